Background: an optimization exercise with open tools, aiming at small area and a short achievable clock period. Do not read the settings as production practice. RTL that was checked went through simulation tests only; none was proved equivalent to the original. Runs are listed by start time; runs that overlapped did not see each other's results, and the first one shown may already differ from the original design. The series may have gaps, and a smaller design here may also do less where the tests do not look. The RTL of runs 2, 11, 12, 16 and 17 was laid out without a check of its function. No driver is modelled on the clock port, so clocking that relies on it looks cheaper here than on a real chip. No activity file was given, so power comes from the tool's default toggle rates.

**design/flow/run.sh**
```bash
#!/bin/bash
# synth_recipe.tcl (not shown) runs the flow's synth.tcl, then flattens the netlist and writes it again
# the make line also repeats each setting of config.mk as NAME=value (left out here)
make -C /OpenROAD-flow-scripts/flow DESIGN_CONFIG=/design/flow/config.mk WORK_HOME=/design/flow/orfs CLKGATE_MAP_FILE= SYNTH_SCRIPT=/design/flow/synth_recipe.tcl finish
```
**design/flow/config.mk**
```make
export PLATFORM = sky130hd
export DESIGN_NAME = frequency_measurement
export DESIGN_NICKNAME = frequency_measurement
export VERILOG_FILES = /design/flow/design.v
export SDC_FILE = /design/flow/constraint.sdc
export NUM_CORES = 4
export LEC_CHECK = 0
export CAP_MARGIN = 20
export CORE_MARGIN = 2
export CORE_UTILIZATION = 50
export CTS_CLUSTER_DIAMETER = 40
export CTS_CLUSTER_SIZE = 10
export SLEW_MARGIN = 20
```
**design/flow/constraint.sdc**
```tcl
create_clock -name core_clock -period 75.0 [get_ports {clk}]
set_input_delay 15.0000 -clock core_clock [delete_from_list [all_inputs] [get_ports {clk}]]
set_output_delay 15.0000 -clock core_clock [all_outputs]
set_load 0.01 [all_outputs]
```
**design/flow/design.v**
```verilog
module full_adder #(
    parameter WIDTH = 1   
)(
    input logic [WIDTH-1:0] a,   
    input logic [WIDTH-1:0] b,   
    input logic [WIDTH-1:0] cin,  
    output logic [WIDTH-1:0] sum,  
    output logic [WIDTH-1:0] cout  
);
    assign sum = a ^ b ^ cin;                 
    assign cout = (a & b) | (cin & (a ^ b));  
endmodule
module adder #(
    parameter WIDTH = 4   
)(
    input logic [WIDTH-1:0] a, b,                 
    output logic [WIDTH-1:0] result,              
    output logic carry, overflow
);
    logic [WIDTH-1:0] carry_out;                  
    logic cin;
    assign cin = 1'b0;  
    genvar i;
    generate
        for (i = 0; i < WIDTH; i = i + 1) begin : adder_block
            if (i == 0) begin
                full_adder #(
                    .WIDTH(1)   
                ) fa (
                    .a(a[i]),
                    .b(b[i]),
                    .cin(cin),
                    .sum(result[i]),
                    .cout(carry_out[i])
                );
            end else begin
                full_adder #(
                    .WIDTH(1)   
                ) fa (
                    .a(a[i]),
                    .b(b[i]),
                    .cin(carry_out[i-1]),
                    .sum(result[i]),
                    .cout(carry_out[i])
                );
            end
        end
    endgenerate
    assign carry = carry_out[WIDTH-1];            
    assign overflow = (a[WIDTH-1] == b[WIDTH-1]) && (result[WIDTH-1] != a[WIDTH-1]);
endmodule
module subtractor #(
    parameter WIDTH = 4   
)(
    input logic [WIDTH-1:0] a, b,                 
    output logic [WIDTH-1:0] result,              
    output logic borrow, overflow
);
    logic [WIDTH-1:0] b_complement;
    logic [WIDTH-1:0] b_not;
    logic [WIDTH-1:0] one;                         
    logic carry_out;
    assign one = {WIDTH{1'b0}} + 1;                
    assign b_not = ~b;                             
    adder #(
        .WIDTH(WIDTH)   
    ) add_1_to_complement (
        .a(b_not),
        .b(one),           
        .result(b_complement),
        .carry(),             
        .overflow()           
    );
    adder #(
        .WIDTH(WIDTH)   
    ) subtract_add (
        .a(a),
        .b(b_complement),
        .result(result),
        .carry(carry_out),
        .overflow(overflow)
    );
    assign borrow = ~carry_out;   
endmodule
module partial_multiplier #(
    parameter WIDTH = 4   
)(
    input logic [WIDTH-1:0] a,           
    input logic b,                       
    input logic [WIDTH-1:0] shift,       
    output logic [2*WIDTH-1:0] result    
);
    always_comb begin
        if (b) begin
            result = {{WIDTH{1'b0}}, a} << shift;   
        end else begin
            result = {2*WIDTH{1'b0}};             
        end
    end
endmodule
module multiplier #(
    parameter WIDTH = 4   
)(
    input logic [WIDTH-1:0] a,                 
    input logic [WIDTH-1:0] b,
    output logic [2*WIDTH-1:0] result          
);
    logic [2*WIDTH-1:0] partial_sum[WIDTH-1:0];   
    logic [2*WIDTH-1:0] product;                  
    generate
        genvar i;
        for (i = 0; i < WIDTH; i = i + 1) begin : gen_partial_multipliers
            partial_multiplier #(
                .WIDTH(WIDTH)
            ) pm (
                .a(a),
                .b(b[i]),
                .shift(i),
                .result(partial_sum[i])
            );
        end
    endgenerate
    always_comb begin
        product = {2*WIDTH{1'b0}};  
        for (int i = 0; i < WIDTH; i = i + 1) begin
            product = product + partial_sum[i];
        end
        result = product[2*WIDTH-1:0];   
    end
endmodule
module alu #(
    parameter WIDTH = 4   
)(
    input logic [WIDTH-1:0] a, b,                      
    input logic [3:0] opcode,                          
    output logic [WIDTH-1:0] result,                   
    output logic N, Z, C, V
);
    logic [WIDTH-1:0] sum, diff, prod, quotient, remainder;
    logic [WIDTH-1:0] and_res, or_res, xor_res, shl_res, shr_res;
    logic carry_out, overflow_sum, overflow_diff;
    adder #(
        .WIDTH(WIDTH)
    ) add_unit (
        .a(a),
        .b(b),
        .result(sum),
        .carry(carry_out),
        .overflow(overflow_sum)
    );
    subtractor #(
        .WIDTH(WIDTH)
    ) sub_unit (
        .a(a),
        .b(b),
        .result(diff),
        .borrow(),  
        .overflow(overflow_diff)
    );
    multiplier #(
        .WIDTH(WIDTH)
    ) mul_unit (
        .a(a),
        .b(b),
        .result(prod)
    );
    assign and_res = a & b;
    assign or_res = a | b;
    assign xor_res = a ^ b;
    assign shl_res = a << b[WIDTH-1:0];   
    assign shr_res = a >> b[WIDTH-1:0];
    assign quotient = b != 0 ? a / b : {WIDTH{1'b0}};  
    assign remainder = b != 0 ? a % b : {WIDTH{1'b0}};  
    always_comb begin
        case (opcode)
            4'b0000: result = sum;           
            4'b0001: result = diff;          
            4'b0010: result = prod;          
            4'b0011: result = quotient;      
            4'b0100: result = remainder;     
            4'b0101: result = and_res;       
            4'b0110: result = or_res;        
            4'b0111: result = xor_res;       
            4'b1000: result = shl_res;       
            4'b1001: result = shr_res;       
            default: result = {WIDTH{1'b0}};  
        endcase
    end
    assign N = result[WIDTH-1];                
    assign Z = (result == {WIDTH{1'b0}});     
    assign C = (opcode == 4'b0000) ? carry_out :  
               (opcode == 4'b1000) ? a[WIDTH-1] :  
               (opcode == 4'b1001) ? a[0] : 1'b0;  
    assign V = (opcode == 4'b0000) ? overflow_sum :  
               (opcode == 4'b0001) ? overflow_diff : 1'b0;  
endmodule
module register #(
    parameter WIDTH = 4     
)(
    input logic clk,        
    input logic reset,      
    input logic [WIDTH-1:0] d,  
    output logic [WIDTH-1:0] q   
);
    always_ff @(posedge clk or posedge reset) begin
        if (reset)
            q <= {WIDTH{1'b0}};   
        else
            q <= d;               
    end
endmodule
module frequency_measurement #(
    parameter WIDTH = 32   
)(
    input logic clk,                 
    input logic reset,               
    input logic [WIDTH-1:0] a, b,    
    input logic [3:0] opcode,        
    output logic [WIDTH-1:0] result, 
    output logic N, Z, C, V          
);
    logic [WIDTH-1:0] reg_a, reg_b;
    logic [WIDTH-1:0] alu_result;
    logic alu_N, alu_Z, alu_C, alu_V;
    register #(.WIDTH(WIDTH)) reg_a_inst (
        .clk(clk),
        .reset(reset),
        .d(a),
        .q(reg_a)
    );
    register #(.WIDTH(WIDTH)) reg_b_inst (
        .clk(clk),
        .reset(reset),
        .d(b),
        .q(reg_b)
    );
    alu #(
        .WIDTH(WIDTH)
    ) alu_instance (
        .a(reg_a),
        .b(reg_b),
        .opcode(opcode),
        .result(alu_result),
        .N(alu_N),
        .Z(alu_Z),
        .C(alu_C),
        .V(alu_V)
    );
    register #(.WIDTH(WIDTH)) reg_out_inst (
        .clk(clk),
        .reset(reset),
        .d(alu_result),
        .q(result)
    );
    register #(.WIDTH(1)) reg_N_inst (
        .clk(clk),
        .reset(reset),
        .d(alu_N),
        .q(N)
    );
    register #(.WIDTH(1)) reg_Z_inst (
        .clk(clk),
        .reset(reset),
        .d(alu_Z),
        .q(Z)
    );
    register #(.WIDTH(1)) reg_C_inst (
        .clk(clk),
        .reset(reset),
        .d(alu_C),
        .q(C)
    );
    register #(.WIDTH(1)) reg_V_inst (
        .clk(clk),
        .reset(reset),
        .d(alu_V),
        .q(V)
    );
endmodule
```
==> flow_metrics.tcl, run 1 <==
set metrics [dict create \
    nFillCells 10800 \
    numPlacedInstances 9234 \
    nets 9039 \
    clockRootBuffer "clkbuf_16" \
    synth_top_family_by_area "adder cells" \
    synth-edff-count 0 \
    wire_per_inst_um 31.4 \
    clkPwrFrac 0.023 \
    cts_tree "done" \
    fin_skew_ns 0.0400 \
    clk_pin_slew_ns 0.11 \
    gp_congestion 1.15 \
    maxCapViolations 0 \
    critPathMaxFanout 23 \
    core_mm2 0.113 \
    grt_pass1_vias 61600 \
    critPathKind "reg2reg" \
    synth_top_area_cell "fa_1" \
    cp.required_ns 75.37 \
    via_per_inst 6.95 \
    synth_compound_area_frac 0.251 \
    slew-limit-headroom 0.223 \
    fp-row-count 123 \
    antenna_found_initial 31 \
    final_cells 9271 \
    drt_iter0_markers 9285 \
    fin_area_mm2 0.0629 \
    die_h_um 342 \
    drc 0 \
    area.growth.synth_to_final_pct 10.4 \
    min_path_type "reg2reg" \
    grt_max_degree 65 \
    status "timing/DRC/antenna clean" \
    path_buf_inv 32 \
    hold_violations 0 \
    postPlaceCellArea_mm2 0.0618 \
    synth_area_leaders "fa_1, ha_1, nand2_1" \
    crit_arrival_ns 72.97 \
    firstDrtPassIters 9 \
    worst_pin_slew_ns 1.15 \
    synthAdderAreaFrac 0.330 \
    p_int_uw 947 \
    multi_input_area_mm2 0.0517 \
    pin_count 106 \
    die_area_mm2 0.117 \
    drive_above_1_share 0.100 \
    synth_mux_area_frac 0.0384 \
    routed_wl_um 291000 \
    powerDensity_mw_per_mm2 38.4 \
    grt-ovfl-total 0 \
    postSynthAreaPerCell_um2 7.52 \
    cts-hold-fix-buffers 0 \
    cp_top_family "compound AO/OA/AOI/OAI gates" \
    register_area_mm2 0.00250 \
    ys.flop_type "dfrtp_1" \
    synth_top_area_frac 0.167 \
    gr-usage-all-layers 0.487 \
    dpl.hpwl_um 229000 \
    grt_pass1_wl_um 419000 \
    synthXorXnorAreaFrac 0.0698 \
    p_leak_uw 0.0292 \
    cp-start-kind "flip-flop" \
    start_util 0.505 \
    period_needed_ns 72.60 \
    cts_sinks 99 \
    htree_levels 3 \
    ant_nets 0 \
    ys.warnings.count 7 \
    crit_top_cell "ha_1" \
    setup.worst_path.end_class "flip-flop" \
    num_vias 64400 \
    combPwrFrac 0.948 \
    worst_ir_drop_vdd_mv 0.155 \
    async_flop_share 1.00 \
    cts_max_path_buffers 2 \
    synthCells 7576 \
    syn_nets 8865 \
    fmax_mhz 13.8 \
    power.switching_uw 1470 \
    seqPwrFrac 0.029 \
    synth_cell_type_count 106 \
    io_buffers 105 \
    yosysSeqAreaShare 0.0435 \
    final_core_util 0.558 \
    cp_slowest_cell "nor3_1" \
    timing.final.crit_share 0.968 \
    swShare 0.608 \
    numCtsBuffers 9 \
    slew_violations 0 \
    ys_seq_elements 99 \
    die_w_um 342 \
    synth-simple-area-share 0.204 \
    setup-violations-final 0 \
    synth_area_mm2 0.0570 \
    insertion_delay_ns 0.48 \
    cpPeakStageDelay_ns 0.73 \
]
-- final cells by class --
class                           count  area share
Sequential cell                    99      0.0397
Multi-Input combinational cell   6534       0.822
Antenna cell                       17    0.000676
Clock inverter                      6    0.000895
Timing Repair Buffer              507      0.0674
Inverter                          599      0.0359
Clock buffer                        9     0.00358
Tap cell                         1500      0.0298
-- placed cells by master (no fill, tap or decap), types with 74 or more instances in the layout --
cell,n
o21a_1,127
a21o_1,189
nor2_1,723
fa_1,476
o21ai_0,373
nor3_1,173
xor2_1,184
ha_1,742
a211oi_1,74
nand2_1,951
buf_4,385
dfrtp_1,87
nand3_1,144
xnor2_1,269
clkdlybuf4s50_1,105
a21oi_1,516
a31oi_1,78
mux2i_1,85
or3_1,76
inv_1,575
-- worst paths after layout --
kind | startpoint | depth (start not counted) | slack, ns | endpoint
setup / recovery | reg_b_inst.q[21]$_DFF_PP0_ | 285 | 2.40 | reg_Z_inst.q$_DFF_PP0_
hold reg to reg | reg_a_inst.q[31]$_DFF_PP0_ | 3 | 1.01 | reg_V_inst.q$_DFF_PP0_
hold / removal | reg_a_inst.q[31]$_DFF_PP0_ | 3 | 1.01 | reg_V_inst.q$_DFF_PP0_
min in group asynchronous | reset | 2 | 14.97 | reg_a_inst.q[10]$_DFF_PP0_
max in group asynchronous | reset | 3 | 58.47 | reg_b_inst.q[1]$_DFF_PP0_
setup reg to reg | reg_b_inst.q[21]$_DFF_PP0_ | 285 | 2.40 | reg_Z_inst.q$_DFF_PP0_
-- power by group through the flow --
stage | sequential (uW) | combinational, uW | clock (uW)
6_report | 69.1 | 2290 | 56.7
3_5_place_dp | 69.4 | 2150 | 0
4_1_cts | 68.5 | 2180 | 57.3
2_1_floorplan | 68.7 | 1430 | 0
5_1_grt | 69.2 | 2430 | 58.8
3_3_place_gp | 69.3 | 2130 | 0
-- what timing repair did --
item                                    4_1_cts  5_1_grt
setup buffers                                 0        5
gates resized for setup                      25      145
pin swaps                                     0        5
endpoints found under the setup margin       33       33
-- cells by family after synthesis --
group | count (synthesis)
XOR/XNOR | 454
AO/OA/AOI/OAI | 2133
multiplexers | 171
adder cells (fa/ha/maj) | 1219
buffers and inverters | 943
AND/OR/NAND/NOR | 2557
flip-flops | 99
-- synth_stat cells, drive strengths merged (47+ instances only) --
cell type and n:
a211o 47, a211oi 79, a21o 189, a21oi 530, a31oi 82, and3 57
buf 93, clkbuf 251, dfrtp 99, fa 476, ha 743, inv 589
mux2 51, mux2i 87, nand2 956, nand2b 59, nand3 145, nand4 55
nor2 739, nor3 187, nor4 53, o211ai 70, o21a 131, o21ai 403
o21bai 56, o31ai 49, or2 52, or3 77, xnor2 270, xor2 184
-- registers in the layout, indices dropped and copies added (netlist names) --
register	flops
reg_b_inst.q	32
reg_C_inst.q	1
reg_V_inst.q	1
reg_out_inst.q	31
reg_a_inst.q	32
reg_N_inst.q	1
reg_Z_inst.q	1
-- layer usage --
| metal | vias to the layer above | track usage | routed length (um) |
|---|---|---|---|
| met1 | 30600 | 0.622 | 108000 |
| met2 | 5008 | 0.692 | 116000 |
| li1 | 27400 | - | - |
| met3 | 1312 | 0.160 | 41800 |
| met5 | - | 0 | 194 |
| met4 | 28 | 0.335 | 24700 |
-- tightest hold or removal path, cell delays in order (launching register included) --
cell and delay [ns]:
dfrtp_1 0.34, buf_4 0.27, xnor2_1 0.16, o32ai_1 0.14
-- per-stage QoR --
stage | hold slack, ns | setup TNS (ns) | worst slack, ns | total power (uW)
after CTS | 0.977 | 0 | 0.0634 | 2300
after global placement | 0.963 | -11.96 | -2.40 | 2200
after floorplan | 0.743 | 0 | 2.51 | 1500
after detailed placement | 0.942 | -27.13 | -2.24 | 2220
after global routing | 1.02 | -0.0553 | -0.0553 | 2560
final | 1.01 | 0 | 2.40 | 2420
==> run 2, diff against run 1 <==
==> design/flow/design.v (replaced) <==
module frequency_measurement #(
    parameter WIDTH = 32
)(
    input  logic clk,
    input  logic reset,
    input  logic [WIDTH-1:0] a, b,
    input  logic [3:0] opcode,
    output logic [WIDTH-1:0] result,
    output logic N, Z, C, V
);
    wire [0:0] a_t31 = a[31];
    wire [1:0] a_d31 = {1'b0, a_t31} - {1'b0, b[0:0]};
    wire qa31 = (~|b[31:1]) & ~a_d31[1];
    wire [0:0] a_r31 = qa31 ? a_d31[0:0] : a_t31;
    wire [1:0] a_t30 = {a_r31, a[30]};
    wire [2:0] a_d30 = {1'b0, a_t30} - {1'b0, b[1:0]};
    wire qa30 = (~|b[31:2]) & ~a_d30[2];
    wire [1:0] a_r30 = qa30 ? a_d30[1:0] : a_t30;
    wire [2:0] a_t29 = {a_r30, a[29]};
    wire [3:0] a_d29 = {1'b0, a_t29} - {1'b0, b[2:0]};
    wire qa29 = (~|b[31:3]) & ~a_d29[3];
    wire [2:0] a_r29 = qa29 ? a_d29[2:0] : a_t29;
    wire [3:0] a_t28 = {a_r29, a[28]};
    wire [4:0] a_d28 = {1'b0, a_t28} - {1'b0, b[3:0]};
    wire qa28 = (~|b[31:4]) & ~a_d28[4];
    wire [3:0] a_r28 = qa28 ? a_d28[3:0] : a_t28;
    wire [4:0] a_t27 = {a_r28, a[27]};
    wire [5:0] a_d27 = {1'b0, a_t27} - {1'b0, b[4:0]};
    wire qa27 = (~|b[31:5]) & ~a_d27[5];
    wire [4:0] a_r27 = qa27 ? a_d27[4:0] : a_t27;
    wire [5:0] a_t26 = {a_r27, a[26]};
    wire [6:0] a_d26 = {1'b0, a_t26} - {1'b0, b[5:0]};
    wire qa26 = (~|b[31:6]) & ~a_d26[6];
    wire [5:0] a_r26 = qa26 ? a_d26[5:0] : a_t26;
    wire [6:0] a_t25 = {a_r26, a[25]};
    wire [7:0] a_d25 = {1'b0, a_t25} - {1'b0, b[6:0]};
    wire qa25 = (~|b[31:7]) & ~a_d25[7];
    wire [6:0] a_r25 = qa25 ? a_d25[6:0] : a_t25;
    wire [7:0] a_t24 = {a_r25, a[24]};
    wire [8:0] a_d24 = {1'b0, a_t24} - {1'b0, b[7:0]};
    wire qa24 = (~|b[31:8]) & ~a_d24[8];
    wire [7:0] a_r24 = qa24 ? a_d24[7:0] : a_t24;
    wire [8:0] a_t23 = {a_r24, a[23]};
    wire [9:0] a_d23 = {1'b0, a_t23} - {1'b0, b[8:0]};
    wire qa23 = (~|b[31:9]) & ~a_d23[9];
    wire [8:0] a_r23 = qa23 ? a_d23[8:0] : a_t23;
    wire [9:0] a_t22 = {a_r23, a[22]};
    wire [10:0] a_d22 = {1'b0, a_t22} - {1'b0, b[9:0]};
    wire qa22 = (~|b[31:10]) & ~a_d22[10];
    wire [9:0] a_r22 = qa22 ? a_d22[9:0] : a_t22;
    logic [31:0] ra, rb;
    logic [9:0] rq, rc;
    always_ff @(posedge clk or posedge reset)
        if (reset) begin ra <= '0; rb <= '0; end
        else begin ra <= a; rb <= b; end
    always_ff @(posedge clk) begin
        rq <= {qa31, qa30, qa29, qa28, qa27, qa26, qa25, qa24, qa23, qa22};
        rc <= a_r22;
    end
    wire [10:0] b_t21 = {rc, ra[21]};
    wire [11:0] b_d21 = {1'b0, b_t21} - {1'b0, rb[10:0]};
    wire qb21 = (~|rb[31:11]) & ~b_d21[11];
    wire [10:0] b_r21 = qb21 ? b_d21[10:0] : b_t21;
    wire [11:0] b_t20 = {b_r21, ra[20]};
    wire [12:0] b_d20 = {1'b0, b_t20} - {1'b0, rb[11:0]};
    wire qb20 = (~|rb[31:12]) & ~b_d20[12];
    wire [11:0] b_r20 = qb20 ? b_d20[11:0] : b_t20;
    wire [12:0] b_t19 = {b_r20, ra[19]};
    wire [13:0] b_d19 = {1'b0, b_t19} - {1'b0, rb[12:0]};
    wire qb19 = (~|rb[31:13]) & ~b_d19[13];
    wire [12:0] b_r19 = qb19 ? b_d19[12:0] : b_t19;
    wire [13:0] b_t18 = {b_r19, ra[18]};
    wire [14:0] b_d18 = {1'b0, b_t18} - {1'b0, rb[13:0]};
    wire qb18 = (~|rb[31:14]) & ~b_d18[14];
    wire [13:0] b_r18 = qb18 ? b_d18[13:0] : b_t18;
    wire [14:0] b_t17 = {b_r18, ra[17]};
    wire [15:0] b_d17 = {1'b0, b_t17} - {1'b0, rb[14:0]};
    wire qb17 = (~|rb[31:15]) & ~b_d17[15];
    wire [14:0] b_r17 = qb17 ? b_d17[14:0] : b_t17;
    wire [15:0] b_t16 = {b_r17, ra[16]};
    wire [16:0] b_d16 = {1'b0, b_t16} - {1'b0, rb[15:0]};
    wire qb16 = (~|rb[31:16]) & ~b_d16[16];
    wire [15:0] b_r16 = qb16 ? b_d16[15:0] : b_t16;
    wire [16:0] b_t15 = {b_r16, ra[15]};
    wire [17:0] b_d15 = {1'b0, b_t15} - {1'b0, rb[16:0]};
    wire qb15 = (~|rb[31:17]) & ~b_d15[17];
    wire [16:0] b_r15 = qb15 ? b_d15[16:0] : b_t15;
    wire [17:0] b_t14 = {b_r15, ra[14]};
    wire [18:0] b_d14 = {1'b0, b_t14} - {1'b0, rb[17:0]};
    wire qb14 = (~|rb[31:18]) & ~b_d14[18];
    wire [17:0] b_r14 = qb14 ? b_d14[17:0] : b_t14;
    wire [18:0] b_t13 = {b_r14, ra[13]};
    wire [19:0] b_d13 = {1'b0, b_t13} - {1'b0, rb[18:0]};
    wire qb13 = (~|rb[31:19]) & ~b_d13[19];
    wire [18:0] b_r13 = qb13 ? b_d13[18:0] : b_t13;
    wire [19:0] b_t12 = {b_r13, ra[12]};
    wire [20:0] b_d12 = {1'b0, b_t12} - {1'b0, rb[19:0]};
    wire qb12 = (~|rb[31:20]) & ~b_d12[20];
    wire [19:0] b_r12 = qb12 ? b_d12[19:0] : b_t12;
    wire [20:0] b_t11 = {b_r12, ra[11]};
    wire [21:0] b_d11 = {1'b0, b_t11} - {1'b0, rb[20:0]};
    wire qb11 = (~|rb[31:21]) & ~b_d11[21];
    wire [20:0] b_r11 = qb11 ? b_d11[20:0] : b_t11;
    wire [21:0] b_t10 = {b_r11, ra[10]};
    wire [22:0] b_d10 = {1'b0, b_t10} - {1'b0, rb[21:0]};
    wire qb10 = (~|rb[31:22]) & ~b_d10[22];
    wire [21:0] b_r10 = qb10 ? b_d10[21:0] : b_t10;
    wire [22:0] b_t9 = {b_r10, ra[9]};
    wire [23:0] b_d9 = {1'b0, b_t9} - {1'b0, rb[22:0]};
    wire qb9 = (~|rb[31:23]) & ~b_d9[23];
    wire [22:0] b_r9 = qb9 ? b_d9[22:0] : b_t9;
    wire [23:0] b_t8 = {b_r9, ra[8]};
    wire [24:0] b_d8 = {1'b0, b_t8} - {1'b0, rb[23:0]};
    wire qb8 = (~|rb[31:24]) & ~b_d8[24];
    wire [23:0] b_r8 = qb8 ? b_d8[23:0] : b_t8;
    wire [24:0] b_t7 = {b_r8, ra[7]};
    wire [25:0] b_d7 = {1'b0, b_t7} - {1'b0, rb[24:0]};
    wire qb7 = (~|rb[31:25]) & ~b_d7[25];
    wire [24:0] b_r7 = qb7 ? b_d7[24:0] : b_t7;
    wire bnz = |rb;
    wire sub = (opcode == 4'd1);
    wire [32:0] addr = {1'b0, ra} + {1'b0, rb ^ {32{sub}}} + {32'd0, sub};
    wire [31:0] prod;
    wire bo0_one = rb[0] ^ 1'b0;
    wire bo0_two = (rb[1] & ~rb[0] & ~1'b0) | (~rb[1] & rb[0] & 1'b0);
    wire bo0_neg = rb[1];
    wire [31:0] pp0;
    assign pp0[0] = ((bo0_one & ra[0]) | (bo0_two & 1'b0)) ^ bo0_neg;
    assign pp0[1] = ((bo0_one & ra[1]) | (bo0_two & ra[0])) ^ bo0_neg;
    assign pp0[2] = ((bo0_one & ra[2]) | (bo0_two & ra[1])) ^ bo0_neg;
    assign pp0[3] = ((bo0_one & ra[3]) | (bo0_two & ra[2])) ^ bo0_neg;
    assign pp0[4] = ((bo0_one & ra[4]) | (bo0_two & ra[3])) ^ bo0_neg;
    assign pp0[5] = ((bo0_one & ra[5]) | (bo0_two & ra[4])) ^ bo0_neg;
    assign pp0[6] = ((bo0_one & ra[6]) | (bo0_two & ra[5])) ^ bo0_neg;
    assign pp0[7] = ((bo0_one & ra[7]) | (bo0_two & ra[6])) ^ bo0_neg;
    assign pp0[8] = ((bo0_one & ra[8]) | (bo0_two & ra[7])) ^ bo0_neg;
    assign pp0[9] = ((bo0_one & ra[9]) | (bo0_two & ra[8])) ^ bo0_neg;
    assign pp0[10] = ((bo0_one & ra[10]) | (bo0_two & ra[9])) ^ bo0_neg;
    assign pp0[11] = ((bo0_one & ra[11]) | (bo0_two & ra[10])) ^ bo0_neg;
    assign pp0[12] = ((bo0_one & ra[12]) | (bo0_two & ra[11])) ^ bo0_neg;
    assign pp0[13] = ((bo0_one & ra[13]) | (bo0_two & ra[12])) ^ bo0_neg;
    assign pp0[14] = ((bo0_one & ra[14]) | (bo0_two & ra[13])) ^ bo0_neg;
    assign pp0[15] = ((bo0_one & ra[15]) | (bo0_two & ra[14])) ^ bo0_neg;
    assign pp0[16] = ((bo0_one & ra[16]) | (bo0_two & ra[15])) ^ bo0_neg;
    assign pp0[17] = ((bo0_one & ra[17]) | (bo0_two & ra[16])) ^ bo0_neg;
    assign pp0[18] = ((bo0_one & ra[18]) | (bo0_two & ra[17])) ^ bo0_neg;
    assign pp0[19] = ((bo0_one & ra[19]) | (bo0_two & ra[18])) ^ bo0_neg;
    assign pp0[20] = ((bo0_one & ra[20]) | (bo0_two & ra[19])) ^ bo0_neg;
    assign pp0[21] = ((bo0_one & ra[21]) | (bo0_two & ra[20])) ^ bo0_neg;
    assign pp0[22] = ((bo0_one & ra[22]) | (bo0_two & ra[21])) ^ bo0_neg;
    assign pp0[23] = ((bo0_one & ra[23]) | (bo0_two & ra[22])) ^ bo0_neg;
    assign pp0[24] = ((bo0_one & ra[24]) | (bo0_two & ra[23])) ^ bo0_neg;
    assign pp0[25] = ((bo0_one & ra[25]) | (bo0_two & ra[24])) ^ bo0_neg;
    assign pp0[26] = ((bo0_one & ra[26]) | (bo0_two & ra[25])) ^ bo0_neg;
    assign pp0[27] = ((bo0_one & ra[27]) | (bo0_two & ra[26])) ^ bo0_neg;
    assign pp0[28] = ((bo0_one & ra[28]) | (bo0_two & ra[27])) ^ bo0_neg;
    assign pp0[29] = ((bo0_one & ra[29]) | (bo0_two & ra[28])) ^ bo0_neg;
    assign pp0[30] = ((bo0_one & ra[30]) | (bo0_two & ra[29])) ^ bo0_neg;
    assign pp0[31] = ((bo0_one & ra[31]) | (bo0_two & ra[30])) ^ bo0_neg;
    wire bo1_one = rb[2] ^ rb[1];
    wire bo1_two = (rb[3] & ~rb[2] & ~rb[1]) | (~rb[3] & rb[2] & rb[1]);
    wire bo1_neg = rb[3];
    wire [29:0] pp1;
    assign pp1[0] = ((bo1_one & ra[0]) | (bo1_two & 1'b0)) ^ bo1_neg;
    assign pp1[1] = ((bo1_one & ra[1]) | (bo1_two & ra[0])) ^ bo1_neg;
    assign pp1[2] = ((bo1_one & ra[2]) | (bo1_two & ra[1])) ^ bo1_neg;
    assign pp1[3] = ((bo1_one & ra[3]) | (bo1_two & ra[2])) ^ bo1_neg;
    assign pp1[4] = ((bo1_one & ra[4]) | (bo1_two & ra[3])) ^ bo1_neg;
    assign pp1[5] = ((bo1_one & ra[5]) | (bo1_two & ra[4])) ^ bo1_neg;
    assign pp1[6] = ((bo1_one & ra[6]) | (bo1_two & ra[5])) ^ bo1_neg;
    assign pp1[7] = ((bo1_one & ra[7]) | (bo1_two & ra[6])) ^ bo1_neg;
    assign pp1[8] = ((bo1_one & ra[8]) | (bo1_two & ra[7])) ^ bo1_neg;
    assign pp1[9] = ((bo1_one & ra[9]) | (bo1_two & ra[8])) ^ bo1_neg;
    assign pp1[10] = ((bo1_one & ra[10]) | (bo1_two & ra[9])) ^ bo1_neg;
    assign pp1[11] = ((bo1_one & ra[11]) | (bo1_two & ra[10])) ^ bo1_neg;
    assign pp1[12] = ((bo1_one & ra[12]) | (bo1_two & ra[11])) ^ bo1_neg;
    assign pp1[13] = ((bo1_one & ra[13]) | (bo1_two & ra[12])) ^ bo1_neg;
    assign pp1[14] = ((bo1_one & ra[14]) | (bo1_two & ra[13])) ^ bo1_neg;
    assign pp1[15] = ((bo1_one & ra[15]) | (bo1_two & ra[14])) ^ bo1_neg;
    assign pp1[16] = ((bo1_one & ra[16]) | (bo1_two & ra[15])) ^ bo1_neg;
    assign pp1[17] = ((bo1_one & ra[17]) | (bo1_two & ra[16])) ^ bo1_neg;
    assign pp1[18] = ((bo1_one & ra[18]) | (bo1_two & ra[17])) ^ bo1_neg;
    assign pp1[19] = ((bo1_one & ra[19]) | (bo1_two & ra[18])) ^ bo1_neg;
    assign pp1[20] = ((bo1_one & ra[20]) | (bo1_two & ra[19])) ^ bo1_neg;
    assign pp1[21] = ((bo1_one & ra[21]) | (bo1_two & ra[20])) ^ bo1_neg;
    assign pp1[22] = ((bo1_one & ra[22]) | (bo1_two & ra[21])) ^ bo1_neg;
    assign pp1[23] = ((bo1_one & ra[23]) | (bo1_two & ra[22])) ^ bo1_neg;
    assign pp1[24] = ((bo1_one & ra[24]) | (bo1_two & ra[23])) ^ bo1_neg;
    assign pp1[25] = ((bo1_one & ra[25]) | (bo1_two & ra[24])) ^ bo1_neg;
    assign pp1[26] = ((bo1_one & ra[26]) | (bo1_two & ra[25])) ^ bo1_neg;
    assign pp1[27] = ((bo1_one & ra[27]) | (bo1_two & ra[26])) ^ bo1_neg;
    assign pp1[28] = ((bo1_one & ra[28]) | (bo1_two & ra[27])) ^ bo1_neg;
    assign pp1[29] = ((bo1_one & ra[29]) | (bo1_two & ra[28])) ^ bo1_neg;
    wire bo2_one = rb[4] ^ rb[3];
    wire bo2_two = (rb[5] & ~rb[4] & ~rb[3]) | (~rb[5] & rb[4] & rb[3]);
    wire bo2_neg = rb[5];
    wire [27:0] pp2;
    assign pp2[0] = ((bo2_one & ra[0]) | (bo2_two & 1'b0)) ^ bo2_neg;
    assign pp2[1] = ((bo2_one & ra[1]) | (bo2_two & ra[0])) ^ bo2_neg;
    assign pp2[2] = ((bo2_one & ra[2]) | (bo2_two & ra[1])) ^ bo2_neg;
    assign pp2[3] = ((bo2_one & ra[3]) | (bo2_two & ra[2])) ^ bo2_neg;
    assign pp2[4] = ((bo2_one & ra[4]) | (bo2_two & ra[3])) ^ bo2_neg;
    assign pp2[5] = ((bo2_one & ra[5]) | (bo2_two & ra[4])) ^ bo2_neg;
    assign pp2[6] = ((bo2_one & ra[6]) | (bo2_two & ra[5])) ^ bo2_neg;
    assign pp2[7] = ((bo2_one & ra[7]) | (bo2_two & ra[6])) ^ bo2_neg;
    assign pp2[8] = ((bo2_one & ra[8]) | (bo2_two & ra[7])) ^ bo2_neg;
    assign pp2[9] = ((bo2_one & ra[9]) | (bo2_two & ra[8])) ^ bo2_neg;
    assign pp2[10] = ((bo2_one & ra[10]) | (bo2_two & ra[9])) ^ bo2_neg;
    assign pp2[11] = ((bo2_one & ra[11]) | (bo2_two & ra[10])) ^ bo2_neg;
    assign pp2[12] = ((bo2_one & ra[12]) | (bo2_two & ra[11])) ^ bo2_neg;
    assign pp2[13] = ((bo2_one & ra[13]) | (bo2_two & ra[12])) ^ bo2_neg;
    assign pp2[14] = ((bo2_one & ra[14]) | (bo2_two & ra[13])) ^ bo2_neg;
    assign pp2[15] = ((bo2_one & ra[15]) | (bo2_two & ra[14])) ^ bo2_neg;
    assign pp2[16] = ((bo2_one & ra[16]) | (bo2_two & ra[15])) ^ bo2_neg;
    assign pp2[17] = ((bo2_one & ra[17]) | (bo2_two & ra[16])) ^ bo2_neg;
    assign pp2[18] = ((bo2_one & ra[18]) | (bo2_two & ra[17])) ^ bo2_neg;
    assign pp2[19] = ((bo2_one & ra[19]) | (bo2_two & ra[18])) ^ bo2_neg;
    assign pp2[20] = ((bo2_one & ra[20]) | (bo2_two & ra[19])) ^ bo2_neg;
    assign pp2[21] = ((bo2_one & ra[21]) | (bo2_two & ra[20])) ^ bo2_neg;
    assign pp2[22] = ((bo2_one & ra[22]) | (bo2_two & ra[21])) ^ bo2_neg;
    assign pp2[23] = ((bo2_one & ra[23]) | (bo2_two & ra[22])) ^ bo2_neg;
    assign pp2[24] = ((bo2_one & ra[24]) | (bo2_two & ra[23])) ^ bo2_neg;
    assign pp2[25] = ((bo2_one & ra[25]) | (bo2_two & ra[24])) ^ bo2_neg;
    assign pp2[26] = ((bo2_one & ra[26]) | (bo2_two & ra[25])) ^ bo2_neg;
    assign pp2[27] = ((bo2_one & ra[27]) | (bo2_two & ra[26])) ^ bo2_neg;
    wire bo3_one = rb[6] ^ rb[5];
    wire bo3_two = (rb[7] & ~rb[6] & ~rb[5]) | (~rb[7] & rb[6] & rb[5]);
    wire bo3_neg = rb[7];
    wire [25:0] pp3;
    assign pp3[0] = ((bo3_one & ra[0]) | (bo3_two & 1'b0)) ^ bo3_neg;
    assign pp3[1] = ((bo3_one & ra[1]) | (bo3_two & ra[0])) ^ bo3_neg;
    assign pp3[2] = ((bo3_one & ra[2]) | (bo3_two & ra[1])) ^ bo3_neg;
    assign pp3[3] = ((bo3_one & ra[3]) | (bo3_two & ra[2])) ^ bo3_neg;
    assign pp3[4] = ((bo3_one & ra[4]) | (bo3_two & ra[3])) ^ bo3_neg;
    assign pp3[5] = ((bo3_one & ra[5]) | (bo3_two & ra[4])) ^ bo3_neg;
    assign pp3[6] = ((bo3_one & ra[6]) | (bo3_two & ra[5])) ^ bo3_neg;
    assign pp3[7] = ((bo3_one & ra[7]) | (bo3_two & ra[6])) ^ bo3_neg;
    assign pp3[8] = ((bo3_one & ra[8]) | (bo3_two & ra[7])) ^ bo3_neg;
    assign pp3[9] = ((bo3_one & ra[9]) | (bo3_two & ra[8])) ^ bo3_neg;
    assign pp3[10] = ((bo3_one & ra[10]) | (bo3_two & ra[9])) ^ bo3_neg;
    assign pp3[11] = ((bo3_one & ra[11]) | (bo3_two & ra[10])) ^ bo3_neg;
    assign pp3[12] = ((bo3_one & ra[12]) | (bo3_two & ra[11])) ^ bo3_neg;
    assign pp3[13] = ((bo3_one & ra[13]) | (bo3_two & ra[12])) ^ bo3_neg;
    assign pp3[14] = ((bo3_one & ra[14]) | (bo3_two & ra[13])) ^ bo3_neg;
    assign pp3[15] = ((bo3_one & ra[15]) | (bo3_two & ra[14])) ^ bo3_neg;
    assign pp3[16] = ((bo3_one & ra[16]) | (bo3_two & ra[15])) ^ bo3_neg;
    assign pp3[17] = ((bo3_one & ra[17]) | (bo3_two & ra[16])) ^ bo3_neg;
    assign pp3[18] = ((bo3_one & ra[18]) | (bo3_two & ra[17])) ^ bo3_neg;
    assign pp3[19] = ((bo3_one & ra[19]) | (bo3_two & ra[18])) ^ bo3_neg;
    assign pp3[20] = ((bo3_one & ra[20]) | (bo3_two & ra[19])) ^ bo3_neg;
    assign pp3[21] = ((bo3_one & ra[21]) | (bo3_two & ra[20])) ^ bo3_neg;
    assign pp3[22] = ((bo3_one & ra[22]) | (bo3_two & ra[21])) ^ bo3_neg;
    assign pp3[23] = ((bo3_one & ra[23]) | (bo3_two & ra[22])) ^ bo3_neg;
    assign pp3[24] = ((bo3_one & ra[24]) | (bo3_two & ra[23])) ^ bo3_neg;
    assign pp3[25] = ((bo3_one & ra[25]) | (bo3_two & ra[24])) ^ bo3_neg;
    wire bo4_one = rb[8] ^ rb[7];
    wire bo4_two = (rb[9] & ~rb[8] & ~rb[7]) | (~rb[9] & rb[8] & rb[7]);
    wire bo4_neg = rb[9];
    wire [23:0] pp4;
    assign pp4[0] = ((bo4_one & ra[0]) | (bo4_two & 1'b0)) ^ bo4_neg;
    assign pp4[1] = ((bo4_one & ra[1]) | (bo4_two & ra[0])) ^ bo4_neg;
    assign pp4[2] = ((bo4_one & ra[2]) | (bo4_two & ra[1])) ^ bo4_neg;
    assign pp4[3] = ((bo4_one & ra[3]) | (bo4_two & ra[2])) ^ bo4_neg;
    assign pp4[4] = ((bo4_one & ra[4]) | (bo4_two & ra[3])) ^ bo4_neg;
    assign pp4[5] = ((bo4_one & ra[5]) | (bo4_two & ra[4])) ^ bo4_neg;
    assign pp4[6] = ((bo4_one & ra[6]) | (bo4_two & ra[5])) ^ bo4_neg;
    assign pp4[7] = ((bo4_one & ra[7]) | (bo4_two & ra[6])) ^ bo4_neg;
    assign pp4[8] = ((bo4_one & ra[8]) | (bo4_two & ra[7])) ^ bo4_neg;
    assign pp4[9] = ((bo4_one & ra[9]) | (bo4_two & ra[8])) ^ bo4_neg;
    assign pp4[10] = ((bo4_one & ra[10]) | (bo4_two & ra[9])) ^ bo4_neg;
    assign pp4[11] = ((bo4_one & ra[11]) | (bo4_two & ra[10])) ^ bo4_neg;
    assign pp4[12] = ((bo4_one & ra[12]) | (bo4_two & ra[11])) ^ bo4_neg;
    assign pp4[13] = ((bo4_one & ra[13]) | (bo4_two & ra[12])) ^ bo4_neg;
    assign pp4[14] = ((bo4_one & ra[14]) | (bo4_two & ra[13])) ^ bo4_neg;
    assign pp4[15] = ((bo4_one & ra[15]) | (bo4_two & ra[14])) ^ bo4_neg;
    assign pp4[16] = ((bo4_one & ra[16]) | (bo4_two & ra[15])) ^ bo4_neg;
    assign pp4[17] = ((bo4_one & ra[17]) | (bo4_two & ra[16])) ^ bo4_neg;
    assign pp4[18] = ((bo4_one & ra[18]) | (bo4_two & ra[17])) ^ bo4_neg;
    assign pp4[19] = ((bo4_one & ra[19]) | (bo4_two & ra[18])) ^ bo4_neg;
    assign pp4[20] = ((bo4_one & ra[20]) | (bo4_two & ra[19])) ^ bo4_neg;
    assign pp4[21] = ((bo4_one & ra[21]) | (bo4_two & ra[20])) ^ bo4_neg;
    assign pp4[22] = ((bo4_one & ra[22]) | (bo4_two & ra[21])) ^ bo4_neg;
    assign pp4[23] = ((bo4_one & ra[23]) | (bo4_two & ra[22])) ^ bo4_neg;
    wire bo5_one = rb[10] ^ rb[9];
    wire bo5_two = (rb[11] & ~rb[10] & ~rb[9]) | (~rb[11] & rb[10] & rb[9]);
    wire bo5_neg = rb[11];
    wire [21:0] pp5;
    assign pp5[0] = ((bo5_one & ra[0]) | (bo5_two & 1'b0)) ^ bo5_neg;
    assign pp5[1] = ((bo5_one & ra[1]) | (bo5_two & ra[0])) ^ bo5_neg;
    assign pp5[2] = ((bo5_one & ra[2]) | (bo5_two & ra[1])) ^ bo5_neg;
    assign pp5[3] = ((bo5_one & ra[3]) | (bo5_two & ra[2])) ^ bo5_neg;
    assign pp5[4] = ((bo5_one & ra[4]) | (bo5_two & ra[3])) ^ bo5_neg;
    assign pp5[5] = ((bo5_one & ra[5]) | (bo5_two & ra[4])) ^ bo5_neg;
    assign pp5[6] = ((bo5_one & ra[6]) | (bo5_two & ra[5])) ^ bo5_neg;
    assign pp5[7] = ((bo5_one & ra[7]) | (bo5_two & ra[6])) ^ bo5_neg;
    assign pp5[8] = ((bo5_one & ra[8]) | (bo5_two & ra[7])) ^ bo5_neg;
    assign pp5[9] = ((bo5_one & ra[9]) | (bo5_two & ra[8])) ^ bo5_neg;
    assign pp5[10] = ((bo5_one & ra[10]) | (bo5_two & ra[9])) ^ bo5_neg;
    assign pp5[11] = ((bo5_one & ra[11]) | (bo5_two & ra[10])) ^ bo5_neg;
    assign pp5[12] = ((bo5_one & ra[12]) | (bo5_two & ra[11])) ^ bo5_neg;
    assign pp5[13] = ((bo5_one & ra[13]) | (bo5_two & ra[12])) ^ bo5_neg;
    assign pp5[14] = ((bo5_one & ra[14]) | (bo5_two & ra[13])) ^ bo5_neg;
    assign pp5[15] = ((bo5_one & ra[15]) | (bo5_two & ra[14])) ^ bo5_neg;
    assign pp5[16] = ((bo5_one & ra[16]) | (bo5_two & ra[15])) ^ bo5_neg;
    assign pp5[17] = ((bo5_one & ra[17]) | (bo5_two & ra[16])) ^ bo5_neg;
    assign pp5[18] = ((bo5_one & ra[18]) | (bo5_two & ra[17])) ^ bo5_neg;
    assign pp5[19] = ((bo5_one & ra[19]) | (bo5_two & ra[18])) ^ bo5_neg;
    assign pp5[20] = ((bo5_one & ra[20]) | (bo5_two & ra[19])) ^ bo5_neg;
    assign pp5[21] = ((bo5_one & ra[21]) | (bo5_two & ra[20])) ^ bo5_neg;
    wire bo6_one = rb[12] ^ rb[11];
    wire bo6_two = (rb[13] & ~rb[12] & ~rb[11]) | (~rb[13] & rb[12] & rb[11]);
    wire bo6_neg = rb[13];
    wire [19:0] pp6;
    assign pp6[0] = ((bo6_one & ra[0]) | (bo6_two & 1'b0)) ^ bo6_neg;
    assign pp6[1] = ((bo6_one & ra[1]) | (bo6_two & ra[0])) ^ bo6_neg;
    assign pp6[2] = ((bo6_one & ra[2]) | (bo6_two & ra[1])) ^ bo6_neg;
    assign pp6[3] = ((bo6_one & ra[3]) | (bo6_two & ra[2])) ^ bo6_neg;
    assign pp6[4] = ((bo6_one & ra[4]) | (bo6_two & ra[3])) ^ bo6_neg;
    assign pp6[5] = ((bo6_one & ra[5]) | (bo6_two & ra[4])) ^ bo6_neg;
    assign pp6[6] = ((bo6_one & ra[6]) | (bo6_two & ra[5])) ^ bo6_neg;
    assign pp6[7] = ((bo6_one & ra[7]) | (bo6_two & ra[6])) ^ bo6_neg;
    assign pp6[8] = ((bo6_one & ra[8]) | (bo6_two & ra[7])) ^ bo6_neg;
    assign pp6[9] = ((bo6_one & ra[9]) | (bo6_two & ra[8])) ^ bo6_neg;
    assign pp6[10] = ((bo6_one & ra[10]) | (bo6_two & ra[9])) ^ bo6_neg;
    assign pp6[11] = ((bo6_one & ra[11]) | (bo6_two & ra[10])) ^ bo6_neg;
    assign pp6[12] = ((bo6_one & ra[12]) | (bo6_two & ra[11])) ^ bo6_neg;
    assign pp6[13] = ((bo6_one & ra[13]) | (bo6_two & ra[12])) ^ bo6_neg;
    assign pp6[14] = ((bo6_one & ra[14]) | (bo6_two & ra[13])) ^ bo6_neg;
    assign pp6[15] = ((bo6_one & ra[15]) | (bo6_two & ra[14])) ^ bo6_neg;
    assign pp6[16] = ((bo6_one & ra[16]) | (bo6_two & ra[15])) ^ bo6_neg;
    assign pp6[17] = ((bo6_one & ra[17]) | (bo6_two & ra[16])) ^ bo6_neg;
    assign pp6[18] = ((bo6_one & ra[18]) | (bo6_two & ra[17])) ^ bo6_neg;
    assign pp6[19] = ((bo6_one & ra[19]) | (bo6_two & ra[18])) ^ bo6_neg;
    wire bo7_one = rb[14] ^ rb[13];
    wire bo7_two = (rb[15] & ~rb[14] & ~rb[13]) | (~rb[15] & rb[14] & rb[13]);
    wire bo7_neg = rb[15];
    wire [17:0] pp7;
    assign pp7[0] = ((bo7_one & ra[0]) | (bo7_two & 1'b0)) ^ bo7_neg;
    assign pp7[1] = ((bo7_one & ra[1]) | (bo7_two & ra[0])) ^ bo7_neg;
    assign pp7[2] = ((bo7_one & ra[2]) | (bo7_two & ra[1])) ^ bo7_neg;
    assign pp7[3] = ((bo7_one & ra[3]) | (bo7_two & ra[2])) ^ bo7_neg;
    assign pp7[4] = ((bo7_one & ra[4]) | (bo7_two & ra[3])) ^ bo7_neg;
    assign pp7[5] = ((bo7_one & ra[5]) | (bo7_two & ra[4])) ^ bo7_neg;
    assign pp7[6] = ((bo7_one & ra[6]) | (bo7_two & ra[5])) ^ bo7_neg;
    assign pp7[7] = ((bo7_one & ra[7]) | (bo7_two & ra[6])) ^ bo7_neg;
    assign pp7[8] = ((bo7_one & ra[8]) | (bo7_two & ra[7])) ^ bo7_neg;
    assign pp7[9] = ((bo7_one & ra[9]) | (bo7_two & ra[8])) ^ bo7_neg;
    assign pp7[10] = ((bo7_one & ra[10]) | (bo7_two & ra[9])) ^ bo7_neg;
    assign pp7[11] = ((bo7_one & ra[11]) | (bo7_two & ra[10])) ^ bo7_neg;
    assign pp7[12] = ((bo7_one & ra[12]) | (bo7_two & ra[11])) ^ bo7_neg;
    assign pp7[13] = ((bo7_one & ra[13]) | (bo7_two & ra[12])) ^ bo7_neg;
    assign pp7[14] = ((bo7_one & ra[14]) | (bo7_two & ra[13])) ^ bo7_neg;
    assign pp7[15] = ((bo7_one & ra[15]) | (bo7_two & ra[14])) ^ bo7_neg;
    assign pp7[16] = ((bo7_one & ra[16]) | (bo7_two & ra[15])) ^ bo7_neg;
    assign pp7[17] = ((bo7_one & ra[17]) | (bo7_two & ra[16])) ^ bo7_neg;
    wire bo8_one = rb[16] ^ rb[15];
    wire bo8_two = (rb[17] & ~rb[16] & ~rb[15]) | (~rb[17] & rb[16] & rb[15]);
    wire bo8_neg = rb[17];
    wire [15:0] pp8;
    assign pp8[0] = ((bo8_one & ra[0]) | (bo8_two & 1'b0)) ^ bo8_neg;
    assign pp8[1] = ((bo8_one & ra[1]) | (bo8_two & ra[0])) ^ bo8_neg;
    assign pp8[2] = ((bo8_one & ra[2]) | (bo8_two & ra[1])) ^ bo8_neg;
    assign pp8[3] = ((bo8_one & ra[3]) | (bo8_two & ra[2])) ^ bo8_neg;
    assign pp8[4] = ((bo8_one & ra[4]) | (bo8_two & ra[3])) ^ bo8_neg;
    assign pp8[5] = ((bo8_one & ra[5]) | (bo8_two & ra[4])) ^ bo8_neg;
    assign pp8[6] = ((bo8_one & ra[6]) | (bo8_two & ra[5])) ^ bo8_neg;
    assign pp8[7] = ((bo8_one & ra[7]) | (bo8_two & ra[6])) ^ bo8_neg;
    assign pp8[8] = ((bo8_one & ra[8]) | (bo8_two & ra[7])) ^ bo8_neg;
    assign pp8[9] = ((bo8_one & ra[9]) | (bo8_two & ra[8])) ^ bo8_neg;
    assign pp8[10] = ((bo8_one & ra[10]) | (bo8_two & ra[9])) ^ bo8_neg;
    assign pp8[11] = ((bo8_one & ra[11]) | (bo8_two & ra[10])) ^ bo8_neg;
    assign pp8[12] = ((bo8_one & ra[12]) | (bo8_two & ra[11])) ^ bo8_neg;
    assign pp8[13] = ((bo8_one & ra[13]) | (bo8_two & ra[12])) ^ bo8_neg;
    assign pp8[14] = ((bo8_one & ra[14]) | (bo8_two & ra[13])) ^ bo8_neg;
    assign pp8[15] = ((bo8_one & ra[15]) | (bo8_two & ra[14])) ^ bo8_neg;
    wire bo9_one = rb[18] ^ rb[17];
    wire bo9_two = (rb[19] & ~rb[18] & ~rb[17]) | (~rb[19] & rb[18] & rb[17]);
    wire bo9_neg = rb[19];
    wire [13:0] pp9;
    assign pp9[0] = ((bo9_one & ra[0]) | (bo9_two & 1'b0)) ^ bo9_neg;
    assign pp9[1] = ((bo9_one & ra[1]) | (bo9_two & ra[0])) ^ bo9_neg;
    assign pp9[2] = ((bo9_one & ra[2]) | (bo9_two & ra[1])) ^ bo9_neg;
    assign pp9[3] = ((bo9_one & ra[3]) | (bo9_two & ra[2])) ^ bo9_neg;
    assign pp9[4] = ((bo9_one & ra[4]) | (bo9_two & ra[3])) ^ bo9_neg;
    assign pp9[5] = ((bo9_one & ra[5]) | (bo9_two & ra[4])) ^ bo9_neg;
    assign pp9[6] = ((bo9_one & ra[6]) | (bo9_two & ra[5])) ^ bo9_neg;
    assign pp9[7] = ((bo9_one & ra[7]) | (bo9_two & ra[6])) ^ bo9_neg;
    assign pp9[8] = ((bo9_one & ra[8]) | (bo9_two & ra[7])) ^ bo9_neg;
    assign pp9[9] = ((bo9_one & ra[9]) | (bo9_two & ra[8])) ^ bo9_neg;
    assign pp9[10] = ((bo9_one & ra[10]) | (bo9_two & ra[9])) ^ bo9_neg;
    assign pp9[11] = ((bo9_one & ra[11]) | (bo9_two & ra[10])) ^ bo9_neg;
    assign pp9[12] = ((bo9_one & ra[12]) | (bo9_two & ra[11])) ^ bo9_neg;
    assign pp9[13] = ((bo9_one & ra[13]) | (bo9_two & ra[12])) ^ bo9_neg;
    wire bo10_one = rb[20] ^ rb[19];
    wire bo10_two = (rb[21] & ~rb[20] & ~rb[19]) | (~rb[21] & rb[20] & rb[19]);
    wire bo10_neg = rb[21];
    wire [11:0] pp10;
    assign pp10[0] = ((bo10_one & ra[0]) | (bo10_two & 1'b0)) ^ bo10_neg;
    assign pp10[1] = ((bo10_one & ra[1]) | (bo10_two & ra[0])) ^ bo10_neg;
    assign pp10[2] = ((bo10_one & ra[2]) | (bo10_two & ra[1])) ^ bo10_neg;
    assign pp10[3] = ((bo10_one & ra[3]) | (bo10_two & ra[2])) ^ bo10_neg;
    assign pp10[4] = ((bo10_one & ra[4]) | (bo10_two & ra[3])) ^ bo10_neg;
    assign pp10[5] = ((bo10_one & ra[5]) | (bo10_two & ra[4])) ^ bo10_neg;
    assign pp10[6] = ((bo10_one & ra[6]) | (bo10_two & ra[5])) ^ bo10_neg;
    assign pp10[7] = ((bo10_one & ra[7]) | (bo10_two & ra[6])) ^ bo10_neg;
    assign pp10[8] = ((bo10_one & ra[8]) | (bo10_two & ra[7])) ^ bo10_neg;
    assign pp10[9] = ((bo10_one & ra[9]) | (bo10_two & ra[8])) ^ bo10_neg;
    assign pp10[10] = ((bo10_one & ra[10]) | (bo10_two & ra[9])) ^ bo10_neg;
    assign pp10[11] = ((bo10_one & ra[11]) | (bo10_two & ra[10])) ^ bo10_neg;
    wire bo11_one = rb[22] ^ rb[21];
    wire bo11_two = (rb[23] & ~rb[22] & ~rb[21]) | (~rb[23] & rb[22] & rb[21]);
    wire bo11_neg = rb[23];
    wire [9:0] pp11;
    assign pp11[0] = ((bo11_one & ra[0]) | (bo11_two & 1'b0)) ^ bo11_neg;
    assign pp11[1] = ((bo11_one & ra[1]) | (bo11_two & ra[0])) ^ bo11_neg;
    assign pp11[2] = ((bo11_one & ra[2]) | (bo11_two & ra[1])) ^ bo11_neg;
    assign pp11[3] = ((bo11_one & ra[3]) | (bo11_two & ra[2])) ^ bo11_neg;
    assign pp11[4] = ((bo11_one & ra[4]) | (bo11_two & ra[3])) ^ bo11_neg;
    assign pp11[5] = ((bo11_one & ra[5]) | (bo11_two & ra[4])) ^ bo11_neg;
    assign pp11[6] = ((bo11_one & ra[6]) | (bo11_two & ra[5])) ^ bo11_neg;
    assign pp11[7] = ((bo11_one & ra[7]) | (bo11_two & ra[6])) ^ bo11_neg;
    assign pp11[8] = ((bo11_one & ra[8]) | (bo11_two & ra[7])) ^ bo11_neg;
    assign pp11[9] = ((bo11_one & ra[9]) | (bo11_two & ra[8])) ^ bo11_neg;
    wire bo12_one = rb[24] ^ rb[23];
    wire bo12_two = (rb[25] & ~rb[24] & ~rb[23]) | (~rb[25] & rb[24] & rb[23]);
    wire bo12_neg = rb[25];
    wire [7:0] pp12;
    assign pp12[0] = ((bo12_one & ra[0]) | (bo12_two & 1'b0)) ^ bo12_neg;
    assign pp12[1] = ((bo12_one & ra[1]) | (bo12_two & ra[0])) ^ bo12_neg;
    assign pp12[2] = ((bo12_one & ra[2]) | (bo12_two & ra[1])) ^ bo12_neg;
    assign pp12[3] = ((bo12_one & ra[3]) | (bo12_two & ra[2])) ^ bo12_neg;
    assign pp12[4] = ((bo12_one & ra[4]) | (bo12_two & ra[3])) ^ bo12_neg;
    assign pp12[5] = ((bo12_one & ra[5]) | (bo12_two & ra[4])) ^ bo12_neg;
    assign pp12[6] = ((bo12_one & ra[6]) | (bo12_two & ra[5])) ^ bo12_neg;
    assign pp12[7] = ((bo12_one & ra[7]) | (bo12_two & ra[6])) ^ bo12_neg;
    wire bo13_one = rb[26] ^ rb[25];
    wire bo13_two = (rb[27] & ~rb[26] & ~rb[25]) | (~rb[27] & rb[26] & rb[25]);
    wire bo13_neg = rb[27];
    wire [5:0] pp13;
    assign pp13[0] = ((bo13_one & ra[0]) | (bo13_two & 1'b0)) ^ bo13_neg;
    assign pp13[1] = ((bo13_one & ra[1]) | (bo13_two & ra[0])) ^ bo13_neg;
    assign pp13[2] = ((bo13_one & ra[2]) | (bo13_two & ra[1])) ^ bo13_neg;
    assign pp13[3] = ((bo13_one & ra[3]) | (bo13_two & ra[2])) ^ bo13_neg;
    assign pp13[4] = ((bo13_one & ra[4]) | (bo13_two & ra[3])) ^ bo13_neg;
    assign pp13[5] = ((bo13_one & ra[5]) | (bo13_two & ra[4])) ^ bo13_neg;
    wire bo14_one = rb[28] ^ rb[27];
    wire bo14_two = (rb[29] & ~rb[28] & ~rb[27]) | (~rb[29] & rb[28] & rb[27]);
    wire bo14_neg = rb[29];
    wire [3:0] pp14;
    assign pp14[0] = ((bo14_one & ra[0]) | (bo14_two & 1'b0)) ^ bo14_neg;
    assign pp14[1] = ((bo14_one & ra[1]) | (bo14_two & ra[0])) ^ bo14_neg;
    assign pp14[2] = ((bo14_one & ra[2]) | (bo14_two & ra[1])) ^ bo14_neg;
    assign pp14[3] = ((bo14_one & ra[3]) | (bo14_two & ra[2])) ^ bo14_neg;
    wire bo15_one = rb[30] ^ rb[29];
    wire bo15_two = (rb[31] & ~rb[30] & ~rb[29]) | (~rb[31] & rb[30] & rb[29]);
    wire bo15_neg = rb[31];
    wire [1:0] pp15;
    assign pp15[0] = ((bo15_one & ra[0]) | (bo15_two & 1'b0)) ^ bo15_neg;
    assign pp15[1] = ((bo15_one & ra[1]) | (bo15_two & ra[0])) ^ bo15_neg;
    wire cs0_s = bo1_neg ^ pp0[2] ^ pp1[0];
    wire cs0_c = (bo1_neg & pp0[2]) | (bo1_neg & pp1[0]) | (pp0[2] & pp1[0]);
    wire cs1_s = pp0[3] ^ pp1[1] ^ cs0_c;
    wire cs1_c = (pp0[3] & pp1[1]) | (pp0[3] & cs0_c) | (pp1[1] & cs0_c);
    wire cs2_s = bo2_neg ^ pp0[4] ^ pp1[2];
    wire cs2_c = (bo2_neg & pp0[4]) | (bo2_neg & pp1[2]) | (pp0[4] & pp1[2]);
    wire cs3_s = pp2[0] ^ cs2_s ^ cs1_c;
    wire cs3_c = (pp2[0] & cs2_s) | (pp2[0] & cs1_c) | (cs2_s & cs1_c);
    wire cs4_s = pp0[5] ^ pp1[3] ^ pp2[1];
    wire cs4_c = (pp0[5] & pp1[3]) | (pp0[5] & pp2[1]) | (pp1[3] & pp2[1]);
    wire cs5_s = cs2_c ^ cs4_s ^ cs3_c;
    wire cs5_c = (cs2_c & cs4_s) | (cs2_c & cs3_c) | (cs4_s & cs3_c);
    wire cs6_s = bo3_neg ^ pp0[6] ^ pp1[4];
    wire cs6_c = (bo3_neg & pp0[6]) | (bo3_neg & pp1[4]) | (pp0[6] & pp1[4]);
    wire cs7_s = pp2[2] ^ pp3[0] ^ cs4_c;
    wire cs7_c = (pp2[2] & pp3[0]) | (pp2[2] & cs4_c) | (pp3[0] & cs4_c);
    wire cs8_s = cs6_s ^ cs7_s ^ cs5_c;
    wire cs8_c = (cs6_s & cs7_s) | (cs6_s & cs5_c) | (cs7_s & cs5_c);
    wire cs9_s = pp0[7] ^ pp1[5] ^ pp2[3];
    wire cs9_c = (pp0[7] & pp1[5]) | (pp0[7] & pp2[3]) | (pp1[5] & pp2[3]);
    wire cs10_s = pp3[1] ^ cs6_c ^ cs9_s;
    wire cs10_c = (pp3[1] & cs6_c) | (pp3[1] & cs9_s) | (cs6_c & cs9_s);
    wire cs11_s = cs7_c ^ cs10_s ^ cs8_c;
    wire cs11_c = (cs7_c & cs10_s) | (cs7_c & cs8_c) | (cs10_s & cs8_c);
    wire cs12_s = bo4_neg ^ pp0[8] ^ pp1[6];
    wire cs12_c = (bo4_neg & pp0[8]) | (bo4_neg & pp1[6]) | (pp0[8] & pp1[6]);
    wire cs13_s = pp2[4] ^ pp3[2] ^ pp4[0];
    wire cs13_c = (pp2[4] & pp3[2]) | (pp2[4] & pp4[0]) | (pp3[2] & pp4[0]);
    wire cs14_s = cs9_c ^ cs12_s ^ cs13_s;
    wire cs14_c = (cs9_c & cs12_s) | (cs9_c & cs13_s) | (cs12_s & cs13_s);
    wire cs15_s = cs10_c ^ cs14_s ^ cs11_c;
    wire cs15_c = (cs10_c & cs14_s) | (cs10_c & cs11_c) | (cs14_s & cs11_c);
    wire cs16_s = pp0[9] ^ pp1[7] ^ pp2[5];
    wire cs16_c = (pp0[9] & pp1[7]) | (pp0[9] & pp2[5]) | (pp1[7] & pp2[5]);
    wire cs17_s = pp3[3] ^ pp4[1] ^ cs12_c;
    wire cs17_c = (pp3[3] & pp4[1]) | (pp3[3] & cs12_c) | (pp4[1] & cs12_c);
    wire cs18_s = cs13_c ^ cs16_s ^ cs14_c;
    wire cs18_c = (cs13_c & cs16_s) | (cs13_c & cs14_c) | (cs16_s & cs14_c);
    wire cs19_s = cs17_s ^ cs18_s ^ cs15_c;
    wire cs19_c = (cs17_s & cs18_s) | (cs17_s & cs15_c) | (cs18_s & cs15_c);
    wire cs20_s = bo5_neg ^ pp0[10] ^ pp1[8];
    wire cs20_c = (bo5_neg & pp0[10]) | (bo5_neg & pp1[8]) | (pp0[10] & pp1[8]);
    wire cs21_s = pp2[6] ^ pp3[4] ^ pp4[2];
    wire cs21_c = (pp2[6] & pp3[4]) | (pp2[6] & pp4[2]) | (pp3[4] & pp4[2]);
    wire cs22_s = pp5[0] ^ cs16_c ^ cs20_s;
    wire cs22_c = (pp5[0] & cs16_c) | (pp5[0] & cs20_s) | (cs16_c & cs20_s);
    wire cs23_s = cs21_s ^ cs17_c ^ cs22_s;
    wire cs23_c = (cs21_s & cs17_c) | (cs21_s & cs22_s) | (cs17_c & cs22_s);
    wire cs24_s = cs18_c ^ cs23_s ^ cs19_c;
    wire cs24_c = (cs18_c & cs23_s) | (cs18_c & cs19_c) | (cs23_s & cs19_c);
    wire cs25_s = pp0[11] ^ pp1[9] ^ pp2[7];
    wire cs25_c = (pp0[11] & pp1[9]) | (pp0[11] & pp2[7]) | (pp1[9] & pp2[7]);
    wire cs26_s = pp3[5] ^ pp4[3] ^ pp5[1];
    wire cs26_c = (pp3[5] & pp4[3]) | (pp3[5] & pp5[1]) | (pp4[3] & pp5[1]);
    wire cs27_s = cs20_c ^ cs21_c ^ cs25_s;
    wire cs27_c = (cs20_c & cs21_c) | (cs20_c & cs25_s) | (cs21_c & cs25_s);
    wire cs28_s = cs26_s ^ cs22_c ^ cs27_s;
    wire cs28_c = (cs26_s & cs22_c) | (cs26_s & cs27_s) | (cs22_c & cs27_s);
    wire cs29_s = cs23_c ^ cs28_s ^ cs24_c;
    wire cs29_c = (cs23_c & cs28_s) | (cs23_c & cs24_c) | (cs28_s & cs24_c);
    wire cs30_s = bo6_neg ^ pp0[12] ^ pp1[10];
    wire cs30_c = (bo6_neg & pp0[12]) | (bo6_neg & pp1[10]) | (pp0[12] & pp1[10]);
    wire cs31_s = pp2[8] ^ pp3[6] ^ pp4[4];
    wire cs31_c = (pp2[8] & pp3[6]) | (pp2[8] & pp4[4]) | (pp3[6] & pp4[4]);
    wire cs32_s = pp5[2] ^ pp6[0] ^ cs25_c;
    wire cs32_c = (pp5[2] & pp6[0]) | (pp5[2] & cs25_c) | (pp6[0] & cs25_c);
    wire cs33_s = cs26_c ^ cs30_s ^ cs31_s;
    wire cs33_c = (cs26_c & cs30_s) | (cs26_c & cs31_s) | (cs30_s & cs31_s);
    wire cs34_s = cs27_c ^ cs32_s ^ cs33_s;
    wire cs34_c = (cs27_c & cs32_s) | (cs27_c & cs33_s) | (cs32_s & cs33_s);
    wire cs35_s = cs28_c ^ cs34_s ^ cs29_c;
    wire cs35_c = (cs28_c & cs34_s) | (cs28_c & cs29_c) | (cs34_s & cs29_c);
    wire cs36_s = pp0[13] ^ pp1[11] ^ pp2[9];
    wire cs36_c = (pp0[13] & pp1[11]) | (pp0[13] & pp2[9]) | (pp1[11] & pp2[9]);
    wire cs37_s = pp3[7] ^ pp4[5] ^ pp5[3];
    wire cs37_c = (pp3[7] & pp4[5]) | (pp3[7] & pp5[3]) | (pp4[5] & pp5[3]);
    wire cs38_s = pp6[1] ^ cs30_c ^ cs31_c;
    wire cs38_c = (pp6[1] & cs30_c) | (pp6[1] & cs31_c) | (cs30_c & cs31_c);
    wire cs39_s = cs36_s ^ cs37_s ^ cs32_c;
    wire cs39_c = (cs36_s & cs37_s) | (cs36_s & cs32_c) | (cs37_s & cs32_c);
    wire cs40_s = cs33_c ^ cs38_s ^ cs34_c;
    wire cs40_c = (cs33_c & cs38_s) | (cs33_c & cs34_c) | (cs38_s & cs34_c);
    wire cs41_s = cs39_s ^ cs40_s ^ cs35_c;
    wire cs41_c = (cs39_s & cs40_s) | (cs39_s & cs35_c) | (cs40_s & cs35_c);
    wire cs42_s = bo7_neg ^ pp0[14] ^ pp1[12];
    wire cs42_c = (bo7_neg & pp0[14]) | (bo7_neg & pp1[12]) | (pp0[14] & pp1[12]);
    wire cs43_s = pp2[10] ^ pp3[8] ^ pp4[6];
    wire cs43_c = (pp2[10] & pp3[8]) | (pp2[10] & pp4[6]) | (pp3[8] & pp4[6]);
    wire cs44_s = pp5[4] ^ pp6[2] ^ pp7[0];
    wire cs44_c = (pp5[4] & pp6[2]) | (pp5[4] & pp7[0]) | (pp6[2] & pp7[0]);
    wire cs45_s = cs36_c ^ cs37_c ^ cs42_s;
    wire cs45_c = (cs36_c & cs37_c) | (cs36_c & cs42_s) | (cs37_c & cs42_s);
    wire cs46_s = cs43_s ^ cs44_s ^ cs38_c;
    wire cs46_c = (cs43_s & cs44_s) | (cs43_s & cs38_c) | (cs44_s & cs38_c);
    wire cs47_s = cs45_s ^ cs39_c ^ cs46_s;
    wire cs47_c = (cs45_s & cs39_c) | (cs45_s & cs46_s) | (cs39_c & cs46_s);
    wire cs48_s = cs40_c ^ cs47_s ^ cs41_c;
    wire cs48_c = (cs40_c & cs47_s) | (cs40_c & cs41_c) | (cs47_s & cs41_c);
    wire cs49_s = pp0[15] ^ pp1[13] ^ pp2[11];
    wire cs49_c = (pp0[15] & pp1[13]) | (pp0[15] & pp2[11]) | (pp1[13] & pp2[11]);
    wire cs50_s = pp3[9] ^ pp4[7] ^ pp5[5];
    wire cs50_c = (pp3[9] & pp4[7]) | (pp3[9] & pp5[5]) | (pp4[7] & pp5[5]);
    wire cs51_s = pp6[3] ^ pp7[1] ^ cs42_c;
    wire cs51_c = (pp6[3] & pp7[1]) | (pp6[3] & cs42_c) | (pp7[1] & cs42_c);
    wire cs52_s = cs43_c ^ cs44_c ^ cs49_s;
    wire cs52_c = (cs43_c & cs44_c) | (cs43_c & cs49_s) | (cs44_c & cs49_s);
    wire cs53_s = cs50_s ^ cs45_c ^ cs51_s;
    wire cs53_c = (cs50_s & cs45_c) | (cs50_s & cs51_s) | (cs45_c & cs51_s);
    wire cs54_s = cs52_s ^ cs46_c ^ cs53_s;
    wire cs54_c = (cs52_s & cs46_c) | (cs52_s & cs53_s) | (cs46_c & cs53_s);
    wire cs55_s = cs47_c ^ cs54_s ^ cs48_c;
    wire cs55_c = (cs47_c & cs54_s) | (cs47_c & cs48_c) | (cs54_s & cs48_c);
    wire cs56_s = bo8_neg ^ pp0[16] ^ pp1[14];
    wire cs56_c = (bo8_neg & pp0[16]) | (bo8_neg & pp1[14]) | (pp0[16] & pp1[14]);
    wire cs57_s = pp2[12] ^ pp3[10] ^ pp4[8];
    wire cs57_c = (pp2[12] & pp3[10]) | (pp2[12] & pp4[8]) | (pp3[10] & pp4[8]);
    wire cs58_s = pp5[6] ^ pp6[4] ^ pp7[2];
    wire cs58_c = (pp5[6] & pp6[4]) | (pp5[6] & pp7[2]) | (pp6[4] & pp7[2]);
    wire cs59_s = pp8[0] ^ cs49_c ^ cs50_c;
    wire cs59_c = (pp8[0] & cs49_c) | (pp8[0] & cs50_c) | (cs49_c & cs50_c);
    wire cs60_s = cs56_s ^ cs57_s ^ cs58_s;
    wire cs60_c = (cs56_s & cs57_s) | (cs56_s & cs58_s) | (cs57_s & cs58_s);
    wire cs61_s = cs51_c ^ cs52_c ^ cs59_s;
    wire cs61_c = (cs51_c & cs52_c) | (cs51_c & cs59_s) | (cs52_c & cs59_s);
    wire cs62_s = cs60_s ^ cs53_c ^ cs61_s;
    wire cs62_c = (cs60_s & cs53_c) | (cs60_s & cs61_s) | (cs53_c & cs61_s);
    wire cs63_s = cs54_c ^ cs62_s ^ cs55_c;
    wire cs63_c = (cs54_c & cs62_s) | (cs54_c & cs55_c) | (cs62_s & cs55_c);
    wire cs64_s = pp0[17] ^ pp1[15] ^ pp2[13];
    wire cs64_c = (pp0[17] & pp1[15]) | (pp0[17] & pp2[13]) | (pp1[15] & pp2[13]);
    wire cs65_s = pp3[11] ^ pp4[9] ^ pp5[7];
    wire cs65_c = (pp3[11] & pp4[9]) | (pp3[11] & pp5[7]) | (pp4[9] & pp5[7]);
    wire cs66_s = pp6[5] ^ pp7[3] ^ pp8[1];
    wire cs66_c = (pp6[5] & pp7[3]) | (pp6[5] & pp8[1]) | (pp7[3] & pp8[1]);
    wire cs67_s = cs56_c ^ cs57_c ^ cs58_c;
    wire cs67_c = (cs56_c & cs57_c) | (cs56_c & cs58_c) | (cs57_c & cs58_c);
    wire cs68_s = cs64_s ^ cs65_s ^ cs66_s;
    wire cs68_c = (cs64_s & cs65_s) | (cs64_s & cs66_s) | (cs65_s & cs66_s);
    wire cs69_s = cs59_c ^ cs60_c ^ cs67_s;
    wire cs69_c = (cs59_c & cs60_c) | (cs59_c & cs67_s) | (cs60_c & cs67_s);
    wire cs70_s = cs68_s ^ cs61_c ^ cs69_s;
    wire cs70_c = (cs68_s & cs61_c) | (cs68_s & cs69_s) | (cs61_c & cs69_s);
    wire cs71_s = cs62_c ^ cs70_s ^ cs63_c;
    wire cs71_c = (cs62_c & cs70_s) | (cs62_c & cs63_c) | (cs70_s & cs63_c);
    wire cs72_s = bo9_neg ^ pp0[18] ^ pp1[16];
    wire cs72_c = (bo9_neg & pp0[18]) | (bo9_neg & pp1[16]) | (pp0[18] & pp1[16]);
    wire cs73_s = pp2[14] ^ pp3[12] ^ pp4[10];
    wire cs73_c = (pp2[14] & pp3[12]) | (pp2[14] & pp4[10]) | (pp3[12] & pp4[10]);
    wire cs74_s = pp5[8] ^ pp6[6] ^ pp7[4];
    wire cs74_c = (pp5[8] & pp6[6]) | (pp5[8] & pp7[4]) | (pp6[6] & pp7[4]);
    wire cs75_s = pp8[2] ^ pp9[0] ^ cs64_c;
    wire cs75_c = (pp8[2] & pp9[0]) | (pp8[2] & cs64_c) | (pp9[0] & cs64_c);
    wire cs76_s = cs65_c ^ cs66_c ^ cs72_s;
    wire cs76_c = (cs65_c & cs66_c) | (cs65_c & cs72_s) | (cs66_c & cs72_s);
    wire cs77_s = cs73_s ^ cs74_s ^ cs67_c;
    wire cs77_c = (cs73_s & cs74_s) | (cs73_s & cs67_c) | (cs74_s & cs67_c);
    wire cs78_s = cs68_c ^ cs75_s ^ cs76_s;
    wire cs78_c = (cs68_c & cs75_s) | (cs68_c & cs76_s) | (cs75_s & cs76_s);
    wire cs79_s = cs69_c ^ cs77_s ^ cs78_s;
    wire cs79_c = (cs69_c & cs77_s) | (cs69_c & cs78_s) | (cs77_s & cs78_s);
    wire cs80_s = cs70_c ^ cs79_s ^ cs71_c;
    wire cs80_c = (cs70_c & cs79_s) | (cs70_c & cs71_c) | (cs79_s & cs71_c);
    wire cs81_s = pp0[19] ^ pp1[17] ^ pp2[15];
    wire cs81_c = (pp0[19] & pp1[17]) | (pp0[19] & pp2[15]) | (pp1[17] & pp2[15]);
    wire cs82_s = pp3[13] ^ pp4[11] ^ pp5[9];
    wire cs82_c = (pp3[13] & pp4[11]) | (pp3[13] & pp5[9]) | (pp4[11] & pp5[9]);
    wire cs83_s = pp6[7] ^ pp7[5] ^ pp8[3];
    wire cs83_c = (pp6[7] & pp7[5]) | (pp6[7] & pp8[3]) | (pp7[5] & pp8[3]);
    wire cs84_s = pp9[1] ^ cs72_c ^ cs73_c;
    wire cs84_c = (pp9[1] & cs72_c) | (pp9[1] & cs73_c) | (cs72_c & cs73_c);
    wire cs85_s = cs74_c ^ cs81_s ^ cs82_s;
    wire cs85_c = (cs74_c & cs81_s) | (cs74_c & cs82_s) | (cs81_s & cs82_s);
    wire cs86_s = cs83_s ^ cs75_c ^ cs76_c;
    wire cs86_c = (cs83_s & cs75_c) | (cs83_s & cs76_c) | (cs75_c & cs76_c);
    wire cs87_s = cs84_s ^ cs85_s ^ cs77_c;
    wire cs87_c = (cs84_s & cs85_s) | (cs84_s & cs77_c) | (cs85_s & cs77_c);
    wire cs88_s = cs78_c ^ cs86_s ^ cs79_c;
    wire cs88_c = (cs78_c & cs86_s) | (cs78_c & cs79_c) | (cs86_s & cs79_c);
    wire cs89_s = cs87_s ^ cs88_s ^ cs80_c;
    wire cs89_c = (cs87_s & cs88_s) | (cs87_s & cs80_c) | (cs88_s & cs80_c);
    wire cs90_s = bo10_neg ^ pp0[20] ^ pp1[18];
    wire cs90_c = (bo10_neg & pp0[20]) | (bo10_neg & pp1[18]) | (pp0[20] & pp1[18]);
    wire cs91_s = pp2[16] ^ pp3[14] ^ pp4[12];
    wire cs91_c = (pp2[16] & pp3[14]) | (pp2[16] & pp4[12]) | (pp3[14] & pp4[12]);
    wire cs92_s = pp5[10] ^ pp6[8] ^ pp7[6];
    wire cs92_c = (pp5[10] & pp6[8]) | (pp5[10] & pp7[6]) | (pp6[8] & pp7[6]);
    wire cs93_s = pp8[4] ^ pp9[2] ^ pp10[0];
    wire cs93_c = (pp8[4] & pp9[2]) | (pp8[4] & pp10[0]) | (pp9[2] & pp10[0]);
    wire cs94_s = cs81_c ^ cs82_c ^ cs83_c;
    wire cs94_c = (cs81_c & cs82_c) | (cs81_c & cs83_c) | (cs82_c & cs83_c);
    wire cs95_s = cs90_s ^ cs91_s ^ cs92_s;
    wire cs95_c = (cs90_s & cs91_s) | (cs90_s & cs92_s) | (cs91_s & cs92_s);
    wire cs96_s = cs93_s ^ cs84_c ^ cs85_c;
    wire cs96_c = (cs93_s & cs84_c) | (cs93_s & cs85_c) | (cs84_c & cs85_c);
    wire cs97_s = cs94_s ^ cs95_s ^ cs86_c;
    wire cs97_c = (cs94_s & cs95_s) | (cs94_s & cs86_c) | (cs95_s & cs86_c);
    wire cs98_s = cs96_s ^ cs87_c ^ cs97_s;
    wire cs98_c = (cs96_s & cs87_c) | (cs96_s & cs97_s) | (cs87_c & cs97_s);
    wire cs99_s = cs88_c ^ cs98_s ^ cs89_c;
    wire cs99_c = (cs88_c & cs98_s) | (cs88_c & cs89_c) | (cs98_s & cs89_c);
    wire cs100_s = pp0[21] ^ pp1[19] ^ pp2[17];
    wire cs100_c = (pp0[21] & pp1[19]) | (pp0[21] & pp2[17]) | (pp1[19] & pp2[17]);
    wire cs101_s = pp3[15] ^ pp4[13] ^ pp5[11];
    wire cs101_c = (pp3[15] & pp4[13]) | (pp3[15] & pp5[11]) | (pp4[13] & pp5[11]);
    wire cs102_s = pp6[9] ^ pp7[7] ^ pp8[5];
    wire cs102_c = (pp6[9] & pp7[7]) | (pp6[9] & pp8[5]) | (pp7[7] & pp8[5]);
    wire cs103_s = pp9[3] ^ pp10[1] ^ cs90_c;
    wire cs103_c = (pp9[3] & pp10[1]) | (pp9[3] & cs90_c) | (pp10[1] & cs90_c);
    wire cs104_s = cs91_c ^ cs92_c ^ cs93_c;
    wire cs104_c = (cs91_c & cs92_c) | (cs91_c & cs93_c) | (cs92_c & cs93_c);
    wire cs105_s = cs100_s ^ cs101_s ^ cs102_s;
    wire cs105_c = (cs100_s & cs101_s) | (cs100_s & cs102_s) | (cs101_s & cs102_s);
    wire cs106_s = cs94_c ^ cs95_c ^ cs103_s;
    wire cs106_c = (cs94_c & cs95_c) | (cs94_c & cs103_s) | (cs95_c & cs103_s);
    wire cs107_s = cs104_s ^ cs105_s ^ cs96_c;
    wire cs107_c = (cs104_s & cs105_s) | (cs104_s & cs96_c) | (cs105_s & cs96_c);
    wire cs108_s = cs106_s ^ cs97_c ^ cs107_s;
    wire cs108_c = (cs106_s & cs97_c) | (cs106_s & cs107_s) | (cs97_c & cs107_s);
    wire cs109_s = cs98_c ^ cs108_s ^ cs99_c;
    wire cs109_c = (cs98_c & cs108_s) | (cs98_c & cs99_c) | (cs108_s & cs99_c);
    wire cs110_s = bo11_neg ^ pp0[22] ^ pp1[20];
    wire cs110_c = (bo11_neg & pp0[22]) | (bo11_neg & pp1[20]) | (pp0[22] & pp1[20]);
    wire cs111_s = pp2[18] ^ pp3[16] ^ pp4[14];
    wire cs111_c = (pp2[18] & pp3[16]) | (pp2[18] & pp4[14]) | (pp3[16] & pp4[14]);
    wire cs112_s = pp5[12] ^ pp6[10] ^ pp7[8];
    wire cs112_c = (pp5[12] & pp6[10]) | (pp5[12] & pp7[8]) | (pp6[10] & pp7[8]);
    wire cs113_s = pp8[6] ^ pp9[4] ^ pp10[2];
    wire cs113_c = (pp8[6] & pp9[4]) | (pp8[6] & pp10[2]) | (pp9[4] & pp10[2]);
    wire cs114_s = pp11[0] ^ cs100_c ^ cs101_c;
    wire cs114_c = (pp11[0] & cs100_c) | (pp11[0] & cs101_c) | (cs100_c & cs101_c);
    wire cs115_s = cs102_c ^ cs110_s ^ cs111_s;
    wire cs115_c = (cs102_c & cs110_s) | (cs102_c & cs111_s) | (cs110_s & cs111_s);
    wire cs116_s = cs112_s ^ cs113_s ^ cs103_c;
    wire cs116_c = (cs112_s & cs113_s) | (cs112_s & cs103_c) | (cs113_s & cs103_c);
    wire cs117_s = cs104_c ^ cs105_c ^ cs114_s;
    wire cs117_c = (cs104_c & cs105_c) | (cs104_c & cs114_s) | (cs105_c & cs114_s);
    wire cs118_s = cs115_s ^ cs106_c ^ cs116_s;
    wire cs118_c = (cs115_s & cs106_c) | (cs115_s & cs116_s) | (cs106_c & cs116_s);
    wire cs119_s = cs117_s ^ cs107_c ^ cs118_s;
    wire cs119_c = (cs117_s & cs107_c) | (cs117_s & cs118_s) | (cs107_c & cs118_s);
    wire cs120_s = cs108_c ^ cs119_s ^ cs109_c;
    wire cs120_c = (cs108_c & cs119_s) | (cs108_c & cs109_c) | (cs119_s & cs109_c);
    wire cs121_s = pp0[23] ^ pp1[21] ^ pp2[19];
    wire cs121_c = (pp0[23] & pp1[21]) | (pp0[23] & pp2[19]) | (pp1[21] & pp2[19]);
    wire cs122_s = pp3[17] ^ pp4[15] ^ pp5[13];
    wire cs122_c = (pp3[17] & pp4[15]) | (pp3[17] & pp5[13]) | (pp4[15] & pp5[13]);
    wire cs123_s = pp6[11] ^ pp7[9] ^ pp8[7];
    wire cs123_c = (pp6[11] & pp7[9]) | (pp6[11] & pp8[7]) | (pp7[9] & pp8[7]);
    wire cs124_s = pp9[5] ^ pp10[3] ^ pp11[1];
    wire cs124_c = (pp9[5] & pp10[3]) | (pp9[5] & pp11[1]) | (pp10[3] & pp11[1]);
    wire cs125_s = cs110_c ^ cs111_c ^ cs112_c;
    wire cs125_c = (cs110_c & cs111_c) | (cs110_c & cs112_c) | (cs111_c & cs112_c);
    wire cs126_s = cs113_c ^ cs121_s ^ cs122_s;
    wire cs126_c = (cs113_c & cs121_s) | (cs113_c & cs122_s) | (cs121_s & cs122_s);
    wire cs127_s = cs123_s ^ cs124_s ^ cs114_c;
    wire cs127_c = (cs123_s & cs124_s) | (cs123_s & cs114_c) | (cs124_s & cs114_c);
    wire cs128_s = cs115_c ^ cs125_s ^ cs126_s;
    wire cs128_c = (cs115_c & cs125_s) | (cs115_c & cs126_s) | (cs125_s & cs126_s);
    wire cs129_s = cs116_c ^ cs117_c ^ cs127_s;
    wire cs129_c = (cs116_c & cs117_c) | (cs116_c & cs127_s) | (cs117_c & cs127_s);
    wire cs130_s = cs128_s ^ cs118_c ^ cs129_s;
    wire cs130_c = (cs128_s & cs118_c) | (cs128_s & cs129_s) | (cs118_c & cs129_s);
    wire cs131_s = cs119_c ^ cs130_s ^ cs120_c;
    wire cs131_c = (cs119_c & cs130_s) | (cs119_c & cs120_c) | (cs130_s & cs120_c);
    wire cs132_s = bo12_neg ^ pp0[24] ^ pp1[22];
    wire cs132_c = (bo12_neg & pp0[24]) | (bo12_neg & pp1[22]) | (pp0[24] & pp1[22]);
    wire cs133_s = pp2[20] ^ pp3[18] ^ pp4[16];
    wire cs133_c = (pp2[20] & pp3[18]) | (pp2[20] & pp4[16]) | (pp3[18] & pp4[16]);
    wire cs134_s = pp5[14] ^ pp6[12] ^ pp7[10];
    wire cs134_c = (pp5[14] & pp6[12]) | (pp5[14] & pp7[10]) | (pp6[12] & pp7[10]);
    wire cs135_s = pp8[8] ^ pp9[6] ^ pp10[4];
    wire cs135_c = (pp8[8] & pp9[6]) | (pp8[8] & pp10[4]) | (pp9[6] & pp10[4]);
    wire cs136_s = pp11[2] ^ pp12[0] ^ cs121_c;
    wire cs136_c = (pp11[2] & pp12[0]) | (pp11[2] & cs121_c) | (pp12[0] & cs121_c);
    wire cs137_s = cs122_c ^ cs123_c ^ cs124_c;
    wire cs137_c = (cs122_c & cs123_c) | (cs122_c & cs124_c) | (cs123_c & cs124_c);
    wire cs138_s = cs132_s ^ cs133_s ^ cs134_s;
    wire cs138_c = (cs132_s & cs133_s) | (cs132_s & cs134_s) | (cs133_s & cs134_s);
    wire cs139_s = cs135_s ^ cs125_c ^ cs126_c;
    wire cs139_c = (cs135_s & cs125_c) | (cs135_s & cs126_c) | (cs125_c & cs126_c);
    wire cs140_s = cs136_s ^ cs137_s ^ cs138_s;
    wire cs140_c = (cs136_s & cs137_s) | (cs136_s & cs138_s) | (cs137_s & cs138_s);
    wire cs141_s = cs127_c ^ cs128_c ^ cs139_s;
    wire cs141_c = (cs127_c & cs128_c) | (cs127_c & cs139_s) | (cs128_c & cs139_s);
    wire cs142_s = cs140_s ^ cs129_c ^ cs141_s;
    wire cs142_c = (cs140_s & cs129_c) | (cs140_s & cs141_s) | (cs129_c & cs141_s);
    wire cs143_s = cs130_c ^ cs142_s ^ cs131_c;
    wire cs143_c = (cs130_c & cs142_s) | (cs130_c & cs131_c) | (cs142_s & cs131_c);
    wire cs144_s = pp0[25] ^ pp1[23] ^ pp2[21];
    wire cs144_c = (pp0[25] & pp1[23]) | (pp0[25] & pp2[21]) | (pp1[23] & pp2[21]);
    wire cs145_s = pp3[19] ^ pp4[17] ^ pp5[15];
    wire cs145_c = (pp3[19] & pp4[17]) | (pp3[19] & pp5[15]) | (pp4[17] & pp5[15]);
    wire cs146_s = pp6[13] ^ pp7[11] ^ pp8[9];
    wire cs146_c = (pp6[13] & pp7[11]) | (pp6[13] & pp8[9]) | (pp7[11] & pp8[9]);
    wire cs147_s = pp9[7] ^ pp10[5] ^ pp11[3];
    wire cs147_c = (pp9[7] & pp10[5]) | (pp9[7] & pp11[3]) | (pp10[5] & pp11[3]);
    wire cs148_s = pp12[1] ^ cs132_c ^ cs133_c;
    wire cs148_c = (pp12[1] & cs132_c) | (pp12[1] & cs133_c) | (cs132_c & cs133_c);
    wire cs149_s = cs134_c ^ cs135_c ^ cs144_s;
    wire cs149_c = (cs134_c & cs135_c) | (cs134_c & cs144_s) | (cs135_c & cs144_s);
    wire cs150_s = cs145_s ^ cs146_s ^ cs147_s;
    wire cs150_c = (cs145_s & cs146_s) | (cs145_s & cs147_s) | (cs146_s & cs147_s);
    wire cs151_s = cs136_c ^ cs137_c ^ cs138_c;
    wire cs151_c = (cs136_c & cs137_c) | (cs136_c & cs138_c) | (cs137_c & cs138_c);
    wire cs152_s = cs148_s ^ cs149_s ^ cs150_s;
    wire cs152_c = (cs148_s & cs149_s) | (cs148_s & cs150_s) | (cs149_s & cs150_s);
    wire cs153_s = cs139_c ^ cs140_c ^ cs151_s;
    wire cs153_c = (cs139_c & cs140_c) | (cs139_c & cs151_s) | (cs140_c & cs151_s);
    wire cs154_s = cs152_s ^ cs141_c ^ cs153_s;
    wire cs154_c = (cs152_s & cs141_c) | (cs152_s & cs153_s) | (cs141_c & cs153_s);
    wire cs155_s = cs142_c ^ cs154_s ^ cs143_c;
    wire cs155_c = (cs142_c & cs154_s) | (cs142_c & cs143_c) | (cs154_s & cs143_c);
    wire cs156_s = bo13_neg ^ pp0[26] ^ pp1[24];
    wire cs156_c = (bo13_neg & pp0[26]) | (bo13_neg & pp1[24]) | (pp0[26] & pp1[24]);
    wire cs157_s = pp2[22] ^ pp3[20] ^ pp4[18];
    wire cs157_c = (pp2[22] & pp3[20]) | (pp2[22] & pp4[18]) | (pp3[20] & pp4[18]);
    wire cs158_s = pp5[16] ^ pp6[14] ^ pp7[12];
    wire cs158_c = (pp5[16] & pp6[14]) | (pp5[16] & pp7[12]) | (pp6[14] & pp7[12]);
    wire cs159_s = pp8[10] ^ pp9[8] ^ pp10[6];
    wire cs159_c = (pp8[10] & pp9[8]) | (pp8[10] & pp10[6]) | (pp9[8] & pp10[6]);
    wire cs160_s = pp11[4] ^ pp12[2] ^ pp13[0];
    wire cs160_c = (pp11[4] & pp12[2]) | (pp11[4] & pp13[0]) | (pp12[2] & pp13[0]);
    wire cs161_s = cs144_c ^ cs145_c ^ cs146_c;
    wire cs161_c = (cs144_c & cs145_c) | (cs144_c & cs146_c) | (cs145_c & cs146_c);
    wire cs162_s = cs147_c ^ cs156_s ^ cs157_s;
    wire cs162_c = (cs147_c & cs156_s) | (cs147_c & cs157_s) | (cs156_s & cs157_s);
    wire cs163_s = cs158_s ^ cs159_s ^ cs160_s;
    wire cs163_c = (cs158_s & cs159_s) | (cs158_s & cs160_s) | (cs159_s & cs160_s);
    wire cs164_s = cs148_c ^ cs149_c ^ cs150_c;
    wire cs164_c = (cs148_c & cs149_c) | (cs148_c & cs150_c) | (cs149_c & cs150_c);
    wire cs165_s = cs161_s ^ cs162_s ^ cs163_s;
    wire cs165_c = (cs161_s & cs162_s) | (cs161_s & cs163_s) | (cs162_s & cs163_s);
    wire cs166_s = cs151_c ^ cs152_c ^ cs164_s;
    wire cs166_c = (cs151_c & cs152_c) | (cs151_c & cs164_s) | (cs152_c & cs164_s);
    wire cs167_s = cs165_s ^ cs153_c ^ cs166_s;
    wire cs167_c = (cs165_s & cs153_c) | (cs165_s & cs166_s) | (cs153_c & cs166_s);
    wire cs168_s = cs154_c ^ cs167_s ^ cs155_c;
    wire cs168_c = (cs154_c & cs167_s) | (cs154_c & cs155_c) | (cs167_s & cs155_c);
    wire cs169_s = pp0[27] ^ pp1[25] ^ pp2[23];
    wire cs169_c = (pp0[27] & pp1[25]) | (pp0[27] & pp2[23]) | (pp1[25] & pp2[23]);
    wire cs170_s = pp3[21] ^ pp4[19] ^ pp5[17];
    wire cs170_c = (pp3[21] & pp4[19]) | (pp3[21] & pp5[17]) | (pp4[19] & pp5[17]);
    wire cs171_s = pp6[15] ^ pp7[13] ^ pp8[11];
    wire cs171_c = (pp6[15] & pp7[13]) | (pp6[15] & pp8[11]) | (pp7[13] & pp8[11]);
    wire cs172_s = pp9[9] ^ pp10[7] ^ pp11[5];
    wire cs172_c = (pp9[9] & pp10[7]) | (pp9[9] & pp11[5]) | (pp10[7] & pp11[5]);
    wire cs173_s = pp12[3] ^ pp13[1] ^ cs156_c;
    wire cs173_c = (pp12[3] & pp13[1]) | (pp12[3] & cs156_c) | (pp13[1] & cs156_c);
    wire cs174_s = cs157_c ^ cs158_c ^ cs159_c;
    wire cs174_c = (cs157_c & cs158_c) | (cs157_c & cs159_c) | (cs158_c & cs159_c);
    wire cs175_s = cs160_c ^ cs169_s ^ cs170_s;
    wire cs175_c = (cs160_c & cs169_s) | (cs160_c & cs170_s) | (cs169_s & cs170_s);
    wire cs176_s = cs171_s ^ cs172_s ^ cs161_c;
    wire cs176_c = (cs171_s & cs172_s) | (cs171_s & cs161_c) | (cs172_s & cs161_c);
    wire cs177_s = cs162_c ^ cs163_c ^ cs173_s;
    wire cs177_c = (cs162_c & cs163_c) | (cs162_c & cs173_s) | (cs163_c & cs173_s);
    wire cs178_s = cs174_s ^ cs175_s ^ cs164_c;
    wire cs178_c = (cs174_s & cs175_s) | (cs174_s & cs164_c) | (cs175_s & cs164_c);
    wire cs179_s = cs165_c ^ cs176_s ^ cs177_s;
    wire cs179_c = (cs165_c & cs176_s) | (cs165_c & cs177_s) | (cs176_s & cs177_s);
    wire cs180_s = cs166_c ^ cs178_s ^ cs179_s;
    wire cs180_c = (cs166_c & cs178_s) | (cs166_c & cs179_s) | (cs178_s & cs179_s);
    wire cs181_s = cs167_c ^ cs180_s ^ cs168_c;
    wire cs181_c = (cs167_c & cs180_s) | (cs167_c & cs168_c) | (cs180_s & cs168_c);
    wire cs182_s = bo14_neg ^ pp0[28] ^ pp1[26];
    wire cs182_c = (bo14_neg & pp0[28]) | (bo14_neg & pp1[26]) | (pp0[28] & pp1[26]);
    wire cs183_s = pp2[24] ^ pp3[22] ^ pp4[20];
    wire cs183_c = (pp2[24] & pp3[22]) | (pp2[24] & pp4[20]) | (pp3[22] & pp4[20]);
    wire cs184_s = pp5[18] ^ pp6[16] ^ pp7[14];
    wire cs184_c = (pp5[18] & pp6[16]) | (pp5[18] & pp7[14]) | (pp6[16] & pp7[14]);
    wire cs185_s = pp8[12] ^ pp9[10] ^ pp10[8];
    wire cs185_c = (pp8[12] & pp9[10]) | (pp8[12] & pp10[8]) | (pp9[10] & pp10[8]);
    wire cs186_s = pp11[6] ^ pp12[4] ^ pp13[2];
    wire cs186_c = (pp11[6] & pp12[4]) | (pp11[6] & pp13[2]) | (pp12[4] & pp13[2]);
    wire cs187_s = pp14[0] ^ cs169_c ^ cs170_c;
    wire cs187_c = (pp14[0] & cs169_c) | (pp14[0] & cs170_c) | (cs169_c & cs170_c);
    wire cs188_s = cs171_c ^ cs172_c ^ cs182_s;
    wire cs188_c = (cs171_c & cs172_c) | (cs171_c & cs182_s) | (cs172_c & cs182_s);
    wire cs189_s = cs183_s ^ cs184_s ^ cs185_s;
    wire cs189_c = (cs183_s & cs184_s) | (cs183_s & cs185_s) | (cs184_s & cs185_s);
    wire cs190_s = cs186_s ^ cs173_c ^ cs174_c;
    wire cs190_c = (cs186_s & cs173_c) | (cs186_s & cs174_c) | (cs173_c & cs174_c);
    wire cs191_s = cs175_c ^ cs187_s ^ cs188_s;
    wire cs191_c = (cs175_c & cs187_s) | (cs175_c & cs188_s) | (cs187_s & cs188_s);
    wire cs192_s = cs189_s ^ cs176_c ^ cs177_c;
    wire cs192_c = (cs189_s & cs176_c) | (cs189_s & cs177_c) | (cs176_c & cs177_c);
    wire cs193_s = cs190_s ^ cs191_s ^ cs178_c;
    wire cs193_c = (cs190_s & cs191_s) | (cs190_s & cs178_c) | (cs191_s & cs178_c);
    wire cs194_s = cs179_c ^ cs192_s ^ cs180_c;
    wire cs194_c = (cs179_c & cs192_s) | (cs179_c & cs180_c) | (cs192_s & cs180_c);
    wire cs195_s = cs193_s ^ cs194_s ^ cs181_c;
    wire cs195_c = (cs193_s & cs194_s) | (cs193_s & cs181_c) | (cs194_s & cs181_c);
    wire cs196_s = pp0[29] ^ pp1[27] ^ pp2[25];
    wire cs196_c = (pp0[29] & pp1[27]) | (pp0[29] & pp2[25]) | (pp1[27] & pp2[25]);
    wire cs197_s = pp3[23] ^ pp4[21] ^ pp5[19];
    wire cs197_c = (pp3[23] & pp4[21]) | (pp3[23] & pp5[19]) | (pp4[21] & pp5[19]);
    wire cs198_s = pp6[17] ^ pp7[15] ^ pp8[13];
    wire cs198_c = (pp6[17] & pp7[15]) | (pp6[17] & pp8[13]) | (pp7[15] & pp8[13]);
    wire cs199_s = pp9[11] ^ pp10[9] ^ pp11[7];
    wire cs199_c = (pp9[11] & pp10[9]) | (pp9[11] & pp11[7]) | (pp10[9] & pp11[7]);
    wire cs200_s = pp12[5] ^ pp13[3] ^ pp14[1];
    wire cs200_c = (pp12[5] & pp13[3]) | (pp12[5] & pp14[1]) | (pp13[3] & pp14[1]);
    wire cs201_s = cs182_c ^ cs183_c ^ cs184_c;
    wire cs201_c = (cs182_c & cs183_c) | (cs182_c & cs184_c) | (cs183_c & cs184_c);
    wire cs202_s = cs185_c ^ cs186_c ^ cs196_s;
    wire cs202_c = (cs185_c & cs186_c) | (cs185_c & cs196_s) | (cs186_c & cs196_s);
    wire cs203_s = cs197_s ^ cs198_s ^ cs199_s;
    wire cs203_c = (cs197_s & cs198_s) | (cs197_s & cs199_s) | (cs198_s & cs199_s);
    wire cs204_s = cs200_s ^ cs187_c ^ cs188_c;
    wire cs204_c = (cs200_s & cs187_c) | (cs200_s & cs188_c) | (cs187_c & cs188_c);
    wire cs205_s = cs189_c ^ cs201_s ^ cs202_s;
    wire cs205_c = (cs189_c & cs201_s) | (cs189_c & cs202_s) | (cs201_s & cs202_s);
    wire cs206_s = cs203_s ^ cs190_c ^ cs191_c;
    wire cs206_c = (cs203_s & cs190_c) | (cs203_s & cs191_c) | (cs190_c & cs191_c);
    wire cs207_s = cs204_s ^ cs205_s ^ cs192_c;
    wire cs207_c = (cs204_s & cs205_s) | (cs204_s & cs192_c) | (cs205_s & cs192_c);
    wire cs208_s = cs206_s ^ cs193_c ^ cs207_s;
    wire cs208_c = (cs206_s & cs193_c) | (cs206_s & cs207_s) | (cs193_c & cs207_s);
    wire cs209_s = cs194_c ^ cs208_s ^ cs195_c;
    wire cs209_c = (cs194_c & cs208_s) | (cs194_c & cs195_c) | (cs208_s & cs195_c);
    wire cs210_s = bo15_neg ^ pp0[30] ^ pp1[28];
    wire cs210_c = (bo15_neg & pp0[30]) | (bo15_neg & pp1[28]) | (pp0[30] & pp1[28]);
    wire cs211_s = pp2[26] ^ pp3[24] ^ pp4[22];
    wire cs211_c = (pp2[26] & pp3[24]) | (pp2[26] & pp4[22]) | (pp3[24] & pp4[22]);
    wire cs212_s = pp5[20] ^ pp6[18] ^ pp7[16];
    wire cs212_c = (pp5[20] & pp6[18]) | (pp5[20] & pp7[16]) | (pp6[18] & pp7[16]);
    wire cs213_s = pp8[14] ^ pp9[12] ^ pp10[10];
    wire cs213_c = (pp8[14] & pp9[12]) | (pp8[14] & pp10[10]) | (pp9[12] & pp10[10]);
    wire cs214_s = pp11[8] ^ pp12[6] ^ pp13[4];
    wire cs214_c = (pp11[8] & pp12[6]) | (pp11[8] & pp13[4]) | (pp12[6] & pp13[4]);
    wire cs215_s = pp14[2] ^ pp15[0] ^ cs196_c;
    wire cs215_c = (pp14[2] & pp15[0]) | (pp14[2] & cs196_c) | (pp15[0] & cs196_c);
    wire cs216_s = cs197_c ^ cs198_c ^ cs199_c;
    wire cs216_c = (cs197_c & cs198_c) | (cs197_c & cs199_c) | (cs198_c & cs199_c);
    wire cs217_s = cs200_c ^ cs210_s ^ cs211_s;
    wire cs217_c = (cs200_c & cs210_s) | (cs200_c & cs211_s) | (cs210_s & cs211_s);
    wire cs218_s = cs212_s ^ cs213_s ^ cs214_s;
    wire cs218_c = (cs212_s & cs213_s) | (cs212_s & cs214_s) | (cs213_s & cs214_s);
    wire cs219_s = cs201_c ^ cs202_c ^ cs203_c;
    wire cs219_c = (cs201_c & cs202_c) | (cs201_c & cs203_c) | (cs202_c & cs203_c);
    wire cs220_s = cs215_s ^ cs216_s ^ cs217_s;
    wire cs220_c = (cs215_s & cs216_s) | (cs215_s & cs217_s) | (cs216_s & cs217_s);
    wire cs221_s = cs218_s ^ cs204_c ^ cs205_c;
    wire cs221_c = (cs218_s & cs204_c) | (cs218_s & cs205_c) | (cs204_c & cs205_c);
    wire cs222_s = cs219_s ^ cs220_s ^ cs206_c;
    wire cs222_c = (cs219_s & cs220_s) | (cs219_s & cs206_c) | (cs220_s & cs206_c);
    wire cs223_s = cs221_s ^ cs207_c ^ cs222_s;
    wire cs223_c = (cs221_s & cs207_c) | (cs221_s & cs222_s) | (cs207_c & cs222_s);
    wire cs224_s = cs208_c ^ cs223_s ^ cs209_c;
    wire cs224_c = (cs208_c & cs223_s) | (cs208_c & cs209_c) | (cs223_s & cs209_c);
    wire cs225_s = pp0[31] ^ pp1[29] ^ pp2[27];
    wire cs226_s = pp3[25] ^ pp4[23] ^ pp5[21];
    wire cs227_s = pp6[19] ^ pp7[17] ^ pp8[15];
    wire cs228_s = pp9[13] ^ pp10[11] ^ pp11[9];
    wire cs229_s = pp12[7] ^ pp13[5] ^ pp14[3];
    wire cs230_s = pp15[1] ^ cs210_c ^ cs211_c;
    wire cs231_s = cs212_c ^ cs213_c ^ cs214_c;
    wire cs232_s = cs225_s ^ cs226_s ^ cs227_s;
    wire cs233_s = cs228_s ^ cs229_s ^ cs215_c;
    wire cs234_s = cs216_c ^ cs217_c ^ cs218_c;
    wire cs235_s = cs230_s ^ cs231_s ^ cs232_s;
    wire cs236_s = cs219_c ^ cs220_c ^ cs233_s;
    wire cs237_s = cs234_s ^ cs235_s ^ cs221_c;
    wire cs238_s = cs236_s ^ cs222_c ^ cs237_s;
    wire cs239_s = cs223_c ^ cs238_s ^ cs224_c;
    wire [31:0] mr0 = {cs239_s, cs224_s, cs209_s, cs195_s, cs181_s, cs168_s, cs155_s, cs143_s, cs131_s, cs120_s, cs109_s, cs99_s, cs89_s, cs80_s, cs71_s, cs63_s, cs55_s, cs48_s, cs41_s, cs35_s, cs29_s, cs24_s, cs19_s, cs15_s, cs11_s, cs8_s, cs5_s, cs3_s, cs1_s, cs0_s, pp0[1], pp0[0]};
    wire [31:0] mr1 = {1'b0, 1'b0, 1'b0, 1'b0, 1'b0, 1'b0, 1'b0, 1'b0, 1'b0, 1'b0, 1'b0, 1'b0, 1'b0, 1'b0, 1'b0, 1'b0, 1'b0, 1'b0, 1'b0, 1'b0, 1'b0, 1'b0, 1'b0, 1'b0, 1'b0, 1'b0, 1'b0, 1'b0, 1'b0, 1'b0, 1'b0, bo0_neg};
    assign prod = mr0 + mr1;
    wire big = |rb[31:5];
    wire right = opcode[0];
    wire [31:0] sh_in, sh_rev, sh_out, sh_res;
    genvar gi;
    for (gi = 0; gi < 32; gi = gi + 1) begin : rev
        assign sh_rev[gi] = ra[31-gi];
        assign sh_res[gi] = right ? sh_out[31-gi] : sh_out[gi];
    end
    assign sh_in = right ? sh_rev : ra;
    assign sh_out = big ? 32'd0 : (sh_in << rb[4:0]);
    wire m31 = rb[31] ^ (|rb[30:0]);
    logic [31:0] oth;
    logic c_n, v_n;
    logic [1:0] sel;
    always_comb begin
        c_n = 1'b0;
        v_n = 1'b0;
        sel = 2'd0;
        oth = 32'd0;
        case (opcode)
            4'd0: begin oth = addr[31:0]; c_n = addr[32]; v_n = (ra[31] == rb[31]) && (addr[31] != ra[31]); end
            4'd1: begin oth = addr[31:0]; v_n = (ra[31] == m31) && (addr[31] != ra[31]); end
            4'd2: oth = prod;
            4'd3: sel = bnz ? 2'd1 : 2'd0;
            4'd4: sel = bnz ? 2'd2 : 2'd0;
            4'd5: oth = ra & rb;
            4'd6: oth = ra | rb;
            4'd7: oth = ra ^ rb;
            4'd8: begin oth = sh_res; c_n = ra[31]; end
            4'd9: begin oth = sh_res; c_n = ra[0]; end
            default: ;
        endcase
    end
    logic [31:0] roth;
    logic [1:0] rsel;
    logic rzo;
    always_ff @(posedge clk or posedge reset)
        if (reset) begin roth <= '0; rsel <= 2'd0; rzo <= 1'b0; C <= 1'b0; V <= 1'b0; end
        else begin roth <= oth; rsel <= sel; rzo <= (oth == 32'd0); C <= c_n; V <= v_n; end
    logic [31:0] cb;
    logic [24:0] cq;
    logic [24:0] cr;
    logic [6:0] ca;
    always_ff @(posedge clk) begin
        cb <= rb;
        cq <= {rq, qb21, qb20, qb19, qb18, qb17, qb16, qb15, qb14, qb13, qb12, qb11, qb10, qb9, qb8, qb7};
        cr <= b_r7;
        ca <= ra[6:0];
    end
    wire [25:0] c_t6 = {cr, ca[6]};
    wire [26:0] c_d6 = {1'b0, c_t6} - {1'b0, cb[25:0]};
    wire qc6 = (~|cb[31:26]) & ~c_d6[26];
    wire [25:0] c_r6 = qc6 ? c_d6[25:0] : c_t6;
    wire [26:0] c_t5 = {c_r6, ca[5]};
    wire [27:0] c_d5 = {1'b0, c_t5} - {1'b0, cb[26:0]};
    wire qc5 = (~|cb[31:27]) & ~c_d5[27];
    wire [26:0] c_r5 = qc5 ? c_d5[26:0] : c_t5;
    wire [27:0] c_t4 = {c_r5, ca[4]};
    wire [28:0] c_d4 = {1'b0, c_t4} - {1'b0, cb[27:0]};
    wire qc4 = (~|cb[31:28]) & ~c_d4[28];
    wire [27:0] c_r4 = qc4 ? c_d4[27:0] : c_t4;
    wire [28:0] c_t3 = {c_r4, ca[3]};
    wire [29:0] c_d3 = {1'b0, c_t3} - {1'b0, cb[28:0]};
    wire qc3 = (~|cb[31:29]) & ~c_d3[29];
    wire [28:0] c_r3 = qc3 ? c_d3[28:0] : c_t3;
    wire [29:0] c_t2 = {c_r3, ca[2]};
    wire [30:0] c_d2 = {1'b0, c_t2} - {1'b0, cb[29:0]};
    wire qc2 = (~|cb[31:30]) & ~c_d2[30];
    wire [29:0] c_r2 = qc2 ? c_d2[29:0] : c_t2;
    wire [30:0] c_t1 = {c_r2, ca[1]};
    wire [31:0] c_d1 = {1'b0, c_t1} - {1'b0, cb[30:0]};
    wire qc1 = (~|cb[31:31]) & ~c_d1[31];
    wire [30:0] c_r1 = qc1 ? c_d1[30:0] : c_t1;
    wire [31:0] c_t0 = {c_r1, ca[0]};
    wire [32:0] c_d0 = {1'b0, c_t0} - {1'b0, cb[31:0]};
    wire qc0 = (1'b1) & ~c_d0[32];
    wire [31:0] c_r0 = qc0 ? c_d0[31:0] : c_t0;
    wire [31:0] quo = {cq, qc6, qc5, qc4, qc3, qc2, qc1, qc0};
    wire [31:0] rem = c_r0;
    always_comb begin
        case (rsel)
            2'd1: begin result = quo; Z = (quo == 32'd0); end
            2'd2: begin result = rem; Z = (rem == 32'd0); end
            default: begin result = roth; Z = rzo; end
        endcase
        N = result[31];
    end
endmodule
--- a/design/flow/config.mk
+++ b/design/flow/config.mk
@@ -5,6 +5,7 @@
 export SDC_FILE = /design/flow/constraint.sdc
 export NUM_CORES = 4
 export LEC_CHECK = 0
+export ABC_AREA = 1
 export CAP_MARGIN = 20
 export CORE_MARGIN = 2
 export CORE_UTILIZATION = 50
==> flow_metrics.tcl, run 2 <==
set metrics [dict create \
    status "timing/DRC/antenna clean" \
    setup_ws_ns 37.10 \
    worst_pin_slew_ns 1.17 \
    postSynthAreaPerCell_um2 6.46 \
    grt_pass1_vias 57600 \
    r2r_cells 187 \
    synthCells 8462 \
    fin_area_mm2 0.0592 \
    ys.flop_type "dfxtp_1" \
    layout_common_cells "nand2_1, inv_1, a21oi_1, ha_1, xor2_1" \
    fin_skew_ns 0.0647 \
    core_mm2 0.109 \
    ys_seq_elements 210 \
    drc 0 \
    drive_above_1_share 0.0484 \
    synth-edff-count 0 \
    cp_slowest_cell "dfrtp_1" \
    slew_violations 0 \
    clk_pin_slew_ns 0.05 \
    tns_ns 0 \
    r2r_end "cr[18]$_DFF_P_" \
    setup.worst_path.end_class "flip-flop" \
    rrSetupSlack_ns 37.10 \
    grt_pass1_wl_um 374000 \
    setup-violations-final 0 \
    maxCapViolations 0 \
    routed_wl_um 260000 \
    crit_top_cell "nand2_1" \
    synth_area_leaders "ha_1, nand2_1, fa_1" \
    die_h_um 335 \
    critPathMaxFanout 33 \
    layout_commonest_cell "nand2_1" \
    timing.final.crit_share 0.505 \
    cp.required_ns 75.50 \
    critPathKind "reg2reg" \
    die_w_um 335 \
    gr-usage-all-layers 0.451 \
    cts_sinks 210 \
    worst_ir_drop_vdd_mv 0.120 \
    nFillCells 11000 \
    powerDensity_mw_per_mm2 35.1 \
    postCtsResizedCells 0 \
    cp-start-kind "flip-flop" \
    pre_cts_ws_ns 37.43 \
    antenna_found_initial 21 \
    rsz0062_at_grt "false" \
    cpPeakStageDelay_ns 0.81 \
    hold_violations 0 \
    synth_top_area_frac 0.150 \
    ant_nets 0 \
    numCtsBuffers 53 \
    firstDrtPassIters 10 \
    synth_cell_type_count 74 \
    htree_levels 2 \
    final_cells 9969 \
    gp_congestion 1.08 \
    grt_max_degree 61 \
    clockRootBuffer "clkbuf_16" \
    cts_setup_buffers 0 \
    drt_iter0_markers 7124 \
    io_buffers 105 \
    slew-limit-headroom 0.214 \
    crit_path_start "rb[8]$_DFF_PP0_" \
    grt-ovfl-total 0 \
    async_flop_share 0.481 \
    numPlacedInstances 9851 \
    via_per_inst 6.18 \
    yosysSeqAreaShare 0.0862 \
    synth_area_mm2 0.0546 \
    yosysMostFrequentCell "nand2_1" \
    wire_per_inst_um 26.1 \
    crit_end "cr[18]$_DFF_P_" \
    nets 9474 \
    die_area_mm2 0.112 \
    fp-row-count 121 \
    postPlaceCellArea_mm2 0.0574 \
    ys.warnings.count 1 \
    p_leak_uw 0.0304 \
    cts_max_path_buffers 3 \
    crit_arrival_ns 38.40 \
    area.growth.synth_to_final_pct 8.42 \
    cts_tree "done" \
    fmax_mhz 26.4 \
    synth_top_area_cell "ha_1" \
    insertion_delay_ns 0.66 \
    syn_nets 9442 \
    synthTopCellsByCount "nand2_1, inv_1, a21oi_1, ha_1, xor2_1" \
    start_util 0.503 \
    period_needed_ns 37.90 \
    pin_count 106 \
    dpl.hpwl_um 204000 \
    min_path_type "reg2reg" \
    num_vias 61600 \
    cts-hold-fix-buffers 0 \
    r2r-start "rb[8]$_DFF_PP0_" \
]
==> run 2: changes by cell type in the layout (fill, tap and decap cells not counted), moves of 96 or more <==
cell | before | now
a21oi_1 | 516 | 680
nor2_1 | 723 | 444
inv_1 | 575 | 1065
o22ai_1 | 35 | 245
buf_4 | 385 | 136
nand2_1 | 951 | 2079
xor2_1 | 184 | 529
o21a_1 | 127 | 31
a21o_1 | 189 | 33
dfxtp_1 | 0 | 109
fa_1 | 476 | 256
nand3_1 | 144 | 479
==> run 2: cell families after synthesis <==
| group | share of synthesized area |
|---|---|
| adders and majority gates | 0.244 |
| and+or+nand+nor | 0.263 |
| buffers and inverters | 0.0979 |
| DFF | 0.0862 |
| AOI/OAI and AO/OA | 0.189 |
| muxes | 0.00678 |
| xor gates and xnor gates | 0.114 |
==> run 2: worst max-delay path, delay by kind of cell (launching register included) <==
family,cells,cell delay [ns]
adder cells (fa/ha/maj),15,5.63
AO/OA/AOI/OAI,54,9.70
flip-flops,1,0.81
AND/OR/NAND/NOR,91,14.72
buffers and inverters,27,6.77
==> run 2: through the flow <==
step            util  total power, uW  hold slack [ns]
4_1_cts        0.545             2000            0.319
3_3_place_gp   0.528             1730            0.314
2_1_floorplan      -             1250            0.310
5_1_grt        0.545             2230            0.318
6_report       0.546             2080            0.320
3_5_place_dp   0.528             1760            0.313
==> run 2: report_power, final <==
group	switching, uW	internal [uW]	total, uW
sequential	11.5	122	134
clock	86.7	153	240
combinational	1110	602	1710
total	1200	878	2080
==> run 2: cell type report <==
cell class	count	area (um^2)	area share
Multi-Input combinational cell	6865	44600	0.753
Sequential cell	210	4710	0.0796
Inverter	1122	4220	0.0712
Timing Repair Buffer	242	2080	0.0352
Tap cell	1414	1770	0.0299
Clock buffer	58	1360	0.0229
Clock inverter	41	460	0.00777
Antenna cell	17	42.5	0.000718
==> run 2: how the worst min path moves through the flow <==
stage | slack, ns | endpoint | startpoint | cells past startpoint
finish | 0.32 | cq[16]$_DFF_P_ | rq[1]$_DFF_P_ | 0
global route | 0.32 | cq[16]$_DFF_P_ | rq[1]$_DFF_P_ | 0
CTS | 0.32 | cq[16]$_DFF_P_ | rq[1]$_DFF_P_ | 0
detailed placement | 0.31 | cq[16]$_DFF_P_ | rq[1]$_DFF_P_ | 0
global placement | 0.31 | cq[17]$_DFF_P_ | rq[2]$_DFF_P_ | 0
floorplan | 0.31 | cq[15]$_DFF_P_ | rq[0]$_DFF_P_ | 0
==> run 2: per-layer routing <==
| metal | GRT usage | share of wire | up-vias |
|---|---|---|---|
| li1 | - | - | 28200 |
| met1 | 0.546 | 0.38 | 28600 |
| met2 | 0.673 | 0.42 | 3760 |
| met3 | 0.142 | 0.12 | 1038 |
| met4 | 0.320 | 0.084 | 26 |
| met5 | 0.0187 | 0.0018 | - |
==> run 3, diff against run 2 <==
--- a/design/flow/design.v
+++ b/design/flow/design.v
@@ -1004,10 +1004,11 @@
     wire [31:0] c_r0 = qc0 ? c_d0[31:0] : c_t0;
     wire [31:0] quo = {cq, qc6, qc5, qc4, qc3, qc2, qc1, qc0};
     wire [31:0] rem = c_r0;
+    wire zrem = qc0 ? (c_t0 == cb) : (c_t0 == 32'd0);
     always_comb begin
         case (rsel)
             2'd1: begin result = quo; Z = (quo == 32'd0); end
-            2'd2: begin result = rem; Z = (rem == 32'd0); end
+            2'd2: begin result = rem; Z = zrem; end
             default: begin result = roth; Z = rzo; end
         endcase
         N = result[31];
==> flow_metrics.tcl, run 3 <==
set metrics [dict create \
    crit_end "cr[24]$_DFF_P_" \
    fp-row-count 121 \
    layout_common_cells "nand2_1, inv_1, a21oi_1, ha_1, xor2_1" \
    nets 9360 \
    hold_violations 0 \
    synth-edff-count 0 \
    ys_seq_elements 210 \
    synthTopCellsByCount "nand2_1, inv_1, a21oi_1, ha_1, xor2_1" \
    cp_slowest_cell "o21ai_0" \
    min_path_type "reg2reg" \
    drt_iter0_markers 6603 \
    total_power_uw 2250 \
    yosysSeqAreaShare 0.0857 \
    drive_above_1_share 0.0602 \
    p_int_uw 917 \
    die_w_um 336 \
    numCtsBuffers 49 \
    crit_arrival_ns 37.95 \
    core_mm2 0.109 \
    powerDensity_mw_per_mm2 38.2 \
    crit_top_cell "nand2_1" \
    routed_wl_um 249000 \
    maxCapViolations 0 \
    clkPwrFrac 0.100 \
    r2r_cells 222 \
    crit_path_start "rb[8]$_DFF_PP0_" \
    antenna_found_initial 11 \
    swShare 0.593 \
    status "timing/DRC/antenna clean" \
    slew-limit-headroom 0.167 \
    hold_slack_ns 0.325 \
    worst_pin_slew_ns 1.24 \
    synthAdderAreaFrac 0.242 \
    drc 0 \
    die_h_um 336 \
    synth_mux_area_frac 0.00531 \
    synth_top_area_frac 0.149 \
    firstDrtPassIters 9 \
    synth_top_family_by_area "simple AND/OR/NAND/NOR gates" \
    synth-simple-area-share 0.260 \
    insertion_delay_ns 0.66 \
    cp.required_ns 75.56 \
    die_area_mm2 0.113 \
    clk_pin_slew_ns 0.05 \
    gr-usage-all-layers 0.429 \
    synth_cell_type_count 85 \
    synth_area_leaders "ha_1, nand2_1, fa_1" \
    fmax_mhz 26.8 \
    grt_max_degree 69 \
    pin_count 106 \
    synth_area_mm2 0.0550 \
    fin_skew_ns 0.0494 \
    layout_commonest_cell "nand2_1" \
    ys.flop_type "dfxtp_1" \
    worst_ir_drop_vdd_mv 0.114 \
    period_needed_ns 37.38 \
    synth_compound_area_frac 0.195 \
    cp-start-kind "flip-flop" \
    dpl.hpwl_um 197000 \
    cts_max_path_buffers 3 \
    r2r_end "cr[24]$_DFF_P_" \
    area.growth.synth_to_final_pct 7.45 \
    ant_nets 0 \
    setup-violations-final 0 \
    async_flop_share 0.481 \
    start_util 0.504 \
    postSynthAreaPerCell_um2 6.56 \
    slew_violations 0 \
    setup.worst_path.end_class "flip-flop" \
    synthXorXnorAreaFrac 0.112 \
    grt_pass1_vias 55800 \
    clockRootBuffer "clkbuf_16" \
    seqPwrFrac 0.059 \
    syn_nets 9354 \
    setup_ws_ns 37.62 \
    num_vias 60000 \
    synth_top_area_cell "ha_1" \
    synthCells 8374 \
    gp_congestion 1.07 \
    cts_tree "done" \
    ys.warnings.count 1 \
    power.switching_uw 1340 \
    yosysMostFrequentCell "nand2_1" \
    r2r-start "rb[8]$_DFF_PP0_" \
    tns_ns 0 \
    htree_levels 2 \
    grt-ovfl-total 0 \
    combPwrFrac 0.841 \
    cts-hold-fix-buffers 0 \
    wire_per_inst_um 25.3 \
    grt_pass1_wl_um 359000 \
    via_per_inst 6.10 \
    cpPeakStageDelay_ns 0.64 \
    io_buffers 105 \
    pre_cts_ws_ns 38.26 \
    critPathMaxFanout 35 \
    rrSetupSlack_ns 37.62 \
    postCtsResizedCells 0 \
    p_leak_uw 0.0300 \
    critPathKind "reg2reg" \
    cts_sinks 210 \
    cts_setup_buffers 0 \
    timing.final.crit_share 0.498 \
    rsz0062_at_grt "false" \
]
run 3: cell families (layout without fill, tap and decap cells):
group | after synthesis | count (layout)
AND/OR/NAND/NOR | 3313 | 3313
AO/OA/AOI/OAI | 1857 | 1857
buffers and inverters | 1352 | 1399
adder cells (fa/ha/maj) | 910 | 910
XOR/XNOR | 703 | 703
flip-flops | 210 | 210
multiplexers | 29 | 29
other | 0 | 4
run 3: power groups by stage:
stage / Clock (uW) / Sequential (uW) / Combinational (uW)
6_report: 226 / 133 / 1890
5_1_grt: 232 / 133 / 2030
4_1_cts: 227 / 132 / 1830
3_5_place_dp: 0 / 134 / 1810
3_3_place_gp: 0 / 134 / 1800
2_1_floorplan: 0 / 129 / 1200
run 3: how the worst min path moves through the flow:
stage               slack (ns)  depth (start not counted)          start        endpoint
global placement          0.31                          0  rq[2]$_DFF_P_  cq[17]$_DFF_P_
CTS                       0.33                          0  rq[7]$_DFF_P_  cq[22]$_DFF_P_
global route              0.33                          0  rq[1]$_DFF_P_  cq[16]$_DFF_P_
detailed placement        0.31                          0  rq[8]$_DFF_P_  cq[23]$_DFF_P_
floorplan                 0.31                          0  rq[0]$_DFF_P_  cq[15]$_DFF_P_
finish                    0.33                          0  rq[7]$_DFF_P_  cq[22]$_DFF_P_
run 3: per-stage QoR:
step                std cells   util  instance area [um^2]
finish                   9839  0.542                 59000
global route             9835  0.542                 59000
CTS                      9835  0.542                 59000
detailed placement       9743  0.526                 57300
global placement         9743  0.526                 57300
floorplan                8374      -                 55000
run 3: layout make-up:
class,count,area [um^2]
Clock buffer,54,1260
Inverter,1083,4100
Timing Repair Buffer,224,1940
Multi-Input combinational cell,6812,44800
Clock inverter,38,434
Sequential cell,210,4720
Tap cell,1414,1770
Antenna cell,4,10.0
Fill cell,11100,50000
run 3: critical path: cells and delay by family, from the launching register on:
family	cells	cell delay, ns
AND/OR/NAND/NOR	111	14.09
adder cells (fa/ha/maj)	15	5.31
buffers and inverters	32	6.31
XOR/XNOR	1	0.14
AO/OA/AOI/OAI	63	10.81
flip-flops	1	0.51
run 3: per-layer routing:
| layer | global-route usage | wire length, um | part of all wire |
|---|---|---|---|
| met1 | 0.554 | 100000 | 0.40 |
| met2 | 0.632 | 102000 | 0.41 |
| met3 | 0.119 | 28500 | 0.11 |
| met4 | 0.263 | 18000 | 0.073 |
| met5 | 0 | 78 | 0.00031 |
==> run 4, diff against run 3 <==
==> design/flow/flow/run.sh (new file) <==
#!/bin/bash
# Standard layout, run through standard.sh; keeps its output in std.log.
set -e
bash standard.sh > std.log 2>&1
==> design/flow/standard.sh (new file) <==
#!/bin/bash
# synth_recipe.tcl (not shown) runs the flow's synth.tcl, then flattens the netlist and writes it again
# the make line also repeats each setting of config.mk as NAME=value (left out here)
make -C /OpenROAD-flow-scripts/flow DESIGN_CONFIG=/design/flow/config.mk WORK_HOME=/design/flow/orfs CLKGATE_MAP_FILE= SYNTH_SCRIPT=/design/flow/synth_recipe.tcl "${@:-finish}"
removed: design/flow/run.sh
==> flow_metrics.tcl, run 4 <==
set metrics [dict create \
    gr-usage-all-layers 0.429 \
    cp_slowest_cell "o21ai_0" \
    drc 0 \
    clk_pin_slew_ns 0.05 \
    pin_count 106 \
    layout_commonest_cell "nand2_1" \
    antenna_found_initial 11 \
    crit_path_start "rb[8]$_DFF_PP0_" \
    grt_pass1_wl_um 359000 \
    core_mm2 0.109 \
    async_flop_share 0.481 \
    cp.required_ns 75.56 \
    rsz0062_at_grt "false" \
    cts_max_path_buffers 3 \
    period_needed_ns 37.38 \
    htree_levels 2 \
    hold_violations 0 \
    drt_iter0_markers 6603 \
    yosysMostFrequentCell "nand2_1" \
    worst_pin_slew_ns 1.24 \
    synth_cell_type_count 85 \
    synth_area_mm2 0.0550 \
    cpPeakStageDelay_ns 0.64 \
    multi_input_area_mm2 0.0448 \
    ys.flop_type "dfxtp_1" \
    ant_nets 0 \
    ys.warnings.count 1 \
    syn_nets 9354 \
    powerDensity_mw_per_mm2 38.2 \
    io_buffers 105 \
    dpl.hpwl_um 197000 \
    yosysSeqAreaShare 0.0857 \
    layout_common_cells "nand2_1, inv_1, a21oi_1, ha_1, xor2_1" \
    grt-ovfl-total 0 \
    routed_wl_um 249000 \
    grt_pass1_vias 55800 \
    die_h_um 336 \
    ys_seq_elements 210 \
    crit_arrival_ns 37.95 \
    critPathKind "reg2reg" \
    min_path_type "reg2reg" \
    register_area_mm2 0.00472 \
    r2r-start "rb[8]$_DFF_PP0_" \
    status "timing/DRC/antenna clean" \
    clockRootBuffer "clkbuf_16" \
    setup-violations-final 0 \
    grt_max_degree 69 \
    gp_congestion 1.07 \
    critPathMaxFanout 35 \
    slew_violations 0 \
    drive_above_1_share 0.0602 \
    slew-limit-headroom 0.167 \
    insertion_delay_ns 0.66 \
    postSynthAreaPerCell_um2 6.56 \
    numCtsBuffers 49 \
    start_util 0.504 \
    synth_top_area_frac 0.149 \
    maxCapViolations 0 \
    worst_ir_drop_vdd_mv 0.114 \
    fin_skew_ns 0.0494 \
    numPlacedInstances 9743 \
    cts_tree "done" \
    fmax_mhz 26.8 \
    p_leak_uw 0.0300 \
    worstHoldStart "rq[7]$_DFF_P_" \
    crit_top_cell "nand2_1" \
    cts_sinks 210 \
    postCtsResizedCells 0 \
    die_w_um 336 \
    nets 9360 \
    die_area_mm2 0.113 \
    timing.final.crit_share 0.498 \
    firstDrtPassIters 9 \
    nFillCells 11100 \
    cp-start-kind "flip-flop" \
    synthCells 8374 \
    num_vias 60000 \
    synth_top_area_cell "ha_1" \
    synth_area_leaders "ha_1, nand2_1, fa_1" \
    final_cells 9839 \
    synthTopCellsByCount "nand2_1, inv_1, a21oi_1, ha_1, xor2_1" \
    synth-edff-count 0 \
    via_per_inst 6.10 \
    cts-hold-fix-buffers 0 \
    area.growth.synth_to_final_pct 7.45 \
    wire_per_inst_um 25.3 \
    setup.worst_path.end_class "flip-flop" \
    cts_setup_buffers 0 \
    fp-row-count 121 \
    tns_ns 0 \
]
## run 4: cell counts after synthesis
Identical to the previous run, type by type.
## run 4: layout make-up
class,count,share of cell area
diodes,4,0.000170
well taps,1414,0.0300
inverters,1083,0.0694
multi-input cells,6812,0.759
clock inverters,38,0.00735
repair buffers,224,0.0329
clock buffers,54,0.0214
flip-flops and latches,210,0.0799
## run 4: worst max-delay path, delay by kind of cell (launching register included)
kind | cells | cell delay, ns
AND/OR/NAND/NOR | 111 | 14.09
XOR/XNOR | 1 | 0.14
flip-flops | 1 | 0.51
adder cells (fa/ha/maj) | 15 | 5.31
buffers and inverters | 32 | 6.31
AO/OA/AOI/OAI | 63 | 10.81
## run 4: cell families (layout without fill, tap and decap cells)
family                   count (synthesis)  after routing  synth area share
AND/OR/NAND/NOR                       3313           3313             0.260
AO/OA/AOI/OAI                         1857           1857             0.195
buffers and inverters                 1352           1399            0.0995
adder cells (fa/ha/maj)                910            910             0.242
XOR/XNOR                               703            703             0.112
flip-flops                             210            210            0.0857
multiplexers                            29             29           0.00531
other                                    0              4                 0
## run 4: final timing paths
kind	endpoint	slack (ns)	cells past startpoint
max	cr[24]$_DFF_P_	37.62	222
min	cq[22]$_DFF_P_	0.33	0
max reg2reg	cr[24]$_DFF_P_	37.62	222
min reg2reg	cq[22]$_DFF_P_	0.33	0
max in group asynchronous	ra[15]$_DFF_PP0_	58.65	3
min in group asynchronous	ra[2]$_DFF_PP0_	14.86	2
## run 4: per-stage QoR
step / utilization / total power [uW] / hold slack (ns) / setup WS [ns] / cell area (um^2)
4_1_cts: 0.542 / 2190 / 0.327 / 38.06 / 59000
3_3_place_gp: 0.526 / 1940 / 0.312 / 39.09 / 57300
6_report: 0.542 / 2250 / 0.325 / 37.62 / 59000
5_1_grt: 0.542 / 2390 / 0.328 / 33.72 / 59000
2_1_floorplan: - / 1320 / 0.310 / 45.46 / 55000
3_5_place_dp: 0.526 / 1940 / 0.312 / 38.26 / 57300
## run 4: routing by layer
metal,share of wire,vias up,wire [um],global-route usage
li1,-,27900,-,-
met1,0.40,28000,100000,0.554
met2,0.41,3287,102000,0.632
met3,0.11,767,28500,0.119
met4,0.073,8,18000,0.263
met5,0.00031,-,78,0
## run 4: where the power goes
group	leakage (uW)	total [uW]	internal (uW)	switching (uW)
clock network	0.000814	226	137	89.2
registers	0.00214	133	122	10.3
logic	0.0270	1890	658	1240
==> run 5, diff against run 4 <==
--- a/design/flow/design.v
+++ b/design/flow/design.v
@@ -1,462 +1,343 @@
-module frequency_measurement #(
-    parameter WIDTH = 32
-)(
-    input  logic clk,
-    input  logic reset,
-    input  logic [WIDTH-1:0] a, b,
-    input  logic [3:0] opcode,
-    output logic [WIDTH-1:0] result,
-    output logic N, Z, C, V
+module booth_mul (
+    input  logic [31:0] x, y,
+    output logic [31:0] p
 );
-    wire [0:0] a_t31 = a[31];
-    wire [1:0] a_d31 = {1'b0, a_t31} - {1'b0, b[0:0]};
-    wire qa31 = (~|b[31:1]) & ~a_d31[1];
-    wire [0:0] a_r31 = qa31 ? a_d31[0:0] : a_t31;
-    wire [1:0] a_t30 = {a_r31, a[30]};
-    wire [2:0] a_d30 = {1'b0, a_t30} - {1'b0, b[1:0]};
-    wire qa30 = (~|b[31:2]) & ~a_d30[2];
-    wire [1:0] a_r30 = qa30 ? a_d30[1:0] : a_t30;
-    wire [2:0] a_t29 = {a_r30, a[29]};
-    wire [3:0] a_d29 = {1'b0, a_t29} - {1'b0, b[2:0]};
-    wire qa29 = (~|b[31:3]) & ~a_d29[3];
-    wire [2:0] a_r29 = qa29 ? a_d29[2:0] : a_t29;
-    wire [3:0] a_t28 = {a_r29, a[28]};
-    wire [4:0] a_d28 = {1'b0, a_t28} - {1'b0, b[3:0]};
-    wire qa28 = (~|b[31:4]) & ~a_d28[4];
-    wire [3:0] a_r28 = qa28 ? a_d28[3:0] : a_t28;
-    wire [4:0] a_t27 = {a_r28, a[27]};
-    wire [5:0] a_d27 = {1'b0, a_t27} - {1'b0, b[4:0]};
-    wire qa27 = (~|b[31:5]) & ~a_d27[5];
-    wire [4:0] a_r27 = qa27 ? a_d27[4:0] : a_t27;
-    wire [5:0] a_t26 = {a_r27, a[26]};
-    wire [6:0] a_d26 = {1'b0, a_t26} - {1'b0, b[5:0]};
-    wire qa26 = (~|b[31:6]) & ~a_d26[6];
-    wire [5:0] a_r26 = qa26 ? a_d26[5:0] : a_t26;
-    wire [6:0] a_t25 = {a_r26, a[25]};
-    wire [7:0] a_d25 = {1'b0, a_t25} - {1'b0, b[6:0]};
-    wire qa25 = (~|b[31:7]) & ~a_d25[7];
-    wire [6:0] a_r25 = qa25 ? a_d25[6:0] : a_t25;
-    wire [7:0] a_t24 = {a_r25, a[24]};
-    wire [8:0] a_d24 = {1'b0, a_t24} - {1'b0, b[7:0]};
-    wire qa24 = (~|b[31:8]) & ~a_d24[8];
-    wire [7:0] a_r24 = qa24 ? a_d24[7:0] : a_t24;
-    wire [8:0] a_t23 = {a_r24, a[23]};
-    wire [9:0] a_d23 = {1'b0, a_t23} - {1'b0, b[8:0]};
-    wire qa23 = (~|b[31:9]) & ~a_d23[9];
-    wire [8:0] a_r23 = qa23 ? a_d23[8:0] : a_t23;
-    wire [9:0] a_t22 = {a_r23, a[22]};
-    wire [10:0] a_d22 = {1'b0, a_t22} - {1'b0, b[9:0]};
-    wire qa22 = (~|b[31:10]) & ~a_d22[10];
-    wire [9:0] a_r22 = qa22 ? a_d22[9:0] : a_t22;
-    logic [31:0] ra, rb;
-    logic [9:0] rq, rc;
-    always_ff @(posedge clk or posedge reset)
-        if (reset) begin ra <= '0; rb <= '0; end
-        else begin ra <= a; rb <= b; end
-    always_ff @(posedge clk) begin
-        rq <= {qa31, qa30, qa29, qa28, qa27, qa26, qa25, qa24, qa23, qa22};
-        rc <= a_r22;
-    end
-    wire [10:0] b_t21 = {rc, ra[21]};
-    wire [11:0] b_d21 = {1'b0, b_t21} - {1'b0, rb[10:0]};
-    wire qb21 = (~|rb[31:11]) & ~b_d21[11];
-    wire [10:0] b_r21 = qb21 ? b_d21[10:0] : b_t21;
-    wire [11:0] b_t20 = {b_r21, ra[20]};
-    wire [12:0] b_d20 = {1'b0, b_t20} - {1'b0, rb[11:0]};
-    wire qb20 = (~|rb[31:12]) & ~b_d20[12];
-    wire [11:0] b_r20 = qb20 ? b_d20[11:0] : b_t20;
-    wire [12:0] b_t19 = {b_r20, ra[19]};
-    wire [13:0] b_d19 = {1'b0, b_t19} - {1'b0, rb[12:0]};
-    wire qb19 = (~|rb[31:13]) & ~b_d19[13];
-    wire [12:0] b_r19 = qb19 ? b_d19[12:0] : b_t19;
-    wire [13:0] b_t18 = {b_r19, ra[18]};
-    wire [14:0] b_d18 = {1'b0, b_t18} - {1'b0, rb[13:0]};
-    wire qb18 = (~|rb[31:14]) & ~b_d18[14];
-    wire [13:0] b_r18 = qb18 ? b_d18[13:0] : b_t18;
-    wire [14:0] b_t17 = {b_r18, ra[17]};
-    wire [15:0] b_d17 = {1'b0, b_t17} - {1'b0, rb[14:0]};
-    wire qb17 = (~|rb[31:15]) & ~b_d17[15];
-    wire [14:0] b_r17 = qb17 ? b_d17[14:0] : b_t17;
-    wire [15:0] b_t16 = {b_r17, ra[16]};
-    wire [16:0] b_d16 = {1'b0, b_t16} - {1'b0, rb[15:0]};
-    wire qb16 = (~|rb[31:16]) & ~b_d16[16];
-    wire [15:0] b_r16 = qb16 ? b_d16[15:0] : b_t16;
-    wire [16:0] b_t15 = {b_r16, ra[15]};
-    wire [17:0] b_d15 = {1'b0, b_t15} - {1'b0, rb[16:0]};
-    wire qb15 = (~|rb[31:17]) & ~b_d15[17];
-    wire [16:0] b_r15 = qb15 ? b_d15[16:0] : b_t15;
-    wire [17:0] b_t14 = {b_r15, ra[14]};
-    wire [18:0] b_d14 = {1'b0, b_t14} - {1'b0, rb[17:0]};
-    wire qb14 = (~|rb[31:18]) & ~b_d14[18];
-    wire [17:0] b_r14 = qb14 ? b_d14[17:0] : b_t14;
-    wire [18:0] b_t13 = {b_r14, ra[13]};
-    wire [19:0] b_d13 = {1'b0, b_t13} - {1'b0, rb[18:0]};
-    wire qb13 = (~|rb[31:19]) & ~b_d13[19];
-    wire [18:0] b_r13 = qb13 ? b_d13[18:0] : b_t13;
-    wire [19:0] b_t12 = {b_r13, ra[12]};
-    wire [20:0] b_d12 = {1'b0, b_t12} - {1'b0, rb[19:0]};
-    wire qb12 = (~|rb[31:20]) & ~b_d12[20];
-    wire [19:0] b_r12 = qb12 ? b_d12[19:0] : b_t12;
-    wire [20:0] b_t11 = {b_r12, ra[11]};
-    wire [21:0] b_d11 = {1'b0, b_t11} - {1'b0, rb[20:0]};
-    wire qb11 = (~|rb[31:21]) & ~b_d11[21];
-    wire [20:0] b_r11 = qb11 ? b_d11[20:0] : b_t11;
-    wire [21:0] b_t10 = {b_r11, ra[10]};
-    wire [22:0] b_d10 = {1'b0, b_t10} - {1'b0, rb[21:0]};
-    wire qb10 = (~|rb[31:22]) & ~b_d10[22];
-    wire [21:0] b_r10 = qb10 ? b_d10[21:0] : b_t10;
-    wire [22:0] b_t9 = {b_r10, ra[9]};
-    wire [23:0] b_d9 = {1'b0, b_t9} - {1'b0, rb[22:0]};
-    wire qb9 = (~|rb[31:23]) & ~b_d9[23];
-    wire [22:0] b_r9 = qb9 ? b_d9[22:0] : b_t9;
-    wire [23:0] b_t8 = {b_r9, ra[8]};
-    wire [24:0] b_d8 = {1'b0, b_t8} - {1'b0, rb[23:0]};
-    wire qb8 = (~|rb[31:24]) & ~b_d8[24];
-    wire [23:0] b_r8 = qb8 ? b_d8[23:0] : b_t8;
-    wire [24:0] b_t7 = {b_r8, ra[7]};
-    wire [25:0] b_d7 = {1'b0, b_t7} - {1'b0, rb[24:0]};
-    wire qb7 = (~|rb[31:25]) & ~b_d7[25];
-    wire [24:0] b_r7 = qb7 ? b_d7[24:0] : b_t7;
-    wire bnz = |rb;
-    wire sub = (opcode == 4'd1);
-    wire [32:0] addr = {1'b0, ra} + {1'b0, rb ^ {32{sub}}} + {32'd0, sub};
-    wire [31:0] prod;
-    wire bo0_one = rb[0] ^ 1'b0;
-    wire bo0_two = (rb[1] & ~rb[0] & ~1'b0) | (~rb[1] & rb[0] & 1'b0);
-    wire bo0_neg = rb[1];
+    wire bo0_one = y[0] ^ 1'b0;
+    wire bo0_two = (y[1] & ~y[0] & ~1'b0) | (~y[1] & y[0] & 1'b0);
+    wire bo0_neg = y[1];
     wire [31:0] pp0;
-    assign pp0[0] = ((bo0_one & ra[0]) | (bo0_two & 1'b0)) ^ bo0_neg;
-    assign pp0[1] = ((bo0_one & ra[1]) | (bo0_two & ra[0])) ^ bo0_neg;
-    assign pp0[2] = ((bo0_one & ra[2]) | (bo0_two & ra[1])) ^ bo0_neg;
-    assign pp0[3] = ((bo0_one & ra[3]) | (bo0_two & ra[2])) ^ bo0_neg;
-    assign pp0[4] = ((bo0_one & ra[4]) | (bo0_two & ra[3])) ^ bo0_neg;
-    assign pp0[5] = ((bo0_one & ra[5]) | (bo0_two & ra[4])) ^ bo0_neg;
-    assign pp0[6] = ((bo0_one & ra[6]) | (bo0_two & ra[5])) ^ bo0_neg;
-    assign pp0[7] = ((bo0_one & ra[7]) | (bo0_two & ra[6])) ^ bo0_neg;
-    assign pp0[8] = ((bo0_one & ra[8]) | (bo0_two & ra[7])) ^ bo0_neg;
-    assign pp0[9] = ((bo0_one & ra[9]) | (bo0_two & ra[8])) ^ bo0_neg;
-    assign pp0[10] = ((bo0_one & ra[10]) | (bo0_two & ra[9])) ^ bo0_neg;
-    assign pp0[11] = ((bo0_one & ra[11]) | (bo0_two & ra[10])) ^ bo0_neg;
-    assign pp0[12] = ((bo0_one & ra[12]) | (bo0_two & ra[11])) ^ bo0_neg;
-    assign pp0[13] = ((bo0_one & ra[13]) | (bo0_two & ra[12])) ^ bo0_neg;
-    assign pp0[14] = ((bo0_one & ra[14]) | (bo0_two & ra[13])) ^ bo0_neg;
-    assign pp0[15] = ((bo0_one & ra[15]) | (bo0_two & ra[14])) ^ bo0_neg;
-    assign pp0[16] = ((bo0_one & ra[16]) | (bo0_two & ra[15])) ^ bo0_neg;
-    assign pp0[17] = ((bo0_one & ra[17]) | (bo0_two & ra[16])) ^ bo0_neg;
-    assign pp0[18] = ((bo0_one & ra[18]) | (bo0_two & ra[17])) ^ bo0_neg;
-    assign pp0[19] = ((bo0_one & ra[19]) | (bo0_two & ra[18])) ^ bo0_neg;
-    assign pp0[20] = ((bo0_one & ra[20]) | (bo0_two & ra[19])) ^ bo0_neg;
-    assign pp0[21] = ((bo0_one & ra[21]) | (bo0_two & ra[20])) ^ bo0_neg;
-    assign pp0[22] = ((bo0_one & ra[22]) | (bo0_two & ra[21])) ^ bo0_neg;
-    assign pp0[23] = ((bo0_one & ra[23]) | (bo0_two & ra[22])) ^ bo0_neg;
-    assign pp0[24] = ((bo0_one & ra[24]) | (bo0_two & ra[23])) ^ bo0_neg;
-    assign pp0[25] = ((bo0_one & ra[25]) | (bo0_two & ra[24])) ^ bo0_neg;
-    assign pp0[26] = ((bo0_one & ra[26]) | (bo0_two & ra[25])) ^ bo0_neg;
-    assign pp0[27] = ((bo0_one & ra[27]) | (bo0_two & ra[26])) ^ bo0_neg;
-    assign pp0[28] = ((bo0_one & ra[28]) | (bo0_two & ra[27])) ^ bo0_neg;
-    assign pp0[29] = ((bo0_one & ra[29]) | (bo0_two & ra[28])) ^ bo0_neg;
-    assign pp0[30] = ((bo0_one & ra[30]) | (bo0_two & ra[29])) ^ bo0_neg;
-    assign pp0[31] = ((bo0_one & ra[31]) | (bo0_two & ra[30])) ^ bo0_neg;
-    wire bo1_one = rb[2] ^ rb[1];
-    wire bo1_two = (rb[3] & ~rb[2] & ~rb[1]) | (~rb[3] & rb[2] & rb[1]);
-    wire bo1_neg = rb[3];
+    assign pp0[0] = ((bo0_one & x[0]) | (bo0_two & 1'b0)) ^ bo0_neg;
+    assign pp0[1] = ((bo0_one & x[1]) | (bo0_two & x[0])) ^ bo0_neg;
+    assign pp0[2] = ((bo0_one & x[2]) | (bo0_two & x[1])) ^ bo0_neg;
+    assign pp0[3] = ((bo0_one & x[3]) | (bo0_two & x[2])) ^ bo0_neg;
+    assign pp0[4] = ((bo0_one & x[4]) | (bo0_two & x[3])) ^ bo0_neg;
+    assign pp0[5] = ((bo0_one & x[5]) | (bo0_two & x[4])) ^ bo0_neg;
+    assign pp0[6] = ((bo0_one & x[6]) | (bo0_two & x[5])) ^ bo0_neg;
+    assign pp0[7] = ((bo0_one & x[7]) | (bo0_two & x[6])) ^ bo0_neg;
+    assign pp0[8] = ((bo0_one & x[8]) | (bo0_two & x[7])) ^ bo0_neg;
+    assign pp0[9] = ((bo0_one & x[9]) | (bo0_two & x[8])) ^ bo0_neg;
+    assign pp0[10] = ((bo0_one & x[10]) | (bo0_two & x[9])) ^ bo0_neg;
+    assign pp0[11] = ((bo0_one & x[11]) | (bo0_two & x[10])) ^ bo0_neg;
+    assign pp0[12] = ((bo0_one & x[12]) | (bo0_two & x[11])) ^ bo0_neg;
+    assign pp0[13] = ((bo0_one & x[13]) | (bo0_two & x[12])) ^ bo0_neg;
+    assign pp0[14] = ((bo0_one & x[14]) | (bo0_two & x[13])) ^ bo0_neg;
+    assign pp0[15] = ((bo0_one & x[15]) | (bo0_two & x[14])) ^ bo0_neg;
+    assign pp0[16] = ((bo0_one & x[16]) | (bo0_two & x[15])) ^ bo0_neg;
+    assign pp0[17] = ((bo0_one & x[17]) | (bo0_two & x[16])) ^ bo0_neg;
+    assign pp0[18] = ((bo0_one & x[18]) | (bo0_two & x[17])) ^ bo0_neg;
+    assign pp0[19] = ((bo0_one & x[19]) | (bo0_two & x[18])) ^ bo0_neg;
+    assign pp0[20] = ((bo0_one & x[20]) | (bo0_two & x[19])) ^ bo0_neg;
+    assign pp0[21] = ((bo0_one & x[21]) | (bo0_two & x[20])) ^ bo0_neg;
+    assign pp0[22] = ((bo0_one & x[22]) | (bo0_two & x[21])) ^ bo0_neg;
+    assign pp0[23] = ((bo0_one & x[23]) | (bo0_two & x[22])) ^ bo0_neg;
+    assign pp0[24] = ((bo0_one & x[24]) | (bo0_two & x[23])) ^ bo0_neg;
+    assign pp0[25] = ((bo0_one & x[25]) | (bo0_two & x[24])) ^ bo0_neg;
+    assign pp0[26] = ((bo0_one & x[26]) | (bo0_two & x[25])) ^ bo0_neg;
+    assign pp0[27] = ((bo0_one & x[27]) | (bo0_two & x[26])) ^ bo0_neg;
+    assign pp0[28] = ((bo0_one & x[28]) | (bo0_two & x[27])) ^ bo0_neg;
+    assign pp0[29] = ((bo0_one & x[29]) | (bo0_two & x[28])) ^ bo0_neg;
+    assign pp0[30] = ((bo0_one & x[30]) | (bo0_two & x[29])) ^ bo0_neg;
+    assign pp0[31] = ((bo0_one & x[31]) | (bo0_two & x[30])) ^ bo0_neg;
+    wire bo1_one = y[2] ^ y[1];
+    wire bo1_two = (y[3] & ~y[2] & ~y[1]) | (~y[3] & y[2] & y[1]);
+    wire bo1_neg = y[3];
     wire [29:0] pp1;
-    assign pp1[0] = ((bo1_one & ra[0]) | (bo1_two & 1'b0)) ^ bo1_neg;
-    assign pp1[1] = ((bo1_one & ra[1]) | (bo1_two & ra[0])) ^ bo1_neg;
-    assign pp1[2] = ((bo1_one & ra[2]) | (bo1_two & ra[1])) ^ bo1_neg;
-    assign pp1[3] = ((bo1_one & ra[3]) | (bo1_two & ra[2])) ^ bo1_neg;
-    assign pp1[4] = ((bo1_one & ra[4]) | (bo1_two & ra[3])) ^ bo1_neg;
-    assign pp1[5] = ((bo1_one & ra[5]) | (bo1_two & ra[4])) ^ bo1_neg;
-    assign pp1[6] = ((bo1_one & ra[6]) | (bo1_two & ra[5])) ^ bo1_neg;
-    assign pp1[7] = ((bo1_one & ra[7]) | (bo1_two & ra[6])) ^ bo1_neg;
-    assign pp1[8] = ((bo1_one & ra[8]) | (bo1_two & ra[7])) ^ bo1_neg;
-    assign pp1[9] = ((bo1_one & ra[9]) | (bo1_two & ra[8])) ^ bo1_neg;
-    assign pp1[10] = ((bo1_one & ra[10]) | (bo1_two & ra[9])) ^ bo1_neg;
-    assign pp1[11] = ((bo1_one & ra[11]) | (bo1_two & ra[10])) ^ bo1_neg;
-    assign pp1[12] = ((bo1_one & ra[12]) | (bo1_two & ra[11])) ^ bo1_neg;
-    assign pp1[13] = ((bo1_one & ra[13]) | (bo1_two & ra[12])) ^ bo1_neg;
-    assign pp1[14] = ((bo1_one & ra[14]) | (bo1_two & ra[13])) ^ bo1_neg;
-    assign pp1[15] = ((bo1_one & ra[15]) | (bo1_two & ra[14])) ^ bo1_neg;
-    assign pp1[16] = ((bo1_one & ra[16]) | (bo1_two & ra[15])) ^ bo1_neg;
-    assign pp1[17] = ((bo1_one & ra[17]) | (bo1_two & ra[16])) ^ bo1_neg;
-    assign pp1[18] = ((bo1_one & ra[18]) | (bo1_two & ra[17])) ^ bo1_neg;
-    assign pp1[19] = ((bo1_one & ra[19]) | (bo1_two & ra[18])) ^ bo1_neg;
-    assign pp1[20] = ((bo1_one & ra[20]) | (bo1_two & ra[19])) ^ bo1_neg;
-    assign pp1[21] = ((bo1_one & ra[21]) | (bo1_two & ra[20])) ^ bo1_neg;
-    assign pp1[22] = ((bo1_one & ra[22]) | (bo1_two & ra[21])) ^ bo1_neg;
-    assign pp1[23] = ((bo1_one & ra[23]) | (bo1_two & ra[22])) ^ bo1_neg;
-    assign pp1[24] = ((bo1_one & ra[24]) | (bo1_two & ra[23])) ^ bo1_neg;
-    assign pp1[25] = ((bo1_one & ra[25]) | (bo1_two & ra[24])) ^ bo1_neg;
-    assign pp1[26] = ((bo1_one & ra[26]) | (bo1_two & ra[25])) ^ bo1_neg;
-    assign pp1[27] = ((bo1_one & ra[27]) | (bo1_two & ra[26])) ^ bo1_neg;
-    assign pp1[28] = ((bo1_one & ra[28]) | (bo1_two & ra[27])) ^ bo1_neg;
-    assign pp1[29] = ((bo1_one & ra[29]) | (bo1_two & ra[28])) ^ bo1_neg;
-    wire bo2_one = rb[4] ^ rb[3];
-    wire bo2_two = (rb[5] & ~rb[4] & ~rb[3]) | (~rb[5] & rb[4] & rb[3]);
-    wire bo2_neg = rb[5];
+    assign pp1[0] = ((bo1_one & x[0]) | (bo1_two & 1'b0)) ^ bo1_neg;
+    assign pp1[1] = ((bo1_one & x[1]) | (bo1_two & x[0])) ^ bo1_neg;
+    assign pp1[2] = ((bo1_one & x[2]) | (bo1_two & x[1])) ^ bo1_neg;
+    assign pp1[3] = ((bo1_one & x[3]) | (bo1_two & x[2])) ^ bo1_neg;
+    assign pp1[4] = ((bo1_one & x[4]) | (bo1_two & x[3])) ^ bo1_neg;
+    assign pp1[5] = ((bo1_one & x[5]) | (bo1_two & x[4])) ^ bo1_neg;
+    assign pp1[6] = ((bo1_one & x[6]) | (bo1_two & x[5])) ^ bo1_neg;
+    assign pp1[7] = ((bo1_one & x[7]) | (bo1_two & x[6])) ^ bo1_neg;
+    assign pp1[8] = ((bo1_one & x[8]) | (bo1_two & x[7])) ^ bo1_neg;
+    assign pp1[9] = ((bo1_one & x[9]) | (bo1_two & x[8])) ^ bo1_neg;
+    assign pp1[10] = ((bo1_one & x[10]) | (bo1_two & x[9])) ^ bo1_neg;
+    assign pp1[11] = ((bo1_one & x[11]) | (bo1_two & x[10])) ^ bo1_neg;
+    assign pp1[12] = ((bo1_one & x[12]) | (bo1_two & x[11])) ^ bo1_neg;
+    assign pp1[13] = ((bo1_one & x[13]) | (bo1_two & x[12])) ^ bo1_neg;
+    assign pp1[14] = ((bo1_one & x[14]) | (bo1_two & x[13])) ^ bo1_neg;
+    assign pp1[15] = ((bo1_one & x[15]) | (bo1_two & x[14])) ^ bo1_neg;
+    assign pp1[16] = ((bo1_one & x[16]) | (bo1_two & x[15])) ^ bo1_neg;
+    assign pp1[17] = ((bo1_one & x[17]) | (bo1_two & x[16])) ^ bo1_neg;
+    assign pp1[18] = ((bo1_one & x[18]) | (bo1_two & x[17])) ^ bo1_neg;
+    assign pp1[19] = ((bo1_one & x[19]) | (bo1_two & x[18])) ^ bo1_neg;
+    assign pp1[20] = ((bo1_one & x[20]) | (bo1_two & x[19])) ^ bo1_neg;
+    assign pp1[21] = ((bo1_one & x[21]) | (bo1_two & x[20])) ^ bo1_neg;
+    assign pp1[22] = ((bo1_one & x[22]) | (bo1_two & x[21])) ^ bo1_neg;
+    assign pp1[23] = ((bo1_one & x[23]) | (bo1_two & x[22])) ^ bo1_neg;
+    assign pp1[24] = ((bo1_one & x[24]) | (bo1_two & x[23])) ^ bo1_neg;
+    assign pp1[25] = ((bo1_one & x[25]) | (bo1_two & x[24])) ^ bo1_neg;
+    assign pp1[26] = ((bo1_one & x[26]) | (bo1_two & x[25])) ^ bo1_neg;
+    assign pp1[27] = ((bo1_one & x[27]) | (bo1_two & x[26])) ^ bo1_neg;
+    assign pp1[28] = ((bo1_one & x[28]) | (bo1_two & x[27])) ^ bo1_neg;
+    assign pp1[29] = ((bo1_one & x[29]) | (bo1_two & x[28])) ^ bo1_neg;
+    wire bo2_one = y[4] ^ y[3];
+    wire bo2_two = (y[5] & ~y[4] & ~y[3]) | (~y[5] & y[4] & y[3]);
+    wire bo2_neg = y[5];
     wire [27:0] pp2;
-    assign pp2[0] = ((bo2_one & ra[0]) | (bo2_two & 1'b0)) ^ bo2_neg;
-    assign pp2[1] = ((bo2_one & ra[1]) | (bo2_two & ra[0])) ^ bo2_neg;
-    assign pp2[2] = ((bo2_one & ra[2]) | (bo2_two & ra[1])) ^ bo2_neg;
-    assign pp2[3] = ((bo2_one & ra[3]) | (bo2_two & ra[2])) ^ bo2_neg;
-    assign pp2[4] = ((bo2_one & ra[4]) | (bo2_two & ra[3])) ^ bo2_neg;
-    assign pp2[5] = ((bo2_one & ra[5]) | (bo2_two & ra[4])) ^ bo2_neg;
-    assign pp2[6] = ((bo2_one & ra[6]) | (bo2_two & ra[5])) ^ bo2_neg;
-    assign pp2[7] = ((bo2_one & ra[7]) | (bo2_two & ra[6])) ^ bo2_neg;
-    assign pp2[8] = ((bo2_one & ra[8]) | (bo2_two & ra[7])) ^ bo2_neg;
-    assign pp2[9] = ((bo2_one & ra[9]) | (bo2_two & ra[8])) ^ bo2_neg;
-    assign pp2[10] = ((bo2_one & ra[10]) | (bo2_two & ra[9])) ^ bo2_neg;
-    assign pp2[11] = ((bo2_one & ra[11]) | (bo2_two & ra[10])) ^ bo2_neg;
-    assign pp2[12] = ((bo2_one & ra[12]) | (bo2_two & ra[11])) ^ bo2_neg;
-    assign pp2[13] = ((bo2_one & ra[13]) | (bo2_two & ra[12])) ^ bo2_neg;
-    assign pp2[14] = ((bo2_one & ra[14]) | (bo2_two & ra[13])) ^ bo2_neg;
-    assign pp2[15] = ((bo2_one & ra[15]) | (bo2_two & ra[14])) ^ bo2_neg;
-    assign pp2[16] = ((bo2_one & ra[16]) | (bo2_two & ra[15])) ^ bo2_neg;
-    assign pp2[17] = ((bo2_one & ra[17]) | (bo2_two & ra[16])) ^ bo2_neg;
-    assign pp2[18] = ((bo2_one & ra[18]) | (bo2_two & ra[17])) ^ bo2_neg;
-    assign pp2[19] = ((bo2_one & ra[19]) | (bo2_two & ra[18])) ^ bo2_neg;
-    assign pp2[20] = ((bo2_one & ra[20]) | (bo2_two & ra[19])) ^ bo2_neg;
-    assign pp2[21] = ((bo2_one & ra[21]) | (bo2_two & ra[20])) ^ bo2_neg;
-    assign pp2[22] = ((bo2_one & ra[22]) | (bo2_two & ra[21])) ^ bo2_neg;
-    assign pp2[23] = ((bo2_one & ra[23]) | (bo2_two & ra[22])) ^ bo2_neg;
-    assign pp2[24] = ((bo2_one & ra[24]) | (bo2_two & ra[23])) ^ bo2_neg;
-    assign pp2[25] = ((bo2_one & ra[25]) | (bo2_two & ra[24])) ^ bo2_neg;
-    assign pp2[26] = ((bo2_one & ra[26]) | (bo2_two & ra[25])) ^ bo2_neg;
-    assign pp2[27] = ((bo2_one & ra[27]) | (bo2_two & ra[26])) ^ bo2_neg;
-    wire bo3_one = rb[6] ^ rb[5];
-    wire bo3_two = (rb[7] & ~rb[6] & ~rb[5]) | (~rb[7] & rb[6] & rb[5]);
-    wire bo3_neg = rb[7];
+    assign pp2[0] = ((bo2_one & x[0]) | (bo2_two & 1'b0)) ^ bo2_neg;
+    assign pp2[1] = ((bo2_one & x[1]) | (bo2_two & x[0])) ^ bo2_neg;
+    assign pp2[2] = ((bo2_one & x[2]) | (bo2_two & x[1])) ^ bo2_neg;
+    assign pp2[3] = ((bo2_one & x[3]) | (bo2_two & x[2])) ^ bo2_neg;
+    assign pp2[4] = ((bo2_one & x[4]) | (bo2_two & x[3])) ^ bo2_neg;
+    assign pp2[5] = ((bo2_one & x[5]) | (bo2_two & x[4])) ^ bo2_neg;
+    assign pp2[6] = ((bo2_one & x[6]) | (bo2_two & x[5])) ^ bo2_neg;
+    assign pp2[7] = ((bo2_one & x[7]) | (bo2_two & x[6])) ^ bo2_neg;
+    assign pp2[8] = ((bo2_one & x[8]) | (bo2_two & x[7])) ^ bo2_neg;
+    assign pp2[9] = ((bo2_one & x[9]) | (bo2_two & x[8])) ^ bo2_neg;
+    assign pp2[10] = ((bo2_one & x[10]) | (bo2_two & x[9])) ^ bo2_neg;
+    assign pp2[11] = ((bo2_one & x[11]) | (bo2_two & x[10])) ^ bo2_neg;
+    assign pp2[12] = ((bo2_one & x[12]) | (bo2_two & x[11])) ^ bo2_neg;
+    assign pp2[13] = ((bo2_one & x[13]) | (bo2_two & x[12])) ^ bo2_neg;
+    assign pp2[14] = ((bo2_one & x[14]) | (bo2_two & x[13])) ^ bo2_neg;
+    assign pp2[15] = ((bo2_one & x[15]) | (bo2_two & x[14])) ^ bo2_neg;
+    assign pp2[16] = ((bo2_one & x[16]) | (bo2_two & x[15])) ^ bo2_neg;
+    assign pp2[17] = ((bo2_one & x[17]) | (bo2_two & x[16])) ^ bo2_neg;
+    assign pp2[18] = ((bo2_one & x[18]) | (bo2_two & x[17])) ^ bo2_neg;
+    assign pp2[19] = ((bo2_one & x[19]) | (bo2_two & x[18])) ^ bo2_neg;
+    assign pp2[20] = ((bo2_one & x[20]) | (bo2_two & x[19])) ^ bo2_neg;
+    assign pp2[21] = ((bo2_one & x[21]) | (bo2_two & x[20])) ^ bo2_neg;
+    assign pp2[22] = ((bo2_one & x[22]) | (bo2_two & x[21])) ^ bo2_neg;
+    assign pp2[23] = ((bo2_one & x[23]) | (bo2_two & x[22])) ^ bo2_neg;
+    assign pp2[24] = ((bo2_one & x[24]) | (bo2_two & x[23])) ^ bo2_neg;
+    assign pp2[25] = ((bo2_one & x[25]) | (bo2_two & x[24])) ^ bo2_neg;
+    assign pp2[26] = ((bo2_one & x[26]) | (bo2_two & x[25])) ^ bo2_neg;
+    assign pp2[27] = ((bo2_one & x[27]) | (bo2_two & x[26])) ^ bo2_neg;
+    wire bo3_one = y[6] ^ y[5];
+    wire bo3_two = (y[7] & ~y[6] & ~y[5]) | (~y[7] & y[6] & y[5]);
+    wire bo3_neg = y[7];
     wire [25:0] pp3;
-    assign pp3[0] = ((bo3_one & ra[0]) | (bo3_two & 1'b0)) ^ bo3_neg;
-    assign pp3[1] = ((bo3_one & ra[1]) | (bo3_two & ra[0])) ^ bo3_neg;
-    assign pp3[2] = ((bo3_one & ra[2]) | (bo3_two & ra[1])) ^ bo3_neg;
-    assign pp3[3] = ((bo3_one & ra[3]) | (bo3_two & ra[2])) ^ bo3_neg;
-    assign pp3[4] = ((bo3_one & ra[4]) | (bo3_two & ra[3])) ^ bo3_neg;
-    assign pp3[5] = ((bo3_one & ra[5]) | (bo3_two & ra[4])) ^ bo3_neg;
-    assign pp3[6] = ((bo3_one & ra[6]) | (bo3_two & ra[5])) ^ bo3_neg;
-    assign pp3[7] = ((bo3_one & ra[7]) | (bo3_two & ra[6])) ^ bo3_neg;
-    assign pp3[8] = ((bo3_one & ra[8]) | (bo3_two & ra[7])) ^ bo3_neg;
-    assign pp3[9] = ((bo3_one & ra[9]) | (bo3_two & ra[8])) ^ bo3_neg;
-    assign pp3[10] = ((bo3_one & ra[10]) | (bo3_two & ra[9])) ^ bo3_neg;
-    assign pp3[11] = ((bo3_one & ra[11]) | (bo3_two & ra[10])) ^ bo3_neg;
-    assign pp3[12] = ((bo3_one & ra[12]) | (bo3_two & ra[11])) ^ bo3_neg;
-    assign pp3[13] = ((bo3_one & ra[13]) | (bo3_two & ra[12])) ^ bo3_neg;
-    assign pp3[14] = ((bo3_one & ra[14]) | (bo3_two & ra[13])) ^ bo3_neg;
-    assign pp3[15] = ((bo3_one & ra[15]) | (bo3_two & ra[14])) ^ bo3_neg;
-    assign pp3[16] = ((bo3_one & ra[16]) | (bo3_two & ra[15])) ^ bo3_neg;
-    assign pp3[17] = ((bo3_one & ra[17]) | (bo3_two & ra[16])) ^ bo3_neg;
-    assign pp3[18] = ((bo3_one & ra[18]) | (bo3_two & ra[17])) ^ bo3_neg;
-    assign pp3[19] = ((bo3_one & ra[19]) | (bo3_two & ra[18])) ^ bo3_neg;
-    assign pp3[20] = ((bo3_one & ra[20]) | (bo3_two & ra[19])) ^ bo3_neg;
-    assign pp3[21] = ((bo3_one & ra[21]) | (bo3_two & ra[20])) ^ bo3_neg;
-    assign pp3[22] = ((bo3_one & ra[22]) | (bo3_two & ra[21])) ^ bo3_neg;
-    assign pp3[23] = ((bo3_one & ra[23]) | (bo3_two & ra[22])) ^ bo3_neg;
-    assign pp3[24] = ((bo3_one & ra[24]) | (bo3_two & ra[23])) ^ bo3_neg;
-    assign pp3[25] = ((bo3_one & ra[25]) | (bo3_two & ra[24])) ^ bo3_neg;
-    wire bo4_one = rb[8] ^ rb[7];
-    wire bo4_two = (rb[9] & ~rb[8] & ~rb[7]) | (~rb[9] & rb[8] & rb[7]);
-    wire bo4_neg = rb[9];
+    assign pp3[0] = ((bo3_one & x[0]) | (bo3_two & 1'b0)) ^ bo3_neg;
+    assign pp3[1] = ((bo3_one & x[1]) | (bo3_two & x[0])) ^ bo3_neg;
+    assign pp3[2] = ((bo3_one & x[2]) | (bo3_two & x[1])) ^ bo3_neg;
+    assign pp3[3] = ((bo3_one & x[3]) | (bo3_two & x[2])) ^ bo3_neg;
+    assign pp3[4] = ((bo3_one & x[4]) | (bo3_two & x[3])) ^ bo3_neg;
+    assign pp3[5] = ((bo3_one & x[5]) | (bo3_two & x[4])) ^ bo3_neg;
+    assign pp3[6] = ((bo3_one & x[6]) | (bo3_two & x[5])) ^ bo3_neg;
+    assign pp3[7] = ((bo3_one & x[7]) | (bo3_two & x[6])) ^ bo3_neg;
+    assign pp3[8] = ((bo3_one & x[8]) | (bo3_two & x[7])) ^ bo3_neg;
+    assign pp3[9] = ((bo3_one & x[9]) | (bo3_two & x[8])) ^ bo3_neg;
+    assign pp3[10] = ((bo3_one & x[10]) | (bo3_two & x[9])) ^ bo3_neg;
+    assign pp3[11] = ((bo3_one & x[11]) | (bo3_two & x[10])) ^ bo3_neg;
+    assign pp3[12] = ((bo3_one & x[12]) | (bo3_two & x[11])) ^ bo3_neg;
+    assign pp3[13] = ((bo3_one & x[13]) | (bo3_two & x[12])) ^ bo3_neg;
+    assign pp3[14] = ((bo3_one & x[14]) | (bo3_two & x[13])) ^ bo3_neg;
+    assign pp3[15] = ((bo3_one & x[15]) | (bo3_two & x[14])) ^ bo3_neg;
+    assign pp3[16] = ((bo3_one & x[16]) | (bo3_two & x[15])) ^ bo3_neg;
+    assign pp3[17] = ((bo3_one & x[17]) | (bo3_two & x[16])) ^ bo3_neg;
+    assign pp3[18] = ((bo3_one & x[18]) | (bo3_two & x[17])) ^ bo3_neg;
+    assign pp3[19] = ((bo3_one & x[19]) | (bo3_two & x[18])) ^ bo3_neg;
+    assign pp3[20] = ((bo3_one & x[20]) | (bo3_two & x[19])) ^ bo3_neg;
+    assign pp3[21] = ((bo3_one & x[21]) | (bo3_two & x[20])) ^ bo3_neg;
+    assign pp3[22] = ((bo3_one & x[22]) | (bo3_two & x[21])) ^ bo3_neg;
+    assign pp3[23] = ((bo3_one & x[23]) | (bo3_two & x[22])) ^ bo3_neg;
+    assign pp3[24] = ((bo3_one & x[24]) | (bo3_two & x[23])) ^ bo3_neg;
+    assign pp3[25] = ((bo3_one & x[25]) | (bo3_two & x[24])) ^ bo3_neg;
+    wire bo4_one = y[8] ^ y[7];
+    wire bo4_two = (y[9] & ~y[8] & ~y[7]) | (~y[9] & y[8] & y[7]);
+    wire bo4_neg = y[9];
     wire [23:0] pp4;
-    assign pp4[0] = ((bo4_one & ra[0]) | (bo4_two & 1'b0)) ^ bo4_neg;
-    assign pp4[1] = ((bo4_one & ra[1]) | (bo4_two & ra[0])) ^ bo4_neg;
-    assign pp4[2] = ((bo4_one & ra[2]) | (bo4_two & ra[1])) ^ bo4_neg;
-    assign pp4[3] = ((bo4_one & ra[3]) | (bo4_two & ra[2])) ^ bo4_neg;
-    assign pp4[4] = ((bo4_one & ra[4]) | (bo4_two & ra[3])) ^ bo4_neg;
-    assign pp4[5] = ((bo4_one & ra[5]) | (bo4_two & ra[4])) ^ bo4_neg;
-    assign pp4[6] = ((bo4_one & ra[6]) | (bo4_two & ra[5])) ^ bo4_neg;
-    assign pp4[7] = ((bo4_one & ra[7]) | (bo4_two & ra[6])) ^ bo4_neg;
-    assign pp4[8] = ((bo4_one & ra[8]) | (bo4_two & ra[7])) ^ bo4_neg;
-    assign pp4[9] = ((bo4_one & ra[9]) | (bo4_two & ra[8])) ^ bo4_neg;
-    assign pp4[10] = ((bo4_one & ra[10]) | (bo4_two & ra[9])) ^ bo4_neg;
-    assign pp4[11] = ((bo4_one & ra[11]) | (bo4_two & ra[10])) ^ bo4_neg;
-    assign pp4[12] = ((bo4_one & ra[12]) | (bo4_two & ra[11])) ^ bo4_neg;
-    assign pp4[13] = ((bo4_one & ra[13]) | (bo4_two & ra[12])) ^ bo4_neg;
-    assign pp4[14] = ((bo4_one & ra[14]) | (bo4_two & ra[13])) ^ bo4_neg;
-    assign pp4[15] = ((bo4_one & ra[15]) | (bo4_two & ra[14])) ^ bo4_neg;
-    assign pp4[16] = ((bo4_one & ra[16]) | (bo4_two & ra[15])) ^ bo4_neg;
-    assign pp4[17] = ((bo4_one & ra[17]) | (bo4_two & ra[16])) ^ bo4_neg;
-    assign pp4[18] = ((bo4_one & ra[18]) | (bo4_two & ra[17])) ^ bo4_neg;
-    assign pp4[19] = ((bo4_one & ra[19]) | (bo4_two & ra[18])) ^ bo4_neg;
-    assign pp4[20] = ((bo4_one & ra[20]) | (bo4_two & ra[19])) ^ bo4_neg;
-    assign pp4[21] = ((bo4_one & ra[21]) | (bo4_two & ra[20])) ^ bo4_neg;
-    assign pp4[22] = ((bo4_one & ra[22]) | (bo4_two & ra[21])) ^ bo4_neg;
-    assign pp4[23] = ((bo4_one & ra[23]) | (bo4_two & ra[22])) ^ bo4_neg;
-    wire bo5_one = rb[10] ^ rb[9];
-    wire bo5_two = (rb[11] & ~rb[10] & ~rb[9]) | (~rb[11] & rb[10] & rb[9]);
-    wire bo5_neg = rb[11];
+    assign pp4[0] = ((bo4_one & x[0]) | (bo4_two & 1'b0)) ^ bo4_neg;
+    assign pp4[1] = ((bo4_one & x[1]) | (bo4_two & x[0])) ^ bo4_neg;
+    assign pp4[2] = ((bo4_one & x[2]) | (bo4_two & x[1])) ^ bo4_neg;
+    assign pp4[3] = ((bo4_one & x[3]) | (bo4_two & x[2])) ^ bo4_neg;
+    assign pp4[4] = ((bo4_one & x[4]) | (bo4_two & x[3])) ^ bo4_neg;
+    assign pp4[5] = ((bo4_one & x[5]) | (bo4_two & x[4])) ^ bo4_neg;
+    assign pp4[6] = ((bo4_one & x[6]) | (bo4_two & x[5])) ^ bo4_neg;
+    assign pp4[7] = ((bo4_one & x[7]) | (bo4_two & x[6])) ^ bo4_neg;
+    assign pp4[8] = ((bo4_one & x[8]) | (bo4_two & x[7])) ^ bo4_neg;
+    assign pp4[9] = ((bo4_one & x[9]) | (bo4_two & x[8])) ^ bo4_neg;
+    assign pp4[10] = ((bo4_one & x[10]) | (bo4_two & x[9])) ^ bo4_neg;
+    assign pp4[11] = ((bo4_one & x[11]) | (bo4_two & x[10])) ^ bo4_neg;
+    assign pp4[12] = ((bo4_one & x[12]) | (bo4_two & x[11])) ^ bo4_neg;
+    assign pp4[13] = ((bo4_one & x[13]) | (bo4_two & x[12])) ^ bo4_neg;
+    assign pp4[14] = ((bo4_one & x[14]) | (bo4_two & x[13])) ^ bo4_neg;
+    assign pp4[15] = ((bo4_one & x[15]) | (bo4_two & x[14])) ^ bo4_neg;
+    assign pp4[16] = ((bo4_one & x[16]) | (bo4_two & x[15])) ^ bo4_neg;
+    assign pp4[17] = ((bo4_one & x[17]) | (bo4_two & x[16])) ^ bo4_neg;
+    assign pp4[18] = ((bo4_one & x[18]) | (bo4_two & x[17])) ^ bo4_neg;
+    assign pp4[19] = ((bo4_one & x[19]) | (bo4_two & x[18])) ^ bo4_neg;
+    assign pp4[20] = ((bo4_one & x[20]) | (bo4_two & x[19])) ^ bo4_neg;
+    assign pp4[21] = ((bo4_one & x[21]) | (bo4_two & x[20])) ^ bo4_neg;
+    assign pp4[22] = ((bo4_one & x[22]) | (bo4_two & x[21])) ^ bo4_neg;
+    assign pp4[23] = ((bo4_one & x[23]) | (bo4_two & x[22])) ^ bo4_neg;
+    wire bo5_one = y[10] ^ y[9];
+    wire bo5_two = (y[11] & ~y[10] & ~y[9]) | (~y[11] & y[10] & y[9]);
+    wire bo5_neg = y[11];
     wire [21:0] pp5;
-    assign pp5[0] = ((bo5_one & ra[0]) | (bo5_two & 1'b0)) ^ bo5_neg;
-    assign pp5[1] = ((bo5_one & ra[1]) | (bo5_two & ra[0])) ^ bo5_neg;
-    assign pp5[2] = ((bo5_one & ra[2]) | (bo5_two & ra[1])) ^ bo5_neg;
-    assign pp5[3] = ((bo5_one & ra[3]) | (bo5_two & ra[2])) ^ bo5_neg;
-    assign pp5[4] = ((bo5_one & ra[4]) | (bo5_two & ra[3])) ^ bo5_neg;
-    assign pp5[5] = ((bo5_one & ra[5]) | (bo5_two & ra[4])) ^ bo5_neg;
-    assign pp5[6] = ((bo5_one & ra[6]) | (bo5_two & ra[5])) ^ bo5_neg;
-    assign pp5[7] = ((bo5_one & ra[7]) | (bo5_two & ra[6])) ^ bo5_neg;
-    assign pp5[8] = ((bo5_one & ra[8]) | (bo5_two & ra[7])) ^ bo5_neg;
-    assign pp5[9] = ((bo5_one & ra[9]) | (bo5_two & ra[8])) ^ bo5_neg;
-    assign pp5[10] = ((bo5_one & ra[10]) | (bo5_two & ra[9])) ^ bo5_neg;
-    assign pp5[11] = ((bo5_one & ra[11]) | (bo5_two & ra[10])) ^ bo5_neg;
-    assign pp5[12] = ((bo5_one & ra[12]) | (bo5_two & ra[11])) ^ bo5_neg;
-    assign pp5[13] = ((bo5_one & ra[13]) | (bo5_two & ra[12])) ^ bo5_neg;
-    assign pp5[14] = ((bo5_one & ra[14]) | (bo5_two & ra[13])) ^ bo5_neg;
-    assign pp5[15] = ((bo5_one & ra[15]) | (bo5_two & ra[14])) ^ bo5_neg;
-    assign pp5[16] = ((bo5_one & ra[16]) | (bo5_two & ra[15])) ^ bo5_neg;
-    assign pp5[17] = ((bo5_one & ra[17]) | (bo5_two & ra[16])) ^ bo5_neg;
-    assign pp5[18] = ((bo5_one & ra[18]) | (bo5_two & ra[17])) ^ bo5_neg;
-    assign pp5[19] = ((bo5_one & ra[19]) | (bo5_two & ra[18])) ^ bo5_neg;
-    assign pp5[20] = ((bo5_one & ra[20]) | (bo5_two & ra[19])) ^ bo5_neg;
-    assign pp5[21] = ((bo5_one & ra[21]) | (bo5_two & ra[20])) ^ bo5_neg;
-    wire bo6_one = rb[12] ^ rb[11];
-    wire bo6_two = (rb[13] & ~rb[12] & ~rb[11]) | (~rb[13] & rb[12] & rb[11]);
-    wire bo6_neg = rb[13];
+    assign pp5[0] = ((bo5_one & x[0]) | (bo5_two & 1'b0)) ^ bo5_neg;
+    assign pp5[1] = ((bo5_one & x[1]) | (bo5_two & x[0])) ^ bo5_neg;
+    assign pp5[2] = ((bo5_one & x[2]) | (bo5_two & x[1])) ^ bo5_neg;
+    assign pp5[3] = ((bo5_one & x[3]) | (bo5_two & x[2])) ^ bo5_neg;
+    assign pp5[4] = ((bo5_one & x[4]) | (bo5_two & x[3])) ^ bo5_neg;
+    assign pp5[5] = ((bo5_one & x[5]) | (bo5_two & x[4])) ^ bo5_neg;
+    assign pp5[6] = ((bo5_one & x[6]) | (bo5_two & x[5])) ^ bo5_neg;
+    assign pp5[7] = ((bo5_one & x[7]) | (bo5_two & x[6])) ^ bo5_neg;
+    assign pp5[8] = ((bo5_one & x[8]) | (bo5_two & x[7])) ^ bo5_neg;
+    assign pp5[9] = ((bo5_one & x[9]) | (bo5_two & x[8])) ^ bo5_neg;
+    assign pp5[10] = ((bo5_one & x[10]) | (bo5_two & x[9])) ^ bo5_neg;
+    assign pp5[11] = ((bo5_one & x[11]) | (bo5_two & x[10])) ^ bo5_neg;
+    assign pp5[12] = ((bo5_one & x[12]) | (bo5_two & x[11])) ^ bo5_neg;
+    assign pp5[13] = ((bo5_one & x[13]) | (bo5_two & x[12])) ^ bo5_neg;
+    assign pp5[14] = ((bo5_one & x[14]) | (bo5_two & x[13])) ^ bo5_neg;
+    assign pp5[15] = ((bo5_one & x[15]) | (bo5_two & x[14])) ^ bo5_neg;
+    assign pp5[16] = ((bo5_one & x[16]) | (bo5_two & x[15])) ^ bo5_neg;
+    assign pp5[17] = ((bo5_one & x[17]) | (bo5_two & x[16])) ^ bo5_neg;
+    assign pp5[18] = ((bo5_one & x[18]) | (bo5_two & x[17])) ^ bo5_neg;
+    assign pp5[19] = ((bo5_one & x[19]) | (bo5_two & x[18])) ^ bo5_neg;
+    assign pp5[20] = ((bo5_one & x[20]) | (bo5_two & x[19])) ^ bo5_neg;
+    assign pp5[21] = ((bo5_one & x[21]) | (bo5_two & x[20])) ^ bo5_neg;
+    wire bo6_one = y[12] ^ y[11];
+    wire bo6_two = (y[13] & ~y[12] & ~y[11]) | (~y[13] & y[12] & y[11]);
+    wire bo6_neg = y[13];
     wire [19:0] pp6;
-    assign pp6[0] = ((bo6_one & ra[0]) | (bo6_two & 1'b0)) ^ bo6_neg;
-    assign pp6[1] = ((bo6_one & ra[1]) | (bo6_two & ra[0])) ^ bo6_neg;
-    assign pp6[2] = ((bo6_one & ra[2]) | (bo6_two & ra[1])) ^ bo6_neg;
-    assign pp6[3] = ((bo6_one & ra[3]) | (bo6_two & ra[2])) ^ bo6_neg;
-    assign pp6[4] = ((bo6_one & ra[4]) | (bo6_two & ra[3])) ^ bo6_neg;
-    assign pp6[5] = ((bo6_one & ra[5]) | (bo6_two & ra[4])) ^ bo6_neg;
-    assign pp6[6] = ((bo6_one & ra[6]) | (bo6_two & ra[5])) ^ bo6_neg;
-    assign pp6[7] = ((bo6_one & ra[7]) | (bo6_two & ra[6])) ^ bo6_neg;
-    assign pp6[8] = ((bo6_one & ra[8]) | (bo6_two & ra[7])) ^ bo6_neg;
-    assign pp6[9] = ((bo6_one & ra[9]) | (bo6_two & ra[8])) ^ bo6_neg;
-    assign pp6[10] = ((bo6_one & ra[10]) | (bo6_two & ra[9])) ^ bo6_neg;
-    assign pp6[11] = ((bo6_one & ra[11]) | (bo6_two & ra[10])) ^ bo6_neg;
-    assign pp6[12] = ((bo6_one & ra[12]) | (bo6_two & ra[11])) ^ bo6_neg;
-    assign pp6[13] = ((bo6_one & ra[13]) | (bo6_two & ra[12])) ^ bo6_neg;
-    assign pp6[14] = ((bo6_one & ra[14]) | (bo6_two & ra[13])) ^ bo6_neg;
-    assign pp6[15] = ((bo6_one & ra[15]) | (bo6_two & ra[14])) ^ bo6_neg;
-    assign pp6[16] = ((bo6_one & ra[16]) | (bo6_two & ra[15])) ^ bo6_neg;
-    assign pp6[17] = ((bo6_one & ra[17]) | (bo6_two & ra[16])) ^ bo6_neg;
-    assign pp6[18] = ((bo6_one & ra[18]) | (bo6_two & ra[17])) ^ bo6_neg;
-    assign pp6[19] = ((bo6_one & ra[19]) | (bo6_two & ra[18])) ^ bo6_neg;
-    wire bo7_one = rb[14] ^ rb[13];
-    wire bo7_two = (rb[15] & ~rb[14] & ~rb[13]) | (~rb[15] & rb[14] & rb[13]);
-    wire bo7_neg = rb[15];
+    assign pp6[0] = ((bo6_one & x[0]) | (bo6_two & 1'b0)) ^ bo6_neg;
+    assign pp6[1] = ((bo6_one & x[1]) | (bo6_two & x[0])) ^ bo6_neg;
+    assign pp6[2] = ((bo6_one & x[2]) | (bo6_two & x[1])) ^ bo6_neg;
+    assign pp6[3] = ((bo6_one & x[3]) | (bo6_two & x[2])) ^ bo6_neg;
+    assign pp6[4] = ((bo6_one & x[4]) | (bo6_two & x[3])) ^ bo6_neg;
+    assign pp6[5] = ((bo6_one & x[5]) | (bo6_two & x[4])) ^ bo6_neg;
+    assign pp6[6] = ((bo6_one & x[6]) | (bo6_two & x[5])) ^ bo6_neg;
+    assign pp6[7] = ((bo6_one & x[7]) | (bo6_two & x[6])) ^ bo6_neg;
+    assign pp6[8] = ((bo6_one & x[8]) | (bo6_two & x[7])) ^ bo6_neg;
+    assign pp6[9] = ((bo6_one & x[9]) | (bo6_two & x[8])) ^ bo6_neg;
+    assign pp6[10] = ((bo6_one & x[10]) | (bo6_two & x[9])) ^ bo6_neg;
+    assign pp6[11] = ((bo6_one & x[11]) | (bo6_two & x[10])) ^ bo6_neg;
+    assign pp6[12] = ((bo6_one & x[12]) | (bo6_two & x[11])) ^ bo6_neg;
+    assign pp6[13] = ((bo6_one & x[13]) | (bo6_two & x[12])) ^ bo6_neg;
+    assign pp6[14] = ((bo6_one & x[14]) | (bo6_two & x[13])) ^ bo6_neg;
+    assign pp6[15] = ((bo6_one & x[15]) | (bo6_two & x[14])) ^ bo6_neg;
+    assign pp6[16] = ((bo6_one & x[16]) | (bo6_two & x[15])) ^ bo6_neg;
+    assign pp6[17] = ((bo6_one & x[17]) | (bo6_two & x[16])) ^ bo6_neg;
+    assign pp6[18] = ((bo6_one & x[18]) | (bo6_two & x[17])) ^ bo6_neg;
+    assign pp6[19] = ((bo6_one & x[19]) | (bo6_two & x[18])) ^ bo6_neg;
+    wire bo7_one = y[14] ^ y[13];
+    wire bo7_two = (y[15] & ~y[14] & ~y[13]) | (~y[15] & y[14] & y[13]);
+    wire bo7_neg = y[15];
     wire [17:0] pp7;
-    assign pp7[0] = ((bo7_one & ra[0]) | (bo7_two & 1'b0)) ^ bo7_neg;
-    assign pp7[1] = ((bo7_one & ra[1]) | (bo7_two & ra[0])) ^ bo7_neg;
-    assign pp7[2] = ((bo7_one & ra[2]) | (bo7_two & ra[1])) ^ bo7_neg;
-    assign pp7[3] = ((bo7_one & ra[3]) | (bo7_two & ra[2])) ^ bo7_neg;
-    assign pp7[4] = ((bo7_one & ra[4]) | (bo7_two & ra[3])) ^ bo7_neg;
-    assign pp7[5] = ((bo7_one & ra[5]) | (bo7_two & ra[4])) ^ bo7_neg;
-    assign pp7[6] = ((bo7_one & ra[6]) | (bo7_two & ra[5])) ^ bo7_neg;
-    assign pp7[7] = ((bo7_one & ra[7]) | (bo7_two & ra[6])) ^ bo7_neg;
-    assign pp7[8] = ((bo7_one & ra[8]) | (bo7_two & ra[7])) ^ bo7_neg;
-    assign pp7[9] = ((bo7_one & ra[9]) | (bo7_two & ra[8])) ^ bo7_neg;
-    assign pp7[10] = ((bo7_one & ra[10]) | (bo7_two & ra[9])) ^ bo7_neg;
-    assign pp7[11] = ((bo7_one & ra[11]) | (bo7_two & ra[10])) ^ bo7_neg;
-    assign pp7[12] = ((bo7_one & ra[12]) | (bo7_two & ra[11])) ^ bo7_neg;
-    assign pp7[13] = ((bo7_one & ra[13]) | (bo7_two & ra[12])) ^ bo7_neg;
-    assign pp7[14] = ((bo7_one & ra[14]) | (bo7_two & ra[13])) ^ bo7_neg;
-    assign pp7[15] = ((bo7_one & ra[15]) | (bo7_two & ra[14])) ^ bo7_neg;
-    assign pp7[16] = ((bo7_one & ra[16]) | (bo7_two & ra[15])) ^ bo7_neg;
-    assign pp7[17] = ((bo7_one & ra[17]) | (bo7_two & ra[16])) ^ bo7_neg;
-    wire bo8_one = rb[16] ^ rb[15];
-    wire bo8_two = (rb[17] & ~rb[16] & ~rb[15]) | (~rb[17] & rb[16] & rb[15]);
-    wire bo8_neg = rb[17];
+    assign pp7[0] = ((bo7_one & x[0]) | (bo7_two & 1'b0)) ^ bo7_neg;
+    assign pp7[1] = ((bo7_one & x[1]) | (bo7_two & x[0])) ^ bo7_neg;
+    assign pp7[2] = ((bo7_one & x[2]) | (bo7_two & x[1])) ^ bo7_neg;
+    assign pp7[3] = ((bo7_one & x[3]) | (bo7_two & x[2])) ^ bo7_neg;
+    assign pp7[4] = ((bo7_one & x[4]) | (bo7_two & x[3])) ^ bo7_neg;
+    assign pp7[5] = ((bo7_one & x[5]) | (bo7_two & x[4])) ^ bo7_neg;
+    assign pp7[6] = ((bo7_one & x[6]) | (bo7_two & x[5])) ^ bo7_neg;
+    assign pp7[7] = ((bo7_one & x[7]) | (bo7_two & x[6])) ^ bo7_neg;
+    assign pp7[8] = ((bo7_one & x[8]) | (bo7_two & x[7])) ^ bo7_neg;
+    assign pp7[9] = ((bo7_one & x[9]) | (bo7_two & x[8])) ^ bo7_neg;
+    assign pp7[10] = ((bo7_one & x[10]) | (bo7_two & x[9])) ^ bo7_neg;
+    assign pp7[11] = ((bo7_one & x[11]) | (bo7_two & x[10])) ^ bo7_neg;
+    assign pp7[12] = ((bo7_one & x[12]) | (bo7_two & x[11])) ^ bo7_neg;
+    assign pp7[13] = ((bo7_one & x[13]) | (bo7_two & x[12])) ^ bo7_neg;
+    assign pp7[14] = ((bo7_one & x[14]) | (bo7_two & x[13])) ^ bo7_neg;
+    assign pp7[15] = ((bo7_one & x[15]) | (bo7_two & x[14])) ^ bo7_neg;
+    assign pp7[16] = ((bo7_one & x[16]) | (bo7_two & x[15])) ^ bo7_neg;
+    assign pp7[17] = ((bo7_one & x[17]) | (bo7_two & x[16])) ^ bo7_neg;
+    wire bo8_one = y[16] ^ y[15];
+    wire bo8_two = (y[17] & ~y[16] & ~y[15]) | (~y[17] & y[16] & y[15]);
+    wire bo8_neg = y[17];
     wire [15:0] pp8;
-    assign pp8[0] = ((bo8_one & ra[0]) | (bo8_two & 1'b0)) ^ bo8_neg;
-    assign pp8[1] = ((bo8_one & ra[1]) | (bo8_two & ra[0])) ^ bo8_neg;
-    assign pp8[2] = ((bo8_one & ra[2]) | (bo8_two & ra[1])) ^ bo8_neg;
-    assign pp8[3] = ((bo8_one & ra[3]) | (bo8_two & ra[2])) ^ bo8_neg;
-    assign pp8[4] = ((bo8_one & ra[4]) | (bo8_two & ra[3])) ^ bo8_neg;
-    assign pp8[5] = ((bo8_one & ra[5]) | (bo8_two & ra[4])) ^ bo8_neg;
-    assign pp8[6] = ((bo8_one & ra[6]) | (bo8_two & ra[5])) ^ bo8_neg;
-    assign pp8[7] = ((bo8_one & ra[7]) | (bo8_two & ra[6])) ^ bo8_neg;
-    assign pp8[8] = ((bo8_one & ra[8]) | (bo8_two & ra[7])) ^ bo8_neg;
-    assign pp8[9] = ((bo8_one & ra[9]) | (bo8_two & ra[8])) ^ bo8_neg;
-    assign pp8[10] = ((bo8_one & ra[10]) | (bo8_two & ra[9])) ^ bo8_neg;
-    assign pp8[11] = ((bo8_one & ra[11]) | (bo8_two & ra[10])) ^ bo8_neg;
-    assign pp8[12] = ((bo8_one & ra[12]) | (bo8_two & ra[11])) ^ bo8_neg;
-    assign pp8[13] = ((bo8_one & ra[13]) | (bo8_two & ra[12])) ^ bo8_neg;
-    assign pp8[14] = ((bo8_one & ra[14]) | (bo8_two & ra[13])) ^ bo8_neg;
-    assign pp8[15] = ((bo8_one & ra[15]) | (bo8_two & ra[14])) ^ bo8_neg;
-    wire bo9_one = rb[18] ^ rb[17];
-    wire bo9_two = (rb[19] & ~rb[18] & ~rb[17]) | (~rb[19] & rb[18] & rb[17]);
-    wire bo9_neg = rb[19];
+    assign pp8[0] = ((bo8_one & x[0]) | (bo8_two & 1'b0)) ^ bo8_neg;
+    assign pp8[1] = ((bo8_one & x[1]) | (bo8_two & x[0])) ^ bo8_neg;
+    assign pp8[2] = ((bo8_one & x[2]) | (bo8_two & x[1])) ^ bo8_neg;
+    assign pp8[3] = ((bo8_one & x[3]) | (bo8_two & x[2])) ^ bo8_neg;
+    assign pp8[4] = ((bo8_one & x[4]) | (bo8_two & x[3])) ^ bo8_neg;
+    assign pp8[5] = ((bo8_one & x[5]) | (bo8_two & x[4])) ^ bo8_neg;
+    assign pp8[6] = ((bo8_one & x[6]) | (bo8_two & x[5])) ^ bo8_neg;
+    assign pp8[7] = ((bo8_one & x[7]) | (bo8_two & x[6])) ^ bo8_neg;
+    assign pp8[8] = ((bo8_one & x[8]) | (bo8_two & x[7])) ^ bo8_neg;
+    assign pp8[9] = ((bo8_one & x[9]) | (bo8_two & x[8])) ^ bo8_neg;
+    assign pp8[10] = ((bo8_one & x[10]) | (bo8_two & x[9])) ^ bo8_neg;
+    assign pp8[11] = ((bo8_one & x[11]) | (bo8_two & x[10])) ^ bo8_neg;
+    assign pp8[12] = ((bo8_one & x[12]) | (bo8_two & x[11])) ^ bo8_neg;
+    assign pp8[13] = ((bo8_one & x[13]) | (bo8_two & x[12])) ^ bo8_neg;
+    assign pp8[14] = ((bo8_one & x[14]) | (bo8_two & x[13])) ^ bo8_neg;
+    assign pp8[15] = ((bo8_one & x[15]) | (bo8_two & x[14])) ^ bo8_neg;
+    wire bo9_one = y[18] ^ y[17];
+    wire bo9_two = (y[19] & ~y[18] & ~y[17]) | (~y[19] & y[18] & y[17]);
+    wire bo9_neg = y[19];
     wire [13:0] pp9;
-    assign pp9[0] = ((bo9_one & ra[0]) | (bo9_two & 1'b0)) ^ bo9_neg;
-    assign pp9[1] = ((bo9_one & ra[1]) | (bo9_two & ra[0])) ^ bo9_neg;
-    assign pp9[2] = ((bo9_one & ra[2]) | (bo9_two & ra[1])) ^ bo9_neg;
-    assign pp9[3] = ((bo9_one & ra[3]) | (bo9_two & ra[2])) ^ bo9_neg;
-    assign pp9[4] = ((bo9_one & ra[4]) | (bo9_two & ra[3])) ^ bo9_neg;
-    assign pp9[5] = ((bo9_one & ra[5]) | (bo9_two & ra[4])) ^ bo9_neg;
-    assign pp9[6] = ((bo9_one & ra[6]) | (bo9_two & ra[5])) ^ bo9_neg;
-    assign pp9[7] = ((bo9_one & ra[7]) | (bo9_two & ra[6])) ^ bo9_neg;
-    assign pp9[8] = ((bo9_one & ra[8]) | (bo9_two & ra[7])) ^ bo9_neg;
-    assign pp9[9] = ((bo9_one & ra[9]) | (bo9_two & ra[8])) ^ bo9_neg;
-    assign pp9[10] = ((bo9_one & ra[10]) | (bo9_two & ra[9])) ^ bo9_neg;
-    assign pp9[11] = ((bo9_one & ra[11]) | (bo9_two & ra[10])) ^ bo9_neg;
-    assign pp9[12] = ((bo9_one & ra[12]) | (bo9_two & ra[11])) ^ bo9_neg;
-    assign pp9[13] = ((bo9_one & ra[13]) | (bo9_two & ra[12])) ^ bo9_neg;
-    wire bo10_one = rb[20] ^ rb[19];
-    wire bo10_two = (rb[21] & ~rb[20] & ~rb[19]) | (~rb[21] & rb[20] & rb[19]);
-    wire bo10_neg = rb[21];
+    assign pp9[0] = ((bo9_one & x[0]) | (bo9_two & 1'b0)) ^ bo9_neg;
+    assign pp9[1] = ((bo9_one & x[1]) | (bo9_two & x[0])) ^ bo9_neg;
+    assign pp9[2] = ((bo9_one & x[2]) | (bo9_two & x[1])) ^ bo9_neg;
+    assign pp9[3] = ((bo9_one & x[3]) | (bo9_two & x[2])) ^ bo9_neg;
+    assign pp9[4] = ((bo9_one & x[4]) | (bo9_two & x[3])) ^ bo9_neg;
+    assign pp9[5] = ((bo9_one & x[5]) | (bo9_two & x[4])) ^ bo9_neg;
+    assign pp9[6] = ((bo9_one & x[6]) | (bo9_two & x[5])) ^ bo9_neg;
+    assign pp9[7] = ((bo9_one & x[7]) | (bo9_two & x[6])) ^ bo9_neg;
+    assign pp9[8] = ((bo9_one & x[8]) | (bo9_two & x[7])) ^ bo9_neg;
+    assign pp9[9] = ((bo9_one & x[9]) | (bo9_two & x[8])) ^ bo9_neg;
+    assign pp9[10] = ((bo9_one & x[10]) | (bo9_two & x[9])) ^ bo9_neg;
+    assign pp9[11] = ((bo9_one & x[11]) | (bo9_two & x[10])) ^ bo9_neg;
+    assign pp9[12] = ((bo9_one & x[12]) | (bo9_two & x[11])) ^ bo9_neg;
+    assign pp9[13] = ((bo9_one & x[13]) | (bo9_two & x[12])) ^ bo9_neg;
+    wire bo10_one = y[20] ^ y[19];
+    wire bo10_two = (y[21] & ~y[20] & ~y[19]) | (~y[21] & y[20] & y[19]);
+    wire bo10_neg = y[21];
     wire [11:0] pp10;
-    assign pp10[0] = ((bo10_one & ra[0]) | (bo10_two & 1'b0)) ^ bo10_neg;
-    assign pp10[1] = ((bo10_one & ra[1]) | (bo10_two & ra[0])) ^ bo10_neg;
-    assign pp10[2] = ((bo10_one & ra[2]) | (bo10_two & ra[1])) ^ bo10_neg;
-    assign pp10[3] = ((bo10_one & ra[3]) | (bo10_two & ra[2])) ^ bo10_neg;
-    assign pp10[4] = ((bo10_one & ra[4]) | (bo10_two & ra[3])) ^ bo10_neg;
-    assign pp10[5] = ((bo10_one & ra[5]) | (bo10_two & ra[4])) ^ bo10_neg;
-    assign pp10[6] = ((bo10_one & ra[6]) | (bo10_two & ra[5])) ^ bo10_neg;
-    assign pp10[7] = ((bo10_one & ra[7]) | (bo10_two & ra[6])) ^ bo10_neg;
-    assign pp10[8] = ((bo10_one & ra[8]) | (bo10_two & ra[7])) ^ bo10_neg;
-    assign pp10[9] = ((bo10_one & ra[9]) | (bo10_two & ra[8])) ^ bo10_neg;
-    assign pp10[10] = ((bo10_one & ra[10]) | (bo10_two & ra[9])) ^ bo10_neg;
-    assign pp10[11] = ((bo10_one & ra[11]) | (bo10_two & ra[10])) ^ bo10_neg;
-    wire bo11_one = rb[22] ^ rb[21];
-    wire bo11_two = (rb[23] & ~rb[22] & ~rb[21]) | (~rb[23] & rb[22] & rb[21]);
-    wire bo11_neg = rb[23];
+    assign pp10[0] = ((bo10_one & x[0]) | (bo10_two & 1'b0)) ^ bo10_neg;
+    assign pp10[1] = ((bo10_one & x[1]) | (bo10_two & x[0])) ^ bo10_neg;
+    assign pp10[2] = ((bo10_one & x[2]) | (bo10_two & x[1])) ^ bo10_neg;
+    assign pp10[3] = ((bo10_one & x[3]) | (bo10_two & x[2])) ^ bo10_neg;
+    assign pp10[4] = ((bo10_one & x[4]) | (bo10_two & x[3])) ^ bo10_neg;
+    assign pp10[5] = ((bo10_one & x[5]) | (bo10_two & x[4])) ^ bo10_neg;
+    assign pp10[6] = ((bo10_one & x[6]) | (bo10_two & x[5])) ^ bo10_neg;
+    assign pp10[7] = ((bo10_one & x[7]) | (bo10_two & x[6])) ^ bo10_neg;
+    assign pp10[8] = ((bo10_one & x[8]) | (bo10_two & x[7])) ^ bo10_neg;
+    assign pp10[9] = ((bo10_one & x[9]) | (bo10_two & x[8])) ^ bo10_neg;
+    assign pp10[10] = ((bo10_one & x[10]) | (bo10_two & x[9])) ^ bo10_neg;
+    assign pp10[11] = ((bo10_one & x[11]) | (bo10_two & x[10])) ^ bo10_neg;
+    wire bo11_one = y[22] ^ y[21];
+    wire bo11_two = (y[23] & ~y[22] & ~y[21]) | (~y[23] & y[22] & y[21]);
+    wire bo11_neg = y[23];
     wire [9:0] pp11;
-    assign pp11[0] = ((bo11_one & ra[0]) | (bo11_two & 1'b0)) ^ bo11_neg;
-    assign pp11[1] = ((bo11_one & ra[1]) | (bo11_two & ra[0])) ^ bo11_neg;
-    assign pp11[2] = ((bo11_one & ra[2]) | (bo11_two & ra[1])) ^ bo11_neg;
-    assign pp11[3] = ((bo11_one & ra[3]) | (bo11_two & ra[2])) ^ bo11_neg;
-    assign pp11[4] = ((bo11_one & ra[4]) | (bo11_two & ra[3])) ^ bo11_neg;
-    assign pp11[5] = ((bo11_one & ra[5]) | (bo11_two & ra[4])) ^ bo11_neg;
-    assign pp11[6] = ((bo11_one & ra[6]) | (bo11_two & ra[5])) ^ bo11_neg;
-    assign pp11[7] = ((bo11_one & ra[7]) | (bo11_two & ra[6])) ^ bo11_neg;
-    assign pp11[8] = ((bo11_one & ra[8]) | (bo11_two & ra[7])) ^ bo11_neg;
-    assign pp11[9] = ((bo11_one & ra[9]) | (bo11_two & ra[8])) ^ bo11_neg;
-    wire bo12_one = rb[24] ^ rb[23];
-    wire bo12_two = (rb[25] & ~rb[24] & ~rb[23]) | (~rb[25] & rb[24] & rb[23]);
-    wire bo12_neg = rb[25];
+    assign pp11[0] = ((bo11_one & x[0]) | (bo11_two & 1'b0)) ^ bo11_neg;
+    assign pp11[1] = ((bo11_one & x[1]) | (bo11_two & x[0])) ^ bo11_neg;
+    assign pp11[2] = ((bo11_one & x[2]) | (bo11_two & x[1])) ^ bo11_neg;
+    assign pp11[3] = ((bo11_one & x[3]) | (bo11_two & x[2])) ^ bo11_neg;
+    assign pp11[4] = ((bo11_one & x[4]) | (bo11_two & x[3])) ^ bo11_neg;
+    assign pp11[5] = ((bo11_one & x[5]) | (bo11_two & x[4])) ^ bo11_neg;
+    assign pp11[6] = ((bo11_one & x[6]) | (bo11_two & x[5])) ^ bo11_neg;
+    assign pp11[7] = ((bo11_one & x[7]) | (bo11_two & x[6])) ^ bo11_neg;
+    assign pp11[8] = ((bo11_one & x[8]) | (bo11_two & x[7])) ^ bo11_neg;
+    assign pp11[9] = ((bo11_one & x[9]) | (bo11_two & x[8])) ^ bo11_neg;
+    wire bo12_one = y[24] ^ y[23];
+    wire bo12_two = (y[25] & ~y[24] & ~y[23]) | (~y[25] & y[24] & y[23]);
+    wire bo12_neg = y[25];
     wire [7:0] pp12;
-    assign pp12[0] = ((bo12_one & ra[0]) | (bo12_two & 1'b0)) ^ bo12_neg;
-    assign pp12[1] = ((bo12_one & ra[1]) | (bo12_two & ra[0])) ^ bo12_neg;
-    assign pp12[2] = ((bo12_one & ra[2]) | (bo12_two & ra[1])) ^ bo12_neg;
-    assign pp12[3] = ((bo12_one & ra[3]) | (bo12_two & ra[2])) ^ bo12_neg;
-    assign pp12[4] = ((bo12_one & ra[4]) | (bo12_two & ra[3])) ^ bo12_neg;
-    assign pp12[5] = ((bo12_one & ra[5]) | (bo12_two & ra[4])) ^ bo12_neg;
-    assign pp12[6] = ((bo12_one & ra[6]) | (bo12_two & ra[5])) ^ bo12_neg;
-    assign pp12[7] = ((bo12_one & ra[7]) | (bo12_two & ra[6])) ^ bo12_neg;
-    wire bo13_one = rb[26] ^ rb[25];
-    wire bo13_two = (rb[27] & ~rb[26] & ~rb[25]) | (~rb[27] & rb[26] & rb[25]);
-    wire bo13_neg = rb[27];
+    assign pp12[0] = ((bo12_one & x[0]) | (bo12_two & 1'b0)) ^ bo12_neg;
+    assign pp12[1] = ((bo12_one & x[1]) | (bo12_two & x[0])) ^ bo12_neg;
+    assign pp12[2] = ((bo12_one & x[2]) | (bo12_two & x[1])) ^ bo12_neg;
+    assign pp12[3] = ((bo12_one & x[3]) | (bo12_two & x[2])) ^ bo12_neg;
+    assign pp12[4] = ((bo12_one & x[4]) | (bo12_two & x[3])) ^ bo12_neg;
+    assign pp12[5] = ((bo12_one & x[5]) | (bo12_two & x[4])) ^ bo12_neg;
+    assign pp12[6] = ((bo12_one & x[6]) | (bo12_two & x[5])) ^ bo12_neg;
+    assign pp12[7] = ((bo12_one & x[7]) | (bo12_two & x[6])) ^ bo12_neg;
+    wire bo13_one = y[26] ^ y[25];
+    wire bo13_two = (y[27] & ~y[26] & ~y[25]) | (~y[27] & y[26] & y[25]);
+    wire bo13_neg = y[27];
     wire [5:0] pp13;
-    assign pp13[0] = ((bo13_one & ra[0]) | (bo13_two & 1'b0)) ^ bo13_neg;
-    assign pp13[1] = ((bo13_one & ra[1]) | (bo13_two & ra[0])) ^ bo13_neg;
-    assign pp13[2] = ((bo13_one & ra[2]) | (bo13_two & ra[1])) ^ bo13_neg;
-    assign pp13[3] = ((bo13_one & ra[3]) | (bo13_two & ra[2])) ^ bo13_neg;
-    assign pp13[4] = ((bo13_one & ra[4]) | (bo13_two & ra[3])) ^ bo13_neg;
-    assign pp13[5] = ((bo13_one & ra[5]) | (bo13_two & ra[4])) ^ bo13_neg;
-    wire bo14_one = rb[28] ^ rb[27];
-    wire bo14_two = (rb[29] & ~rb[28] & ~rb[27]) | (~rb[29] & rb[28] & rb[27]);
-    wire bo14_neg = rb[29];
+    assign pp13[0] = ((bo13_one & x[0]) | (bo13_two & 1'b0)) ^ bo13_neg;
+    assign pp13[1] = ((bo13_one & x[1]) | (bo13_two & x[0])) ^ bo13_neg;
+    assign pp13[2] = ((bo13_one & x[2]) | (bo13_two & x[1])) ^ bo13_neg;
+    assign pp13[3] = ((bo13_one & x[3]) | (bo13_two & x[2])) ^ bo13_neg;
+    assign pp13[4] = ((bo13_one & x[4]) | (bo13_two & x[3])) ^ bo13_neg;
+    assign pp13[5] = ((bo13_one & x[5]) | (bo13_two & x[4])) ^ bo13_neg;
+    wire bo14_one = y[28] ^ y[27];
+    wire bo14_two = (y[29] & ~y[28] & ~y[27]) | (~y[29] & y[28] & y[27]);
+    wire bo14_neg = y[29];
     wire [3:0] pp14;
-    assign pp14[0] = ((bo14_one & ra[0]) | (bo14_two & 1'b0)) ^ bo14_neg;
-    assign pp14[1] = ((bo14_one & ra[1]) | (bo14_two & ra[0])) ^ bo14_neg;
-    assign pp14[2] = ((bo14_one & ra[2]) | (bo14_two & ra[1])) ^ bo14_neg;
-    assign pp14[3] = ((bo14_one & ra[3]) | (bo14_two & ra[2])) ^ bo14_neg;
-    wire bo15_one = rb[30] ^ rb[29];
-    wire bo15_two = (rb[31] & ~rb[30] & ~rb[29]) | (~rb[31] & rb[30] & rb[29]);
-    wire bo15_neg = rb[31];
+    assign pp14[0] = ((bo14_one & x[0]) | (bo14_two & 1'b0)) ^ bo14_neg;
+    assign pp14[1] = ((bo14_one & x[1]) | (bo14_two & x[0])) ^ bo14_neg;
+    assign pp14[2] = ((bo14_one & x[2]) | (bo14_two & x[1])) ^ bo14_neg;
+    assign pp14[3] = ((bo14_one & x[3]) | (bo14_two & x[2])) ^ bo14_neg;
+    wire bo15_one = y[30] ^ y[29];
+    wire bo15_two = (y[31] & ~y[30] & ~y[29]) | (~y[31] & y[30] & y[29]);
+    wire bo15_neg = y[31];
     wire [1:0] pp15;
-    assign pp15[0] = ((bo15_one & ra[0]) | (bo15_two & 1'b0)) ^ bo15_neg;
-    assign pp15[1] = ((bo15_one & ra[1]) | (bo15_two & ra[0])) ^ bo15_neg;
+    assign pp15[0] = ((bo15_one & x[0]) | (bo15_two & 1'b0)) ^ bo15_neg;
+    assign pp15[1] = ((bo15_one & x[1]) | (bo15_two & x[0])) ^ bo15_neg;
     wire cs0_s = bo1_neg ^ pp0[2] ^ pp1[0];
     wire cs0_c = (bo1_neg & pp0[2]) | (bo1_neg & pp1[0]) | (pp0[2] & pp1[0]);
     wire cs1_s = pp0[3] ^ pp1[1] ^ cs0_c;
@@ -924,7 +805,132 @@
     wire cs239_s = cs223_c ^ cs238_s ^ cs224_c;
     wire [31:0] mr0 = {cs239_s, cs224_s, cs209_s, cs195_s, cs181_s, cs168_s, cs155_s, cs143_s, cs131_s, cs120_s, cs109_s, cs99_s, cs89_s, cs80_s, cs71_s, cs63_s, cs55_s, cs48_s, cs41_s, cs35_s, cs29_s, cs24_s, cs19_s, cs15_s, cs11_s, cs8_s, cs5_s, cs3_s, cs1_s, cs0_s, pp0[1], pp0[0]};
     wire [31:0] mr1 = {1'b0, 1'b0, 1'b0, 1'b0, 1'b0, 1'b0, 1'b0, 1'b0, 1'b0, 1'b0, 1'b0, 1'b0, 1'b0, 1'b0, 1'b0, 1'b0, 1'b0, 1'b0, 1'b0, 1'b0, 1'b0, 1'b0, 1'b0, 1'b0, 1'b0, 1'b0, 1'b0, 1'b0, 1'b0, 1'b0, 1'b0, bo0_neg};
-    assign prod = mr0 + mr1;
+    assign p = mr0 + mr1;
+endmodule
+module frequency_measurement #(
+    parameter WIDTH = 32
+)(
+    input  logic clk,
+    input  logic reset,
+    input  logic [WIDTH-1:0] a, b,
+    input  logic [3:0] opcode,
+    output logic [WIDTH-1:0] result,
+    output logic N, Z, C, V
+);
+    wire [0:0] a_t31 = a[31];
+    wire [1:0] a_d31 = {1'b0, a_t31} - {1'b0, b[0:0]};
+    wire qa31 = (~|b[31:1]) & ~a_d31[1];
+    wire [0:0] a_r31 = qa31 ? a_d31[0:0] : a_t31;
+    wire [1:0] a_t30 = {a_r31, a[30]};
+    wire [2:0] a_d30 = {1'b0, a_t30} - {1'b0, b[1:0]};
+    wire qa30 = (~|b[31:2]) & ~a_d30[2];
+    wire [1:0] a_r30 = qa30 ? a_d30[1:0] : a_t30;
+    wire [2:0] a_t29 = {a_r30, a[29]};
+    wire [3:0] a_d29 = {1'b0, a_t29} - {1'b0, b[2:0]};
+    wire qa29 = (~|b[31:3]) & ~a_d29[3];
+    wire [2:0] a_r29 = qa29 ? a_d29[2:0] : a_t29;
+    wire [3:0] a_t28 = {a_r29, a[28]};
+    wire [4:0] a_d28 = {1'b0, a_t28} - {1'b0, b[3:0]};
+    wire qa28 = (~|b[31:4]) & ~a_d28[4];
+    wire [3:0] a_r28 = qa28 ? a_d28[3:0] : a_t28;
+    wire [4:0] a_t27 = {a_r28, a[27]};
+    wire [5:0] a_d27 = {1'b0, a_t27} - {1'b0, b[4:0]};
+    wire qa27 = (~|b[31:5]) & ~a_d27[5];
+    wire [4:0] a_r27 = qa27 ? a_d27[4:0] : a_t27;
+    wire [5:0] a_t26 = {a_r27, a[26]};
+    wire [6:0] a_d26 = {1'b0, a_t26} - {1'b0, b[5:0]};
+    wire qa26 = (~|b[31:6]) & ~a_d26[6];
+    wire [5:0] a_r26 = qa26 ? a_d26[5:0] : a_t26;
+    wire [6:0] a_t25 = {a_r26, a[25]};
+    wire [7:0] a_d25 = {1'b0, a_t25} - {1'b0, b[6:0]};
+    wire qa25 = (~|b[31:7]) & ~a_d25[7];
+    wire [6:0] a_r25 = qa25 ? a_d25[6:0] : a_t25;
+    wire [7:0] a_t24 = {a_r25, a[24]};
+    wire [8:0] a_d24 = {1'b0, a_t24} - {1'b0, b[7:0]};
+    wire qa24 = (~|b[31:8]) & ~a_d24[8];
+    wire [7:0] a_r24 = qa24 ? a_d24[7:0] : a_t24;
+    wire [8:0] a_t23 = {a_r24, a[23]};
+    wire [9:0] a_d23 = {1'b0, a_t23} - {1'b0, b[8:0]};
+    wire qa23 = (~|b[31:9]) & ~a_d23[9];
+    wire [8:0] a_r23 = qa23 ? a_d23[8:0] : a_t23;
+    wire [9:0] a_t22 = {a_r23, a[22]};
+    wire [10:0] a_d22 = {1'b0, a_t22} - {1'b0, b[9:0]};
+    wire qa22 = (~|b[31:10]) & ~a_d22[10];
+    wire [9:0] a_r22 = qa22 ? a_d22[9:0] : a_t22;
+    logic [31:0] ra, rb;
+    logic [9:0] rq, rc;
+    always_ff @(posedge clk or posedge reset)
+        if (reset) begin ra <= '0; rb <= '0; end
+        else begin ra <= a; rb <= b; end
+    always_ff @(posedge clk) begin
+        rq <= {qa31, qa30, qa29, qa28, qa27, qa26, qa25, qa24, qa23, qa22};
+        rc <= a_r22;
+    end
+    wire [10:0] b_t21 = {rc, ra[21]};
+    wire [11:0] b_d21 = {1'b0, b_t21} - {1'b0, rb[10:0]};
+    wire qb21 = (~|rb[31:11]) & ~b_d21[11];
+    wire [10:0] b_r21 = qb21 ? b_d21[10:0] : b_t21;
+    wire [11:0] b_t20 = {b_r21, ra[20]};
+    wire [12:0] b_d20 = {1'b0, b_t20} - {1'b0, rb[11:0]};
+    wire qb20 = (~|rb[31:12]) & ~b_d20[12];
+    wire [11:0] b_r20 = qb20 ? b_d20[11:0] : b_t20;
+    wire [12:0] b_t19 = {b_r20, ra[19]};
+    wire [13:0] b_d19 = {1'b0, b_t19} - {1'b0, rb[12:0]};
+    wire qb19 = (~|rb[31:13]) & ~b_d19[13];
+    wire [12:0] b_r19 = qb19 ? b_d19[12:0] : b_t19;
+    wire [13:0] b_t18 = {b_r19, ra[18]};
+    wire [14:0] b_d18 = {1'b0, b_t18} - {1'b0, rb[13:0]};
+    wire qb18 = (~|rb[31:14]) & ~b_d18[14];
+    wire [13:0] b_r18 = qb18 ? b_d18[13:0] : b_t18;
+    wire [14:0] b_t17 = {b_r18, ra[17]};
+    wire [15:0] b_d17 = {1'b0, b_t17} - {1'b0, rb[14:0]};
+    wire qb17 = (~|rb[31:15]) & ~b_d17[15];
+    wire [14:0] b_r17 = qb17 ? b_d17[14:0] : b_t17;
+    wire [15:0] b_t16 = {b_r17, ra[16]};
+    wire [16:0] b_d16 = {1'b0, b_t16} - {1'b0, rb[15:0]};
+    wire qb16 = (~|rb[31:16]) & ~b_d16[16];
+    wire [15:0] b_r16 = qb16 ? b_d16[15:0] : b_t16;
+    wire [16:0] b_t15 = {b_r16, ra[15]};
+    wire [17:0] b_d15 = {1'b0, b_t15} - {1'b0, rb[16:0]};
+    wire qb15 = (~|rb[31:17]) & ~b_d15[17];
+    wire [16:0] b_r15 = qb15 ? b_d15[16:0] : b_t15;
+    wire [17:0] b_t14 = {b_r15, ra[14]};
+    wire [18:0] b_d14 = {1'b0, b_t14} - {1'b0, rb[17:0]};
+    wire qb14 = (~|rb[31:18]) & ~b_d14[18];
+    wire [17:0] b_r14 = qb14 ? b_d14[17:0] : b_t14;
+    wire [18:0] b_t13 = {b_r14, ra[13]};
+    wire [19:0] b_d13 = {1'b0, b_t13} - {1'b0, rb[18:0]};
+    wire qb13 = (~|rb[31:19]) & ~b_d13[19];
+    wire [18:0] b_r13 = qb13 ? b_d13[18:0] : b_t13;
+    wire [19:0] b_t12 = {b_r13, ra[12]};
+    wire [20:0] b_d12 = {1'b0, b_t12} - {1'b0, rb[19:0]};
+    wire qb12 = (~|rb[31:20]) & ~b_d12[20];
+    wire [19:0] b_r12 = qb12 ? b_d12[19:0] : b_t12;
+    wire [20:0] b_t11 = {b_r12, ra[11]};
+    wire [21:0] b_d11 = {1'b0, b_t11} - {1'b0, rb[20:0]};
+    wire qb11 = (~|rb[31:21]) & ~b_d11[21];
+    wire [20:0] b_r11 = qb11 ? b_d11[20:0] : b_t11;
+    wire [21:0] b_t10 = {b_r11, ra[10]};
+    wire [22:0] b_d10 = {1'b0, b_t10} - {1'b0, rb[21:0]};
+    wire qb10 = (~|rb[31:22]) & ~b_d10[22];
+    wire [21:0] b_r10 = qb10 ? b_d10[21:0] : b_t10;
+    wire [22:0] b_t9 = {b_r10, ra[9]};
+    wire [23:0] b_d9 = {1'b0, b_t9} - {1'b0, rb[22:0]};
+    wire qb9 = (~|rb[31:23]) & ~b_d9[23];
+    wire [22:0] b_r9 = qb9 ? b_d9[22:0] : b_t9;
+    wire [23:0] b_t8 = {b_r9, ra[8]};
+    wire [24:0] b_d8 = {1'b0, b_t8} - {1'b0, rb[23:0]};
+    wire qb8 = (~|rb[31:24]) & ~b_d8[24];
+    wire [23:0] b_r8 = qb8 ? b_d8[23:0] : b_t8;
+    wire [24:0] b_t7 = {b_r8, ra[7]};
+    wire [25:0] b_d7 = {1'b0, b_t7} - {1'b0, rb[24:0]};
+    wire qb7 = (~|rb[31:25]) & ~b_d7[25];
+    wire [24:0] b_r7 = qb7 ? b_d7[24:0] : b_t7;
+    wire bnz = |rb;
+    wire sub = (opcode == 4'd1);
+    wire [32:0] addr = {1'b0, ra} + {1'b0, rb ^ {32{sub}}} + {32'd0, sub};
+    wire [31:0] prod;
+    booth_mul mul_unit (.x(ra), .y(rb), .p(prod));
     wire big = |rb[31:5];
     wire right = opcode[0];
     wire [31:0] sh_in, sh_rev, sh_out, sh_res;
@@ -936,6 +942,8 @@
     assign sh_in = right ? sh_rev : ra;
     assign sh_out = big ? 32'd0 : (sh_in << rb[4:0]);
     wire m31 = rb[31] ^ (|rb[30:0]);
+    wire [24:0] qhi = {rq, qb21, qb20, qb19, qb18, qb17, qb16, qb15, qb14, qb13, qb12, qb11, qb10, qb9, qb8, qb7};
+    wire [31:0] dstate = {qhi, ra[6:0]};
     logic [31:0] oth;
     logic c_n, v_n;
     logic [1:0] sel;
@@ -958,22 +966,22 @@
             default: ;
         endcase
     end
+    wire [31:0] othz = oth;
+    wire [31:0] othd = (sel != 2'd0) ? dstate : oth;
     logic [31:0] roth;
     logic [1:0] rsel;
     logic rzo;
     always_ff @(posedge clk or posedge reset)
         if (reset) begin roth <= '0; rsel <= 2'd0; rzo <= 1'b0; C <= 1'b0; V <= 1'b0; end
-        else begin roth <= oth; rsel <= sel; rzo <= (oth == 32'd0); C <= c_n; V <= v_n; end
+        else begin roth <= othd; rsel <= sel; rzo <= (othz == 32'd0); C <= c_n; V <= v_n; end
     logic [31:0] cb;
-    logic [24:0] cq;
     logic [24:0] cr;
-    logic [6:0] ca;
     always_ff @(posedge clk) begin
         cb <= rb;
-        cq <= {rq, qb21, qb20, qb19, qb18, qb17, qb16, qb15, qb14, qb13, qb12, qb11, qb10, qb9, qb8, qb7};
         cr <= b_r7;
-        ca <= ra[6:0];
     end
+    wire [24:0] cq = roth[31:7];
+    wire [6:0] ca = roth[6:0];
     wire [25:0] c_t6 = {cr, ca[6]};
     wire [26:0] c_d6 = {1'b0, c_t6} - {1'b0, cb[25:0]};
     wire qc6 = (~|cb[31:26]) & ~c_d6[26];
==> design/flow/flow/run.sh (replaced) <==
#!/bin/bash
# Standard layout (standard.sh), with an extra timing repair after
# placement and after clock-tree synthesis that aims below the 75 ns period.
# Each step's full output goes to its own log file in this folder.
set -euo pipefail
MARGIN=$(cat flow/margin.txt)
R=$PWD/orfs/results/sky130hd/frequency_measurement/base
bash standard.sh place > std_place.log 2>&1
ODB_IN=$R/3_place.odb ODB_OUT=$R/3_place.odb SDC=$R/3_place.sdc MARGIN=$MARGIN TNS=0 PROPAGATED=0 \
  openroad -no_splash -exit flow/repair.tcl > repair_place.log 2>&1
bash standard.sh cts > std_cts.log 2>&1
ODB_IN=$R/4_cts.odb ODB_OUT=$R/4_cts.odb SDC=$R/4_cts.sdc MARGIN=$MARGIN TNS=0 PROPAGATED=1 \
  openroad -no_splash -exit flow/repair.tcl > repair_cts.log 2>&1
bash standard.sh finish > std_finish.log 2>&1
==> design/flow/flow/margin.txt (new file) <==
45
==> design/flow/flow/repair.tcl (new file) <==
read_liberty $::env(FLOW_HOME)/platforms/sky130hd/lib/sky130_fd_sc_hd__tt_025C_1v80.lib
read_db $::env(ODB_IN)
read_sdc $::env(SDC)
if {$::env(PROPAGATED)} { set_propagated_clock [all_clocks] }
source $::env(FLOW_HOME)/platforms/sky130hd/setRC.tcl
set_dont_use [get_lib_cells {sky130_fd_sc_hd__probe* sky130_fd_sc_hd__lpflow*}]
estimate_parasitics -placement
puts "before: worst slack [sta::worst_slack_cmd max] area [rsz::design_area]"
repair_timing -setup -setup_margin $::env(MARGIN) -repair_tns $::env(TNS) -sequence "unbuffer,sizeup,swap,buffer" -verbose
detailed_placement
check_placement -verbose
estimate_parasitics -placement
puts "after: worst slack [sta::worst_slack_cmd max] area [rsz::design_area]"
report_worst_slack -max
report_worst_slack -min
write_db $::env(ODB_OUT)
==> flow_metrics.tcl, run 5 <==
set metrics [dict create \
    status "timing/DRC/antenna clean" \
    gr-usage-met1 0.507 \
    htree_levels 4 \
    grt-busiest-layer "met2" \
    antenna_found_initial 12 \
    gr-usage-all-layers 0.416 \
    dpl.hpwl_um 188000 \
    cp_slowest_cell "clkdlybuf4s50_1" \
    rrSetupSlack_ns 44.35 \
    grt_use_met3 0.0892 \
    synthCells 8640 \
    r2r-start "rb[30]$_DFF_PP0_" \
    core_mm2 0.111 \
    period_needed_ns 30.85 \
    powerDensity_mw_per_mm2 32.4 \
    via_per_inst 6.00 \
    cts_max_path_buffers 2 \
    ys.warnings.count 1 \
    area.growth.synth_to_final_pct 9.38 \
    drc 0 \
    crit_path_start "cb[0]$_DFF_P_" \
    rsz0062_at_grt "false" \
    cp-start-kind "flip-flop" \
    crit_top_cell "nand2_1" \
    slew_violations 0 \
    postSynthAreaPerCell_um2 6.45 \
    synth_area_mm2 0.0558 \
    setup-violations-final 0 \
    critPathKind "reg2out" \
    clk_pin_slew_ns 0.08 \
    nets 9681 \
    r2r_cells 195 \
    syn_nets 9620 \
    drive_above_1_share 0.0879 \
    fin_skew_ns 0.0229 \
    start_util 0.504 \
    cts_setup_buffers 0 \
    die_area_mm2 0.114 \
    grt_use_met2 0.644 \
    grt_pass1_vias 58200 \
    io_buffers 105 \
    layout_common_cells "nand2_1, inv_1, ha_1, a21oi_1, xor2_1" \
    grt_max_degree 61 \
    hold_violations 0 \
    die_w_um 338 \
    num_vias 61200 \
    grt-ovfl-total 0 \
    ys_seq_elements 178 \
    pin_count 106 \
    final_core_util 0.551 \
    crit_arrival_ns 15.85 \
    tns_ns 0 \
    numPlacedInstances 10100 \
    synthTopCellsByCount "nand2_1, inv_1, ha_1, a21oi_1, xor2_1" \
    worst_pin_slew_ns 1.31 \
    insertion_delay_ns 0.50 \
    critPathMaxFanout 38 \
    synth_top_area_frac 0.147 \
    r2r_end "cr[23]$_DFF_P_" \
    ant_nets 0 \
    yosysSeqAreaShare 0.0730 \
    synth_area_leaders "ha_1, nand2_1, fa_1" \
    hold_slack_ns 0.517 \
    slew-limit-headroom 0.121 \
    postCtsResizedCells 0 \
    layout_commonest_cell "nand2_1" \
    p_leak_uw 0.0310 \
    cpPeakStageDelay_ns 0.51 \
    routed_wl_um 242000 \
    clockRootBuffer "clkbuf_16" \
    cts-hold-fix-buffers 0 \
    cts_sinks 178 \
    synth_top_area_cell "ha_1" \
    fp-row-count 122 \
    ys.flop_type "dfrtp_1" \
    yosysMostFrequentCell "nand2_1" \
    final_cells 10200 \
    synth-edff-count 0 \
    timing.final.crit_share 0.411 \
    die_h_um 338 \
    maxCapViolations 0 \
    gp_congestion 1.10 \
    wire_per_inst_um 23.7 \
    min_path_type "reg2reg" \
    drt_iter0_markers 5947 \
    cts_tree "done" \
    worst_ir_drop_vdd_mv 0.0984 \
    numCtsBuffers 17 \
    async_flop_share 0.567 \
    crit_end "result[5]" \
    fmax_mhz 32.4 \
    grt_pass1_wl_um 357000 \
    cp.required_ns 60.00 \
    synth_cell_type_count 81 \
    firstDrtPassIters 7 \
    setup.worst_path.end_class "output pin" \
]
[run 5: worst min path at each step]
stage	start	endpoint	slack, ns	depth (start not counted)
after floorplan	rb[3]$_DFF_PP0_	cb[3]$_DFF_P_	0.37	0
after global placement	rb[8]$_DFF_PP0_	cb[8]$_DFF_P_	0.47	0
after detailed placement	rb[8]$_DFF_PP0_	cb[8]$_DFF_P_	0.48	0
after CTS	rb[8]$_DFF_PP0_	cb[8]$_DFF_P_	0.50	0
after global routing	rq[6]$_DFF_P_	roth[28]$_DFF_PP0_	0.53	2
final	rb[12]$_DFF_PP0_	cb[12]$_DFF_P_	0.52	0
[run 5: power by group]
part | total [uW] | switching, uW | internal [uW] | leakage (uW)
clock | 92.2 | 44.4 | 47.7 | 0.000291
sequential | 117 | 12.3 | 105 | 0.00186
combinational | 1770 | 1130 | 637 | 0.0289
total | 1980 | 1190 | 790 | 0.0310
[run 5: logic make-up (layout without fill, tap and decap cells)]
logic type | Yosys count | count (layout) | share of synthesized area
AND/OR/NAND/NOR | 3503 | 3503 | 0.274
AO/OA/AOI/OAI | 1878 | 1878 | 0.197
buffers and inverters | 1453 | 1527 | 0.104
adder cells (fa/ha/maj) | 910 | 910 | 0.239
XOR/XNOR | 701 | 701 | 0.110
flip-flops | 178 | 178 | 0.0730
multiplexers | 17 | 17 | 0.00328
other | 0 | 8 | 0
[run 5: metrics by stage]
step | power (uW) | setup slack, ns | instance area (um^2)
2_1_floorplan | 1290 | 46.41 | 55800
3_3_place_gp | 1800 | 36.15 | 58200
3_5_place_dp | 1800 | 36.28 | 58300
4_1_cts | 1920 | 43.93 | 60400
5_1_grt | 2140 | 41.48 | 61000
6_report | 1980 | 44.15 | 61000
[run 5: area by class of cell]
cell class,count,area [um^2]
Fill cell,11400,49700
Multi-Input combinational cell,7009,46900
Inverter,1178,4670
Sequential cell,178,4090
Timing Repair Buffer,317,2870
Tap cell,1488,1860
Clock buffer,19,443
Clock inverter,13,139
Antenna cell,8,20.0
[run 5: worst max-delay path, delay by kind of cell, from the launching register on]
kind | cells | cell delay (ns)
compound gates | 23 | 3.93
xor+xnor | 1 | 0.18
fa+ha+maj | 8 | 2.75
buf+inv | 13 | 1.65
flops | 1 | 0.47
simple gates | 45 | 6.23
[run 5: routing by layer]
metal / vias up / share of wire
met5: - / 0.00019
met4: 8 / 0.089
met3: 926 / 0.093
met2: 3030 / 0.43
met1: 28400 / 0.39
li1: 28900 / -
==> run 6, diff against run 5 <==
==> design/flow/flow/run.sh (replaced) <==
#!/bin/bash
set -euo pipefail
MARGIN=$(cat flow/margin.txt)
SEQ="-sequence unbuffer,sizeup,swap,buffer"
R=$PWD/orfs/results/sky130hd/frequency_measurement/base
bash standard.sh place > std_place.log 2>&1
PORTBUF=buf_2 RTARGS="$SEQ" ODB_IN=$R/3_place.odb ODB_OUT=$R/3_place.odb SDC=$R/3_place.sdc MARGIN=$MARGIN TNS=0 PROPAGATED=0 \
  openroad -no_splash -exit flow/repair.tcl > repair_place.log 2>&1
bash standard.sh cts > std_cts.log 2>&1
RTARGS="$SEQ" ODB_IN=$R/4_cts.odb ODB_OUT=$R/4_cts.odb SDC=$R/4_cts.sdc MARGIN=$MARGIN TNS=0 PROPAGATED=1 \
  openroad -no_splash -exit flow/repair.tcl > repair_cts.log 2>&1
bash standard.sh finish > std_finish.log 2>&1
--- a/design/flow/flow/repair.tcl
+++ b/design/flow/flow/repair.tcl
@@ -4,9 +4,21 @@
 if {$::env(PROPAGATED)} { set_propagated_clock [all_clocks] }
 source $::env(FLOW_HOME)/platforms/sky130hd/setRC.tcl
 set_dont_use [get_lib_cells {sky130_fd_sc_hd__probe* sky130_fd_sc_hd__lpflow*}]
+# the port buffers the standard flow inserts are slow delay cells; use plain buffers
+if {[info exists ::env(PORTBUF)]} {
+  foreach inst [get_cells {input* output*}] {
+    if {[get_property $inst ref_name] == "sky130_fd_sc_hd__clkdlybuf4s50_1"} {
+      replace_cell $inst [get_lib_cells sky130_fd_sc_hd__$::env(PORTBUF)]
+    }
+  }
+}
 estimate_parasitics -placement
 puts "before: worst slack [sta::worst_slack_cmd max] area [rsz::design_area]"
-repair_timing -setup -setup_margin $::env(MARGIN) -repair_tns $::env(TNS) -sequence "unbuffer,sizeup,swap,buffer" -verbose
+set reps 1
+if {[info exists ::env(REPEAT)]} { set reps $::env(REPEAT) }
+for {set i 0} {$i < $reps} {incr i} {
+  repair_timing -setup -setup_margin $::env(MARGIN) -repair_tns $::env(TNS) {*}$::env(RTARGS) -verbose
+}
 detailed_placement
 check_placement -verbose
 estimate_parasitics -placement
--- a/design/flow/config.mk
+++ b/design/flow/config.mk
@@ -8,7 +8,7 @@
 export ABC_AREA = 1
 export CAP_MARGIN = 20
 export CORE_MARGIN = 2
-export CORE_UTILIZATION = 50
+export CORE_UTILIZATION = 65
 export CTS_CLUSTER_DIAMETER = 40
 export CTS_CLUSTER_SIZE = 10
 export SLEW_MARGIN = 20
==> flow_metrics.tcl, run 6 <==
set metrics [dict create \
    worst_ir_drop_vdd_mv 0.117 \
    syn_nets 9620 \
    synth_area_leaders "ha_1, nand2_1, fa_1" \
    ys_seq_elements 178 \
    p_leak_uw 0.0306 \
    hold_violations 0 \
    ys.flop_type "dfrtp_1" \
    fp-row-count 107 \
    period_needed_ns 31.06 \
    synth_area_mm2 0.0558 \
    postCtsResizedCells 0 \
    fin_skew_ns 0.0267 \
    synthAdderAreaFrac 0.239 \
    clk_pin_slew_ns 0.07 \
    core_mm2 0.0851 \
    synthXorXnorAreaFrac 0.110 \
    start_util 0.655 \
    cts_setup_buffers 0 \
    slew-limit-headroom 0.162 \
    fmax_mhz 32.2 \
    r2r-start "rb[15]$_DFF_PP0_" \
    worstHoldStart "rb[20]$_DFF_PP0_" \
    yosysMostFrequentCell "nand2_1" \
    die_h_um 297 \
    setup-violations-final 0 \
    crit_arrival_ns 16.06 \
    grt_pass1_wl_um 354000 \
    drt_iter0_markers 8463 \
    die_w_um 297 \
    synth-edff-count 0 \
    synth_compound_area_frac 0.197 \
    final_cells 9861 \
    num_vias 64300 \
    clockRootBuffer "clkbuf_16" \
    grt_pass1_vias 61900 \
    yosysSeqAreaShare 0.0730 \
    gp_congestion 1.11 \
    synthTopCellsByCount "nand2_1, inv_1, ha_1, a21oi_1, xor2_1" \
    grt-busiest-layer "met2" \
    pin_count 106 \
    nets 9669 \
    grt_max_degree 60 \
    htree_levels 4 \
    setup.worst_path.end_class "output pin" \
    synthCells 8640 \
    cts_sinks 178 \
    path_buf_inv 20 \
    synth_cell_type_count 81 \
    antenna_found_initial 18 \
    io_buffers 105 \
    ant_nets 0 \
    tns_ns 0 \
    cts_max_path_buffers 2 \
    critPathMaxFanout 37 \
    grt-ovfl-total 0 \
    r2r_cells 188 \
    numPlacedInstances 9715 \
    slew_violations 0 \
    critPathKind "reg2out" \
    cpPeakStageDelay_ns 0.54 \
    firstDrtPassIters 22 \
    crit_path_start "roth[6]$_DFF_PP0_" \
    drive_above_1_share 0.107 \
    rrSetupSlack_ns 44.39 \
    synth-simple-area-share 0.274 \
    drc 0 \
    min_path_type "reg2reg" \
    async_flop_share 0.567 \
    synth_top_area_frac 0.147 \
    postSynthAreaPerCell_um2 6.45 \
    synth_mux_area_frac 0.00328 \
    layout_commonest_cell "nand2_1" \
    grt_use_met3 0.202 \
    r2r_end "roth[7]$_DFF_PP0_" \
    via_per_inst 6.52 \
    crit_end "result[9]" \
    synth_top_family_by_area "simple AND/OR/NAND/NOR gates" \
    cp_top_family "simple AND/OR/NAND/NOR gates" \
    cts-hold-fix-buffers 0 \
    crit_top_cell "nand2_1" \
    timing.final.crit_share 0.414 \
    area.growth.synth_to_final_pct 8.63 \
    status "timing/DRC/antenna clean" \
    dpl.hpwl_um 175000 \
    insertion_delay_ns 0.51 \
    path_depth 99 \
    rsz0062_at_grt "false" \
    cp_slowest_cell "dfrtp_1" \
    wire_per_inst_um 23.8 \
    cp-start-kind "flip-flop" \
    gr-usage-all-layers 0.517 \
    synth_top_area_cell "ha_1" \
    routed_wl_um 234000 \
    powerDensity_mw_per_mm2 33.9 \
    worst_pin_slew_ns 1.25 \
    maxCapViolations 0 \
    grt_use_met2 0.767 \
    gr-usage-met1 0.582 \
    die_area_mm2 0.0881 \
    cts_tree "done" \
    cp.required_ns 60.00 \
    layout_common_cells "nand2_1, inv_1, ha_1, a21oi_1, xor2_1" \
    ys.warnings.count 1 \
    numCtsBuffers 17 \
]
run 6: cell types whose count changed in the layout (fill, tap and decap cells not counted), moves of 9 or more:
cell | before | now
buf_2 | 2 | 105
clkdlybuf4s50_1 | 69 | 0
ha_4 | 13 | 48
dlymetal6s2s_1 | 33 | 0
ha_1 | 630 | 600
nand2_1 | 1999 | 1974
nand2_2 | 44 | 66
inv_1 | 1075 | 1063
clkinvlp_4 | 22 | 32
nand3_1 | 513 | 504
run 6: final cells by class:
| type | count | area, um^2 |
|---|---|---|
| Sequential cell | 178 | 4080 |
| Antenna cell | 15 | 37.5 |
| Tap cell | 1144 | 1430 |
| Clock inverter | 12 | 111 |
| Clock buffer | 20 | 468 |
| Fill cell | 7435 | 24600 |
| Inverter | 1178 | 4790 |
| Multi-Input combinational cell | 7009 | 47500 |
| Timing Repair Buffer | 305 | 2110 |
run 6: per-layer routing:
layer	share of wire	vias to the layer above	routed length, um
met4	0.11	14	25300
met2	0.41	4646	95400
met3	0.14	1640	32900
li1	-	28900	-
met1	0.34	29200	80500
met5	0.00096	-	225
run 6: report_power, final:
group / internal [uW] / switching (uW) / total [uW]
clock network: 46.6 / 45.0 / 91.5
logic: 655 / 1190 / 1840
registers: 105 / 13.6 / 119
run 6: cell families after synthesis:
group	after synthesis
AO/OA/AOI/OAI	1878
XOR/XNOR	701
adder cells (fa/ha/maj)	910
buffers and inverters	1453
flip-flops	178
multiplexers	17
AND/OR/NAND/NOR	3503
run 6: worst min path at each step:
| stage | end | depth (start not counted) | slack, ns |
|---|---|---|---|
| 2_1_floorplan | cb[3]$_DFF_P_ | 0 | 0.37 |
| 3_3_place_gp | cb[20]$_DFF_P_ | 0 | 0.43 |
| 3_5_place_dp | cb[20]$_DFF_P_ | 0 | 0.45 |
| 4_1_cts | cb[20]$_DFF_P_ | 0 | 0.47 |
| 5_1_grt | cb[20]$_DFF_P_ | 0 | 0.51 |
| 6_report | cb[20]$_DFF_P_ | 0 | 0.48 |
run 6: per-stage QoR:
step	utilization	cell area [um^2]	setup WS, ns	total power [uW]	hold WS, ns
2_1_floorplan	-	55800	46.41	1290	0.369
3_3_place_gp	0.677	57600	39.73	1790	0.435
3_5_place_dp	0.677	57700	38.04	1820	0.454
4_1_cts	0.696	59200	44.23	1930	0.472
5_1_grt	0.711	60500	41.60	2160	0.510
6_report	0.711	60600	43.94	2050	0.483
==> run 7, diff against run 6 <==
--- a/design/flow/design.v
+++ b/design/flow/design.v
@@ -950,14 +950,14 @@
     always_comb begin
         c_n = 1'b0;
         v_n = 1'b0;
-        sel = 2'd0;
+        sel = 2'd3;
         oth = 32'd0;
         case (opcode)
             4'd0: begin oth = addr[31:0]; c_n = addr[32]; v_n = (ra[31] == rb[31]) && (addr[31] != ra[31]); end
             4'd1: begin oth = addr[31:0]; v_n = (ra[31] == m31) && (addr[31] != ra[31]); end
             4'd2: oth = prod;
-            4'd3: sel = bnz ? 2'd1 : 2'd0;
-            4'd4: sel = bnz ? 2'd2 : 2'd0;
+            4'd3: sel = bnz ? 2'd1 : 2'd3;
+            4'd4: sel = bnz ? 2'd2 : 2'd3;
             4'd5: oth = ra & rb;
             4'd6: oth = ra | rb;
             4'd7: oth = ra ^ rb;
@@ -967,13 +967,14 @@
         endcase
     end
     wire [31:0] othz = oth;
-    wire [31:0] othd = (sel != 2'd0) ? dstate : oth;
+    wire [31:0] othd = (sel == 2'd1 || sel == 2'd2) ? dstate : oth;
     logic [31:0] roth;
     logic [1:0] rsel;
     logic rzo;
     always_ff @(posedge clk or posedge reset)
-        if (reset) begin roth <= '0; rsel <= 2'd0; rzo <= 1'b0; C <= 1'b0; V <= 1'b0; end
-        else begin roth <= othd; rsel <= sel; rzo <= (othz == 32'd0); C <= c_n; V <= v_n; end
+        if (reset) begin rsel <= 2'd0; C <= 1'b0; V <= 1'b0; end
+        else begin rsel <= sel; C <= c_n; V <= v_n; end
+    always_ff @(posedge clk) begin roth <= othd; rzo <= (othz == 32'd0); end
     logic [31:0] cb;
     logic [24:0] cr;
     always_ff @(posedge clk) begin
@@ -1017,7 +1018,8 @@
         case (rsel)
             2'd1: begin result = quo; Z = (quo == 32'd0); end
             2'd2: begin result = rem; Z = zrem; end
-            default: begin result = roth; Z = rzo; end
+            2'd3: begin result = roth; Z = rzo; end
+            default: begin result = 32'd0; Z = 1'b0; end
         endcase
         N = result[31];
     end
==> design/flow/flow/run.sh (replaced) <==
#!/bin/bash
set -euo pipefail
MARGIN=$(cat flow/margin.txt)
MARGIN_CTS=$(cat flow/margin_cts.txt)
SEQ="-sequence unbuffer,sizeup,swap,buffer"
R=$PWD/orfs/results/sky130hd/frequency_measurement/base
bash standard.sh place > std_place.log 2>&1
PORTBUF=buf_2 RTARGS="$SEQ" ODB_IN=$R/3_place.odb ODB_OUT=$R/3_place.odb SDC=$R/3_place.sdc MARGIN=$MARGIN TNS=0 PROPAGATED=0 \
  openroad -no_splash -exit flow/repair.tcl > repair_place.log 2>&1
bash standard.sh cts > std_cts.log 2>&1
RTARGS="$SEQ" ODB_IN=$R/4_cts.odb ODB_OUT=$R/4_cts.odb SDC=$R/4_cts.sdc MARGIN=$MARGIN_CTS TNS=0 PROPAGATED=1 \
  openroad -no_splash -exit flow/repair.tcl > repair_cts.log 2>&1
bash standard.sh finish > std_finish.log 2>&1
==> design/flow/flow/margin_cts.txt (new file) <==
44.3
==> flow_metrics.tcl, run 7 <==
set metrics [dict create \
    status "timing/DRC/antenna clean" \
    p_leak_uw 0.0302 \
    drive_above_1_share 0.115 \
    start_util 0.656 \
    synth_top_area_frac 0.149 \
    yosysMostFrequentCell "nand2_1" \
    cts-hold-fix-buffers 0 \
    ys_seq_elements 178 \
    synth_cell_type_count 81 \
    pin_count 106 \
    timing.final.crit_share 0.426 \
    synth_top_area_cell "ha_1" \
    synth_compound_area_frac 0.203 \
    period_needed_ns 31.94 \
    critPathKind "reg2out" \
    synthCells 8455 \
    synthXorXnorAreaFrac 0.112 \
    fin_skew_ns 0.0325 \
    hold_violations 0 \
    min_path_cells 0 \
    synth-edff-count 0 \
    ant_nets 0 \
    postCtsResizedCells 0 \
    synth_area_mm2 0.0549 \
    crit_arrival_ns 16.94 \
    area.growth.synth_to_final_pct 9.41 \
    ys.warnings.count 1 \
    via_per_inst 6.56 \
    dpl.hpwl_um 174000 \
    slew_violations 0 \
    ys.flop_type "dfxtp_1" \
    yosysSeqAreaShare 0.0711 \
    r2r_cells 191 \
    fp-row-count 106 \
    insertion_delay_ns 0.54 \
    postSynthAreaPerCell_um2 6.49 \
    synthTopCellsByCount "nand2_1, inv_1, ha_1, a21oi_1, xor2_1" \
    cts_sinks 178 \
    maxCapViolations 0 \
    clockRootBuffer "clkbuf_16" \
    die_area_mm2 0.0868 \
    final_cells 9717 \
    routed_wl_um 239000 \
    synth_area_leaders "ha_1, nand2_1, fa_1" \
    die_w_um 295 \
    cpPeakStageDelay_ns 0.83 \
    core_mm2 0.0837 \
    cts_max_path_buffers 2 \
    grt_pass1_vias 61600 \
    io_buffers 105 \
    worstHoldStart "rb[20]$_DFF_PP0_" \
    layout_common_cells "nand2_1, inv_1, a21oi_1, ha_1, xor2_1" \
    htree_levels 4 \
    drt_iter0_markers 8543 \
    syn_nets 9433 \
    firstDrtPassIters 15 \
    grt_pass1_wl_um 358000 \
    clk_pin_slew_ns 0.08 \
    gr-usage-all-layers 0.545 \
    tns_ns 0 \
    nets 9520 \
    synth_top_family_by_area "simple AND/OR/NAND/NOR gates" \
    grt-ovfl-total 0 \
    rsz0062_at_grt "false" \
    worst_pin_slew_ns 1.24 \
    r2r_end "roth[7]$_DFF_P_" \
    synthAdderAreaFrac 0.242 \
    gp_congestion 1.17 \
    setup-violations-final 0 \
    drc 0 \
    numPlacedInstances 9510 \
    die_h_um 295 \
    cts_setup_buffers 0 \
    slew-limit-headroom 0.177 \
    wire_per_inst_um 24.6 \
    cp_slowest_cell "o21ai_2" \
    cp-start-kind "flip-flop" \
    layout_commonest_cell "nand2_1" \
    numCtsBuffers 17 \
    antenna_found_initial 35 \
    r2r-start "rb[13]$_DFF_PP0_" \
    nFillCells 6947 \
    critPathMaxFanout 63 \
    grt_max_degree 72 \
    num_vias 63700 \
    cp.required_ns 60.00 \
    hold_end "cb[20]$_DFF_P_" \
    powerDensity_mw_per_mm2 34.5 \
    setup.worst_path.end_class "output pin" \
    crit_top_cell "nand2_1" \
    fmax_mhz 31.3 \
    final_core_util 0.718 \
    worst_ir_drop_vdd_mv 0.0914 \
    rrSetupSlack_ns 43.55 \
    min_path_type "reg2reg" \
    synth-simple-area-share 0.262 \
    cts_tree "done" \
    synth_mux_area_frac 0.00328 \
    async_flop_share 0.382 \
]
-- run 7: changes by cell type after synthesis, sizes merged, moves of 10 or more --
cell | before | now
a21oi | 633 | 650
a31oi | 47 | 37
and2 | 73 | 59
dfrtp | 101 | 68
dfxtp | 77 | 110
inv | 1157 | 1144
nand2 | 2064 | 2006
nand3 | 556 | 495
nand4 | 81 | 71
nor2 | 465 | 447
nor3 | 102 | 75
o21bai | 54 | 66
or2 | 102 | 90
-- run 7: through the flow --
stage               power [uW]  worst slack, ns  hold WS [ns]  instance area (um^2)
global placement          1770            36.85         0.489                 56600
floorplan                 1310            46.24         0.366                 54900
CTS                       1940            43.99         0.516                 59800
global route              2210            41.53         0.545                 60000
finish                    2070            43.06         0.578                 60100
detailed placement        1800            36.35         0.500                 56600
-- run 7: logic make-up (layout without fill, tap and decap cells) --
group / after synthesis / in the layout
compound gates: 1902 / 1902
buf+inv: 1443 / 1543
mux: 18 / 18
fa+ha+maj: 908 / 908
xor+xnor: 702 / 702
other cells: 0 / 28
flops: 178 / 178
simple gates: 3304 / 3304
-- run 7: report_power, final --
part	total, uW	switching, uW	internal [uW]
sequential	125	19.7	105
combinational	1850	1190	662
clock	99.7	46.7	53.0
-- run 7: how the worst max path moves through the flow --
stage	startpoint	end	slack, ns	depth (start not counted)
6_report	cb[1]$_DFF_P_	result[5]	43.06	87
3_5_place_dp	rb[1]$_DFF_PP0_	roth[7]$_DFF_P_	36.35	185
2_1_floorplan	rb[1]$_DFF_PP0_	cr[4]$_DFF_P_	46.24	202
5_1_grt	rb[13]$_DFF_PP0_	cr[23]$_DFF_P_	41.53	195
4_1_cts	cb[9]$_DFF_P_	N	43.99	96
3_3_place_gp	rb[1]$_DFF_PP0_	roth[7]$_DFF_P_	36.85	182
-- run 7: cell type report --
cell class | instances | area, um^2 | area share
diodes | 28 | 70.1 | 0.00117
clock inverters | 10 | 121 | 0.00202
clock buffers | 22 | 485 | 0.00808
multi-input cells | 6834 | 46900 | 0.781
repair buffers | 346 | 2450 | 0.0407
inverters | 1165 | 4670 | 0.0778
flip-flops and latches | 178 | 3930 | 0.0654
well taps | 1134 | 1420 | 0.0236
-- run 7: metal layers --
metal / part of all wire / wire length (um) / up-vias / GRT usage
met5: 0.0034 / 812 / - / 0.0613
met4: 0.11 / 26900 / 30 / 0.472
met3: 0.15 / 35600 / 1906 / 0.259
met1: 0.34 / 80300 / 28700 / 0.591
li1: - / - / 28300 / -
met2: 0.40 / 95700 / 4764 / 0.790
-- run 7: critical path, delay by kind of cell, from the launching register on --
kind | cells | cell delay [ns]
simple gates | 47 | 5.79
compound gates | 22 | 5.21
fa+ha+maj | 7 | 2.85
buf+inv | 10 | 1.72
flops | 1 | 0.57
xor+xnor | 1 | 0.13
==> run 8, diff against run 7 <==
--- a/design/flow/config.mk
+++ b/design/flow/config.mk
@@ -8,7 +8,7 @@
 export ABC_AREA = 1
 export CAP_MARGIN = 20
 export CORE_MARGIN = 2
-export CORE_UTILIZATION = 65
+export CORE_UTILIZATION = 42
 export CTS_CLUSTER_DIAMETER = 40
 export CTS_CLUSTER_SIZE = 10
 export SLEW_MARGIN = 20
==> flow_metrics.tcl, run 8 <==
set metrics [dict create \
    routed_wl_um 245000 \
    synth-simple-area-share 0.262 \
    clk_pin_slew_ns 0.08 \
    synth_top_family_by_area "simple AND/OR/NAND/NOR gates" \
    fin_skew_ns 0.0236 \
    synthAdderAreaFrac 0.242 \
    crit_top_cell "nand2_1" \
    die_h_um 366 \
    critPathKind "reg2out" \
    layout_commonest_cell "nand2_1" \
    cts-hold-fix-buffers 0 \
    grt-ovfl-total 0 \
    die_area_mm2 0.134 \
    worst_pin_slew_ns 1.21 \
    drt_iter0_markers 5722 \
    clockRootBuffer "clkbuf_16" \
    critPathMaxFanout 62 \
    min_path_type "reg2reg" \
    num_vias 60100 \
    synth_top_area_cell "ha_1" \
    insertion_delay_ns 0.51 \
    ant_nets 0 \
    status "timing/DRC/antenna clean" \
    postSynthAreaPerCell_um2 6.49 \
    cts_max_path_buffers 2 \
    cts_sinks 178 \
    crit_arrival_ns 16.06 \
    core_mm2 0.130 \
    min_path_cells 2 \
    p_leak_uw 0.0305 \
    setup-violations-final 0 \
    start_util 0.424 \
    hold_violations 0 \
    ys.flop_type "dfxtp_1" \
    area.growth.synth_to_final_pct 12.5 \
    yosysSeqAreaShare 0.0711 \
    nFillCells 13500 \
    r2r_cells 192 \
    grt_max_degree 97 \
    fp-row-count 132 \
    slew-limit-headroom 0.189 \
    antenna_found_initial 10 \
    firstDrtPassIters 8 \
    syn_nets 9433 \
    slew_violations 0 \
    cts_setup_buffers 0 \
    via_per_inst 5.82 \
    numCtsBuffers 17 \
    period_needed_ns 31.06 \
    synthCells 8455 \
    dpl.hpwl_um 190000 \
    timing.final.crit_share 0.414 \
    swShare 0.604 \
    synth_compound_area_frac 0.203 \
    hold_slack_ns 0.461 \
    synth_area_leaders "ha_1, nand2_1, fa_1" \
    fmax_mhz 32.2 \
    die_w_um 366 \
    postCtsResizedCells 0 \
    p_int_uw 808 \
    maxCapViolations 0 \
    yosysMostFrequentCell "nand2_1" \
    cp-start-kind "flip-flop" \
    seqPwrFrac 0.058 \
    tns_ns 0 \
    synth_top_area_frac 0.149 \
    setup.worst_path.end_class "output pin" \
    synth_mux_area_frac 0.00328 \
    ys.warnings.count 1 \
    pin_count 106 \
    synth-edff-count 0 \
    drive_above_1_share 0.133 \
    drc 0 \
    synthTopCellsByCount "nand2_1, inv_1, ha_1, a21oi_1, xor2_1" \
    combPwrFrac 0.896 \
    clkPwrFrac 0.046 \
    powerDensity_mw_per_mm2 33.0 \
    gr-usage-all-layers 0.363 \
    gp_congestion 1.08 \
    grt_pass1_wl_um 366000 \
    worst_ir_drop_vdd_mv 0.0722 \
    grt_pass1_vias 59100 \
    cp.required_ns 60.00 \
    synthXorXnorAreaFrac 0.112 \
    rsz0062_at_grt "false" \
    cts_tree "done" \
    power.switching_uw 1230 \
    async_flop_share 0.382 \
    htree_levels 4 \
    io_buffers 105 \
    ys_seq_elements 178 \
    synth_cell_type_count 81 \
    synth_area_mm2 0.0549 \
    nets 9554 \
    layout_common_cells "nand2_1, inv_1, a21oi_1, ha_1, xor2_1" \
    wire_per_inst_um 23.7 \
    cpPeakStageDelay_ns 0.64 \
    cp_slowest_cell "a21oi_4" \
]
## run 8: cell counts after synthesis
Identical to the previous run, type by type.
## run 8: worst max-delay path, delay by kind of cell (launching register included)
family                     cells  cell delay, ns
buffers and inverters         15            2.11
adders and majority gates      7            2.40
and+or+nand+nor               35            5.28
AOI/OAI and AO/OA             24            5.06
xor gates and xnor gates       1            0.16
DFF                            1            0.36
## run 8: stage by stage
| stage | total power [uW] | cell area (um^2) | instances | util | worst slack, ns |
|---|---|---|---|---|---|
| final | 2040 | 61800 | 10300 | 0.477 | 43.94 |
| after CTS | 1990 | 61700 | 10300 | 0.476 | 44.13 |
| after global routing | 2210 | 61800 | 10300 | 0.477 | 41.71 |
| after detailed placement | 1850 | 57500 | 10100 | 0.444 | 35.76 |
| after global placement | 1840 | 57500 | 10100 | 0.444 | 35.43 |
| after floorplan | 1310 | 54900 | 8455 | - | 46.24 |
## run 8: routing by layer
metal	global-route usage	wire, um	vias up
met1	0.440	96900	28100
met2	0.575	106000	2909
met3	0.0740	21800	854
met5	0	27	-
met4	0.252	20400	4
li1	-	-	28300
## run 8: kinds of logic after synthesis
group	count (synthesis)
buffers and inverters	1443
adder cells (fa/ha/maj)	908
AO/OA/AOI/OAI	1902
XOR/XNOR	702
flip-flops	178
AND/OR/NAND/NOR	3304
multiplexers	18
## run 8: layout make-up
cell class,count,area (um^2),share of cell area
antenna,5,12.5,0.000202
inverter,1165,4700,0.0760
sequential,178,3930,0.0636
clock inverter,15,161,0.00261
timing repair buffer,380,2780,0.0450
multi-input combinational,6834,47600,0.770
tap,1742,2180,0.0353
clock buffer,17,425,0.00688
## run 8: worst paths after layout
kind / startpoint / end / slack, ns
hold reg to reg: rq[5]$_DFF_P_ / roth[27]$_DFF_P_ / 0.46
setup / recovery: cb[11]$_DFF_P_ / result[12] / 43.94
hold / removal: rq[5]$_DFF_P_ / roth[27]$_DFF_P_ / 0.46
min in group asynchronous: reset / rb[22]$_DFF_PP0_ / 14.36
setup reg to reg: rb[21]$_DFF_PP0_ / roth[7]$_DFF_P_ / 44.39
max in group asynchronous: reset / rb[7]$_DFF_PP0_ / 59.34
## run 8: power by group through the flow
stage	Clock, uW	Sequential (uW)	Combinational, uW
after global placement	0	119	1720
after floorplan	0	112	1200
final	93.0	119	1830
after detailed placement	0	119	1730
after global routing	98.1	119	1990
after CTS	95.1	118	1780
==> run 9, diff against run 8 <==
--- a/design/flow/config.mk
+++ b/design/flow/config.mk
@@ -8,7 +8,7 @@
 export ABC_AREA = 1
 export CAP_MARGIN = 20
 export CORE_MARGIN = 2
-export CORE_UTILIZATION = 42
+export CORE_UTILIZATION = 50
 export CTS_CLUSTER_DIAMETER = 40
 export CTS_CLUSTER_SIZE = 10
 export SLEW_MARGIN = 20
==> flow_metrics.tcl, run 9 <==
set metrics [dict create \
    postCtsResizedCells 0 \
    grt-ovfl-total 0 \
    cts_max_path_buffers 2 \
    crit_path_start "cb[4]$_DFF_P_" \
    syn_nets 9433 \
    critPathMaxFanout 38 \
    grt_pass1_vias 57400 \
    cts-hold-fix-buffers 0 \
    fmax_mhz 32.2 \
    io_buffers 105 \
    clk_pin_slew_ns 0.09 \
    die_h_um 335 \
    setup.worst_path.end_class "output pin" \
    wire_per_inst_um 23.8 \
    nFillCells 11200 \
    fin_skew_ns 0.0338 \
    r2r-start "rb[17]$_DFF_PP0_" \
    maxCapViolations 0 \
    cpPeakStageDelay_ns 0.52 \
    ys.warnings.count 1 \
    fin_area_mm2 0.0604 \
    rrSetupSlack_ns 44.35 \
    p_leak_uw 0.0303 \
    seqPwrFrac 0.058 \
    r2r_cells 192 \
    start_util 0.504 \
    ant_nets 0 \
    worst_pin_slew_ns 1.18 \
    crit_end "result[3]" \
    slew-limit-headroom 0.211 \
    nets 9514 \
    critPathKind "reg2out" \
    worst_ir_drop_vdd_mv 0.0813 \
    synth_cell_type_count 81 \
    synth-edff-count 0 \
    synthTopCellsByCount "nand2_1, inv_1, ha_1, a21oi_1, xor2_1" \
    async_flop_share 0.382 \
    setup-violations-final 0 \
    pin_count 106 \
    yosysSeqAreaShare 0.0711 \
    synth_top_area_frac 0.149 \
    via_per_inst 6.02 \
    powerDensity_mw_per_mm2 35.1 \
    grt_pass1_wl_um 352000 \
    gr-usage-all-layers 0.414 \
    crit_arrival_ns 16.04 \
    postPlaceCellArea_mm2 0.0571 \
    layout_common_cells "nand2_1, inv_1, a21oi_1, ha_1, xor2_1" \
    yosysMostFrequentCell "nand2_1" \
    antenna_found_initial 15 \
    area.growth.synth_to_final_pct 9.95 \
    num_vias 60100 \
    die_w_um 335 \
    synth_area_leaders "ha_1, nand2_1, fa_1" \
    status "timing/DRC/antenna clean" \
    htree_levels 4 \
    dpl.hpwl_um 184000 \
    register_area_mm2 0.00394 \
    insertion_delay_ns 0.52 \
    path_depth 85 \
    crit_top_cell "nand2_1" \
    cp-start-kind "flip-flop" \
    core_mm2 0.109 \
    cp_top_family "simple AND/OR/NAND/NOR gates" \
    timing.final.crit_share 0.414 \
    path_buf_inv 14 \
    routed_wl_um 238000 \
    rsz0062_at_grt "false" \
    synth_top_area_cell "ha_1" \
    tns_ns 0 \
    ys_seq_elements 178 \
    worstHoldStart "rb[20]$_DFF_PP0_" \
    multi_input_area_mm2 0.0469 \
    fp-row-count 121 \
    synthCells 8455 \
    gp_congestion 1.05 \
    cp_slowest_cell "o21ai_1" \
    firstDrtPassIters 8 \
    p_int_uw 814 \
    numCtsBuffers 17 \
    min_path_type "reg2reg" \
    slew_violations 0 \
    hold_violations 0 \
    layout_commonest_cell "nand2_1" \
    cts_sinks 178 \
    swShare 0.616 \
    drt_iter0_markers 5558 \
    combPwrFrac 0.896 \
    clkPwrFrac 0.046 \
    cp.required_ns 60.00 \
    drive_above_1_share 0.114 \
    drc 0 \
    cts_tree "done" \
    period_needed_ns 31.04 \
    die_area_mm2 0.112 \
    synth_area_mm2 0.0549 \
    cts_setup_buffers 0 \
    ys.flop_type "dfxtp_1" \
    grt_max_degree 58 \
    r2r_end "cr[4]$_DFF_P_" \
    clockRootBuffer "clkbuf_16" \
    power.switching_uw 1310 \
    postSynthAreaPerCell_um2 6.49 \
]
run 9: cell counts after synthesis:
Identical to the previous run, type by type.
run 9: cell type report:
class	instances	area share
Clock inverter	14	0.00296
Timing Repair Buffer	340	0.0407
Clock buffer	18	0.00727
Multi-Input combinational cell	6834	0.777
Inverter	1165	0.0771
Antenna cell	16	0.000663
Sequential cell	178	0.0653
Tap cell	1414	0.0293
run 9: how the worst min path moves through the flow:
stage                     end  slack (ns)  cells after the start
2_1_floorplan  cb[11]$_DFF_P_        0.37                      0
6_report       cb[20]$_DFF_P_        0.51                      0
3_3_place_gp   cb[20]$_DFF_P_        0.46                      0
4_1_cts        cb[20]$_DFF_P_        0.49                      0
3_5_place_dp   cb[20]$_DFF_P_        0.47                      0
5_1_grt        cb[20]$_DFF_P_        0.51                      0
run 9: worst reg2reg max path, delay by kind of cell, from the launching register on:
| kind | cells | cell delay (ns) |
|---|---|---|
| AO/OA/AOI/OAI | 69 | 10.30 |
| XOR/XNOR | 1 | 0.19 |
| AND/OR/NAND/NOR | 85 | 11.13 |
| buffers and inverters | 22 | 3.49 |
| adder cells (fa/ha/maj) | 15 | 5.11 |
| flip-flops | 1 | 0.36 |
run 9: metrics by stage:
| step | setup WS, ns | power [uW] | hold slack [ns] | std cells | utilization |
|---|---|---|---|---|---|
| floorplan | 46.24 | 1310 | 0.366 | 8455 | - |
| global placement | 39.31 | 1920 | 0.460 | 9807 | 0.525 |
| detailed placement | 38.26 | 1930 | 0.474 | 9807 | 0.525 |
| CTS | 44.17 | 2070 | 0.492 | 9961 | 0.554 |
| global route | 41.56 | 2270 | 0.508 | 9963 | 0.554 |
| finish | 43.96 | 2120 | 0.511 | 9979 | 0.555 |
run 9: cells by family (layout without fill, tap and decap cells):
logic type,count (synthesis),after routing,share of synthesized area
simple gates,3304,3304,0.262
fa+ha+maj,908,908,0.242
other cells,0,16,0
mux,18,18,0.00328
compound gates,1902,1902,0.203
buf+inv,1443,1537,0.107
flops,178,178,0.0711
xor+xnor,702,702,0.112
run 9: per-layer routing:
metal,global-route usage,part of all wire
met1,0.497,0.39
met2,0.644,0.43
met3,0.0893,0.094
met4,0.319,0.092
met5,0,0.00024
run 9: power by group through the flow:
stage | registers [uW] | logic [uW] | clock network (uW)
2_1_floorplan | 112 | 1200 | 0
3_3_place_gp | 122 | 1800 | 0
3_5_place_dp | 122 | 1810 | 0
4_1_cts | 121 | 1850 | 99.2
5_1_grt | 122 | 2050 | 102
6_report | 123 | 1900 | 96.9
==> run 10, diff against run 9 <==
--- a/design/flow/design.v
+++ b/design/flow/design.v
@@ -857,20 +857,20 @@
     wire [10:0] a_d22 = {1'b0, a_t22} - {1'b0, b[9:0]};
     wire qa22 = (~|b[31:10]) & ~a_d22[10];
     wire [9:0] a_r22 = qa22 ? a_d22[9:0] : a_t22;
+    wire [10:0] a_t21 = {a_r22, a[21]};
+    wire [11:0] a_d21 = {1'b0, a_t21} - {1'b0, b[10:0]};
+    wire qa21 = (~|b[31:11]) & ~a_d21[11];
+    wire [10:0] a_r21 = qa21 ? a_d21[10:0] : a_t21;
     logic [31:0] ra, rb;
-    logic [9:0] rq, rc;
+    logic [10:0] rq, rc;
     always_ff @(posedge clk or posedge reset)
         if (reset) begin ra <= '0; rb <= '0; end
         else begin ra <= a; rb <= b; end
     always_ff @(posedge clk) begin
-        rq <= {qa31, qa30, qa29, qa28, qa27, qa26, qa25, qa24, qa23, qa22};
-        rc <= a_r22;
+        rq <= {qa31, qa30, qa29, qa28, qa27, qa26, qa25, qa24, qa23, qa22, qa21};
+        rc <= a_r21;
     end
-    wire [10:0] b_t21 = {rc, ra[21]};
-    wire [11:0] b_d21 = {1'b0, b_t21} - {1'b0, rb[10:0]};
-    wire qb21 = (~|rb[31:11]) & ~b_d21[11];
-    wire [10:0] b_r21 = qb21 ? b_d21[10:0] : b_t21;
-    wire [11:0] b_t20 = {b_r21, ra[20]};
+    wire [11:0] b_t20 = {rc, ra[20]};
     wire [12:0] b_d20 = {1'b0, b_t20} - {1'b0, rb[11:0]};
     wire qb20 = (~|rb[31:12]) & ~b_d20[12];
     wire [11:0] b_r20 = qb20 ? b_d20[11:0] : b_t20;
@@ -926,6 +926,10 @@
     wire [25:0] b_d7 = {1'b0, b_t7} - {1'b0, rb[24:0]};
     wire qb7 = (~|rb[31:25]) & ~b_d7[25];
     wire [24:0] b_r7 = qb7 ? b_d7[24:0] : b_t7;
+    wire [25:0] b_t6 = {b_r7, ra[6]};
+    wire [26:0] b_d6 = {1'b0, b_t6} - {1'b0, rb[25:0]};
+    wire qb6 = (~|rb[31:26]) & ~b_d6[26];
+    wire [25:0] b_r6 = qb6 ? b_d6[25:0] : b_t6;
     wire bnz = |rb;
     wire sub = (opcode == 4'd1);
     wire [32:0] addr = {1'b0, ra} + {1'b0, rb ^ {32{sub}}} + {32'd0, sub};
@@ -942,8 +946,8 @@
     assign sh_in = right ? sh_rev : ra;
     assign sh_out = big ? 32'd0 : (sh_in << rb[4:0]);
     wire m31 = rb[31] ^ (|rb[30:0]);
-    wire [24:0] qhi = {rq, qb21, qb20, qb19, qb18, qb17, qb16, qb15, qb14, qb13, qb12, qb11, qb10, qb9, qb8, qb7};
-    wire [31:0] dstate = {qhi, ra[6:0]};
+    wire [25:0] qhi = {rq, qb20, qb19, qb18, qb17, qb16, qb15, qb14, qb13, qb12, qb11, qb10, qb9, qb8, qb7, qb6};
+    wire [31:0] dstate = {qhi, ra[5:0]};
     logic [31:0] oth;
     logic c_n, v_n;
     logic [1:0] sel;
@@ -976,18 +980,14 @@
         else begin rsel <= sel; C <= c_n; V <= v_n; end
     always_ff @(posedge clk) begin roth <= othd; rzo <= (othz == 32'd0); end
     logic [31:0] cb;
-    logic [24:0] cr;
+    logic [25:0] cr;
     always_ff @(posedge clk) begin
         cb <= rb;
-        cr <= b_r7;
+        cr <= b_r6;
     end
-    wire [24:0] cq = roth[31:7];
-    wire [6:0] ca = roth[6:0];
-    wire [25:0] c_t6 = {cr, ca[6]};
-    wire [26:0] c_d6 = {1'b0, c_t6} - {1'b0, cb[25:0]};
-    wire qc6 = (~|cb[31:26]) & ~c_d6[26];
-    wire [25:0] c_r6 = qc6 ? c_d6[25:0] : c_t6;
-    wire [26:0] c_t5 = {c_r6, ca[5]};
+    wire [25:0] cq = roth[31:6];
+    wire [5:0] ca = roth[5:0];
+    wire [26:0] c_t5 = {cr, ca[5]};
     wire [27:0] c_d5 = {1'b0, c_t5} - {1'b0, cb[26:0]};
     wire qc5 = (~|cb[31:27]) & ~c_d5[27];
     wire [26:0] c_r5 = qc5 ? c_d5[26:0] : c_t5;
@@ -1011,7 +1011,7 @@
     wire [32:0] c_d0 = {1'b0, c_t0} - {1'b0, cb[31:0]};
     wire qc0 = (1'b1) & ~c_d0[32];
     wire [31:0] c_r0 = qc0 ? c_d0[31:0] : c_t0;
-    wire [31:0] quo = {cq, qc6, qc5, qc4, qc3, qc2, qc1, qc0};
+    wire [31:0] quo = {cq, qc5, qc4, qc3, qc2, qc1, qc0};
     wire [31:0] rem = c_r0;
     wire zrem = qc0 ? (c_t0 == cb) : (c_t0 == 32'd0);
     always_comb begin
==> flow_metrics.tcl, run 10 <==
set metrics [dict create \
    status "timing/DRC/antenna clean" \
    worst_pin_slew_ns 1.15 \
    layout_common_cells "nand2_1, inv_1, ha_1, a21oi_1, xor2_1" \
    nFillCells 11000 \
    cts-hold-fix-buffers 0 \
    num_vias 57900 \
    total_power_uw 1930 \
    numCtsBuffers 17 \
    cpPeakStageDelay_ns 0.36 \
    path_depth 127 \
    tns_ns 0 \
    synthCells 8180 \
    setup_ws_ns 43.88 \
    syn_nets 9158 \
    power.switching_uw 1160 \
    yosysMostFrequentCell "nand2_1" \
    slew_violations 0 \
    seqPwrFrac 0.064 \
    die_area_mm2 0.110 \
    ys.warnings.count 1 \
    dpl.hpwl_um 179000 \
    path_buf_inv 13 \
    layout_commonest_cell "nand2_1" \
    setup.worst_path.end_class "flip-flop" \
    grt-ovfl-total 0 \
    cp_top_family "simple AND/OR/NAND/NOR gates" \
    synth_top_area_cell "ha_1" \
    crit_arrival_ns 31.56 \
    setup-violations-final 0 \
    fp-row-count 120 \
    multi_input_area_mm2 0.0451 \
    area.growth.synth_to_final_pct 8.49 \
    synth_area_leaders "ha_1, nand2_1, fa_1" \
    cp.required_ns 75.44 \
    dr_wl_met3_um 20700 \
    wl_met1_um 91300 \
    async_flop_share 0.376 \
    pre_cts_ws_ns 38.42 \
    drc 0 \
    core_mm2 0.107 \
    worst_ir_drop_vdd_mv 0.107 \
    min_path_cells 2 \
    period_needed_ns 31.12 \
    wl_met2_um 100000 \
    start_util 0.504 \
    wire_per_inst_um 23.5 \
    min_path_type "reg2reg" \
    cts_tree "done" \
    yosysSeqAreaShare 0.0735 \
    rsz0062_at_grt "false" \
    cts_setup_buffers 0 \
    drive_above_1_share 0.111 \
    clk_pin_slew_ns 0.10 \
    rrSetupSlack_ns 44.00 \
    die_h_um 332 \
    grt_max_degree 60 \
    critPathKind "in2reg" \
    hold_slack_ns 0.536 \
    htree_levels 4 \
    firstDrtPassIters 6 \
    synth_area_mm2 0.0539 \
    cts_sinks 181 \
    timing.final.crit_share 0.415 \
    top_layer_used "met5" \
    slew-limit-headroom 0.226 \
    cp_slowest_cell "fa_2" \
    synth_top_area_frac 0.151 \
    combPwrFrac 0.879 \
    swShare 0.601 \
    drt_iter0_markers 5378 \
    hold_violations 0 \
    postCtsResizedCells 0 \
    p_int_uw 769 \
    grt_pass1_wl_um 340000 \
    routed_wl_um 229000 \
    powerDensity_mw_per_mm2 32.9 \
    fmax_mhz 32.1 \
    p_leak_uw 0.0298 \
    synth_cell_type_count 80 \
    ys.flop_type "dfxtp_1" \
    synth-edff-count 0 \
    pin_count 106 \
    ant_nets 0 \
    cp-start-kind "primary input" \
    postSynthAreaPerCell_um2 6.59 \
    grt_pass1_vias 55500 \
    fin_skew_ns 0.0384 \
    antenna_found_initial 14 \
    die_w_um 332 \
    postPlaceCellArea_mm2 0.0562 \
    ys_seq_elements 181 \
    clockRootBuffer "clkbuf_16" \
    cts_max_path_buffers 2 \
    crit_top_cell "nor2_1" \
    io_buffers 105 \
    maxCapViolations 0 \
    gp_congestion 1.05 \
    clkPwrFrac 0.057 \
    r2r_cells 198 \
    insertion_delay_ns 0.56 \
    critPathMaxFanout 21 \
    nets 9292 \
    gr-usage-all-layers 0.404 \
    via_per_inst 5.94 \
    synthTopCellsByCount "nand2_1, inv_1, ha_1, a21oi_1, xor2_1" \
    fin_area_mm2 0.0585 \
    register_area_mm2 0.00398 \
]
run 10: power groups by stage:
| stage | Sequential, uW | Combinational, uW | Clock, uW |
|---|---|---|---|
| after global placement | 124 | 1620 | 0 |
| after CTS | 121 | 1660 | 111 |
| after floorplan | 114 | 1150 | 0 |
| final | 123 | 1690 | 110 |
| after global routing | 122 | 1840 | 114 |
| after detailed placement | 124 | 1640 | 0 |
run 10: worst paths after layout:
kind | start | to
hold reg to reg | rq[9]$_DFF_P_ | roth[30]$_DFF_P_
hold / removal | rq[9]$_DFF_P_ | roth[30]$_DFF_P_
setup reg to reg | rb[7]$_DFF_PP0_ | cr[17]$_DFF_P_
setup / recovery | b[25] | rc[7]$_DFF_P_
min in group asynchronous | reset | rb[31]$_DFF_PP0_
max in group asynchronous | reset | rb[10]$_DFF_PP0_
run 10: area by class of cell:
type,count,area share
Antenna cell,8,0.000342
Multi-Input combinational cell,6646,0.771
Inverter,1083,0.0727
Tap cell,1403,0.0300
Clock inverter,15,0.00398
Sequential cell,181,0.0681
Clock buffer,17,0.00727
Timing Repair Buffer,385,0.0470
run 10: routing by layer:
layer	global-route usage	vias to the layer above
li1	-	27600
met1	0.497	26800
met2	0.642	2760
met3	0.0890	725
met4	0.256	4
met5	0	-
run 10: metrics by stage:
stage               instances   util
finish                   9738  0.546
detailed placement       9536  0.525
global placement         9536  0.525
CTS                      9717  0.544
floorplan                8180      -
global route             9731  0.546
run 10: cell families after synthesis:
| family | after synthesis | share of synthesized area |
|---|---|---|
| compound gates | 1890 | 0.207 |
| xor+xnor | 709 | 0.115 |
| mux | 28 | 0.00520 |
| fa+ha+maj | 908 | 0.246 |
| buf+inv | 1353 | 0.102 |
| flops | 181 | 0.0735 |
| simple gates | 3111 | 0.251 |
run 10: worst min-delay path, cell delays in order, from the launching register on:
cell and delay (ns):
dfxtp_1 0.31, nor2_1 0.09, nor2_1 0.08
==> run 11, diff against run 10 <==
--- a/design/flow/design.v
+++ b/design/flow/design.v
@@ -861,20 +861,20 @@
     wire [11:0] a_d21 = {1'b0, a_t21} - {1'b0, b[10:0]};
     wire qa21 = (~|b[31:11]) & ~a_d21[11];
     wire [10:0] a_r21 = qa21 ? a_d21[10:0] : a_t21;
+    wire [11:0] a_t20 = {a_r21, a[20]};
+    wire [12:0] a_d20 = {1'b0, a_t20} - {1'b0, b[11:0]};
+    wire qa20 = (~|b[31:12]) & ~a_d20[12];
+    wire [11:0] a_r20 = qa20 ? a_d20[11:0] : a_t20;
     logic [31:0] ra, rb;
-    logic [10:0] rq, rc;
+    logic [11:0] rq, rc;
     always_ff @(posedge clk or posedge reset)
         if (reset) begin ra <= '0; rb <= '0; end
         else begin ra <= a; rb <= b; end
     always_ff @(posedge clk) begin
-        rq <= {qa31, qa30, qa29, qa28, qa27, qa26, qa25, qa24, qa23, qa22, qa21};
-        rc <= a_r21;
+        rq <= {qa31, qa30, qa29, qa28, qa27, qa26, qa25, qa24, qa23, qa22, qa21, qa20};
+        rc <= a_r20;
     end
-    wire [11:0] b_t20 = {rc, ra[20]};
-    wire [12:0] b_d20 = {1'b0, b_t20} - {1'b0, rb[11:0]};
-    wire qb20 = (~|rb[31:12]) & ~b_d20[12];
-    wire [11:0] b_r20 = qb20 ? b_d20[11:0] : b_t20;
-    wire [12:0] b_t19 = {b_r20, ra[19]};
+    wire [12:0] b_t19 = {rc, ra[19]};
     wire [13:0] b_d19 = {1'b0, b_t19} - {1'b0, rb[12:0]};
     wire qb19 = (~|rb[31:13]) & ~b_d19[13];
     wire [12:0] b_r19 = qb19 ? b_d19[12:0] : b_t19;
@@ -930,6 +930,10 @@
     wire [26:0] b_d6 = {1'b0, b_t6} - {1'b0, rb[25:0]};
     wire qb6 = (~|rb[31:26]) & ~b_d6[26];
     wire [25:0] b_r6 = qb6 ? b_d6[25:0] : b_t6;
+    wire [26:0] b_t5 = {b_r6, ra[5]};
+    wire [27:0] b_d5 = {1'b0, b_t5} - {1'b0, rb[26:0]};
+    wire qb5 = (~|rb[31:27]) & ~b_d5[27];
+    wire [26:0] b_r5 = qb5 ? b_d5[26:0] : b_t5;
     wire bnz = |rb;
     wire sub = (opcode == 4'd1);
     wire [32:0] addr = {1'b0, ra} + {1'b0, rb ^ {32{sub}}} + {32'd0, sub};
@@ -946,8 +950,8 @@
     assign sh_in = right ? sh_rev : ra;
     assign sh_out = big ? 32'd0 : (sh_in << rb[4:0]);
     wire m31 = rb[31] ^ (|rb[30:0]);
-    wire [25:0] qhi = {rq, qb20, qb19, qb18, qb17, qb16, qb15, qb14, qb13, qb12, qb11, qb10, qb9, qb8, qb7, qb6};
-    wire [31:0] dstate = {qhi, ra[5:0]};
+    wire [26:0] qhi = {rq, qb19, qb18, qb17, qb16, qb15, qb14, qb13, qb12, qb11, qb10, qb9, qb8, qb7, qb6, qb5};
+    wire [31:0] dstate = {qhi, ra[4:0]};
     logic [31:0] oth;
     logic c_n, v_n;
     logic [1:0] sel;
@@ -980,18 +984,14 @@
         else begin rsel <= sel; C <= c_n; V <= v_n; end
     always_ff @(posedge clk) begin roth <= othd; rzo <= (othz == 32'd0); end
     logic [31:0] cb;
-    logic [25:0] cr;
+    logic [26:0] cr;
     always_ff @(posedge clk) begin
         cb <= rb;
-        cr <= b_r6;
+        cr <= b_r5;
     end
-    wire [25:0] cq = roth[31:6];
-    wire [5:0] ca = roth[5:0];
-    wire [26:0] c_t5 = {cr, ca[5]};
-    wire [27:0] c_d5 = {1'b0, c_t5} - {1'b0, cb[26:0]};
-    wire qc5 = (~|cb[31:27]) & ~c_d5[27];
-    wire [26:0] c_r5 = qc5 ? c_d5[26:0] : c_t5;
-    wire [27:0] c_t4 = {c_r5, ca[4]};
+    wire [26:0] cq = roth[31:5];
+    wire [4:0] ca = roth[4:0];
+    wire [27:0] c_t4 = {cr, ca[4]};
     wire [28:0] c_d4 = {1'b0, c_t4} - {1'b0, cb[27:0]};
     wire qc4 = (~|cb[31:28]) & ~c_d4[28];
     wire [27:0] c_r4 = qc4 ? c_d4[27:0] : c_t4;
@@ -1011,7 +1011,7 @@
     wire [32:0] c_d0 = {1'b0, c_t0} - {1'b0, cb[31:0]};
     wire qc0 = (1'b1) & ~c_d0[32];
     wire [31:0] c_r0 = qc0 ? c_d0[31:0] : c_t0;
-    wire [31:0] quo = {cq, qc5, qc4, qc3, qc2, qc1, qc0};
+    wire [31:0] quo = {cq, qc4, qc3, qc2, qc1, qc0};
     wire [31:0] rem = c_r0;
     wire zrem = qc0 ? (c_t0 == cb) : (c_t0 == 32'd0);
     always_comb begin
==> flow_metrics.tcl, run 11 <==
set metrics [dict create \
    antenna_found_initial 14 \
    worst_pin_slew_ns 1.25 \
    synthAdderAreaFrac 0.250 \
    fp-row-count 119 \
    start_util 0.504 \
    powerDensity_mw_per_mm2 35.8 \
    cts_sinks 184 \
    clk_pin_slew_ns 0.09 \
    firstDrtPassIters 9 \
    fin_area_mm2 0.0580 \
    cts_max_path_buffers 2 \
    dpl.hpwl_um 177000 \
    cp-start-kind "primary input" \
    io_buffers 105 \
    final_core_util 0.551 \
    tns_ns 0 \
    cp.required_ns 75.46 \
    timing.final.crit_share 0.435 \
    setup.worst_path.end_class "flip-flop" \
    slew_violations 0 \
    clockRootBuffer "clkbuf_16" \
    critPathMaxFanout 24 \
    setup-violations-final 0 \
    postCtsResizedCells 0 \
    grt_pass1_vias 54600 \
    gp_congestion 1.06 \
    async_flop_share 0.370 \
    cp_top_family "simple AND/OR/NAND/NOR gates" \
    wire_per_inst_um 23.7 \
    ys_seq_elements 184 \
    synth_cell_type_count 77 \
    cpPeakStageDelay_ns 0.34 \
    layout_common_cells "nand2_1, inv_1, ha_1, a21oi_1, xor2_1" \
    synth-simple-area-share 0.250 \
    fmax_mhz 30.7 \
    die_h_um 330 \
    cp_slowest_cell "nor4_4" \
    drt_iter0_markers 6282 \
    layout_commonest_cell "nand2_1" \
    synth_top_area_frac 0.154 \
    die_area_mm2 0.109 \
    synth_area_leaders "ha_1, nand2_1, fa_1" \
    path_buf_inv 13 \
    yosysSeqAreaShare 0.0758 \
    synthTopCellsByCount "nand2_1, inv_1, ha_1, a21oi_1, xor2_1" \
    grt-ovfl-total 0 \
    critPathKind "in2reg" \
    pin_count 106 \
    synth_compound_area_frac 0.202 \
    r2r_end "cr[26]$_DFF_P_" \
    yosysMostFrequentCell "nand2_1" \
    drive_above_1_share 0.100 \
    insertion_delay_ns 0.54 \
    worst_ir_drop_vdd_mv 0.0845 \
    fin_skew_ns 0.0403 \
    gr-usage-all-layers 0.414 \
    ys.flop_type "dfxtp_1" \
    rsz0062_at_grt "false" \
    ys.warnings.count 1 \
    core_mm2 0.105 \
    area.growth.synth_to_final_pct 9.25 \
    htree_levels 4 \
    synthXorXnorAreaFrac 0.117 \
    hold_end "roth[27]$_DFF_P_" \
    synth_top_family_by_area "adder cells" \
    synth-edff-count 0 \
    grt_pass1_wl_um 339000 \
    path_depth 132 \
    synthCells 8177 \
    min_path_cells 2 \
    pre_cts_ws_ns 35.96 \
    r2r_cells 218 \
    crit_arrival_ns 33.08 \
    routed_wl_um 229000 \
    p_leak_uw 0.0295 \
    rrSetupSlack_ns 43.01 \
    syn_nets 9155 \
    min_path_type "reg2reg" \
    die_w_um 330 \
    postSynthAreaPerCell_um2 6.49 \
    cts_tree "done" \
    maxCapViolations 0 \
    hold_violations 0 \
    status "timing/DRC/antenna clean" \
    num_vias 57500 \
    cts-hold-fix-buffers 0 \
    postPlaceCellArea_mm2 0.0556 \
    crit_top_cell "nand2_1" \
    synth_top_area_cell "ha_1" \
    r2r-start "rb[21]$_DFF_PP0_" \
    setup_ws_ns 42.38 \
    nets 9259 \
    via_per_inst 5.93 \
    drc 0 \
    ant_nets 0 \
    synth_mux_area_frac 0.00490 \
    slew-limit-headroom 0.157 \
    synth_area_mm2 0.0531 \
    grt_max_degree 62 \
    cts_setup_buffers 0 \
    worstHoldStart "rq[7]$_DFF_P_" \
    period_needed_ns 32.62 \
    numCtsBuffers 17 \
]
==> run 11: cell count changes in the layout (fill, tap and decap cells not counted), moves of 21 or more <==
cell / change
a21oi_1: -46
buf_4: -31
inv_1: +37
nand2_1: +93
nand2_2: -34
nand3_2: -24
nand4_1: +25
nor2_1: -21
o21ai_0: +59
o21ai_2: -38
==> run 11: layout make-up <==
type	instances	area, um^2
Inverter	1084	4160
Fill cell	10800	47300
Tap cell	1391	1740
Clock inverter	15	171
Antenna cell	3	7.51
Timing Repair Buffer	355	2570
Multi-Input combinational cell	6639	44900
Clock buffer	17	425
Sequential cell	184	4050
==> run 11: power breakdown <==
| group | internal [uW] | switching (uW) | total [uW] |
|---|---|---|---|
| Sequential | 109 | 13.4 | 122 |
| Clock | 45.2 | 54.2 | 99.4 |
| Combinational | 658 | 1200 | 1850 |
| Total | 812 | 1260 | 2080 |
==> run 11: metal layers <==
metal	GRT usage	vias to the layer above	share of wire
met1	0.543	26500	0.41
met4	0.231	12	0.067
met2	0.626	2892	0.41
met5	0	-	0.00035
met3	0.0961	748	0.11
li1	-	27300	-
==> run 11: how the worst max path moves through the flow <==
stage / start / endpoint / slack, ns
detailed placement: rb[1]$_DFF_PP0_ / cr[5]$_DFF_P_ / 35.96
CTS: rb[10]$_DFF_PP0_ / cr[8]$_DFF_P_ / 41.09
global placement: rb[1]$_DFF_PP0_ / cr[8]$_DFF_P_ / 37.02
global route: rb[2]$_DFF_PP0_ / cr[26]$_DFF_P_ / 39.81
finish: b[30] / rc[10]$_DFF_P_ / 42.38
floorplan: b[29] / rc[3]$_DFF_P_ / 42.70
==> run 11: per-stage QoR <==
stage               power, uW  std cells  hold WS (ns)
finish                   2080       9688         0.443
global placement         1890       9521         0.412
detailed placement       1900       9521         0.418
CTS                      2010       9584         0.444
floorplan                1310       8177         0.369
global route             2220       9685         0.465
==> run 11: worst register-to-register path, delay by kind of cell (launching register included) <==
kind                       cells  cell delay, ns
and+or+nand+nor              105           11.22
AOI/OAI and AO/OA             64           10.04
adders and majority gates     15            5.31
buffers and inverters         33            4.79
DFF                            1            0.34
xor gates and xnor gates       1            0.15
==> run 11: cells by family after synthesis <==
family                   count (synthesis)
multiplexers                            26
AO/OA/AOI/OAI                         1862
adder cells (fa/ha/maj)                908
XOR/XNOR                               707
AND/OR/NAND/NOR                       3136
flip-flops                             184
buffers and inverters                 1354
==> run 12, diff against run 11 <==
--- a/design/flow/design.v
+++ b/design/flow/design.v
@@ -861,20 +861,20 @@
     wire [11:0] a_d21 = {1'b0, a_t21} - {1'b0, b[10:0]};
     wire qa21 = (~|b[31:11]) & ~a_d21[11];
     wire [10:0] a_r21 = qa21 ? a_d21[10:0] : a_t21;
-    wire [11:0] a_t20 = {a_r21, a[20]};
-    wire [12:0] a_d20 = {1'b0, a_t20} - {1'b0, b[11:0]};
-    wire qa20 = (~|b[31:12]) & ~a_d20[12];
-    wire [11:0] a_r20 = qa20 ? a_d20[11:0] : a_t20;
     logic [31:0] ra, rb;
-    logic [11:0] rq, rc;
+    logic [10:0] rq, rc;
     always_ff @(posedge clk or posedge reset)
         if (reset) begin ra <= '0; rb <= '0; end
         else begin ra <= a; rb <= b; end
     always_ff @(posedge clk) begin
-        rq <= {qa31, qa30, qa29, qa28, qa27, qa26, qa25, qa24, qa23, qa22, qa21, qa20};
-        rc <= a_r20;
+        rq <= {qa31, qa30, qa29, qa28, qa27, qa26, qa25, qa24, qa23, qa22, qa21};
+        rc <= a_r21;
     end
-    wire [12:0] b_t19 = {rc, ra[19]};
+    wire [11:0] b_t20 = {rc, ra[20]};
+    wire [12:0] b_d20 = {1'b0, b_t20} - {1'b0, rb[11:0]};
+    wire qb20 = (~|rb[31:12]) & ~b_d20[12];
+    wire [11:0] b_r20 = qb20 ? b_d20[11:0] : b_t20;
+    wire [12:0] b_t19 = {b_r20, ra[19]};
     wire [13:0] b_d19 = {1'b0, b_t19} - {1'b0, rb[12:0]};
     wire qb19 = (~|rb[31:13]) & ~b_d19[13];
     wire [12:0] b_r19 = qb19 ? b_d19[12:0] : b_t19;
@@ -950,7 +950,7 @@
     assign sh_in = right ? sh_rev : ra;
     assign sh_out = big ? 32'd0 : (sh_in << rb[4:0]);
     wire m31 = rb[31] ^ (|rb[30:0]);
-    wire [26:0] qhi = {rq, qb19, qb18, qb17, qb16, qb15, qb14, qb13, qb12, qb11, qb10, qb9, qb8, qb7, qb6, qb5};
+    wire [26:0] qhi = {rq, qb20, qb19, qb18, qb17, qb16, qb15, qb14, qb13, qb12, qb11, qb10, qb9, qb8, qb7, qb6, qb5};
     wire [31:0] dstate = {qhi, ra[4:0]};
     logic [31:0] oth;
     logic c_n, v_n;
==> flow_metrics.tcl, run 12 <==
set metrics [dict create \
    status "timing/DRC/antenna clean" \
    synthCells 7934 \
    cts_max_path_buffers 2 \
    ys.warnings.count 1 \
    gr-usage-all-layers 0.412 \
    start_util 0.503 \
    drc 0 \
    wire_per_inst_um 23.8 \
    yosysMostFrequentCell "nand2_1" \
    clk_pin_slew_ns 0.07 \
    multi_input_area_mm2 0.0462 \
    area.growth.synth_to_final_pct 13.5 \
    grt_max_degree 80 \
    drt_iter0_markers 5902 \
    insertion_delay_ns 0.53 \
    layout_commonest_cell "nand2_1" \
    grt_use_met2 0.648 \
    critPathKind "reg2reg" \
    cp_slowest_cell "fa_2" \
    core_mm2 0.105 \
    nets 9122 \
    die_h_um 329 \
    dpl.hpwl_um 173000 \
    cts_sinks 182 \
    rsz0062_at_grt "false" \
    fin_skew_ns 0.0420 \
    hold_violations 0 \
    powerDensity_mw_per_mm2 34.4 \
    ys.flop_type "dfxtp_1" \
    layout_common_cells "nand2_1, inv_1, a21oi_1, xor2_1, ha_1" \
    firstDrtPassIters 6 \
    min_path_type "reg2reg" \
    routed_wl_um 228000 \
    cts_tree "done" \
    grt_pass1_wl_um 338000 \
    worst_pin_slew_ns 1.18 \
    critPathMaxFanout 41 \
    htree_levels 4 \
    drive_above_1_share 0.148 \
    crit_arrival_ns 31.57 \
    synth_top_area_frac 0.155 \
    nFillCells 10400 \
    grt-busiest-layer "met2" \
    setup_ws_ns 43.85 \
    io_buffers 105 \
    cts_setup_buffers 0 \
    synth-edff-count 0 \
    die_w_um 329 \
    grt_pass1_vias 55300 \
    fp-row-count 119 \
    slew_violations 0 \
    grt-ovfl-total 0 \
    die_area_mm2 0.108 \
    postPlaceCellArea_mm2 0.0550 \
    setup.worst_path.end_class "flip-flop" \
    timing.final.crit_share 0.415 \
    syn_nets 8913 \
    synth_area_mm2 0.0528 \
    synth_area_leaders "ha_1, nand2_1, fa_1" \
    total_power_uw 2070 \
    fmax_mhz 32.1 \
    fin_area_mm2 0.0600 \
    synthTopCellsByCount "nand2_1, inv_1, ha_1, a21oi_1, xor2_1" \
    clockRootBuffer "clkbuf_16" \
    tns_ns 0 \
    synth_top_area_cell "ha_1" \
    num_vias 57500 \
    yosysSeqAreaShare 0.0754 \
    numCtsBuffers 17 \
    ant_nets 0 \
    cpPeakStageDelay_ns 0.38 \
    gr-usage-met1 0.531 \
    pin_count 106 \
    gp_congestion 1.03 \
    cp-start-kind "flip-flop" \
    register_area_mm2 0.00401 \
    postCtsResizedCells 0 \
    maxCapViolations 0 \
    via_per_inst 6.01 \
    crit_top_cell "nand2_1" \
    p_leak_uw 0.0298 \
    postSynthAreaPerCell_um2 6.66 \
    setup-violations-final 0 \
    period_needed_ns 31.15 \
    cts-hold-fix-buffers 0 \
    cp.required_ns 75.42 \
    synth_cell_type_count 79 \
    async_flop_share 0.374 \
    antenna_found_initial 13 \
    grt_use_met3 0.0758 \
    slew-limit-headroom 0.202 \
    ys_seq_elements 182 \
    worst_ir_drop_vdd_mv 0.0935 \
    pre_cts_ws_ns 37.06 \
]
==> run 12: cell count changes in the layout (fill, tap and decap cells not counted), moves of 62 or more <==
cell     delta
ha_1       -62
nand2_1   -199
buf_4     +106
nand3_1    -66
inv_1      -69
ha_4       +67
o21ai_0   -105
==> run 12: per-stage QoR <==
step           instances  hold WS (ns)   util
6_report            9557         0.446  0.571
2_1_floorplan       7934         0.366      -
4_1_cts             9507         0.444  0.564
3_5_place_dp        9270         0.412  0.523
3_3_place_gp        9270         0.419  0.523
5_1_grt             9549         0.467  0.571
==> run 12: path summary, 6_finish.rpt <==
path	startpoint	end	slack, ns	cells after the start
hold reg to reg	rq[7]$_DFF_P_	roth[28]$_DFF_P_	0.45	2
hold / removal	rq[7]$_DFF_P_	roth[28]$_DFF_P_	0.45	2
setup / recovery	rb[13]$_DFF_PP0_	cr[5]$_DFF_P_	43.85	214
setup reg to reg	rb[13]$_DFF_PP0_	cr[5]$_DFF_P_	43.85	214
max in group asynchronous	reset	rb[10]$_DFF_PP0_	59.20	3
min in group asynchronous	reset	ra[10]$_DFF_PP0_	14.50	2
==> run 12: critical path: cells and delay by family (launching register included) <==
family | cells | cell delay, ns
and+or+nand+nor | 98 | 11.97
AOI/OAI and AO/OA | 59 | 8.48
buffers and inverters | 39 | 4.89
adders and majority gates | 15 | 4.65
xor gates and xnor gates | 3 | 0.45
DFF | 1 | 0.36
==> run 12: power by group <==
group / internal, uW / switching [uW]
clock: 48.0 / 51.9
sequential: 107 / 13.2
combinational: 641 / 1200
==> run 12: area by class of cell <==
type / instances / area share
clock buffers: 20 / 0.00797
well taps: 1391 / 0.0290
multi-input cells: 6460 / 0.770
diodes: 10 / 0.000417
flip-flops and latches: 182 / 0.0668
clock inverters: 12 / 0.00213
repair buffers: 459 / 0.0557
inverters: 1023 / 0.0675
==> run 12: kinds of logic (layout without fill, tap and decap cells) <==
logic type	count (synthesis)	count (layout)	synth area share
and+or+nand+nor	2924	2924	0.240
xor gates and xnor gates	733	733	0.121
muxes	36	36	0.00682
AOI/OAI and AO/OA	1858	1858	0.204
buffers and inverters	1292	1514	0.101
DFF	182	182	0.0754
other	0	10	0
adders and majority gates	909	909	0.252
==> run 12: routing by layer <==
| layer | share of wire | routed length, um | vias to the layer above |
|---|---|---|---|
| met5 | 0.00011 | 25 | - |
| met2 | 0.43 | 98800 | 2807 |
| met3 | 0.090 | 20500 | 711 |
| li1 | - | - | 27000 |
| met1 | 0.41 | 93500 | 27000 |
| met4 | 0.065 | 14800 | 4 |
==> run 13, diff against run 12 <==
--- a/design/flow/design.v
+++ b/design/flow/design.v
@@ -930,10 +930,6 @@
     wire [26:0] b_d6 = {1'b0, b_t6} - {1'b0, rb[25:0]};
     wire qb6 = (~|rb[31:26]) & ~b_d6[26];
     wire [25:0] b_r6 = qb6 ? b_d6[25:0] : b_t6;
-    wire [26:0] b_t5 = {b_r6, ra[5]};
-    wire [27:0] b_d5 = {1'b0, b_t5} - {1'b0, rb[26:0]};
-    wire qb5 = (~|rb[31:27]) & ~b_d5[27];
-    wire [26:0] b_r5 = qb5 ? b_d5[26:0] : b_t5;
     wire bnz = |rb;
     wire sub = (opcode == 4'd1);
     wire [32:0] addr = {1'b0, ra} + {1'b0, rb ^ {32{sub}}} + {32'd0, sub};
@@ -950,8 +946,8 @@
     assign sh_in = right ? sh_rev : ra;
     assign sh_out = big ? 32'd0 : (sh_in << rb[4:0]);
     wire m31 = rb[31] ^ (|rb[30:0]);
-    wire [26:0] qhi = {rq, qb20, qb19, qb18, qb17, qb16, qb15, qb14, qb13, qb12, qb11, qb10, qb9, qb8, qb7, qb6, qb5};
-    wire [31:0] dstate = {qhi, ra[4:0]};
+    wire [25:0] qhi = {rq, qb20, qb19, qb18, qb17, qb16, qb15, qb14, qb13, qb12, qb11, qb10, qb9, qb8, qb7, qb6};
+    wire [31:0] dstate = {qhi, ra[5:0]};
     logic [31:0] oth;
     logic c_n, v_n;
     logic [1:0] sel;
@@ -984,14 +980,18 @@
         else begin rsel <= sel; C <= c_n; V <= v_n; end
     always_ff @(posedge clk) begin roth <= othd; rzo <= (othz == 32'd0); end
     logic [31:0] cb;
-    logic [26:0] cr;
+    logic [25:0] cr;
     always_ff @(posedge clk) begin
         cb <= rb;
-        cr <= b_r5;
+        cr <= b_r6;
     end
-    wire [26:0] cq = roth[31:5];
-    wire [4:0] ca = roth[4:0];
-    wire [27:0] c_t4 = {cr, ca[4]};
+    wire [25:0] cq = roth[31:6];
+    wire [5:0] ca = roth[5:0];
+    wire [26:0] c_t5 = {cr, ca[5]};
+    wire [27:0] c_d5 = {1'b0, c_t5} - {1'b0, cb[26:0]};
+    wire qc5 = (~|cb[31:27]) & ~c_d5[27];
+    wire [26:0] c_r5 = qc5 ? c_d5[26:0] : c_t5;
+    wire [27:0] c_t4 = {c_r5, ca[4]};
     wire [28:0] c_d4 = {1'b0, c_t4} - {1'b0, cb[27:0]};
     wire qc4 = (~|cb[31:28]) & ~c_d4[28];
     wire [27:0] c_r4 = qc4 ? c_d4[27:0] : c_t4;
@@ -1011,7 +1011,7 @@
     wire [32:0] c_d0 = {1'b0, c_t0} - {1'b0, cb[31:0]};
     wire qc0 = (1'b1) & ~c_d0[32];
     wire [31:0] c_r0 = qc0 ? c_d0[31:0] : c_t0;
-    wire [31:0] quo = {cq, qc4, qc3, qc2, qc1, qc0};
+    wire [31:0] quo = {cq, qc5, qc4, qc3, qc2, qc1, qc0};
     wire [31:0] rem = c_r0;
     wire zrem = qc0 ? (c_t0 == cb) : (c_t0 == 32'd0);
     always_comb begin
==> design/flow/flow/margin.txt (replaced) <==
45.7
==> design/flow/flow/margin_cts.txt (replaced) <==
44.8
==> flow_metrics.tcl, run 13 <==
set metrics [dict create \
    critPathKind "in2reg" \
    syn_nets 9158 \
    min_path_cells 2 \
    drc 0 \
    firstDrtPassIters 8 \
    fp-row-count 120 \
    crit_top_cell "nor2_1" \
    num_vias 58100 \
    layout_commonest_cell "nand2_1" \
    synth_top_family_by_area "simple AND/OR/NAND/NOR gates" \
    die_h_um 332 \
    fin_skew_ns 0.0339 \
    synth_area_leaders "ha_1, nand2_1, fa_1" \
    wire_per_inst_um 23.6 \
    synth_mux_area_frac 0.00520 \
    synthXorXnorAreaFrac 0.115 \
    ys_seq_elements 181 \
    antenna_found_initial 14 \
    synth-simple-area-share 0.251 \
    grt_pass1_wl_um 342000 \
    hold_slack_ns 0.529 \
    htree_levels 4 \
    area.growth.synth_to_final_pct 9.51 \
    period_needed_ns 30.96 \
    setup_ws_ns 44.04 \
    cp-start-kind "primary input" \
    gr-usage-all-layers 0.407 \
    async_flop_share 0.376 \
    timing.final.crit_share 0.413 \
    maxCapViolations 0 \
    synthCells 8180 \
    drt_iter0_markers 5469 \
    cp.required_ns 75.44 \
    die_area_mm2 0.110 \
    ys.flop_type "dfxtp_1" \
    synth-edff-count 0 \
    insertion_delay_ns 0.55 \
    die_w_um 332 \
    synth_area_mm2 0.0539 \
    io_buffers 105 \
    routed_wl_um 230000 \
    fmax_mhz 32.3 \
    slew-limit-headroom 0.228 \
    crit_arrival_ns 31.40 \
    cts_setup_buffers 0 \
    powerDensity_mw_per_mm2 32.8 \
    setup.worst_path.end_class "flip-flop" \
    synth_compound_area_frac 0.207 \
    postPlaceCellArea_mm2 0.0562 \
    postSynthAreaPerCell_um2 6.59 \
    via_per_inst 5.94 \
    tns_ns 0 \
    ant_nets 0 \
    synth_cell_type_count 80 \
    cts_sinks 181 \
    yosysSeqAreaShare 0.0735 \
    hold_violations 0 \
    total_power_uw 1940 \
    drive_above_1_share 0.121 \
    pin_count 106 \
    status "timing/DRC/antenna clean" \
    core_mm2 0.107 \
    numCtsBuffers 17 \
    synth_top_area_frac 0.151 \
    cts-hold-fix-buffers 0 \
    cpPeakStageDelay_ns 0.45 \
    rsz0062_at_grt "false" \
    grt_pass1_vias 55800 \
    synthTopCellsByCount "nand2_1, inv_1, ha_1, a21oi_1, xor2_1" \
    critPathMaxFanout 8 \
    worst_ir_drop_vdd_mv 0.105 \
    layout_common_cells "nand2_1, inv_1, ha_1, a21oi_1, xor2_1" \
    synth_top_area_cell "ha_1" \
    postCtsResizedCells 0 \
    pre_cts_ws_ns 38.42 \
    yosysMostFrequentCell "nand2_1" \
    grt-ovfl-total 0 \
    worst_pin_slew_ns 1.15 \
    p_leak_uw 0.0300 \
    clk_pin_slew_ns 0.10 \
    cts_tree "done" \
    grt_max_degree 60 \
    synthAdderAreaFrac 0.246 \
    gp_congestion 1.05 \
    fin_area_mm2 0.0590 \
    nFillCells 10900 \
    ys.warnings.count 1 \
    start_util 0.504 \
    nets 9330 \
    slew_violations 0 \
    cp_slowest_cell "nor4_4" \
    clockRootBuffer "clkbuf_16" \
    dpl.hpwl_um 179000 \
    min_path_type "reg2reg" \
    setup-violations-final 0 \
    cts_max_path_buffers 2 \
    r2r_cells 205 \
]
run 13: power breakdown:
part	leakage, uW	switching (uW)	internal (uW)
registers	0.00173	16.0	107
clock network	0.000320	61.6	48.3
logic	0.0279	1090	617
total	0.0300	1170	772
run 13: through the flow:
step / std cells / utilization
floorplan: 8180 / -
global route: 9769 / 0.551
detailed placement: 9536 / 0.525
finish: 9777 / 0.551
CTS: 9717 / 0.544
global placement: 9536 / 0.525
run 13: worst max-delay path: cells and delay by family:
kind / cells / cell delay (ns)
buffers and inverters: 28 / 3.06
AO/OA/AOI/OAI: 31 / 3.68
adder cells (fa/ha/maj): 9 / 2.83
AND/OR/NAND/NOR: 63 / 6.81
run 13: layout make-up:
type,count,area [um^2],area share
repair buffers,423,3050,0.0517
clock buffers,17,425,0.00721
inverters,1083,4260,0.0722
well taps,1403,1760,0.0297
clock inverters,15,233,0.00394
multi-input cells,6646,45300,0.767
flip-flops and latches,181,3980,0.0674
diodes,9,22.5,0.000381
run 13: cells by family after synthesis:
family	count (synthesis)
simple gates	3111
compound gates	1890
buf+inv	1353
fa+ha+maj	908
xor+xnor	709
flops	181
mux	28
run 13: worst paths after layout:
kind / start / to / slack (ns)
setup / recovery: b[24] / rc[1]$_DFF_P_ / 44.04
hold / removal: rq[9]$_DFF_P_ / roth[30]$_DFF_P_ / 0.53
setup reg to reg: rb[8]$_DFF_PP0_ / cr[20]$_DFF_P_ / 44.45
hold reg to reg: rq[9]$_DFF_P_ / roth[30]$_DFF_P_ / 0.53
max in group asynchronous: reset / rb[10]$_DFF_PP0_ / 59.26
min in group asynchronous: reset / rb[31]$_DFF_PP0_ / 14.56
run 13: metal layers:
layer	routed length, um	up-vias	track usage
met3	20800	727	0.0886
met4	17400	4	0.262
met5	29	-	0
met2	100000	2789	0.647
met1	91800	26900	0.497
li1	-	27600	-
==> run 14, diff against run 13 <==
==> design/flow/flow/margin.txt (replaced) <==
46.4
==> design/flow/flow/margin_cts.txt (replaced) <==
45.3
==> flow_metrics.tcl, run 14 <==
set metrics [dict create \
    crit_arrival_ns 31.40 \
    crit_top_cell "nor2_1" \
    numCtsBuffers 17 \
    cp-start-kind "primary input" \
    worst_pin_slew_ns 1.15 \
    rrSetupSlack_ns 44.45 \
    critPathMaxFanout 8 \
    cts_tree "done" \
    fmax_mhz 32.3 \
    synth_top_area_frac 0.151 \
    io_buffers 105 \
    yosysMostFrequentCell "nand2_1" \
    num_vias 58100 \
    critPathKind "in2reg" \
    ys.warnings.count 1 \
    final_core_util 0.551 \
    rsz0062_at_grt "false" \
    min_path_type "reg2reg" \
    worst_ir_drop_vdd_mv 0.105 \
    grt_max_degree 60 \
    area.growth.synth_to_final_pct 9.51 \
    drc 0 \
    powerDensity_mw_per_mm2 32.8 \
    grt-ovfl-total 0 \
    synth_cell_type_count 80 \
    routed_wl_um 230000 \
    synthTopCellsByCount "nand2_1, inv_1, ha_1, a21oi_1, xor2_1" \
    hold_violations 0 \
    die_area_mm2 0.110 \
    layout_common_cells "nand2_1, inv_1, ha_1, a21oi_1, xor2_1" \
    maxCapViolations 0 \
    slew_violations 0 \
    drive_above_1_share 0.121 \
    ys.flop_type "dfxtp_1" \
    hold_slack_ns 0.529 \
    postSynthAreaPerCell_um2 6.59 \
    synth-edff-count 0 \
    insertion_delay_ns 0.55 \
    slew-limit-headroom 0.228 \
    cts_sinks 181 \
    gr-usage-all-layers 0.407 \
    cts-hold-fix-buffers 0 \
    grt_pass1_wl_um 342000 \
    htree_levels 4 \
    core_mm2 0.107 \
    crit_end "rc[1]$_DFF_P_" \
    crit_path_start "b[24]" \
    setup_ws_ns 44.04 \
    total_power_uw 1940 \
    ant_nets 0 \
    grt_pass1_vias 55800 \
    setup.worst_path.end_class "flip-flop" \
    cp.required_ns 75.44 \
    firstDrtPassIters 8 \
    fp-row-count 120 \
    dpl.hpwl_um 179000 \
    start_util 0.504 \
    antenna_found_initial 14 \
    status "timing/DRC/antenna clean" \
    synth_area_mm2 0.0539 \
    via_per_inst 5.94 \
    postCtsResizedCells 0 \
    clockRootBuffer "clkbuf_16" \
    cts_max_path_buffers 2 \
    period_needed_ns 30.96 \
    layout_commonest_cell "nand2_1" \
    async_flop_share 0.376 \
    gp_congestion 1.05 \
    nFillCells 10900 \
    pin_count 106 \
    r2r_cells 205 \
    synth_top_area_cell "ha_1" \
    nets 9330 \
    p_leak_uw 0.0300 \
    drt_iter0_markers 5469 \
    ys_seq_elements 181 \
    setup-violations-final 0 \
    clk_pin_slew_ns 0.10 \
    cts_setup_buffers 0 \
    die_h_um 332 \
    r2r_end "cr[20]$_DFF_P_" \
    wire_per_inst_um 23.6 \
    pre_cts_ws_ns 38.42 \
    syn_nets 9158 \
    fin_skew_ns 0.0339 \
    timing.final.crit_share 0.413 \
    die_w_um 332 \
    multi_input_area_mm2 0.0453 \
    r2r-start "rb[8]$_DFF_PP0_" \
    synth_area_leaders "ha_1, nand2_1, fa_1" \
    cp_slowest_cell "nor4_4" \
    cpPeakStageDelay_ns 0.45 \
    tns_ns 0 \
    register_area_mm2 0.00398 \
    yosysSeqAreaShare 0.0735 \
    synthCells 8180 \
]
run 14: how the worst min path moves through the flow:
stage | from | to | slack [ns] | cells after the start
2_1_floorplan | rb[5]$_DFF_PP0_ | cb[5]$_DFF_P_ | 0.37 | 0
3_3_place_gp | rq[10]$_DFF_P_ | roth[31]$_DFF_P_ | 0.51 | 2
3_5_place_dp | rq[9]$_DFF_P_ | roth[30]$_DFF_P_ | 0.51 | 2
4_1_cts | rq[9]$_DFF_P_ | roth[30]$_DFF_P_ | 0.52 | 2
5_1_grt | rq[9]$_DFF_P_ | roth[30]$_DFF_P_ | 0.55 | 2
6_report | rq[9]$_DFF_P_ | roth[30]$_DFF_P_ | 0.53 | 2
run 14: report_power, final:
part           internal (uW)  switching, uW  total (uW)
Combinational            617           1090        1710
Clock                   48.3           61.6         110
Sequential               107           16.0         123
run 14: final cells by class:
class                      instances  area share
multi-input combinational       6646       0.767
inverter                        1083      0.0722
sequential                       181      0.0674
timing repair buffer             423      0.0517
tap                             1403      0.0297
clock buffer                      17     0.00721
clock inverter                    15     0.00394
antenna                            9    0.000381
run 14: per-stage QoR:
stage,cell area [um^2],cells
2_1_floorplan,53900,8180
3_3_place_gp,56200,9536
3_5_place_dp,56200,9536
4_1_cts,58200,9717
5_1_grt,59000,9769
6_report,59000,9777
run 14: metal layers:
metal	share of wire	vias to the layer above	GRT usage
met5	0.00013	-	0
met4	0.076	4	0.262
met3	0.090	727	0.0886
met2	0.44	2789	0.647
met1	0.40	26900	0.497
li1	-	27600	-
run 14: worst max-delay path: cells and delay by family:
kind	cells	cell delay [ns]
AO/OA/AOI/OAI	31	3.68
buffers and inverters	28	3.06
AND/OR/NAND/NOR	63	6.81
adder cells (fa/ha/maj)	9	2.83
run 14: cell families after synthesis:
group	count (synthesis)	share of synthesized area
mux	28	0.00520
buf+inv	1353	0.102
fa+ha+maj	908	0.246
simple gates	3111	0.251
xor+xnor	709	0.115
flops	181	0.0735
compound gates	1890	0.207
==> run 15, diff against run 14 <==
--- a/design/flow/design.v
+++ b/design/flow/design.v
@@ -805,7 +805,72 @@
     wire cs239_s = cs223_c ^ cs238_s ^ cs224_c;
     wire [31:0] mr0 = {cs239_s, cs224_s, cs209_s, cs195_s, cs181_s, cs168_s, cs155_s, cs143_s, cs131_s, cs120_s, cs109_s, cs99_s, cs89_s, cs80_s, cs71_s, cs63_s, cs55_s, cs48_s, cs41_s, cs35_s, cs29_s, cs24_s, cs19_s, cs15_s, cs11_s, cs8_s, cs5_s, cs3_s, cs1_s, cs0_s, pp0[1], pp0[0]};
     wire [31:0] mr1 = {1'b0, 1'b0, 1'b0, 1'b0, 1'b0, 1'b0, 1'b0, 1'b0, 1'b0, 1'b0, 1'b0, 1'b0, 1'b0, 1'b0, 1'b0, 1'b0, 1'b0, 1'b0, 1'b0, 1'b0, 1'b0, 1'b0, 1'b0, 1'b0, 1'b0, 1'b0, 1'b0, 1'b0, 1'b0, 1'b0, 1'b0, bo0_neg};
-    assign p = mr0 + mr1;
+    wire [32:0] mc;
+    assign mc[0] = 1'b0;
+    assign p[0] = mr0[0] ^ mr1[0] ^ mc[0];
+    assign mc[1] = (mr0[0] & mr1[0]) | (mr0[0] & mc[0]) | (mr1[0] & mc[0]);
+    assign p[1] = mr0[1] ^ mr1[1] ^ mc[1];
+    assign mc[2] = (mr0[1] & mr1[1]) | (mr0[1] & mc[1]) | (mr1[1] & mc[1]);
+    assign p[2] = mr0[2] ^ mr1[2] ^ mc[2];
+    assign mc[3] = (mr0[2] & mr1[2]) | (mr0[2] & mc[2]) | (mr1[2] & mc[2]);
+    assign p[3] = mr0[3] ^ mr1[3] ^ mc[3];
+    assign mc[4] = (mr0[3] & mr1[3]) | (mr0[3] & mc[3]) | (mr1[3] & mc[3]);
+    assign p[4] = mr0[4] ^ mr1[4] ^ mc[4];
+    assign mc[5] = (mr0[4] & mr1[4]) | (mr0[4] & mc[4]) | (mr1[4] & mc[4]);
+    assign p[5] = mr0[5] ^ mr1[5] ^ mc[5];
+    assign mc[6] = (mr0[5] & mr1[5]) | (mr0[5] & mc[5]) | (mr1[5] & mc[5]);
+    assign p[6] = mr0[6] ^ mr1[6] ^ mc[6];
+    assign mc[7] = (mr0[6] & mr1[6]) | (mr0[6] & mc[6]) | (mr1[6] & mc[6]);
+    assign p[7] = mr0[7] ^ mr1[7] ^ mc[7];
+    assign mc[8] = (mr0[7] & mr1[7]) | (mr0[7] & mc[7]) | (mr1[7] & mc[7]);
+    assign p[8] = mr0[8] ^ mr1[8] ^ mc[8];
+    assign mc[9] = (mr0[8] & mr1[8]) | (mr0[8] & mc[8]) | (mr1[8] & mc[8]);
+    assign p[9] = mr0[9] ^ mr1[9] ^ mc[9];
+    assign mc[10] = (mr0[9] & mr1[9]) | (mr0[9] & mc[9]) | (mr1[9] & mc[9]);
+    assign p[10] = mr0[10] ^ mr1[10] ^ mc[10];
+    assign mc[11] = (mr0[10] & mr1[10]) | (mr0[10] & mc[10]) | (mr1[10] & mc[10]);
+    assign p[11] = mr0[11] ^ mr1[11] ^ mc[11];
+    assign mc[12] = (mr0[11] & mr1[11]) | (mr0[11] & mc[11]) | (mr1[11] & mc[11]);
+    assign p[12] = mr0[12] ^ mr1[12] ^ mc[12];
+    assign mc[13] = (mr0[12] & mr1[12]) | (mr0[12] & mc[12]) | (mr1[12] & mc[12]);
+    assign p[13] = mr0[13] ^ mr1[13] ^ mc[13];
+    assign mc[14] = (mr0[13] & mr1[13]) | (mr0[13] & mc[13]) | (mr1[13] & mc[13]);
+    assign p[14] = mr0[14] ^ mr1[14] ^ mc[14];
+    assign mc[15] = (mr0[14] & mr1[14]) | (mr0[14] & mc[14]) | (mr1[14] & mc[14]);
+    assign p[15] = mr0[15] ^ mr1[15] ^ mc[15];
+    assign mc[16] = (mr0[15] & mr1[15]) | (mr0[15] & mc[15]) | (mr1[15] & mc[15]);
+    assign p[16] = mr0[16] ^ mr1[16] ^ mc[16];
+    assign mc[17] = (mr0[16] & mr1[16]) | (mr0[16] & mc[16]) | (mr1[16] & mc[16]);
+    assign p[17] = mr0[17] ^ mr1[17] ^ mc[17];
+    assign mc[18] = (mr0[17] & mr1[17]) | (mr0[17] & mc[17]) | (mr1[17] & mc[17]);
+    assign p[18] = mr0[18] ^ mr1[18] ^ mc[18];
+    assign mc[19] = (mr0[18] & mr1[18]) | (mr0[18] & mc[18]) | (mr1[18] & mc[18]);
+    assign p[19] = mr0[19] ^ mr1[19] ^ mc[19];
+    assign mc[20] = (mr0[19] & mr1[19]) | (mr0[19] & mc[19]) | (mr1[19] & mc[19]);
+    assign p[20] = mr0[20] ^ mr1[20] ^ mc[20];
+    assign mc[21] = (mr0[20] & mr1[20]) | (mr0[20] & mc[20]) | (mr1[20] & mc[20]);
+    assign p[21] = mr0[21] ^ mr1[21] ^ mc[21];
+    assign mc[22] = (mr0[21] & mr1[21]) | (mr0[21] & mc[21]) | (mr1[21] & mc[21]);
+    assign p[22] = mr0[22] ^ mr1[22] ^ mc[22];
+    assign mc[23] = (mr0[22] & mr1[22]) | (mr0[22] & mc[22]) | (mr1[22] & mc[22]);
+    assign p[23] = mr0[23] ^ mr1[23] ^ mc[23];
+    assign mc[24] = (mr0[23] & mr1[23]) | (mr0[23] & mc[23]) | (mr1[23] & mc[23]);
+    assign p[24] = mr0[24] ^ mr1[24] ^ mc[24];
+    assign mc[25] = (mr0[24] & mr1[24]) | (mr0[24] & mc[24]) | (mr1[24] & mc[24]);
+    assign p[25] = mr0[25] ^ mr1[25] ^ mc[25];
+    assign mc[26] = (mr0[25] & mr1[25]) | (mr0[25] & mc[25]) | (mr1[25] & mc[25]);
+    assign p[26] = mr0[26] ^ mr1[26] ^ mc[26];
+    assign mc[27] = (mr0[26] & mr1[26]) | (mr0[26] & mc[26]) | (mr1[26] & mc[26]);
+    assign p[27] = mr0[27] ^ mr1[27] ^ mc[27];
+    assign mc[28] = (mr0[27] & mr1[27]) | (mr0[27] & mc[27]) | (mr1[27] & mc[27]);
+    assign p[28] = mr0[28] ^ mr1[28] ^ mc[28];
+    assign mc[29] = (mr0[28] & mr1[28]) | (mr0[28] & mc[28]) | (mr1[28] & mc[28]);
+    assign p[29] = mr0[29] ^ mr1[29] ^ mc[29];
+    assign mc[30] = (mr0[29] & mr1[29]) | (mr0[29] & mc[29]) | (mr1[29] & mc[29]);
+    assign p[30] = mr0[30] ^ mr1[30] ^ mc[30];
+    assign mc[31] = (mr0[30] & mr1[30]) | (mr0[30] & mc[30]) | (mr1[30] & mc[30]);
+    assign p[31] = mr0[31] ^ mr1[31] ^ mc[31];
+    assign mc[32] = (mr0[31] & mr1[31]) | (mr0[31] & mc[31]) | (mr1[31] & mc[31]);
 endmodule
 module frequency_measurement #(
     parameter WIDTH = 32
==> design/flow/flow/margin.txt (replaced) <==
45.7
==> design/flow/flow/margin_cts.txt (replaced) <==
44.8
==> flow_metrics.tcl, run 15 <==
set metrics [dict create \
    worst_ir_drop_vdd_mv 0.0822 \
    htree_levels 4 \
    cpPeakStageDelay_ns 0.82 \
    postCtsResizedCells 0 \
    ant_nets 0 \
    rsz0062_at_grt "false" \
    fin_skew_ns 0.0431 \
    fin_area_mm2 0.0592 \
    clockRootBuffer "clkbuf_16" \
    p_int_uw 726 \
    num_vias 56700 \
    grt_use_met2 0.612 \
    min_path_cells 2 \
    wire_per_inst_um 22.3 \
    die_h_um 331 \
    nets 9259 \
    yosysMostFrequentCell "nand2_1" \
    synth_area_leaders "ha_1, nand2_1, fa_1" \
    cp-start-kind "flip-flop" \
    cts_max_path_buffers 2 \
    die_w_um 331 \
    rrSetupSlack_ns 44.55 \
    async_flop_share 0.376 \
    layout_common_cells "nand2_1, inv_1, ha_1, a21oi_1, xor2_1" \
    gp_congestion 1.00 \
    layout_commonest_cell "nand2_1" \
    firstDrtPassIters 8 \
    ys_seq_elements 181 \
    synth_cell_type_count 82 \
    status "timing/DRC/antenna clean" \
    powerDensity_mw_per_mm2 28.9 \
    seqPwrFrac 0.071 \
    clkPwrFrac 0.061 \
    setup-violations-final 0 \
    slew-limit-headroom 0.156 \
    drive_above_1_share 0.121 \
    cp.required_ns 75.39 \
    maxCapViolations 0 \
    via_per_inst 5.86 \
    cts-hold-fix-buffers 0 \
    synthCells 8136 \
    cts_tree "done" \
    core_mm2 0.107 \
    cp_slowest_cell "dfrtp_4" \
    grt-busiest-layer "met2" \
    ys.flop_type "dfxtp_1" \
    cts_setup_buffers 0 \
    dpl.hpwl_um 167000 \
    synth-edff-count 0 \
    tns_ns 0 \
    grt_pass1_wl_um 323000 \
    crit_arrival_ns 30.84 \
    postPlaceCellArea_mm2 0.0558 \
    io_buffers 105 \
    r2r-start "rb[1]$_DFF_PP0_" \
    timing.final.crit_share 0.406 \
    cts_sinks 181 \
    hold_violations 0 \
    slew_violations 0 \
    combPwrFrac 0.867 \
    power.switching_uw 986 \
    start_util 0.502 \
    synth_area_mm2 0.0536 \
    grt_max_degree 56 \
    gr-usage-all-layers 0.383 \
    synth_top_area_frac 0.159 \
    drt_iter0_markers 5170 \
    r2r_end "roth[6]$_DFF_P_" \
    synth_top_area_cell "ha_1" \
    pin_count 106 \
    grt_pass1_vias 54400 \
    critPathMaxFanout 34 \
    grt_use_met3 0.0726 \
    nFillCells 10800 \
    setup.worst_path.end_class "flip-flop" \
    numPlacedInstances 9478 \
    swShare 0.576 \
    area.growth.synth_to_final_pct 10.5 \
    period_needed_ns 30.45 \
    fmax_mhz 32.8 \
    final_cells 9679 \
    r2r_cells 218 \
    syn_nets 9143 \
    hold_end "roth[27]$_DFF_P_" \
    drc 0 \
    ys.warnings.count 1 \
    worst_pin_slew_ns 1.27 \
    die_area_mm2 0.110 \
    p_leak_uw 0.0300 \
    hold_slack_ns 0.442 \
    synthTopCellsByCount "nand2_1, inv_1, ha_1, a21oi_1, xor2_1" \
    numCtsBuffers 17 \
    postSynthAreaPerCell_um2 6.58 \
    worstHoldStart "rq[6]$_DFF_P_" \
    total_power_uw 1710 \
    insertion_delay_ns 0.57 \
    fp-row-count 120 \
    routed_wl_um 216000 \
    crit_top_cell "nand2_1" \
    critPathKind "reg2reg" \
    gr-usage-met1 0.478 \
    clk_pin_slew_ns 0.11 \
    yosysSeqAreaShare 0.0740 \
    min_path_type "reg2reg" \
    antenna_found_initial 12 \
    crit_path_start "rb[1]$_DFF_PP0_" \
    grt-ovfl-total 0 \
]
run 15: changes by cell type in the layout (fill, tap and decap cells not counted), moves of 14 or more:
| cell | before | now |
|---|---|---|
| o21ai_0 | 374 | 408 |
| nand2_1 | 1844 | 1900 |
| a21oi_1 | 618 | 576 |
| nor3_1 | 67 | 52 |
| nand3_1 | 377 | 343 |
| nand2_2 | 85 | 70 |
| nand3_2 | 38 | 54 |
| o21ai_1 | 122 | 108 |
| ha_4 | 11 | 51 |
| inv_1 | 960 | 999 |
| buf_4 | 298 | 244 |
| nor2_1 | 407 | 355 |
| o21ai_4 | 7 | 21 |
| o21ai_2 | 109 | 78 |
run 15: metal layers:
metal / vias to the layer above / share of wire
met5: - / 0.00011
met1: 26200 / 0.41
li1: 27200 / -
met4: 4 / 0.071
met2: 2597 / 0.44
met3: 685 / 0.085
run 15: cells by family (layout without fill, tap and decap cells):
logic type / after synthesis / in the layout / synth area share
AO/OA/AOI/OAI: 1833 / 1833 / 0.200
XOR/XNOR: 713 / 713 / 0.117
adder cells (fa/ha/maj): 937 / 937 / 0.255
buffers and inverters: 1385 / 1514 / 0.104
flip-flops: 181 / 181 / 0.0740
multiplexers: 19 / 19 / 0.00355
other: 0 / 11 / 0
AND/OR/NAND/NOR: 3068 / 3068 / 0.246
run 15: worst max-delay path: cells and delay by family (launching register included):
family / cells / cell delay [ns]
adders and majority gates: 15 / 4.75
xor gates and xnor gates: 1 / 0.19
buffers and inverters: 27 / 2.93
AOI/OAI and AO/OA: 71 / 9.96
DFF: 1 / 0.82
and+or+nand+nor: 104 / 11.46
run 15: worst max path at each step:
stage / end / cells past startpoint
floorplan: rc[3]$_DFF_P_ / 114
global placement: roth[6]$_DFF_P_ / 225
detailed placement: cr[17]$_DFF_P_ / 225
CTS: result[15] / 97
global route: cr[23]$_DFF_P_ / 228
finish: roth[6]$_DFF_P_ / 218
run 15: final cells by class:
type | count | area [um^2] | area share
repair buffers | 370 | 2700 | 0.0455
clock inverters | 13 | 154 | 0.00260
diodes | 11 | 27.5 | 0.000465
flip-flops and latches | 181 | 3990 | 0.0673
inverters | 1112 | 4440 | 0.0751
well taps | 1403 | 1760 | 0.0297
multi-input cells | 6570 | 45700 | 0.771
clock buffers | 19 | 464 | 0.00784
run 15: power by group through the flow:
stage                     Clock (uW)  Combinational, uW  Sequential (uW)
after floorplan                    0                883              114
after global placement             0               1430              123
after detailed placement           0               1440              123
after CTS                        106               1460              121
after global routing             109               1600              122
final                            105               1480              122
run 15: metrics by stage:
step | utilization | setup WS (ns)
2_1_floorplan | - | 44.79
3_3_place_gp | 0.524 | 38.07
3_5_place_dp | 0.524 | 36.95
4_1_cts | 0.546 | 43.74
5_1_grt | 0.555 | 41.25
6_report | 0.555 | 44.55
==> run 16, diff against run 15 <==
--- a/design/flow/design.v
+++ b/design/flow/design.v
@@ -805,72 +805,7 @@
     wire cs239_s = cs223_c ^ cs238_s ^ cs224_c;
     wire [31:0] mr0 = {cs239_s, cs224_s, cs209_s, cs195_s, cs181_s, cs168_s, cs155_s, cs143_s, cs131_s, cs120_s, cs109_s, cs99_s, cs89_s, cs80_s, cs71_s, cs63_s, cs55_s, cs48_s, cs41_s, cs35_s, cs29_s, cs24_s, cs19_s, cs15_s, cs11_s, cs8_s, cs5_s, cs3_s, cs1_s, cs0_s, pp0[1], pp0[0]};
     wire [31:0] mr1 = {1'b0, 1'b0, 1'b0, 1'b0, 1'b0, 1'b0, 1'b0, 1'b0, 1'b0, 1'b0, 1'b0, 1'b0, 1'b0, 1'b0, 1'b0, 1'b0, 1'b0, 1'b0, 1'b0, 1'b0, 1'b0, 1'b0, 1'b0, 1'b0, 1'b0, 1'b0, 1'b0, 1'b0, 1'b0, 1'b0, 1'b0, bo0_neg};
-    wire [32:0] mc;
-    assign mc[0] = 1'b0;
-    assign p[0] = mr0[0] ^ mr1[0] ^ mc[0];
-    assign mc[1] = (mr0[0] & mr1[0]) | (mr0[0] & mc[0]) | (mr1[0] & mc[0]);
-    assign p[1] = mr0[1] ^ mr1[1] ^ mc[1];
-    assign mc[2] = (mr0[1] & mr1[1]) | (mr0[1] & mc[1]) | (mr1[1] & mc[1]);
-    assign p[2] = mr0[2] ^ mr1[2] ^ mc[2];
-    assign mc[3] = (mr0[2] & mr1[2]) | (mr0[2] & mc[2]) | (mr1[2] & mc[2]);
-    assign p[3] = mr0[3] ^ mr1[3] ^ mc[3];
-    assign mc[4] = (mr0[3] & mr1[3]) | (mr0[3] & mc[3]) | (mr1[3] & mc[3]);
-    assign p[4] = mr0[4] ^ mr1[4] ^ mc[4];
-    assign mc[5] = (mr0[4] & mr1[4]) | (mr0[4] & mc[4]) | (mr1[4] & mc[4]);
-    assign p[5] = mr0[5] ^ mr1[5] ^ mc[5];
-    assign mc[6] = (mr0[5] & mr1[5]) | (mr0[5] & mc[5]) | (mr1[5] & mc[5]);
-    assign p[6] = mr0[6] ^ mr1[6] ^ mc[6];
-    assign mc[7] = (mr0[6] & mr1[6]) | (mr0[6] & mc[6]) | (mr1[6] & mc[6]);
-    assign p[7] = mr0[7] ^ mr1[7] ^ mc[7];
-    assign mc[8] = (mr0[7] & mr1[7]) | (mr0[7] & mc[7]) | (mr1[7] & mc[7]);
-    assign p[8] = mr0[8] ^ mr1[8] ^ mc[8];
-    assign mc[9] = (mr0[8] & mr1[8]) | (mr0[8] & mc[8]) | (mr1[8] & mc[8]);
-    assign p[9] = mr0[9] ^ mr1[9] ^ mc[9];
-    assign mc[10] = (mr0[9] & mr1[9]) | (mr0[9] & mc[9]) | (mr1[9] & mc[9]);
-    assign p[10] = mr0[10] ^ mr1[10] ^ mc[10];
-    assign mc[11] = (mr0[10] & mr1[10]) | (mr0[10] & mc[10]) | (mr1[10] & mc[10]);
-    assign p[11] = mr0[11] ^ mr1[11] ^ mc[11];
-    assign mc[12] = (mr0[11] & mr1[11]) | (mr0[11] & mc[11]) | (mr1[11] & mc[11]);
-    assign p[12] = mr0[12] ^ mr1[12] ^ mc[12];
-    assign mc[13] = (mr0[12] & mr1[12]) | (mr0[12] & mc[12]) | (mr1[12] & mc[12]);
-    assign p[13] = mr0[13] ^ mr1[13] ^ mc[13];
-    assign mc[14] = (mr0[13] & mr1[13]) | (mr0[13] & mc[13]) | (mr1[13] & mc[13]);
-    assign p[14] = mr0[14] ^ mr1[14] ^ mc[14];
-    assign mc[15] = (mr0[14] & mr1[14]) | (mr0[14] & mc[14]) | (mr1[14] & mc[14]);
-    assign p[15] = mr0[15] ^ mr1[15] ^ mc[15];
-    assign mc[16] = (mr0[15] & mr1[15]) | (mr0[15] & mc[15]) | (mr1[15] & mc[15]);
-    assign p[16] = mr0[16] ^ mr1[16] ^ mc[16];
-    assign mc[17] = (mr0[16] & mr1[16]) | (mr0[16] & mc[16]) | (mr1[16] & mc[16]);
-    assign p[17] = mr0[17] ^ mr1[17] ^ mc[17];
-    assign mc[18] = (mr0[17] & mr1[17]) | (mr0[17] & mc[17]) | (mr1[17] & mc[17]);
-    assign p[18] = mr0[18] ^ mr1[18] ^ mc[18];
-    assign mc[19] = (mr0[18] & mr1[18]) | (mr0[18] & mc[18]) | (mr1[18] & mc[18]);
-    assign p[19] = mr0[19] ^ mr1[19] ^ mc[19];
-    assign mc[20] = (mr0[19] & mr1[19]) | (mr0[19] & mc[19]) | (mr1[19] & mc[19]);
-    assign p[20] = mr0[20] ^ mr1[20] ^ mc[20];
-    assign mc[21] = (mr0[20] & mr1[20]) | (mr0[20] & mc[20]) | (mr1[20] & mc[20]);
-    assign p[21] = mr0[21] ^ mr1[21] ^ mc[21];
-    assign mc[22] = (mr0[21] & mr1[21]) | (mr0[21] & mc[21]) | (mr1[21] & mc[21]);
-    assign p[22] = mr0[22] ^ mr1[22] ^ mc[22];
-    assign mc[23] = (mr0[22] & mr1[22]) | (mr0[22] & mc[22]) | (mr1[22] & mc[22]);
-    assign p[23] = mr0[23] ^ mr1[23] ^ mc[23];
-    assign mc[24] = (mr0[23] & mr1[23]) | (mr0[23] & mc[23]) | (mr1[23] & mc[23]);
-    assign p[24] = mr0[24] ^ mr1[24] ^ mc[24];
-    assign mc[25] = (mr0[24] & mr1[24]) | (mr0[24] & mc[24]) | (mr1[24] & mc[24]);
-    assign p[25] = mr0[25] ^ mr1[25] ^ mc[25];
-    assign mc[26] = (mr0[25] & mr1[25]) | (mr0[25] & mc[25]) | (mr1[25] & mc[25]);
-    assign p[26] = mr0[26] ^ mr1[26] ^ mc[26];
-    assign mc[27] = (mr0[26] & mr1[26]) | (mr0[26] & mc[26]) | (mr1[26] & mc[26]);
-    assign p[27] = mr0[27] ^ mr1[27] ^ mc[27];
-    assign mc[28] = (mr0[27] & mr1[27]) | (mr0[27] & mc[27]) | (mr1[27] & mc[27]);
-    assign p[28] = mr0[28] ^ mr1[28] ^ mc[28];
-    assign mc[29] = (mr0[28] & mr1[28]) | (mr0[28] & mc[28]) | (mr1[28] & mc[28]);
-    assign p[29] = mr0[29] ^ mr1[29] ^ mc[29];
-    assign mc[30] = (mr0[29] & mr1[29]) | (mr0[29] & mc[29]) | (mr1[29] & mc[29]);
-    assign p[30] = mr0[30] ^ mr1[30] ^ mc[30];
-    assign mc[31] = (mr0[30] & mr1[30]) | (mr0[30] & mc[30]) | (mr1[30] & mc[30]);
-    assign p[31] = mr0[31] ^ mr1[31] ^ mc[31];
-    assign mc[32] = (mr0[31] & mr1[31]) | (mr0[31] & mc[31]) | (mr1[31] & mc[31]);
+    assign p = mr0 + mr1;
 endmodule
 module frequency_measurement #(
     parameter WIDTH = 32
@@ -999,17 +934,19 @@
     wire sub = (opcode == 4'd1);
     wire [32:0] addr = {1'b0, ra} + {1'b0, rb ^ {32{sub}}} + {32'd0, sub};
     wire [31:0] prod;
-    booth_mul mul_unit (.x(ra), .y(rb), .p(prod));
     wire big = |rb[31:5];
+    wire is_sh = opcode[3] & ~opcode[2] & ~opcode[1];
     wire right = opcode[0];
-    wire [31:0] sh_in, sh_rev, sh_out, sh_res;
+    wire [31:0] sh_rev, sh_res, pow2, mx, my;
     genvar gi;
     for (gi = 0; gi < 32; gi = gi + 1) begin : rev
         assign sh_rev[gi] = ra[31-gi];
-        assign sh_res[gi] = right ? sh_out[31-gi] : sh_out[gi];
+        assign sh_res[gi] = right ? prod[31-gi] : prod[gi];
+        assign pow2[gi] = ~big & (rb[4:0] == gi);
     end
-    assign sh_in = right ? sh_rev : ra;
-    assign sh_out = big ? 32'd0 : (sh_in << rb[4:0]);
+    assign mx = (is_sh & right) ? sh_rev : ra;
+    assign my = is_sh ? pow2 : rb;
+    booth_mul mul_unit (.x(mx), .y(my), .p(prod));
     wire m31 = rb[31] ^ (|rb[30:0]);
     wire [25:0] qhi = {rq, qb20, qb19, qb18, qb17, qb16, qb15, qb14, qb13, qb12, qb11, qb10, qb9, qb8, qb7, qb6};
     wire [31:0] dstate = {qhi, ra[5:0]};
==> flow_metrics.tcl, run 16 <==
set metrics [dict create \
    synth_top_area_frac 0.148 \
    ys_seq_elements 181 \
    rrSetupSlack_ns 43.23 \
    synth_compound_area_frac 0.178 \
    slew_violations 0 \
    layout_commonest_cell "nand2_1" \
    numPlacedInstances 9865 \
    routed_wl_um 229000 \
    powerDensity_mw_per_mm2 48.5 \
    numCtsBuffers 17 \
    gp_congestion 1.07 \
    grt_max_degree 58 \
    setup.worst_path.end_class "flip-flop" \
    grt-ovfl-total 0 \
    clk_pin_slew_ns 0.10 \
    postSynthAreaPerCell_um2 6.30 \
    ys.flop_type "dfxtp_1" \
    p_leak_uw 0.0313 \
    fp-row-count 119 \
    crit_arrival_ns 32.15 \
    synthAdderAreaFrac 0.242 \
    setup-violations-final 0 \
    ant_nets 0 \
    r2r-start "rb[21]$_DFF_PP0_" \
    cp.required_ns 75.39 \
    drc 0 \
    layout_common_cells "nand2_1, inv_1, nand3_1, ha_1, a21oi_1" \
    pin_count 106 \
    final_core_util 0.577 \
    fmax_mhz 31.5 \
    synthCells 8495 \
    die_area_mm2 0.110 \
    maxCapViolations 0 \
    yosysSeqAreaShare 0.0741 \
    via_per_inst 5.97 \
    synth_mux_area_frac 0 \
    syn_nets 9445 \
    period_needed_ns 31.77 \
    fin_skew_ns 0.0286 \
    async_flop_share 0.376 \
    gr-usage-all-layers 0.408 \
    tns_ns 0 \
    die_w_um 331 \
    antenna_found_initial 11 \
    rsz0062_at_grt "false" \
    timing.final.crit_share 0.424 \
    critPathMaxFanout 31 \
    synthTopCellsByCount "nand2_1, inv_1, ha_1, nand3_1, a21oi_1" \
    grt_pass1_vias 57400 \
    min_path_cells 0 \
    ys.warnings.count 1 \
    worstHoldStart "rb[5]$_DFF_PP0_" \
    dpl.hpwl_um 177000 \
    drt_iter0_markers 6626 \
    r2r_end "cr[25]$_DFF_P_" \
    num_vias 60700 \
    hold_slack_ns 0.436 \
    synth_cell_type_count 66 \
    hold_end "cb[5]$_DFF_P_" \
    clockRootBuffer "clkbuf_16" \
    cts_max_path_buffers 2 \
    min_path_type "reg2reg" \
    wire_per_inst_um 22.6 \
    synth_area_mm2 0.0535 \
    postCtsResizedCells 0 \
    worst_ir_drop_vdd_mv 0.632 \
    slew-limit-headroom 0.107 \
    area.growth.synth_to_final_pct 14.1 \
    core_mm2 0.106 \
    cts_setup_buffers 0 \
    cts_sinks 181 \
    firstDrtPassIters 6 \
    die_h_um 331 \
    crit_top_cell "nand2_1" \
    synth_top_area_cell "nand2_1" \
    synth-simple-area-share 0.295 \
    fin_area_mm2 0.0610 \
    postPlaceCellArea_mm2 0.0561 \
    critPathKind "reg2reg" \
    final_cells 10200 \
    start_util 0.506 \
    htree_levels 4 \
    synth_area_leaders "nand2_1, ha_1, fa_1" \
    status "timing/DRC/antenna clean" \
    yosysMostFrequentCell "nand2_1" \
    cp-start-kind "flip-flop" \
    cp_slowest_cell "dfrtp_1" \
    cts-hold-fix-buffers 0 \
    synthXorXnorAreaFrac 0.109 \
    cpPeakStageDelay_ns 0.67 \
    hold_violations 0 \
    grt_pass1_wl_um 341000 \
    synth_top_family_by_area "simple AND/OR/NAND/NOR gates" \
    worst_pin_slew_ns 1.32 \
    nets 9710 \
    io_buffers 105 \
    cts_tree "done" \
    drive_above_1_share 0.129 \
    r2r_cells 204 \
    insertion_delay_ns 0.52 \
    synth-edff-count 0 \
]
[run 16: where the power goes]
group | total (uW) | internal [uW] | switching (uW)
Clock | 97.5 | 45.8 | 51.8
Sequential | 125 | 110 | 14.4
Combinational | 2740 | 853 | 1880
Total | 2960 | 1010 | 1950
[run 16: worst max path at each step]
stage | to | from | depth (start not counted)
final | cr[25]$_DFF_P_ | rb[21]$_DFF_PP0_ | 204
after CTS | result[26] | cb[6]$_DFF_P_ | 104
after detailed placement | cr[4]$_DFF_P_ | rb[7]$_DFF_PP0_ | 201
after global placement | cr[4]$_DFF_P_ | rb[7]$_DFF_PP0_ | 208
after global routing | cr[23]$_DFF_P_ | rb[0]$_DFF_PP0_ | 208
after floorplan | cr[15]$_DFF_P_ | rb[1]$_DFF_PP0_ | 211
[run 16: cells by family (layout without fill, tap and decap cells)]
kind of cell | count (synthesis) | after routing
AOI/OAI and AO/OA | 1662 | 1662
xor gates and xnor gates | 664 | 664
adders and majority gates | 880 | 880
buffers and inverters | 1446 | 1724
DFF | 181 | 181
other | 0 | 3
and+or+nand+nor | 3662 | 3662
[run 16: metrics by stage]
step           total power, uW  setup slack (ns)
4_1_cts                   2870             43.11
3_5_place_dp              2720             33.97
5_1_grt                   3130             40.17
3_3_place_gp              2710             35.47
6_report                  2960             43.23
2_1_floorplan             1670             44.07
[run 16: routing by layer]
metal / wire length [um] / share of wire / track usage / vias to the layer above
li1: - / - / - / 28600
met1: 93700 / 0.41 / 0.532 / 28300
met2: 97700 / 0.43 / 0.629 / 3073
met3: 23300 / 0.10 / 0.0886 / 695
met4: 14700 / 0.064 / 0.221 / 12
met5: 73 / 0.00032 / 0 / -
[run 16: cell type report]
type	instances	area, um^2
Antenna cell	3	7.51
Clock inverter	14	158
Timing Repair Buffer	463	3520
Fill cell	10600	44700
Inverter	1229	4790
Tap cell	1391	1740
Sequential cell	181	4000
Multi-Input combinational cell	6868	46400
Clock buffer	18	439
[run 16: worst max-delay path, delay by kind of cell (launching register included)]
kind                     cells  cell delay (ns)
AND/OR/NAND/NOR             94            11.65
AO/OA/AOI/OAI               67            10.60
adder cells (fa/ha/maj)     14             4.43
buffers and inverters       28             3.99
flip-flops                   1             0.67
XOR/XNOR                     1             0.15
==> run 17, diff against run 16 <==
--- a/design/flow/design.v
+++ b/design/flow/design.v
@@ -805,7 +805,72 @@
     wire cs239_s = cs223_c ^ cs238_s ^ cs224_c;
     wire [31:0] mr0 = {cs239_s, cs224_s, cs209_s, cs195_s, cs181_s, cs168_s, cs155_s, cs143_s, cs131_s, cs120_s, cs109_s, cs99_s, cs89_s, cs80_s, cs71_s, cs63_s, cs55_s, cs48_s, cs41_s, cs35_s, cs29_s, cs24_s, cs19_s, cs15_s, cs11_s, cs8_s, cs5_s, cs3_s, cs1_s, cs0_s, pp0[1], pp0[0]};
     wire [31:0] mr1 = {1'b0, 1'b0, 1'b0, 1'b0, 1'b0, 1'b0, 1'b0, 1'b0, 1'b0, 1'b0, 1'b0, 1'b0, 1'b0, 1'b0, 1'b0, 1'b0, 1'b0, 1'b0, 1'b0, 1'b0, 1'b0, 1'b0, 1'b0, 1'b0, 1'b0, 1'b0, 1'b0, 1'b0, 1'b0, 1'b0, 1'b0, bo0_neg};
-    assign p = mr0 + mr1;
+    wire [32:0] mc;
+    assign mc[0] = 1'b0;
+    assign p[0] = mr0[0] ^ mr1[0] ^ mc[0];
+    assign mc[1] = (mr0[0] & mr1[0]) | (mr0[0] & mc[0]) | (mr1[0] & mc[0]);
+    assign p[1] = mr0[1] ^ mr1[1] ^ mc[1];
+    assign mc[2] = (mr0[1] & mr1[1]) | (mr0[1] & mc[1]) | (mr1[1] & mc[1]);
+    assign p[2] = mr0[2] ^ mr1[2] ^ mc[2];
+    assign mc[3] = (mr0[2] & mr1[2]) | (mr0[2] & mc[2]) | (mr1[2] & mc[2]);
+    assign p[3] = mr0[3] ^ mr1[3] ^ mc[3];
+    assign mc[4] = (mr0[3] & mr1[3]) | (mr0[3] & mc[3]) | (mr1[3] & mc[3]);
+    assign p[4] = mr0[4] ^ mr1[4] ^ mc[4];
+    assign mc[5] = (mr0[4] & mr1[4]) | (mr0[4] & mc[4]) | (mr1[4] & mc[4]);
+    assign p[5] = mr0[5] ^ mr1[5] ^ mc[5];
+    assign mc[6] = (mr0[5] & mr1[5]) | (mr0[5] & mc[5]) | (mr1[5] & mc[5]);
+    assign p[6] = mr0[6] ^ mr1[6] ^ mc[6];
+    assign mc[7] = (mr0[6] & mr1[6]) | (mr0[6] & mc[6]) | (mr1[6] & mc[6]);
+    assign p[7] = mr0[7] ^ mr1[7] ^ mc[7];
+    assign mc[8] = (mr0[7] & mr1[7]) | (mr0[7] & mc[7]) | (mr1[7] & mc[7]);
+    assign p[8] = mr0[8] ^ mr1[8] ^ mc[8];
+    assign mc[9] = (mr0[8] & mr1[8]) | (mr0[8] & mc[8]) | (mr1[8] & mc[8]);
+    assign p[9] = mr0[9] ^ mr1[9] ^ mc[9];
+    assign mc[10] = (mr0[9] & mr1[9]) | (mr0[9] & mc[9]) | (mr1[9] & mc[9]);
+    assign p[10] = mr0[10] ^ mr1[10] ^ mc[10];
+    assign mc[11] = (mr0[10] & mr1[10]) | (mr0[10] & mc[10]) | (mr1[10] & mc[10]);
+    assign p[11] = mr0[11] ^ mr1[11] ^ mc[11];
+    assign mc[12] = (mr0[11] & mr1[11]) | (mr0[11] & mc[11]) | (mr1[11] & mc[11]);
+    assign p[12] = mr0[12] ^ mr1[12] ^ mc[12];
+    assign mc[13] = (mr0[12] & mr1[12]) | (mr0[12] & mc[12]) | (mr1[12] & mc[12]);
+    assign p[13] = mr0[13] ^ mr1[13] ^ mc[13];
+    assign mc[14] = (mr0[13] & mr1[13]) | (mr0[13] & mc[13]) | (mr1[13] & mc[13]);
+    assign p[14] = mr0[14] ^ mr1[14] ^ mc[14];
+    assign mc[15] = (mr0[14] & mr1[14]) | (mr0[14] & mc[14]) | (mr1[14] & mc[14]);
+    assign p[15] = mr0[15] ^ mr1[15] ^ mc[15];
+    assign mc[16] = (mr0[15] & mr1[15]) | (mr0[15] & mc[15]) | (mr1[15] & mc[15]);
+    assign p[16] = mr0[16] ^ mr1[16] ^ mc[16];
+    assign mc[17] = (mr0[16] & mr1[16]) | (mr0[16] & mc[16]) | (mr1[16] & mc[16]);
+    assign p[17] = mr0[17] ^ mr1[17] ^ mc[17];
+    assign mc[18] = (mr0[17] & mr1[17]) | (mr0[17] & mc[17]) | (mr1[17] & mc[17]);
+    assign p[18] = mr0[18] ^ mr1[18] ^ mc[18];
+    assign mc[19] = (mr0[18] & mr1[18]) | (mr0[18] & mc[18]) | (mr1[18] & mc[18]);
+    assign p[19] = mr0[19] ^ mr1[19] ^ mc[19];
+    assign mc[20] = (mr0[19] & mr1[19]) | (mr0[19] & mc[19]) | (mr1[19] & mc[19]);
+    assign p[20] = mr0[20] ^ mr1[20] ^ mc[20];
+    assign mc[21] = (mr0[20] & mr1[20]) | (mr0[20] & mc[20]) | (mr1[20] & mc[20]);
+    assign p[21] = mr0[21] ^ mr1[21] ^ mc[21];
+    assign mc[22] = (mr0[21] & mr1[21]) | (mr0[21] & mc[21]) | (mr1[21] & mc[21]);
+    assign p[22] = mr0[22] ^ mr1[22] ^ mc[22];
+    assign mc[23] = (mr0[22] & mr1[22]) | (mr0[22] & mc[22]) | (mr1[22] & mc[22]);
+    assign p[23] = mr0[23] ^ mr1[23] ^ mc[23];
+    assign mc[24] = (mr0[23] & mr1[23]) | (mr0[23] & mc[23]) | (mr1[23] & mc[23]);
+    assign p[24] = mr0[24] ^ mr1[24] ^ mc[24];
+    assign mc[25] = (mr0[24] & mr1[24]) | (mr0[24] & mc[24]) | (mr1[24] & mc[24]);
+    assign p[25] = mr0[25] ^ mr1[25] ^ mc[25];
+    assign mc[26] = (mr0[25] & mr1[25]) | (mr0[25] & mc[25]) | (mr1[25] & mc[25]);
+    assign p[26] = mr0[26] ^ mr1[26] ^ mc[26];
+    assign mc[27] = (mr0[26] & mr1[26]) | (mr0[26] & mc[26]) | (mr1[26] & mc[26]);
+    assign p[27] = mr0[27] ^ mr1[27] ^ mc[27];
+    assign mc[28] = (mr0[27] & mr1[27]) | (mr0[27] & mc[27]) | (mr1[27] & mc[27]);
+    assign p[28] = mr0[28] ^ mr1[28] ^ mc[28];
+    assign mc[29] = (mr0[28] & mr1[28]) | (mr0[28] & mc[28]) | (mr1[28] & mc[28]);
+    assign p[29] = mr0[29] ^ mr1[29] ^ mc[29];
+    assign mc[30] = (mr0[29] & mr1[29]) | (mr0[29] & mc[29]) | (mr1[29] & mc[29]);
+    assign p[30] = mr0[30] ^ mr1[30] ^ mc[30];
+    assign mc[31] = (mr0[30] & mr1[30]) | (mr0[30] & mc[30]) | (mr1[30] & mc[30]);
+    assign p[31] = mr0[31] ^ mr1[31] ^ mc[31];
+    assign mc[32] = (mr0[31] & mr1[31]) | (mr0[31] & mc[31]) | (mr1[31] & mc[31]);
 endmodule
 module frequency_measurement #(
     parameter WIDTH = 32
@@ -857,20 +922,20 @@
     wire [10:0] a_d22 = {1'b0, a_t22} - {1'b0, b[9:0]};
     wire qa22 = (~|b[31:10]) & ~a_d22[10];
     wire [9:0] a_r22 = qa22 ? a_d22[9:0] : a_t22;
-    wire [10:0] a_t21 = {a_r22, a[21]};
-    wire [11:0] a_d21 = {1'b0, a_t21} - {1'b0, b[10:0]};
-    wire qa21 = (~|b[31:11]) & ~a_d21[11];
-    wire [10:0] a_r21 = qa21 ? a_d21[10:0] : a_t21;
     logic [31:0] ra, rb;
-    logic [10:0] rq, rc;
+    logic [9:0] rq, rc;
     always_ff @(posedge clk or posedge reset)
         if (reset) begin ra <= '0; rb <= '0; end
         else begin ra <= a; rb <= b; end
     always_ff @(posedge clk) begin
-        rq <= {qa31, qa30, qa29, qa28, qa27, qa26, qa25, qa24, qa23, qa22, qa21};
-        rc <= a_r21;
+        rq <= {qa31, qa30, qa29, qa28, qa27, qa26, qa25, qa24, qa23, qa22};
+        rc <= a_r22;
     end
-    wire [11:0] b_t20 = {rc, ra[20]};
+    wire [10:0] b_t21 = {rc, ra[21]};
+    wire [11:0] b_d21 = {1'b0, b_t21} - {1'b0, rb[10:0]};
+    wire qb21 = (~|rb[31:11]) & ~b_d21[11];
+    wire [10:0] b_r21 = qb21 ? b_d21[10:0] : b_t21;
+    wire [11:0] b_t20 = {b_r21, ra[20]};
     wire [12:0] b_d20 = {1'b0, b_t20} - {1'b0, rb[11:0]};
     wire qb20 = (~|rb[31:12]) & ~b_d20[12];
     wire [11:0] b_r20 = qb20 ? b_d20[11:0] : b_t20;
@@ -934,21 +999,19 @@
     wire sub = (opcode == 4'd1);
     wire [32:0] addr = {1'b0, ra} + {1'b0, rb ^ {32{sub}}} + {32'd0, sub};
     wire [31:0] prod;
+    booth_mul mul_unit (.x(ra), .y(rb), .p(prod));
     wire big = |rb[31:5];
-    wire is_sh = opcode[3] & ~opcode[2] & ~opcode[1];
     wire right = opcode[0];
-    wire [31:0] sh_rev, sh_res, pow2, mx, my;
+    wire [31:0] sh_in, sh_rev, sh_out, sh_res;
     genvar gi;
     for (gi = 0; gi < 32; gi = gi + 1) begin : rev
         assign sh_rev[gi] = ra[31-gi];
-        assign sh_res[gi] = right ? prod[31-gi] : prod[gi];
-        assign pow2[gi] = ~big & (rb[4:0] == gi);
+        assign sh_res[gi] = right ? sh_out[31-gi] : sh_out[gi];
     end
-    assign mx = (is_sh & right) ? sh_rev : ra;
-    assign my = is_sh ? pow2 : rb;
-    booth_mul mul_unit (.x(mx), .y(my), .p(prod));
+    assign sh_in = right ? sh_rev : ra;
+    assign sh_out = big ? 32'd0 : (sh_in << rb[4:0]);
     wire m31 = rb[31] ^ (|rb[30:0]);
-    wire [25:0] qhi = {rq, qb20, qb19, qb18, qb17, qb16, qb15, qb14, qb13, qb12, qb11, qb10, qb9, qb8, qb7, qb6};
+    wire [25:0] qhi = {rq, qb21, qb20, qb19, qb18, qb17, qb16, qb15, qb14, qb13, qb12, qb11, qb10, qb9, qb8, qb7, qb6};
     wire [31:0] dstate = {qhi, ra[5:0]};
     logic [31:0] oth;
     logic c_n, v_n;
==> flow_metrics.tcl, run 17 <==
set metrics [dict create \
    start_util 0.505 \
    pre_cts_ws_ns 35.89 \
    grt_pass1_vias 54800 \
    hold_end "roth[27]$_DFF_P_" \
    register_area_mm2 0.00395 \
    fmax_mhz 32.1 \
    drc 0 \
    power.switching_uw 897 \
    worstHoldStart "rq[5]$_DFF_P_" \
    io_buffers 105 \
    area.growth.synth_to_final_pct 14.6 \
    yosysMostFrequentCell "nand2_1" \
    yosysSeqAreaShare 0.0736 \
    gp_congestion 1.03 \
    die_h_um 331 \
    antenna_found_initial 11 \
    postSynthAreaPerCell_um2 6.65 \
    r2r_end "cr[25]$_DFF_P_" \
    layout_commonest_cell "nand2_1" \
    drive_above_1_share 0.159 \
    postPlaceCellArea_mm2 0.0554 \
    ys.warnings.count 1 \
    swShare 0.559 \
    clk_pin_slew_ns 0.09 \
    combPwrFrac 0.860 \
    fin_area_mm2 0.0611 \
    maxCapViolations 0 \
    synth_cell_type_count 81 \
    critPathMaxFanout 34 \
    grt_pass1_wl_um 333000 \
    r2r_cells 221 \
    grt_max_degree 100 \
    rrSetupSlack_ns 43.80 \
    crit_top_cell "nand2_1" \
    die_area_mm2 0.109 \
    ys.flop_type "dfxtp_1" \
    tns_ns 0 \
    cpPeakStageDelay_ns 0.43 \
    timing.final.crit_share 0.416 \
    cp.required_ns 75.44 \
    cts_tree "done" \
    synthTopCellsByCount "nand2_1, inv_1, ha_1, a21oi_1, xor2_1" \
    r2r-start "rb[25]$_DFF_PP0_" \
    firstDrtPassIters 7 \
    layout_common_cells "nand2_1, inv_1, ha_1, a21oi_1, xor2_1" \
    insertion_delay_ns 0.54 \
    core_mm2 0.106 \
    async_flop_share 0.380 \
    synth-edff-count 0 \
    pin_count 106 \
    cts-hold-fix-buffers 0 \
    critPathKind "reg2reg" \
    rsz0062_at_grt "false" \
    cts_setup_buffers 0 \
    min_path_type "reg2reg" \
    ant_nets 0 \
    slew-limit-headroom 0.178 \
    nFillCells 10300 \
    synth_top_area_frac 0.160 \
    cp_slowest_cell "fa_1" \
    htree_levels 4 \
    dpl.hpwl_um 168000 \
    period_needed_ns 31.20 \
    numCtsBuffers 17 \
    ys_seq_elements 179 \
    worst_ir_drop_vdd_mv 0.0755 \
    fin_skew_ns 0.0507 \
    num_vias 57300 \
    synthCells 8020 \
    setup.worst_path.end_class "flip-flop" \
    nets 9243 \
    p_int_uw 709 \
    p_leak_uw 0.0302 \
    die_w_um 331 \
    fp-row-count 119 \
    min_path_cells 2 \
    grt-ovfl-total 0 \
    setup-violations-final 0 \
    via_per_inst 5.94 \
    syn_nets 9028 \
    cp-start-kind "flip-flop" \
    clockRootBuffer "clkbuf_16" \
    total_power_uw 1610 \
    multi_input_area_mm2 0.0471 \
    hold_violations 0 \
    slew_violations 0 \
    clkPwrFrac 0.064 \
    synth_area_mm2 0.0533 \
    crit_arrival_ns 31.64 \
    routed_wl_um 224000 \
    gr-usage-all-layers 0.402 \
    powerDensity_mw_per_mm2 26.3 \
    wire_per_inst_um 23.2 \
    postCtsResizedCells 0 \
    worst_pin_slew_ns 1.23 \
    cts_max_path_buffers 2 \
    seqPwrFrac 0.076 \
    setup_ws_ns 43.80 \
    synth_area_leaders "ha_1, nand2_1, fa_1" \
    cts_sinks 179 \
    status "timing/DRC/antenna clean" \
    synth_top_area_cell "ha_1" \
    drt_iter0_markers 5786 \
]
==> run 17: cell types whose count changed after synthesis, sizes merged, moves of 58 or more <==
cell / previous run / this run
inv: 1216 / 1024
o21ai: 495 / 611
nor2: 462 / 362
nand3: 621 / 398
ha: 624 / 682
nand2: 2137 / 1937
==> run 17: worst max path at each step <==
stage | from | endpoint | slack [ns] | cells past startpoint
after floorplan | rb[1]$_DFF_PP0_ | roth[6]$_DFF_P_ | 44.04 | 233
after global placement | rb[4]$_DFF_PP0_ | cr[13]$_DFF_P_ | 37.13 | 209
after detailed placement | rb[4]$_DFF_PP0_ | cr[13]$_DFF_P_ | 35.89 | 210
after CTS | rb[9]$_DFF_PP0_ | cr[13]$_DFF_P_ | 43.14 | 225
after global routing | rb[9]$_DFF_PP0_ | cr[25]$_DFF_P_ | 41.02 | 224
final | rb[25]$_DFF_PP0_ | cr[25]$_DFF_P_ | 43.80 | 221
==> run 17: layout make-up <==
cell class | count | share of cell area
inverters | 1049 | 0.0681
multi-input cells | 6519 | 0.771
repair buffers | 469 | 0.0565
clock buffers | 18 | 0.00737
diodes | 5 | 0.000205
well taps | 1391 | 0.0285
clock inverters | 14 | 0.00324
flip-flops and latches | 179 | 0.0646
==> run 17: critical path: cells and delay by family (launching register included) <==
family,cells,cell delay (ns)
adders and majority gates,16,4.68
and+or+nand+nor,89,10.19
xor gates and xnor gates,5,0.83
buffers and inverters,52,6.41
AOI/OAI and AO/OA,59,8.49
DFF,1,0.38
==> run 17: power groups by stage <==
| stage | sequential (uW) | combinational, uW | clock (uW) |
|---|---|---|---|
| 2_1_floorplan | 112 | 873 | 0 |
| 3_3_place_gp | 123 | 1300 | 0 |
| 3_5_place_dp | 123 | 1300 | 0 |
| 4_1_cts | 121 | 1340 | 103 |
| 5_1_grt | 122 | 1520 | 107 |
| 6_report | 122 | 1380 | 102 |
==> run 17: logic make-up (layout without fill, tap and decap cells) <==
kind of cell / count (synthesis) / in the layout / synth area share
compound gates: 1862 / 1862 / 0.207
xor+xnor: 718 / 718 / 0.118
fa+ha+maj: 938 / 938 / 0.256
buf+inv: 1322 / 1550 / 0.101
flops: 179 / 179 / 0.0736
mux: 22 / 22 / 0.00413
other cells: 0 / 5 / 0
simple gates: 2979 / 2979 / 0.239
==> run 17: through the flow <==
| stage | std cells | hold slack (ns) | util |
|---|---|---|---|
| CTS | 9583 | 0.460 | 0.567 |
| floorplan | 8020 | 0.366 | - |
| global placement | 9343 | 0.434 | 0.525 |
| detailed placement | 9344 | 0.428 | 0.525 |
| global route | 9639 | 0.474 | 0.579 |
| finish | 9644 | 0.453 | 0.579 |
==> run 17: per-layer routing <==
layer  GRT usage  up-vias  wire length (um)
met4       0.196       12             12900
met2       0.635     2628             96900
met5           0        -                89
li1            -    27200                 -
met3      0.0838      618             21000
met1       0.520    26800             92900

static timing again, ports no longer ideal:
The flow's constraints put no driver on any port. The routed layouts listed below were extracted and timed again, unchanged, in two steps. Step 1: set_driving_cell puts a clkbuf_16 on clk and a buf_2 on each other input, an assumption about the parent block. Step 2 moves the port delays by t, midway between the first and last clock arrival at a register: inputs arrive t later, outputs are due t later. That takes back most of the time a late clock gives input paths. Three values: ideal, step 1, step 2; two values: the first two.
| run | shift t [ns] | setup WS [ns] | slew at the worst register clock pin (ns) | worst slew at a driven data input, ns |
|---|---|---|---|---|
| run 1 | 0.528 | 2.405 / 2.405 / 2.405 | 0.12 / 0.12 | 0.20 |
| run 2 | 0.701 | 37.099 / 37.099 / 37.099 | 0.06 / 0.06 | 0.18 |
| run 3 | 0.716 | 37.617 / 37.617 / 37.617 | 0.06 / 0.06 | 0.12 |
| run 4 | 0.716 | 37.617 / 37.617 / 37.617 | 0.06 / 0.06 | 0.12 |
| run 5 | 0.554 | 44.147 / 44.084 / 44.324 | 0.08 / 0.08 | 0.12 |
| run 6 | 0.567 | 43.944 / 43.870 / 44.393 | 0.08 / 0.08 | 0.14 |
| run 7 | 0.597 | 43.057 / 42.981 / 43.551 | 0.09 / 0.09 | 0.14 |
| run 8 | 0.567 | 43.943 / 43.877 / 44.393 | 0.09 / 0.09 | 0.13 |
| run 9 | 0.579 | 43.958 / 43.883 / 44.350 | 0.10 / 0.10 | 0.13 |
| run 10 | 0.605 | 43.876 / 43.922 / 43.318 | 0.12 / 0.12 | 0.10 |
| run 11 | 0.593 | 42.379 / 42.429 / 41.836 | 0.11 / 0.11 | 0.10 |
| run 12 | 0.589 | 43.850 / 43.850 / 43.850 | 0.11 / 0.11 | 0.09 |
| run 13 | 0.601 | 44.038 / 44.079 / 43.478 | 0.12 / 0.12 | 0.11 |
| run 14 | 0.601 | 44.038 / 44.079 / 43.478 | 0.12 / 0.12 | 0.11 |
| run 15 | 0.627 | 44.549 / 44.540 / 43.985 | 0.12 / 0.12 | 0.10 |
| run 16 | 0.581 | 43.235 / 43.224 / 43.235 | 0.10 / 0.10 | 0.11 |
| run 17 | 0.586 | 43.802 / 43.802 / 43.802 | 0.12 / 0.12 | 0.20 |
After both steps every run listed still meets setup and hold. The setup slack of run 15, which loses most, moves by -0.009 ns with the drivers and by -0.564 ns with both steps.
